What follows belongs to an exercise in optimizing a design on an open flow for small area and a short achievable clock period; a production flow would make more cautious choices. Where RTL was checked, it was by simulation tests only, not by an equivalence proof against the original. Order is by start time. A run may have started before the one above it ended, and the first run may already hold edits. The series may have gaps, and a smaller design here may also do less where the tests do not look. For runs 11, 16, 18, 26 and 50, only the layout was checked, not whether the RTL still works. The clock port is modelled as an ideal driver; clocking choices that lean on that would not hold on a real chip. Power and IR drop assume default switching activity.

### design/flow/design.v
module ALU_DESIGN #(parameter DW = 8, CW = 4)(INP_VALID,OPA,OPB,CIN,CLK,RST,CMD,CE,MODE,COUT,OFLOW,RES,G,E,L,ERR);
  input [DW-1:0] OPA,OPB;
  input CLK,RST,CE,MODE,CIN;
  input [CW-1:0] CMD;
  input [1:0] INP_VALID;
  output reg [DW+1:0] RES;
  output reg COUT;
  output reg OFLOW;
  output reg G;
  output reg E;
  output reg L;
  output reg ERR;
  reg [DW-1:0] OPA_1, OPB_1;
  reg [DW-1:0] oprd1, oprd2;
  reg [3:0] CMD_tmp;
  reg [DW-1:0] AU_out_tmp1,AU_out_tmp2 ;
  reg [4:0] wait_counter;
  reg oprd1_valid, oprd2_valid;
  wire timeout_err = !RST && (((INP_VALID==2'b01) && oprd2_valid && (wait_counter >= 16)) ||
                              ((INP_VALID==2'b10) && (wait_counter >= 16)));
  wire [DW:0] add_s  = oprd1 + oprd2;
  wire [DW:0] addc_s = oprd1 + oprd2 + CIN;
  always @ (posedge CLK) begin
      if(RST) begin
        oprd1<=0;
        oprd2<=0;
        CMD_tmp<=0;
        wait_counter<=0;
        oprd1_valid<=0;
        oprd2_valid<=0;
      end
      else if (INP_VALID==2'b01)  begin
        oprd1<=OPA;
        CMD_tmp<=CMD;
        oprd1_valid<=1;
        wait_counter<=0;
      end
      else if (INP_VALID==2'b10)  begin
        oprd2<=OPB;
        CMD_tmp<=CMD;
        oprd2_valid<=1;
        wait_counter<=0;
      end
      else if (INP_VALID==2'b11)  begin
        oprd1<=OPA;
        oprd2<=OPB;
        CMD_tmp<=CMD;
        oprd1_valid<=1;
        oprd2_valid<=1;
        wait_counter<=0;
      end
      else begin
        if((oprd1_valid && !oprd2_valid) || (!oprd1_valid && oprd2_valid)) begin
          if(wait_counter < 16) begin
            wait_counter <= wait_counter + 1;
          end else begin
            wait_counter <= 16;
          end
        end
      end
    end
  always @(*) begin
    if (CMD_tmp[0] == 1'b0) begin
      if(oprd2[0])
        OPA_1 = {oprd1[6:0], oprd1[7]};
      else
        OPA_1 = oprd1;
      if(oprd2[1])
        OPB_1 =  {OPA_1[5:0], OPA_1[7:6]};
      else
        OPB_1= OPA_1;
    end else begin
      if(oprd2[0])
        OPA_1 = {oprd1[0], oprd1[7:1]};
      else
        OPA_1 = oprd1;
      if(oprd2[1])
        OPB_1 =  {OPA_1[1:0], OPA_1[7:2]};
      else
        OPB_1= OPA_1;
    end
  end
    always@(posedge CLK)
      begin
       if(CE)
        begin
         if(RST)
          begin
            RES<=0;
            COUT<=0;
            OFLOW<=0;
            G<=0;
            E<=0;
            L<=0;
            ERR<=0;
            AU_out_tmp1<=0;
            AU_out_tmp2<=0;
          end
         else if(MODE && oprd1_valid && oprd2_valid)
         begin
           RES<=0;
           COUT<=0;
           OFLOW<=0;
           G<=0;
           E<=0;
           L<=0;
           ERR<=0;
          case(CMD_tmp)
    4'b0000:                   begin
              RES<=add_s;
              COUT<=add_s[DW];
            end
      4'b0001 :                begin
             OFLOW<=(oprd1<oprd2)?1:0;
             RES<=oprd1-oprd2;
            end
           4'h2:
            begin
             RES<=addc_s;
             COUT<=addc_s[DW];
            end
           4'b0011:
           begin
            OFLOW<=(oprd1<oprd2)?1:0;
            RES<=oprd1-oprd2-CIN;
           end
           4'b0100:RES<=oprd1;
           4'b0101:RES<=oprd1-1;
           4'b0110:RES<=oprd2-1;
           4'b0111:RES<=oprd2+1;
           4'b1000:
           begin
            RES<=0;
            if(oprd1==oprd2)
               E<=1'b1;
            else if(oprd1>oprd2)
               G<=1'b1;
            else
               L<=1'b1;
           end
     4'b1001: begin
                    AU_out_tmp1 <= oprd1 + 1;
                    AU_out_tmp2 <= oprd2 + 1;
                    RES <=AU_out_tmp1 * AU_out_tmp2;
                  end
           4'b1010: begin
                    AU_out_tmp1 <= oprd1 << 1;
                    AU_out_tmp2 <= oprd2;
                    RES <=AU_out_tmp1 - AU_out_tmp2;
                  end
           default:
            begin
            end
          endcase
         end
        else if(!MODE && oprd1_valid && oprd2_valid)
        begin
           RES<=0;
           COUT<=0;
           OFLOW<=0;
           G<=0;
           E<=0;
           L<=0;
           ERR<=0;
           case(CMD_tmp)
             4'b0000:RES<={1'b0,oprd1&oprd2};
             4'b0001:RES<={1'b0,~(oprd1&oprd2)};
             4'b0010:RES<={1'b0,oprd1&&oprd2};
             4'b0011:RES<={1'b0,~(oprd1|oprd2)};
             4'b0100:RES<={1'b0,oprd1^oprd2};
             4'b0101:RES<={1'b0,~(oprd1^oprd2)};
             4'b0110:RES<={1'b0,~oprd1};
             4'b0111:RES<={1'b0,~oprd2};
             4'b1000:RES<={1'b0,oprd1};
             4'b1001:RES<={1'b0,oprd1<<1};
             4'b1010:RES<={1'b0,oprd2<<1};
             4'b1011:RES<={1'b0,oprd2<<1};
             4'b1100:
             begin
               if(oprd2[2])
                 RES <=  {OPB_1[3:0], OPB_1[7:4]} ;
               else
                 RES <= OPB_1;
               if(oprd2[4] | oprd2[5] | oprd2[6] | oprd2[7])
                 ERR<=1'b1;
             end
             4'b1101:
             begin
               if(oprd2[2])
                 RES <=  {OPB_1[3:0], OPB_1[7:4]} ;
               else
                 RES <= OPB_1;
             end
             default:
               begin
               end
          endcase
     end
        if (timeout_err)
          ERR <= 1'b1;
    end
    else if (timeout_err)
      ERR <= 1'b1;
   end
endmodule
### design/flow/run.sh
#!/bin/bash
# synth_recipe.tcl (not shown) runs the flow's synth.tcl, then flattens the netlist and writes it again
# the make line also repeats each setting of config.mk as NAME=value (left out here)
make -C /OpenROAD-flow-scripts/flow DESIGN_CONFIG=/design/flow/config.mk WORK_HOME=/design/flow/orfs CLKGATE_MAP_FILE= SYNTH_SCRIPT=/design/flow/synth_recipe.tcl finish
### design/flow/config.mk
export PLATFORM = sky130hd
export DESIGN_NAME = ALU_DESIGN
export DESIGN_NICKNAME = ALU_DESIGN
export VERILOG_FILES = /design/flow/design.v
export SDC_FILE = /design/flow/constraint.sdc
export NUM_CORES = 4
export LEC_CHECK = 0
export CAP_MARGIN = 20
export CORE_MARGIN = 2
export CORE_UTILIZATION = 40
export SLEW_MARGIN = 20
### design/flow/constraint.sdc
create_clock -name core_clock -period 5.0 [get_ports {CLK}]
set_input_delay 1.0000 -clock core_clock [delete_from_list [all_inputs] [get_ports {CLK}]]
set_output_delay 1.0000 -clock core_clock [all_outputs]
set_load 0.01 [all_outputs]
==> run_results.csv, run 1 <==
group,metric,value,unit
synth,ys.flop_type,"edfxtp_1",
die,die-area,20700,sq um
die,coreArea,19300,sq um
finish,nFillCells,1970,
clocking,post_cts_buffers,0,
synth,syn_area,7820,sq um
power,p_leak,3.43,nW
finish,syn2layout_area_growth,11.7,%
power,peakVddDrop,0.153,mV
placed_design,port_buffers,42,
finish,diodes,0,
finish,drive_above_1_share,7.25,%
clocking,clockRootBuffer,"clkbuf_16",
sta,tightest_slew,0.901,ns
synth,synth.net_count,1081,
detailed_routing,finalWirelength,25100,um
sta,holdWs,0.493,ns
die,io_pins,43,
power,power_density,228,nW/um^2
placed_design,dp_hpwl,19000,um
sta,period_needed,4.39,ns
placed_design,globalplace.congestion,1.01,
detailed_routing,wl_per_cell,20.2,um
synth,async_reset_ff_share,0,%
setup_path,cp_slowest_cell,"fa_1",
clocking,cts_sinks,59,
sta,max_slew_margin,39.8,%
synth,yosysWarnings,1,
synth,synth_edf_count,32,
detailed_routing,firstDrtPassIters,8,
die,initial_utilization,40.5,%
sta,period_share,87.8,%
sta,fmax,228,MHz
detailed_routing,ant_nets,0,
finish,multi_input_area,5740,sq um
setup_path,crit_top_cell,"fa_1",
finish,regArea,1500,sq um
global_routing,gr-total-overflow,0,
synth,yosysUniqueCellTypes,86,
synth,syn_avg_cell_area,8.15,sq um
placed_design,pre_cts_ws,0.589,ns
sta,tns,0,ns
setup_path,cpLargestDelayFamily,"adder cells",
setup_path,path_buf_inv,3,
sta,setup_viol,0,
synth,yosys.area.top_type,"edfxtp_1",
setup_path,worstPathCellList,"inv_1 -> nor2_1 -> fa_1 -> fa_1 -> inv_1 -> fa_1 -> fa_1 -> inv_1 -> ha_1 -> a21oi_1 -> o21bai_1 -> a21oi_1 -> xor2_1 -> a221oi_1 -> nor2_1",
synth,synth_top_area_share,12.3,%
setup_path,cp_max_fo,6,
sta,skew,0.0160,ns
clocking,hold_buffers,0,
clocking,htree_levels,3,
detailed_routing,drtIter0Drc,808,
clocking,cts_buffer_depth,2,
clocking,cts_tree,"built",
synth,ys_top_cells_by_area,"edfxtp_1, ha_1, dfxtp_1",
detailed_routing,drc,0,
synth,synth-seq-cells,59,
setup_path,required,5.07,ns
setup_path,crit_path_end_kind,"flip-flop",
setup_path,cpPeakStageDelay,0.55,ns
clocking,worst_skew_pair.late_latency,0.36,ns
worst_hold_path,min_path_type,"reg2reg",
global_routing,antenna_found_initial,0,
sta,rsz0062_at_grt,"false",
detailed_routing,via_per_inst,5.99,
die,row_count,51,
global_routing,grt_pass1_wl,39500,um
global_routing,grt_pass1_vias,6931,
setup_path,worstSetupStartpointType,"flip-flop",
clocking,cts-resized-gates,0,
die,die_x,144,um
sta,setup_ws,0.612,ns
die,die_y,144,um
sta,final_max_slew_viol_count,0,
clocking,cts_made_buffers,9,
clocking,path_clk_slew,0.05,ns
synth,ys_seq_area_share,19.2,%
setup_path,critPathKind,"reg2reg",
job,cap_violations,0,
detailed_routing,vias,7452,
global_routing,globalRouteTotalUtil,25.0,%
finish,finalNetCount,1095,
sta,final-hold-violation-count,0,
global_routing,grt_max_degree,49,
synth,synth_cells,960,
setup_path,critPathArrivalTime,4.46,ns
run_status,status,"finished clean",
==> power by group <==
| part | switching, mW | total, mW | internal, mW |
|---|---|---|---|
| clock | 0.236 | 0.620 | 0.384 |
| combinational | 0.477 | 0.803 | 0.326 |
| sequential | 0.0306 | 0.568 | 0.537 |
| total | 0.744 | 1.99 | 1.25 |
==> metal layers <==
layer	wire length [um]	global-route usage [%]	vias to the layer above
li1	-	-	3489
met1	11100	35.4	3556
met2	10900	37.3	353
met3	2370	6.13	54
met4	693	8.36	0
met5	0	0	-
==> synthesized netlist by cell type (all sizes together), types with 27 or more instances <==
cell,count
o21ai,37
dfxtp,27
inv,74
mux2i,28
xnor2,34
ha,68
edfxtp,32
clkbuf,32
nand2,79
nor2,115
buf,30
nand3,29
a21oi,40
==> flip-flops by register name (all words and copies together), names as in the netlist <==
| signal | count |
|---|---|
| RES | 10 |
| AU_out_tmp1 | 8 |
| AU_out_tmp2 | 8 |
| oprd1 | 8 |
| oprd2 | 8 |
| wait_counter | 5 |
| CMD_tmp | 4 |
| COUT | 1 |
| E | 1 |
| ERR | 1 |
| G | 1 |
| L | 1 |
| OFLOW | 1 |
| oprd1_valid | 1 |
| oprd2_valid | 1 |
==> metrics by stage <==
stage               total power, mW  utilization [%]  instance area, sq um  std cells
floorplan                      1.15                -                  7820        960
global placement               1.36             43.7                  8450       1228
detailed placement             1.36             43.7                  8450       1228
CTS                            1.99             45.2                  8740       1244
global route                   2.10             45.2                  8740       1244
finish                         1.99             45.2                  8740       1244
==> cell type report <==
cell class | count | area share (%)
multi-input combinational | 764 | 65.7
sequential | 59 | 17.2
timing repair buffer | 65 | 6.79
tap | 265 | 3.79
inverter | 75 | 3.22
clock buffer | 11 | 2.66
clock inverter | 5 | 0.616
==> path summary, 6_finish.rpt <==
kind	startpoint	slack [ns]	endpoint	cells after the start
hold / removal	wait_counter[1]	0.49	wait_counter[1]	2
hold reg to reg	wait_counter[1]	0.49	wait_counter[1]	2
setup reg to reg	AU_out_tmp1[1]	0.61	RES[9]	15
setup / recovery	AU_out_tmp1[1]	0.61	RES[9]	15
==> worst reg2reg max path: stages, from the launching register on <==
cell      delay [ns]
edfxtp_1        0.48
inv_1           0.22
nor2_1          0.10
fa_1            0.46
fa_1            0.55
inv_1           0.05
fa_1            0.46
fa_1            0.54
inv_1           0.05
ha_1            0.33
a21oi_1         0.22
o21bai_1        0.08
a21oi_1         0.17
xor2_1          0.10
a221oi_1        0.24
nor2_1          0.06
==> logic make-up after synthesis <==
logic type / after synthesis / synth area share, %
simple gates: 352 / 21.9
mux: 37 / 6.03
compound gates: 225 / 21.5
flops: 59 / 19.2
fa+ha+maj: 94 / 17.5
buf+inv: 137 / 7.42
xor+xnor: 56 / 6.44
==> cell usage in the layout (no fill, tap or decap), types with 5 or more instances in the layout <==
cell,Yosys,final
a311oi_1,6,6
mux4_2,8,8
inv_1,72,72
xnor2_1,34,34
a31oi_1,13,13
xor2_1,21,21
nor2_1,114,114
dfxtp_1,27,26
o21ai_0,33,33
o211ai_1,6,6
o221ai_1,9,9
nand2_1,79,79
a22oi_1,11,11
nand2b_1,16,16
or3_1,9,9
a21oi_1,40,40
nor2b_1,10,10
clkbuf_16,0,9
edfxtp_1,32,32
nor4_1,9,9
and3_1,10,10
nand3_1,29,29
buf_4,7,23
fa_1,26,26
o22ai_1,8,8
mux2i_1,28,28
nor3_1,21,21
and2_1,22,22
nand4_1,8,8
clkdlybuf4s50_1,0,42
a221oi_1,8,8
a211oi_1,19,19
a21o_1,7,7
a221o_1,5,5
ha_1,68,68
==> run 2, diff against run 1 <==
==> design/flow/design.v (replaced) <==
module ALU_DESIGN #(parameter DW = 8, CW = 4)(INP_VALID,OPA,OPB,CIN,CLK,RST,CMD,CE,MODE,COUT,OFLOW,RES,G,E,L,ERR);
  input [DW-1:0] OPA,OPB;
  input CLK,RST,CE,MODE,CIN;
  input [CW-1:0] CMD;
  input [1:0] INP_VALID;
  output reg [DW+1:0] RES;
  output reg COUT;
  output reg OFLOW;
  output reg G;
  output reg E;
  output reg L;
  output reg ERR;
  reg [7:0] A, B;
  reg [3:0] C;
  reg [4:0] W;
  reg VA, VB;
  reg [7:0] P, Q;
  always @(posedge CLK) begin
    if (INP_VALID[0]) A <= OPA;
    if (INP_VALID[1]) B <= OPB;
    if (|INP_VALID) C <= CMD;
  end
  always @(posedge CLK) begin
    if (RST) begin
      VA <= 1'b0;
      VB <= 1'b0;
    end else begin
      if (INP_VALID[0]) VA <= 1'b1;
      if (INP_VALID[1]) VB <= 1'b1;
    end
  end
  always @(posedge CLK) begin
    if (|INP_VALID)
      W[3:0] <= 4'd0;
    else if ((VA ^ VB) && !W[4])
      W[3:0] <= W[3:0] + 4'd1;
  end
  always @(posedge CLK) begin
    if (RST || (|INP_VALID))
      W[4] <= 1'b0;
    else if ((VA ^ VB) && (&W[3:0]))
      W[4] <= 1'b1;
  end
  wire timeout_err = !RST && W[4] && (INP_VALID == 2'b10 || (INP_VALID == 2'b01 && VB));
  wire c0  = (C == 4'd0);
  wire c1  = (C == 4'd1);
  wire c2  = (C == 4'd2);
  wire c3  = (C == 4'd3);
  wire c4  = (C == 4'd4);
  wire c5  = (C == 4'd5);
  wire c6  = (C == 4'd6);
  wire c7  = (C == 4'd7);
  wire c8  = (C == 4'd8);
  wire c9  = (C == 4'd9);
  wire c10 = (C == 4'd10);
  wire c11 = (C == 4'd11);
  wire c12 = (C == 4'd12);
  wire c13 = (C == 4'd13);
  wire xa   = c0 | c1 | c2 | c3 | c4 | c5 | c8 | c9;
  wire xp   = c10;
  wire x1   = c6;
  wire yb   = c0 | c2 | c6 | c7;
  wire ybn  = c1 | c3 | c8;
  wire y1   = c5;
  wire yqn  = c10;
  wire ci   = c1 | c7 | c9 | c10 | (c2 & CIN) | (c3 & ~CIN);
  wire [7:0] xl = ({8{xa}} & A) | ({8{xp}} & P) | {8{x1}};
  wire [7:0] yl = ({8{yb}} & B) | ({8{ybn}} & ~B) | {8{y1}} | ({8{yqn}} & ~Q);
  wire xh = x1;
  wire yh = ybn | y1 | yqn;
  wire [10:0] sum_c = {xh, xh, xl, 1'b1} + {yh, yh, yl, ci};
  wire [9:0] sum = sum_c[10:1];
  wire allones = &sum[7:0];
  wire lt = sum[9] & ~(~ci & allones);
  wire [63:0] pp;
  genvar gi, gj;
  generate for (gi = 0; gi < 8; gi = gi + 1) begin : g_pp
    for (gj = 0; gj < 8; gj = gj + 1) begin : g_ppj
      assign pp[gi*8+gj] = P[gi] & Q[gj];
    end
  end endgenerate
  wire t1 = pp[6] ^ pp[13];
  wire t2 = pp[6] & pp[13];
  wire t3 = pp[7] ^ pp[14] ^ pp[21];
  wire t4 = (pp[7] & pp[14]) | (pp[7] & pp[21]) | (pp[14] & pp[21]);
  wire t5 = pp[28] ^ pp[35];
  wire t6 = pp[28] & pp[35];
  wire t7 = pp[15] ^ pp[22] ^ pp[29];
  wire t8 = (pp[15] & pp[22]) | (pp[15] & pp[29]) | (pp[22] & pp[29]);
  wire t9 = pp[36] ^ pp[43];
  wire t10 = pp[36] & pp[43];
  wire t11 = pp[23] ^ pp[30] ^ pp[37];
  wire t13 = pp[4] ^ pp[11];
  wire t14 = pp[4] & pp[11];
  wire t15 = pp[5] ^ pp[12] ^ pp[19];
  wire t16 = (pp[5] & pp[12]) | (pp[5] & pp[19]) | (pp[12] & pp[19]);
  wire t17 = pp[26] ^ pp[33];
  wire t18 = pp[26] & pp[33];
  wire t19 = pp[20] ^ pp[27] ^ pp[34];
  wire t20 = (pp[20] & pp[27]) | (pp[20] & pp[34]) | (pp[27] & pp[34]);
  wire t21 = pp[41] ^ pp[48] ^ t1;
  wire t22 = (pp[41] & pp[48]) | (pp[41] & t1) | (pp[48] & t1);
  wire t23 = pp[42] ^ pp[49] ^ pp[56];
  wire t24 = (pp[42] & pp[49]) | (pp[42] & pp[56]) | (pp[49] & pp[56]);
  wire t25 = t3 ^ t5 ^ t2;
  wire t26 = (t3 & t5) | (t3 & t2) | (t5 & t2);
  wire t27 = pp[50] ^ pp[57] ^ t7;
  wire t28 = (pp[50] & pp[57]) | (pp[50] & t7) | (pp[57] & t7);
  wire t29 = t9 ^ t4 ^ t6;
  wire t30 = (t9 & t4) | (t9 & t6) | (t4 & t6);
  wire t31 = pp[44] ^ pp[51] ^ pp[58];
  wire t33 = t11 ^ t8 ^ t10;
  wire t35 = pp[3] ^ pp[10];
  wire t36 = pp[3] & pp[10];
  wire t37 = pp[18] ^ pp[25] ^ pp[32];
  wire t38 = (pp[18] & pp[25]) | (pp[18] & pp[32]) | (pp[25] & pp[32]);
  wire t39 = pp[40] ^ t15 ^ t17;
  wire t40 = (pp[40] & t15) | (pp[40] & t17) | (t15 & t17);
  wire t41 = t19 ^ t21 ^ t16;
  wire t42 = (t19 & t21) | (t19 & t16) | (t21 & t16);
  wire t43 = t23 ^ t25 ^ t20;
  wire t44 = (t23 & t25) | (t23 & t20) | (t25 & t20);
  wire t45 = t27 ^ t29 ^ t24;
  wire t46 = (t27 & t29) | (t27 & t24) | (t29 & t24);
  wire t47 = t31 ^ t33 ^ t28;
  wire t49 = pp[2] ^ pp[9];
  wire t50 = pp[2] & pp[9];
  wire t51 = pp[17] ^ pp[24] ^ t35;
  wire t52 = (pp[17] & pp[24]) | (pp[17] & t35) | (pp[24] & t35);
  wire t53 = t13 ^ t37 ^ t36;
  wire t54 = (t13 & t37) | (t13 & t36) | (t37 & t36);
  wire t55 = t14 ^ t39 ^ t38;
  wire t56 = (t14 & t39) | (t14 & t38) | (t39 & t38);
  wire t57 = t18 ^ t41 ^ t40;
  wire t58 = (t18 & t41) | (t18 & t40) | (t41 & t40);
  wire t59 = t22 ^ t43 ^ t42;
  wire t60 = (t22 & t43) | (t22 & t42) | (t43 & t42);
  wire t61 = t26 ^ t45 ^ t44;
  wire t62 = (t26 & t45) | (t26 & t44) | (t45 & t44);
  wire t63 = t30 ^ t47 ^ t46;
  wire [9:0] mr1 = {t63, t61, t59, t57, t55, t53, t51, pp[16], pp[1], pp[0]};
  wire [9:0] mr2 = {t62, t60, t58, t56, t54, t52, t50, t49, pp[8], 1'b0};
  wire [9:0] prod = mr1 + mr2;
  wire [7:0] qinc = B + 8'd1;
  wire [7:0] lres =
      ({8{c0}}  & (A & B)) |
      ({8{c1}}  & ~(A & B)) |
      ({8{c3}}  & ~(A | B)) |
      ({8{c4}}  & (A ^ B)) |
      ({8{c5}}  & ~(A ^ B)) |
      ({8{c6}}  & ~A) |
      ({8{c7}}  & ~B) |
      ({8{c8}}  & A) |
      ({8{c9}}  & {A[6:0], 1'b0}) |
      ({8{c10 | c11}} & {B[6:0], 1'b0}) |
      {7'd0, c2 & (|A) & (|B)};
  wire s0 = B[0];
  wire s1 = B[1] ^ (C[0] & B[0]);
  wire s2 = B[2] ^ (C[0] & (B[1] | B[0]));
  wire [7:0] r1 = s0 ? {A[6:0], A[7]} : A;
  wire [7:0] r2 = s1 ? {r1[5:0], r1[7:6]} : r1;
  wire [7:0] r3 = s2 ? {r2[3:0], r2[7:4]} : r2;
  wire [7:0] lrot = (c12 | c13) ? r3 : 8'd0;
  wire [9:0] ares =
      ({10{c0 | c1 | c2 | c3 | c4 | c5 | c6 | c7 | c10}} & sum) |
      ({10{c9}} & prod);
  wire [9:0] res_n = MODE ? ares : {2'b00, lres | lrot};
  wire cout_n  = MODE & (c0 | c2) & sum[8];
  wire oflow_n = MODE & (c1 | c3) & lt;
  wire e_n     = MODE & c8 & allones;
  wire g_n     = MODE & c8 & ~sum[9];
  wire l_n     = MODE & c8 & sum[9] & ~allones;
  wire err_n   = ~MODE & c12 & (|B[7:4]);
  wire upd = CE & (RST | (VA & VB));
  always @(posedge CLK) begin
    if (upd) begin
      RES   <= RST ? 10'd0 : res_n;
      COUT  <= !RST & cout_n;
      OFLOW <= !RST & oflow_n;
      G     <= !RST & g_n;
      E     <= !RST & e_n;
      L     <= !RST & l_n;
    end
  end
  always @(posedge CLK) begin
    if (timeout_err)
      ERR <= 1'b1;
    else if (upd)
      ERR <= !RST & err_n;
  end
  wire pq_upd = CE & (RST | (VA & VB & MODE & (c9 | c10)));
  always @(posedge CLK) begin
    if (pq_upd) begin
      P <= RST ? 8'd0 : (c9 ? sum[7:0] : {A[6:0], 1'b0});
      Q <= RST ? 8'd0 : (c9 ? qinc : B);
    end
  end
endmodule
==> run_results.csv, run 2 <==
group,metric,value,unit
clocking,cts_tree,"built",
die,die_x,129,um
detailed_routing,vias,5689,
setup_path,worstSetupStartpointType,"flip-flop",
placed_design,globalplace.congestion,0.972,
sta,final_max_slew_viol_count,0,
finish,multi_input_area,4150,sq um
detailed_routing,routedLengthMet1,8540,um
clocking,htree_levels,3,
synth,syn_area,6270,sq um
setup_path,cp-startpoint,"P[0]",
clocking,cts-resized-gates,0,
sta,skew,0.00629,ns
die,io_pins,43,
clocking,hold_buffers,0,
global_routing,use_met1,32.3,%
global_routing,antenna_found_initial,0,
synth,yosysWarnings,1,
finish,drive_above_1_share,8.61,%
synth,synth.net_count,799,
finish,largest_register_ffs,10,
finish,largest-register,"RES",
power,seqPwrFrac,29.9,%
power,p_leak,2.79,nW
sta,tns,0,ns
synth,async_reset_ff_share,0,%
power,switching_share,39.0,%
setup_path,r2r_slack,0.73,ns
setup_path,required,5.07,ns
setup_path,cpLargestDelayFamily,"adder cells",
worst_hold_path,min_path_type,"reg2reg",
finish,final_common_cell,"a21oi_1",
worst_hold_path,hold_start,"VA",
worst_hold_path,hold_depth,2,
die,die-area,16700,sq um
finish,diodes,0,
setup_path,r2r.worst_path.cells,14,
setup_path,critPathKind,"reg2reg",
detailed_routing,drc,0,
finish,syn2layout_area_growth,13.9,%
job,cap_violations,0,
synth,synthTopCellsByCount,"a21oi_1, nand2_1, edfxtp_1",
setup_path,crit_path_end_kind,"flip-flop",
setup_path,critPathArrivalTime,4.34,ns
clocking,clockRootBuffer,"clkbuf_16",
synth,synth-seq-cells,59,
synth,synth_cells,706,
detailed_routing,wl_met3,1310,um
run_status,status,"finished clean",
finish,regArea,1690,sq um
die,initial_utilization,41.1,%
synth,ys_top_cells_by_area,"edfxtp_1, ha_1, fa_1",
power,power_density,298,nW/um^2
power,peakVddDrop,0.217,mV
placed_design,dp.cells,927,
global_routing,grt_pass1_vias,5616,
sta,max_slew_margin,25.0,%
global_routing,top_usage_layer,"met2",
global_routing,grt_pass1_wl,31100,um
setup_path,cp_max_fo,9,
detailed_routing,wl_met2,9150,um
power,switchingPower,829,uW
worst_hold_path,hold_end,"VA",
die,row_count,45,
setup_path,cp_slowest_cell,"fa_1",
synth,ys_seq_area_share,27.0,%
clocking,cts_made_buffers,9,
detailed_routing,top_layer_used,"met4",
sta,period_needed,4.27,ns
synth,syn_avg_cell_area,8.88,sq um
detailed_routing,via_per_inst,6.03,
-- run 2: cell types whose count changed after synthesis, moves of 13 or more --
cell      change
and2_1       +16
nand2_1      -22
mux2i_1      -13
a21oi_1      +18
inv_1        -23
ha_1         -24
dfxtp_1      -19
o22ai_1      +14
edfxtp_1     +19
nor2_1       -71
-- run 2: power by group through the flow --
stage	Clock, mW	Sequential, mW	Combinational [mW]
floorplan	0	0.606	0.667
global placement	0	0.645	0.878
detailed placement	0	0.645	0.887
CTS	0.597	0.635	0.893
global route	0.616	0.641	0.986
finish	0.586	0.637	0.904
-- run 2: logic make-up after synthesis --
family	synth area share, %
mux	6.89
flops	27.0
buf+inv	6.73
fa+ha+maj	15.8
simple gates	18.9
xor+xnor	5.27
compound gates	19.4
-- run 2: per-stage QoR --
step / worst slack, ns / utilization (%) / hold slack (ns) / area, sq um
6_report: 0.733 / 46.8 / 0.483 / 7140
5_1_grt: 0.589 / 46.8 / 0.520 / 7140
4_1_cts: 0.746 / 46.8 / 0.487 / 7140
3_5_place_dp: 0.712 / 45.0 / 0.474 / 6860
3_3_place_gp: 0.753 / 45.0 / 0.450 / 6860
2_1_floorplan: 1.11 / - / 0.444 / 6270
-- run 2: cell type report --
class	count	share of cell area (%)
multi-input combinational	546	58.2
tap	211	3.70
clock buffer	9	3.15
inverter	50	2.63
timing repair buffer	61	7.89
sequential	59	23.7
clock inverter	7	0.754
==> run 3, diff against run 2 <==
==> design/flow/flow/run.sh (new file) <==
#!/bin/bash
# Layout flow: the standard ORFS flow (standard.sh), with two changes:
#  - synthesis is the standard script (synth_recipe.tcl, ORFS synth.tcl) except
#    that full/half-adder extraction is off (ADDER_MAP_FILE empty) and the
#    final ABC mapping runs flow/syn.abc instead of ORFS's speed script;
#    the registers are unchanged (same passes up to dfflibmap);
#  - the port buffers are sky130_fd_sc_hd__buf_2 cells instead of the
#    default delay cells.
set -uo pipefail
W=$(pwd)
{
  head -n 1 synth_recipe.tcl
  cat <<EOT
proc abc {args} {
  set i [lsearch \$args -script]
  lset args [expr {\$i + 1}] $W/flow/syn.abc
  puts "flow/run.sh: abc \$args"
  yosys abc {*}\$args
}
EOT
  tail -n +2 synth_recipe.tcl
} > my_synth.tcl
bash standard.sh SYNTH_SCRIPT=$W/my_synth.tcl ADDER_MAP_FILE= \
  "BUFFER_PORTS_ARGS=-buffer_cell sky130_fd_sc_hd__buf_2" finish > flow_standard.log 2>&1
rc=$?
cp -r orfs/logs flow_orfs_logs 2>/dev/null
exit $rc
==> design/flow/flow/syn.abc (new file) <==
strash
dch
map
topo
buffer -c
upsize -c
dnsize -c
stime -c
==> design/flow/standard.sh (new file) <==
#!/bin/bash
# synth_recipe.tcl (not shown) runs the flow's synth.tcl, then flattens the netlist and writes it again
# the make line also repeats each setting of config.mk as NAME=value (left out here)
make -C /OpenROAD-flow-scripts/flow DESIGN_CONFIG=/design/flow/config.mk WORK_HOME=/design/flow/orfs CLKGATE_MAP_FILE= SYNTH_SCRIPT=/design/flow/synth_recipe.tcl "${@:-finish}"
removed: design/flow/run.sh
==> run_results.csv, run 3 <==
group,metric,value,unit
global_routing,grt_pass1_wl,31700,um
run_status,status,"finished clean",
synth,synthMostInstantiatedCell,"nand2_1",
finish,syn2layout_area_growth,10.0,%
placed_design,dp.cells,1171,
finish,final_common_cell,"nand2_1",
synth,ys_top_cells_by_area,"edfxtp_1, nand2_1, nand3_1",
setup_path,path_buf_inv,3,
power,clkPwrFrac,32.1,%
finish,regArea,1690,sq um
global_routing,gr-total-overflow,0,
placed_design,globalplace.congestion,0.973,
clocking,cts_made_buffers,9,
synth,ys.flop_type,"edfxtp_1",
synth,synth.net_count,995,
power,peakVddDrop,0.219,mV
clocking,cts_sinks,59,
die,die-area,16600,sq um
detailed_routing,finalWirelength,19700,um
clocking,path_clk_slew,0.06,ns
power,power_density,297,nW/um^2
sta,max_slew_margin,40.0,%
synth,synth_top_area_share,24.6,%
power,p_leak,3.13,nW
detailed_routing,drtIter0Drc,549,
clocking,htree_levels,3,
synth,ys_seq_area_share,27.2,%
setup_path,cp_slowest_cell,"edfxtp_1",
global_routing,globalRouteTotalUtil,24.4,%
sta,final_max_slew_viol_count,0,
finish,largest_register_ffs,10,
synth,yosysWarnings,1,
power,combPwrFrac,37.0,%
die,row_count,45,
synth,synth-seq-cells,59,
synth,yosysUniqueCellTypes,64,
setup_path,cpPeakStageDelay,0.54,ns
finish,diodes,0,
power,p_int,1.21,mW
finish,finalNetCount,1021,
setup_path,cp_max_fo,20,
clocking,worst_skew_pair.late_latency,0.35,ns
finish,final_util,45.0,%
global_routing,antenna_found_initial,0,
finish,fin_cells,1187,
power,power.total,2.03,mW
sta,holdWs,0.485,ns
finish,drive_above_1_share,10.1,%
detailed_routing,ant_nets,0,
die,initial_utilization,40.9,%
setup_path,critPathArrivalTime,3.37,ns
sta,setup_ws,1.73,ns
setup_path,cpLargestDelayFamily,"simple AND/OR/NAND/NOR gates",
synth,synth_cells,968,
die,coreArea,15200,sq um
placed_design,dp_hpwl,15300,um
detailed_routing,vias,6816,
synth,syn_avg_cell_area,6.42,sq um
synth,synth_edf_count,51,
worst_hold_path,min_path_type,"reg2reg",
synth,syn_area,6220,sq um
clocking,hold_buffers,0,
finish,multi_input_area,3910,sq um
die,die_y,129,um
synth,yosys.area.top_type,"edfxtp_1",
sta,fmax,305,MHz
detailed_routing,wl_per_cell,16.6,um
detailed_routing,drc,0,
clocking,post_cts_buffers,0,
setup_path,cp-startpoint,"C[1]",
setup_path,critPathKind,"reg2reg",
-- run 3: cell count changes after synthesis, sizes merged, moves of 19 or more --
cell	change
nand2	+194
ha	-44
xnor2	-21
inv	+67
nand4	+32
fa	-22
and2	-33
nor2	+58
a21oi	-19
nand3	+96
o21ai	+40
o22ai	-19
-- run 3: area by class of cell --
type / count / share of cell area, %
Multi-Input combinational cell: 758 / 57.1
Clock buffer: 9 / 3.29
Clock inverter: 7 / 1.23
Tap cell: 188 / 3.44
Inverter: 120 / 6.66
Sequential cell: 59 / 24.7
Timing Repair Buffer: 46 / 3.51
-- run 3: worst paths after layout --
kind                            slack, ns  cells after the start    to
worst max register to register       1.73                     13  Q[7]
worst min-delay path                 0.48                      2    VA
worst max-delay path                 1.73                     13  Q[7]
worst min register to register       0.48                      2    VA
-- run 3: logic make-up after synthesis --
family	share of synthesized area, %
compound gates	20.7
xor+xnor	1.49
buf+inv	9.94
flops	27.2
mux	0.644
simple gates	40.1
-- run 3: power by group through the flow --
stage	clock network, mW	registers [mW]	logic, mW
2_1_floorplan	0	0.603	0.573
3_3_place_gp	0	0.638	0.739
3_5_place_dp	0	0.638	0.736
4_1_cts	0.658	0.627	0.739
5_1_grt	0.676	0.634	0.843
6_report	0.651	0.628	0.751
-- run 3: layer usage --
metal,global-route usage (%),routed length (um)
met3,6.03,1650
met4,11.1,681
met2,38.5,8760
met1,31.6,8630
met5,0,0
==> run 4, diff against run 3 <==
--- a/design/flow/config.mk
+++ b/design/flow/config.mk
@@ -8,4 +8,5 @@
 export CAP_MARGIN = 20
 export CORE_MARGIN = 2
 export CORE_UTILIZATION = 40
+export SETUP_SLACK_MARGIN = 2.4
 export SLEW_MARGIN = 20
==> run_results.csv, run 4 <==
group,metric,value,unit
setup_path,cp_max_fo,7,
power,combPwrFrac,48.7,%
global_routing,use_met2,43.3,%
clocking,cts_buffer_depth,2,
setup_path,cpLargestDelayFamily,"buffers and inverters",
synth,ys_seq_area_share,27.2,%
finish,multi_input_area,4940,sq um
sta,max_slew_margin,51.4,%
sta,tns,0,ns
synth,synth.net_count,995,
die,row_count,45,
power,clkPwrFrac,26.5,%
clocking,clockRootBuffer,"clkbuf_16",
detailed_routing,wl_met2,10800,um
clocking,hold_buffers,0,
finish,final_common_cell,"nand2_1",
detailed_routing,routedLengthMet1,9380,um
finish,diodes,0,
setup_path,r2r_slack,2.16,ns
synth,ys.flop_type,"edfxtp_1",
global_routing,top_usage_layer,"met2",
detailed_routing,drc,0,
sta,setup_viol,0,
setup_path,critPathKind,"reg2reg",
detailed_routing,via_per_inst,5.87,
detailed_routing,finalWirelength,23300,um
synth,synth_cells,968,
synth,async_reset_ff_share,0,%
power,p_int,1.43,mW
synth,ys_top_cells_by_area,"edfxtp_1, nand2_1, nand3_1",
finish,nFillCells,1402,
synth,synth-seq-cells,59,
synth,syn_avg_cell_area,6.42,sq um
placed_design,port_buffers,42,
synth,synth_edf_count,51,
power,switchingPower,1.05,mW
synth,yosysUniqueCellTypes,64,
finish,syn2layout_area_growth,42.9,%
finish,final_area,8880,sq um
synth,synthMostInstantiatedCell,"nand2_1",
worst_hold_path,hold_start,"VA",
setup_path,crit_top_cell,"buf_6",
clocking,htree_levels,3,
clocking,worst_skew_pair.late_latency,0.35,ns
finish,finalNetCount,1138,
die,initial_utilization,40.9,%
synth,synth_compound_area_share,20.7,%
synth,yosys.area.top_type,"edfxtp_1",
finish,layout_common_cells,"nand2_1, inv_1, buf_4",
sta,final-hold-violation-count,0,
setup_path,r2r_start,"C[2]",
setup_path,path_buf_inv,7,
setup_path,cp_slowest_cell,"edfxtp_1",
sta,tightest_slew,0.727,ns
worst_hold_path,hold_depth,2,
global_routing,grt_max_degree,24,
detailed_routing,top_layer_used,"met4",
setup_path,critPathArrivalTime,2.93,ns
clocking,cts_tree,"built",
power,power_density,279,nW/um^2
sta,skew,0.00607,ns
placed_design,dp_hpwl,15300,um
job,cap_violations,0,
setup_path,worstPathCellList,"buf_6 -> inv_8 -> nand4_1 -> buf_6 -> buf_6 -> buf_4 -> o211ai_1 -> buf_4 -> nand4_1 -> buf_6 -> nor3_4 -> nor2_1 -> nand2_1 -> nand2_2 -> nor3_2 -> a41oi_2",
finish,largest-register,"RES",
detailed_routing,wl_met3,1900,um
run_status,status,"finished clean",
finish,drive_above_1_share,35.8,%
power,seqPwrFrac,24.8,%
die,die-area,16600,sq um
worst_hold_path,hold_end,"VA",
[run 4: cell counts after synthesis]
Identical to the previous run, type by type.
[run 4: how the worst max path moves through the flow]
stage               from  endpoint  depth (start not counted)
floorplan           MODE      P[0]                          3
global placement    C[1]      Q[7]                         13
detailed placement  C[1]      Q[7]                         13
CTS                 C[0]     OFLOW                         16
global route        P[1]    RES[8]                         15
finish              C[2]     OFLOW                         16
[run 4: power groups by stage]
stage / registers (mW) / clock network, mW / logic (mW)
after floorplan: 0.603 / 0 / 0.573
after global placement: 0.638 / 0 / 0.739
after detailed placement: 0.638 / 0 / 0.736
after CTS: 0.612 / 0.658 / 0.911
after global routing: 0.619 / 0.676 / 1.29
final: 0.615 / 0.656 / 1.21
[run 4: layout make-up]
cell class                 count  share of cell area (%)
tap                          188                    2.65
multi-input combinational    758                    55.6
clock inverter                 7                   0.944
clock buffer                   9                    2.53
sequential                    59                    19.0
inverter                     120                    5.55
timing repair buffer         163                    13.6
[run 4: per-stage QoR]
step                      cells  hold WS [ns]  power, mW  utilization, %  setup WS [ns]
after floorplan             968         0.451       1.18               -           2.44
after global placement     1171         0.468       1.38            42.9           1.87
after detailed placement   1171         0.481       1.37            42.9           1.81
after CTS                  1256         0.489       2.18            51.5           2.32
after global routing       1304         0.509       2.59            58.4           2.02
final                      1304         0.485       2.48            58.4           2.16
==> run 5, diff against run 4 <==
==> design/flow/flow/syn.abc (replaced) <==
strash
&get -n
&st
&dch
&nf -a
&put
topo
stime -c
--- a/design/flow/config.mk
+++ b/design/flow/config.mk
@@ -8,5 +8,5 @@
 export CAP_MARGIN = 20
 export CORE_MARGIN = 2
 export CORE_UTILIZATION = 40
-export SETUP_SLACK_MARGIN = 2.4
+export SETUP_SLACK_MARGIN = 0
 export SLEW_MARGIN = 20
==> run_results.csv, run 5 <==
group,metric,value,unit
run_status,status,"finished clean",
setup_path,path_buf_inv,0,
finish,largest_register_ffs,10,
detailed_routing,ant_nets,0,
sta,period_share,81.5,%
power,p_leak,2.02,nW
synth,synth_top_family_by_area,"simple AND/OR/NAND/NOR gates",
setup_path,r2r_end,"L",
sta,tightest_slew,0.979,ns
die,die_x,116,um
synth,yosysWarnings,1,
setup_path,r2r.worst_path.cells,11,
finish,final_area,5730,sq um
sta,period_needed,4.07,ns
placed_design,dp.cells,792,
setup_path,cpPeakStageDelay,0.67,ns
global_routing,gr-total-overflow,0,
sta,holdWs,0.475,ns
detailed_routing,drc,0,
clocking,worst_skew_pair.late_latency,0.34,ns
sta,tns,0,ns
finish,final_util,47.3,%
power,power_density,335,nW/um^2
detailed_routing,wl_per_cell,18.7,um
detailed_routing,via_per_inst,5.97,
synth,syn_avg_cell_area,8.61,sq um
setup_path,r2r_slack,0.93,ns
global_routing,globalRouteTotalUtil,23.5,%
sta,rsz0062_at_grt,"false",
detailed_routing,vias,4824,
setup_path,critPathArrivalTime,4.16,ns
clocking,post_cts_buffers,0,
sta,max_slew_margin,34.5,%
synth,synth_fa_ha_area_share,2.61,%
synth,synthMuxAreaShare,1.48,%
clocking,cts_sinks,59,
clocking,cts-resized-gates,0,
setup_path,worstPathCellList,"or4b_1 -> a21oi_1 -> a2111oi_0 -> xor2_1 -> nor4_1 -> a221oi_1 -> nor3_1 -> nor2_1 -> xor2_1 -> nand4_1 -> and3_1",
worst_hold_path,hold_end,"ERR",
placed_design,globalplace.congestion,0.980,
finish,drive_above_1_share,9.69,%
synth,synth_compound_area_share,21.3,%
power,power.total,1.92,mW
synth,synth_cells,579,
die,coreArea,12100,sq um
detailed_routing,drtIter0Drc,513,
sta,final_max_slew_viol_count,0,
finish,finalNetCount,662,
global_routing,grt_pass1_vias,4539,
detailed_routing,finalWirelength,15100,um
die,row_count,40,
setup_path,r2r_start,"C[2]",
die,die_y,116,um
finish,diodes,0,
sta,final-hold-violation-count,0,
setup_path,required,5.08,ns
placed_design,post_dp_cell_area,5430,sq um
global_routing,grt_max_degree,33,
synth,yosysUniqueCellTypes,54,
clocking,cts_tree,"built",
die,die-area,13400,sq um
setup_path,worstSetupStartpointType,"flip-flop",
synth,synthXorXnorAreaFrac,15.9,%
job,cap_violations,0,
finish,multi_input_area,3270,sq um
clocking,htree_levels,3,
synth,ys.flop_type,"edfxtp_1",
setup_path,cpLargestDelayFamily,"simple AND/OR/NAND/NOR gates",
power,peakVddDrop,0.211,mV
finish,layout_common_cells,"nand2_1, nor2_1, edfxtp_1",
sta,setup_ws,0.927,ns
## run 5: changes by cell type in the layout (fill, tap and decap cells not counted), sizes merged, moves of 13 or more
cell   delta
nand3   -100
buf     -118
nand4    -32
nor2     -32
o21ai    -38
xor2     +17
nand2   -163
inv     -120
maj3     +13
xnor2    +48
## run 5: routing by layer
layer / track usage, % / up-vias / routed length [um]
li1: - / 2300 / -
met1: 31.7 / 2286 / 6650
met2: 38.1 / 215 / 7090
met3: 4.55 / 23 / 1130
met4: 7.38 / 0 / 269
met5: 0 / - / 0
## run 5: how the worst max path moves through the flow
stage | endpoint | cells past startpoint
2_1_floorplan | L | 12
3_3_place_gp | L | 11
3_5_place_dp | L | 11
4_1_cts | L | 11
5_1_grt | L | 10
6_report | L | 11
## run 5: worst min-delay path, cell delays in order, from the launching register on
cell and delay (ns):
dfxtp_1 0.31, clkinv_1 0.04, o22ai_1 0.07
## run 5: area by class of cell
class,instances,area share [%]
Tap cell,168,3.67
Sequential cell,59,29.5
Clock buffer,9,3.93
Inverter,8,0.524
Clock inverter,7,1.33
Multi-Input combinational cell,512,57.0
Timing Repair Buffer,45,4.06
## run 5: power by group
part / leakage [nW] / internal [mW] / switching [mW]
registers: 0.565 / 0.574 / 0.0733
logic: 1.31 / 0.273 / 0.381
clock network: 0.142 / 0.388 / 0.232
total: 2.02 / 1.24 / 0.686
==> run 6, diff against run 5 <==
--- a/design/flow/config.mk
+++ b/design/flow/config.mk
@@ -8,5 +8,5 @@
 export CAP_MARGIN = 20
 export CORE_MARGIN = 2
 export CORE_UTILIZATION = 40
-export SETUP_SLACK_MARGIN = 0
+export SETUP_SLACK_MARGIN = 1.8
 export SLEW_MARGIN = 20
==> run_results.csv, run 6 <==
group,metric,value,unit
power,maxPowerGroup,"combinational cells",
synth,yosys.area.top_type,"edfxtp_1",
finish,diodes,0,
sta,tns,0,ns
sta,final_max_slew_viol_count,0,
clocking,clockRootBuffer,"clkbuf_16",
global_routing,grt_use_met3,5.28,%
power,power.total,2.17,mW
placed_design,post_dp_cell_area,5460,sq um
setup_path,r2r_start,"C[2]",
die,row_count,40,
die,io_pins,43,
clocking,worst_skew_pair.late_latency,0.33,ns
sta,final-hold-violation-count,0,
clocking,cts_made_buffers,9,
synth,async_reset_ff_share,0,%
finish,layout_common_cells,"buf_4, nand2_1, nor2_1",
sta,max_slew_margin,38.2,%
power,seqPwrFrac,28.8,%
run_status,status,"finished clean",
worst_hold_path,min_path_type,"reg2reg",
placed_design,dp_hpwl,11400,um
placed_design,dp.cells,791,
global_routing,globalRouteTotalUtil,26.1,%
clocking,cts_sinks,59,
finish,final_util,57.0,%
sta,period_share,68.1,%
detailed_routing,firstDrtPassIters,5,
detailed_routing,via_per_inst,5.83,
clocking,cts_tree,"built",
job,cap_violations,0,
finish,final_area,6910,sq um
finish,largest_register_ffs,10,
setup_path,critPathArrivalTime,3.49,ns
power,seq-power,627,uW
synth,synth_compound_area_share,21.3,%
synth,synthMostInstantiatedCell,"nand2_1",
detailed_routing,wl_per_cell,19.0,um
finish,final_common_cell,"buf_4",
synth,synth_top_family_by_area,"simple AND/OR/NAND/NOR gates",
synth,synthSimpleGateAreaFrac,24.2,%
detailed_routing,wl_met2,8220,um
finish,nFillCells,1095,
finish,multi_input_area,3670,sq um
global_routing,antenna_found_initial,0,
synth,synth_cells,579,
die,initial_utilization,41.2,%
synth,syn_avg_cell_area,8.61,sq um
detailed_routing,vias,5290,
synth,synth_fa_ha_area_share,2.61,%
synth,synth_top_area_share,30.7,%
finish,largest-register,"RES",
setup_path,critPathKind,"reg2reg",
synth,ys_seq_area_share,33.9,%
synth,synthXorXnorAreaFrac,15.9,%
synth,yosysUniqueCellTypes,54,
placed_design,port_buffers,42,
detailed_routing,wl_met3,1350,um
power,power_combinational,923,uW
sta,tightest_slew,0.925,ns
setup_path,worstPathCellList,"buf_6 -> maj3_2 -> clkinvlp_4 -> a221o_1 -> xor2_2 -> nor4_2 -> a221oi_2 -> buf_4 -> nor3_2 -> nor2_1 -> xor2_1 -> nand4_1 -> o21a_1",
detailed_routing,finalWirelength,17300,um
power,p_leak,2.64,nW
sta,holdWs,0.475,ns
setup_path,required,5.08,ns
global_routing,grt_pass1_vias,4975,
global_routing,gr-total-overflow,0,
global_routing,grt_pass1_wl,26500,um
synth,synthTopCellsByCount,"nand2_1, nor2_1, edfxtp_1",
placed_design,globalplace.congestion,0.981,
die,die_y,116,um
## run 6: cell type report
| type | count | area share, % |
|---|---|---|
| Tap cell | 168 | 3.04 |
| Multi-Input combinational cell | 512 | 53.1 |
| Clock inverter | 7 | 1.10 |
| Timing Repair Buffer | 145 | 14.5 |
| Clock buffer | 9 | 3.26 |
| Sequential cell | 59 | 24.5 |
| Inverter | 8 | 0.507 |
## run 6: kinds of logic (layout without fill, tap and decap cells)
kind of cell | count (synthesis) | after routing
buffers and inverters | 8 | 169
and+or+nand+nor | 259 | 259
xor gates and xnor gates | 79 | 79
DFF | 59 | 59
muxes | 7 | 7
adders and majority gates | 13 | 13
AOI/OAI and AO/OA | 154 | 154
## run 6: critical path, delay by kind of cell, from the launching register on
kind / cells / cell delay [ns]
and+or+nand+nor: 4 / 0.76
adders and majority gates: 1 / 0.21
DFF: 1 / 0.52
xor gates and xnor gates: 2 / 0.44
buffers and inverters: 3 / 0.50
AOI/OAI and AO/OA: 3 / 0.74
## run 6: timing repair
item                                   in CTS  in global routing
gates resized for setup                    54                 28
hold buffers                                0                  0
setup endpoints to repair                  19                 17
pin swaps                                  25                 34
cloned                                      0                  0
endpoints found under the hold margin       0                  0
buffers inserted                           69                 32
## run 6: path summary, 6_finish.rpt
path	end	slack, ns	cells past startpoint
hold / removal	ERR	0.47	2
setup / recovery	OFLOW	1.59	13
setup reg to reg	OFLOW	1.59	13
hold reg to reg	ERR	0.47	2
==> run 7, diff against run 6 <==
==> design/flow/flow/syn.abc (replaced) <==
strash
dch
map
topo
buffer -c
upsize -c
dnsize -c
stime -c
--- a/design/flow/config.mk
+++ b/design/flow/config.mk
@@ -7,6 +7,7 @@
 export LEC_CHECK = 0
 export CAP_MARGIN = 20
 export CORE_MARGIN = 2
-export CORE_UTILIZATION = 40
-export SETUP_SLACK_MARGIN = 1.8
+export CORE_UTILIZATION = 60
+export CTS_BUF_LIST = sky130_fd_sc_hd__clkbuf_4
+export SETUP_SLACK_MARGIN = 1.9
 export SLEW_MARGIN = 20
==> run_results.csv, run 7 <==
group,metric,value,unit
run_status,status,"finished clean",
detailed_routing,drtIter0Drc,1242,
placed_design,pre_cts_ws,1.78,ns
sta,final_max_slew_viol_count,0,
sta,tns,0,ns
global_routing,grt_pass1_vias,6836,
synth,synth_top_area_share,24.6,%
setup_path,crit_path_end_kind,"flip-flop",
detailed_routing,drc,0,
global_routing,antenna_found_initial,0,
job,cap_violations,0,
die,row_count,37,
die,die_y,106,um
synth,ys_seq_area_share,27.2,%
clocking,path_clk_slew,0.12,ns
synth,synthTopCellsByCount,"nand2_1, inv_1, nand3_1",
detailed_routing,finalWirelength,22400,um
synth,synth_cells,968,
finish,drive_above_1_share,17.4,%
finish,diodes,0,
sta,skew,0.0165,ns
power,peakVddDrop,0.243,mV
finish,final_util,70.8,%
sta,rsz0062_at_grt,"true",
power,power.total,1.89,mW
detailed_routing,via_per_inst,6.63,
die,io_pins,43,
sta,setup_viol,0,
global_routing,grt_use_met3,9.03,%
setup_path,cpPeakStageDelay,0.56,ns
finish,layout_common_cells,"nand2_1, inv_1, nand3_1",
placed_design,post_dp_cell_area,6460,sq um
synth,synth.net_count,995,
sta,max_slew_margin,28.2,%
clocking,cts_sinks,59,
sta,tightest_slew,1.07,ns
setup_path,cp_slowest_cell,"edfxtp_1",
global_routing,use_met2,60.1,%
setup_path,critPathArrivalTime,3.37,ns
setup_path,worstPathCellList,"buf_4 -> nand2_1 -> o21ai_0 -> nand2_1 -> nand3_2 -> nand2_1 -> nand2_1 -> nand3_2 -> o2bb2ai_1 -> nand3_2 -> nand3_1 -> nand3_1 -> and2_1 -> nand4_1 -> nand4_1 -> nand3_1 -> nand2_1",
power,p_leak,3.37,nW
finish,regArea,1690,sq um
worst_hold_path,min_path_type,"reg2reg",
detailed_routing,wl_met2,10100,um
global_routing,globalRouteTotalUtil,37.5,%
clocking,cts_tree,"built",
die,die-area,11200,sq um
finish,largest_register_ffs,10,
finish,final_area,7210,sq um
clocking,cts_buffer_depth,2,
placed_design,globalplace.congestion,1.01,
detailed_routing,top_layer_used,"met4",
power,seqPwrFrac,32.9,%
setup_path,critPathKind,"reg2reg",
finish,final_common_cell,"nand2_1",
synth,syn_avg_cell_area,6.42,sq um
clocking,clockRootBuffer,"clkbuf_4",
global_routing,use_met1,46.6,%
finish,multi_input_area,4080,sq um
finish,finalNetCount,1077,
placed_design,port_buffers,42,
sta,fmax,314,MHz
global_routing,grt_pass1_wl,33300,um
sta,final-hold-violation-count,0,
synth,async_reset_ff_share,0,%
synth,synthMostInstantiatedCell,"nand2_1",
detailed_routing,wl_per_cell,18.8,um
synth,ys.flop_type,"edfxtp_1",
setup_path,cp_max_fo,8,
synth,syn_area,6220,sq um
synth,yosysUniqueCellTypes,64,
==> run 7: logic make-up (layout without fill, tap and decap cells) <==
logic type                count (synthesis)  count (layout)  synth area share [%]
AOI/OAI and AO/OA                       196             196                  20.7
xor gates and xnor gates                  8               8                  1.49
DFF                                      59              59                  27.2
muxes                                     4               4                 0.644
buffers and inverters                   151             238                  9.94
and+or+nand+nor                         550             550                  40.1
==> run 7: path summary, 6_finish.rpt <==
| path | from | to | slack (ns) | cells after the start |
|---|---|---|---|---|
| worst max-delay path | P[3] | RES[9] | 1.82 | 17 |
| worst min-delay path | VA | VA | 0.50 | 2 |
| worst max register to register | P[3] | RES[9] | 1.82 | 17 |
| worst min register to register | VA | VA | 0.50 | 2 |
==> run 7: area by class of cell <==
cell class,instances,share of cell area [%]
Multi-Input combinational cell,758,56.5
Sequential cell,59,23.5
Timing Repair Buffer,102,9.10
Inverter,120,6.46
Tap cell,136,2.36
Clock inverter,7,1.15
Clock buffer,9,0.937
==> run 7: power groups by stage <==
stage / registers [mW] / clock network [mW] / logic [mW]
after global placement: 0.641 / 0 / 0.725
after floorplan: 0.603 / 0 / 0.573
final: 0.621 / 0.370 / 0.896
after CTS: 0.628 / 0.371 / 0.751
after detailed placement: 0.641 / 0 / 0.738
after global routing: 0.623 / 0.393 / 0.970
==> run 7: timing repair <==
item	CTS	global route
endpoints found under the hold margin	0	0
setup buffers	7	50
resized for setup	3	36
endpoints found under the setup margin	8	18
pin swaps	1	16
hold buffers	0	0
==> run 8, diff against run 7 <==
==> design/flow/flow/syn.abc (replaced) <==
strash
dch
map -D 2000
topo
buffer -c
upsize -c -D 2000
dnsize -c -D 2000
stime -c
==> run_results.csv, run 8 <==
group,metric,value,unit
run_status,status,"finished clean",
finish,layout_common_cells,"nand2_1, nor2_1, inv_1",
detailed_routing,drtIter0Drc,822,
synth,yosysUniqueCellTypes,56,
setup_path,critPathKind,"reg2reg",
clocking,cts_tree,"built",
clocking,clockRootBuffer,"clkbuf_4",
synth,synthMostInstantiatedCell,"nand2_1",
setup_path,critPathArrivalTime,3.50,ns
setup_path,r2r_end,"RES[5]",
finish,fin_cells,1013,
synth,syn_avg_cell_area,6.76,sq um
sta,fmax,307,MHz
setup_path,crit_top_cell,"buf_4",
placed_design,port_buffers,42,
finish,syn2layout_area_growth,25.3,%
finish,finalNetCount,927,
die,coreArea,8760,sq um
finish,final_util,77.7,%
synth,synth_top_area_share,28.2,%
sta,holdWs,0.505,ns
die,initial_utilization,62.0,%
clocking,cts_sinks,59,
sta,final_max_slew_viol_count,0,
clocking,hold_buffers,0,
die,die_x,99.1,um
worst_hold_path,hold_end,"W[3]",
global_routing,grt_max_degree,24,
placed_design,dp_hpwl,13800,um
synth,ys_seq_area_share,31.1,%
placed_design,dp.cells,937,
global_routing,grt_pass1_vias,5826,
die,io_pins,43,
sta,setup_viol,0,
global_routing,gr-total-overflow,0,
setup_path,cp_max_fo,8,
detailed_routing,via_per_inst,6.54,
die,die-area,9830,sq um
sta,final-hold-violation-count,0,
sta,rsz0062_at_grt,"true",
global_routing,antenna_found_initial,0,
setup_path,cpPeakStageDelay,0.43,ns
clocking,cts_made_buffers,9,
setup_path,cpLargestDelayFamily,"simple AND/OR/NAND/NOR gates",
power,power_density,291,nW/um^2
worst_hold_path,hold_start,"W[3]",
sta,tightest_slew,0.718,ns
power,p_leak,3.10,nW
clocking,cts_buffer_depth,2,
clocking,htree_levels,3,
finish,largest-register,"RES",
finish,final_common_cell,"nand2_1",
synth,synth-seq-cells,59,
worst_hold_path,min_path_type,"reg2reg",
setup_path,worstPathCellList,"buf_4 -> nand2_2 -> inv_1 -> nand2_2 -> buf_4 -> o2111ai_2 -> and2_4 -> nor2_2 -> inv_2 -> nor2_1 -> nor2_1 -> o21ai_1 -> a21oi_2 -> buf_4 -> xnor2_2 -> nand2_1 -> a221oi_1",
setup_path,required,5.25,ns
setup_path,cp-startpoint,"C[2]",
finish,final_area,6810,sq um
setup_path,cp_slowest_cell,"edfxtp_1",
setup_path,crit_path_end_kind,"flip-flop",
detailed_routing,ant_nets,0,
die,row_count,34,
sta,period_needed,3.25,ns
synth,yosys.area.top_type,"edfxtp_1",
sta,skew,0.0258,ns
setup_path,r2r_slack,1.75,ns
die,die_y,99.1,um
setup_path,worstSetupStartpointType,"flip-flop",
placed_design,globalplace.congestion,1.05,
setup_path,path_buf_inv,5,
synth,async_reset_ff_share,0,%
## run 8: per-layer routing
metal	GRT usage [%]	vias up	wire length (um)	part of all wire, %
met2	66.0	548	9630	46
met3	8.01	201	2320	11
li1	-	2929	-	-
met1	44.6	2951	7140	34
met5	0	-	0	0
met4	20.4	0	1800	8.6
## run 8: worst max path at each step
| stage | to | slack [ns] | depth (start not counted) |
|---|---|---|---|
| after CTS | OFLOW | 1.87 | 14 |
| after global placement | OFLOW | 1.64 | 16 |
| final | RES[5] | 1.75 | 17 |
| after floorplan | OFLOW | 2.17 | 13 |
| after global routing | RES[5] | 1.57 | 17 |
| after detailed placement | OFLOW | 1.52 | 16 |
## run 8: layout make-up
cell class | count | area, sq um
clock inverters | 5 | 77.6
inverters | 102 | 399
clock buffers | 11 | 82.6
fillers | 622 | 1960
well taps | 108 | 135
flip-flops and latches | 59 | 1690
multi-input cells | 621 | 3670
repair buffers | 107 | 748
## run 8: logic make-up after synthesis
logic type / Yosys count / share of synthesized area (%)
buffers and inverters: 123 / 8.80
muxes: 4 / 0.737
DFF: 59 / 31.1
xor gates and xnor gates: 39 / 6.54
and+or+nand+nor: 407 / 31.7
AOI/OAI and AO/OA: 171 / 21.1
## run 8: where the power goes
part,switching (mW),internal (mW),total [mW]
clock network,0.202,0.212,0.414
registers,0.0433,0.573,0.616
logic,0.598,0.354,0.952
total,0.843,1.14,1.98
==> run 9, diff against run 8 <==
==> design/flow/flow/syn.abc (replaced) <==
strash
dch
map
topo
buffer -c
upsize -c
dnsize -c
stime -c
--- a/design/flow/config.mk
+++ b/design/flow/config.mk
@@ -7,7 +7,6 @@
 export LEC_CHECK = 0
 export CAP_MARGIN = 20
 export CORE_MARGIN = 2
-export CORE_UTILIZATION = 60
-export CTS_BUF_LIST = sky130_fd_sc_hd__clkbuf_4
+export CORE_UTILIZATION = 40
 export SETUP_SLACK_MARGIN = 1.9
 export SLEW_MARGIN = 20
==> run_results.csv, run 9 <==
group,metric,value,unit
synth,ys_top_cells_by_area,"edfxtp_1, nand2_1, nand3_1",
power,peakVddDrop,0.224,mV
finish,layout_common_cells,"nand2_1, inv_1, nand3_1",
global_routing,use_met1,31.5,%
finish,largest-register,"RES",
power,switchingPower,854,uW
finish,comb.multi_input.count,758,
setup_path,worstSetupStartpointType,"flip-flop",
clocking,cts_sinks,59,
placed_design,dp.cells,1171,
power,p_int,1.25,mW
synth,synth_cells,968,
clocking,clockRootBuffer,"clkbuf_16",
power,clkPwrFrac,31.1,%
synth,synth-seq-cells,59,
synth,synth.net_count,995,
clocking,cts_made_buffers,9,
sta,skew,0.00700,ns
sta,tightest_slew,0.890,ns
synth,yosysWarnings,1,
clocking,worst_skew_pair.late_latency,0.35,ns
synth,ys_seq_area_share,27.2,%
synth,syn_avg_cell_area,6.42,sq um
synth,synth_edf_count,51,
finish,buffer_area_share,8.72,%
synth,ys.flop_type,"edfxtp_1",
setup_path,r2r_end,"OFLOW",
detailed_routing,finalWirelength,20400,um
global_routing,grt_pass1_vias,6322,
setup_path,cp-startpoint,"C[0]",
finish,largest_cell_class,"multi-input combinational cells",
detailed_routing,firstDrtPassIters,5,
die,row_count,45,
setup_path,cp.depth,16,
clocking,htree_levels,3,
sta,max_slew_margin,40.1,%
finish,largest_register_ffs,10,
global_routing,antenna_found_initial,0,
synth,yosysUniqueCellTypes,64,
sta,fmax,339,MHz
detailed_routing,drtIter0Drc,487,
setup_path,critPathKind,"reg2reg",
detailed_routing,drc,0,
detailed_routing,routedLengthMet1,8710,um
synth,syn_area,6220,sq um
global_routing,top_usage_layer,"met2",
finish,n_all_inverters,120,
setup_path,crit_path_end_kind,"flip-flop",
finish,final_common_cell,"nand2_1",
die,die_y,129,um
setup_path,path_buf_inv,2,
sta,period_share,59.0,%
clocking,path_clk_slew,0.06,ns
synth,async_reset_ff_share,0,%
detailed_routing,via_per_inst,5.74,
detailed_routing,wl_met3,1710,um
finish,fin_cells,1240,
finish,drive_above_1_share,16.6,%
sta,period_needed,2.95,ns
power,p_leak,3.41,nW
power,seqPwrFrac,29.3,%
synth,synthTopCellsByCount,"nand2_1, inv_1, nand3_1",
setup_path,r2r.worst_path.cells,16,
detailed_routing,ant_nets,0,
job,cap_violations,0,
die,coreArea,15200,sq um
die,die_x,129,um
placed_design,post_dp_cell_area,6530,sq um
detailed_routing,vias,7115,
run_status,status,"finished clean",
sta,final_max_slew_viol_count,0,
-- run 9: changes by cell type in the layout (fill, tap and decap cells not counted), moves of 12 or more --
cell     delta
nor2_2     -12
xor2_1     -18
nand2_1    +59
nand4_1    +24
inv_1      +29
nand3_1    +72
-- run 9: what timing repair did --
action                     in CTS  in global routing
setup buffers                   3                 50
setup endpoints to repair       4                 20
pin swaps                       0                  9
resized for setup               2                 32
-- run 9: logic make-up (layout without fill, tap and decap cells) --
group                     Yosys count  after routing  synth area share [%]
and+or+nand+nor                   550            550                  40.1
muxes                               4              4                 0.644
AOI/OAI and AO/OA                 196            196                  20.7
DFF                                59             59                  27.2
xor gates and xnor gates            8              8                  1.49
buffers and inverters             151            235                  9.94
-- run 9: stage by stage --
step                hold WS, ns  total power [mW]  utilization (%)
CTS                       0.489              2.03             45.2
global placement          0.468              1.38             42.9
finish                    0.484              2.10             48.7
global route              0.509              2.22             48.7
floorplan                 0.451              1.18                -
detailed placement        0.481              1.37             42.9
-- run 9: power groups by stage --
stage | Combinational (mW) | Clock [mW] | Sequential [mW]
after global placement | 0.739 | 0 | 0.638
after global routing | 0.928 | 0.676 | 0.619
after CTS | 0.742 | 0.658 | 0.626
final | 0.833 | 0.653 | 0.615
after detailed placement | 0.736 | 0 | 0.638
after floorplan | 0.573 | 0 | 0.603
==> run 10, diff against run 9 <==
--- a/design/flow/design.v
+++ b/design/flow/design.v
@@ -56,22 +56,21 @@
   wire c11 = (C == 4'd11);
   wire c12 = (C == 4'd12);
   wire c13 = (C == 4'd13);
-  wire xa   = c0 | c1 | c2 | c3 | c4 | c5 | c8 | c9;
-  wire xp   = c10;
-  wire x1   = c6;
-  wire yb   = c0 | c2 | c6 | c7;
-  wire ybn  = c1 | c3 | c8;
-  wire y1   = c5;
-  wire yqn  = c10;
-  wire ci   = c1 | c7 | c9 | c10 | (c2 & CIN) | (c3 & ~CIN);
+  wire xa    = C[3] ? C[0] : ~(C[2] & C[1]);
+  wire x1    = ~C[3] & C[2] & C[1] & ~C[0];
+  wire xp    = C[3] & C[1] & ~C[0];
+  wire ybsel = ~C[3] & ~(C[2] & ~C[1]);
+  wire yinv  = ~C[2] & C[0];
+  wire y1    = ~C[3] & C[2] & ~C[1] & C[0];
+  wire ci    = c1 | c7 | c9 | c10 | (c2 & CIN) | (c3 & ~CIN);
   wire [7:0] xl = ({8{xa}} & A) | ({8{xp}} & P) | {8{x1}};
-  wire [7:0] yl = ({8{yb}} & B) | ({8{ybn}} & ~B) | {8{y1}} | ({8{yqn}} & ~Q);
+  wire [7:0] yl = ({8{ybsel}} & (B ^ {8{yinv}})) | {8{y1}} | ({8{xp}} & ~Q);
   wire xh = x1;
-  wire yh = ybn | y1 | yqn;
+  wire yh = (ybsel & yinv) | y1 | xp;
   wire [10:0] sum_c = {xh, xh, xl, 1'b1} + {yh, yh, yl, ci};
   wire [9:0] sum = sum_c[10:1];
-  wire allones = &sum[7:0];
-  wire lt = sum[9] & ~(~ci & allones);
+  wire a_lt_b = A < B;
+  wire a_eq_b = A == B;
   wire [63:0] pp;
   genvar gi, gj;
   generate for (gi = 0; gi < 8; gi = gi + 1) begin : g_pp
@@ -141,16 +140,21 @@
   wire [9:0] mr1 = {t63, t61, t59, t57, t55, t53, t51, pp[16], pp[1], pp[0]};
   wire [9:0] mr2 = {t62, t60, t58, t56, t54, t52, t50, t49, pp[8], 1'b0};
   wire [9:0] prod = mr1 + mr2;
-  wire [7:0] qinc = B + 8'd1;
-  wire [7:0] lres =
-      ({8{c0}}  & (A & B)) |
-      ({8{c1}}  & ~(A & B)) |
-      ({8{c3}}  & ~(A | B)) |
-      ({8{c4}}  & (A ^ B)) |
-      ({8{c5}}  & ~(A ^ B)) |
-      ({8{c6}}  & ~A) |
-      ({8{c7}}  & ~B) |
-      ({8{c8}}  & A) |
+  wire [7:0] qinc;
+  genvar gq;
+  generate for (gq = 0; gq < 8; gq = gq + 1) begin : g_qinc
+    if (gq == 0) begin : g0
+      assign qinc[0] = ~B[0];
+    end else begin : gn
+      assign qinc[gq] = B[gq] ^ (&B[gq-1:0]);
+    end
+  end endgenerate
+  wire lt0 = c1 | c3 | c5 | c6 | c7;
+  wire lt1 = c1 | c4 | c6;
+  wire lt2 = c1 | c4 | c7 | c8;
+  wire lt3 = c0 | c5 | c8;
+  wire [7:0] lfun = (A & B & {8{lt3}}) | (A & ~B & {8{lt2}}) | (~A & B & {8{lt1}}) | (~A & ~B & {8{lt0}});
+  wire [7:0] lres = lfun |
       ({8{c9}}  & {A[6:0], 1'b0}) |
       ({8{c10 | c11}} & {B[6:0], 1'b0}) |
       {7'd0, c2 & (|A) & (|B)};
@@ -162,14 +166,14 @@
   wire [7:0] r3 = s2 ? {r2[3:0], r2[7:4]} : r2;
   wire [7:0] lrot = (c12 | c13) ? r3 : 8'd0;
   wire [9:0] ares =
-      ({10{c0 | c1 | c2 | c3 | c4 | c5 | c6 | c7 | c10}} & sum) |
+      ({10{~C[3] | c10}} & sum) |
       ({10{c9}} & prod);
   wire [9:0] res_n = MODE ? ares : {2'b00, lres | lrot};
   wire cout_n  = MODE & (c0 | c2) & sum[8];
-  wire oflow_n = MODE & (c1 | c3) & lt;
-  wire e_n     = MODE & c8 & allones;
-  wire g_n     = MODE & c8 & ~sum[9];
-  wire l_n     = MODE & c8 & sum[9] & ~allones;
+  wire oflow_n = MODE & (c1 | c3) & a_lt_b;
+  wire e_n     = MODE & c8 & a_eq_b;
+  wire g_n     = MODE & c8 & ~a_lt_b & ~a_eq_b;
+  wire l_n     = MODE & c8 & a_lt_b;
   wire err_n   = ~MODE & c12 & (|B[7:4]);
   wire upd = CE & (RST | (VA & VB));
   always @(posedge CLK) begin
==> run_results.csv, run 10 <==
group,metric,value,unit
synth,yosysUniqueCellTypes,63,
setup_path,crit_path_end_kind,"flip-flop",
sta,period_share,58.9,%
detailed_routing,ant_nets,0,
synth,syn_area,6200,sq um
synth,synthMostInstantiatedCell,"nand2_1",
clocking,htree_levels,3,
die,die_y,128,um
finish,final_area,7210,sq um
clocking,path_clk_slew,0.06,ns
sta,setup_viol,0,
synth,async_reset_ff_share,0,%
die,die_x,128,um
clocking,cts_tree,"built",
sta,final-hold-violation-count,0,
clocking,cts_buffer_depth,2,
synth,ys.flop_type,"edfxtp_1",
setup_path,cp_slowest_cell,"edfxtp_1",
setup_path,worstSetupStartpointType,"flip-flop",
synth,ys_seq_area_share,27.3,%
finish,syn2layout_area_growth,16.4,%
finish,final_util,47.6,%
finish,finalNetCount,1033,
synth,syn_avg_cell_area,6.62,sq um
sta,tns,0,ns
detailed_routing,wl_per_cell,17.5,um
setup_path,cpLargestDelayFamily,"simple AND/OR/NAND/NOR gates",
global_routing,grt_max_degree,23,
sta,tightest_slew,0.720,ns
run_status,status,"finished clean",
die,die-area,16500,sq um
synth,synth_edf_count,51,
power,p_leak,3.28,nW
setup_path,cp_max_fo,9,
sta,period_needed,2.94,ns
global_routing,globalRouteTotalUtil,25.4,%
sta,skew,0.00676,ns
global_routing,grt_pass1_wl,32600,um
placed_design,port_buffers,42,
setup_path,required,5.09,ns
placed_design,post_dp_cell_area,6480,sq um
sta,setup_ws,2.06,ns
worst_hold_path,min_path_type,"reg2reg",
detailed_routing,drtIter0Drc,777,
global_routing,gr-total-overflow,0,
setup_path,critPathArrivalTime,3.03,ns
sta,holdWs,0.480,ns
finish,fin_cells,1199,
detailed_routing,finalWirelength,21000,um
die,row_count,45,
detailed_routing,via_per_inst,5.92,
clocking,cts_made_buffers,9,
clocking,cts_sinks,59,
die,coreArea,15100,sq um
setup_path,worstPathCellList,"buf_4 -> nand2_1 -> nand3_1 -> a32oi_1 -> o22ai_1 -> nand3_2 -> o2bb2ai_2 -> nand3_1 -> nand3_1 -> nand3_1 -> nand2_1 -> nand4_1 -> o2bb2ai_1 -> nand3_1 -> a21oi_1",
finish,drive_above_1_share,16.5,%
die,io_pins,43,
placed_design,globalplace.congestion,1.00,
sta,fmax,340,MHz
die,initial_utilization,40.9,%
synth,synth-seq-cells,59,
synth,synthTopCellsByCount,"nand2_1, nand3_1, inv_1",
job,cap_violations,0,
setup_path,path_buf_inv,1,
detailed_routing,vias,7094,
synth,synth_cells,936,
power,power.total,2.00,mW
finish,largest_register_ffs,10,
synth,synth_top_area_share,24.7,%
synth,synth.net_count,963,
placed_design,dp.cells,1139,
[run 10: final cells by class]
class | instances | area share [%]
timing repair buffer | 89 | 8.33
tap | 188 | 3.26
multi-input combinational | 746 | 55.7
clock buffer | 11 | 3.66
sequential | 59 | 23.5
clock inverter | 5 | 0.347
inverter | 101 | 5.26
[run 10: path summary, 6_finish.rpt]
| path | from | end | slack (ns) | depth (start not counted) |
|---|---|---|---|---|
| worst max register to register | Q[3] | RES[9] | 2.06 | 15 |
| worst max-delay path | Q[3] | RES[9] | 2.06 | 15 |
| worst min-delay path | ERR | ERR | 0.48 | 2 |
| worst min register to register | ERR | ERR | 0.48 | 2 |
[run 10: power breakdown]
group | internal (mW) | switching [mW]
Clock | 0.374 | 0.218
Sequential | 0.574 | 0.0453
Combinational | 0.262 | 0.522
[run 10: what timing repair did]
action / CTS / global route
setup buffers: 7 / 36
resized for setup: 0 / 14
setup endpoints to repair: 1 / 12
gates cloned: 0 / 1
hold endpoints to repair: 0 / 0
hold buffers: 0 / 0
[run 10: metal layers]
metal  share of wire [%]  GRT usage [%]
met2                  46           41.7
met1                  42           33.0
met3                 7.1           3.58
met4                 4.6           12.0
met5                   0              0
[run 10: logic make-up after synthesis]
group,count (synthesis),share of synthesized area [%]
XOR/XNOR,12,1.70
buffers and inverters,132,9.13
flip-flops,59,27.3
AND/OR/NAND/NOR,542,41.4
multiplexers,8,1.29
AO/OA/AOI/OAI,183,19.2
==> run 11, diff against run 10 <==
--- a/design/flow/design.v
+++ b/design/flow/design.v
@@ -56,13 +56,22 @@
   wire c11 = (C == 4'd11);
   wire c12 = (C == 4'd12);
   wire c13 = (C == 4'd13);
-  wire xa    = C[3] ? C[0] : ~(C[2] & C[1]);
-  wire x1    = ~C[3] & C[2] & C[1] & ~C[0];
-  wire xp    = C[3] & C[1] & ~C[0];
-  wire ybsel = ~C[3] & ~(C[2] & ~C[1]);
-  wire yinv  = ~C[2] & C[0];
-  wire y1    = ~C[3] & C[2] & ~C[1] & C[0];
-  wire ci    = c1 | c7 | c9 | c10 | (c2 & CIN) | (c3 & ~CIN);
+  function [8:0] adder_sel(input [3:0] k);
+    adder_sel = {k[3] ? k[0] : ~(k[2] & k[1]),         
+                 ~k[3] & k[2] & k[1] & ~k[0],          
+                 k[3] & k[1] & ~k[0],                  
+                 ~k[3] & ~(k[2] & ~k[1]),              
+                 ~k[2] & k[0],                         
+                 ~k[3] & k[2] & ~k[1] & k[0],          
+                 (k == 4'd1) | (k == 4'd7) | (k == 4'd9) | (k == 4'd10),  
+                 k == 4'd2,                            
+                 k == 4'd3};                           
+  endfunction
+  reg [8:0] S;
+  always @(posedge CLK)
+    if (|INP_VALID) S <= adder_sel(CMD);
+  wire xa = S[8], x1 = S[7], xp = S[6], ybsel = S[5], yinv = S[4], y1 = S[3];
+  wire ci = S[2] | (S[1] & CIN) | (S[0] & ~CIN);
   wire [7:0] xl = ({8{xa}} & A) | ({8{xp}} & P) | {8{x1}};
   wire [7:0] yl = ({8{ybsel}} & (B ^ {8{yinv}})) | {8{y1}} | ({8{xp}} & ~Q);
   wire xh = x1;
==> run_results.csv, run 11 <==
group,metric,value,unit
run_status,status,"finished clean",
setup_path,path_buf_inv,2,
power,seq-power,710,uW
setup_path,critPathKind,"reg2reg",
worst_hold_path,hold_start,"VB",
finish,final_area,7360,sq um
clocking,worst_skew_pair.late_latency,0.34,ns
power,power.total,1.99,mW
synth,synth_cells,952,
setup_path,cp_max_fo,8,
finish,largest_register_ffs,10,
detailed_routing,vias,7037,
synth,synth.net_count,979,
detailed_routing,drc,0,
power,p_leak,3.23,nW
placed_design,globalplace.congestion,0.993,
clocking,cts_tree,"built",
finish,final_util,46.5,%
die,io_pins,43,
clocking,cts_buffer_depth,2,
finish,reg.largest.list,"RES: 10 flops, S: 9 flops",
detailed_routing,ant_nets,0,
finish,regArea,1960,sq um
sta,final_max_slew_viol_count,0,
die,row_count,46,
setup_path,cp.depth,18,
global_routing,antenna_found_initial,0,
setup_path,worstPathCellList,"buf_4 -> buf_4 -> nand2_2 -> nand2_2 -> nand2_1 -> nand2_1 -> nand3_1 -> nand3_1 -> nand3_1 -> nand3_1 -> a2bb2oi_2 -> a21oi_2 -> o21bai_2 -> nand3_2 -> nand2_1 -> nand3_1 -> nand3_1 -> a21oi_2",
finish,multi_input_area,3910,sq um
placed_design,port_buffers,42,
detailed_routing,wl_met2,9270,um
sta,period_needed,2.95,ns
synth,ys_seq_area_share,30.4,%
finish,final_common_cell,"nand2_1",
synth,synth_top_area_share,27.9,%
sta,setup_ws,2.05,ns
synth,synthTopCellsByCount,"nand2_1, nor2_1, inv_1",
setup_path,r2r_end,"RES[9]",
power,p_int,1.23,mW
power,seqPwrFrac,35.7,%
finish,largest-register,"RES",
sta,setup_viol,0,
clocking,cts_sinks,68,
sta,tns,0,ns
power,combPwrFrac,35.4,%
die,die_x,131,um
synth,synth_top_family_by_area,"simple AND/OR/NAND/NOR gates",
clocking,htree_levels,3,
clocking,path_clk_slew,0.06,ns
setup_path,r2r.worst_path.cells,18,
placed_design,post_dp_cell_area,6810,sq um
setup_path,r2r_slack,2.05,ns
global_routing,gr-total-overflow,0,
power,switching_share,38.0,%
synth,synth_fa_ha_area_share,0,%
setup_path,worstSetupStartpointType,"flip-flop",
detailed_routing,firstDrtPassIters,7,
detailed_routing,via_per_inst,5.71,
setup_path,cpLargestDelayFamily,"simple AND/OR/NAND/NOR gates",
sta,final-hold-violation-count,0,
power,switchingPower,755,uW
detailed_routing,top_layer_used,"met4",
synth,ys_top_cells_by_area,"edfxtp_1, nand2_1, nand3_1",
setup_path,cpPeakStageDelay,0.52,ns
placed_design,pre_cts_ws,1.93,ns
synth,yosysWarnings,1,
synth,syn_avg_cell_area,6.78,sq um
synth,synthMuxAreaShare,1.24,%
setup_path,critPathArrivalTime,3.04,ns
sta,tightest_slew,0.816,ns
worst_hold_path,min_path_type,"reg2reg",
run 11: stage by stage:
stage | std cells | hold slack (ns)
after floorplan | 952 | 0.460
after global placement | 1185 | 0.481
after detailed placement | 1185 | 0.494
after CTS | 1201 | 0.508
after global routing | 1233 | 0.534
final | 1233 | 0.501
run 11: worst max path at each step:
stage / start / to / slack [ns]
floorplan: RST / P[0] / 2.03
global placement: P[1] / RES[9] / 1.93
detailed placement: P[1] / RES[9] / 1.93
CTS: P[1] / RES[9] / 1.91
global route: Q[5] / RES[9] / 1.82
finish: P[0] / RES[9] / 2.05
run 11: final cells by class:
type                    instances  share of cell area, %
multi-input cells             738                   53.2
flip-flops and latches         68                   26.7
repair buffers                 77                   6.94
inverters                     118                   6.02
well taps                     216                   3.67
clock buffers                  11                   3.16
clock inverters                 5                  0.391
run 11: tightest hold or removal path: cells and delay by family (launching register included):
family | cells | cell delay [ns]
AOI/OAI and AO/OA | 1 | 0.06
DFF | 1 | 0.32
buffers and inverters | 1 | 0.07
run 11: repair_timing:
item                                    4_1_cts  5_1_grt
hold endpoints to repair                      0        0
buffers inserted                              0       32
resized for setup                             0        4
endpoints found under the setup margin        0       11
run 11: cells by family after synthesis:
kind of cell              count (synthesis)
AOI/OAI and AO/OA                       193
xor gates and xnor gates                 11
buffers and inverters                   146
DFF                                      68
muxes                                     8
and+or+nand+nor                         526
==> run 12, diff against run 11 <==
--- a/design/flow/design.v
+++ b/design/flow/design.v
@@ -56,22 +56,13 @@
   wire c11 = (C == 4'd11);
   wire c12 = (C == 4'd12);
   wire c13 = (C == 4'd13);
-  function [8:0] adder_sel(input [3:0] k);
-    adder_sel = {k[3] ? k[0] : ~(k[2] & k[1]),         
-                 ~k[3] & k[2] & k[1] & ~k[0],          
-                 k[3] & k[1] & ~k[0],                  
-                 ~k[3] & ~(k[2] & ~k[1]),              
-                 ~k[2] & k[0],                         
-                 ~k[3] & k[2] & ~k[1] & k[0],          
-                 (k == 4'd1) | (k == 4'd7) | (k == 4'd9) | (k == 4'd10),  
-                 k == 4'd2,                            
-                 k == 4'd3};                           
-  endfunction
-  reg [8:0] S;
-  always @(posedge CLK)
-    if (|INP_VALID) S <= adder_sel(CMD);
-  wire xa = S[8], x1 = S[7], xp = S[6], ybsel = S[5], yinv = S[4], y1 = S[3];
-  wire ci = S[2] | (S[1] & CIN) | (S[0] & ~CIN);
+  wire xa    = C[3] ? C[0] : ~(C[2] & C[1]);
+  wire x1    = ~C[3] & C[2] & C[1] & ~C[0];
+  wire xp    = C[3] & C[1] & ~C[0];
+  wire ybsel = ~C[3] & ~(C[2] & ~C[1]);
+  wire yinv  = ~C[2] & C[0];
+  wire y1    = ~C[3] & C[2] & ~C[1] & C[0];
+  wire ci    = c1 | c7 | c9 | c10 | (c2 & CIN) | (c3 & ~CIN);
   wire [7:0] xl = ({8{xa}} & A) | ({8{xp}} & P) | {8{x1}};
   wire [7:0] yl = ({8{ybsel}} & (B ^ {8{yinv}})) | {8{y1}} | ({8{xp}} & ~Q);
   wire xh = x1;
--- a/design/flow/config.mk
+++ b/design/flow/config.mk
@@ -8,5 +8,5 @@
 export CAP_MARGIN = 20
 export CORE_MARGIN = 2
 export CORE_UTILIZATION = 40
-export SETUP_SLACK_MARGIN = 1.9
+export SETUP_SLACK_MARGIN = 1.5
 export SLEW_MARGIN = 20
==> run_results.csv, run 12 <==
group,metric,value,unit
run_status,status,"finished clean",
worst_hold_path,hold_depth,2,
global_routing,grt_pass1_vias,6199,
global_routing,gr-total-overflow,0,
sta,setup_ws,1.79,ns
setup_path,cp_max_fo,22,
finish,layout_common_cells,"nand2_1, nand3_1, inv_1",
sta,final-hold-violation-count,0,
finish,seq_area_share,25.0,%
detailed_routing,top_layer_used,"met4",
synth,ys.flop_type,"edfxtp_1",
finish,regArea,1690,sq um
sta,period_needed,3.21,ns
finish,syn2layout_area_growth,9.33,%
synth,synthTopCellsByCount,"nand2_1, nand3_1, inv_1",
detailed_routing,drtIter0Drc,668,
worst_hold_path,hold_start,"ERR",
synth,synth.net_count,963,
synth,synth_edf_count,51,
clocking,cts_tree,"built",
placed_design,globalplace.congestion,1.00,
synth,yosys.area.top_type,"edfxtp_1",
finish,buffer_area_share,3.55,%
setup_path,required,5.06,ns
detailed_routing,wl_met3,1260,um
die,die_y,128,um
finish,seq_cells,59,
finish,diodes,0,
finish,finalNetCount,989,
finish,clkCellAreaFrac,4.27,%
finish,final_common_cell,"nand2_1",
worst_hold_path,hold_end,"ERR",
global_routing,grt_pass1_wl,32400,um
detailed_routing,finalWirelength,20400,um
die,row_count,45,
detailed_routing,ant_nets,0,
die,die-area,16500,sq um
sta,rsz0062_at_grt,"false",
synth,syn_area,6200,sq um
clocking,path_clk_slew,0.05,ns
placed_design,dp_hpwl,15800,um
placed_design,post_dp_cell_area,6480,sq um
sta,max_slew_margin,53.0,%
die,initial_utilization,40.9,%
detailed_routing,via_per_inst,5.99,
worst_hold_path,min_path_type,"reg2reg",
global_routing,grt_use_met3,3.70,%
global_routing,top_usage_layer,"met2",
clocking,cts_buffer_depth,2,
setup_path,endpoint,"RES[7]",
global_routing,use_met1,32.9,%
sta,period_share,64.3,%
sta,tns,0,ns
setup_path,r2r.worst_path.cells,9,
synth,async_reset_ff_share,0,%
global_routing,use_met2,41.1,%
synth,synth-seq-cells,59,
finish,final_area,6770,sq um
synth,ys_seq_area_share,27.3,%
job,cap_violations,0,
detailed_routing,vias,6920,
detailed_routing,wl_per_cell,17.6,um
setup_path,r2r_slack,1.79,ns
clocking,post_cts_buffers,0,
setup_path,r2r_start,"B[0]",
setup_path,cp-startpoint,"B[0]",
placed_design,pre_cts_ws,1.89,ns
finish,largest_register_ffs,10,
detailed_routing,wl_met2,9250,um
setup_path,crit_path_end_kind,"flip-flop",
clocking,cts_sinks,59,
==> run 12: changes by cell type in the layout (fill, tap and decap cells not counted), sizes merged, moves of 11 or more <==
cell,previous run,this run
buf,77,46
inv,116,100
nand2,184,224
o21ai,59,48
nor2,124,97
==> run 12: critical path, stage by stage, from the launching register on <==
cell,delay (ns)
edfxtp_1,0.68
o21ai_0,0.39
a21oi_1,0.09
a21oi_2,0.47
mux2i_1,0.31
nand2_1,0.07
nand3_1,0.14
o2111ai_1,0.19
o21ai_0,0.52
a31oi_1,0.07
==> run 12: logic make-up (layout without fill, tap and decap cells) <==
kind of cell    after synthesis  after routing  synth area share (%)
flops                        59             59                  27.3
buf+inv                     132            163                  9.13
compound gates              183            183                  19.2
simple gates                542            542                  41.4
mux                           8              8                  1.29
xor+xnor                     12             12                  1.70
==> run 12: through the flow <==
stage | instances | power [mW]
2_1_floorplan | 936 | 1.16
3_3_place_gp | 1139 | 1.35
3_5_place_dp | 1139 | 1.34
4_1_cts | 1155 | 1.94
5_1_grt | 1155 | 2.06
6_report | 1155 | 1.95
==> run 12: where the power goes <==
| part | internal, mW | leakage (nW) | switching (mW) | total, mW |
|---|---|---|---|---|
| Clock | 0.374 | 0.150 | 0.219 | 0.593 |
| Combinational | 0.231 | 2.33 | 0.487 | 0.718 |
| Sequential | 0.574 | 0.562 | 0.0630 | 0.637 |
| Total | 1.18 | 3.05 | 0.769 | 1.95 |
==> run 13, diff against run 12 <==
--- a/design/flow/config.mk
+++ b/design/flow/config.mk
@@ -8,5 +8,5 @@
 export CAP_MARGIN = 20
 export CORE_MARGIN = 2
 export CORE_UTILIZATION = 40
-export SETUP_SLACK_MARGIN = 1.5
+export SETUP_SLACK_MARGIN = 2.2
 export SLEW_MARGIN = 20
==> run_results.csv, run 13 <==
group,metric,value,unit
power,p_leak,3.57,nW
clocking,cts_tree,"built",
power,maxPowerGroup,"combinational cells",
synth,synth-seq-cells,59,
synth,yosysUniqueCellTypes,63,
placed_design,port_buffers,42,
worst_hold_path,hold_depth,2,
synth,syn_avg_cell_area,6.62,sq um
detailed_routing,wl_per_cell,18.0,um
job,cap_violations,0,
die,die-area,16500,sq um
sta,skew,0.00553,ns
finish,layout_common_cells,"nand2_1, inv_1, nand3_1",
clocking,post_cts_buffers,34,
sta,setup_ws,2.23,ns
synth,synth_top_area_share,24.7,%
finish,final_common_cell,"nand2_1",
setup_path,critPathArrivalTime,2.94,ns
synth,yosysWarnings,1,
detailed_routing,ant_nets,0,
die,io_pins,43,
global_routing,antenna_found_initial,0,
power,power_combinational,907,uW
synth,ys_top_cells_by_area,"edfxtp_1, nand2_1, nand3_1",
finish,nFillCells,1489,
power,peakVddDrop,0.209,mV
global_routing,grt_pass1_wl,33700,um
finish,diodes,0,
setup_path,r2r_end,"RES[8]",
power,seqPwrFrac,29.0,%
synth,yosys.area.top_type,"edfxtp_1",
sta,final-hold-violation-count,0,
run_status,status,"finished clean",
sta,tightest_slew,0.764,ns
synth,synth_edf_count,51,
die,die_x,128,um
synth,synthMostInstantiatedCell,"nand2_1",
finish,regArea,1690,sq um
sta,fmax,360,MHz
sta,setup_viol,0,
die,die_y,128,um
clocking,worst_skew_pair.late_latency,0.33,ns
finish,final_util,52.9,%
power,p_int,1.27,mW
finish,finalNetCount,1065,
worst_hold_path,hold_start,"ERR",
detailed_routing,finalWirelength,22200,um
sta,final_max_slew_viol_count,0,
setup_path,endpoint,"RES[8]",
synth,synth.net_count,963,
detailed_routing,firstDrtPassIters,5,
power,p_clk,589,uW
placed_design,post_dp_cell_area,6480,sq um
detailed_routing,drc,0,
power,switching_share,39.8,%
power,combPwrFrac,43.0,%
finish,final_area,8020,sq um
synth,ys_seq_area_share,27.3,%
finish,drive_above_1_share,26.0,%
die,initial_utilization,40.9,%
clocking,hold_buffers,0,
finish,largest-register,"RES",
clocking,cts_made_buffers,9,
synth,synthTopCellsByCount,"nand2_1, nand3_1, inv_1",
finish,fin_cells,1231,
clocking,path_clk_slew,0.05,ns
setup_path,cp_max_fo,5,
sta,max_slew_margin,48.6,%
sta,period_needed,2.77,ns
detailed_routing,via_per_inst,5.95,
die,row_count,45,
run 13: cell counts after synthesis:
No cell type changed its count.
run 13: worst max-delay path: stages, from the launching register on:
cell and delay [ns]:
edfxtp_1 0.51, buf_4 0.19, a22o_1 0.22, nand2_2 0.08, nand3_4 0.12, o2bb2ai_4 0.19
nand3_4 0.11, buf_6 0.10, a21boi_4 0.20, nand3_2 0.13, nand3_2 0.09, nand2_2 0.09
nand4_1 0.14, buf_4 0.13, nand4_1 0.11, o22ai_1 0.20
run 13: cell type report:
class / count / share of cell area, %
flip-flops and latches: 59 / 21.1
well taps: 188 / 2.93
multi-input cells: 746 / 55.9
clock buffers: 11 / 3.29
repair buffers: 121 / 11.7
inverters: 101 / 4.82
clock inverters: 5 / 0.312
run 13: kinds of logic (layout without fill, tap and decap cells):
group	Yosys count	in the layout	synth area share (%)
AND/OR/NAND/NOR	542	543	41.4
AO/OA/AOI/OAI	183	183	19.2
flip-flops	59	59	27.3
XOR/XNOR	12	12	1.70
buffers and inverters	132	238	9.13
multiplexers	8	8	1.29
run 13: layer usage:
| layer | vias to the layer above | share of wire [%] | global-route usage [%] |
|---|---|---|---|
| met5 | - | 0 | 0 |
| met4 | 0 | 5.4 | 13.7 |
| met3 | 90 | 6.7 | 3.28 |
| met2 | 324 | 47 | 43.0 |
| met1 | 3389 | 40 | 33.9 |
| li1 | 3523 | - | - |
==> run 14, diff against run 13 <==
==> design/flow/flow/syn.abc (replaced) <==
strash
dch
map -D 1700
topo
buffer -c
upsize -c -D 1700
dnsize -c -D 1700
stime -c
--- a/design/flow/config.mk
+++ b/design/flow/config.mk
@@ -8,5 +8,5 @@
 export CAP_MARGIN = 20
 export CORE_MARGIN = 2
 export CORE_UTILIZATION = 40
-export SETUP_SLACK_MARGIN = 2.2
+export SETUP_SLACK_MARGIN = 1.9
 export SLEW_MARGIN = 20
==> run_results.csv, run 14 <==
group,metric,value,unit
run_status,status,"finished clean",
synth,synth_edf_count,51,
clocking,cts_made_buffers,9,
power,switching_share,39.5,%
global_routing,globalRouteTotalUtil,23.4,%
die,io_pins,43,
power,maxPowerGroup,"combinational cells",
job,cap_violations,0,
finish,largest_register_ffs,10,
sta,setup_ws,2.00,ns
power,power_density,296,nW/um^2
synth,yosysUniqueCellTypes,61,
synth,synth-seq-cells,59,
finish,largest-register,"RES",
finish,final_common_cell,"nand2_1",
finish,final_util,48.8,%
clocking,cts_sinks,59,
power,clkPwrFrac,32.0,%
finish,syn2layout_area_growth,17.9,%
sta,period_needed,3.00,ns
setup_path,cp_slowest_cell,"edfxtp_1",
global_routing,gr-total-overflow,0,
setup_path,crit_path_end_kind,"flip-flop",
setup_path,cp_max_fo,8,
setup_path,critPathArrivalTime,3.07,ns
power,p_int,1.22,mW
power,seq-power,617,uW
synth,async_reset_ff_share,0,%
sta,holdWs,0.468,ns
setup_path,path_buf_inv,2,
clocking,cts_tree,"built",
die,coreArea,14000,sq um
sta,fmax,333,MHz
setup_path,critPathKind,"reg2reg",
die,die-area,15500,sq um
sta,final_max_slew_viol_count,0,
setup_path,worstPathCellList,"inv_4 -> nor3_2 -> inv_1 -> nand2_2 -> nor2_1 -> a21oi_1 -> a22oi_2 -> nor4_2 -> nand2_1 -> or4_1 -> nand4_1 -> o22ai_1",
synth,yosys.area.top_type,"edfxtp_1",
synth,syn_area,5790,sq um
finish,layout_common_cells,"nand2_1, inv_1, nor2_1",
detailed_routing,finalWirelength,18600,um
finish,diodes,0,
detailed_routing,firstDrtPassIters,8,
setup_path,required,5.07,ns
die,row_count,43,
synth,synthMostInstantiatedCell,"nand2_1",
die,die_x,124,um
finish,drive_above_1_share,16.9,%
power,switchingPower,798,uW
finish,finalNetCount,980,
power,power_combinational,759,uW
setup_path,worstSetupStartpointType,"flip-flop",
clocking,path_clk_slew,0.06,ns
power,combPwrFrac,37.5,%
power,peakVddDrop,0.165,mV
clocking,hold_buffers,0,
sta,rsz0062_at_grt,"true",
sta,skew,0.00748,ns
setup_path,cpPeakStageDelay,0.57,ns
synth,yosysWarnings,1,
detailed_routing,wl_per_cell,16.3,um
detailed_routing,vias,6438,
die,initial_utilization,41.4,%
clocking,clockRootBuffer,"clkbuf_16",
sta,max_slew_margin,49.0,%
synth,ys.flop_type,"edfxtp_1",
detailed_routing,drtIter0Drc,565,
clocking,worst_skew_pair.late_latency,0.34,ns
worst_hold_path,min_path_type,"reg2reg",
synth,synth.net_count,916,
global_routing,grt_max_degree,23,
[run 14: path summary, 6_finish.rpt]
| check | startpoint | to | slack, ns | cells past startpoint |
|---|---|---|---|---|
| max | C[1] | RES[8] | 2.00 | 12 |
| min | VA | VA | 0.47 | 2 |
| max reg2reg | C[1] | RES[8] | 2.00 | 12 |
| min reg2reg | VA | VA | 0.47 | 2 |
[run 14: layout make-up]
| cell class | count | area, sq um |
|---|---|---|
| Clock buffer | 9 | 225 |
| Clock inverter | 7 | 83.8 |
| Fill cell | 1468 | 7160 |
| Inverter | 118 | 455 |
| Multi-Input combinational cell | 693 | 3710 |
| Sequential cell | 59 | 1690 |
| Tap cell | 180 | 225 |
| Timing Repair Buffer | 72 | 437 |
[run 14: metal layers]
metal / track usage, % / vias to the layer above / share of wire, %
li1: - / 3195 / -
met1: 32.1 / 2895 / 44
met2: 37.5 / 304 / 45
met3: 3.95 / 44 / 8.2
met4: 7.53 / 0 / 3.0
met5: 0 / - / 0
[run 14: repair_timing]
action / in CTS / in global routing
setup buffers: 0 / 27
endpoints found under the setup margin: 7 / 14
hold endpoints to repair: 0 / 0
pin swaps: 0 / 5
resized for setup: 2 / 39
[run 14: logic make-up after synthesis]
logic type | Yosys count | synth area share, %
and+or+nand+nor | 479 | 37.4
muxes | 8 | 1.38
buffers and inverters | 137 | 9.33
xor gates and xnor gates | 15 | 2.27
AOI/OAI and AO/OA | 191 | 20.5
DFF | 59 | 29.2
==> run 15, diff against run 14 <==
==> design/flow/flow/syn.abc (replaced) <==
strash
dch
map -D 2300
topo
buffer -c
upsize -c -D 2300
dnsize -c -D 2300
stime -c
==> run_results.csv, run 15 <==
group,metric,value,unit
run_status,status,"finished clean",
synth,syn_area,5280,sq um
detailed_routing,wl_per_cell,17.4,um
detailed_routing,finalWirelength,18100,um
synth,yosysWarnings,1,
clocking,cts-resized-gates,38,
setup_path,r2r_slack,1.73,ns
finish,fin_cells,1037,
detailed_routing,wl_met3,1170,um
die,coreArea,12800,sq um
power,power_combinational,823,uW
power,maxPowerGroup,"combinational cells",
die,die_x,119,um
global_routing,gr-total-overflow,0,
setup_path,critPathKind,"reg2reg",
global_routing,use_met2,42.3,%
power,p_int,1.30,mW
detailed_routing,firstDrtPassIters,7,
finish,nFillCells,1239,
detailed_routing,drtIter0Drc,591,
clocking,htree_levels,3,
power,combPwrFrac,40.0,%
detailed_routing,ant_nets,0,
setup_path,required,5.06,ns
sta,max_slew_margin,46.7,%
setup_path,cp_max_fo,6,
placed_design,dp_hpwl,13100,um
synth,async_reset_ff_share,0,%
sta,tns,0,ns
detailed_routing,vias,5828,
global_routing,use_met1,31.8,%
die,io_pins,43,
power,power.total,2.06,mW
power,power_density,310,nW/um^2
die,row_count,41,
setup_path,r2r_start,"C[2]",
power,seqPwrFrac,29.9,%
placed_design,post_dp_cell_area,5640,sq um
finish,final_area,6650,sq um
global_routing,grt_pass1_vias,5418,
global_routing,grt_max_degree,20,
synth,yosys.area.top_type,"edfxtp_1",
clocking,cts_buffer_depth,2,
finish,diodes,0,
synth,yosysUniqueCellTypes,58,
detailed_routing,top_layer_used,"met4",
die,initial_utilization,41.3,%
global_routing,antenna_found_initial,0,
global_routing,grt_pass1_wl,28100,um
sta,period_needed,3.27,ns
die,die-area,14100,sq um
sta,final_max_slew_viol_count,0,
finish,final_common_cell,"nand2_1",
worst_hold_path,min_path_type,"reg2reg",
finish,drive_above_1_share,22.9,%
worst_hold_path,hold_depth,2,
power,peakVddDrop,0.214,mV
global_routing,grt_use_met3,4.21,%
synth,ys.flop_type,"edfxtp_1",
detailed_routing,via_per_inst,5.62,
synth,ys_top_cells_by_area,"edfxtp_1, nand2_1, nor2_1",
clocking,post_cts_buffers,36,
synth,synth_edf_count,51,
setup_path,cp-startpoint,"C[2]",
synth,synth.net_count,791,
finish,syn2layout_area_growth,25.8,%
global_routing,globalRouteTotalUtil,25.5,%
synth,synth_top_area_share,29.0,%
worst_hold_path,hold_end,"ERR",
detailed_routing,drc,0,
power,seq-power,615,uW
[run 15: cell count changes after synthesis, moves of 4 or more]
cell     change
nand2_1     -28
nand4_1      -5
or2_2        +5
xor2_1      +24
nand3_2      -5
nand3_1     -55
xnor2_1      +6
o21ai_0      -4
a21oi_1     -14
inv_1       -28
[run 15: logic make-up (layout without fill, tap and decap cells)]
| logic type | Yosys count | after routing | share of synthesized area [%] |
|---|---|---|---|
| flops | 59 | 59 | 32.0 |
| mux | 8 | 8 | 1.52 |
| buf+inv | 111 | 212 | 8.46 |
| simple gates | 381 | 381 | 31.4 |
| compound gates | 159 | 159 | 18.8 |
| xor+xnor | 46 | 46 | 7.77 |
[run 15: critical path, stage by stage, from the launching register on]
cell and delay (ns):
edfxtp_1 0.51, buf_6 0.18, nor2_4 0.17, nand2_1 0.07
a31oi_1 0.14, o21ai_1 0.11, or2_1 0.26, a21boi_2 0.18
nor2_1 0.08, a21oi_2 0.18, o21a_4 0.17, nor2_4 0.04
nor3_2 0.12, nor2_2 0.05, nand2_1 0.06, nand2_2 0.08
a21oi_2 0.15, xor2_1 0.19, o21bai_1 0.14, a31oi_1 0.09
[run 15: area by class of cell]
class / count / area [sq um] / area share, %
repair buffers: 107 / 707 / 10.6
clock inverters: 2 / 35.0 / 0.527
multi-input cells: 594 / 3380 / 50.8
well taps: 172 / 215 / 3.24
clock buffers: 14 / 264 / 3.97
flip-flops and latches: 59 / 1690 / 25.5
inverters: 89 / 357 / 5.37
==> run 16, diff against run 15 <==
--- a/design/flow/design.v
+++ b/design/flow/design.v
@@ -165,38 +165,47 @@
   wire [7:0] r2 = s1 ? {r1[5:0], r1[7:6]} : r1;
   wire [7:0] r3 = s2 ? {r2[3:0], r2[7:4]} : r2;
   wire [7:0] lrot = (c12 | c13) ? r3 : 8'd0;
+  reg Z;
+  wire ma = MODE & ~RST;
+  wire ml = ~MODE & ~RST;
   wire [9:0] ares =
-      ({10{~C[3] | c10}} & sum) |
-      ({10{c9}} & prod);
-  wire [9:0] res_n = MODE ? ares : {2'b00, lres | lrot};
-  wire cout_n  = MODE & (c0 | c2) & sum[8];
-  wire oflow_n = MODE & (c1 | c3) & a_lt_b;
-  wire e_n     = MODE & c8 & a_eq_b;
-  wire g_n     = MODE & c8 & ~a_lt_b & ~a_eq_b;
-  wire l_n     = MODE & c8 & a_lt_b;
-  wire err_n   = ~MODE & c12 & (|B[7:4]);
+      ({10{~C[3] | (c10 & ~Z)}} & sum) |
+      ({10{c9 & ~Z}} & prod);
+  wire [9:0] res_n = ({10{ma}} & ares) | {2'b00, {8{ml}} & (lres | lrot)};
+  wire cout_n  = ma & (c0 | c2) & sum[8];
+  wire oflow_n = ma & (c1 | c3) & a_lt_b;
+  wire e_n     = ma & c8 & a_eq_b;
+  wire g_n     = ma & c8 & ~a_lt_b & ~a_eq_b;
+  wire l_n     = ma & c8 & a_lt_b;
+  wire err_n   = ml & c12 & (|B[7:4]);
   wire upd = CE & (RST | (VA & VB));
   always @(posedge CLK) begin
     if (upd) begin
-      RES   <= RST ? 10'd0 : res_n;
-      COUT  <= !RST & cout_n;
-      OFLOW <= !RST & oflow_n;
-      G     <= !RST & g_n;
-      E     <= !RST & e_n;
-      L     <= !RST & l_n;
+      RES   <= res_n;
+      COUT  <= cout_n;
+      OFLOW <= oflow_n;
+      G     <= g_n;
+      E     <= e_n;
+      L     <= l_n;
     end
   end
   always @(posedge CLK) begin
     if (timeout_err)
       ERR <= 1'b1;
     else if (upd)
-      ERR <= !RST & err_n;
-  end
-  wire pq_upd = CE & (RST | (VA & VB & MODE & (c9 | c10)));
+      ERR <= err_n;
+  end
+  wire pq_upd = CE & ~RST & VA & VB & MODE & (c9 | c10);
+  always @(posedge CLK) begin
+    if (CE & RST)
+      Z <= 1'b1;
+    else if (pq_upd)
+      Z <= 1'b0;
+  end
   always @(posedge CLK) begin
     if (pq_upd) begin
-      P <= RST ? 8'd0 : (c9 ? sum[7:0] : {A[6:0], 1'b0});
-      Q <= RST ? 8'd0 : (c9 ? qinc : B);
+      P <= c9 ? sum[7:0] : {A[6:0], 1'b0};
+      Q <= c9 ? qinc : B;
     end
   end
 endmodule
==> design/flow/flow/syn.abc (replaced) <==
strash
dch
map -D 2000
topo
buffer -c
upsize -c -D 2000
dnsize -c -D 2000
stime -c
==> run_results.csv, run 16 <==
group,metric,value,unit
setup_path,critPathArrivalTime,3.28,ns
detailed_routing,vias,6133,
detailed_routing,drtIter0Drc,516,
global_routing,top_usage_layer,"met2",
setup_path,path_buf_inv,1,
detailed_routing,finalWirelength,19200,um
synth,synth_top_area_share,27.9,%
job,cap_violations,0,
detailed_routing,wl_met3,1270,um
setup_path,endpoint,"RES[9]",
power,switchingPower,605,uW
setup_path,cpPeakStageDelay,0.53,ns
finish,syn2layout_area_growth,28.9,%
die,coreArea,13300,sq um
synth,synthTopCellsByCount,"nand2_1, nor2_1, inv_1",
global_routing,grt_use_met3,5.78,%
synth,synth_cells,783,
finish,largest-register,"RES",
global_routing,antenna_found_initial,0,
setup_path,cp_slowest_cell,"edfxtp_1",
global_routing,use_met1,30.9,%
global_routing,globalRouteTotalUtil,24.7,%
finish,layout_common_cells,"nand2_1, nor2_1, inv_1",
finish,diodes,0,
finish,finalNetCount,918,
sta,final-hold-violation-count,0,
detailed_routing,ant_nets,0,
global_routing,use_met2,40.2,%
synth,ys.flop_type,"edfxtp_1",
run_status,status,"finished clean",
synth,synth.net_count,810,
sta,tns,0,ns
power,power_density,242,nW/um^2
setup_path,r2r_end,"RES[9]",
power,combPwrFrac,31.5,%
finish,drive_above_1_share,28.0,%
sta,rsz0062_at_grt,"true",
power,p_int,1.11,mW
setup_path,cp_max_fo,7,
sta,period_share,62.0,%
setup_path,r2r_start,"P[0]",
global_routing,gr-total-overflow,0,
setup_path,cpLargestDelayFamily,"simple AND/OR/NAND/NOR gates",
placed_design,globalplace.congestion,0.962,
power,clkPwrFrac,33.2,%
die,initial_utilization,41.2,%
setup_path,r2r_slack,1.90,ns
worst_hold_path,hold_depth,1,
power,peakVddDrop,0.225,mV
synth,yosys.area.top_type,"edfxtp_1",
detailed_routing,drc,0,
clocking,cts_made_buffers,9,
setup_path,worstSetupStartpointType,"flip-flop",
detailed_routing,wl_per_cell,17.9,um
clocking,hold_buffers,0,
setup_path,crit_path_end_kind,"flip-flop",
placed_design,dp_hpwl,13900,um
synth,synth_edf_count,51,
die,die-area,14700,sq um
sta,setup_ws,1.90,ns
clocking,cts_buffer_depth,2,
detailed_routing,firstDrtPassIters,5,
global_routing,grt_pass1_wl,27700,um
die,io_pins,43,
sta,fmax,323,MHz
synth,ys_top_cells_by_area,"edfxtp_1, nand2_1, nor2_1",
clocking,worst_skew_pair.late_latency,0.34,ns
placed_design,pre_cts_ws,1.69,ns
sta,tightest_slew,0.867,ns
finish,final_common_cell,"nand2_1",
setup_path,critPathKind,"reg2reg",
[run 16: changes by cell type in the layout (fill, tap and decap cells not counted), moves of 6 or more]
cell / delta
a31oi_1: -10
a32oi_1: +9
mux2i_1: -6
nor2_1: -8
nand2_2: +13
nand3_2: +7
nor3_1: -9
[run 16: timing repair]
item / in CTS / in global routing
setup endpoints to repair: 8 / 12
pin swaps: 0 / 38
buffers inserted: 5 / 61
resized for setup: 1 / 96
gates cloned: 0 / 2
[run 16: final cells by class]
cell class / count / area, sq um / area share (%)
timing repair buffer: 112 / 742 / 10.5
sequential: 60 / 1710 / 24.2
clock buffer: 11 / 243 / 3.43
inverter: 99 / 393 / 5.55
multi-input combinational: 609 / 3740 / 52.9
clock inverter: 5 / 27.5 / 0.389
tap: 176 / 220 / 3.11
[run 16: logic make-up after synthesis]
family,share of synthesized area (%)
muxes,0.364
xor gates and xnor gates,7.95
and+or+nand+nor,30.7
DFF,31.2
buffers and inverters,8.29
AOI/OAI and AO/OA,21.5
[run 16: power by group through the flow]
stage,registers [mW],clock network (mW),logic [mW]
final,0.606,0.569,0.540
after global routing,0.609,0.604,0.577
after CTS,0.606,0.575,0.455
after detailed placement,0.620,0,0.443
after global placement,0.620,0,0.442
after floorplan,0.605,0,0.318
[run 16: metrics by stage]
stage               cell area (sq um)  std cells  hold WS, ns
global route                     7080       1072        0.523
CTS                              6180       1009        0.504
detailed placement               5870        988        0.489
global placement                 5870        988        0.482
finish                           7080       1072        0.502
floorplan                        5500        783        0.462
==> run 17, diff against run 16 <==
--- a/design/flow/design.v
+++ b/design/flow/design.v
@@ -165,47 +165,38 @@
   wire [7:0] r2 = s1 ? {r1[5:0], r1[7:6]} : r1;
   wire [7:0] r3 = s2 ? {r2[3:0], r2[7:4]} : r2;
   wire [7:0] lrot = (c12 | c13) ? r3 : 8'd0;
-  reg Z;
-  wire ma = MODE & ~RST;
-  wire ml = ~MODE & ~RST;
   wire [9:0] ares =
-      ({10{~C[3] | (c10 & ~Z)}} & sum) |
-      ({10{c9 & ~Z}} & prod);
-  wire [9:0] res_n = ({10{ma}} & ares) | {2'b00, {8{ml}} & (lres | lrot)};
-  wire cout_n  = ma & (c0 | c2) & sum[8];
-  wire oflow_n = ma & (c1 | c3) & a_lt_b;
-  wire e_n     = ma & c8 & a_eq_b;
-  wire g_n     = ma & c8 & ~a_lt_b & ~a_eq_b;
-  wire l_n     = ma & c8 & a_lt_b;
-  wire err_n   = ml & c12 & (|B[7:4]);
+      ({10{~C[3] | c10}} & sum) |
+      ({10{c9}} & prod);
+  wire [9:0] res_n = MODE ? ares : {2'b00, lres | lrot};
+  wire cout_n  = MODE & (c0 | c2) & sum[8];
+  wire oflow_n = MODE & (c1 | c3) & a_lt_b;
+  wire e_n     = MODE & c8 & a_eq_b;
+  wire g_n     = MODE & c8 & ~a_lt_b & ~a_eq_b;
+  wire l_n     = MODE & c8 & a_lt_b;
+  wire err_n   = ~MODE & c12 & (|B[7:4]);
   wire upd = CE & (RST | (VA & VB));
   always @(posedge CLK) begin
     if (upd) begin
-      RES   <= res_n;
-      COUT  <= cout_n;
-      OFLOW <= oflow_n;
-      G     <= g_n;
-      E     <= e_n;
-      L     <= l_n;
+      RES   <= RST ? 10'd0 : res_n;
+      COUT  <= !RST & cout_n;
+      OFLOW <= !RST & oflow_n;
+      G     <= !RST & g_n;
+      E     <= !RST & e_n;
+      L     <= !RST & l_n;
     end
   end
   always @(posedge CLK) begin
     if (timeout_err)
       ERR <= 1'b1;
     else if (upd)
-      ERR <= err_n;
-  end
-  wire pq_upd = CE & ~RST & VA & VB & MODE & (c9 | c10);
-  always @(posedge CLK) begin
-    if (CE & RST)
-      Z <= 1'b1;
-    else if (pq_upd)
-      Z <= 1'b0;
-  end
+      ERR <= !RST & err_n;
+  end
+  wire pq_upd = CE & (RST | (VA & VB & MODE & (c9 | c10)));
   always @(posedge CLK) begin
     if (pq_upd) begin
-      P <= c9 ? sum[7:0] : {A[6:0], 1'b0};
-      Q <= c9 ? qinc : B;
+      P <= RST ? 8'd0 : (c9 ? sum[7:0] : {A[6:0], 1'b0});
+      Q <= RST ? 8'd0 : (c9 ? qinc : B);
     end
   end
 endmodule
--- a/design/flow/config.mk
+++ b/design/flow/config.mk
@@ -8,5 +8,6 @@
 export CAP_MARGIN = 20
 export CORE_MARGIN = 2
 export CORE_UTILIZATION = 40
+export CTS_CLUSTER_SIZE = 30
 export SETUP_SLACK_MARGIN = 1.9
 export SLEW_MARGIN = 20
==> run_results.csv, run 17 <==
group,metric,value,unit
run_status,status,"finished clean",
power,p_clk,649,uW
clocking,clockRootBuffer,"clkbuf_16",
power,seqPwrFrac,29.9,%
die,row_count,43,
global_routing,antenna_found_initial,0,
power,p_int,1.30,mW
synth,yosysWarnings,1,
clocking,worst_skew_pair.late_latency,0.34,ns
global_routing,grt_pass1_vias,5438,
sta,setup_viol,0,
finish,layout_common_cells,"nand2_1, nor2_1, inv_1",
synth,yosysUniqueCellTypes,61,
finish,final_util,49.4,%
global_routing,globalRouteTotalUtil,24.7,%
synth,ys.flop_type,"edfxtp_1",
power,clkPwrFrac,31.2,%
sta,final-hold-violation-count,0,
clocking,htree_levels,3,
setup_path,r2r_slack,1.98,ns
finish,final_common_cell,"nand2_1",
worst_hold_path,min_path_type,"reg2reg",
power,power_combinational,807,uW
clocking,cts_buffer_depth,2,
setup_path,endpoint,"RES[5]",
setup_path,crit_path_end_kind,"flip-flop",
die,coreArea,13800,sq um
sta,setup_ws,1.98,ns
detailed_routing,finalWirelength,18600,um
detailed_routing,via_per_inst,5.51,
sta,skew,0.00566,ns
placed_design,port_buffers,42,
power,switchingPower,779,uW
die,die-area,15000,sq um
power,combPwrFrac,38.9,%
finish,finalNetCount,945,
detailed_routing,wl_per_cell,16.9,um
finish,drive_above_1_share,20.6,%
clocking,cts-resized-gates,5,
clocking,cts_sinks,59,
synth,synth.net_count,866,
setup_path,required,5.07,ns
power,peakVddDrop,0.246,mV
detailed_routing,drc,0,
synth,ys_seq_area_share,30.1,%
setup_path,r2r_start,"C[1]",
synth,syn_area,5620,sq um
setup_path,worstSetupStartpointType,"flip-flop",
power,power.total,2.08,mW
sta,period_share,60.3,%
detailed_routing,vias,6075,
synth,synthMostInstantiatedCell,"nand2_1",
finish,fin_cells,1103,
power,p_leak,3.05,nW
synth,synth_top_area_share,27.3,%
clocking,cts_tree,"built",
placed_design,dp_hpwl,14000,um
placed_design,globalplace.congestion,1.01,
finish,syn2layout_area_growth,21.2,%
power,maxPowerGroup,"combinational cells",
die,die_x,123,um
sta,tns,0,ns
worst_hold_path,hold_end,"VA",
clocking,path_clk_slew,0.05,ns
die,die_y,123,um
finish,largest_register_ffs,10,
synth,synth-seq-cells,59,
die,initial_utilization,40.8,%
setup_path,critPathArrivalTime,3.08,ns
setup_path,r2r.worst_path.cells,10,
sta,max_slew_margin,56.3,%
==> run 17: cell types whose count changed in the layout (fill, tap and decap cells not counted), sizes merged, moves of 7 or more <==
cell | previous run | this run
a21oi | 39 | 47
a31oi | 6 | 18
a32oi | 10 | 1
buf | 111 | 87
inv | 96 | 105
nand2 | 185 | 203
nor3 | 15 | 22
==> run 17: critical path: stages (launching register included) <==
cell and delay [ns]:
edfxtp_1 0.52, buf_4 0.19, nor3_1 0.05, buf_4 0.16, buf_4 0.14, nor2_1 0.46
nor3_1 0.08, a2111oi_0 0.48, o2111ai_1 0.21, o21ai_1 0.36, a31oi_1 0.09
==> run 17: layer usage <==
| layer | vias to the layer above | wire length (um) | GRT usage [%] |
|---|---|---|---|
| met5 | - | 0 | 0 |
| met4 | 0 | 727 | 12.4 |
| met3 | 45 | 1430 | 5.07 |
| met2 | 249 | 8500 | 38.8 |
| met1 | 2759 | 7930 | 32.3 |
| li1 | 3022 | - | - |
==> run 17: logic make-up (layout without fill, tap and decap cells) <==
family                 after synthesis  in the layout  synth area share, %
AO/OA/AOI/OAI                      173            173                 19.5
XOR/XNOR                            40             40                 6.24
buffers and inverters              128            211                 9.11
flip-flops                          59             59                 30.1
multiplexers                         8              8                 1.43
AND/OR/NAND/NOR                    431            432                 33.6
==> run 17: layout make-up <==
cell class,instances,area [sq um]
clock buffers,10,229
clock inverters,6,80.1
fillers,1410,6960
inverters,107,432
multi-input cells,653,3580
flip-flops and latches,59,1690
well taps,180,225
repair buffers,88,572
==> run 18, diff against run 17 <==
==> design/flow/design.v (replaced) <==
module ALU_DESIGN #(parameter DW = 8, CW = 4)(INP_VALID,OPA,OPB,CIN,CLK,RST,CMD,CE,MODE,COUT,OFLOW,RES,G,E,L,ERR);
  input [DW-1:0] OPA,OPB;
  input CLK,RST,CE,MODE,CIN;
  input [CW-1:0] CMD;
  input [1:0] INP_VALID;
  output reg [DW+1:0] RES;
  output reg COUT;
  output reg OFLOW;
  output reg G;
  output reg E;
  output reg L;
  output reg ERR;
  reg [7:0] A, B;
  reg [3:0] C;
  reg [4:0] W;
  reg VA, VB;
  reg [7:0] P, Q;
  always @(posedge CLK) begin
    if (INP_VALID[0]) A <= OPA;
    if (INP_VALID[1]) B <= OPB;
    if (|INP_VALID) C <= CMD;
  end
  always @(posedge CLK) begin
    if (RST) begin
      VA <= 1'b0;
      VB <= 1'b0;
    end else begin
      if (INP_VALID[0]) VA <= 1'b1;
      if (INP_VALID[1]) VB <= 1'b1;
    end
  end
  always @(posedge CLK) begin
    if (|INP_VALID)
      W[3:0] <= 4'd0;
    else if ((VA ^ VB) && !W[4])
      W[3:0] <= W[3:0] + 4'd1;
  end
  always @(posedge CLK) begin
    if (RST || (|INP_VALID))
      W[4] <= 1'b0;
    else if ((VA ^ VB) && (&W[3:0]))
      W[4] <= 1'b1;
  end
  wire timeout_err = !RST && W[4] && (INP_VALID == 2'b10 || (INP_VALID == 2'b01 && VB));
  wire c0  = (C == 4'd0);
  wire c1  = (C == 4'd1);
  wire c2  = (C == 4'd2);
  wire c3  = (C == 4'd3);
  wire c4  = (C == 4'd4);
  wire c5  = (C == 4'd5);
  wire c6  = (C == 4'd6);
  wire c7  = (C == 4'd7);
  wire c8  = (C == 4'd8);
  wire c9  = (C == 4'd9);
  wire c10 = (C == 4'd10);
  wire c11 = (C == 4'd11);
  wire c12 = (C == 4'd12);
  wire c13 = (C == 4'd13);
  wire xa    = C[3] ? C[0] : ~(C[2] & C[1]);
  wire x1    = ~C[3] & C[2] & C[1] & ~C[0];
  wire xp    = C[3] & C[1] & ~C[0];
  wire ybsel = ~C[3] & ~(C[2] & ~C[1]);
  wire yinv  = ~C[2] & C[0];
  wire y1    = ~C[3] & C[2] & ~C[1] & C[0];
  wire ci    = c1 | c7 | c9 | c10 | (c2 & CIN) | (c3 & ~CIN);
  wire [7:0] xl = ({8{xa}} & A) | ({8{xp}} & P) | {8{x1}};
  wire [7:0] yl = ({8{ybsel}} & (B ^ {8{yinv}})) | {8{y1}} | ({8{xp}} & ~Q);
  wire xh = x1;
  wire yh = (ybsel & yinv) | y1 | xp;
  wire [10:0] sum_c = {xh, xh, xl, 1'b1} + {yh, yh, yl, ci};
  wire [9:0] sum = sum_c[10:1];
  wire a_lt_b = A < B;
  wire a_eq_b = A == B;
  wire [9:0] prod = P * Q;
  wire [7:0] qinc;
  genvar gq;
  generate for (gq = 0; gq < 8; gq = gq + 1) begin : g_qinc
    if (gq == 0) begin : g0
      assign qinc[0] = ~B[0];
    end else begin : gn
      assign qinc[gq] = B[gq] ^ (&B[gq-1:0]);
    end
  end endgenerate
  wire lt0 = c1 | c3 | c5 | c6 | c7;
  wire lt1 = c1 | c4 | c6;
  wire lt2 = c1 | c4 | c7 | c8;
  wire lt3 = c0 | c5 | c8;
  wire [7:0] lfun = (A & B & {8{lt3}}) | (A & ~B & {8{lt2}}) | (~A & B & {8{lt1}}) | (~A & ~B & {8{lt0}});
  wire [7:0] lres = lfun |
      ({8{c9}}  & {A[6:0], 1'b0}) |
      ({8{c10 | c11}} & {B[6:0], 1'b0}) |
      {7'd0, c2 & (|A) & (|B)};
  wire s0 = B[0];
  wire s1 = B[1] ^ (C[0] & B[0]);
  wire s2 = B[2] ^ (C[0] & (B[1] | B[0]));
  wire [7:0] r1 = s0 ? {A[6:0], A[7]} : A;
  wire [7:0] r2 = s1 ? {r1[5:0], r1[7:6]} : r1;
  wire [7:0] r3 = s2 ? {r2[3:0], r2[7:4]} : r2;
  wire [7:0] lrot = (c12 | c13) ? r3 : 8'd0;
  reg Z;
  wire ma = MODE & ~RST;
  wire ml = ~MODE & ~RST;
  wire [9:0] ares =
      ({10{~C[3] | (c10 & ~Z)}} & sum) |
      ({10{c9 & ~Z}} & prod);
  wire [9:0] res_n = ({10{ma}} & ares) | {2'b00, {8{ml}} & (lres | lrot)};
  wire cout_n  = ma & (c0 | c2) & sum[8];
  wire oflow_n = ma & (c1 | c3) & a_lt_b;
  wire e_n     = ma & c8 & a_eq_b;
  wire g_n     = ma & c8 & ~a_lt_b & ~a_eq_b;
  wire l_n     = ma & c8 & a_lt_b;
  wire err_n   = ml & c12 & (|B[7:4]);
  wire upd = CE & (RST | (VA & VB));
  always @(posedge CLK) begin
    if (upd) begin
      RES   <= res_n;
      COUT  <= cout_n;
      OFLOW <= oflow_n;
      G     <= g_n;
      E     <= e_n;
      L     <= l_n;
    end
  end
  always @(posedge CLK) begin
    if (timeout_err)
      ERR <= 1'b1;
    else if (upd)
      ERR <= err_n;
  end
  wire pq_upd = CE & ~RST & VA & VB & MODE & (c9 | c10);
  always @(posedge CLK) begin
    if (CE & RST)
      Z <= 1'b1;
    else if (pq_upd)
      Z <= 1'b0;
  end
  always @(posedge CLK) begin
    if (pq_upd) begin
      P <= c9 ? sum[7:0] : {A[6:0], 1'b0};
      Q <= c9 ? qinc : B;
    end
  end
endmodule
--- a/design/flow/config.mk
+++ b/design/flow/config.mk
@@ -8,6 +8,5 @@
 export CAP_MARGIN = 20
 export CORE_MARGIN = 2
 export CORE_UTILIZATION = 40
-export CTS_CLUSTER_SIZE = 30
 export SETUP_SLACK_MARGIN = 1.9
 export SLEW_MARGIN = 20
==> run_results.csv, run 18 <==
group,metric,value,unit
detailed_routing,via_per_inst,5.75,
finish,n_all_inverters,104,
power,seqPwrFrac,33.5,%
setup_path,endpoint,"RES[7]",
power,p_int,1.21,mW
finish,largest-register,"RES",
finish,multi_input_area,3680,sq um
synth,synthMuxAreaShare,1.10,%
detailed_routing,wl_per_cell,17.0,um
power,power_density,261,nW/um^2
clocking,cts_made_buffers,9,
power,power_combinational,520,uW
power,maxPowerGroup,"the clock network",
sta,fmax,327,MHz
setup_path,crit_path_end_kind,"flip-flop",
clocking,htree_levels,3,
global_routing,antenna_found_initial,0,
setup_path,r2r.worst_path.cells,17,
detailed_routing,drtIter0Drc,548,
clocking,hold_buffers,0,
synth,synth_top_area_share,27.5,%
setup_path,r2r_end,"RES[7]",
finish,fin_cells,1078,
finish,final_util,50.3,%
power,switching_share,32.8,%
job,cap_violations,0,
power,combPwrFrac,28.9,%
global_routing,grt_pass1_vias,5588,
power,p_leak,3.09,nW
global_routing,top_usage_layer,"met2",
sta,setup_ws,1.94,ns
synth,synth.net_count,837,
setup_path,cp_max_fo,5,
synth,synth_fa_ha_area_share,0,%
synth,ys_seq_area_share,30.7,%
finish,buffer_area_share,7.79,%
detailed_routing,routedLengthMet1,7310,um
finish,regArea,1710,sq um
synth,syn_area,5570,sq um
clocking,cts_buffer_depth,2,
setup_path,r2r_slack,1.94,ns
synth,async_reset_ff_share,0,%
finish,nFillCells,1403,
sta,max_slew_margin,46.0,%
sta,holdWs,0.486,ns
power,seq-power,604,uW
sta,period_share,61.2,%
placed_design,pre_cts_ws,1.62,ns
finish,seq_area_share,24.8,%
synth,synth_top_family_by_area,"simple AND/OR/NAND/NOR gates",
finish,final_area,6890,sq um
die,row_count,43,
power,p_clk,677,uW
detailed_routing,wl_met2,9160,um
placed_design,post_dp_cell_area,5960,sq um
run_status,status,"finished clean",
detailed_routing,ant_nets,0,
finish,clkCellAreaFrac,4.83,%
placed_design,dp.cells,1020,
die,die-area,14900,sq um
die,io_pins,43,
global_routing,use_met2,42.1,%
finish,layout_common_cells,"nand2_1, nor2_1, inv_1",
synth,synth_cells,810,
setup_path,cp-startpoint,"P[1]",
sta,final_max_slew_viol_count,0,
sta,tightest_slew,0.807,ns
synth,synth-seq-cells,60,
synth,yosysWarnings,1,
sta,skew,0.00448,ns
placed_design,port_buffers,42,
==> run 18: cell types whose count changed after synthesis, sizes merged, moves of 6 or more <==
cell   previous run  this run
xor2             27        17
inv             107       100
xnor2            13         6
a21oi            47        41
a32oi             1         7
buf              11         5
nand2           203       197
o21ai            61        55
==> run 18: worst min-delay path by stage <==
| stage | from | end | slack [ns] | depth (start not counted) |
|---|---|---|---|---|
| after floorplan | W[3] | W[3] | 0.46 | 1 |
| after global placement | W[2] | W[2] | 0.48 | 2 |
| after detailed placement | W[2] | W[2] | 0.48 | 2 |
| after CTS | W[2] | W[2] | 0.49 | 2 |
| after global routing | W[3] | W[3] | 0.51 | 1 |
| final | W[2] | W[2] | 0.49 | 2 |
==> run 18: what timing repair did <==
item                                    4_1_cts  5_1_grt
gates resized for setup                       8       63
cloned                                        0        1
pin swaps                                     1       25
setup buffers                                 9       32
endpoints found under the setup margin       14       17
==> run 18: worst max-delay path: stages, from the launching register on <==
cell and delay (ns):
edfxtp_1 0.46, buf_6 0.16, nand2_4 0.07, nand2_1 0.09, nand4_1 0.14, nand4_1 0.27, or2_4 0.36, nand2_2 0.06
o21ai_2 0.06, nand2_2 0.10, nor2_4 0.05, nand3b_1 0.21, nand2_1 0.13, nand2_2 0.09, a21boi_4 0.20, a21oi_2 0.08
a32oi_1 0.16, o22ai_1 0.09
==> run 19, diff against run 18 <==
==> design/flow/design.v: back to that of run 10 <==
--- a/design/flow/flow/run.sh
+++ b/design/flow/flow/run.sh
@@ -4,7 +4,7 @@
 #    that full/half-adder extraction is off (ADDER_MAP_FILE empty) and the
 #    final ABC mapping runs flow/syn.abc instead of ORFS's speed script;
 #    the registers are unchanged (same passes up to dfflibmap);
-#  - the port buffers are sky130_fd_sc_hd__buf_2 cells instead of the
+#  - the port buffers are sky130_fd_sc_hd__buf_1 cells instead of the
 #    default delay cells.
 set -uo pipefail
 W=$(pwd)
@@ -21,7 +21,7 @@
   tail -n +2 synth_recipe.tcl
 } > my_synth.tcl
 bash standard.sh SYNTH_SCRIPT=$W/my_synth.tcl ADDER_MAP_FILE= \
-  "BUFFER_PORTS_ARGS=-buffer_cell sky130_fd_sc_hd__buf_2" finish > flow_standard.log 2>&1
+  "BUFFER_PORTS_ARGS=-buffer_cell sky130_fd_sc_hd__buf_1" finish > flow_standard.log 2>&1
 rc=$?
 cp -r orfs/logs flow_orfs_logs 2>/dev/null
 exit $rc
==> run_results.csv, run 19 <==
group,metric,value,unit
power,clkPwrFrac,31.7,%
sta,final_max_slew_viol_count,0,
die,coreArea,13800,sq um
sta,period_share,64.5,%
finish,layout_common_cells,"nand2_1, nor2_1, inv_1",
clocking,cts_sinks,59,
die,row_count,43,
die,die_x,123,um
setup_path,crit_path_end_kind,"flip-flop",
finish,largest-register,"RES",
power,switching_share,38.0,%
synth,syn_area,5620,sq um
synth,synth_top_area_share,27.3,%
detailed_routing,finalWirelength,18200,um
sta,max_slew_margin,41.2,%
global_routing,use_met1,32.7,%
sta,final-hold-violation-count,0,
power,power.total,2.08,mW
sta,fmax,310,MHz
finish,syn2layout_area_growth,20.0,%
synth,synthSimpleGateAreaFrac,33.6,%
finish,drive_above_1_share,15.7,%
clocking,worst_skew_pair.late_latency,0.34,ns
finish,final_common_cell,"nand2_1",
synth,synth_edf_count,51,
placed_design,pre_cts_ws,1.73,ns
detailed_routing,firstDrtPassIters,5,
placed_design,dp_hpwl,13600,um
job,cap_violations,0,
global_routing,use_met2,38.4,%
synth,yosys.area.top_type,"edfxtp_1",
power,p_int,1.29,mW
die,initial_utilization,40.8,%
synth,yosysWarnings,1,
detailed_routing,routedLengthMet1,7990,um
detailed_routing,via_per_inst,5.53,
power,peakVddDrop,0.227,mV
setup_path,path_buf_inv,3,
detailed_routing,wl_per_cell,16.6,um
detailed_routing,wl_met3,1530,um
global_routing,grt_pass1_wl,28000,um
synth,ys.flop_type,"edfxtp_1",
power,combPwrFrac,38.5,%
power,p_clk,660,uW
clocking,hold_buffers,0,
power,power_combinational,800,uW
setup_path,cp_slowest_cell,"a2111oi_0",
run_status,status,"finished clean",
die,die_y,123,um
power,seq-power,620,uW
synth,synthTopCellsByCount,"nand2_1, nor2_1, inv_1",
finish,fin_cells,1097,
power,maxPowerGroup,"combinational cells",
sta,tightest_slew,0.882,ns
placed_design,post_dp_cell_area,5930,sq um
finish,diodes,0,
synth,synth.net_count,866,
global_routing,grt_use_met3,6.32,%
clocking,cts_tree,"built",
detailed_routing,vias,6064,
clocking,path_clk_slew,0.05,ns
sta,tns,0,ns
synth,synthXorXnorAreaFrac,6.24,%
setup_path,crit_top_cell,"buf_4",
power,p_leak,2.90,nW
detailed_routing,drc,0,
synth,async_reset_ff_share,0,%
detailed_routing,wl_met2,8200,um
placed_design,dp.cells,1045,
clocking,htree_levels,3,
synth,synth_fa_ha_area_share,0,%
[run 19: cell types whose count changed in the layout (fill, tap and decap cells not counted), sizes merged, moves of 6 or more]
cell | previous run | this run
a21oi | 41 | 47
o21ai | 55 | 61
a32oi | 7 | 1
xor2 | 17 | 27
inv | 99 | 106
nand2 | 197 | 203
xnor2 | 6 | 13
[run 19: cell type report]
| cell class | instances | area, sq um |
|---|---|---|
| Clock buffer | 11 | 233 |
| Clock inverter | 5 | 77.6 |
| Fill cell | 1392 | 7030 |
| Inverter | 107 | 417 |
| Multi-Input combinational cell | 653 | 3630 |
| Sequential cell | 59 | 1690 |
| Tap cell | 180 | 225 |
| Timing Repair Buffer | 82 | 465 |
[run 19: worst paths after layout]
check                           start     end  slack, ns  cells after the start
worst max-delay path             C[1]  RES[5]       1.77                     10
worst min-delay path              ERR     ERR       0.47                      2
worst max register to register   C[1]  RES[5]       1.77                     10
worst min register to register    ERR     ERR       0.47                      2
[run 19: logic make-up after synthesis]
logic type,count (synthesis)
compound gates,173
simple gates,431
flops,59
mux,8
buf+inv,128
xor+xnor,40
[run 19: worst min-delay path, delay by kind of cell, from the launching register on]
family | cells | cell delay, ns
buf+inv | 1 | 0.05
flops | 1 | 0.30
compound gates | 1 | 0.07
[run 19: repair_timing]
| action | in CTS | in global routing |
|---|---|---|
| pin swaps | 0 | 20 |
| gates cloned | 0 | 1 |
| setup endpoints to repair | 7 | 13 |
| setup buffers | 4 | 31 |
| resized for setup | 1 | 56 |
==> run 20, diff against run 19 <==
--- a/design/flow/flow/run.sh
+++ b/design/flow/flow/run.sh
@@ -4,7 +4,7 @@
 #    that full/half-adder extraction is off (ADDER_MAP_FILE empty) and the
 #    final ABC mapping runs flow/syn.abc instead of ORFS's speed script;
 #    the registers are unchanged (same passes up to dfflibmap);
-#  - the port buffers are sky130_fd_sc_hd__buf_1 cells instead of the
+#  - the port buffers are sky130_fd_sc_hd__buf_2 cells instead of the
 #    default delay cells.
 set -uo pipefail
 W=$(pwd)
@@ -21,7 +21,7 @@
   tail -n +2 synth_recipe.tcl
 } > my_synth.tcl
 bash standard.sh SYNTH_SCRIPT=$W/my_synth.tcl ADDER_MAP_FILE= \
-  "BUFFER_PORTS_ARGS=-buffer_cell sky130_fd_sc_hd__buf_1" finish > flow_standard.log 2>&1
+  "BUFFER_PORTS_ARGS=-buffer_cell sky130_fd_sc_hd__buf_2" finish > flow_standard.log 2>&1
 rc=$?
 cp -r orfs/logs flow_orfs_logs 2>/dev/null
 exit $rc
==> run_results.csv, run 20 <==
group,metric,value,unit
die,die_x,123,um
power,power_density,305,nW/um^2
finish,multi_input_area,3580,sq um
setup_path,cpPeakStageDelay,0.52,ns
global_routing,antenna_found_initial,0,
global_routing,grt_max_degree,22,
run_status,status,"finished clean",
clocking,cts_buffer_depth,2,
detailed_routing,vias,6075,
global_routing,grt_pass1_vias,5438,
die,initial_utilization,40.8,%
synth,synth_top_area_share,27.3,%
setup_path,cp.depth,10,
setup_path,path_buf_inv,3,
global_routing,gr-total-overflow,0,
setup_path,crit_path_end_kind,"flip-flop",
finish,largest_register_ffs,10,
synth,synth.net_count,866,
die,io_pins,43,
sta,final-hold-violation-count,0,
sta,rsz0062_at_grt,"true",
setup_path,critPathArrivalTime,3.08,ns
placed_design,globalplace.congestion,1.01,
synth,yosysUniqueCellTypes,61,
placed_design,port_buffers,42,
job,cap_violations,0,
power,p_clk,649,uW
sta,fmax,332,MHz
synth,ys.flop_type,"edfxtp_1",
detailed_routing,via_per_inst,5.51,
die,row_count,43,
global_routing,globalRouteTotalUtil,24.7,%
synth,syn_area,5620,sq um
power,seq-power,620,uW
sta,tightest_slew,0.653,ns
synth,yosysWarnings,1,
power,switchingPower,779,uW
finish,nFillCells,1410,
sta,tns,0,ns
synth,synthTopCellsByCount,"nand2_1, nor2_1, inv_1",
finish,drive_above_1_share,20.6,%
power,power_combinational,807,uW
setup_path,cpLargestDelayFamily,"compound AO/OA/AOI/OAI gates",
die,die_y,123,um
synth,yosys.area.top_type,"edfxtp_1",
placed_design,dp_hpwl,14000,um
placed_design,post_dp_cell_area,5980,sq um
setup_path,critPathKind,"reg2reg",
clocking,cts_made_buffers,9,
die,die-area,15000,sq um
placed_design,pre_cts_ws,1.75,ns
sta,holdWs,0.473,ns
synth,synth_cells,839,
finish,finalNetCount,945,
power,peakVddDrop,0.246,mV
finish,final_area,6810,sq um
worst_hold_path,hold_depth,2,
setup_path,cp_max_fo,7,
synth,ys_top_cells_by_area,"edfxtp_1, nand2_1, nor2_1",
clocking,clockRootBuffer,"clkbuf_16",
power,clkPwrFrac,31.2,%
setup_path,crit_top_cell,"buf_4",
setup_path,worstSetupStartpointType,"flip-flop",
power,seqPwrFrac,29.9,%
detailed_routing,ant_nets,0,
setup_path,cp_slowest_cell,"edfxtp_1",
clocking,path_clk_slew,0.05,ns
setup_path,required,5.07,ns
detailed_routing,finalWirelength,18600,um
sta,max_slew_margin,56.3,%
synth,synth-seq-cells,59,
[run 20: timing repair]
action | in CTS | in global routing
pin swaps | 0 | 15
buffers inserted | 1 | 41
gates cloned | 0 | 1
gates resized for setup | 5 | 54
endpoints found under the setup margin | 8 | 15
[run 20: worst paths after layout]
path | start | endpoint | slack, ns
max reg2reg | C[1] | RES[5] | 1.98
max | C[1] | RES[5] | 1.98
min | VA | VA | 0.47
min reg2reg | VA | VA | 0.47
[run 20: cell type report]
class	instances	share of cell area (%)
clock buffers	10	3.36
clock inverters	6	1.18
inverters	107	6.34
multi-input cells	653	52.6
flip-flops and latches	59	24.8
well taps	180	3.31
repair buffers	88	8.40
[run 20: cell families (layout without fill, tap and decap cells)]
| group | after synthesis | after routing | synth area share [%] |
|---|---|---|---|
| simple gates | 431 | 432 | 33.6 |
| mux | 8 | 8 | 1.43 |
| flops | 59 | 59 | 30.1 |
| buf+inv | 128 | 211 | 9.11 |
| xor+xnor | 40 | 40 | 6.24 |
| compound gates | 173 | 173 | 19.5 |
[run 20: layer usage]
layer / global-route usage (%) / routed length (um) / vias to the layer above
li1: - / - / 3022
met1: 32.3 / 7930 / 2759
met2: 38.8 / 8500 / 249
met3: 5.07 / 1430 / 45
met4: 12.4 / 727 / 0
met5: 0 / 0 / -
==> run 21, diff against run 20 <==
==> design/flow/flow/syn.abc (replaced) <==
strash
dch
amap
topo
buffer -c
upsize -c -D 2000
dnsize -c -D 2000
stime -c
==> run_results.csv, run 21 <==
group,metric,value,unit
setup_path,cpLargestDelayFamily,"compound AO/OA/AOI/OAI gates",
sta,skew,0.00496,ns
placed_design,globalplace.congestion,0.953,
sta,setup_viol,0,
finish,final_area,6740,sq um
placed_design,pre_cts_ws,0.915,ns
setup_path,cp_slowest_cell,"edfxtp_1",
sta,period_needed,3.65,ns
detailed_routing,ant_nets,0,
detailed_routing,wl_per_cell,18.0,um
worst_hold_path,hold_end,"W[0]",
finish,finalNetCount,851,
synth,synth-seq-cells,59,
setup_path,path_buf_inv,5,
setup_path,worstSetupStartpointType,"flip-flop",
sta,max_slew_margin,43.4,%
sta,setup_ws,1.35,ns
setup_path,r2r_end,"RES[9]",
global_routing,use_met2,44.2,%
sta,fmax,274,MHz
power,power_combinational,783,uW
finish,final_util,55.7,%
finish,drive_above_1_share,32.7,%
power,power_density,307,nW/um^2
job,cap_violations,0,
global_routing,grt_use_met3,6.64,%
power,p_int,1.32,mW
sta,tns,0,ns
detailed_routing,drc,0,
power,seq-power,607,uW
die,row_count,40,
clocking,cts_made_buffers,9,
worst_hold_path,min_path_type,"reg2reg",
power,switchingPower,744,uW
synth,syn_avg_cell_area,7.15,sq um
setup_path,required,5.09,ns
detailed_routing,via_per_inst,5.80,
finish,final_common_cell,"nor2_1",
setup_path,r2r_slack,1.35,ns
global_routing,globalRouteTotalUtil,26.4,%
clocking,path_clk_slew,0.05,ns
die,die-area,13400,sq um
synth,synthTopCellsByCount,"nor2_1, nand2_1, o21ai_0",
setup_path,r2r.worst_path.cells,26,
clocking,clockRootBuffer,"clkbuf_16",
power,switching_share,36.0,%
global_routing,top_usage_layer,"met2",
finish,layout_common_cells,"nor2_1, buf_4, nand2_1",
detailed_routing,finalWirelength,17900,um
power,maxPowerGroup,"combinational cells",
detailed_routing,drtIter0Drc,512,
power,peakVddDrop,0.265,mV
detailed_routing,firstDrtPassIters,6,
run_status,status,"finished clean",
setup_path,r2r_start,"P[1]",
synth,yosysWarnings,1,
global_routing,use_met1,31.2,%
setup_path,cp_max_fo,5,
setup_path,critPathKind,"reg2reg",
sta,tightest_slew,0.849,ns
setup_path,cpPeakStageDelay,0.43,ns
global_routing,grt_pass1_vias,5361,
synth,yosysUniqueCellTypes,53,
sta,rsz0062_at_grt,"true",
placed_design,dp_hpwl,12800,um
clocking,worst_skew_pair.late_latency,0.34,ns
power,combPwrFrac,37.9,%
clocking,htree_levels,3,
synth,synth_top_area_share,30.6,%
placed_design,post_dp_cell_area,5440,sq um
die,coreArea,12100,sq um
==> run 21: cell families (layout without fill, tap and decap cells) <==
group           after synthesis  after routing  synth area share (%)
buf+inv                      76            204                  5.74
simple gates                321            321                  28.4
compound gates              243            243                  31.7
flops                        59             59                  33.8
xor+xnor                      2              2                 0.350
==> run 21: layout make-up <==
class | count | area, sq um
Timing Repair Buffer | 128 | 887
Inverter | 60 | 251
Clock inverter | 7 | 100
Sequential cell | 59 | 1690
Tap cell | 168 | 210
Fill cell | 1141 | 5370
Clock buffer | 9 | 225
Multi-Input combinational cell | 566 | 3370
==> run 21: timing repair <==
action                     CTS  global route
setup endpoints to repair   17            13
cloned                       0             0
pin swaps                   14            37
gates resized for setup     48            63
setup buffers               40            41
==> run 21: how the worst max path moves through the flow <==
stage / startpoint / end / cells after the start
finish: P[1] / RES[9] / 26
global route: Q[6] / RES[9] / 26
CTS: P[0] / RES[9] / 27
detailed placement: C[1] / RES[7] / 19
global placement: C[1] / RES[7] / 19
floorplan: P[1] / RES[9] / 28
==> run 21: per-layer routing <==
layer	up-vias	wire, um	share of wire, %
met2	231	8600	48
met5	-	0	0
met1	2655	7100	40
li1	2821	-	-
met3	80	1240	6.9
met4	0	994	5.5
==> run 22, diff against run 21 <==
==> design/flow/flow/syn.abc (replaced) <==
strash
&get -n
&st
&dch
&nf -D 2000
&put
topo
buffer -c
upsize -c -D 2000
dnsize -c -D 2000
stime -c
==> run_results.csv, run 22 <==
group,metric,value,unit
setup_path,cp_max_fo,6,
power,combPwrFrac,43.6,%
power,power.total,2.22,mW
detailed_routing,drtIter0Drc,615,
detailed_routing,firstDrtPassIters,6,
synth,synth-seq-cells,59,
detailed_routing,finalWirelength,16500,um
setup_path,critPathArrivalTime,3.73,ns
global_routing,use_met2,35.9,%
detailed_routing,via_per_inst,5.91,
finish,syn2layout_area_growth,23.3,%
synth,ys_top_cells_by_area,"edfxtp_1, xnor2_1, nand2_1",
sta,period_share,72.9,%
clocking,cts_tree,"built",
synth,synth_edf_count,51,
sta,setup_viol,0,
sta,holdWs,0.475,ns
synth,syn_avg_cell_area,8.59,sq um
die,io_pins,43,
clocking,hold_buffers,0,
sta,max_slew_margin,34.5,%
global_routing,grt_pass1_vias,4950,
synth,syn_area,5390,sq um
power,maxPowerGroup,"combinational cells",
sta,fmax,274,MHz
sta,tightest_slew,0.978,ns
global_routing,top_usage_layer,"met2",
clocking,cts_made_buffers,9,
power,p_leak,2.55,nW
clocking,htree_levels,3,
finish,multi_input_area,3700,sq um
sta,final-hold-violation-count,0,
global_routing,globalRouteTotalUtil,22.9,%
finish,drive_above_1_share,27.1,%
synth,synthMuxAreaShare,3.48,%
global_routing,grt_max_degree,33,
power,switching_share,36.3,%
power,p_clk,616,uW
global_routing,grt_pass1_wl,25700,um
finish,final_common_cell,"nand2_1",
run_status,status,"finished clean",
detailed_routing,vias,5210,
finish,nFillCells,1251,
setup_path,critPathKind,"reg2reg",
sta,final_max_slew_viol_count,0,
global_routing,antenna_found_initial,0,
finish,final_util,50.4,%
power,clkPwrFrac,27.8,%
global_routing,grt_use_met3,5.28,%
job,cap_violations,0,
synth,synthXorXnorAreaFrac,17.4,%
synth,ys.flop_type,"edfxtp_1",
synth,synth_fa_ha_area_share,3.16,%
die,initial_utilization,40.9,%
detailed_routing,drc,0,
setup_path,worstPathCellList,"buf_4 -> nand2_1 -> xor2_2 -> xor2_2 -> xnor3_1 -> xnor2_2 -> maj3_1 -> xor2_2 -> or4bb_1 -> a31o_1 -> a32oi_1 -> nor2_1",
global_routing,use_met1,30.9,%
synth,synth_top_area_share,28.4,%
power,switchingPower,804,uW
power,power_density,334,nW/um^2
detailed_routing,wl_per_cell,18.7,um
sta,tns,0,ns
synth,synth_top_family_by_area,"simple AND/OR/NAND/NOR gates",
clocking,clockRootBuffer,"clkbuf_16",
placed_design,port_buffers,42,
synth,yosys.area.top_type,"edfxtp_1",
detailed_routing,ant_nets,0,
clocking,cts_buffer_depth,2,
setup_path,worstSetupStartpointType,"flip-flop",
placed_design,globalplace.congestion,0.901,
global_routing,gr-total-overflow,0,
-- run 22: layout make-up --
cell class / instances / share of cell area (%)
multi-input combinational: 515 / 55.6
tap: 176 / 3.31
sequential: 59 / 25.5
clock inverter: 6 / 0.979
inverter: 10 / 0.565
clock buffer: 10 / 3.45
timing repair buffer: 106 / 10.6
-- run 22: worst paths after layout --
check        start  cells after the start  endpoint  slack (ns)
max reg2reg   Q[3]                     12    RES[9]        1.35
max           Q[3]                     12    RES[9]        1.35
min reg2reg    ERR                      2       ERR        0.48
min            ERR                      2       ERR        0.48
-- run 22: what timing repair did --
action	CTS	global route
pin swaps	10	19
setup endpoints to repair	14	11
resized for setup	27	24
setup buffers	48	13
-- run 22: metrics by stage --
stage,worst slack [ns],std cells
3_5_place_dp,0.987,805
4_1_cts,1.38,869
3_3_place_gp,1.07,805
5_1_grt,1.18,882
6_report,1.35,882
2_1_floorplan,1.66,627
-- run 22: per-layer routing --
layer | part of all wire [%] | wire (um)
met1 | 44 | 7210
met2 | 45 | 7360
met3 | 8.8 | 1450
met4 | 2.9 | 478
met5 | 0 | 0
-- run 22: cells by family (layout without fill, tap and decap cells) --
family                     after synthesis  count (layout)
muxes                                   12              12
xor gates and xnor gates                89              89
DFF                                     59              59
buffers and inverters                   53             132
adders and majority gates               17              17
AOI/OAI and AO/OA                      136             136
and+or+nand+nor                        261             261
==> run 23, diff against run 22 <==
==> design/flow/flow/syn.abc (replaced) <==
strash
dch
map -D 1800
strash
dch
map -D 1800
topo
buffer -c
upsize -c -D 1800
dnsize -c -D 1800
stime -c
==> run_results.csv, run 23 <==
group,metric,value,unit
setup_path,path_buf_inv,2,
setup_path,cpLargestDelayFamily,"simple AND/OR/NAND/NOR gates",
finish,final_common_cell,"nand2_1",
synth,async_reset_ff_share,0,%
sta,skew,0.00903,ns
sta,final-hold-violation-count,0,
die,die_x,121,um
sta,fmax,325,MHz
global_routing,globalRouteTotalUtil,26.7,%
setup_path,required,5.05,ns
power,p_clk,584,uW
power,peakVddDrop,0.279,mV
synth,ys_seq_area_share,30.9,%
detailed_routing,drtIter0Drc,642,
placed_design,globalplace.congestion,0.975,
setup_path,r2r_slack,1.92,ns
detailed_routing,wl_met2,9500,um
detailed_routing,drc,0,
synth,synth.net_count,838,
clocking,htree_levels,3,
die,io_pins,43,
synth,yosysUniqueCellTypes,60,
die,row_count,42,
die,die-area,14600,sq um
setup_path,cp_slowest_cell,"edfxtp_1",
detailed_routing,ant_nets,0,
worst_hold_path,min_path_type,"reg2reg",
placed_design,dp_hpwl,14800,um
placed_design,port_buffers,42,
placed_design,dp.cells,1010,
detailed_routing,wl_per_cell,18.5,um
power,p_int,1.24,mW
finish,final_util,50.2,%
clocking,cts_sinks,59,
finish,largest_register_ffs,10,
run_status,status,"finished clean",
detailed_routing,wl_met3,1570,um
setup_path,critPathArrivalTime,3.13,ns
setup_path,worstPathCellList,"inv_2 -> nand2_1 -> nor2_4 -> clkinv_4 -> o211ai_1 -> nand2_1 -> a21boi_2 -> or2_4 -> nor2_4 -> nor2_2 -> xnor2_2 -> nor2_1 -> a211oi_2 -> a311oi_1",
global_routing,grt_use_met3,5.59,%
synth,syn_avg_cell_area,6.75,sq um
setup_path,cpPeakStageDelay,0.50,ns
die,coreArea,13300,sq um
synth,synth_edf_count,51,
clocking,cts_buffer_depth,2,
global_routing,antenna_found_initial,0,
clocking,hold_buffers,0,
finish,syn2layout_area_growth,21.9,%
sta,tns,0,ns
clocking,path_clk_slew,0.05,ns
sta,rsz0062_at_grt,"true",
detailed_routing,routedLengthMet1,7880,um
synth,synth_top_area_share,28.0,%
setup_path,critPathKind,"reg2reg",
synth,synth-seq-cells,59,
power,power_combinational,822,uW
synth,yosys.area.top_type,"edfxtp_1",
sta,setup_viol,0,
detailed_routing,vias,6280,
global_routing,use_met2,43.9,%
global_routing,grt_max_degree,20,
die,die_y,121,um
global_routing,use_met1,32.4,%
clocking,cts_tree,"built",
die,initial_utilization,41.2,%
sta,tightest_slew,0.809,ns
clocking,worst_skew_pair.late_latency,0.34,ns
finish,layout_common_cells,"nand2_1, nor2_1, inv_1",
finish,fin_cells,1074,
setup_path,crit_path_end_kind,"flip-flop",
setup_path,cp_max_fo,8,
run 23: kinds of logic after synthesis:
logic type,after synthesis,synth area share [%]
muxes,8,1.46
and+or+nand+nor,403,31.7
AOI/OAI and AO/OA,196,22.8
DFF,59,30.9
buffers and inverters,118,8.52
xor gates and xnor gates,27,4.59
run 23: area by class of cell:
| class | instances | area (sq um) |
|---|---|---|
| flip-flops and latches | 59 | 1690 |
| repair buffers | 93 | 593 |
| inverters | 96 | 378 |
| fillers | 1323 | 6620 |
| multi-input cells | 634 | 3510 |
| well taps | 176 | 220 |
| clock buffers | 14 | 274 |
| clock inverters | 2 | 10.0 |
run 23: final timing paths:
kind              start      to  cells after the start
hold / removal     W[2]    W[2]                      1
setup / recovery   C[0]  RES[3]                     14
hold reg to reg    W[2]    W[2]                      1
setup reg to reg   C[0]  RES[3]                     14
run 23: metrics by stage:
stage | hold WS (ns) | worst slack, ns | total power, mW | area, sq um
2_1_floorplan | 0.443 | 2.14 | 1.13 | 5480
3_3_place_gp | 0.465 | 1.78 | 1.32 | 5830
3_5_place_dp | 0.470 | 1.77 | 1.32 | 5830
4_1_cts | 0.480 | 1.90 | 1.92 | 6120
5_1_grt | 0.505 | 1.74 | 2.13 | 6680
6_report | 0.477 | 1.92 | 2.02 | 6680
run 23: what timing repair did:
item | CTS | global route
pin swaps | 0 | 12
endpoints found under the setup margin | 3 | 11
buffers inserted | 1 | 47
gates resized for setup | 4 | 49
==> run 24, diff against run 23 <==
==> design/flow/flow/syn.abc (replaced) <==
strash
dch
map -D 2000
strash
dch
map -D 2000
topo
buffer -c
upsize -c -D 2000
dnsize -c -D 2000
stime -c
--- a/design/flow/config.mk
+++ b/design/flow/config.mk
@@ -8,5 +8,5 @@
 export CAP_MARGIN = 20
 export CORE_MARGIN = 2
 export CORE_UTILIZATION = 40
-export SETUP_SLACK_MARGIN = 1.9
+export SETUP_SLACK_MARGIN = 1.7
 export SLEW_MARGIN = 20
==> run_results.csv, run 24 <==
group,metric,value,unit
die,coreArea,13200,sq um
die,die_y,120,um
power,seq-power,616,uW
synth,ys.flop_type,"edfxtp_1",
detailed_routing,finalWirelength,18000,um
worst_hold_path,hold_end,"ERR",
setup_path,r2r_end,"RES[7]",
placed_design,globalplace.congestion,0.971,
sta,tns,0,ns
setup_path,worstSetupStartpointType,"flip-flop",
global_routing,top_usage_layer,"met2",
global_routing,grt_pass1_vias,5360,
finish,largest_register_ffs,10,
global_routing,gr-total-overflow,0,
global_routing,grt_max_degree,25,
power,clkPwrFrac,34.2,%
finish,final_common_cell,"nand2_1",
power,p_leak,2.81,nW
sta,tightest_slew,0.975,ns
clocking,path_clk_slew,0.06,ns
global_routing,use_met1,31.1,%
finish,drive_above_1_share,15.7,%
sta,fmax,317,MHz
sta,final_max_slew_viol_count,0,
finish,finalNetCount,852,
synth,synth_cells,773,
detailed_routing,firstDrtPassIters,5,
sta,period_share,63.1,%
clocking,clockRootBuffer,"clkbuf_16",
run_status,status,"finished clean",
worst_hold_path,hold_start,"ERR",
power,switchingPower,751,uW
setup_path,crit_path_end_kind,"flip-flop",
die,row_count,42,
synth,synth_top_area_share,28.4,%
setup_path,critPathArrivalTime,3.23,ns
sta,max_slew_margin,35.0,%
synth,syn_area,5390,sq um
global_routing,globalRouteTotalUtil,25.1,%
setup_path,r2r_start,"B[1]",
detailed_routing,top_layer_used,"met4",
sta,setup_viol,0,
power,seqPwrFrac,29.8,%
power,switching_share,36.4,%
global_routing,antenna_found_initial,0,
sta,skew,0.0107,ns
clocking,htree_levels,3,
sta,final-hold-violation-count,0,
die,initial_utilization,40.9,%
synth,syn_avg_cell_area,6.97,sq um
worst_hold_path,min_path_type,"reg2reg",
power,power_combinational,742,uW
finish,diodes,0,
synth,yosysUniqueCellTypes,66,
global_routing,grt_use_met3,5.09,%
power,combPwrFrac,36.0,%
synth,synthMostInstantiatedCell,"nand2_1",
setup_path,cp-startpoint,"B[1]",
placed_design,dp_hpwl,13900,um
placed_design,port_buffers,42,
synth,yosys.area.top_type,"edfxtp_1",
detailed_routing,routedLengthMet1,7430,um
worst_hold_path,hold_depth,2,
power,p_int,1.31,mW
global_routing,use_met2,41.3,%
power,power.total,2.06,mW
clocking,cts_sinks,59,
detailed_routing,wl_met3,1260,um
die,io_pins,43,
finish,syn2layout_area_growth,16.7,%
detailed_routing,wl_met2,8550,um
[run 24: timing repair]
action	in CTS	in global routing
hold buffers	0	0
pin swaps	1	7
setup buffers	4	11
endpoints found under the setup margin	1	5
gates cloned	0	0
resized for setup	0	24
[run 24: worst max-delay path: stages, from the launching register on]
cell and delay, ns:
edfxtp_1 0.57, inv_1 0.26, nor2_1 0.10, o22ai_1 0.75, mux2i_1 0.38, nand2_1 0.09, nand3_1 0.15, nand4_1 0.15
o21ai_0 0.36, a21oi_1 0.09
[run 24: cell type report]
cell class | count | area (sq um)
clock inverter | 7 | 116
fill | 1351 | 6900
timing repair buffer | 59 | 338
sequential | 59 | 1690
multi-input combinational | 600 | 3340
inverter | 96 | 365
tap | 176 | 220
clock buffer | 9 | 225
[run 24: kinds of logic (layout without fill, tap and decap cells)]
family                   after synthesis  after routing  synth area share [%]
buffers and inverters                114            171                  8.47
AO/OA/AOI/OAI                        176            176                  21.0
adder cells (fa/ha/maj)                2              2                 0.464
flip-flops                            59             59                  31.4
XOR/XNOR                              43             43                  7.24
multiplexers                           8              8                  1.49
AND/OR/NAND/NOR                      371            371                  29.9
[run 24: per-stage QoR]
step	std cells	setup slack (ns)	util [%]	hold WS (ns)	instance area, sq um
after floorplan	773	2.16	-	0.443	5390
after global placement	975	1.70	43.5	0.466	5740
after detailed placement	975	1.66	43.5	0.476	5740
after CTS	995	1.73	46.4	0.486	6110
after global routing	1006	1.64	47.7	0.512	6290
final	1006	1.85	47.7	0.479	6290
==> run 25, diff against run 24 <==
==> design/flow/flow/syn.abc (replaced) <==
strash
dch
map -D 2000
strash
dch
map -D 2000
strash
dch
map -D 2000
topo
buffer -c
upsize -c -D 2000
dnsize -c -D 2000
stime -c
--- a/design/flow/config.mk
+++ b/design/flow/config.mk
@@ -8,5 +8,5 @@
 export CAP_MARGIN = 20
 export CORE_MARGIN = 2
 export CORE_UTILIZATION = 40
-export SETUP_SLACK_MARGIN = 1.7
+export SETUP_SLACK_MARGIN = 1.9
 export SLEW_MARGIN = 20
==> run_results.csv, run 25 <==
group,metric,value,unit
run_status,status,"finished clean",
detailed_routing,vias,5931,
setup_path,required,5.09,ns
power,p_clk,589,uW
sta,setup_viol,0,
die,io_pins,43,
power,clkPwrFrac,29.1,%
finish,syn2layout_area_growth,25.7,%
placed_design,globalplace.congestion,0.928,
worst_hold_path,hold_start,"W[3]",
power,switchingPower,790,uW
global_routing,antenna_found_initial,0,
worst_hold_path,hold_depth,1,
global_routing,gr-total-overflow,0,
synth,synth.net_count,793,
setup_path,r2r_end,"RES[9]",
setup_path,r2r.worst_path.cells,17,
synth,synth_edf_count,51,
sta,fmax,333,MHz
global_routing,grt_use_met3,5.32,%
synth,syn_area,5400,sq um
clocking,clockRootBuffer,"clkbuf_16",
synth,ys_seq_area_share,31.3,%
finish,final_util,51.5,%
sta,period_needed,3.01,ns
finish,fin_cells,1031,
detailed_routing,ant_nets,0,
clocking,cts_made_buffers,9,
synth,yosys.area.top_type,"edfxtp_1",
global_routing,globalRouteTotalUtil,25.4,%
synth,synth_top_area_share,28.4,%
die,die_y,120,um
finish,drive_above_1_share,25.3,%
detailed_routing,wl_per_cell,18.5,um
setup_path,worstSetupStartpointType,"flip-flop",
worst_hold_path,hold_end,"W[3]",
detailed_routing,drtIter0Drc,484,
sta,final_max_slew_viol_count,0,
placed_design,dp.cells,962,
placed_design,pre_cts_ws,1.52,ns
synth,yosysUniqueCellTypes,63,
synth,async_reset_ff_share,0,%
detailed_routing,wl_met3,1330,um
setup_path,endpoint,"RES[9]",
finish,largest-register,"RES",
setup_path,crit_path_end_kind,"flip-flop",
power,p_int,1.24,mW
die,initial_utilization,40.9,%
power,switching_share,39.0,%
global_routing,grt_pass1_vias,5294,
finish,nFillCells,1305,
detailed_routing,routedLengthMet1,7640,um
setup_path,cpPeakStageDelay,0.52,ns
synth,synthTopCellsByCount,"nand2_1, inv_1, nor2_1",
die,coreArea,13200,sq um
finish,largest_register_ffs,10,
finish,layout_common_cells,"nand2_1, inv_1, nor2_1",
power,maxPowerGroup,"combinational cells",
power,seqPwrFrac,30.4,%
power,power_density,299,nW/um^2
clocking,cts_buffer_depth,2,
detailed_routing,via_per_inst,5.75,
global_routing,grt_pass1_wl,27800,um
global_routing,use_met2,41.4,%
power,combPwrFrac,40.5,%
worst_hold_path,min_path_type,"reg2reg",
sta,max_slew_margin,28.3,%
synth,yosysWarnings,1,
setup_path,critPathArrivalTime,3.09,ns
synth,ys.flop_type,"edfxtp_1",
setup_path,crit_top_cell,"nand2_4",
-- run 25: cell count changes in the layout (fill, tap and decap cells not counted), moves of 6 or more --
cell / before / now
a21oi_1: 42 / 53
buf_4: 17 / 49
inv_1: 82 / 74
nand2_1: 163 / 145
nand2_2: 7 / 16
nand2_4: 1 / 13
nand3_1: 45 / 38
nor2_1: 99 / 71
nor3_1: 18 / 11
o21ai_0: 50 / 58
o22ai_1: 16 / 10
o22ai_2: 0 / 6
xor2_1: 28 / 19
-- run 25: logic make-up (layout without fill, tap and decap cells) --
| logic type | Yosys count | after routing | share of synthesized area, % |
|---|---|---|---|
| and+or+nand+nor | 356 | 357 | 30.9 |
| AOI/OAI and AO/OA | 197 | 197 | 22.3 |
| DFF | 59 | 59 | 31.3 |
| muxes | 6 | 6 | 1.14 |
| xor gates and xnor gates | 34 | 34 | 5.66 |
| buffers and inverters | 114 | 202 | 8.69 |
-- run 25: area by class of cell --
| cell class | instances | area (sq um) | area share, % |
|---|---|---|---|
| Multi-Input combinational cell | 594 | 3600 | 53.1 |
| Sequential cell | 59 | 1690 | 24.9 |
| Timing Repair Buffer | 96 | 631 | 9.29 |
| Inverter | 90 | 360 | 5.31 |
| Clock buffer | 12 | 258 | 3.80 |
| Tap cell | 176 | 220 | 3.24 |
| Clock inverter | 4 | 23.8 | 0.350 |
==> run 26, diff against run 25 <==
--- a/design/flow/design.v
+++ b/design/flow/design.v
@@ -62,7 +62,7 @@
   wire ybsel = ~C[3] & ~(C[2] & ~C[1]);
   wire yinv  = ~C[2] & C[0];
   wire y1    = ~C[3] & C[2] & ~C[1] & C[0];
-  wire ci    = c1 | c7 | c9 | c10 | (c2 & CIN) | (c3 & ~CIN);
+  wire ci    = c1 | c7 | c10 | (c2 & CIN) | (c3 & ~CIN);
   wire [7:0] xl = ({8{xa}} & A) | ({8{xp}} & P) | {8{x1}};
   wire [7:0] yl = ({8{ybsel}} & (B ^ {8{yinv}})) | {8{y1}} | ({8{xp}} & ~Q);
   wire xh = x1;
@@ -140,12 +140,14 @@
   wire [9:0] mr1 = {t63, t61, t59, t57, t55, t53, t51, pp[16], pp[1], pp[0]};
   wire [9:0] mr2 = {t62, t60, t58, t56, t54, t52, t50, t49, pp[8], 1'b0};
   wire [9:0] prod = mr1 + mr2;
-  wire [7:0] qinc;
+  wire [7:0] pinc, qinc;
   genvar gq;
-  generate for (gq = 0; gq < 8; gq = gq + 1) begin : g_qinc
+  generate for (gq = 0; gq < 8; gq = gq + 1) begin : g_inc
     if (gq == 0) begin : g0
+      assign pinc[0] = ~A[0];
       assign qinc[0] = ~B[0];
     end else begin : gn
+      assign pinc[gq] = A[gq] ^ (&A[gq-1:0]);
       assign qinc[gq] = B[gq] ^ (&B[gq-1:0]);
     end
   end endgenerate
@@ -195,7 +197,7 @@
   wire pq_upd = CE & (RST | (VA & VB & MODE & (c9 | c10)));
   always @(posedge CLK) begin
     if (pq_upd) begin
-      P <= RST ? 8'd0 : (c9 ? sum[7:0] : {A[6:0], 1'b0});
+      P <= RST ? 8'd0 : (c9 ? pinc : {A[6:0], 1'b0});
       Q <= RST ? 8'd0 : (c9 ? qinc : B);
     end
   end
==> design/flow/flow/syn.abc (replaced) <==
strash
dch
map -D 2000
strash
dch
map -D 2000
topo
buffer -c
upsize -c -D 2000
dnsize -c -D 2000
stime -c
==> run_results.csv, run 26 <==
group,metric,value,unit
detailed_routing,firstDrtPassIters,6,
clocking,path_clk_slew,0.05,ns
setup_path,cpLargestDelayFamily,"compound AO/OA/AOI/OAI gates",
placed_design,pre_cts_ws,1.59,ns
sta,skew,0.00821,ns
setup_path,critPathArrivalTime,3.25,ns
die,initial_utilization,41.1,%
global_routing,use_met1,34.4,%
power,p_leak,2.96,nW
finish,finalNetCount,893,
synth,synth.net_count,811,
sta,period_needed,3.08,ns
detailed_routing,via_per_inst,5.76,
synth,synthXorXnorAreaFrac,6.69,%
global_routing,antenna_found_initial,0,
power,power.total,2.06,mW
global_routing,grt_use_met3,4.39,%
detailed_routing,wl_met2,8640,um
synth,ys_seq_area_share,31.0,%
power,p_int,1.29,mW
setup_path,cp_max_fo,12,
power,combPwrFrac,37.5,%
sta,holdWs,0.480,ns
synth,yosys.area.top_type,"edfxtp_1",
synth,yosysWarnings,1,
sta,final-hold-violation-count,0,
clocking,cts_made_buffers,9,
synth,synthSimpleGateAreaFrac,30.5,%
power,seqPwrFrac,30.1,%
die,coreArea,13300,sq um
setup_path,worstPathCellList,"buf_4 -> nand3_4 -> inv_4 -> a221oi_4 -> or2_1 -> and2_4 -> inv_1 -> o21a_1 -> or2_1 -> nand2_1 -> a21oi_1 -> o311ai_2 -> nand2_1 -> a41oi_2",
finish,drive_above_1_share,22.5,%
power,switching_share,37.2,%
setup_path,cpPeakStageDelay,0.49,ns
sta,tns,0,ns
finish,syn2layout_area_growth,23.8,%
synth,synth_compound_area_share,21.3,%
finish,largest_register_ffs,10,
global_routing,grt_max_degree,21,
run_status,status,"finished clean",
finish,fin_cells,1047,
die,die-area,14600,sq um
sta,fmax,325,MHz
sta,tightest_slew,0.684,ns
clocking,cts_buffer_depth,2,
clocking,worst_skew_pair.late_latency,0.34,ns
worst_hold_path,hold_depth,2,
power,clkPwrFrac,32.4,%
global_routing,use_met2,41.3,%
detailed_routing,vias,6035,
placed_design,dp_hpwl,13900,um
synth,ys_top_cells_by_area,"edfxtp_1, nand2_1, nor2_1",
synth,yosysUniqueCellTypes,64,
clocking,cts_tree,"built",
synth,synth_top_area_share,28.1,%
clocking,htree_levels,3,
finish,final_area,6760,sq um
setup_path,crit_path_end_kind,"flip-flop",
detailed_routing,routedLengthMet1,8330,um
synth,synth_fa_ha_area_share,0,%
synth,synthMuxAreaShare,1.47,%
setup_path,worstSetupStartpointType,"flip-flop",
global_routing,gr-total-overflow,0,
detailed_routing,drc,0,
finish,final_common_cell,"nand2_1",
setup_path,required,5.17,ns
sta,max_slew_margin,54.2,%
finish,diodes,0,
sta,final_max_slew_viol_count,0,
clocking,clockRootBuffer,"clkbuf_16",
setup_path,r2r.worst_path.cells,14,
-- run 26: cell count changes after synthesis, moves of 5 or more --
cell / previous run / this run
nor2_1: 76 / 100
nor3_1: 11 / 22
inv_1: 78 / 88
o221ai_1: 12 / 4
a221oi_1: 3 / 10
nand4_1: 15 / 8
nand2_2: 11 / 6
-- run 26: area by class of cell --
cell class / instances / area [sq um]
clock inverter: 5 / 86.3
sequential: 59 / 1690
timing repair inverter: 1 / 5.00
tap: 176 / 220
multi-input combinational: 605 / 3550
inverter: 98 / 380
clock buffer: 11 / 233
timing repair buffer: 92 / 594
fill: 1286 / 6540
-- run 26: path summary, 6_finish.rpt --
kind / startpoint / to / slack [ns]
max: C[3] / RES[3] / 1.92
min: W[3] / W[3] / 0.48
max reg2reg: C[3] / RES[3] / 1.92
min reg2reg: W[3] / W[3] / 0.48
-- run 26: power groups by stage --
stage / Sequential (mW) / Clock (mW) / Combinational [mW]
2_1_floorplan: 0.604 / 0 / 0.503
3_3_place_gp: 0.638 / 0 / 0.630
3_5_place_dp: 0.638 / 0 / 0.641
4_1_cts: 0.619 / 0.678 / 0.672
5_1_grt: 0.623 / 0.701 / 0.846
6_report: 0.619 / 0.667 / 0.770
-- run 26: what timing repair did --
item                                    in CTS  in global routing
cloned                                       0                  1
endpoints found under the setup margin      10                 10
pin swaps                                    2                 15
hold buffers                                 0                  0
setup buffers                               16                 30
hold endpoints to repair                     0                  0
gates resized for setup                      3                 70
==> run 27, diff against run 26 <==
--- a/design/flow/design.v
+++ b/design/flow/design.v
@@ -67,8 +67,21 @@
   wire [7:0] yl = ({8{ybsel}} & (B ^ {8{yinv}})) | {8{y1}} | ({8{xp}} & ~Q);
   wire xh = x1;
   wire yh = (ybsel & yinv) | y1 | xp;
-  wire [10:0] sum_c = {xh, xh, xl, 1'b1} + {yh, yh, yl, ci};
-  wire [9:0] sum = sum_c[10:1];
+  wire [9:0] xx = {xh, xh, xl};
+  wire [9:0] yy = {yh, yh, yl};
+  wire [9:0] sxy = xx + yy;
+  wire [9:0] pr = xx ^ yy;
+  wire [9:0] cxy = sxy ^ pr;
+  wire [9:0] pa;
+  genvar gp;
+  generate for (gp = 0; gp < 10; gp = gp + 1) begin : g_pa
+    if (gp == 0) begin : g0
+      assign pa[0] = 1'b1;
+    end else begin : gn
+      assign pa[gp] = &pr[gp-1:0];
+    end
+  end endgenerate
+  wire [9:0] sum = pr ^ (cxy | (pa & {10{ci}}));
   wire a_lt_b = A < B;
   wire a_eq_b = A == B;
   wire [63:0] pp;
--- a/design/flow/flow/run.sh
+++ b/design/flow/flow/run.sh
@@ -5,7 +5,9 @@
 #    final ABC mapping runs flow/syn.abc instead of ORFS's speed script;
 #    the registers are unchanged (same passes up to dfflibmap);
 #  - the port buffers are sky130_fd_sc_hd__buf_2 cells instead of the
-#    default delay cells.
+#    default delay cells;
+#  - after CTS, flow/skew.tcl delays the clock of the output registers
+#    (useful skew for the register-to-register paths into them).
 set -uo pipefail
 W=$(pwd)
 {
@@ -21,7 +23,8 @@
   tail -n +2 synth_recipe.tcl
 } > my_synth.tcl
 bash standard.sh SYNTH_SCRIPT=$W/my_synth.tcl ADDER_MAP_FILE= \
-  "BUFFER_PORTS_ARGS=-buffer_cell sky130_fd_sc_hd__buf_2" finish > flow_standard.log 2>&1
+  "BUFFER_PORTS_ARGS=-buffer_cell sky130_fd_sc_hd__buf_2" \
+  POST_CTS_TCL=$W/flow/skew.tcl finish > flow_standard.log 2>&1
 rc=$?
 cp -r orfs/logs flow_orfs_logs 2>/dev/null
 exit $rc
==> design/flow/flow/skew.tcl (new file) <==
# Useful skew between registers: the output registers (RES and the flags)
# get their clock later than the registers that feed them (the second
# group, P and Q, has an empty chain here). Each group of
# target registers on one clock-tree leaf net gets a chain of delay cells.
proc skew_esc {s} { return [string map {[ \\[ ] \\]} $s] }
set skew_rx [list {^(RES\[[0-9]+\]|COUT|OFLOW|G|E|L|ERR)\$_} {^(P|Q)\[[0-9]+\]\$_}]
set skew_chain [list {sky130_fd_sc_hd__clkdlybuf4s25_1 sky130_fd_sc_hd__clkbuf_2} {}]
array unset skew_grp
foreach cell [get_cells *] {
  set name [get_full_name $cell]
  for {set gi 0} {$gi < 2} {incr gi} {
    if {[regexp [lindex $skew_rx $gi] $name]} {
      set pin [get_pins -quiet "[skew_esc $name]/CLK"]
      if {$pin eq ""} { continue }
      set net [get_full_name [get_nets -of_objects $pin]]
      lappend skew_grp([list $net $gi]) $pin
    }
  }
}
set nins 0
foreach key [lsort [array names skew_grp]] {
  lassign $key net gi
  set chain [lindex $skew_chain $gi]
  set curnet $net
  foreach bc $chain {
    set pins $skew_grp($key)
    insert_buffer -buffer_cell $bc -net [get_nets [skew_esc $curnet]] -load_pins $pins
    incr nins
    set curnet [get_full_name [get_nets -of_objects [lindex $pins 0]]]
  }
  puts "skew: group $gi on $net: [llength $skew_grp($key)] registers, now on $curnet"
}
puts "skew: inserted $nins cells"
detailed_placement
estimate_parasitics -placement
repair_timing_helper
detailed_placement
check_placement -verbose
--- a/design/flow/config.mk
+++ b/design/flow/config.mk
@@ -8,5 +8,5 @@
 export CAP_MARGIN = 20
 export CORE_MARGIN = 2
 export CORE_UTILIZATION = 40
-export SETUP_SLACK_MARGIN = 1.9
+export SETUP_SLACK_MARGIN = 2.3
 export SLEW_MARGIN = 20
==> run_results.csv, run 27 <==
group,metric,value,unit
global_routing,grt_pass1_vias,5527,
synth,ys_top_cells_by_area,"edfxtp_1, nand2_1, nor2_1",
global_routing,grt_max_degree,23,
synth,async_reset_ff_share,0,%
sta,period_needed,2.50,ns
die,die_y,122,um
synth,ys.flop_type,"edfxtp_1",
global_routing,top_usage_layer,"met2",
power,power.total,2.09,mW
detailed_routing,drtIter0Drc,506,
run_status,status,"finished clean",
synth,synthMostInstantiatedCell,"nand2_1",
sta,fmax,399,MHz
synth,yosys.area.top_type,"edfxtp_1",
job,cap_violations,0,
power,seqPwrFrac,29.2,%
global_routing,gr-total-overflow,0,
detailed_routing,routedLengthMet1,8040,um
detailed_routing,wl_met3,1240,um
worst_hold_path,min_path_type,"reg2reg",
finish,multi_input_area,3590,sq um
synth,synthTopCellsByCount,"nand2_1, nor2_1, inv_1",
synth,synth.net_count,828,
setup_path,worstSetupStartpointType,"flip-flop",
sta,holdWs,0.238,ns
detailed_routing,ant_nets,0,
setup_path,critPathArrivalTime,2.97,ns
global_routing,use_met1,34.0,%
power,clkPwrFrac,34.6,%
synth,synth_compound_area_share,21.0,%
die,initial_utilization,41.3,%
synth,synth_cells,801,
synth,syn_area,5540,sq um
synth,ys_seq_area_share,30.5,%
sta,rsz0062_at_grt,"true",
sta,max_slew_margin,56.1,%
die,die-area,14800,sq um
finish,largest_register_ffs,10,
finish,drive_above_1_share,23.2,%
global_routing,grt_use_met3,4.87,%
placed_design,post_dp_cell_area,5890,sq um
finish,largest-register,"RES",
finish,final_common_cell,"nand2_1",
detailed_routing,wl_per_cell,16.8,um
power,combPwrFrac,36.2,%
clocking,worst_skew_pair.late_latency,0.72,ns
sta,final_max_slew_viol_count,0,
synth,synthXorXnorAreaFrac,5.81,%
global_routing,antenna_found_initial,0,
detailed_routing,firstDrtPassIters,6,
die,row_count,42,
sta,skew,0.398,ns
placed_design,port_buffers,42,
detailed_routing,via_per_inst,5.47,
sta,final-hold-violation-count,0,
finish,diodes,0,
finish,finalNetCount,919,
synth,syn_avg_cell_area,6.91,sq um
worst_hold_path,hold_depth,2,
finish,layout_common_cells,"nand2_1, nor2_1, inv_1",
placed_design,globalplace.congestion,1.06,
power,switching_share,37.4,%
synth,yosysUniqueCellTypes,61,
setup_path,r2r.worst_path.cells,14,
finish,regArea,1690,sq um
synth,synthSimpleGateAreaFrac,32.7,%
power,power_density,306,nW/um^2
setup_path,required,5.47,ns
synth,synth_fa_ha_area_share,0,%
power,p_leak,3.07,nW
die,io_pins,43,
run 27: cell count changes after synthesis, sizes merged, moves of 5 or more:
cell	change
o21ai	-14
xor2	-7
o211ai	+7
nor2	+12
a21oi	-5
nand2	+28
nor3	-8
a221oi	-7
run 27: worst max-delay path, stage by stage, from the launching register on:
cell and delay (ns):
edfxtp_1 0.52, nand2_1 0.16, nor3_2 0.29, nor2_1 0.11
or2_1 0.27, nand2_1 0.08, xnor2_1 0.12, or2_1 0.15
a21boi_4 0.22, nand2_1 0.08, a31o_2 0.26, nand3_1 0.10
nand4_1 0.11, nand3_2 0.11, o22ai_1 0.06
run 27: final cells by class, without the clock buffers:
cell class	count	area share, %
Multi-Input combinational cell	623	52.6
Sequential cell	59	24.8
Timing Repair Buffer	90	8.41
Inverter	101	5.66
Tap cell	176	3.23
Clock inverter	7	1.10
run 27: power groups by stage:
stage	sequential [mW]	combinational, mW	clock, mW
floorplan	0.605	0.508	0
global placement	0.628	0.644	0
detailed placement	0.628	0.643	0
global route	0.615	0.838	0.748
finish	0.611	0.756	0.722
run 27: final timing paths:
kind / to / from / slack [ns]
setup / recovery: RES[8] / Q[4] / 2.50
hold / removal: ERR / W[4] / 0.24
setup reg to reg: RES[8] / Q[4] / 2.50
hold reg to reg: ERR / W[4] / 0.24
run 27: through the flow:
step                      setup slack, ns  std cells  utilization, %
after floorplan                      2.36        801               -
after global placement               1.93       1003            44.0
after detailed placement             1.92       1003            44.0
after global routing                 2.28       1073            50.9
final                                2.50       1073            50.9
==> run 28, diff against run 27 <==
--- a/design/flow/design.v
+++ b/design/flow/design.v
@@ -62,26 +62,13 @@
   wire ybsel = ~C[3] & ~(C[2] & ~C[1]);
   wire yinv  = ~C[2] & C[0];
   wire y1    = ~C[3] & C[2] & ~C[1] & C[0];
-  wire ci    = c1 | c7 | c10 | (c2 & CIN) | (c3 & ~CIN);
+  wire ci    = c1 | c7 | c9 | c10 | (c2 & CIN) | (c3 & ~CIN);
   wire [7:0] xl = ({8{xa}} & A) | ({8{xp}} & P) | {8{x1}};
   wire [7:0] yl = ({8{ybsel}} & (B ^ {8{yinv}})) | {8{y1}} | ({8{xp}} & ~Q);
   wire xh = x1;
   wire yh = (ybsel & yinv) | y1 | xp;
-  wire [9:0] xx = {xh, xh, xl};
-  wire [9:0] yy = {yh, yh, yl};
-  wire [9:0] sxy = xx + yy;
-  wire [9:0] pr = xx ^ yy;
-  wire [9:0] cxy = sxy ^ pr;
-  wire [9:0] pa;
-  genvar gp;
-  generate for (gp = 0; gp < 10; gp = gp + 1) begin : g_pa
-    if (gp == 0) begin : g0
-      assign pa[0] = 1'b1;
-    end else begin : gn
-      assign pa[gp] = &pr[gp-1:0];
-    end
-  end endgenerate
-  wire [9:0] sum = pr ^ (cxy | (pa & {10{ci}}));
+  wire [10:0] sum_c = {xh, xh, xl, 1'b1} + {yh, yh, yl, ci};
+  wire [9:0] sum = sum_c[10:1];
   wire a_lt_b = A < B;
   wire a_eq_b = A == B;
   wire [63:0] pp;
@@ -153,14 +140,12 @@
   wire [9:0] mr1 = {t63, t61, t59, t57, t55, t53, t51, pp[16], pp[1], pp[0]};
   wire [9:0] mr2 = {t62, t60, t58, t56, t54, t52, t50, t49, pp[8], 1'b0};
   wire [9:0] prod = mr1 + mr2;
-  wire [7:0] pinc, qinc;
+  wire [7:0] qinc;
   genvar gq;
-  generate for (gq = 0; gq < 8; gq = gq + 1) begin : g_inc
+  generate for (gq = 0; gq < 8; gq = gq + 1) begin : g_qinc
     if (gq == 0) begin : g0
-      assign pinc[0] = ~A[0];
       assign qinc[0] = ~B[0];
     end else begin : gn
-      assign pinc[gq] = A[gq] ^ (&A[gq-1:0]);
       assign qinc[gq] = B[gq] ^ (&B[gq-1:0]);
     end
   end endgenerate
@@ -210,7 +195,7 @@
   wire pq_upd = CE & (RST | (VA & VB & MODE & (c9 | c10)));
   always @(posedge CLK) begin
     if (pq_upd) begin
-      P <= RST ? 8'd0 : (c9 ? pinc : {A[6:0], 1'b0});
+      P <= RST ? 8'd0 : (c9 ? sum[7:0] : {A[6:0], 1'b0});
       Q <= RST ? 8'd0 : (c9 ? qinc : B);
     end
   end
--- a/design/flow/flow/run.sh
+++ b/design/flow/flow/run.sh
@@ -5,9 +5,7 @@
 #    final ABC mapping runs flow/syn.abc instead of ORFS's speed script;
 #    the registers are unchanged (same passes up to dfflibmap);
 #  - the port buffers are sky130_fd_sc_hd__buf_2 cells instead of the
-#    default delay cells;
-#  - after CTS, flow/skew.tcl delays the clock of the output registers
-#    (useful skew for the register-to-register paths into them).
+#    default delay cells.
 set -uo pipefail
 W=$(pwd)
 {
@@ -23,8 +21,7 @@
   tail -n +2 synth_recipe.tcl
 } > my_synth.tcl
 bash standard.sh SYNTH_SCRIPT=$W/my_synth.tcl ADDER_MAP_FILE= \
-  "BUFFER_PORTS_ARGS=-buffer_cell sky130_fd_sc_hd__buf_2" \
-  POST_CTS_TCL=$W/flow/skew.tcl finish > flow_standard.log 2>&1
+  "BUFFER_PORTS_ARGS=-buffer_cell sky130_fd_sc_hd__buf_2" finish > flow_standard.log 2>&1
 rc=$?
 cp -r orfs/logs flow_orfs_logs 2>/dev/null
 exit $rc
--- a/design/flow/config.mk
+++ b/design/flow/config.mk
@@ -8,5 +8,5 @@
 export CAP_MARGIN = 20
 export CORE_MARGIN = 2
 export CORE_UTILIZATION = 40
-export SETUP_SLACK_MARGIN = 2.3
+export SETUP_SLACK_MARGIN = 1.9
 export SLEW_MARGIN = 20
removed: design/flow/flow/skew.tcl
==> run_results.csv, run 28 <==
group,metric,value,unit
power,peakVddDrop,0.256,mV
sta,final-hold-violation-count,0,
die,die_y,120,um
job,cap_violations,0,
detailed_routing,finalWirelength,18300,um
clocking,htree_levels,3,
synth,ys.flop_type,"edfxtp_1",
detailed_routing,drc,0,
clocking,cts_tree,"built",
detailed_routing,wl_met3,1220,um
detailed_routing,wl_met2,8760,um
global_routing,grt_pass1_wl,27800,um
sta,tightest_slew,0.828,ns
sta,period_needed,3.02,ns
synth,synth_edf_count,51,
sta,period_share,60.5,%
clocking,hold_buffers,0,
power,p_leak,2.91,nW
setup_path,path_buf_inv,3,
finish,drive_above_1_share,20.0,%
sta,final_max_slew_viol_count,0,
setup_path,r2r_slack,1.98,ns
setup_path,cpPeakStageDelay,0.44,ns
placed_design,port_buffers,42,
setup_path,critPathKind,"reg2reg",
synth,synth_top_area_share,28.4,%
power,power.total,2.10,mW
clocking,cts_buffer_depth,2,
clocking,clockRootBuffer,"clkbuf_16",
setup_path,cpLargestDelayFamily,"XOR/XNOR gates",
setup_path,critPathArrivalTime,3.11,ns
die,row_count,42,
synth,syn_area,5390,sq um
finish,seq_area_share,26.0,%
finish,multi_input_area,3420,sq um
finish,multi_input_area_share,52.6,%
worst_hold_path,hold_depth,2,
run_status,status,"finished clean",
global_routing,grt_max_degree,25,
sta,holdWs,0.478,ns
finish,clkCellAreaFrac,5.25,%
setup_path,r2r_end,"RES[9]",
global_routing,use_met2,41.4,%
sta,setup_ws,1.98,ns
global_routing,grt_use_met3,5.09,%
sta,fmax,331,MHz
clocking,cts_sinks,59,
synth,ys_top_cells_by_area,"edfxtp_1, nand2_1, nor2_1",
placed_design,globalplace.congestion,0.971,
worst_hold_path,min_path_type,"reg2reg",
sta,skew,0.00720,ns
detailed_routing,top_layer_used,"met4",
worst_hold_path,hold_start,"ERR",
finish,buffers,74,
synth,ys_seq_area_share,31.4,%
die,die_x,120,um
finish,seq_cells,59,
finish,layout_common_cells,"nand2_1, nor2_1, inv_1",
finish,largest_cell_class,"multi-input combinational cells",
synth,syn_avg_cell_area,6.97,sq um
setup_path,crit_path_end_kind,"flip-flop",
global_routing,top_usage_layer,"met2",
finish,syn2layout_area_growth,20.6,%
setup_path,cp_max_fo,6,
detailed_routing,firstDrtPassIters,6,
sta,rsz0062_at_grt,"true",
placed_design,dp_hpwl,13900,um
worst_hold_path,hold_end,"ERR",
clocking,cts_made_buffers,9,
die,taps,176,
detailed_routing,routedLengthMet1,7480,um
==> run 28: worst max-delay path by stage <==
stage | start | to | slack [ns] | cells after the start
after detailed placement | B[0] | RES[5] | 1.66 | 11
after floorplan | CIN | P[7] | 2.16 | 12
after CTS | P[0] | RES[7] | 1.90 | 18
after global placement | B[0] | RES[5] | 1.70 | 11
final | Q[2] | RES[9] | 1.98 | 12
after global routing | Q[4] | RES[8] | 1.78 | 19
==> run 28: kinds of logic after synthesis <==
family	share of synthesized area, %
xor+xnor	7.24
compound gates	21.0
simple gates	29.9
mux	1.49
fa+ha+maj	0.464
flops	31.4
buf+inv	8.47
==> run 28: per-stage QoR <==
| stage | area, sq um | utilization (%) |
|---|---|---|
| after floorplan | 5390 | - |
| after global placement | 5740 | 43.5 |
| after detailed placement | 5740 | 43.5 |
| after CTS | 6170 | 46.8 |
| after global routing | 6500 | 49.3 |
| final | 6500 | 49.3 |
==> run 28: timing repair <==
| action | in CTS | in global routing |
|---|---|---|
| endpoints found under the hold margin | 0 | 0 |
| setup buffers | 8 | 22 |
| pin swaps | 2 | 16 |
| setup endpoints to repair | 11 | 11 |
| resized for setup | 5 | 48 |
==> run 28: where the power goes <==
group          leakage, nW  switching, mW  internal, mW  total, mW
logic                 2.18          0.505         0.279      0.784
registers            0.563         0.0397         0.574      0.613
clock network        0.165          0.222         0.485      0.707
total                 2.91          0.767          1.34       2.10
==> run 29, diff against run 28 <==
--- a/design/flow/design.v
+++ b/design/flow/design.v
@@ -62,13 +62,26 @@
   wire ybsel = ~C[3] & ~(C[2] & ~C[1]);
   wire yinv  = ~C[2] & C[0];
   wire y1    = ~C[3] & C[2] & ~C[1] & C[0];
-  wire ci    = c1 | c7 | c9 | c10 | (c2 & CIN) | (c3 & ~CIN);
+  wire ci    = c1 | c7 | c10 | (c2 & CIN) | (c3 & ~CIN);
   wire [7:0] xl = ({8{xa}} & A) | ({8{xp}} & P) | {8{x1}};
   wire [7:0] yl = ({8{ybsel}} & (B ^ {8{yinv}})) | {8{y1}} | ({8{xp}} & ~Q);
   wire xh = x1;
   wire yh = (ybsel & yinv) | y1 | xp;
-  wire [10:0] sum_c = {xh, xh, xl, 1'b1} + {yh, yh, yl, ci};
-  wire [9:0] sum = sum_c[10:1];
+  wire [9:0] xx = {xh, xh, xl};
+  wire [9:0] yy = {yh, yh, yl};
+  wire [9:0] sxy = xx + yy;
+  wire [9:0] pr = xx ^ yy;
+  wire [9:0] cxy = sxy ^ pr;
+  wire [9:0] pa;
+  genvar gp;
+  generate for (gp = 0; gp < 10; gp = gp + 1) begin : g_pa
+    if (gp == 0) begin : g0
+      assign pa[0] = 1'b1;
+    end else begin : gn
+      assign pa[gp] = &pr[gp-1:0];
+    end
+  end endgenerate
+  wire [9:0] sum = pr ^ (cxy | (pa & {10{ci}}));
   wire a_lt_b = A < B;
   wire a_eq_b = A == B;
   wire [63:0] pp;
@@ -140,12 +153,14 @@
   wire [9:0] mr1 = {t63, t61, t59, t57, t55, t53, t51, pp[16], pp[1], pp[0]};
   wire [9:0] mr2 = {t62, t60, t58, t56, t54, t52, t50, t49, pp[8], 1'b0};
   wire [9:0] prod = mr1 + mr2;
-  wire [7:0] qinc;
+  wire [7:0] pinc, qinc;
   genvar gq;
-  generate for (gq = 0; gq < 8; gq = gq + 1) begin : g_qinc
+  generate for (gq = 0; gq < 8; gq = gq + 1) begin : g_inc
     if (gq == 0) begin : g0
+      assign pinc[0] = ~A[0];
       assign qinc[0] = ~B[0];
     end else begin : gn
+      assign pinc[gq] = A[gq] ^ (&A[gq-1:0]);
       assign qinc[gq] = B[gq] ^ (&B[gq-1:0]);
     end
   end endgenerate
@@ -195,7 +210,7 @@
   wire pq_upd = CE & (RST | (VA & VB & MODE & (c9 | c10)));
   always @(posedge CLK) begin
     if (pq_upd) begin
-      P <= RST ? 8'd0 : (c9 ? sum[7:0] : {A[6:0], 1'b0});
+      P <= RST ? 8'd0 : (c9 ? pinc : {A[6:0], 1'b0});
       Q <= RST ? 8'd0 : (c9 ? qinc : B);
     end
   end
--- a/design/flow/flow/run.sh
+++ b/design/flow/flow/run.sh
@@ -5,7 +5,9 @@
 #    final ABC mapping runs flow/syn.abc instead of ORFS's speed script;
 #    the registers are unchanged (same passes up to dfflibmap);
 #  - the port buffers are sky130_fd_sc_hd__buf_2 cells instead of the
-#    default delay cells.
+#    default delay cells;
+#  - after CTS, flow/skew.tcl delays the clock of the output registers
+#    (useful skew for the register-to-register paths into them).
 set -uo pipefail
 W=$(pwd)
 {
@@ -21,7 +23,8 @@
   tail -n +2 synth_recipe.tcl
 } > my_synth.tcl
 bash standard.sh SYNTH_SCRIPT=$W/my_synth.tcl ADDER_MAP_FILE= \
-  "BUFFER_PORTS_ARGS=-buffer_cell sky130_fd_sc_hd__buf_2" finish > flow_standard.log 2>&1
+  "BUFFER_PORTS_ARGS=-buffer_cell sky130_fd_sc_hd__buf_2" \
+  POST_CTS_TCL=$W/flow/skew.tcl finish > flow_standard.log 2>&1
 rc=$?
 cp -r orfs/logs flow_orfs_logs 2>/dev/null
 exit $rc
==> design/flow/flow/skew.tcl (new file) <==
# Useful skew between registers: the output registers (RES and the flags)
# get their clock later than the registers that feed them (the second
# group, P and Q, has an empty chain here). Each group of
# target registers on one clock-tree leaf net gets a chain of delay cells.
proc skew_esc {s} { return [string map {[ \\[ ] \\]} $s] }
set skew_rx [list {^(RES\[[0-9]+\]|COUT|OFLOW|G|E|L|ERR)\$_} {^(P|Q)\[[0-9]+\]\$_}]
set skew_chain [list {sky130_fd_sc_hd__clkdlybuf4s25_1 sky130_fd_sc_hd__clkbuf_4} {}]
array unset skew_grp
foreach cell [get_cells *] {
  set name [get_full_name $cell]
  for {set gi 0} {$gi < 2} {incr gi} {
    if {[regexp [lindex $skew_rx $gi] $name]} {
      set pin [get_pins -quiet "[skew_esc $name]/CLK"]
      if {$pin eq ""} { continue }
      set net [get_full_name [get_nets -of_objects $pin]]
      lappend skew_grp([list $net $gi]) $pin
    }
  }
}
set nins 0
foreach key [lsort [array names skew_grp]] {
  lassign $key net gi
  set chain [lindex $skew_chain $gi]
  set curnet $net
  foreach bc $chain {
    set pins $skew_grp($key)
    insert_buffer -buffer_cell $bc -net [get_nets [skew_esc $curnet]] -load_pins $pins
    incr nins
    set curnet [get_full_name [get_nets -of_objects [lindex $pins 0]]]
  }
  puts "skew: group $gi on $net: [llength $skew_grp($key)] registers, now on $curnet"
}
puts "skew: inserted $nins cells"
# The skew must not be what makes the input paths meet timing: from here on
# the repair sees CIN and MODE, whose paths end mostly at the delayed
# registers, arriving later by more than the skew.
set_input_delay 1.5 -clock [get_clocks core_clock] [get_ports {CIN MODE}]
detailed_placement
estimate_parasitics -placement
repair_timing_helper
detailed_placement
check_placement -verbose
--- a/design/flow/config.mk
+++ b/design/flow/config.mk
@@ -8,5 +8,5 @@
 export CAP_MARGIN = 20
 export CORE_MARGIN = 2
 export CORE_UTILIZATION = 40
-export SETUP_SLACK_MARGIN = 1.9
+export SETUP_SLACK_MARGIN = 2.2
 export SLEW_MARGIN = 20
==> run_results.csv, run 29 <==
group,metric,value,unit
run_status,status,"finished clean",
power,power_combinational,726,uW
setup_path,cp.depth,12,
job,cap_violations,0,
power,maxPowerGroup,"the clock network",
synth,synth_compound_area_share,21.0,%
setup_path,cpPeakStageDelay,0.43,ns
clocking,cts_sinks,59,
synth,synthMuxAreaShare,1.45,%
synth,ys_seq_area_share,30.5,%
synth,synth_top_area_share,27.7,%
setup_path,worstSetupStartpointType,"primary input",
sta,setup_viol,0,
detailed_routing,ant_nets,0,
power,combPwrFrac,35.1,%
power,p_int,1.30,mW
power,p_clk,730,uW
detailed_routing,firstDrtPassIters,5,
finish,diodes,0,
synth,ys.flop_type,"edfxtp_1",
sta,tns,0,ns
finish,syn2layout_area_growth,20.7,%
setup_path,r2r_slack,2.46,ns
worst_hold_path,hold_start,"W[4]",
clocking,cts_tree,"built",
setup_path,endpoint,"RES[2]",
synth,synthSimpleGateAreaFrac,32.7,%
sta,tightest_slew,0.816,ns
synth,async_reset_ff_share,0,%
global_routing,grt_pass1_vias,5554,
sta,final_max_slew_viol_count,0,
setup_path,r2r.worst_path.cells,21,
setup_path,worstPathCellList,"buf_2 -> a2111o_1 -> nand2_1 -> inv_1 -> nor2_1 -> nor2_1 -> nor2_1 -> xnor2_1 -> nand2_1 -> o311ai_0 -> nand2_1 -> a31oi_1",
synth,synth.net_count,828,
detailed_routing,vias,5891,
finish,final_common_cell,"nand2_1",
sta,skew,0.429,ns
power,seqPwrFrac,29.6,%
detailed_routing,wl_per_cell,16.8,um
finish,largest-register,"RES",
sta,fmax,369,MHz
power,p_leak,3.00,nW
sta,max_slew_margin,45.6,%
placed_design,port_buffers,42,
sta,period_share,54.2,%
worst_hold_path,min_path_type,"reg2reg",
synth,synth_cells,801,
global_routing,antenna_found_initial,0,
die,io_pins,43,
power,switching_share,37.1,%
sta,period_needed,2.71,ns
die,die-area,14800,sq um
setup_path,crit_path_end_kind,"flip-flop",
synth,yosysUniqueCellTypes,61,
detailed_routing,drc,0,
die,coreArea,13400,sq um
synth,synth_fa_ha_area_share,0,%
setup_path,cp_slowest_cell,"a2111o_1",
synth,synthTopCellsByCount,"nand2_1, nor2_1, inv_1",
setup_path,r2r_start,"C[1]",
synth,synth_top_family_by_area,"simple AND/OR/NAND/NOR gates",
finish,finalNetCount,908,
power,peakVddDrop,0.168,mV
setup_path,path_buf_inv,2,
sta,rsz0062_at_grt,"false",
synth,syn_area,5540,sq um
synth,yosysWarnings,1,
detailed_routing,finalWirelength,17900,um
setup_path,cp-startpoint,"CIN",
sta,holdWs,0.274,ns
setup_path,required,5.54,ns
[run 29: cell count changes in the layout (fill, tap and decap cells not counted), sizes merged, moves of 4 or more]
cell / previous run / this run
o21ai: 58 / 51
a311oi: 7 / 1
o211ai: 2 / 10
nand2: 171 / 195
nor2: 108 / 115
clkdlybuf4s25: 0 / 4
xor2: 29 / 19
or2: 2 / 6
a21oi: 44 / 50
inv: 94 / 101
clkbuf: 9 / 13
buf: 73 / 79
[run 29: logic make-up (layout without fill, tap and decap cells)]
| group | count (synthesis) | after routing |
|---|---|---|
| simple gates | 400 | 400 |
| compound gates | 180 | 180 |
| flops | 59 | 59 |
| xor+xnor | 35 | 35 |
| buf+inv | 119 | 204 |
| mux | 8 | 8 |
[run 29: per-layer routing]
layer | global-route usage [%] | part of all wire, %
met1 | 32.8 | 44
met4 | 8.26 | 2.6
met5 | 0 | 0
met3 | 5.62 | 7.0
met2 | 41.9 | 46
[run 29: per-stage QoR]
stage                     utilization, %  instances  power (mW)  setup slack (ns)
after floorplan                        -        801        1.11              2.24
after global placement              44.0       1004        1.27              1.97
after detailed placement            44.0       1004        1.27              1.90
after global routing                49.9       1062        2.19              2.21
final                               49.9       1062        2.07              2.29
[run 29: area by class of cell]
class | count | area (sq um)
clock inverters | 7 | 76.3
fillers | 1404 | 6720
inverters | 101 | 384
multi-input cells | 623 | 3520
flip-flops and latches | 59 | 1690
well taps | 176 | 220
repair buffers | 79 | 492
==> run 30, diff against run 29 <==
--- a/design/flow/flow/skew.tcl
+++ b/design/flow/flow/skew.tcl
@@ -4,7 +4,7 @@
 # target registers on one clock-tree leaf net gets a chain of delay cells.
 proc skew_esc {s} { return [string map {[ \\[ ] \\]} $s] }
 set skew_rx [list {^(RES\[[0-9]+\]|COUT|OFLOW|G|E|L|ERR)\$_} {^(P|Q)\[[0-9]+\]\$_}]
-set skew_chain [list {sky130_fd_sc_hd__clkdlybuf4s25_1 sky130_fd_sc_hd__clkbuf_4} {}]
+set skew_chain [list {sky130_fd_sc_hd__clkdlybuf4s50_1 sky130_fd_sc_hd__clkbuf_4} {}]
 array unset skew_grp
 foreach cell [get_cells *] {
   set name [get_full_name $cell]
@@ -34,7 +34,7 @@
 # The skew must not be what makes the input paths meet timing: from here on
 # the repair sees CIN and MODE, whose paths end mostly at the delayed
 # registers, arriving later by more than the skew.
-set_input_delay 1.5 -clock [get_clocks core_clock] [get_ports {CIN MODE}]
+set_input_delay 1.65 -clock [get_clocks core_clock] [get_ports {CIN MODE}]
 detailed_placement
 estimate_parasitics -placement
 repair_timing_helper
--- a/design/flow/config.mk
+++ b/design/flow/config.mk
@@ -8,5 +8,5 @@
 export CAP_MARGIN = 20
 export CORE_MARGIN = 2
 export CORE_UTILIZATION = 40
-export SETUP_SLACK_MARGIN = 2.2
+export SETUP_SLACK_MARGIN = 2.5
 export SLEW_MARGIN = 20
==> run_results.csv, run 30 <==
group,metric,value,unit
finish,final_util,52.8,%
die,die-area,14800,sq um
power,p_leak,3.14,nW
setup_path,critPathKind,"reg2out",
clocking,cts_tree,"built",
finish,layout_common_cells,"nand2_1, nor2_1, inv_1",
finish,fin_cells,1085,
global_routing,grt_pass1_wl,29700,um
clocking,cts_sinks,59,
setup_path,path_buf_inv,1,
detailed_routing,drtIter0Drc,675,
clocking,worst_skew_pair.late_latency,0.97,ns
setup_path,cp-startpoint,"RES[7]",
global_routing,grt_pass1_vias,5887,
sta,period_share,50.4,%
worst_hold_path,hold_start,"W[4]",
placed_design,pre_cts_ws,1.95,ns
detailed_routing,firstDrtPassIters,6,
synth,yosysWarnings,1,
setup_path,critPathArrivalTime,1.52,ns
finish,diodes,0,
sta,setup_viol,0,
synth,synthTopCellsByCount,"nand2_1, nor2_1, inv_1",
setup_path,cpPeakStageDelay,0.40,ns
global_routing,grt_max_degree,18,
power,power_density,298,nW/um^2
sta,holdWs,0.00337,ns
sta,final_max_slew_viol_count,0,
clocking,path_clk_slew,0.08,ns
placed_design,dp_hpwl,13500,um
placed_design,dp.cells,1003,
synth,async_reset_ff_share,0,%
sta,rsz0062_at_grt,"true",
detailed_routing,via_per_inst,5.63,
sta,tightest_slew,0.661,ns
setup_path,cp_slowest_cell,"edfxtp_1",
global_routing,globalRouteTotalUtil,26.0,%
power,peakVddDrop,0.244,mV
sta,final-hold-violation-count,0,
finish,final_common_cell,"nand2_1",
global_routing,antenna_found_initial,0,
die,die_x,122,um
finish,drive_above_1_share,26.0,%
synth,synth_cells,801,
detailed_routing,wl_per_cell,17.2,um
setup_path,cpLargestDelayFamily,"flip-flops",
global_routing,gr-total-overflow,0,
synth,synth.net_count,828,
die,io_pins,43,
synth,syn_area,5540,sq um
placed_design,port_buffers,42,
finish,finalNetCount,931,
placed_design,globalplace.congestion,1.00,
synth,ys_top_cells_by_area,"edfxtp_1, nand2_1, nor2_1",
sta,fmax,397,MHz
die,die_y,122,um
setup_path,worstPathCellList,"buf_2",
synth,yosysUniqueCellTypes,61,
sta,skew,0.637,ns
finish,final_area,7080,sq um
power,power.total,2.11,mW
sta,setup_ws,2.48,ns
run_status,status,"finished clean",
synth,ys_seq_area_share,30.5,%
finish,syn2layout_area_growth,27.8,%
setup_path,required,4.00,ns
sta,period_needed,2.52,ns
worst_hold_path,min_path_type,"reg2reg",
sta,tns,0,ns
detailed_routing,finalWirelength,18700,um
synth,ys.flop_type,"edfxtp_1",
==> run 30: cell counts after synthesis <==
Identical to the previous run, type by type.
==> run 30: kinds of logic after synthesis <==
family / count (synthesis) / share of synthesized area (%)
flip-flops: 59 / 30.5
buffers and inverters: 119 / 8.52
multiplexers: 8 / 1.45
XOR/XNOR: 35 / 5.81
AND/OR/NAND/NOR: 400 / 32.7
AO/OA/AOI/OAI: 180 / 21.0
==> run 30: metal layers <==
layer | vias to the layer above | wire length, um | global-route usage, %
li1 | 2955 | - | -
met1 | 2802 | 7830 | 32.4
met2 | 288 | 8830 | 43.7
met3 | 64 | 1340 | 4.78
met4 | 0 | 711 | 12.4
met5 | - | 0 | 0
==> run 30: final cells by class, without the clock buffers <==
class                           count  area (sq um)
Clock inverter                      5          53.8
Fill cell                        1340          6320
Inverter                          101           394
Multi-Input combinational cell    623          3710
Sequential cell                    59          1690
Tap cell                          176           220
Timing Repair Buffer              103           719
Timing Repair inverter              1          7.51
==> run 30: path summary, 6_finish.rpt <==
path,endpoint,cells after the start
worst max register to register,P[5],10
worst max-delay path,RES[7],1
worst min register to register,ERR,2
worst min-delay path,ERR,2
==> run 30: power breakdown <==
part	switching [mW]	leakage (nW)	internal (mW)
registers	0.0361	0.564	0.573
clock network	0.238	0.159	0.448
logic	0.509	2.41	0.302
==> run 31, diff against run 30 <==
--- a/design/flow/flow/skew.tcl
+++ b/design/flow/flow/skew.tcl
@@ -4,7 +4,7 @@
 # target registers on one clock-tree leaf net gets a chain of delay cells.
 proc skew_esc {s} { return [string map {[ \\[ ] \\]} $s] }
 set skew_rx [list {^(RES\[[0-9]+\]|COUT|OFLOW|G|E|L|ERR)\$_} {^(P|Q)\[[0-9]+\]\$_}]
-set skew_chain [list {sky130_fd_sc_hd__clkdlybuf4s50_1 sky130_fd_sc_hd__clkbuf_4} {}]
+set skew_chain [list {sky130_fd_sc_hd__clkdlybuf4s25_1 sky130_fd_sc_hd__clkbuf_4} {}]
 array unset skew_grp
 foreach cell [get_cells *] {
   set name [get_full_name $cell]
--- a/design/flow/config.mk
+++ b/design/flow/config.mk
@@ -8,5 +8,5 @@
 export CAP_MARGIN = 20
 export CORE_MARGIN = 2
 export CORE_UTILIZATION = 40
-export SETUP_SLACK_MARGIN = 2.5
+export SETUP_SLACK_MARGIN = 2.45
 export SLEW_MARGIN = 20
==> run_results.csv, run 31 <==
group,metric,value,unit
sta,setup_ws,2.24,ns
job,cap_violations,0,
setup_path,cp_max_fo,3,
setup_path,required,5.53,ns
finish,final_common_cell,"nand2_1",
synth,yosys.area.top_type,"edfxtp_1",
synth,synth-seq-cells,59,
detailed_routing,ant_nets,0,
detailed_routing,finalWirelength,19100,um
finish,layout_common_cells,"nand2_1, nor2_1, inv_1",
detailed_routing,drc,0,
synth,yosysUniqueCellTypes,61,
finish,largest-register,"RES",
die,coreArea,13400,sq um
detailed_routing,drtIter0Drc,544,
global_routing,grt_use_met3,5.24,%
global_routing,grt_max_degree,23,
global_routing,use_met1,34.2,%
synth,async_reset_ff_share,0,%
placed_design,globalplace.congestion,0.996,
die,die_y,122,um
finish,drive_above_1_share,30.7,%
sta,fmax,363,MHz
setup_path,cpPeakStageDelay,0.40,ns
run_status,status,"finished clean",
setup_path,crit_path_end_kind,"flip-flop",
synth,syn_area,5540,sq um
sta,setup_viol,0,
sta,skew,0.408,ns
detailed_routing,top_layer_used,"met4",
synth,synth.net_count,828,
die,die-area,14800,sq um
global_routing,grt_pass1_wl,30800,um
global_routing,globalRouteTotalUtil,26.9,%
placed_design,pre_cts_ws,1.95,ns
die,initial_utilization,41.3,%
clocking,cts_tree,"built",
detailed_routing,wl_met3,1340,um
placed_design,port_buffers,42,
setup_path,critPathArrivalTime,3.29,ns
synth,synth_top_area_share,27.7,%
synth,synthMostInstantiatedCell,"nand2_1",
worst_hold_path,min_path_type,"reg2reg",
finish,largest_register_ffs,10,
synth,ys_top_cells_by_area,"edfxtp_1, nand2_1, nor2_1",
detailed_routing,vias,6169,
sta,period_needed,2.76,ns
sta,rsz0062_at_grt,"true",
die,die_x,122,um
placed_design,dp_hpwl,13600,um
detailed_routing,firstDrtPassIters,6,
finish,final_util,54.7,%
power,peakVddDrop,0.264,mV
sta,period_share,55.2,%
sta,tns,0,ns
die,row_count,42,
synth,synth_edf_count,51,
synth,synth_cells,801,
synth,yosysWarnings,1,
sta,final-hold-violation-count,0,
finish,syn2layout_area_growth,32.4,%
power,power_density,301,nW/um^2
global_routing,grt_pass1_vias,5894,
global_routing,top_usage_layer,"met2",
sta,max_slew_margin,56.3,%
setup_path,worstSetupStartpointType,"primary input",
sta,tightest_slew,0.649,ns
setup_path,path_buf_inv,2,
synth,ys.flop_type,"edfxtp_1",
die,io_pins,43,
global_routing,antenna_found_initial,0,
## run 31: cell families after synthesis
logic type	count (synthesis)	share of synthesized area [%]
mux	8	1.45
compound gates	180	21.0
buf+inv	119	8.52
simple gates	400	32.7
flops	59	30.5
xor+xnor	35	5.81
## run 31: final cells by class
cell class              count  area [sq um]  area share (%)
well taps                 176           220            3.00
repair buffers            120           837            11.4
repair inverters            1          5.00          0.0683
multi-input cells         624          3810            52.0
inverters                 101           397            5.41
flip-flops and latches     59          1690            23.1
clock inverters             7          76.3            1.04
## run 31: final timing paths
path / endpoint / start / slack (ns) / cells after the start
worst max-delay path: RES[2] / CIN / 2.24 / 12
worst min-delay path: ERR / W[4] / 0.26 / 2
worst max register to register: RES[9] / Q[3] / 2.55 / 13
worst min register to register: ERR / W[4] / 0.26 / 2
## run 31: stage by stage
step           hold WS [ns]  instances  power [mW]  instance area [sq um]
6_report              0.263       1105        2.21                   7330
2_1_floorplan         0.443        801        1.12                   5550
3_3_place_gp          0.469       1003        1.28                   5900
5_1_grt               0.322       1105        2.33                   7330
3_5_place_dp          0.472       1003        1.28                   5900
## run 31: where the power goes
| part | internal (mW) | total, mW | switching (mW) |
|---|---|---|---|
| logic | 0.340 | 0.874 | 0.534 |
| clock network | 0.465 | 0.726 | 0.260 |
| registers | 0.573 | 0.610 | 0.0374 |
| total | 1.38 | 2.21 | 0.832 |
==> run 32, diff against run 31 <==
--- a/design/flow/flow/skew.tcl
+++ b/design/flow/flow/skew.tcl
@@ -34,7 +34,7 @@
 # The skew must not be what makes the input paths meet timing: from here on
 # the repair sees CIN and MODE, whose paths end mostly at the delayed
 # registers, arriving later by more than the skew.
-set_input_delay 1.65 -clock [get_clocks core_clock] [get_ports {CIN MODE}]
+set_input_delay 1.5 -clock [get_clocks core_clock] [get_ports {CIN MODE}]
 detailed_placement
 estimate_parasitics -placement
 repair_timing_helper
--- a/design/flow/config.mk
+++ b/design/flow/config.mk
@@ -8,5 +8,5 @@
 export CAP_MARGIN = 20
 export CORE_MARGIN = 2
 export CORE_UTILIZATION = 40
-export SETUP_SLACK_MARGIN = 2.45
+export SETUP_SLACK_MARGIN = 2.4
 export SLEW_MARGIN = 20
==> run_results.csv, run 32 <==
group,metric,value,unit
die,die_y,122,um
power,power_density,296,nW/um^2
die,initial_utilization,41.3,%
synth,yosysUniqueCellTypes,61,
sta,tightest_slew,0.672,ns
synth,syn_avg_cell_area,6.91,sq um
power,clkPwrFrac,31.7,%
finish,finalNetCount,942,
synth,ys_top_cells_by_area,"edfxtp_1, nand2_1, nor2_1",
setup_path,crit_path_end_kind,"flip-flop",
power,seqPwrFrac,28.4,%
clocking,cts_sinks,59,
global_routing,antenna_found_initial,0,
power,switching_share,38.6,%
global_routing,grt_pass1_vias,5674,
synth,synth_edf_count,51,
sta,rsz0062_at_grt,"true",
finish,n_all_inverters,102,
detailed_routing,drtIter0Drc,576,
sta,max_slew_margin,55.1,%
sta,setup_viol,0,
sta,fmax,386,MHz
sta,holdWs,0.229,ns
power,p_leak,3.19,nW
setup_path,critPathArrivalTime,2.56,ns
clocking,cts_tree,"built",
clocking,worst_skew_pair.late_latency,0.73,ns
finish,syn2layout_area_growth,31.3,%
setup_path,r2r_end,"P[5]",
finish,comb.multi_input.count,623,
setup_path,r2r.worst_path.cells,9,
global_routing,top_usage_layer,"met2",
synth,async_reset_ff_share,0,%
finish,largest_register_ffs,10,
die,coreArea,13400,sq um
run_status,status,"finished clean",
sta,tns,0,ns
placed_design,port_buffers,42,
finish,largest-register,"RES",
detailed_routing,finalWirelength,18700,um
finish,final_common_cell,"nand2_1",
detailed_routing,routedLengthMet1,8080,um
sta,final-hold-violation-count,0,
placed_design,dp.cells,1003,
worst_hold_path,min_path_type,"reg2reg",
finish,nFillCells,1294,
finish,drive_above_1_share,29.6,%
setup_path,worstSetupStartpointType,"primary input",
global_routing,use_met2,41.9,%
die,die-area,14800,sq um
clocking,path_clk_slew,0.05,ns
detailed_routing,via_per_inst,5.51,
synth,synth.net_count,828,
finish,largest_cell_class,"multi-input combinational cells",
detailed_routing,vias,6042,
synth,ys.flop_type,"edfxtp_1",
power,switchingPower,829,uW
die,io_pins,43,
power,combPwrFrac,39.9,%
finish,diodes,0,
die,die_x,122,um
synth,yosys.area.top_type,"edfxtp_1",
die,taps,176,
synth,syn_area,5540,sq um
setup_path,cp-startpoint,"MODE",
synth,synth_top_area_share,27.7,%
detailed_routing,drc,0,
synth,synth_cells,801,
synth,synth-seq-cells,59,
global_routing,use_met1,34.0,%
finish,layout_common_cells,"nand2_1, nor2_1, inv_1",
-- run 32: cell count changes in the layout (fill, tap and decap cells not counted), moves of 3 or more --
cell	before	now
nor2_1	95	100
o21ai_0	39	43
a21oi_2	9	5
buf_4	71	66
o21ai_1	6	3
nor2_2	10	5
-- run 32: power by group through the flow --
stage	registers [mW]	clock network, mW	logic [mW]
2_1_floorplan	0.605	0	0.508
3_5_place_dp	0.627	0	0.647
3_3_place_gp	0.627	0	0.646
6_report	0.611	0.681	0.857
5_1_grt	0.614	0.713	0.937
-- run 32: through the flow --
| stage | cell area, sq um | util (%) | setup WS, ns |
|---|---|---|---|
| 2_1_floorplan | 5540 | - | 2.36 |
| 3_3_place_gp | 5890 | 44.0 | 1.94 |
| 3_5_place_dp | 5890 | 44.0 | 1.92 |
| 5_1_grt | 7270 | 54.2 | 2.31 |
| 6_report | 7270 | 54.2 | 2.41 |
-- run 32: critical path, cell delays in order --
cell and delay (ns):
buf_2 0.30, o211ai_1 0.20, a21oi_4 0.53
-- run 32: kinds of logic after synthesis --
group	Yosys count	share of synthesized area [%]
AO/OA/AOI/OAI	180	21.0
XOR/XNOR	35	5.81
buffers and inverters	119	8.52
flip-flops	59	30.5
multiplexers	8	1.45
AND/OR/NAND/NOR	400	32.7
-- run 32: how the worst min path moves through the flow --
stage / slack, ns / endpoint
after floorplan: 0.44 / W[2]
after detailed placement: 0.47 / W[3]
after global placement: 0.46 / W[2]
after global routing: 0.24 / ERR
final: 0.23 / ERR
==> run 33, diff against run 32 <==
--- a/design/flow/flow/skew.tcl
+++ b/design/flow/flow/skew.tcl
@@ -34,7 +34,7 @@
 # The skew must not be what makes the input paths meet timing: from here on
 # the repair sees CIN and MODE, whose paths end mostly at the delayed
 # registers, arriving later by more than the skew.
-set_input_delay 1.5 -clock [get_clocks core_clock] [get_ports {CIN MODE}]
+set_input_delay 1.65 -clock [get_clocks core_clock] [get_ports {CIN MODE}]
 detailed_placement
 estimate_parasitics -placement
 repair_timing_helper
--- a/design/flow/config.mk
+++ b/design/flow/config.mk
@@ -8,5 +8,7 @@
 export CAP_MARGIN = 20
 export CORE_MARGIN = 2
 export CORE_UTILIZATION = 40
-export SETUP_SLACK_MARGIN = 2.4
+export CTS_CLUSTER_DIAMETER = 500
+export CTS_CLUSTER_SIZE = 60
+export SETUP_SLACK_MARGIN = 2.3
 export SLEW_MARGIN = 20
==> run_results.csv, run 33 <==
group,metric,value,unit
run_status,status,"finished clean",
finish,diodes,0,
placed_design,pre_cts_ws,1.92,ns
power,power.total,2.13,mW
detailed_routing,wl_per_cell,16.8,um
sta,skew,0.405,ns
global_routing,grt_max_degree,23,
synth,async_reset_ff_share,0,%
die,die_y,122,um
sta,period_share,53.9,%
power,p_leak,3.11,nW
sta,setup_viol,0,
finish,final_common_cell,"nand2_1",
placed_design,post_dp_cell_area,5890,sq um
sta,tightest_slew,0.644,ns
sta,holdWs,0.226,ns
detailed_routing,vias,5929,
sta,final_max_slew_viol_count,0,
placed_design,dp.cells,1003,
finish,syn2layout_area_growth,25.0,%
global_routing,gr-total-overflow,0,
finish,drive_above_1_share,24.4,%
finish,final_area,6920,sq um
synth,yosys.area.top_type,"edfxtp_1",
synth,synthMostInstantiatedCell,"nand2_1",
detailed_routing,drc,0,
sta,max_slew_margin,56.9,%
finish,fin_cells,1078,
clocking,cts_tree,"built",
setup_path,worstSetupStartpointType,"primary input",
synth,ys.flop_type,"edfxtp_1",
synth,synthTopCellsByCount,"nand2_1, nor2_1, inv_1",
setup_path,r2r.worst_path.cells,14,
die,coreArea,13400,sq um
worst_hold_path,hold_depth,2,
power,peakVddDrop,0.152,mV
die,die-area,14800,sq um
finish,largest-register,"RES",
detailed_routing,finalWirelength,18100,um
global_routing,globalRouteTotalUtil,25.4,%
synth,synth_top_area_share,27.7,%
setup_path,critPathKind,"in2reg",
detailed_routing,drtIter0Drc,537,
synth,syn_area,5540,sq um
sta,final-hold-violation-count,0,
sta,tns,0,ns
worst_hold_path,min_path_type,"reg2reg",
die,die_x,122,um
setup_path,r2r_end,"RES[8]",
finish,final_util,51.7,%
clocking,cts_sinks,59,
worst_hold_path,hold_end,"ERR",
detailed_routing,firstDrtPassIters,5,
synth,syn_avg_cell_area,6.91,sq um
clocking,path_clk_slew,0.06,ns
power,power_density,307,nW/um^2
placed_design,port_buffers,42,
sta,setup_ws,2.31,ns
detailed_routing,ant_nets,0,
job,cap_violations,0,
setup_path,critPathArrivalTime,3.27,ns
finish,largest_register_ffs,10,
setup_path,r2r_start,"Q[4]",
setup_path,required,5.58,ns
sta,fmax,371,MHz
finish,finalNetCount,924,
detailed_routing,via_per_inst,5.50,
setup_path,cp_max_fo,11,
placed_design,globalplace.congestion,1.06,
synth,synth_cells,801,
die,row_count,42,
[run 33: power by group]
part	total (mW)	switching, mW	internal [mW]	leakage (nW)
combinational	0.777	0.481	0.295	2.36
sequential	0.611	0.0384	0.573	0.564
clock	0.737	0.270	0.467	0.184
[run 33: per-layer routing]
metal  global-route usage (%)  part of all wire, %  vias to the layer above
li1                         -                    -                     2952
met1                     34.0                   45                     2697
met2                     42.1                   47                      243
met3                     4.92                  6.8                       37
met4                     6.75                  1.8                        0
met5                        0                    0                        -
[run 33: area by class of cell]
type	count	area, sq um
Fill cell	1312	6480
Multi-Input combinational cell	623	3620
Sequential cell	59	1690
Timing Repair Buffer	95	634
Inverter	101	388
Tap cell	176	220
Clock inverter	7	75.1
[run 33: cell families after synthesis]
logic type	synth area share (%)
simple gates	32.7
mux	1.45
compound gates	21.0
xor+xnor	5.81
flops	30.5
buf+inv	8.52
[run 33: worst max-delay path by stage]
| stage | from | to | slack, ns | depth (start not counted) |
|---|---|---|---|---|
| 3_3_place_gp | C[3] | RES[8] | 1.93 | 19 |
| 3_5_place_dp | C[0] | RES[8] | 1.92 | 17 |
| 5_1_grt | CIN | RES[8] | 2.25 | 14 |
| 2_1_floorplan | P[1] | RES[9] | 2.36 | 20 |
| 6_report | MODE | RES[8] | 2.31 | 7 |
[run 33: critical path, stage by stage]
cell	delay, ns
buf_2	0.28
clkinv_2	0.26
nor2_1	0.35
inv_1	0.19
nor2_1	0.29
nand3_2	0.13
o22ai_1	0.11
==> run 34, diff against run 33 <==
--- a/design/flow/config.mk
+++ b/design/flow/config.mk
@@ -8,7 +8,5 @@
 export CAP_MARGIN = 20
 export CORE_MARGIN = 2
 export CORE_UTILIZATION = 40
-export CTS_CLUSTER_DIAMETER = 500
-export CTS_CLUSTER_SIZE = 60
 export SETUP_SLACK_MARGIN = 2.3
 export SLEW_MARGIN = 20
==> run_results.csv, run 34 <==
group,metric,value,unit
run_status,status,"finished clean",
synth,synthTopCellsByCount,"nand2_1, nor2_1, inv_1",
global_routing,grt_use_met3,4.92,%
finish,finalNetCount,924,
sta,tightest_slew,0.644,ns
worst_hold_path,hold_start,"W[4]",
synth,synth-seq-cells,59,
worst_hold_path,min_path_type,"reg2reg",
die,io_pins,43,
synth,yosysUniqueCellTypes,61,
setup_path,cp_max_fo,11,
finish,layout_common_cells,"nand2_1, nor2_1, inv_1",
detailed_routing,vias,5929,
setup_path,r2r_slack,2.50,ns
global_routing,grt_pass1_wl,29200,um
sta,skew,0.405,ns
synth,async_reset_ff_share,0,%
detailed_routing,ant_nets,0,
detailed_routing,firstDrtPassIters,5,
global_routing,use_met1,34.0,%
detailed_routing,routedLengthMet1,8080,um
detailed_routing,via_per_inst,5.50,
global_routing,grt_max_degree,23,
sta,max_slew_margin,56.9,%
setup_path,cpLargestDelayFamily,"simple AND/OR/NAND/NOR gates",
setup_path,worstSetupStartpointType,"primary input",
global_routing,top_usage_layer,"met2",
global_routing,use_met2,42.1,%
finish,fin_cells,1078,
sta,period_needed,2.69,ns
power,clkPwrFrac,34.7,%
synth,syn_area,5540,sq um
synth,synth_cells,801,
power,p_leak,3.11,nW
synth,synth_edf_count,51,
synth,synth_fa_ha_area_share,0,%
clocking,worst_skew_pair.late_latency,0.73,ns
detailed_routing,wl_per_cell,16.8,um
synth,synthXorXnorAreaFrac,5.81,%
synth,syn_avg_cell_area,6.91,sq um
setup_path,crit_path_end_kind,"flip-flop",
sta,period_share,53.9,%
detailed_routing,finalWirelength,18100,um
sta,rsz0062_at_grt,"true",
global_routing,antenna_found_initial,0,
detailed_routing,drtIter0Drc,537,
setup_path,r2r_start,"Q[4]",
detailed_routing,drc,0,
detailed_routing,top_layer_used,"met4",
setup_path,critPathArrivalTime,3.27,ns
finish,drive_above_1_share,24.4,%
setup_path,cp_slowest_cell,"nor2_1",
synth,synthMuxAreaShare,1.45,%
power,peakVddDrop,0.152,mV
synth,synth_top_area_share,27.7,%
placed_design,globalplace.congestion,1.06,
synth,ys_seq_area_share,30.5,%
clocking,path_clk_slew,0.06,ns
die,coreArea,13400,sq um
finish,syn2layout_area_growth,25.0,%
setup_path,crit_top_cell,"nor2_1",
synth,synthSimpleGateAreaFrac,32.7,%
synth,yosys.area.top_type,"edfxtp_1",
power,p_int,1.34,mW
synth,synth_top_family_by_area,"simple AND/OR/NAND/NOR gates",
die,initial_utilization,41.3,%
placed_design,dp_hpwl,13400,um
finish,largest-register,"RES",
setup_path,cpPeakStageDelay,0.35,ns
synth,synth_compound_area_share,21.0,%
placed_design,port_buffers,42,
run 34: cell counts after synthesis:
No cell type changed its count.
run 34: cells by family after synthesis:
family / count (synthesis)
simple gates: 400
compound gates: 180
buf+inv: 119
flops: 59
xor+xnor: 35
mux: 8
run 34: final cells by class:
| class | count | area, sq um |
|---|---|---|
| clock inverter | 7 | 75.1 |
| inverter | 101 | 388 |
| multi-input combinational | 623 | 3620 |
| tap | 176 | 220 |
| sequential | 59 | 1690 |
| timing repair buffer | 95 | 634 |
| fill | 1312 | 6480 |
run 34: power groups by stage:
stage	Sequential, mW	Clock [mW]	Combinational, mW
2_1_floorplan	0.605	0	0.508
3_3_place_gp	0.628	0	0.644
3_5_place_dp	0.628	0	0.643
5_1_grt	0.615	0.765	0.858
6_report	0.611	0.737	0.777
run 34: stage by stage:
| stage | cell area [sq um] | setup slack (ns) | utilization, % |
|---|---|---|---|
| 6_report | 6920 | 2.31 | 51.7 |
| 5_1_grt | 6920 | 2.25 | 51.7 |
| 3_5_place_dp | 5890 | 1.92 | 44.0 |
| 3_3_place_gp | 5890 | 1.93 | 44.0 |
| 2_1_floorplan | 5540 | 2.36 | - |
run 34: worst max path at each step:
stage	startpoint	to	slack [ns]	cells past startpoint
final	MODE	RES[8]	2.31	7
after global routing	CIN	RES[8]	2.25	14
after detailed placement	C[0]	RES[8]	1.92	17
after global placement	C[3]	RES[8]	1.93	19
after floorplan	P[1]	RES[9]	2.36	20
==> run 35, diff against run 34 <==
--- a/design/flow/flow/run.sh
+++ b/design/flow/flow/run.sh
@@ -24,6 +24,7 @@
 } > my_synth.tcl
 bash standard.sh SYNTH_SCRIPT=$W/my_synth.tcl ADDER_MAP_FILE= \
   "BUFFER_PORTS_ARGS=-buffer_cell sky130_fd_sc_hd__buf_2" \
+  "CTS_ARGS=-sink_clustering_enable -repair_clock_nets -sink_clustering_size 60 -sink_clustering_max_diameter 300 -dont_use_dummy_load" \
   POST_CTS_TCL=$W/flow/skew.tcl finish > flow_standard.log 2>&1
 rc=$?
 cp -r orfs/logs flow_orfs_logs 2>/dev/null
==> run_results.csv, run 35 <==
group,metric,value,unit
run_status,status,"finished clean",
clocking,cts_sinks,59,
global_routing,antenna_found_initial,0,
setup_path,required,5.46,ns
detailed_routing,via_per_inst,5.49,
placed_design,port_buffers,42,
detailed_routing,vias,5870,
synth,syn_area,5540,sq um
setup_path,cpPeakStageDelay,0.41,ns
worst_hold_path,hold_start,"W[4]",
power,switching_share,37.3,%
global_routing,globalRouteTotalUtil,25.2,%
worst_hold_path,hold_depth,2,
sta,rsz0062_at_grt,"true",
placed_design,dp.cells,1003,
job,cap_violations,0,
placed_design,dp_hpwl,13400,um
sta,period_share,54.8,%
finish,final_common_cell,"nand2_1",
finish,final_util,51.2,%
sta,period_needed,2.74,ns
setup_path,cp_slowest_cell,"a2111o_1",
die,coreArea,13400,sq um
sta,tns,0,ns
die,die_x,122,um
sta,fmax,365,MHz
detailed_routing,finalWirelength,18100,um
setup_path,worstPathCellList,"buf_8 -> a21oi_2 -> a2111o_1 -> nand2_1 -> inv_2 -> nand3_4 -> o21ai_2 -> a21oi_2 -> or2_1 -> nand3_2 -> nand2_2 -> nand2_2 -> nand3_2 -> o22ai_1",
sta,setup_viol,0,
detailed_routing,drtIter0Drc,523,
die,initial_utilization,41.3,%
global_routing,gr-total-overflow,0,
synth,async_reset_ff_share,0,%
synth,syn_avg_cell_area,6.91,sq um
die,row_count,42,
synth,ys_top_cells_by_area,"edfxtp_1, nand2_1, nor2_1",
power,p_int,1.26,mW
worst_hold_path,hold_end,"ERR",
die,die_y,122,um
synth,ys.flop_type,"edfxtp_1",
sta,skew,0.407,ns
setup_path,worstSetupStartpointType,"primary input",
synth,synth-seq-cells,59,
synth,yosys.area.top_type,"edfxtp_1",
setup_path,endpoint,"RES[8]",
setup_path,critPathKind,"in2reg",
synth,synth_cells,801,
clocking,cts_tree,"built",
setup_path,r2r_end,"RES[6]",
setup_path,r2r.worst_path.cells,18,
clocking,path_clk_slew,0.07,ns
sta,max_slew_margin,45.0,%
setup_path,r2r_start,"C[0]",
power,combPwrFrac,38.9,%
finish,fin_cells,1070,
die,io_pins,43,
finish,layout_common_cells,"nand2_1, nor2_1, inv_1",
global_routing,grt_pass1_vias,5544,
detailed_routing,drc,0,
sta,tightest_slew,0.825,ns
finish,diodes,0,
finish,finalNetCount,923,
sta,final-hold-violation-count,0,
power,switchingPower,746,uW
power,power.total,2.00,mW
setup_path,crit_path_end_kind,"flip-flop",
detailed_routing,firstDrtPassIters,6,
setup_path,cp.depth,14,
die,die-area,14800,sq um
placed_design,globalplace.congestion,1.06,
detailed_routing,ant_nets,0,
-- run 35: cell types whose count changed in the layout (fill, tap and decap cells not counted), sizes merged --
cell,previous run,this run
buf,95,94
bufinv,1,0
clkinv,5,1
inv,102,100
-- run 35: power groups by stage --
stage,combinational (mW),sequential (mW),clock [mW]
after detailed placement,0.643,0.628,0
after global routing,0.858,0.614,0.636
after floorplan,0.508,0.605,0
after global placement,0.644,0.628,0
final,0.778,0.610,0.614
-- run 35: cell type report --
| type | count | area, sq um | share of cell area, % |
|---|---|---|---|
| Inverter | 101 | 390 | 5.69 |
| Multi-Input combinational cell | 623 | 3640 | 53.0 |
| Sequential cell | 59 | 1690 | 24.6 |
| Tap cell | 176 | 220 | 3.21 |
| Timing Repair Buffer | 94 | 631 | 9.19 |
-- run 35: kinds of logic after synthesis --
group / after synthesis / synth area share [%]
buf+inv: 119 / 8.52
simple gates: 400 / 32.7
xor+xnor: 35 / 5.81
flops: 59 / 30.5
compound gates: 180 / 21.0
mux: 8 / 1.45
-- run 35: per-layer routing --
| layer | up-vias | global-route usage [%] | wire length (um) |
|---|---|---|---|
| met1 | 2659 | 33.9 | 7980 |
| met4 | 0 | 8.26 | 464 |
| met3 | 48 | 4.54 | 1240 |
| li1 | 2927 | - | - |
| met5 | - | 0 | 0 |
| met2 | 236 | 41.3 | 8440 |
-- run 35: worst min-delay path, delay by kind of cell (launching register included) --
| kind | cells | cell delay, ns |
|---|---|---|
| compound gates | 2 | 0.23 |
| flops | 1 | 0.35 |
==> run 36, diff against run 35 <==
--- a/design/flow/flow/run.sh
+++ b/design/flow/flow/run.sh
@@ -24,7 +24,7 @@
 } > my_synth.tcl
 bash standard.sh SYNTH_SCRIPT=$W/my_synth.tcl ADDER_MAP_FILE= \
   "BUFFER_PORTS_ARGS=-buffer_cell sky130_fd_sc_hd__buf_2" \
-  "CTS_ARGS=-sink_clustering_enable -repair_clock_nets -sink_clustering_size 60 -sink_clustering_max_diameter 300 -dont_use_dummy_load" \
+  "CTS_ARGS=-sink_clustering_enable -repair_clock_nets -dont_use_dummy_load" \
   POST_CTS_TCL=$W/flow/skew.tcl finish > flow_standard.log 2>&1
 rc=$?
 cp -r orfs/logs flow_orfs_logs 2>/dev/null
==> run_results.csv, run 36 <==
group,metric,value,unit
setup_path,cpPeakStageDelay,0.41,ns
placed_design,port_buffers,42,
power,power_density,292,nW/um^2
run_status,status,"finished clean",
sta,final-hold-violation-count,0,
synth,yosysWarnings,1,
global_routing,globalRouteTotalUtil,25.2,%
sta,holdWs,0.224,ns
setup_path,worstPathCellList,"buf_8 -> a21oi_2 -> a2111o_1 -> nand2_1 -> inv_2 -> nand3_4 -> o21ai_2 -> a21oi_2 -> or2_1 -> nand3_2 -> nand2_2 -> nand2_2 -> nand3_2 -> o22ai_1",
die,io_pins,43,
finish,largest-register,"RES",
power,power.total,2.00,mW
die,die_x,122,um
sta,fmax,365,MHz
die,die-area,14800,sq um
sta,setup_ws,2.26,ns
synth,synth_top_area_share,27.7,%
finish,syn2layout_area_growth,24.0,%
die,die_y,122,um
synth,yosys.area.top_type,"edfxtp_1",
clocking,cts_tree,"built",
synth,syn_area,5540,sq um
synth,yosysUniqueCellTypes,61,
synth,ys_seq_area_share,30.5,%
global_routing,antenna_found_initial,0,
worst_hold_path,min_path_type,"reg2reg",
synth,synthTopCellsByCount,"nand2_1, nor2_1, inv_1",
sta,tns,0,ns
setup_path,crit_path_end_kind,"flip-flop",
clocking,worst_skew_pair.late_latency,0.72,ns
detailed_routing,firstDrtPassIters,6,
sta,final_max_slew_viol_count,0,
sta,period_share,54.8,%
setup_path,required,5.46,ns
global_routing,grt_pass1_wl,29000,um
placed_design,dp.cells,1003,
global_routing,grt_max_degree,23,
setup_path,worstSetupStartpointType,"primary input",
setup_path,cp_slowest_cell,"a2111o_1",
detailed_routing,vias,5870,
clocking,path_clk_slew,0.07,ns
setup_path,critPathKind,"in2reg",
setup_path,critPathArrivalTime,3.20,ns
power,p_leak,3.07,nW
synth,async_reset_ff_share,0,%
die,row_count,42,
finish,largest_register_ffs,10,
finish,finalNetCount,923,
synth,ys.flop_type,"edfxtp_1",
finish,final_util,51.2,%
detailed_routing,ant_nets,0,
placed_design,dp_hpwl,13400,um
synth,synthMostInstantiatedCell,"nand2_1",
finish,drive_above_1_share,23.6,%
finish,final_common_cell,"nand2_1",
sta,setup_viol,0,
synth,syn_avg_cell_area,6.91,sq um
sta,rsz0062_at_grt,"true",
die,coreArea,13400,sq um
finish,final_area,6870,sq um
sta,max_slew_margin,45.0,%
synth,synth.net_count,828,
setup_path,path_buf_inv,2,
setup_path,cpLargestDelayFamily,"compound AO/OA/AOI/OAI gates",
detailed_routing,via_per_inst,5.49,
clocking,cts_sinks,59,
finish,diodes,0,
sta,tightest_slew,0.825,ns
detailed_routing,finalWirelength,18100,um
placed_design,pre_cts_ws,1.92,ns
power,peakVddDrop,0.147,mV
==> run 36: cell counts after synthesis <==
No cell type changed its count.
==> run 36: worst paths after layout <==
| path | from | cells after the start | slack [ns] | end |
|---|---|---|---|---|
| worst min register to register | W[4] | 2 | 0.22 | ERR |
| worst min-delay path | W[4] | 2 | 0.22 | ERR |
| worst max register to register | C[0] | 18 | 2.45 | RES[6] |
| worst max-delay path | CIN | 14 | 2.26 | RES[8] |
==> run 36: power breakdown <==
group	switching, mW	internal [mW]
Combinational	0.487	0.292
Sequential	0.0368	0.573
Clock	0.223	0.391
==> run 36: layer usage <==
metal / track usage, % / wire [um] / part of all wire (%)
met1: 33.9 / 7980 / 44
met4: 8.26 / 464 / 2.6
met3: 4.54 / 1240 / 6.8
met5: 0 / 0 / 0
met2: 41.3 / 8440 / 47
==> run 36: area by class of cell <==
type                    count  area, sq um
flip-flops and latches     59         1690
well taps                 176          220
inverters                 101          390
repair buffers             94          631
multi-input cells         623         3640
fillers                  1326         6540
==> run 36: worst register-to-register path, delay by kind of cell, from the launching register on <==
| kind | cells | cell delay [ns] |
|---|---|---|
| compound gates | 5 | 0.58 |
| buf+inv | 4 | 0.38 |
| flops | 1 | 0.49 |
| simple gates | 9 | 1.24 |
==> run 36: logic make-up after synthesis <==
family | share of synthesized area, %
DFF | 30.5
and+or+nand+nor | 32.7
AOI/OAI and AO/OA | 21.0
xor gates and xnor gates | 5.81
buffers and inverters | 8.52
muxes | 1.45
==> run 37, diff against run 36 <==
--- a/design/flow/flow/run.sh
+++ b/design/flow/flow/run.sh
@@ -24,7 +24,6 @@
 } > my_synth.tcl
 bash standard.sh SYNTH_SCRIPT=$W/my_synth.tcl ADDER_MAP_FILE= \
   "BUFFER_PORTS_ARGS=-buffer_cell sky130_fd_sc_hd__buf_2" \
-  "CTS_ARGS=-sink_clustering_enable -repair_clock_nets -dont_use_dummy_load" \
   POST_CTS_TCL=$W/flow/skew.tcl finish > flow_standard.log 2>&1
 rc=$?
 cp -r orfs/logs flow_orfs_logs 2>/dev/null
--- a/design/flow/config.mk
+++ b/design/flow/config.mk
@@ -8,5 +8,6 @@
 export CAP_MARGIN = 20
 export CORE_MARGIN = 2
 export CORE_UTILIZATION = 40
+export PLACE_DENSITY = 0.75
 export SETUP_SLACK_MARGIN = 2.3
 export SLEW_MARGIN = 20
==> run_results.csv, run 37 <==
group,metric,value,unit
global_routing,globalRouteTotalUtil,24.6,%
global_routing,gr-total-overflow,0,
sta,final_max_slew_viol_count,0,
finish,largest_register_ffs,10,
synth,synth_cells,801,
finish,diodes,0,
die,row_count,42,
detailed_routing,vias,6109,
synth,synth.net_count,828,
clocking,path_clk_slew,0.08,ns
finish,layout_common_cells,"nand2_1, nor2_1, inv_1",
synth,syn_area,5540,sq um
sta,final-hold-violation-count,0,
synth,synthMuxAreaShare,1.45,%
finish,final_area,6920,sq um
detailed_routing,top_layer_used,"met4",
finish,fin_cells,1070,
run_status,status,"finished clean",
synth,synthMostInstantiatedCell,"nand2_1",
placed_design,dp_hpwl,13200,um
clocking,cts_sinks,59,
synth,yosysWarnings,1,
synth,yosysUniqueCellTypes,61,
sta,setup_viol,0,
setup_path,cpPeakStageDelay,0.25,ns
global_routing,top_usage_layer,"met2",
clocking,worst_skew_pair.late_latency,0.73,ns
detailed_routing,routedLengthMet1,7320,um
setup_path,cpLargestDelayFamily,"compound AO/OA/AOI/OAI gates",
synth,synth_edf_count,51,
detailed_routing,drtIter0Drc,620,
global_routing,antenna_found_initial,0,
sta,period_share,54.7,%
synth,synth_top_area_share,27.7,%
finish,largest-register,"RES",
power,peakVddDrop,0.247,mV
global_routing,grt_pass1_vias,5600,
global_routing,grt_max_degree,23,
synth,ys_seq_area_share,30.5,%
synth,syn_avg_cell_area,6.91,sq um
setup_path,crit_path_end_kind,"flip-flop",
sta,fmax,366,MHz
placed_design,globalplace.congestion,1.05,
detailed_routing,ant_nets,0,
synth,synthXorXnorAreaFrac,5.81,%
sta,skew,0.398,ns
setup_path,cp_max_fo,4,
synth,synth-seq-cells,59,
power,power_density,313,nW/um^2
detailed_routing,finalWirelength,18300,um
sta,setup_ws,2.27,ns
detailed_routing,wl_met3,1660,um
sta,period_needed,2.73,ns
setup_path,path_buf_inv,2,
worst_hold_path,min_path_type,"reg2reg",
finish,nFillCells,1252,
die,die_x,122,um
global_routing,use_met2,40.7,%
sta,max_slew_margin,43.4,%
placed_design,pre_cts_ws,1.94,ns
setup_path,worstPathCellList,"buf_6 -> a21oi_2 -> a2111o_1 -> nand2_1 -> inv_2 -> nand3_4 -> nor2_1 -> nand2_1 -> a41oi_1 -> xnor2_1 -> a21oi_1 -> a21oi_1",
synth,synth_fa_ha_area_share,0,%
detailed_routing,drc,0,
synth,synthSimpleGateAreaFrac,32.7,%
detailed_routing,wl_per_cell,17.1,um
finish,multi_input_area,3660,sq um
finish,finalNetCount,916,
global_routing,grt_pass1_wl,28400,um
global_routing,use_met1,31.8,%
finish,syn2layout_area_growth,24.9,%
synth,ys_top_cells_by_area,"edfxtp_1, nand2_1, nor2_1",
## run 37: worst reg2reg max path: cells and delay by family, from the launching register on
family	cells	cell delay (ns)
AO/OA/AOI/OAI	6	1.03
buffers and inverters	1	0.12
AND/OR/NAND/NOR	11	0.94
flip-flops	1	0.46
XOR/XNOR	1	0.17
## run 37: layout make-up
class | instances | area share (%)
clock inverters | 7 | 1.45
inverters | 101 | 5.57
multi-input cells | 623 | 52.8
flip-flops and latches | 59 | 24.4
well taps | 176 | 3.18
repair buffers | 87 | 8.25
## run 37: cells by family (layout without fill, tap and decap cells)
logic type                count (synthesis)  count (layout)
buffers and inverters                   119             212
and+or+nand+nor                         400             400
AOI/OAI and AO/OA                       180             180
muxes                                     8               8
DFF                                      59              59
xor gates and xnor gates                 35              35
## run 37: path summary, 6_finish.rpt
path	from	end	slack [ns]	cells past startpoint
setup / recovery	CIN	RES[7]	2.27	12
hold / removal	W[4]	ERR	0.26	2
setup reg to reg	P[0]	RES[9]	2.42	19
hold reg to reg	W[4]	ERR	0.26	2
## run 37: power by group
group          switching, mW  internal (mW)  total [mW]  leakage, nW
clock network          0.262          0.517       0.779        0.182
registers             0.0390          0.573       0.612        0.564
logic                  0.495          0.282       0.777         2.32
total                  0.796           1.37        2.17         3.07
==> run 38, diff against run 37 <==
--- a/design/flow/flow/run.sh
+++ b/design/flow/flow/run.sh
@@ -24,6 +24,7 @@
 } > my_synth.tcl
 bash standard.sh SYNTH_SCRIPT=$W/my_synth.tcl ADDER_MAP_FILE= \
   "BUFFER_PORTS_ARGS=-buffer_cell sky130_fd_sc_hd__buf_2" \
+  "CTS_ARGS=-sink_clustering_enable -repair_clock_nets -dont_use_dummy_load" \
   POST_CTS_TCL=$W/flow/skew.tcl finish > flow_standard.log 2>&1
 rc=$?
 cp -r orfs/logs flow_orfs_logs 2>/dev/null
--- a/design/flow/flow/skew.tcl
+++ b/design/flow/flow/skew.tcl
@@ -34,7 +34,7 @@
 # The skew must not be what makes the input paths meet timing: from here on
 # the repair sees CIN and MODE, whose paths end mostly at the delayed
 # registers, arriving later by more than the skew.
-set_input_delay 1.65 -clock [get_clocks core_clock] [get_ports {CIN MODE}]
+set_input_delay 1.75 -clock [get_clocks core_clock] [get_ports {CIN MODE}]
 detailed_placement
 estimate_parasitics -placement
 repair_timing_helper
--- a/design/flow/config.mk
+++ b/design/flow/config.mk
@@ -8,6 +8,5 @@
 export CAP_MARGIN = 20
 export CORE_MARGIN = 2
 export CORE_UTILIZATION = 40
-export PLACE_DENSITY = 0.75
-export SETUP_SLACK_MARGIN = 2.3
+export SETUP_SLACK_MARGIN = 2.4
 export SLEW_MARGIN = 20
==> run_results.csv, run 38 <==
group,metric,value,unit
sta,fmax,355,MHz
global_routing,antenna_found_initial,0,
placed_design,pre_cts_ws,1.92,ns
worst_hold_path,hold_end,"ERR",
worst_hold_path,hold_depth,2,
global_routing,gr-total-overflow,0,
detailed_routing,vias,5983,
clocking,path_clk_slew,0.08,ns
synth,synth.net_count,828,
finish,n_all_inverters,103,
power,peakVddDrop,0.157,mV
setup_path,cp_max_fo,4,
detailed_routing,finalWirelength,18500,um
setup_path,path_buf_inv,2,
sta,skew,0.396,ns
setup_path,r2r_slack,2.46,ns
finish,multi_input_area_share,53.2,%
finish,largest-register,"RES",
finish,drive_above_1_share,27.1,%
setup_path,r2r_start,"C[1]",
synth,synthMostInstantiatedCell,"nand2_1",
detailed_routing,drtIter0Drc,614,
finish,nFillCells,1308,
sta,setup_viol,0,
synth,synthTopCellsByCount,"nand2_1, nor2_1, inv_1",
synth,synth_top_area_share,27.7,%
clocking,cts_tree,"built",
synth,synth_cells,801,
sta,rsz0062_at_grt,"true",
setup_path,worstPathCellList,"buf_6 -> a2111o_1 -> nand2_1 -> inv_2 -> nand3_4 -> o21ai_4 -> a21oi_2 -> or2_1 -> nand3_2 -> nand2_2 -> nand2_2 -> nand3_2 -> o22ai_1",
finish,seq_cells,59,
setup_path,crit_path_end_kind,"flip-flop",
finish,seq_area_share,23.9,%
setup_path,r2r.worst_path.cells,19,
sta,tightest_slew,0.728,ns
detailed_routing,drc,0,
global_routing,grt_pass1_vias,5646,
placed_design,dp_hpwl,13400,um
finish,largest_cell_class,"multi-input combinational cells",
finish,diodes,0,
finish,regArea,1690,sq um
finish,comb.multi_input.count,623,
finish,multi_input_area,3770,sq um
global_routing,grt_pass1_wl,29100,um
detailed_routing,via_per_inst,5.53,
detailed_routing,ant_nets,0,
detailed_routing,wl_per_cell,17.1,um
synth,ys_seq_area_share,30.5,%
setup_path,cpLargestDelayFamily,"compound AO/OA/AOI/OAI gates",
die,taps,176,
setup_path,critPathArrivalTime,3.27,ns
sta,period_share,56.4,%
sta,final_max_slew_viol_count,0,
synth,ys_top_cells_by_area,"edfxtp_1, nand2_1, nor2_1",
placed_design,globalplace.congestion,1.04,
power,power_density,290,nW/um^2
finish,largest_register_ffs,10,
sta,period_needed,2.82,ns
run_status,status,"finished clean",
setup_path,critPathKind,"in2reg",
worst_hold_path,hold_start,"W[4]",
finish,layout_common_cells,"nand2_1, nor2_1, inv_1",
global_routing,grt_max_degree,18,
die,die_x,122,um
sta,max_slew_margin,51.0,%
job,cap_violations,0,
synth,syn_area,5540,sq um
finish,final_common_cell,"nand2_1",
die,row_count,42,
setup_path,required,5.45,ns
setup_path,cp_slowest_cell,"a2111o_1",
## run 38: cell families after synthesis
| logic type | after synthesis | synth area share, % |
|---|---|---|
| muxes | 8 | 1.45 |
| AOI/OAI and AO/OA | 180 | 21.0 |
| and+or+nand+nor | 400 | 32.7 |
| DFF | 59 | 30.5 |
| xor gates and xnor gates | 35 | 5.81 |
| buffers and inverters | 119 | 8.52 |
## run 38: stage by stage
step	std cells	area [sq um]	utilization (%)
floorplan	801	5540	-
global placement	1003	5890	44.0
detailed placement	1003	5890	44.0
global route	1081	7090	52.9
finish	1081	7090	52.9
## run 38: worst reg2reg max path: stages, from the launching register on
cell and delay (ns):
edfxtp_1 0.47, inv_2 0.14, nand2_2 0.12, nand2_4 0.12, a21oi_1 0.05, o21ai_1 0.10, o211ai_1 0.14, and2_1 0.20
nor2_2 0.20, nand3_1 0.11, nand2_1 0.08, inv_2 0.04, nand2_2 0.05, nand2_2 0.07, nand2_1 0.09, nand3_1 0.09
a41oi_2 0.22, xnor2_1 0.10, a21oi_1 0.20, a21oi_1 0.09
## run 38: report_power, final
group / internal, mW / switching [mW] / total [mW]
clock network: 0.391 / 0.217 / 0.607
registers: 0.574 / 0.0365 / 0.610
logic: 0.319 / 0.519 / 0.838
total: 1.28 / 0.772 / 2.06
## run 38: layer usage
layer	part of all wire (%)	global-route usage, %	vias up
met3	6.9	4.03	50
li1	-	-	2956
met4	3.0	8.84	0
met2	46	42.2	251
met1	44	34.0	2726
met5	0	0	-
==> run 39, diff against run 38 <==
--- a/design/flow/flow/skew.tcl
+++ b/design/flow/flow/skew.tcl
@@ -4,7 +4,7 @@
 # target registers on one clock-tree leaf net gets a chain of delay cells.
 proc skew_esc {s} { return [string map {[ \\[ ] \\]} $s] }
 set skew_rx [list {^(RES\[[0-9]+\]|COUT|OFLOW|G|E|L|ERR)\$_} {^(P|Q)\[[0-9]+\]\$_}]
-set skew_chain [list {sky130_fd_sc_hd__clkdlybuf4s25_1 sky130_fd_sc_hd__clkbuf_4} {}]
+set skew_chain [list {sky130_fd_sc_hd__clkdlybuf4s50_1 sky130_fd_sc_hd__clkbuf_4} {}]
 array unset skew_grp
 foreach cell [get_cells *] {
   set name [get_full_name $cell]
@@ -34,7 +34,7 @@
 # The skew must not be what makes the input paths meet timing: from here on
 # the repair sees CIN and MODE, whose paths end mostly at the delayed
 # registers, arriving later by more than the skew.
-set_input_delay 1.75 -clock [get_clocks core_clock] [get_ports {CIN MODE}]
+set_input_delay 1.85 -clock [get_clocks core_clock] [get_ports {CIN MODE}]
 detailed_placement
 estimate_parasitics -placement
 repair_timing_helper
--- a/design/flow/config.mk
+++ b/design/flow/config.mk
@@ -8,5 +8,5 @@
 export CAP_MARGIN = 20
 export CORE_MARGIN = 2
 export CORE_UTILIZATION = 40
-export SETUP_SLACK_MARGIN = 2.4
+export SETUP_SLACK_MARGIN = 2.35
 export SLEW_MARGIN = 20
==> run_results.csv, run 39 <==
group,metric,value,unit
sta,setup_ws,2.35,ns
die,taps,176,
detailed_routing,drc,0,
synth,ys_seq_area_share,30.5,%
global_routing,grt_pass1_vias,5568,
global_routing,gr-total-overflow,0,
placed_design,dp_hpwl,13400,um
worst_hold_path,hold_start,"VA",
setup_path,path_buf_inv,2,
die,die_y,122,um
detailed_routing,wl_met3,1250,um
run_status,status,"finished clean",
synth,synth.net_count,828,
power,seqPwrFrac,30.1,%
finish,final_area,6910,sq um
setup_path,worstPathCellList,"buf_6 -> a2111o_1 -> nand2_1 -> inv_2 -> nor2_4 -> nor2_1 -> nor2_1 -> xnor2_1 -> nand2_1 -> o311ai_1 -> nand2_1 -> a31oi_1",
setup_path,critPathKind,"in2reg",
setup_path,crit_top_cell,"nand2_1",
finish,seq_area_share,24.5,%
global_routing,use_met1,34.3,%
global_routing,grt_pass1_wl,29200,um
sta,holdWs,0.117,ns
synth,synth_top_area_share,27.7,%
job,cap_violations,0,
setup_path,r2r_end,"Q[7]",
setup_path,cp_max_fo,3,
finish,comb.multi_input.count,623,
synth,synth-seq-cells,59,
detailed_routing,wl_per_cell,16.9,um
die,io_pins,43,
setup_path,cp_slowest_cell,"a2111o_1",
finish,syn2layout_area_growth,24.8,%
synth,synthTopCellsByCount,"nand2_1, nor2_1, inv_1",
power,power.total,2.03,mW
synth,yosysWarnings,1,
setup_path,worstSetupStartpointType,"primary input",
finish,largest-register,"RES",
detailed_routing,vias,5984,
finish,diodes,0,
die,row_count,42,
die,coreArea,13400,sq um
synth,yosys.area.top_type,"edfxtp_1",
detailed_routing,firstDrtPassIters,6,
clocking,cts_sinks,59,
sta,period_needed,2.65,ns
detailed_routing,top_layer_used,"met4",
global_routing,top_usage_layer,"met2",
detailed_routing,wl_met2,8470,um
finish,largest_cell_class,"multi-input combinational cells",
placed_design,post_dp_cell_area,5890,sq um
finish,n_all_inverters,101,
detailed_routing,finalWirelength,18200,um
detailed_routing,ant_nets,0,
sta,tns,0,ns
power,power_density,293,nW/um^2
synth,ys_top_cells_by_area,"edfxtp_1, nand2_1, nor2_1",
synth,async_reset_ff_share,0,%
sta,final-hold-violation-count,0,
finish,drive_above_1_share,24.2,%
setup_path,r2r_start,"C[2]",
detailed_routing,drtIter0Drc,521,
sta,fmax,377,MHz
sta,rsz0062_at_grt,"true",
finish,layout_common_cells,"nand2_1, nor2_1, inv_1",
finish,multi_input_area_share,52.7,%
sta,skew,0.641,ns
setup_path,r2r_slack,2.63,ns
placed_design,dp.cells,1003,
finish,finalNetCount,927,
synth,synthMostInstantiatedCell,"nand2_1",
setup_path,crit_path_end_kind,"flip-flop",
==> run 39: cell counts after synthesis <==
Identical to the previous run, type by type.
==> run 39: worst max-delay path by stage <==
stage | start | endpoint | slack, ns
2_1_floorplan | P[1] | RES[9] | 2.36
6_report | CIN | RES[2] | 2.35
3_5_place_dp | C[0] | RES[8] | 1.92
3_3_place_gp | C[3] | RES[8] | 1.93
5_1_grt | CIN | RES[8] | 2.30
==> run 39: cells by family (layout without fill, tap and decap cells) <==
kind of cell              Yosys count  count (layout)  share of synthesized area, %
xor gates and xnor gates           35              35                          5.81
buffers and inverters             119             216                          8.52
and+or+nand+nor                   400             400                          32.7
AOI/OAI and AO/OA                 180             180                          21.0
muxes                               8               8                          1.45
DFF                                59              59                          30.5
==> run 39: worst reg2reg max path: stages (launching register included) <==
cell and delay, ns:
edfxtp_1 0.47, inv_2 0.14, nand2_2 0.18, nor3_2 0.18, buf_4 0.22, nand2_1 0.09, nor2_1 0.22, nand2_1 0.11
nor2_1 0.17, nand2_1 0.12, nor2_1 0.14, nor2_1 0.05, nor3_1 0.13
==> run 39: power groups by stage <==
| stage | Sequential (mW) | Clock (mW) | Combinational, mW |
|---|---|---|---|
| floorplan | 0.605 | 0 | 0.508 |
| global placement | 0.628 | 0 | 0.644 |
| detailed placement | 0.628 | 0 | 0.643 |
| global route | 0.614 | 0.649 | 0.872 |
| finish | 0.610 | 0.624 | 0.792 |
==> run 40, diff against run 39 <==
--- a/design/flow/config.mk
+++ b/design/flow/config.mk
@@ -8,5 +8,5 @@
 export CAP_MARGIN = 20
 export CORE_MARGIN = 2
 export CORE_UTILIZATION = 40
-export SETUP_SLACK_MARGIN = 2.35
+export SETUP_SLACK_MARGIN = 2.45
 export SLEW_MARGIN = 20
==> run_results.csv, run 40 <==
group,metric,value,unit
job,cap_violations,0,
detailed_routing,routedLengthMet1,8060,um
worst_hold_path,min_path_type,"reg2reg",
finish,nFillCells,1325,
global_routing,grt_max_degree,23,
clocking,worst_skew_pair.late_latency,0.94,ns
run_status,status,"finished clean",
setup_path,r2r.worst_path.cells,21,
setup_path,required,5.67,ns
placed_design,post_dp_cell_area,5900,sq um
detailed_routing,wl_met2,8840,um
die,initial_utilization,41.3,%
global_routing,grt_use_met3,5.99,%
global_routing,top_usage_layer,"met2",
detailed_routing,firstDrtPassIters,7,
synth,ys_top_cells_by_area,"edfxtp_1, nand2_1, nor2_1",
power,seqPwrFrac,29.8,%
synth,synthMostInstantiatedCell,"nand2_1",
finish,diodes,0,
finish,largest-register,"RES",
power,seq-power,611,uW
detailed_routing,wl_met3,1430,um
detailed_routing,drtIter0Drc,559,
setup_path,worstPathCellList,"buf_6 -> a2111o_1 -> nand2_1 -> inv_2 -> nand3_4 -> o21ai_4 -> a21oi_2 -> or2_1 -> nand3_2 -> nand2_2 -> nand2_2 -> nand3_4 -> o22ai_1",
power,switching_share,37.4,%
synth,yosysWarnings,1,
sta,max_slew_margin,58.0,%
placed_design,pre_cts_ws,1.95,ns
setup_path,critPathArrivalTime,3.37,ns
power,combPwrFrac,40.3,%
global_routing,globalRouteTotalUtil,26.3,%
power,power.total,2.05,mW
die,io_pins,43,
detailed_routing,via_per_inst,5.53,
sta,rsz0062_at_grt,"true",
sta,period_share,53.9,%
sta,period_needed,2.70,ns
sta,holdWs,0.0390,ns
synth,synth_top_area_share,27.7,%
global_routing,use_met1,34.1,%
sta,final-hold-violation-count,0,
synth,async_reset_ff_share,0,%
setup_path,crit_path_end_kind,"flip-flop",
worst_hold_path,hold_depth,2,
sta,setup_viol,0,
global_routing,grt_pass1_vias,5738,
synth,yosys.area.top_type,"edfxtp_1",
worst_hold_path,hold_end,"ERR",
finish,finalNetCount,931,
power,clkPwrFrac,29.9,%
synth,synthTopCellsByCount,"nand2_1, nor2_1, inv_1",
sta,setup_ws,2.30,ns
synth,synth_cells,801,
detailed_routing,drc,0,
synth,syn_area,5540,sq um
die,coreArea,13400,sq um
global_routing,antenna_found_initial,0,
die,die_x,122,um
global_routing,grt_pass1_wl,30000,um
setup_path,r2r_slack,2.63,ns
placed_design,globalplace.congestion,0.996,
detailed_routing,wl_per_cell,17.5,um
sta,final_max_slew_viol_count,0,
placed_design,dp_hpwl,13600,um
finish,fin_cells,1078,
synth,synth-seq-cells,59,
setup_path,cp_max_fo,3,
detailed_routing,ant_nets,0,
power,power_density,291,nW/um^2
die,die-area,14800,sq um
detailed_routing,finalWirelength,18800,um
## run 40: logic make-up after synthesis
| logic type | share of synthesized area, % |
|---|---|
| AND/OR/NAND/NOR | 32.7 |
| AO/OA/AOI/OAI | 21.0 |
| flip-flops | 30.5 |
| XOR/XNOR | 5.81 |
| buffers and inverters | 8.52 |
| multiplexers | 1.45 |
## run 40: cell type report
class | count | area share [%]
Inverter | 101 | 5.56
Tap cell | 176 | 3.13
Sequential cell | 59 | 24.0
Timing Repair Buffer | 102 | 9.79
Multi-Input combinational cell | 623 | 53.3
## run 40: worst register-to-register path, cell delays in order (launching register included)
cell and delay (ns):
edfxtp_1 0.45, inv_2 0.14, nand2_2 0.14, nand2_4 0.14, a21oi_1 0.05, o21ai_0 0.11, o211ai_1 0.17, nand2_1 0.11
inv_1 0.08, nor2_4 0.18, nand3_1 0.09, nand2_1 0.08, inv_2 0.05, nand2_1 0.05, nand2_1 0.09, o21ai_4 0.08
a21oi_2 0.08, or2_1 0.27, nand3_2 0.09, nand3_1 0.12, nand3_4 0.09, o22ai_1 0.07
## run 40: worst max path at each step
stage	slack, ns	endpoint	cells past startpoint	start
final	2.30	RES[8]	13	CIN
after detailed placement	1.95	RES[9]	16	Q[3]
after floorplan	2.36	RES[9]	20	P[1]
after global placement	1.98	RES[9]	16	Q[3]
after global routing	2.24	RES[8]	13	CIN
==> run 41, diff against run 40 <==
--- a/design/flow/flow/skew.tcl
+++ b/design/flow/flow/skew.tcl
@@ -34,7 +34,7 @@
 # The skew must not be what makes the input paths meet timing: from here on
 # the repair sees CIN and MODE, whose paths end mostly at the delayed
 # registers, arriving later by more than the skew.
-set_input_delay 1.85 -clock [get_clocks core_clock] [get_ports {CIN MODE}]
+set_input_delay 2.0 -clock [get_clocks core_clock] [get_ports {CIN MODE}]
 detailed_placement
 estimate_parasitics -placement
 repair_timing_helper
--- a/design/flow/config.mk
+++ b/design/flow/config.mk
@@ -8,5 +8,5 @@
 export CAP_MARGIN = 20
 export CORE_MARGIN = 2
 export CORE_UTILIZATION = 40
-export SETUP_SLACK_MARGIN = 2.45
+export SETUP_SLACK_MARGIN = 2.35
 export SLEW_MARGIN = 20
==> run_results.csv, run 41 <==
group,metric,value,unit
setup_path,worstSetupStartpointType,"primary input",
detailed_routing,firstDrtPassIters,5,
setup_path,cpLargestDelayFamily,"compound AO/OA/AOI/OAI gates",
worst_hold_path,hold_start,"VA",
finish,diodes,0,
die,initial_utilization,41.3,%
sta,setup_viol,0,
synth,synth_top_area_share,27.7,%
setup_path,path_buf_inv,2,
setup_path,r2r_start,"C[0]",
setup_path,worstPathCellList,"buf_8 -> a21oi_2 -> a2111o_1 -> nand2_1 -> inv_2 -> nand3_4 -> o21ai_2 -> a21oi_2 -> or2_1 -> nand3_2 -> nand2_2 -> nand2_2 -> nand3_2 -> o22ai_1",
sta,skew,0.633,ns
sta,final_max_slew_viol_count,0,
die,die-area,14800,sq um
global_routing,grt_pass1_wl,29500,um
run_status,status,"finished clean",
sta,tns,0,ns
synth,synthTopCellsByCount,"nand2_1, nor2_1, inv_1",
global_routing,globalRouteTotalUtil,25.6,%
finish,final_common_cell,"nand2_1",
detailed_routing,vias,6031,
power,p_leak,3.14,nW
synth,synth-seq-cells,59,
placed_design,globalplace.congestion,1.06,
synth,synth.net_count,828,
worst_hold_path,min_path_type,"reg2reg",
setup_path,cp-startpoint,"CIN",
power,peakVddDrop,0.147,mV
sta,tightest_slew,0.842,ns
placed_design,post_dp_cell_area,5890,sq um
finish,largest-register,"RES",
worst_hold_path,hold_depth,5,
synth,syn_avg_cell_area,6.91,sq um
setup_path,critPathKind,"in2reg",
detailed_routing,drc,0,
clocking,path_clk_slew,0.07,ns
finish,final_util,52.3,%
placed_design,pre_cts_ws,1.92,ns
detailed_routing,via_per_inst,5.57,
sta,max_slew_margin,43.8,%
synth,async_reset_ff_share,0,%
sta,period_share,57.7,%
synth,yosysUniqueCellTypes,61,
synth,synthMostInstantiatedCell,"nand2_1",
die,row_count,42,
die,die_y,122,um
clocking,cts_sinks,59,
power,power_density,292,nW/um^2
placed_design,dp_hpwl,13400,um
synth,ys.flop_type,"edfxtp_1",
setup_path,cp.depth,14,
finish,finalNetCount,935,
sta,setup_ws,2.11,ns
detailed_routing,finalWirelength,18400,um
synth,ys_top_cells_by_area,"edfxtp_1, nand2_1, nor2_1",
sta,period_needed,2.89,ns
worst_hold_path,hold_end,"ERR",
finish,syn2layout_area_growth,26.5,%
setup_path,cpPeakStageDelay,0.41,ns
synth,yosys.area.top_type,"edfxtp_1",
finish,largest_register_ffs,10,
detailed_routing,ant_nets,0,
setup_path,r2r.worst_path.cells,19,
sta,fmax,347,MHz
finish,final_area,7010,sq um
setup_path,cp_max_fo,4,
setup_path,r2r_slack,2.58,ns
global_routing,antenna_found_initial,0,
setup_path,crit_path_end_kind,"flip-flop",
placed_design,port_buffers,42,
setup_path,required,5.69,ns
-- run 41: cell types whose count changed in the layout (fill, tap and decap cells not counted), sizes merged --
cell,change
clkbuf,+1
dlygate4sd3,+1
inv,+1
clkinvlp,-1
buf,+2
-- run 41: logic make-up after synthesis --
logic type      after synthesis  synth area share, %
simple gates                400                 32.7
compound gates              180                 21.0
buf+inv                     119                 8.52
flops                        59                 30.5
xor+xnor                     35                 5.81
mux                           8                 1.45
-- run 41: final cells by class --
type / count / area (sq um)
fill: 1310 / 6390
inverter: 101 / 390
multi-input combinational: 623 / 3650
sequential: 59 / 1690
tap: 176 / 220
timing repair buffer: 106 / 759
-- run 41: layer usage --
metal	routed length (um)	global-route usage [%]	vias to the layer above
met4	544	8.76	0
met1	8090	34.4	2754
met3	1280	4.21	46
met2	8480	42.0	281
li1	-	-	2950
met5	0	0	-
-- run 41: where the power goes --
group,switching (mW),internal (mW)
combinational,0.497,0.314
clock,0.225,0.402
sequential,0.0369,0.573
total,0.760,1.29
-- run 41: worst max-delay path by stage --
stage / to / slack (ns)
after floorplan: RES[9] / 2.36
after global placement: RES[8] / 1.93
after detailed placement: RES[8] / 1.92
after global routing: RES[8] / 2.06
final: RES[8] / 2.11
-- run 41: through the flow --
stage	hold slack (ns)	power, mW	cells
finish	0.117	2.05	1082
global route	0.183	2.15	1082
detailed placement	0.471	1.27	1003
global placement	0.466	1.27	1003
floorplan	0.443	1.11	801
==> run 42, diff against run 41 <==
--- a/design/flow/config.mk
+++ b/design/flow/config.mk
@@ -8,5 +8,5 @@
 export CAP_MARGIN = 20
 export CORE_MARGIN = 2
 export CORE_UTILIZATION = 40
-export SETUP_SLACK_MARGIN = 2.35
+export SETUP_SLACK_MARGIN = 2.42
 export SLEW_MARGIN = 20
==> run_results.csv, run 42 <==
group,metric,value,unit
finish,nFillCells,1307,
global_routing,grt_pass1_vias,5796,
global_routing,grt_pass1_wl,30300,um
power,p_leak,3.18,nW
synth,synthMostInstantiatedCell,"nand2_1",
finish,finalNetCount,938,
synth,syn_avg_cell_area,6.91,sq um
sta,period_needed,2.89,ns
sta,skew,0.612,ns
synth,ys_top_cells_by_area,"edfxtp_1, nand2_1, nor2_1",
synth,ys.flop_type,"edfxtp_1",
power,p_int,1.29,mW
global_routing,grt_max_degree,23,
die,die_x,122,um
synth,synth_cells,801,
setup_path,crit_top_cell,"nand2_1",
sta,final-hold-violation-count,0,
finish,largest-register,"RES",
power,maxPowerGroup,"combinational cells",
placed_design,dp_hpwl,13600,um
sta,setup_ws,2.11,ns
power,power_density,289,nW/um^2
detailed_routing,vias,6045,
detailed_routing,via_per_inst,5.57,
power,seq-power,610,uW
power,switching_share,37.4,%
setup_path,required,5.76,ns
die,initial_utilization,41.3,%
placed_design,globalplace.congestion,0.996,
placed_design,port_buffers,42,
power,power_combinational,845,uW
sta,tns,0,ns
finish,syn2layout_area_growth,29.2,%
sta,holdWs,0.0425,ns
synth,yosysUniqueCellTypes,61,
synth,synth-seq-cells,59,
sta,setup_viol,0,
synth,yosysWarnings,1,
sta,tightest_slew,0.678,ns
job,cap_violations,0,
sta,fmax,347,MHz
die,io_pins,43,
synth,syn_area,5540,sq um
power,switchingPower,775,uW
setup_path,critPathArrivalTime,3.64,ns
sta,final_max_slew_viol_count,0,
detailed_routing,wl_per_cell,17.4,um
setup_path,worstSetupStartpointType,"primary input",
detailed_routing,firstDrtPassIters,6,
run_status,status,"finished clean",
worst_hold_path,min_path_type,"reg2reg",
setup_path,cpPeakStageDelay,0.56,ns
die,coreArea,13400,sq um
sta,period_share,57.7,%
finish,final_common_cell,"nand2_1",
synth,synth_top_area_share,27.7,%
global_routing,antenna_found_initial,0,
finish,largest_register_ffs,10,
finish,layout_common_cells,"nand2_1, nor2_1, inv_1",
detailed_routing,drc,0,
power,peakVddDrop,0.236,mV
die,die-area,14800,sq um
global_routing,gr-total-overflow,0,
power,seqPwrFrac,29.5,%
sta,rsz0062_at_grt,"true",
clocking,cts_sinks,59,
global_routing,globalRouteTotalUtil,26.6,%
synth,yosys.area.top_type,"edfxtp_1",
clocking,worst_skew_pair.late_latency,0.94,ns
sta,max_slew_margin,54.4,%
synth,synth_edf_count,51,
-- run 42: cell counts after synthesis --
No cell type changed its count.
-- run 42: logic make-up after synthesis --
kind of cell | share of synthesized area [%]
and+or+nand+nor | 32.7
AOI/OAI and AO/OA | 21.0
buffers and inverters | 8.52
DFF | 30.5
xor gates and xnor gates | 5.81
muxes | 1.45
-- run 42: routing by layer --
layer | vias up | global-route usage, % | share of wire, %
li1 | 2972 | - | -
met1 | 2772 | 34.5 | 42
met5 | - | 0 | 0
met3 | 53 | 6.13 | 7.8
met2 | 248 | 44.3 | 47
met4 | 0 | 8.05 | 2.9
-- run 42: worst max-delay path: cells and delay by family --
kind	cells	cell delay [ns]
compound gates	3	1.14
simple gates	2	0.21
buf+inv	3	0.30
-- run 42: final cells by class --
class,count,area [sq um],area share [%]
multi-input combinational,623,3770,52.7
timing repair buffer,109,786,11.0
inverter,101,392,5.47
tap,176,220,3.08
sequential,59,1690,23.6
-- run 42: final timing paths --
check	to	slack, ns	depth (start not counted)	start
setup reg to reg	P[1]	2.63	8	C[2]
hold reg to reg	ERR	0.04	2	W[4]
setup / recovery	RES[0]	2.11	8	CIN
hold / removal	ERR	0.04	2	W[4]
-- run 42: through the flow --
step                      power, mW  cell area, sq um  utilization [%]  instances
after floorplan                1.12              5550                -        801
after global placement         1.28              5900             44.1       1003
after detailed placement       1.28              5900             44.1       1003
after global routing           2.18              7150             53.4       1085
final                          2.07              7150             53.4       1085
==> run 43, diff against run 42 <==
--- a/design/flow/flow/run.sh
+++ b/design/flow/flow/run.sh
@@ -24,7 +24,7 @@
 } > my_synth.tcl
 bash standard.sh SYNTH_SCRIPT=$W/my_synth.tcl ADDER_MAP_FILE= \
   "BUFFER_PORTS_ARGS=-buffer_cell sky130_fd_sc_hd__buf_2" \
-  "CTS_ARGS=-sink_clustering_enable -repair_clock_nets -dont_use_dummy_load" \
+  "CTS_ARGS=-sink_clustering_enable -repair_clock_nets -dont_use_dummy_load -root_buf sky130_fd_sc_hd__clkbuf_16 -buf_list sky130_fd_sc_hd__clkbuf_8" \
   POST_CTS_TCL=$W/flow/skew.tcl finish > flow_standard.log 2>&1
 rc=$?
 cp -r orfs/logs flow_orfs_logs 2>/dev/null
--- a/design/flow/flow/skew.tcl
+++ b/design/flow/flow/skew.tcl
@@ -34,7 +34,7 @@
 # The skew must not be what makes the input paths meet timing: from here on
 # the repair sees CIN and MODE, whose paths end mostly at the delayed
 # registers, arriving later by more than the skew.
-set_input_delay 2.0 -clock [get_clocks core_clock] [get_ports {CIN MODE}]
+set_input_delay 1.85 -clock [get_clocks core_clock] [get_ports {CIN MODE}]
 detailed_placement
 estimate_parasitics -placement
 repair_timing_helper
--- a/design/flow/config.mk
+++ b/design/flow/config.mk
@@ -8,5 +8,5 @@
 export CAP_MARGIN = 20
 export CORE_MARGIN = 2
 export CORE_UTILIZATION = 40
-export SETUP_SLACK_MARGIN = 2.42
+export SETUP_SLACK_MARGIN = 2.35
 export SLEW_MARGIN = 20
==> run_results.csv, run 43 <==
group,metric,value,unit
run_status,status,"finished clean",
sta,final_max_slew_viol_count,0,
clocking,worst_skew_pair.late_latency,0.95,ns
sta,tns,0,ns
finish,finalNetCount,927,
synth,ys_top_cells_by_area,"edfxtp_1, nand2_1, nor2_1",
detailed_routing,ant_nets,0,
sta,tightest_slew,0.822,ns
synth,async_reset_ff_share,0,%
synth,synth_top_family_by_area,"simple AND/OR/NAND/NOR gates",
clocking,cts_tree,"built",
synth,synthMuxAreaShare,1.45,%
finish,drive_above_1_share,24.2,%
finish,largest_register_ffs,10,
synth,yosysUniqueCellTypes,61,
clocking,cts_sinks,59,
synth,synth_fa_ha_area_share,0,%
sta,period_needed,2.65,ns
finish,comb.multi_input.count,623,
synth,synthTopCellsByCount,"nand2_1, nor2_1, inv_1",
finish,layout_common_cells,"nand2_1, nor2_1, inv_1",
detailed_routing,vias,5984,
synth,ys.flop_type,"edfxtp_1",
setup_path,critPathArrivalTime,3.42,ns
synth,synthSimpleGateAreaFrac,32.7,%
worst_hold_path,min_path_type,"reg2reg",
setup_path,required,5.77,ns
setup_path,crit_path_end_kind,"flip-flop",
global_routing,antenna_found_initial,0,
synth,synthMostInstantiatedCell,"nand2_1",
die,initial_utilization,41.3,%
finish,syn2layout_area_growth,24.8,%
finish,seq_area_share,24.5,%
global_routing,grt_pass1_vias,5568,
job,cap_violations,0,
detailed_routing,drtIter0Drc,521,
sta,final-hold-violation-count,0,
placed_design,dp_hpwl,13400,um
sta,setup_viol,0,
sta,fmax,377,MHz
sta,period_share,53.1,%
synth,synth_top_area_share,27.7,%
synth,synth_cells,801,
detailed_routing,drc,0,
synth,ys_seq_area_share,30.5,%
finish,nFillCells,1312,
die,row_count,42,
global_routing,grt_pass1_wl,29200,um
finish,final_common_cell,"nand2_1",
finish,diodes,0,
setup_path,worstSetupStartpointType,"primary input",
die,taps,176,
power,power_density,293,nW/um^2
synth,syn_area,5540,sq um
finish,multi_input_area,3640,sq um
global_routing,globalRouteTotalUtil,25.4,%
synth,yosysWarnings,1,
detailed_routing,wl_per_cell,16.9,um
die,die-area,14800,sq um
finish,largest-register,"RES",
synth,syn_avg_cell_area,6.91,sq um
finish,seq_cells,59,
sta,max_slew_margin,45.1,%
synth,synth_compound_area_share,21.0,%
finish,regArea,1690,sq um
synth,synthXorXnorAreaFrac,5.81,%
power,power.total,2.03,mW
sta,setup_ws,2.35,ns
synth,synth_edf_count,51,
placed_design,pre_cts_ws,1.92,ns
setup_path,cp_max_fo,3,
[run 43: path summary, 6_finish.rpt]
| check | slack, ns | depth (start not counted) | from | endpoint |
|---|---|---|---|---|
| worst max register to register | 2.63 | 12 | C[2] | Q[7] |
| worst min register to register | 0.12 | 5 | VA | ERR |
| worst max-delay path | 2.35 | 12 | CIN | RES[2] |
| worst min-delay path | 0.12 | 5 | VA | ERR |
[run 43: through the flow]
stage | cells | util [%] | hold slack [ns] | area [sq um]
2_1_floorplan | 801 | - | 0.443 | 5540
3_3_place_gp | 1003 | 44.0 | 0.466 | 5890
3_5_place_dp | 1003 | 44.0 | 0.471 | 5890
5_1_grt | 1074 | 51.6 | 0.183 | 6910
6_report | 1074 | 51.6 | 0.117 | 6910
[run 43: power by group]
part           leakage (nW)  switching, mW  internal, mW
sequential            0.564         0.0369         0.573
combinational          2.38          0.491         0.301
clock                 0.145          0.222         0.402
[run 43: critical path: stages]
cell and delay [ns]:
buf_6 0.10, a2111o_1 0.39, nand2_1 0.09, inv_2 0.06, nor2_4 0.09, nor2_1 0.04, nor2_1 0.11, xnor2_1 0.12
nand2_1 0.08, o311ai_1 0.10, nand2_1 0.15, a31oi_1 0.23
[run 43: per-layer routing]
metal / GRT usage (%) / vias up / wire length, um
li1: - / 2940 / -
met1: 34.3 / 2737 / 8010
met2: 41.4 / 259 / 8470
met3: 4.17 / 48 / 1250
met4: 8.62 / 0 / 460
met5: 0 / - / 0
==> run 44, diff against run 43 <==
--- a/design/flow/design.v
+++ b/design/flow/design.v
@@ -180,38 +180,47 @@
   wire [7:0] r2 = s1 ? {r1[5:0], r1[7:6]} : r1;
   wire [7:0] r3 = s2 ? {r2[3:0], r2[7:4]} : r2;
   wire [7:0] lrot = (c12 | c13) ? r3 : 8'd0;
+  reg Z;
+  wire ma = MODE & ~RST;
+  wire ml = ~MODE & ~RST;
   wire [9:0] ares =
-      ({10{~C[3] | c10}} & sum) |
-      ({10{c9}} & prod);
-  wire [9:0] res_n = MODE ? ares : {2'b00, lres | lrot};
-  wire cout_n  = MODE & (c0 | c2) & sum[8];
-  wire oflow_n = MODE & (c1 | c3) & a_lt_b;
-  wire e_n     = MODE & c8 & a_eq_b;
-  wire g_n     = MODE & c8 & ~a_lt_b & ~a_eq_b;
-  wire l_n     = MODE & c8 & a_lt_b;
-  wire err_n   = ~MODE & c12 & (|B[7:4]);
+      ({10{~C[3] | (c10 & ~Z)}} & sum) |
+      ({10{c9 & ~Z}} & prod);
+  wire [9:0] res_n = ({10{ma}} & ares) | {2'b00, {8{ml}} & (lres | lrot)};
+  wire cout_n  = ma & (c0 | c2) & sum[8];
+  wire oflow_n = ma & (c1 | c3) & a_lt_b;
+  wire e_n     = ma & c8 & a_eq_b;
+  wire g_n     = ma & c8 & ~a_lt_b & ~a_eq_b;
+  wire l_n     = ma & c8 & a_lt_b;
+  wire err_n   = ml & c12 & (|B[7:4]);
   wire upd = CE & (RST | (VA & VB));
   always @(posedge CLK) begin
     if (upd) begin
-      RES   <= RST ? 10'd0 : res_n;
-      COUT  <= !RST & cout_n;
-      OFLOW <= !RST & oflow_n;
-      G     <= !RST & g_n;
-      E     <= !RST & e_n;
-      L     <= !RST & l_n;
+      RES   <= res_n;
+      COUT  <= cout_n;
+      OFLOW <= oflow_n;
+      G     <= g_n;
+      E     <= e_n;
+      L     <= l_n;
     end
   end
   always @(posedge CLK) begin
     if (timeout_err)
       ERR <= 1'b1;
     else if (upd)
-      ERR <= !RST & err_n;
-  end
-  wire pq_upd = CE & (RST | (VA & VB & MODE & (c9 | c10)));
+      ERR <= err_n;
+  end
+  wire pq_upd = CE & ~RST & VA & VB & MODE & (c9 | c10);
+  always @(posedge CLK) begin
+    if (CE & RST)
+      Z <= 1'b1;
+    else if (pq_upd)
+      Z <= 1'b0;
+  end
   always @(posedge CLK) begin
     if (pq_upd) begin
-      P <= RST ? 8'd0 : (c9 ? pinc : {A[6:0], 1'b0});
-      Q <= RST ? 8'd0 : (c9 ? qinc : B);
+      P <= c9 ? pinc : {A[6:0], 1'b0};
+      Q <= c9 ? qinc : B;
     end
   end
 endmodule
--- a/design/flow/flow/run.sh
+++ b/design/flow/flow/run.sh
@@ -24,7 +24,7 @@
 } > my_synth.tcl
 bash standard.sh SYNTH_SCRIPT=$W/my_synth.tcl ADDER_MAP_FILE= \
   "BUFFER_PORTS_ARGS=-buffer_cell sky130_fd_sc_hd__buf_2" \
-  "CTS_ARGS=-sink_clustering_enable -repair_clock_nets -dont_use_dummy_load -root_buf sky130_fd_sc_hd__clkbuf_16 -buf_list sky130_fd_sc_hd__clkbuf_8" \
+  "CTS_ARGS=-sink_clustering_enable -repair_clock_nets -dont_use_dummy_load" \
   POST_CTS_TCL=$W/flow/skew.tcl finish > flow_standard.log 2>&1
 rc=$?
 cp -r orfs/logs flow_orfs_logs 2>/dev/null
==> run_results.csv, run 44 <==
group,metric,value,unit
power,seq-power,600,uW
job,cap_violations,0,
die,coreArea,13300,sq um
synth,synth-seq-cells,60,
power,p_leak,3.07,nW
finish,final_area,6740,sq um
sta,tightest_slew,0.772,ns
detailed_routing,wl_per_cell,16.3,um
synth,synth_edf_count,51,
sta,period_needed,2.89,ns
worst_hold_path,min_path_type,"reg2reg",
setup_path,required,5.69,ns
synth,synthXorXnorAreaFrac,6.86,%
synth,synth.net_count,827,
die,io_pins,43,
run_status,status,"finished clean",
clocking,cts_tree,"built",
detailed_routing,vias,5890,
synth,synthMuxAreaShare,0,%
synth,synth_compound_area_share,20.5,%
power,switching_share,32.3,%
synth,synthMostInstantiatedCell,"nand2_1",
sta,final-hold-violation-count,0,
sta,max_slew_margin,48.1,%
global_routing,grt_max_degree,20,
power,p_clk,582,uW
setup_path,crit_path_end_kind,"flip-flop",
sta,setup_viol,0,
clocking,cts_sinks,60,
synth,synthSimpleGateAreaFrac,32.3,%
detailed_routing,firstDrtPassIters,5,
finish,diodes,0,
detailed_routing,drc,0,
setup_path,worstPathCellList,"buf_6 -> a21oi_2 -> a2111o_1 -> inv_2 -> or2_4 -> nor2_4 -> nand3_2 -> nor2_2 -> nand2_1 -> nand2_2 -> nand2_2 -> a31o_1 -> o21ai_2 -> a21oi_1 -> a21oi_2 -> o22ai_2",
synth,syn_avg_cell_area,6.87,sq um
synth,synth_top_area_share,27.9,%
finish,final_common_cell,"nand2_1",
setup_path,cp_slowest_cell,"or2_4",
clocking,worst_skew_pair.late_latency,0.95,ns
synth,ys.flop_type,"edfxtp_1",
sta,period_share,57.8,%
synth,yosysUniqueCellTypes,65,
sta,tns,0,ns
setup_path,cpLargestDelayFamily,"compound AO/OA/AOI/OAI gates",
power,p_int,1.12,mW
global_routing,antenna_found_initial,0,
synth,synth_cells,800,
detailed_routing,ant_nets,0,
power,peakVddDrop,0.241,mV
finish,largest_register_ffs,10,
synth,synthTopCellsByCount,"nand2_1, nor2_1, inv_1",
setup_path,cp_max_fo,2,
finish,finalNetCount,920,
detailed_routing,via_per_inst,5.52,
global_routing,grt_pass1_vias,5765,
finish,nFillCells,1390,
finish,layout_common_cells,"nand2_1, nor2_1, inv_1",
sta,fmax,346,MHz
finish,largest-register,"RES",
global_routing,globalRouteTotalUtil,24.7,%
power,seqPwrFrac,36.2,%
placed_design,dp_hpwl,12900,um
sta,holdWs,0.0784,ns
synth,async_reset_ff_share,0,%
finish,syn2layout_area_growth,22.7,%
synth,synth_fa_ha_area_share,0,%
placed_design,post_dp_cell_area,5840,sq um
global_routing,grt_pass1_wl,28300,um
placed_design,globalplace.congestion,0.951,
clocking,path_clk_slew,0.08,ns
synth,syn_area,5490,sq um
==> run 44: cell types whose count changed after synthesis, moves of 7 or more <==
cell	previous run	this run
nand4_1	6	21
inv_1	88	98
nand2_2	16	6
xor2_1	17	27
inv_2	12	4
mux2i_1	8	0
o211ai_1	8	1
==> run 44: cell type report <==
cell class,instances,area [sq um],share of cell area (%)
tap,176,220,3.27
sequential,60,1710,25.4
multi-input combinational,614,3470,51.6
inverter,107,407,6.04
timing repair buffer,95,647,9.60
==> run 44: cells by family (layout without fill, tap and decap cells) <==
family	after synthesis	count (layout)
compound gates	172	172
xor+xnor	43	43
buf+inv	126	217
flops	60	60
simple gates	399	399
==> run 44: metal layers <==
layer	vias up	GRT usage [%]	share of wire, %
li1	2923	-	-
met1	2693	30.0	43
met2	216	42.0	47
met4	0	11.4	4.5
met3	58	4.79	5.9
met5	-	0	0
==> run 44: path summary, 6_finish.rpt <==
check             start  cells past startpoint  endpoint  slack [ns]
hold / removal       VB                      4       ERR        0.08
setup / recovery    CIN                     16    RES[7]        2.11
setup reg to reg   C[2]                      9      Q[7]        2.56
hold reg to reg      VB                      4       ERR        0.08
==> run 44: through the flow <==
stage                     worst slack (ns)  utilization [%]  std cells
after floorplan                       2.30                -        800
after global placement                1.77             43.7       1000
after detailed placement              1.77             43.7       1000
after global routing                  2.01             50.5       1067
final                                 2.11             50.5       1067
==> run 45, diff against run 44 <==
--- a/design/flow/flow/skew.tcl
+++ b/design/flow/flow/skew.tcl
@@ -34,7 +34,7 @@
 # The skew must not be what makes the input paths meet timing: from here on
 # the repair sees CIN and MODE, whose paths end mostly at the delayed
 # registers, arriving later by more than the skew.
-set_input_delay 1.85 -clock [get_clocks core_clock] [get_ports {CIN MODE}]
+set_input_delay 1.75 -clock [get_clocks core_clock] [get_ports {CIN MODE}]
 detailed_placement
 estimate_parasitics -placement
 repair_timing_helper
==> run_results.csv, run 45 <==
group,metric,value,unit
synth,synth_edf_count,51,
sta,skew,0.631,ns
global_routing,use_met2,42.0,%
setup_path,crit_path_end_kind,"flip-flop",
die,initial_utilization,41.2,%
detailed_routing,drtIter0Drc,448,
job,cap_violations,0,
detailed_routing,routedLengthMet1,7460,um
setup_path,cp_slowest_cell,"or2_4",
finish,largest_register_ffs,10,
power,seqPwrFrac,36.1,%
finish,final_util,50.4,%
synth,synth_cells,800,
global_routing,grt_pass1_vias,5765,
global_routing,globalRouteTotalUtil,24.7,%
placed_design,port_buffers,42,
power,combPwrFrac,28.8,%
global_routing,top_usage_layer,"met2",
clocking,path_clk_slew,0.09,ns
clocking,cts_tree,"built",
setup_path,critPathKind,"in2reg",
global_routing,grt_max_degree,20,
finish,final_common_cell,"nand2_1",
finish,largest-register,"RES",
detailed_routing,wl_per_cell,16.3,um
power,maxPowerGroup,"registers",
global_routing,use_met1,30.0,%
setup_path,path_buf_inv,2,
finish,layout_common_cells,"nand2_1, nor2_1, inv_1",
sta,tightest_slew,0.774,ns
setup_path,cpLargestDelayFamily,"compound AO/OA/AOI/OAI gates",
power,p_int,1.12,mW
sta,setup_viol,0,
synth,synth_top_area_share,27.9,%
run_status,status,"finished clean",
die,coreArea,13300,sq um
setup_path,worstSetupStartpointType,"primary input",
setup_path,worstPathCellList,"buf_6 -> a21oi_2 -> a2111o_1 -> inv_2 -> or2_4 -> nor2_4 -> nand3_2 -> nor2_2 -> nand2_1 -> nand2_2 -> nand2_2 -> a31o_1 -> o21ai_2 -> a21oi_1 -> a21oi_2 -> o22ai_2",
placed_design,dp_hpwl,12900,um
die,die_x,121,um
sta,tns,0,ns
sta,period_needed,2.79,ns
synth,async_reset_ff_share,0,%
die,io_pins,43,
sta,max_slew_margin,47.9,%
sta,final_max_slew_viol_count,0,
power,clkPwrFrac,35.1,%
synth,ys_top_cells_by_area,"edfxtp_1, nand2_1, nor2_1",
detailed_routing,finalWirelength,17400,um
placed_design,dp.cells,1000,
power,peakVddDrop,0.241,mV
global_routing,gr-total-overflow,0,
finish,syn2layout_area_growth,22.6,%
synth,synth.net_count,827,
setup_path,critPathArrivalTime,3.47,ns
clocking,worst_skew_pair.late_latency,0.95,ns
detailed_routing,ant_nets,0,
synth,synthMostInstantiatedCell,"nand2_1",
finish,drive_above_1_share,21.1,%
setup_path,required,5.69,ns
placed_design,globalplace.congestion,0.951,
synth,ys.flop_type,"edfxtp_1",
global_routing,grt_use_met3,4.79,%
power,p_leak,3.07,nW
worst_hold_path,min_path_type,"reg2reg",
global_routing,grt_pass1_wl,28300,um
detailed_routing,top_layer_used,"met4",
detailed_routing,drc,0,
power,power_density,247,nW/um^2
finish,diodes,0,
global_routing,antenna_found_initial,0,
-- run 45: cell type report --
class                   count  area, sq um
repair buffers             95          643
fillers                  1390         6620
inverters                 107          407
flip-flops and latches     60         1710
multi-input cells         614         3470
well taps                 176          220
-- run 45: kinds of logic (layout without fill, tap and decap cells) --
| kind of cell | Yosys count | count (layout) | share of synthesized area [%] |
|---|---|---|---|
| and+or+nand+nor | 399 | 399 | 32.3 |
| AOI/OAI and AO/OA | 172 | 172 | 20.5 |
| buffers and inverters | 126 | 217 | 9.18 |
| DFF | 60 | 60 | 31.2 |
| xor gates and xnor gates | 43 | 43 | 6.86 |
-- run 45: metrics by stage --
step | worst slack [ns] | hold slack (ns) | area (sq um)
6_report | 2.21 | 0.0789 | 6730
5_1_grt | 2.11 | 0.164 | 6730
3_5_place_dp | 1.77 | 0.463 | 5840
3_3_place_gp | 1.77 | 0.459 | 5840
2_1_floorplan | 2.30 | 0.440 | 5500
-- run 45: worst register-to-register path: stages (launching register included) --
cell	delay (ns)
edfxtp_1	0.42
buf_4	0.18
nor2_1	0.16
nand2_2	0.28
nor2_1	0.38
nand2_1	0.13
nor3_2	0.26
nand2_1	0.10
nor2_1	0.17
xor2_1	0.08
-- run 45: final timing paths --
check / start / end / slack (ns) / cells past startpoint
worst max-delay path: CIN / RES[7] / 2.21 / 16
worst min register to register: VB / ERR / 0.08 / 4
worst max register to register: C[2] / Q[7] / 2.57 / 9
worst min-delay path: VB / ERR / 0.08 / 4
==> run 46, diff against run 45 <==
--- a/design/flow/flow/skew.tcl
+++ b/design/flow/flow/skew.tcl
@@ -4,7 +4,7 @@
 # target registers on one clock-tree leaf net gets a chain of delay cells.
 proc skew_esc {s} { return [string map {[ \\[ ] \\]} $s] }
 set skew_rx [list {^(RES\[[0-9]+\]|COUT|OFLOW|G|E|L|ERR)\$_} {^(P|Q)\[[0-9]+\]\$_}]
-set skew_chain [list {sky130_fd_sc_hd__clkdlybuf4s50_1 sky130_fd_sc_hd__clkbuf_4} {}]
+set skew_chain [list {sky130_fd_sc_hd__clkdlybuf4s25_1 sky130_fd_sc_hd__clkbuf_4} {}]
 array unset skew_grp
 foreach cell [get_cells *] {
   set name [get_full_name $cell]
@@ -34,7 +34,7 @@
 # The skew must not be what makes the input paths meet timing: from here on
 # the repair sees CIN and MODE, whose paths end mostly at the delayed
 # registers, arriving later by more than the skew.
-set_input_delay 1.75 -clock [get_clocks core_clock] [get_ports {CIN MODE}]
+set_input_delay 1.65 -clock [get_clocks core_clock] [get_ports {CIN MODE}]
 detailed_placement
 estimate_parasitics -placement
 repair_timing_helper
--- a/design/flow/config.mk
+++ b/design/flow/config.mk
@@ -8,5 +8,5 @@
 export CAP_MARGIN = 20
 export CORE_MARGIN = 2
 export CORE_UTILIZATION = 40
-export SETUP_SLACK_MARGIN = 2.35
+export SETUP_SLACK_MARGIN = 2.3
 export SLEW_MARGIN = 20
==> run_results.csv, run 46 <==
group,metric,value,unit
setup_path,cpPeakStageDelay,0.26,ns
synth,ys.flop_type,"edfxtp_1",
setup_path,required,5.46,ns
setup_path,cp_slowest_cell,"or2_4",
die,die_x,121,um
global_routing,gr-total-overflow,0,
setup_path,critPathArrivalTime,3.38,ns
power,seqPwrFrac,36.4,%
sta,tightest_slew,0.854,ns
finish,largest-register,"RES",
setup_path,r2r_start,"C[1]",
setup_path,endpoint,"RES[7]",
sta,final-hold-violation-count,0,
global_routing,antenna_found_initial,0,
setup_path,cp_max_fo,3,
die,coreArea,13300,sq um
clocking,cts_tree,"built",
power,power_density,248,nW/um^2
finish,final_area,6720,sq um
finish,layout_common_cells,"nand2_1, nor2_1, inv_1",
sta,period_needed,2.92,ns
power,switching_share,32.5,%
sta,rsz0062_at_grt,"true",
synth,synth.net_count,827,
power,switchingPower,540,uW
detailed_routing,finalWirelength,17400,um
setup_path,path_buf_inv,2,
synth,yosysWarnings,1,
detailed_routing,via_per_inst,5.48,
synth,synthMostInstantiatedCell,"nand2_1",
die,die-area,14700,sq um
synth,synth-seq-cells,60,
synth,yosys.area.top_type,"edfxtp_1",
setup_path,r2r.worst_path.cells,16,
synth,synth_cells,800,
setup_path,r2r_end,"RES[5]",
setup_path,worstPathCellList,"buf_6 -> a21oi_2 -> a2111o_1 -> inv_1 -> or2_4 -> nor2_4 -> nand3_2 -> nor2_2 -> nand2_1 -> nand2_2 -> nand2_2 -> a31o_1 -> o21ai_2 -> a21oi_1 -> a21oi_2 -> o22ai_2",
setup_path,r2r_slack,2.37,ns
setup_path,cp.depth,16,
sta,setup_ws,2.08,ns
power,maxPowerGroup,"registers",
die,die_y,121,um
worst_hold_path,hold_end,"ERR",
setup_path,worstSetupStartpointType,"primary input",
die,io_pins,43,
synth,synth_top_area_share,27.9,%
detailed_routing,drc,0,
setup_path,crit_path_end_kind,"flip-flop",
worst_hold_path,hold_start,"W[4]",
synth,yosysUniqueCellTypes,65,
finish,syn2layout_area_growth,22.4,%
power,peakVddDrop,0.180,mV
clocking,worst_skew_pair.late_latency,0.72,ns
setup_path,cp-startpoint,"CIN",
sta,fmax,343,MHz
run_status,status,"finished clean",
global_routing,grt_pass1_vias,5791,
job,cap_violations,0,
worst_hold_path,hold_depth,2,
synth,synthTopCellsByCount,"nand2_1, nor2_1, inv_1",
power,p_clk,573,uW
synth,syn_area,5490,sq um
clocking,cts_sinks,60,
finish,largest_register_ffs,10,
power,combPwrFrac,29.2,%
die,row_count,42,
finish,diodes,0,
sta,setup_viol,0,
power,seq-power,605,uW
placed_design,dp_hpwl,12800,um
placed_design,pre_cts_ws,1.75,ns
==> run 46: cell counts after synthesis <==
Identical to the previous run, type by type.
==> run 46: stage by stage <==
stage / util, % / cells / hold WS, ns / power (mW)
5_1_grt: 50.4 / 1064 / 0.177 / 1.75
3_3_place_gp: 43.7 / 1000 / 0.466 / 1.03
2_1_floorplan: - / 800 / 0.440 / 0.908
6_report: 50.4 / 1064 / 0.150 / 1.66
3_5_place_dp: 43.7 / 1000 / 0.468 / 1.03
==> run 46: cells by family (layout without fill, tap and decap cells) <==
logic type | Yosys count | after routing | synth area share (%)
xor gates and xnor gates | 43 | 43 | 6.86
AOI/OAI and AO/OA | 172 | 172 | 20.5
DFF | 60 | 60 | 31.2
buffers and inverters | 126 | 214 | 9.18
and+or+nand+nor | 399 | 399 | 32.3
==> run 46: per-layer routing <==
| metal | up-vias | GRT usage [%] | wire length [um] |
|---|---|---|---|
| met5 | - | 0 | 0 |
| met4 | 0 | 14.4 | 922 |
| met3 | 68 | 3.57 | 852 |
| met2 | 214 | 41.3 | 8120 |
| met1 | 2646 | 29.6 | 7500 |
| li1 | 2907 | - | - |
==> run 46: layout make-up <==
cell class,count,area [sq um],share of cell area [%]
multi-input cells,614,3480,51.7
flip-flops and latches,60,1710,25.5
repair buffers,92,628,9.34
inverters,107,407,6.05
well taps,176,220,3.28
==> run 47, diff against run 46 <==
--- a/design/flow/flow/skew.tcl
+++ b/design/flow/flow/skew.tcl
@@ -4,7 +4,7 @@
 # target registers on one clock-tree leaf net gets a chain of delay cells.
 proc skew_esc {s} { return [string map {[ \\[ ] \\]} $s] }
 set skew_rx [list {^(RES\[[0-9]+\]|COUT|OFLOW|G|E|L|ERR)\$_} {^(P|Q)\[[0-9]+\]\$_}]
-set skew_chain [list {sky130_fd_sc_hd__clkdlybuf4s25_1 sky130_fd_sc_hd__clkbuf_4} {}]
+set skew_chain [list {sky130_fd_sc_hd__clkdlybuf4s50_1 sky130_fd_sc_hd__clkbuf_4} {}]
 array unset skew_grp
 foreach cell [get_cells *] {
   set name [get_full_name $cell]
@@ -34,7 +34,7 @@
 # The skew must not be what makes the input paths meet timing: from here on
 # the repair sees CIN and MODE, whose paths end mostly at the delayed
 # registers, arriving later by more than the skew.
-set_input_delay 1.65 -clock [get_clocks core_clock] [get_ports {CIN MODE}]
+set_input_delay 1.95 -clock [get_clocks core_clock] [get_ports {CIN MODE}]
 detailed_placement
 estimate_parasitics -placement
 repair_timing_helper
==> run_results.csv, run 47 <==
group,metric,value,unit
run_status,status,"finished clean",
setup_path,r2r.worst_path.cells,8,
die,io_pins,43,
clocking,path_clk_slew,0.09,ns
detailed_routing,ant_nets,0,
detailed_routing,drc,0,
placed_design,port_buffers,42,
finish,drive_above_1_share,21.7,%
synth,ys_seq_area_share,31.2,%
synth,async_reset_ff_share,0,%
die,die_x,121,um
power,switching_share,32.3,%
sta,final-hold-violation-count,0,
finish,diodes,0,
clocking,cts_tree,"built",
die,die_y,121,um
power,p_leak,3.07,nW
power,peakVddDrop,0.180,mV
sta,skew,0.629,ns
setup_path,cp-startpoint,"CIN",
detailed_routing,vias,5900,
sta,max_slew_margin,44.5,%
die,coreArea,13300,sq um
global_routing,grt_pass1_vias,5781,
worst_hold_path,min_path_type,"reg2reg",
power,combPwrFrac,29.1,%
setup_path,critPathArrivalTime,3.69,ns
sta,period_needed,3.00,ns
setup_path,path_buf_inv,2,
global_routing,gr-total-overflow,0,
finish,layout_common_cells,"nand2_1, nor2_1, inv_1",
synth,synth.net_count,827,
placed_design,dp.cells,1000,
sta,setup_viol,0,
detailed_routing,wl_per_cell,16.5,um
finish,largest-register,"RES",
setup_path,required,5.69,ns
synth,synthMostInstantiatedCell,"nand2_1",
placed_design,globalplace.congestion,0.948,
setup_path,endpoint,"RES[7]",
setup_path,cp.depth,16,
global_routing,grt_pass1_wl,28200,um
power,power_density,247,nW/um^2
global_routing,antenna_found_initial,0,
finish,fin_cells,1066,
global_routing,grt_max_degree,20,
synth,synthTopCellsByCount,"nand2_1, nor2_1, inv_1",
setup_path,worstPathCellList,"buf_6 -> a21oi_2 -> a2111o_1 -> inv_1 -> or2_4 -> nor2_4 -> nand3_2 -> nor2_2 -> nand2_1 -> nand2_2 -> nand2_2 -> a31o_1 -> o21ai_2 -> a21oi_1 -> a21oi_2 -> o22ai_2",
clocking,cts_sinks,60,
setup_path,r2r_end,"Q[7]",
power,seqPwrFrac,36.2,%
job,cap_violations,0,
worst_hold_path,hold_depth,4,
sta,tns,0,ns
setup_path,critPathKind,"in2reg",
power,switchingPower,541,uW
setup_path,r2r_slack,2.54,ns
sta,period_share,60.0,%
synth,synth_top_area_share,27.9,%
sta,tightest_slew,0.825,ns
power,clkPwrFrac,34.7,%
finish,final_util,50.7,%
die,row_count,42,
synth,ys.flop_type,"edfxtp_1",
detailed_routing,finalWirelength,17600,um
setup_path,crit_path_end_kind,"flip-flop",
synth,synth-seq-cells,60,
sta,rsz0062_at_grt,"true",
sta,fmax,334,MHz
detailed_routing,drtIter0Drc,498,
synth,yosys.area.top_type,"edfxtp_1",
## run 47: worst min-delay path by stage
stage,slack (ns),endpoint,startpoint
after global placement,0.47,VA,VA
after detailed placement,0.47,VA,VA
after floorplan,0.44,VA,VA
final,0.08,ERR,VB
after global routing,0.14,ERR,VB
## run 47: per-stage QoR
step           cell area [sq um]  worst slack [ns]  power (mW)  hold WS [ns]
6_report                    6770              2.00        1.67        0.0812
5_1_grt                     6770              1.90        1.76         0.143
3_5_place_dp                5830              1.75        1.03         0.468
3_3_place_gp                5830              1.72        1.03         0.466
2_1_floorplan               5500              2.28       0.908         0.440
## run 47: area by class of cell
type | instances | area [sq um]
fill | 1341 | 6570
multi-input combinational | 614 | 3500
sequential | 60 | 1710
timing repair buffer | 94 | 657
inverter | 107 | 407
tap | 176 | 220
## run 47: power groups by stage
stage          Combinational (mW)  Clock [mW]  Sequential (mW)
2_1_floorplan               0.302           0            0.606
3_3_place_gp                0.416           0            0.618
3_5_place_dp                0.412           0            0.618
5_1_grt                     0.532       0.616            0.608
6_report                    0.487       0.581            0.605
## run 47: kinds of logic after synthesis
family	synth area share, %
buf+inv	9.18
xor+xnor	6.86
simple gates	32.3
compound gates	20.5
flops	31.2
## run 47: routing by layer
metal  share of wire, %  vias to the layer above  GRT usage [%]
met2                 47                      264           41.3
met5                  0                        -              0
met4                5.2                        0           14.4
li1                   -                     2917              -
met1                 42                     2650           29.6
met3                5.8                       69           3.57
==> run 48, diff against run 47 <==
--- a/design/flow/design.v
+++ b/design/flow/design.v
@@ -180,47 +180,38 @@
   wire [7:0] r2 = s1 ? {r1[5:0], r1[7:6]} : r1;
   wire [7:0] r3 = s2 ? {r2[3:0], r2[7:4]} : r2;
   wire [7:0] lrot = (c12 | c13) ? r3 : 8'd0;
-  reg Z;
-  wire ma = MODE & ~RST;
-  wire ml = ~MODE & ~RST;
   wire [9:0] ares =
-      ({10{~C[3] | (c10 & ~Z)}} & sum) |
-      ({10{c9 & ~Z}} & prod);
-  wire [9:0] res_n = ({10{ma}} & ares) | {2'b00, {8{ml}} & (lres | lrot)};
-  wire cout_n  = ma & (c0 | c2) & sum[8];
-  wire oflow_n = ma & (c1 | c3) & a_lt_b;
-  wire e_n     = ma & c8 & a_eq_b;
-  wire g_n     = ma & c8 & ~a_lt_b & ~a_eq_b;
-  wire l_n     = ma & c8 & a_lt_b;
-  wire err_n   = ml & c12 & (|B[7:4]);
+      ({10{~C[3] | c10}} & sum) |
+      ({10{c9}} & prod);
+  wire [9:0] res_n = MODE ? ares : {2'b00, lres | lrot};
+  wire cout_n  = MODE & (c0 | c2) & sum[8];
+  wire oflow_n = MODE & (c1 | c3) & a_lt_b;
+  wire e_n     = MODE & c8 & a_eq_b;
+  wire g_n     = MODE & c8 & ~a_lt_b & ~a_eq_b;
+  wire l_n     = MODE & c8 & a_lt_b;
+  wire err_n   = ~MODE & c12 & (|B[7:4]);
   wire upd = CE & (RST | (VA & VB));
   always @(posedge CLK) begin
     if (upd) begin
-      RES   <= res_n;
-      COUT  <= cout_n;
-      OFLOW <= oflow_n;
-      G     <= g_n;
-      E     <= e_n;
-      L     <= l_n;
+      RES   <= RST ? 10'd0 : res_n;
+      COUT  <= !RST & cout_n;
+      OFLOW <= !RST & oflow_n;
+      G     <= !RST & g_n;
+      E     <= !RST & e_n;
+      L     <= !RST & l_n;
     end
   end
   always @(posedge CLK) begin
     if (timeout_err)
       ERR <= 1'b1;
     else if (upd)
-      ERR <= err_n;
-  end
-  wire pq_upd = CE & ~RST & VA & VB & MODE & (c9 | c10);
-  always @(posedge CLK) begin
-    if (CE & RST)
-      Z <= 1'b1;
-    else if (pq_upd)
-      Z <= 1'b0;
-  end
+      ERR <= !RST & err_n;
+  end
+  wire pq_upd = CE & (RST | (VA & VB & MODE & (c9 | c10)));
   always @(posedge CLK) begin
     if (pq_upd) begin
-      P <= c9 ? pinc : {A[6:0], 1'b0};
-      Q <= c9 ? qinc : B;
+      P <= RST ? 8'd0 : (c9 ? pinc : {A[6:0], 1'b0});
+      Q <= RST ? 8'd0 : (c9 ? qinc : B);
     end
   end
 endmodule
--- a/design/flow/flow/skew.tcl
+++ b/design/flow/flow/skew.tcl
@@ -4,7 +4,7 @@
 # target registers on one clock-tree leaf net gets a chain of delay cells.
 proc skew_esc {s} { return [string map {[ \\[ ] \\]} $s] }
 set skew_rx [list {^(RES\[[0-9]+\]|COUT|OFLOW|G|E|L|ERR)\$_} {^(P|Q)\[[0-9]+\]\$_}]
-set skew_chain [list {sky130_fd_sc_hd__clkdlybuf4s50_1 sky130_fd_sc_hd__clkbuf_4} {}]
+set skew_chain [list {sky130_fd_sc_hd__clkdlybuf4s25_1 sky130_fd_sc_hd__clkbuf_4} {}]
 array unset skew_grp
 foreach cell [get_cells *] {
   set name [get_full_name $cell]
@@ -34,7 +34,7 @@
 # The skew must not be what makes the input paths meet timing: from here on
 # the repair sees CIN and MODE, whose paths end mostly at the delayed
 # registers, arriving later by more than the skew.
-set_input_delay 1.95 -clock [get_clocks core_clock] [get_ports {CIN MODE}]
+set_input_delay 1.75 -clock [get_clocks core_clock] [get_ports {CIN MODE}]
 detailed_placement
 estimate_parasitics -placement
 repair_timing_helper
--- a/design/flow/config.mk
+++ b/design/flow/config.mk
@@ -8,5 +8,5 @@
 export CAP_MARGIN = 20
 export CORE_MARGIN = 2
 export CORE_UTILIZATION = 40
-export SETUP_SLACK_MARGIN = 2.3
+export SETUP_SLACK_MARGIN = 2.35
 export SLEW_MARGIN = 20
==> run_results.csv, run 48 <==
group,metric,value,unit
run_status,status,"finished clean",
sta,holdWs,0.223,ns
die,initial_utilization,41.3,%
die,die-area,14800,sq um
power,switchingPower,758,uW
finish,syn2layout_area_growth,25.4,%
setup_path,cpPeakStageDelay,0.41,ns
clocking,path_clk_slew,0.07,ns
sta,max_slew_margin,44.2,%
setup_path,critPathArrivalTime,3.31,ns
sta,final-hold-violation-count,0,
finish,final_util,51.8,%
synth,syn_area,5540,sq um
synth,synth_cells,801,
detailed_routing,firstDrtPassIters,5,
power,power_density,293,nW/um^2
setup_path,worstPathCellList,"buf_8 -> a21oi_2 -> a2111o_1 -> nand2_1 -> inv_2 -> nand3_4 -> o21ai_2 -> a21oi_2 -> or2_1 -> nand3_2 -> nand2_2 -> nand2_2 -> nand3_2 -> o22ai_1",
clocking,cts_tree,"built",
power,combPwrFrac,39.6,%
worst_hold_path,hold_depth,2,
synth,synthSimpleGateAreaFrac,32.7,%
synth,syn_avg_cell_area,6.91,sq um
global_routing,gr-total-overflow,0,
finish,nFillCells,1314,
synth,synth_edf_count,51,
sta,tns,0,ns
clocking,cts_sinks,59,
global_routing,globalRouteTotalUtil,25.6,%
global_routing,grt_max_degree,23,
synth,synthMostInstantiatedCell,"nand2_1",
setup_path,cp_slowest_cell,"a2111o_1",
power,power.total,2.03,mW
detailed_routing,wl_per_cell,16.9,um
setup_path,r2r.worst_path.cells,19,
finish,layout_common_cells,"nand2_1, nor2_1, inv_1",
synth,synthMuxAreaShare,1.45,%
setup_path,critPathKind,"in2reg",
detailed_routing,vias,5982,
global_routing,antenna_found_initial,0,
finish,fin_cells,1078,
die,die_x,122,um
finish,final_area,6950,sq um
synth,ys_seq_area_share,30.5,%
power,peakVddDrop,0.147,mV
worst_hold_path,hold_start,"W[4]",
worst_hold_path,hold_end,"ERR",
synth,yosysUniqueCellTypes,61,
power,p_int,1.27,mW
sta,setup_viol,0,
synth,synth_fa_ha_area_share,0,%
global_routing,grt_pass1_vias,5615,
setup_path,worstSetupStartpointType,"primary input",
power,switching_share,37.3,%
detailed_routing,via_per_inst,5.55,
synth,async_reset_ff_share,0,%
synth,synth-seq-cells,59,
sta,fmax,352,MHz
sta,tightest_slew,0.837,ns
power,p_leak,3.11,nW
setup_path,crit_path_end_kind,"flip-flop",
finish,largest-register,"RES",
placed_design,post_dp_cell_area,5890,sq um
die,io_pins,43,
detailed_routing,drtIter0Drc,472,
synth,synth_compound_area_share,21.0,%
power,seqPwrFrac,30.0,%
clocking,worst_skew_pair.late_latency,0.73,ns
worst_hold_path,min_path_type,"reg2reg",
synth,ys_top_cells_by_area,"edfxtp_1, nand2_1, nor2_1",
power,clkPwrFrac,30.3,%
sta,period_share,56.8,%
-- run 48: cell types whose count changed after synthesis, sizes merged, moves of 8 or more --
cell    delta
xor2       -8
nand4     -12
mux2i      +8
nand3     +12
o211ai     +9
nand2     +12
-- run 48: worst max path at each step --
stage,startpoint,end,slack [ns],cells after the start
after detailed placement,C[0],RES[8],1.92,17
final,CIN,RES[8],2.16,14
after global routing,CIN,RES[8],2.08,14
after floorplan,P[1],RES[9],2.36,20
after global placement,C[3],RES[8],1.93,19
-- run 48: critical path, delay by kind of cell --
kind,cells,cell delay [ns]
buffers and inverters,2,0.13
AOI/OAI and AO/OA,5,0.77
and+or+nand+nor,7,0.64
-- run 48: power groups by stage --
stage / clock network [mW] / registers, mW / logic [mW]
detailed placement: 0 / 0.628 / 0.643
global placement: 0 / 0.628 / 0.644
global route: 0.636 / 0.614 / 0.886
finish: 0.616 / 0.610 / 0.806
floorplan: 0 / 0.605 / 0.508
-- run 48: area by class of cell --
| type | count | area share [%] |
|---|---|---|
| multi-input cells | 623 | 52.6 |
| flip-flops and latches | 59 | 24.4 |
| repair buffers | 102 | 10.0 |
| inverters | 101 | 5.62 |
| well taps | 176 | 3.17 |
-- run 48: metal layers --
| layer | track usage (%) | vias up | wire, um |
|---|---|---|---|
| li1 | - | 2947 | - |
| met1 | 34.4 | 2727 | 8030 |
| met2 | 41.8 | 257 | 8460 |
| met3 | 4.21 | 51 | 1230 |
| met4 | 8.76 | 0 | 523 |
| met5 | 0 | - | 0 |
==> run 49, diff against run 48 <==
--- a/design/flow/flow/skew.tcl
+++ b/design/flow/flow/skew.tcl
@@ -4,7 +4,7 @@
 # target registers on one clock-tree leaf net gets a chain of delay cells.
 proc skew_esc {s} { return [string map {[ \\[ ] \\]} $s] }
 set skew_rx [list {^(RES\[[0-9]+\]|COUT|OFLOW|G|E|L|ERR)\$_} {^(P|Q)\[[0-9]+\]\$_}]
-set skew_chain [list {sky130_fd_sc_hd__clkdlybuf4s25_1 sky130_fd_sc_hd__clkbuf_4} {}]
+set skew_chain [list {sky130_fd_sc_hd__clkdlybuf4s50_1 sky130_fd_sc_hd__clkbuf_4} {}]
 array unset skew_grp
 foreach cell [get_cells *] {
   set name [get_full_name $cell]
@@ -34,7 +34,7 @@
 # The skew must not be what makes the input paths meet timing: from here on
 # the repair sees CIN and MODE, whose paths end mostly at the delayed
 # registers, arriving later by more than the skew.
-set_input_delay 1.75 -clock [get_clocks core_clock] [get_ports {CIN MODE}]
+set_input_delay 1.8 -clock [get_clocks core_clock] [get_ports {CIN MODE}]
 detailed_placement
 estimate_parasitics -placement
 repair_timing_helper
--- a/design/flow/config.mk
+++ b/design/flow/config.mk
@@ -8,5 +8,5 @@
 export CAP_MARGIN = 20
 export CORE_MARGIN = 2
 export CORE_UTILIZATION = 40
-export SETUP_SLACK_MARGIN = 2.35
+export SETUP_SLACK_MARGIN = 2.4
 export SLEW_MARGIN = 20
==> run_results.csv, run 49 <==
group,metric,value,unit
run_status,status,"finished clean",
die,initial_utilization,41.3,%
sta,max_slew_margin,50.1,%
sta,tightest_slew,0.742,ns
synth,ys.flop_type,"edfxtp_1",
global_routing,antenna_found_initial,0,
synth,ys_top_cells_by_area,"edfxtp_1, nand2_1, nor2_1",
finish,fin_cells,1082,
synth,async_reset_ff_share,0,%
sta,setup_ws,2.34,ns
sta,period_needed,2.66,ns
finish,diodes,0,
global_routing,grt_pass1_vias,5648,
setup_path,cp_max_fo,3,
global_routing,grt_pass1_wl,29100,um
power,p_leak,3.13,nW
detailed_routing,vias,6005,
placed_design,post_dp_cell_area,5890,sq um
finish,finalNetCount,935,
die,coreArea,13400,sq um
global_routing,grt_max_degree,18,
synth,yosysWarnings,1,
sta,period_share,53.1,%
detailed_routing,drc,0,
finish,final_area,7080,sq um
die,io_pins,43,
power,power_density,291,nW/um^2
synth,yosys.area.top_type,"edfxtp_1",
worst_hold_path,hold_depth,5,
synth,syn_avg_cell_area,6.91,sq um
finish,final_util,52.8,%
clocking,cts_sinks,59,
global_routing,gr-total-overflow,0,
finish,drive_above_1_share,26.7,%
synth,synth_edf_count,51,
power,peakVddDrop,0.157,mV
clocking,worst_skew_pair.late_latency,0.94,ns
finish,final_common_cell,"nand2_1",
setup_path,r2r_slack,2.55,ns
finish,syn2layout_area_growth,27.8,%
synth,ys_seq_area_share,30.5,%
setup_path,required,5.76,ns
setup_path,critPathArrivalTime,3.42,ns
sta,setup_viol,0,
global_routing,globalRouteTotalUtil,25.5,%
placed_design,dp.cells,1003,
finish,largest_register_ffs,10,
detailed_routing,via_per_inst,5.55,
setup_path,worstSetupStartpointType,"primary input",
synth,synth_cells,801,
setup_path,crit_path_end_kind,"flip-flop",
die,row_count,42,
setup_path,critPathKind,"in2reg",
worst_hold_path,min_path_type,"reg2reg",
sta,fmax,377,MHz
synth,syn_area,5540,sq um
synth,synth_top_area_share,27.7,%
clocking,cts_tree,"built",
die,die-area,14800,sq um
sta,skew,0.622,ns
detailed_routing,drtIter0Drc,541,
die,die_x,122,um
sta,holdWs,0.127,ns
synth,synth-seq-cells,59,
sta,rsz0062_at_grt,"true",
sta,final-hold-violation-count,0,
synth,synthTopCellsByCount,"nand2_1, nor2_1, inv_1",
detailed_routing,ant_nets,0,
placed_design,dp_hpwl,13400,um
detailed_routing,firstDrtPassIters,5,
synth,synthMostInstantiatedCell,"nand2_1",
run 49: cell counts after synthesis:
Identical to the previous run, type by type.
run 49: worst paths after layout:
check	from	endpoint
hold / removal	VA	ERR
setup reg to reg	C[1]	P[7]
setup / recovery	CIN	RES[2]
hold reg to reg	VA	ERR
run 49: where the power goes:
part | total (mW) | internal (mW) | switching [mW]
clock network | 0.617 | 0.401 | 0.216
logic | 0.835 | 0.317 | 0.518
registers | 0.610 | 0.574 | 0.0367
total | 2.06 | 1.29 | 0.771
run 49: worst max-delay path: stages:
cell      delay, ns
buf_6          0.10
a2111o_1       0.39
nand2_1        0.09
inv_2          0.06
nor2_2         0.10
nor2_1         0.05
nor2_1         0.12
xnor2_1        0.14
nand2_1        0.11
o311ai_2       0.09
nand2_1        0.14
a31oi_2        0.22
run 49: layout make-up:
class,instances,area [sq um]
multi-input cells,623,3750
inverters,101,394
fillers,1312,6320
repair buffers,104,712
well taps,176,220
repair inverters,2,12.5
flip-flops and latches,59,1690
run 49: cells by family (layout without fill, tap and decap cells):
family | after synthesis | after routing | share of synthesized area, %
flip-flops | 59 | 59 | 30.5
buffers and inverters | 119 | 224 | 8.52
AO/OA/AOI/OAI | 180 | 180 | 21.0
multiplexers | 8 | 8 | 1.45
XOR/XNOR | 35 | 35 | 5.81
AND/OR/NAND/NOR | 400 | 400 | 32.7
run 49: metal layers:
metal,track usage [%],wire [um]
met1,34.0,8150
met2,42.2,8600
met3,4.03,1290
met4,8.84,531
met5,0,0
==> run 50, diff against run 49 <==
--- a/design/flow/design.v
+++ b/design/flow/design.v
@@ -180,9 +180,10 @@
   wire [7:0] r2 = s1 ? {r1[5:0], r1[7:6]} : r1;
   wire [7:0] r3 = s2 ? {r2[3:0], r2[7:4]} : r2;
   wire [7:0] lrot = (c12 | c13) ? r3 : 8'd0;
+  reg Z;
   wire [9:0] ares =
-      ({10{~C[3] | c10}} & sum) |
-      ({10{c9}} & prod);
+      ({10{~C[3] | (c10 & ~Z)}} & sum) |
+      ({10{c9 & ~Z}} & prod);
   wire [9:0] res_n = MODE ? ares : {2'b00, lres | lrot};
   wire cout_n  = MODE & (c0 | c2) & sum[8];
   wire oflow_n = MODE & (c1 | c3) & a_lt_b;
@@ -207,11 +208,17 @@
     else if (upd)
       ERR <= !RST & err_n;
   end
-  wire pq_upd = CE & (RST | (VA & VB & MODE & (c9 | c10)));
+  wire pq_upd = CE & ~RST & VA & VB & MODE & (c9 | c10);
+  always @(posedge CLK) begin
+    if (CE & RST)
+      Z <= 1'b1;
+    else if (pq_upd)
+      Z <= 1'b0;
+  end
   always @(posedge CLK) begin
     if (pq_upd) begin
-      P <= RST ? 8'd0 : (c9 ? pinc : {A[6:0], 1'b0});
-      Q <= RST ? 8'd0 : (c9 ? qinc : B);
+      P <= c9 ? pinc : {A[6:0], 1'b0};
+      Q <= c9 ? qinc : B;
     end
   end
 endmodule
--- a/design/flow/flow/skew.tcl
+++ b/design/flow/flow/skew.tcl
@@ -34,7 +34,7 @@
 # The skew must not be what makes the input paths meet timing: from here on
 # the repair sees CIN and MODE, whose paths end mostly at the delayed
 # registers, arriving later by more than the skew.
-set_input_delay 1.8 -clock [get_clocks core_clock] [get_ports {CIN MODE}]
+set_input_delay 1.85 -clock [get_clocks core_clock] [get_ports {CIN MODE}]
 detailed_placement
 estimate_parasitics -placement
 repair_timing_helper
--- a/design/flow/config.mk
+++ b/design/flow/config.mk
@@ -8,5 +8,5 @@
 export CAP_MARGIN = 20
 export CORE_MARGIN = 2
 export CORE_UTILIZATION = 40
-export SETUP_SLACK_MARGIN = 2.4
+export SETUP_SLACK_MARGIN = 2.35
 export SLEW_MARGIN = 20
==> run_results.csv, run 50 <==
group,metric,value,unit
placed_design,globalplace.congestion,1.04,
global_routing,grt_pass1_wl,31300,um
power,peakVddDrop,0.207,mV
detailed_routing,wl_per_cell,18.4,um
power,power.total,1.76,mW
finish,final_util,53.6,%
die,io_pins,43,
finish,syn2layout_area_growth,30.8,%
sta,rsz0062_at_grt,"true",
finish,drive_above_1_share,25.6,%
worst_hold_path,min_path_type,"reg2reg",
finish,finalNetCount,936,
power,p_int,1.18,mW
detailed_routing,via_per_inst,5.65,
power,p_leak,3.19,nW
power,switching_share,32.7,%
setup_path,required,5.68,ns
finish,largest-register,"RES",
placed_design,post_dp_cell_area,5850,sq um
setup_path,r2r_slack,2.43,ns
die,die_y,121,um
sta,setup_viol,0,
detailed_routing,finalWirelength,20000,um
setup_path,r2r_end,"P[2]",
power,maxPowerGroup,"the clock network",
setup_path,cp-startpoint,"CIN",
clocking,path_clk_slew,0.07,ns
run_status,status,"finished clean",
die,die_x,121,um
die,row_count,42,
power,power_density,247,nW/um^2
finish,fin_cells,1083,
synth,synth_cells,780,
die,die-area,14600,sq um
synth,syn_avg_cell_area,6.98,sq um
synth,async_reset_ff_share,0,%
power,power_combinational,546,uW
synth,syn_area,5450,sq um
sta,final-hold-violation-count,0,
detailed_routing,vias,6116,
sta,period_needed,2.82,ns
synth,synth-seq-cells,60,
setup_path,crit_path_end_kind,"flip-flop",
synth,yosysWarnings,1,
synth,synth.net_count,807,
finish,regArea,1710,sq um
job,cap_violations,0,
detailed_routing,ant_nets,0,
setup_path,cp_max_fo,4,
die,initial_utilization,41.0,%
setup_path,critPathKind,"in2reg",
sta,final_max_slew_viol_count,0,
global_routing,gr-total-overflow,0,
power,p_clk,608,uW
synth,ys_seq_area_share,31.4,%
sta,max_slew_margin,45.1,%
power,clkPwrFrac,34.6,%
finish,multi_input_area,3490,sq um
clocking,cts_sinks,60,
sta,tns,0,ns
power,seq-power,605,uW
synth,synth_top_area_share,28.1,%
sta,period_share,56.4,%
synth,synthMostInstantiatedCell,"nand2_1",
setup_path,worstSetupStartpointType,"primary input",
setup_path,worstPathCellList,"buf_6 -> inv_2 -> o21ai_2 -> nand3_2 -> nand2_4 -> nor4_4 -> nor3b_2 -> o21a_4 -> o21ai_4 -> buf_12 -> nand3_2 -> o21ai_2 -> and2_4 -> o21ai_4 -> nor2_1",
power,combPwrFrac,31.1,%
synth,ys.flop_type,"edfxtp_1",
setup_path,r2r_start,"C[0]",
sta,skew,0.618,ns
global_routing,globalRouteTotalUtil,28.0,%
## run 50: worst max-delay path: cells and delay by family
kind / cells / cell delay (ns)
simple gates: 7 / 0.81
compound gates: 5 / 0.58
buf+inv: 3 / 0.23
## run 50: how the worst min path moves through the flow
stage          start    to  slack (ns)  cells after the start
6_report          VB   ERR        0.21                      4
5_1_grt           VB   ERR        0.26                      4
3_5_place_dp    W[2]  W[2]        0.47                      1
3_3_place_gp    W[3]  W[3]        0.46                      2
2_1_floorplan   W[2]  W[2]        0.44                      1
## run 50: layout make-up
cell class / count / share of cell area (%)
multi-input combinational: 601 / 49.1
sequential: 60 / 24.0
inverter: 102 / 5.81
tap: 176 / 3.09
timing repair buffer: 127 / 13.9
## run 50: metrics by stage
| step | hold slack [ns] | setup WS (ns) |
|---|---|---|
| detailed placement | 0.470 | 1.59 |
| floorplan | 0.443 | 2.27 |
| finish | 0.207 | 2.18 |
| global route | 0.263 | 2.11 |
| global placement | 0.464 | 1.59 |
## run 50: cell families after synthesis
kind of cell    synth area share, %
compound gates                 21.4
xor+xnor                       7.69
buf+inv                        9.28
flops                          31.4
mux                           0.919
simple gates                   29.3
## run 50: routing by layer
metal / global-route usage, % / up-vias / share of wire (%)
met3: 4.58 / 59 / 7.1
met5: 0 / - / 0.065
met2: 46.9 / 277 / 48
li1: - / 2928 / -
met1: 35.1 / 2850 / 41
met4: 13.1 / 2 / 3.6
==> run 51, diff against run 50 <==
--- a/design/flow/design.v
+++ b/design/flow/design.v
@@ -180,10 +180,9 @@
   wire [7:0] r2 = s1 ? {r1[5:0], r1[7:6]} : r1;
   wire [7:0] r3 = s2 ? {r2[3:0], r2[7:4]} : r2;
   wire [7:0] lrot = (c12 | c13) ? r3 : 8'd0;
-  reg Z;
   wire [9:0] ares =
-      ({10{~C[3] | (c10 & ~Z)}} & sum) |
-      ({10{c9 & ~Z}} & prod);
+      ({10{~C[3] | c10}} & sum) |
+      ({10{c9}} & prod);
   wire [9:0] res_n = MODE ? ares : {2'b00, lres | lrot};
   wire cout_n  = MODE & (c0 | c2) & sum[8];
   wire oflow_n = MODE & (c1 | c3) & a_lt_b;
@@ -208,17 +207,11 @@
     else if (upd)
       ERR <= !RST & err_n;
   end
-  wire pq_upd = CE & ~RST & VA & VB & MODE & (c9 | c10);
-  always @(posedge CLK) begin
-    if (CE & RST)
-      Z <= 1'b1;
-    else if (pq_upd)
-      Z <= 1'b0;
-  end
+  wire pq_upd = CE & (RST | (VA & VB & MODE & (c9 | c10)));
   always @(posedge CLK) begin
     if (pq_upd) begin
-      P <= c9 ? pinc : {A[6:0], 1'b0};
-      Q <= c9 ? qinc : B;
+      P <= RST ? 8'd0 : (c9 ? pinc : {A[6:0], 1'b0});
+      Q <= RST ? 8'd0 : (c9 ? qinc : B);
     end
   end
 endmodule
--- a/design/flow/config.mk
+++ b/design/flow/config.mk
@@ -8,5 +8,5 @@
 export CAP_MARGIN = 20
 export CORE_MARGIN = 2
 export CORE_UTILIZATION = 40
-export SETUP_SLACK_MARGIN = 2.35
+export SETUP_SLACK_MARGIN = 2.3
 export SLEW_MARGIN = 20
==> run_results.csv, run 51 <==
group,metric,value,unit
die,row_count,42,
detailed_routing,drc,0,
run_status,status,"finished clean",
synth,ys.flop_type,"edfxtp_1",
global_routing,top_usage_layer,"met2",
clocking,cts_sinks,59,
detailed_routing,routedLengthMet1,7970,um
setup_path,crit_path_end_kind,"flip-flop",
sta,max_slew_margin,44.2,%
die,coreArea,13400,sq um
global_routing,use_met2,41.2,%
synth,synth-seq-cells,59,
clocking,worst_skew_pair.late_latency,0.95,ns
finish,largest_register_ffs,10,
sta,setup_ws,2.33,ns
setup_path,required,5.68,ns
power,power.total,2.01,mW
die,die_x,122,um
finish,nFillCells,1326,
finish,finalNetCount,922,
global_routing,grt_pass1_vias,5540,
synth,async_reset_ff_share,0,%
clocking,cts_tree,"built",
setup_path,cp_max_fo,4,
die,die_y,122,um
placed_design,globalplace.congestion,1.06,
global_routing,use_met1,34.2,%
setup_path,cp_slowest_cell,"a2111o_1",
synth,synthTopCellsByCount,"nand2_1, nor2_1, inv_1",
synth,yosys.area.top_type,"edfxtp_1",
detailed_routing,finalWirelength,18100,um
sta,period_share,53.4,%
detailed_routing,vias,5902,
setup_path,cpPeakStageDelay,0.38,ns
synth,synthMuxAreaShare,1.45,%
synth,synth_edf_count,51,
power,p_leak,3.06,nW
synth,synth_cells,801,
global_routing,antenna_found_initial,0,
sta,tns,0,ns
setup_path,worstSetupStartpointType,"primary input",
synth,synth_fa_ha_area_share,0,%
synth,ys_seq_area_share,30.5,%
synth,synth_compound_area_share,21.0,%
finish,drive_above_1_share,23.4,%
setup_path,worstPathCellList,"buf_6 -> a2111o_1 -> nand2_1 -> inv_2 -> nand3_4 -> o21ai_2 -> a21oi_2 -> or2_1 -> nand3_2 -> nand2_2 -> nand2_2 -> nand3_2 -> o22ai_1",
sta,setup_viol,0,
setup_path,critPathArrivalTime,3.35,ns
synth,synthXorXnorAreaFrac,5.81,%
synth,syn_avg_cell_area,6.91,sq um
detailed_routing,wl_per_cell,17.0,um
synth,syn_area,5540,sq um
setup_path,path_buf_inv,2,
finish,layout_common_cells,"nand2_1, nor2_1, inv_1",
setup_path,r2r_start,"C[2]",
synth,synthSimpleGateAreaFrac,32.7,%
finish,final_common_cell,"nand2_1",
synth,yosysWarnings,1,
clocking,path_clk_slew,0.07,ns
finish,final_area,6850,sq um
die,initial_utilization,41.3,%
global_routing,grt_max_degree,23,
worst_hold_path,hold_start,"VA",
sta,tightest_slew,0.836,ns
detailed_routing,wl_met2,8380,um
placed_design,dp_hpwl,13400,um
synth,yosysUniqueCellTypes,61,
placed_design,pre_cts_ws,1.92,ns
finish,largest-register,"RES",
sta,skew,0.633,ns
die,io_pins,43,
## run 51: cell count changes in the layout (fill, tap and decap cells not counted), sizes merged, moves of 6 or more
cell,delta
o21ai,-19
buf,-35
nand2,+35
nor2,+9
xor2,-16
nand4,-6
## run 51: through the flow
step / hold WS [ns] / util, %
floorplan: 0.443 / -
global route: 0.183 / 51.1
finish: 0.119 / 51.1
detailed placement: 0.471 / 44.0
global placement: 0.466 / 44.0
## run 51: path summary, 6_finish.rpt
| kind | end | slack, ns | cells after the start |
|---|---|---|---|
| max | RES[8] | 2.33 | 13 |
| min | ERR | 0.12 | 5 |
| max reg2reg | Q[7] | 2.57 | 12 |
| min reg2reg | ERR | 0.12 | 5 |
## run 51: final cells by class
cell class                 instances  area (sq um)  share of cell area [%]
tap                              176           220                    3.22
inverter                         101           390                    5.70
sequential                        59          1690                    24.7
multi-input combinational        623          3620                    52.9
timing repair buffer              93           624                    9.12
## run 51: power breakdown
group / switching [mW] / leakage [nW] / internal [mW]
clock: 0.223 / 0.145 / 0.402
sequential: 0.0366 / 0.564 / 0.573
combinational: 0.484 / 2.35 / 0.286
## run 51: worst register-to-register path, delay by kind of cell (launching register included)
kind	cells	cell delay, ns
AND/OR/NAND/NOR	10	1.42
buffers and inverters	2	0.38
flip-flops	1	0.47
## run 51: logic make-up after synthesis
family,after synthesis
buffers and inverters,119
DFF,59
and+or+nand+nor,400
xor gates and xnor gates,35
AOI/OAI and AO/OA,180
muxes,8
==> run 52, diff against run 51 <==
--- a/design/flow/flow/skew.tcl
+++ b/design/flow/flow/skew.tcl
@@ -2,6 +2,11 @@
 # get their clock later than the registers that feed them (the second
 # group, P and Q, has an empty chain here). Each group of
 # target registers on one clock-tree leaf net gets a chain of delay cells.
+# The clock-tree leaf buffers drive a dozen registers at most: a smaller
+# buffer is enough.
+foreach cell [get_cells clkbuf_*_f_CLK] {
+  replace_cell $cell sky130_fd_sc_hd__clkbuf_8
+}
 proc skew_esc {s} { return [string map {[ \\[ ] \\]} $s] }
 set skew_rx [list {^(RES\[[0-9]+\]|COUT|OFLOW|G|E|L|ERR)\$_} {^(P|Q)\[[0-9]+\]\$_}]
 set skew_chain [list {sky130_fd_sc_hd__clkdlybuf4s50_1 sky130_fd_sc_hd__clkbuf_4} {}]
==> run_results.csv, run 52 <==
group,metric,value,unit
power,p_leak,3.03,nW
synth,synth_edf_count,51,
die,io_pins,43,
finish,diodes,0,
placed_design,dp_hpwl,13400,um
setup_path,cpPeakStageDelay,0.41,ns
die,die-area,14800,sq um
synth,async_reset_ff_share,0,%
sta,final-hold-violation-count,0,
sta,max_slew_margin,42.3,%
worst_hold_path,hold_depth,5,
synth,yosysUniqueCellTypes,61,
detailed_routing,ant_nets,0,
detailed_routing,drtIter0Drc,508,
sta,holdWs,0.120,ns
finish,finalNetCount,924,
global_routing,grt_max_degree,23,
synth,synthMuxAreaShare,1.45,%
synth,synth_compound_area_share,21.0,%
power,power_density,274,nW/um^2
die,coreArea,13400,sq um
setup_path,critPathArrivalTime,3.40,ns
synth,synthMostInstantiatedCell,"nand2_1",
worst_hold_path,hold_end,"ERR",
global_routing,grt_pass1_vias,5528,
sta,tightest_slew,0.865,ns
power,peakVddDrop,0.134,mV
setup_path,cp_slowest_cell,"a2111o_1",
sta,tns,0,ns
finish,layout_common_cells,"nand2_1, nor2_1, inv_1",
setup_path,r2r_slack,2.58,ns
detailed_routing,via_per_inst,5.53,
clocking,cts_tree,"built",
synth,ys_seq_area_share,30.5,%
die,die_x,122,um
die,row_count,42,
synth,synth_fa_ha_area_share,0,%
finish,nFillCells,1339,
finish,drive_above_1_share,23.8,%
finish,largest_register_ffs,10,
die,die_y,122,um
setup_path,r2r_start,"C[2]",
sta,fmax,365,MHz
synth,synthTopCellsByCount,"nand2_1, nor2_1, inv_1",
setup_path,r2r.worst_path.cells,12,
synth,synth_top_area_share,27.7,%
setup_path,r2r_end,"Q[7]",
setup_path,crit_path_end_kind,"flip-flop",
synth,yosys.area.top_type,"edfxtp_1",
sta,period_needed,2.74,ns
global_routing,globalRouteTotalUtil,25.3,%
run_status,status,"finished clean",
detailed_routing,wl_per_cell,16.9,um
finish,largest-register,"RES",
setup_path,required,5.66,ns
synth,synth_cells,801,
clocking,path_clk_slew,0.07,ns
global_routing,grt_pass1_wl,29100,um
sta,final_max_slew_viol_count,0,
placed_design,port_buffers,42,
synth,syn_avg_cell_area,6.91,sq um
detailed_routing,firstDrtPassIters,5,
clocking,worst_skew_pair.late_latency,0.92,ns
sta,skew,0.642,ns
synth,yosysWarnings,1,
finish,fin_cells,1071,
finish,final_common_cell,"nand2_1",
setup_path,worstPathCellList,"buf_8 -> a21oi_2 -> a2111o_1 -> nand2_1 -> inv_2 -> nand3_4 -> o21ai_2 -> a21oi_2 -> or2_1 -> nand3_2 -> nand2_2 -> nand2_2 -> nand3_2 -> o22ai_1",
global_routing,antenna_found_initial,0,
placed_design,globalplace.congestion,1.06,
sta,period_share,54.8,%
-- run 52: per-layer routing --
metal / GRT usage (%) / share of wire, %
met5: 0 / 0
met4: 8.48 / 2.5
met3: 4.17 / 6.7
met2: 41.2 / 46
met1: 34.3 / 44
-- run 52: worst max-delay path by stage --
stage               slack [ns]  cells after the start     end  start
finish                    2.26                     14  RES[8]    CIN
global route              2.21                     14  RES[8]    CIN
detailed placement        1.92                     17  RES[8]   C[0]
global placement          1.93                     19  RES[8]   C[3]
floorplan                 2.36                     20  RES[9]   P[1]
-- run 52: report_power, final --
part	switching, mW	internal, mW
registers	0.0369	0.573
logic	0.487	0.291
clock network	0.204	0.267
total	0.728	1.13
-- run 52: worst max-delay path: cells and delay by family --
kind	cells	cell delay (ns)
compound gates	5	0.76
buf+inv	2	0.14
simple gates	7	0.64
-- run 52: final cells by class --
| cell class | count | area (sq um) | share of cell area, % |
|---|---|---|---|
| flip-flops and latches | 59 | 1690 | 24.9 |
| multi-input cells | 623 | 3630 | 53.6 |
| inverters | 101 | 390 | 5.76 |
| well taps | 176 | 220 | 3.25 |
| repair buffers | 95 | 643 | 9.48 |
-- run 52: through the flow --
stage | setup WS (ns) | cell area, sq um | util [%]
after global placement | 1.93 | 5890 | 44.0
final | 2.26 | 6780 | 50.6
after detailed placement | 1.92 | 5890 | 44.0
after global routing | 2.21 | 6780 | 50.6
after floorplan | 2.36 | 5540 | -
==> run 53, diff against run 52 <==
--- a/design/flow/flow/skew.tcl
+++ b/design/flow/flow/skew.tcl
@@ -5,7 +5,7 @@
 # The clock-tree leaf buffers drive a dozen registers at most: a smaller
 # buffer is enough.
 foreach cell [get_cells clkbuf_*_f_CLK] {
-  replace_cell $cell sky130_fd_sc_hd__clkbuf_8
+  replace_cell $cell sky130_fd_sc_hd__clkbuf_4
 }
 proc skew_esc {s} { return [string map {[ \\[ ] \\]} $s] }
 set skew_rx [list {^(RES\[[0-9]+\]|COUT|OFLOW|G|E|L|ERR)\$_} {^(P|Q)\[[0-9]+\]\$_}]
==> run_results.csv, run 53 <==
group,metric,value,unit
run_status,status,"finished clean",
die,initial_utilization,41.3,%
global_routing,top_usage_layer,"met2",
power,p_clk,394,uW
power,clkPwrFrac,22.2,%
die,die_x,122,um
finish,regArea,1690,sq um
synth,ys_top_cells_by_area,"edfxtp_1, nand2_1, nor2_1",
power,p_int,1.06,mW
synth,yosysWarnings,1,
power,p_leak,3.00,nW
sta,tightest_slew,0.843,ns
detailed_routing,drtIter0Drc,470,
setup_path,cp_max_fo,4,
die,coreArea,13400,sq um
global_routing,grt_max_degree,23,
finish,largest_register_ffs,10,
synth,syn_avg_cell_area,6.91,sq um
synth,syn_area,5540,sq um
sta,period_needed,2.70,ns
sta,setup_ws,2.30,ns
setup_path,required,5.66,ns
synth,synthMostInstantiatedCell,"nand2_1",
die,die_y,122,um
synth,synth_top_area_share,27.7,%
clocking,cts_sinks,59,
finish,multi_input_area,3630,sq um
power,combPwrFrac,43.5,%
placed_design,dp_hpwl,13400,um
sta,period_share,54.0,%
detailed_routing,drc,0,
placed_design,post_dp_cell_area,5890,sq um
global_routing,globalRouteTotalUtil,25.3,%
global_routing,gr-total-overflow,0,
setup_path,critPathKind,"in2reg",
power,seq-power,609,uW
detailed_routing,wl_per_cell,17.0,um
placed_design,port_buffers,42,
finish,final_common_cell,"nand2_1",
synth,synth_cells,801,
worst_hold_path,min_path_type,"reg2reg",
power,switchingPower,716,uW
global_routing,grt_pass1_vias,5527,
die,die-area,14800,sq um
sta,setup_viol,0,
sta,tns,0,ns
job,cap_violations,0,
finish,final_util,50.1,%
power,power_density,265,nW/um^2
sta,skew,0.660,ns
finish,nFillCells,1342,
detailed_routing,via_per_inst,5.54,
power,power.total,1.77,mW
synth,synth_edf_count,51,
setup_path,worstSetupStartpointType,"primary input",
global_routing,use_met2,41.2,%
detailed_routing,finalWirelength,18200,um
synth,yosys.area.top_type,"edfxtp_1",
clocking,worst_skew_pair.late_latency,0.94,ns
global_routing,grt_pass1_wl,29100,um
synth,ys.flop_type,"edfxtp_1",
global_routing,grt_use_met3,4.12,%
die,row_count,42,
finish,drive_above_1_share,23.5,%
clocking,cts_tree,"built",
placed_design,globalplace.congestion,1.06,
sta,rsz0062_at_grt,"true",
clocking,path_clk_slew,0.09,ns
die,io_pins,43,
setup_path,crit_path_end_kind,"flip-flop",
power,seqPwrFrac,34.3,%
[run 53: per-layer routing]
layer	vias up	share of wire [%]
met1	2695	44
met3	50	7.0
met4	0	2.8
met2	244	46
li1	2936	-
met5	-	0
[run 53: path summary, 6_finish.rpt]
path	startpoint	to	slack, ns	cells after the start
worst min-delay path	VA	ERR	0.12	5
worst min register to register	VA	ERR	0.12	5
worst max register to register	C[2]	Q[7]	2.59	12
worst max-delay path	CIN	RES[8]	2.30	13
[run 53: cells by family (layout without fill, tap and decap cells)]
kind of cell | count (synthesis) | after routing | synth area share, %
AO/OA/AOI/OAI | 180 | 180 | 21.0
XOR/XNOR | 35 | 35 | 5.81
buffers and inverters | 119 | 211 | 8.52
flip-flops | 59 | 59 | 30.5
multiplexers | 8 | 8 | 1.45
AND/OR/NAND/NOR | 400 | 400 | 32.7
[run 53: critical path: stages]
cell and delay, ns:
buf_6 0.10, a2111o_1 0.38, nand2_1 0.08, inv_2 0.06, nand3_4 0.07, o21ai_2 0.08
a21oi_2 0.15, or2_1 0.16, nand3_2 0.08, nand2_2 0.09, nand2_2 0.05, nand3_2 0.11
o22ai_1 0.07
[run 53: cell type report]
class | instances | area share (%)
Tap cell | 176 | 3.28
Sequential cell | 59 | 25.2
Timing Repair Buffer | 93 | 9.30
Multi-Input combinational cell | 623 | 54.1
Inverter | 101 | 5.82
==> run 54, diff against run 53 <==
==> design/flow/flow/run.sh (replaced) <==
#!/bin/bash
# Layout flow: the standard ORFS flow (standard.sh), with these changes:
#  - synthesis is the standard script (synth_recipe.tcl, ORFS synth.tcl) except
#    that full/half-adder extraction is off (ADDER_MAP_FILE empty), Yosys's
#    quick ABC run inside synth is skipped (-noabc), and the final ABC
#    mapping runs in two parts: the logic downstream of the CIN port (which
#    arrives late) with flow/late.abc, the rest with flow/syn.abc, so that
#    ABC cannot fold CIN into the start of the adder's carry chain; the
#    registers are unchanged (same passes up to dfflibmap);
#  - the port buffers are sky130_fd_sc_hd__buf_2 cells instead of the
#    default delay cells;
#  - after CTS, flow/skew.tcl delays the clock of the output registers
#    (useful skew for the register-to-register paths into them).
set -uo pipefail
W=$(pwd)
{
  head -n 1 synth_recipe.tcl
  cat <<EOT
proc synth {args} { yosys synth -nofsm -noshare -noabc {*}\$args }
proc abc {args} {
  set i [lsearch \$args -script]
  set g {\$_AND_,\$_OR_,\$_XOR_,\$_XNOR_,\$_MUX_,\$_NOT_,\$_NAND_,\$_NOR_,\$_ANDNOT_,\$_ORNOT_}
  yosys select -set late w:CIN %co*:+\$g
  lset args [expr {\$i + 1}] $W/flow/syn.abc
  puts "flow/run.sh: abc \$args * @late %d"
  yosys abc {*}\$args * @late %d
  lset args [expr {\$i + 1}] $W/flow/late.abc
  puts "flow/run.sh: abc \$args @late"
  yosys abc {*}\$args @late
}
EOT
  tail -n +2 synth_recipe.tcl
} > my_synth.tcl
bash standard.sh SYNTH_SCRIPT=$W/my_synth.tcl ADDER_MAP_FILE= \
  "BUFFER_PORTS_ARGS=-buffer_cell sky130_fd_sc_hd__buf_2" \
  "CTS_ARGS=-sink_clustering_enable -repair_clock_nets -dont_use_dummy_load" \
  POST_CTS_TCL=$W/flow/skew.tcl finish > flow_standard.log 2>&1
rc=$?
cp -r orfs/logs flow_orfs_logs 2>/dev/null
exit $rc
==> design/flow/flow/late.abc (new file) <==
strash
dch
map
topo
buffer -c
upsize -c
dnsize -c
stime -c
--- a/design/flow/flow/skew.tcl
+++ b/design/flow/flow/skew.tcl
@@ -2,11 +2,6 @@
 # get their clock later than the registers that feed them (the second
 # group, P and Q, has an empty chain here). Each group of
 # target registers on one clock-tree leaf net gets a chain of delay cells.
-# The clock-tree leaf buffers drive a dozen registers at most: a smaller
-# buffer is enough.
-foreach cell [get_cells clkbuf_*_f_CLK] {
-  replace_cell $cell sky130_fd_sc_hd__clkbuf_4
-}
 proc skew_esc {s} { return [string map {[ \\[ ] \\]} $s] }
 set skew_rx [list {^(RES\[[0-9]+\]|COUT|OFLOW|G|E|L|ERR)\$_} {^(P|Q)\[[0-9]+\]\$_}]
 set skew_chain [list {sky130_fd_sc_hd__clkdlybuf4s50_1 sky130_fd_sc_hd__clkbuf_4} {}]
@@ -39,7 +34,7 @@
 # The skew must not be what makes the input paths meet timing: from here on
 # the repair sees CIN and MODE, whose paths end mostly at the delayed
 # registers, arriving later by more than the skew.
-set_input_delay 1.85 -clock [get_clocks core_clock] [get_ports {CIN MODE}]
+set_input_delay 1.6 -clock [get_clocks core_clock] [get_ports {CIN MODE}]
 detailed_placement
 estimate_parasitics -placement
 repair_timing_helper
--- a/design/flow/config.mk
+++ b/design/flow/config.mk
@@ -8,5 +8,5 @@
 export CAP_MARGIN = 20
 export CORE_MARGIN = 2
 export CORE_UTILIZATION = 40
-export SETUP_SLACK_MARGIN = 2.3
+export SETUP_SLACK_MARGIN = 2.45
 export SLEW_MARGIN = 20
==> run_results.csv, run 54 <==
group,metric,value,unit
worst_hold_path,hold_end,"ERR",
global_routing,gr-total-overflow,0,
synth,synth_top_family_by_area,"simple AND/OR/NAND/NOR gates",
setup_path,cpPeakStageDelay,0.36,ns
synth,ys_top_cells_by_area,"edfxtp_1, nand2_1, nor2_1",
synth,synth_cells,865,
finish,nFillCells,1426,
placed_design,post_dp_cell_area,6220,sq um
setup_path,critPathKind,"reg2out",
synth,async_reset_ff_share,0,%
sta,period_share,49.4,%
synth,synthXorXnorAreaFrac,6.07,%
power,power_density,288,nW/um^2
die,initial_utilization,41.4,%
placed_design,dp_hpwl,13900,um
setup_path,cp_slowest_cell,"edfxtp_1",
synth,ys_seq_area_share,29.2,%
finish,fin_cells,1155,
power,p_leak,3.28,nW
detailed_routing,ant_nets,0,
synth,synth_compound_area_share,20.9,%
power,peakVddDrop,0.199,mV
job,cap_violations,0,
sta,final_max_slew_viol_count,0,
finish,final_util,52.5,%
placed_design,pre_cts_ws,1.84,ns
die,die-area,15500,sq um
setup_path,required,4.00,ns
die,die_y,124,um
synth,synthSimpleGateAreaFrac,31.9,%
synth,synth.net_count,892,
setup_path,worstSetupStartpointType,"flip-flop",
finish,largest-register,"RES",
clocking,cts_tree,"built",
run_status,status,"finished clean",
clocking,cts_sinks,59,
detailed_routing,firstDrtPassIters,5,
synth,synth_edf_count,51,
sta,tightest_slew,0.938,ns
global_routing,globalRouteTotalUtil,24.6,%
placed_design,dp.cells,1077,
global_routing,grt_pass1_vias,6169,
synth,ys.flop_type,"edfxtp_1",
detailed_routing,finalWirelength,18900,um
die,coreArea,14000,sq um
synth,synthTopCellsByCount,"nand2_1, nor2_1, inv_1",
synth,syn_avg_cell_area,6.70,sq um
synth,synthMuxAreaShare,1.38,%
setup_path,critPathArrivalTime,1.47,ns
sta,setup_ws,2.53,ns
sta,skew,0.637,ns
detailed_routing,via_per_inst,5.44,
setup_path,cp-startpoint,"G",
sta,final-hold-violation-count,0,
setup_path,cp_max_fo,1,
die,io_pins,43,
setup_path,r2r_slack,2.62,ns
synth,yosysUniqueCellTypes,61,
die,row_count,43,
worst_hold_path,hold_start,"W[4]",
power,power.total,2.11,mW
worst_hold_path,min_path_type,"reg2reg",
placed_design,port_buffers,42,
finish,final_common_cell,"nand2_1",
synth,yosysWarnings,1,
global_routing,grt_max_degree,19,
setup_path,r2r_end,"RES[9]",
synth,syn_area,5790,sq um
setup_path,cp.depth,1,
setup_path,path_buf_inv,1,
synth,synth-seq-cells,59,
## run 54: cell types whose count changed after synthesis, moves of 5 or more
cell and change:
nor3_1 +7, nand2_2 -6, a21oi_1 +9, o21bai_1 +9, nand3_1 +19, nor2_1 +25, inv_1 +38, o221ai_1 +6
nand2_1 -16, a21oi_2 +5, nand3_2 -7
## run 54: final cells by class, without the clock buffers
cell class | count | area (sq um) | share of cell area [%]
flip-flops and latches | 59 | 1690 | 23.0
repair buffers | 105 | 709 | 9.66
well taps | 180 | 225 | 3.07
multi-input cells | 656 | 3880 | 52.8
inverters | 138 | 544 | 7.41
## run 54: where the power goes
group / leakage (nW) / switching, mW / internal, mW
clock network: 0.145 / 0.215 / 0.400
logic: 2.57 / 0.551 / 0.340
registers: 0.564 / 0.0357 / 0.573
## run 54: cells by family (layout without fill, tap and decap cells)
| logic type | Yosys count | after routing |
|---|---|---|
| buffers and inverters | 150 | 260 |
| AOI/OAI and AO/OA | 188 | 188 |
| xor gates and xnor gates | 36 | 36 |
| and+or+nand+nor | 422 | 422 |
| muxes | 8 | 8 |
| DFF | 59 | 59 |
| adders and majority gates | 2 | 2 |
## run 54: routing by layer
layer	GRT usage (%)	up-vias	wire length [um]
li1	-	3134	-
met1	31.2	2876	8280
met2	40.6	220	8890
met3	5.28	51	1160
met4	9.98	0	601
met5	0	-	0
==> run 55, diff against run 54 <==
--- a/design/flow/config.mk
+++ b/design/flow/config.mk
@@ -8,5 +8,5 @@
 export CAP_MARGIN = 20
 export CORE_MARGIN = 2
 export CORE_UTILIZATION = 40
-export SETUP_SLACK_MARGIN = 2.45
+export SETUP_SLACK_MARGIN = 2.55
 export SLEW_MARGIN = 20
==> run_results.csv, run 55 <==
group,metric,value,unit
power,power_density,282,nW/um^2
sta,fmax,398,MHz
setup_path,cp-startpoint,"G",
setup_path,r2r.worst_path.cells,16,
placed_design,pre_cts_ws,1.81,ns
synth,yosysWarnings,1,
sta,tns,0,ns
detailed_routing,vias,6489,
synth,syn_area,5790,sq um
power,peakVddDrop,0.208,mV
setup_path,r2r_slack,2.58,ns
run_status,status,"finished clean",
detailed_routing,firstDrtPassIters,5,
placed_design,port_buffers,42,
global_routing,grt_max_degree,19,
detailed_routing,wl_met2,9120,um
sta,setup_viol,0,
finish,drive_above_1_share,29.0,%
sta,rsz0062_at_grt,"true",
synth,yosys.area.top_type,"edfxtp_1",
finish,largest_register_ffs,10,
die,die_x,124,um
detailed_routing,routedLengthMet1,8450,um
placed_design,post_dp_cell_area,6240,sq um
finish,diodes,0,
synth,synth_edf_count,51,
sta,holdWs,0.0254,ns
sta,period_needed,2.51,ns
synth,synth_top_area_share,26.4,%
detailed_routing,drtIter0Drc,620,
finish,fin_cells,1175,
finish,layout_common_cells,"nand2_1, inv_1, nor2_1",
finish,final_area,7660,sq um
setup_path,crit_path_end_kind,"primary output",
finish,final_util,54.8,%
setup_path,worstPathCellList,"buf_2",
synth,ys_top_cells_by_area,"edfxtp_1, nand2_1, nor2_1",
detailed_routing,finalWirelength,19600,um
finish,final_common_cell,"nand2_1",
global_routing,gr-total-overflow,0,
sta,period_share,50.2,%
finish,syn2layout_area_growth,32.3,%
setup_path,endpoint,"G",
detailed_routing,wl_met3,1380,um
setup_path,critPathKind,"reg2out",
finish,finalNetCount,1024,
sta,max_slew_margin,40.0,%
setup_path,required,4.00,ns
finish,largest-register,"RES",
die,io_pins,43,
power,power.total,2.16,mW
setup_path,cpLargestDelayFamily,"flip-flops",
detailed_routing,top_layer_used,"met4",
synth,synth.net_count,892,
die,die_y,124,um
setup_path,cp_slowest_cell,"edfxtp_1",
synth,synthXorXnorAreaFrac,6.07,%
die,initial_utilization,41.4,%
sta,skew,0.643,ns
synth,synthSimpleGateAreaFrac,31.9,%
clocking,cts_tree,"built",
synth,synthMostInstantiatedCell,"nand2_1",
setup_path,cp.depth,1,
detailed_routing,wl_per_cell,16.6,um
setup_path,r2r_end,"RES[9]",
synth,synth-seq-cells,59,
global_routing,antenna_found_initial,0,
detailed_routing,ant_nets,0,
setup_path,cpPeakStageDelay,0.39,ns
sta,setup_ws,2.49,ns
sta,final_max_slew_viol_count,0,
## run 55: cell counts after synthesis
No cell type changed its count.
## run 55: worst min path at each step
| stage | from | to | slack, ns | depth (start not counted) |
|---|---|---|---|---|
| after floorplan | VA | VA | 0.46 | 2 |
| after global placement | ERR | ERR | 0.48 | 2 |
| after global routing | W[4] | ERR | 0.04 | 2 |
| final | W[4] | ERR | 0.03 | 2 |
| after detailed placement | ERR | ERR | 0.48 | 2 |
## run 55: report_power, final
| part | switching, mW | leakage (nW) | internal (mW) | total (mW) |
|---|---|---|---|---|
| logic | 0.577 | 2.71 | 0.361 | 0.938 |
| clock network | 0.214 | 0.145 | 0.400 | 0.614 |
| registers | 0.0376 | 0.564 | 0.573 | 0.611 |
| total | 0.829 | 3.42 | 1.33 | 2.16 |
## run 55: area by class of cell, without the clock buffers
class                           count  area, sq um
Fill cell                        1345         6320
Inverter                          138          533
Multi-Input combinational cell    658         4080
Sequential cell                    59         1690
Tap cell                          180          225
Timing Repair Buffer              123          838
## run 55: worst min-delay path, cell delays in order, from the launching register on
cell and delay (ns):
dfxtp_1 0.35, a32oi_1 0.09, o21ai_0 0.13
## run 55: routing by layer
| layer | vias to the layer above | global-route usage [%] |
|---|---|---|
| li1 | 3182 | - |
| met1 | 2949 | 32.0 |
| met2 | 299 | 40.3 |
| met3 | 59 | 4.64 |
| met4 | 0 | 8.00 |
| met5 | - | 0 |
==> run 56, diff against run 55 <==
==> design/flow/flow/run.sh (replaced) <==
#!/bin/bash
# Layout flow: the standard ORFS flow (standard.sh), with two changes:
#  - synthesis is the standard script (synth_recipe.tcl, ORFS synth.tcl) except
#    that full/half-adder extraction is off (ADDER_MAP_FILE empty) and the
#    final ABC mapping runs flow/syn.abc instead of ORFS's speed script;
#    the registers are unchanged (same passes up to dfflibmap);
#  - the port buffers are sky130_fd_sc_hd__buf_2 cells instead of the
#    default delay cells;
#  - after CTS, flow/skew.tcl delays the clock of the output registers
#    (useful skew for the register-to-register paths into them).
set -uo pipefail
W=$(pwd)
{
  head -n 1 synth_recipe.tcl
  cat <<EOT
proc abc {args} {
  set i [lsearch \$args -script]
  lset args [expr {\$i + 1}] $W/flow/syn.abc
  puts "flow/run.sh: abc \$args"
  yosys abc {*}\$args
}
EOT
  tail -n +2 synth_recipe.tcl
} > my_synth.tcl
bash standard.sh SYNTH_SCRIPT=$W/my_synth.tcl ADDER_MAP_FILE= \
  "BUFFER_PORTS_ARGS=-buffer_cell sky130_fd_sc_hd__buf_2" \
  "CTS_ARGS=-sink_clustering_enable -repair_clock_nets -dont_use_dummy_load" \
  POST_CTS_TCL=$W/flow/skew.tcl finish > flow_standard.log 2>&1
rc=$?
cp -r orfs/logs flow_orfs_logs 2>/dev/null
exit $rc
--- a/design/flow/flow/skew.tcl
+++ b/design/flow/flow/skew.tcl
@@ -34,7 +34,7 @@
 # The skew must not be what makes the input paths meet timing: from here on
 # the repair sees CIN and MODE, whose paths end mostly at the delayed
 # registers, arriving later by more than the skew.
-set_input_delay 1.6 -clock [get_clocks core_clock] [get_ports {CIN MODE}]
+set_input_delay 1.85 -clock [get_clocks core_clock] [get_ports {CIN MODE}]
 detailed_placement
 estimate_parasitics -placement
 repair_timing_helper
--- a/design/flow/config.mk
+++ b/design/flow/config.mk
@@ -8,5 +8,5 @@
 export CAP_MARGIN = 20
 export CORE_MARGIN = 2
 export CORE_UTILIZATION = 40
-export SETUP_SLACK_MARGIN = 2.55
+export SETUP_SLACK_MARGIN = 2.25
 export SLEW_MARGIN = 20
removed: design/flow/flow/late.abc
==> run_results.csv, run 56 <==
group,metric,value,unit
synth,synth_top_area_share,27.7,%
setup_path,worstSetupStartpointType,"primary input",
clocking,cts_tree,"built",
setup_path,required,5.77,ns
sta,skew,0.645,ns
synth,ys_seq_area_share,30.5,%
setup_path,cpPeakStageDelay,0.39,ns
worst_hold_path,hold_end,"ERR",
synth,async_reset_ff_share,0,%
detailed_routing,wl_met2,8400,um
synth,ys.flop_type,"edfxtp_1",
clocking,cts_sinks,59,
global_routing,grt_pass1_vias,5534,
synth,synthTopCellsByCount,"nand2_1, nor2_1, inv_1",
finish,syn2layout_area_growth,23.1,%
global_routing,grt_pass1_wl,29000,um
placed_design,globalplace.congestion,1.06,
placed_design,pre_cts_ws,1.92,ns
detailed_routing,routedLengthMet1,7970,um
sta,rsz0062_at_grt,"false",
detailed_routing,via_per_inst,5.54,
finish,diodes,0,
global_routing,globalRouteTotalUtil,25.2,%
power,peakVddDrop,0.140,mV
setup_path,r2r_start,"C[2]",
synth,synth_cells,801,
global_routing,top_usage_layer,"met2",
detailed_routing,finalWirelength,18100,um
power,p_leak,3.05,nW
run_status,status,"finished clean",
setup_path,r2r_slack,2.55,ns
synth,yosys.area.top_type,"edfxtp_1",
setup_path,path_buf_inv,2,
synth,syn_area,5540,sq um
synth,ys_top_cells_by_area,"edfxtp_1, nand2_1, nor2_1",
power,power_density,293,nW/um^2
detailed_routing,firstDrtPassIters,6,
finish,largest-register,"RES",
setup_path,cp_slowest_cell,"a2111o_1",
detailed_routing,ant_nets,0,
die,io_pins,43,
worst_hold_path,hold_start,"VA",
finish,largest_register_ffs,10,
synth,synth-seq-cells,59,
setup_path,critPathKind,"in2reg",
detailed_routing,drtIter0Drc,559,
global_routing,use_met2,41.2,%
sta,holdWs,0.113,ns
clocking,path_clk_slew,0.05,ns
synth,synthMostInstantiatedCell,"nand2_1",
sta,setup_ws,2.28,ns
setup_path,cpLargestDelayFamily,"compound AO/OA/AOI/OAI gates",
global_routing,gr-total-overflow,0,
setup_path,crit_top_cell,"nand2_1",
finish,layout_common_cells,"nand2_1, nor2_1, inv_1",
global_routing,grt_use_met3,4.31,%
die,die-area,14800,sq um
detailed_routing,wl_met3,1240,um
die,coreArea,13400,sq um
detailed_routing,top_layer_used,"met4",
synth,yosysUniqueCellTypes,61,
sta,final_max_slew_viol_count,0,
finish,finalNetCount,922,
placed_design,post_dp_cell_area,5890,sq um
setup_path,cp_max_fo,3,
global_routing,grt_max_degree,23,
sta,final-hold-violation-count,0,
sta,setup_viol,0,
finish,nFillCells,1326,
sta,period_share,54.4,%
worst_hold_path,min_path_type,"reg2reg",
## run 56: worst max path at each step
stage	start	endpoint	slack (ns)	cells past startpoint
after global placement	C[3]	RES[8]	1.93	19
after global routing	CIN	RES[8]	2.22	14
final	CIN	RES[2]	2.28	12
after detailed placement	C[0]	RES[8]	1.92	17
after floorplan	P[1]	RES[9]	2.36	20
## run 56: logic make-up (layout without fill, tap and decap cells)
| logic type | after synthesis | in the layout | share of synthesized area (%) |
|---|---|---|---|
| muxes | 8 | 8 | 1.45 |
| DFF | 59 | 59 | 30.5 |
| buffers and inverters | 119 | 211 | 8.52 |
| xor gates and xnor gates | 35 | 35 | 5.81 |
| AOI/OAI and AO/OA | 180 | 180 | 21.0 |
| and+or+nand+nor | 400 | 400 | 32.7 |
## run 56: cell type report
| cell class | count | area, sq um | share of cell area, % |
|---|---|---|---|
| inverter | 101 | 393 | 5.76 |
| multi-input combinational | 623 | 3600 | 52.8 |
| sequential | 59 | 1690 | 24.8 |
| tap | 176 | 220 | 3.23 |
| timing repair buffer | 93 | 616 | 9.03 |
## run 56: report_power, final
part / switching [mW] / internal (mW) / total, mW
clock network: 0.225 / 0.402 / 0.627
registers: 0.0379 / 0.573 / 0.611
logic: 0.478 / 0.284 / 0.762
## run 56: through the flow
stage	util, %	power [mW]
after floorplan	-	1.11
after global placement	44.0	1.27
after detailed placement	44.0	1.27
after global routing	50.9	2.10
final	50.9	2.00
==> run 57, diff against run 56 <==
==> design/flow/flow/syn.abc (replaced) <==
strash
dch
map -D 2100
strash
dch
map -D 2100
topo
buffer -c
upsize -c -D 2100
dnsize -c -D 2100
stime -c
--- a/design/flow/config.mk
+++ b/design/flow/config.mk
@@ -8,5 +8,5 @@
 export CAP_MARGIN = 20
 export CORE_MARGIN = 2
 export CORE_UTILIZATION = 40
-export SETUP_SLACK_MARGIN = 2.25
+export SETUP_SLACK_MARGIN = 2.3
 export SLEW_MARGIN = 20
==> run_results.csv, run 57 <==
group,metric,value,unit
synth,syn_area,5350,sq um
power,maxPowerGroup,"combinational cells",
global_routing,gr-total-overflow,0,
global_routing,globalRouteTotalUtil,27.2,%
run_status,status,"finished clean",
die,coreArea,13100,sq um
global_routing,grt_pass1_vias,5781,
power,clkPwrFrac,30.6,%
power,p_int,1.33,mW
detailed_routing,ant_nets,0,
synth,synth_edf_count,51,
placed_design,dp.cells,975,
finish,final_common_cell,"nand2_1",
detailed_routing,wl_per_cell,18.1,um
finish,syn2layout_area_growth,29.2,%
detailed_routing,vias,6136,
die,die-area,14300,sq um
power,seqPwrFrac,29.3,%
synth,synthMostInstantiatedCell,"nand2_1",
worst_hold_path,min_path_type,"reg2reg",
power,power_density,303,nW/um^2
setup_path,critPathArrivalTime,3.53,ns
sta,setup_viol,0,
synth,ys_seq_area_share,31.6,%
sta,tightest_slew,0.791,ns
synth,yosysWarnings,1,
die,io_pins,43,
detailed_routing,drtIter0Drc,594,
sta,fmax,348,MHz
synth,synth-seq-cells,59,
global_routing,grt_pass1_wl,29900,um
power,p_clk,642,uW
synth,synth_cells,773,
sta,tns,0,ns
sta,final-hold-violation-count,0,
die,die_x,120,um
setup_path,crit_path_end_kind,"flip-flop",
finish,final_util,52.6,%
power,switching_share,36.7,%
sta,skew,0.630,ns
sta,final_max_slew_viol_count,0,
synth,async_reset_ff_share,0,%
power,peakVddDrop,0.188,mV
job,cap_violations,0,
die,initial_utilization,40.7,%
sta,holdWs,0.0294,ns
synth,yosys.area.top_type,"edfxtp_1",
worst_hold_path,hold_start,"W[4]",
setup_path,r2r.worst_path.cells,19,
finish,drive_above_1_share,24.7,%
power,switchingPower,769,uW
clocking,path_clk_slew,0.05,ns
setup_path,cp-startpoint,"CIN",
finish,diodes,0,
global_routing,antenna_found_initial,0,
placed_design,post_dp_cell_area,5700,sq um
detailed_routing,via_per_inst,5.72,
clocking,cts_tree,"built",
setup_path,required,5.65,ns
sta,setup_ws,2.13,ns
worst_hold_path,hold_depth,2,
power,power.total,2.10,mW
placed_design,port_buffers,42,
sta,period_needed,2.87,ns
finish,largest-register,"RES",
synth,syn_avg_cell_area,6.92,sq um
sta,max_slew_margin,46.8,%
die,row_count,42,
synth,ys.flop_type,"edfxtp_1",
finish,fin_cells,1073,
setup_path,r2r_start,"C[3]",
run 57: area by class of cell:
cell class | instances | area, sq um | share of cell area (%)
Timing Repair Buffer | 124 | 872 | 12.6
Tap cell | 176 | 220 | 3.18
Multi-Input combinational cell | 608 | 3470 | 50.2
Inverter | 87 | 344 | 4.98
Sequential cell | 59 | 1690 | 24.5
run 57: routing by layer:
layer  part of all wire [%]  global-route usage, %  wire length [um]
met3                    7.2                   6.18              1400
met4                    5.0                   15.1               969
met5                      0                      0                 0
met1                     42                   34.4              8160
met2                     46                   43.0              8840
run 57: critical path, cell delays in order:
cell and delay (ns):
buf_6 0.10, a2111o_1 0.41, nand2_2 0.13, nor3_4 0.06, o21ai_2 0.15, nand2_2 0.08, buf_4 0.14, buf_6 0.10
buf_4 0.12, xnor2_1 0.11, a21oi_1 0.20, a21oi_1 0.09
run 57: logic make-up (layout without fill, tap and decap cells):
logic type | after synthesis | after routing | share of synthesized area [%]
DFF | 59 | 59 | 31.6
buffers and inverters | 106 | 230 | 8.13
muxes | 8 | 8 | 1.50
and+or+nand+nor | 377 | 377 | 30.8
AOI/OAI and AO/OA | 181 | 181 | 21.0
xor gates and xnor gates | 42 | 42 | 7.01
run 57: worst paths after layout:
kind,endpoint
max,RES[5]
min,ERR
max reg2reg,RES[5]
min reg2reg,ERR
==> run 58, diff against run 57 <==
==> design/flow/flow/syn.abc (replaced) <==
strash
dch
map -D 1900
strash
dch
map -D 1900
topo
buffer -c
upsize -c -D 1900
dnsize -c -D 1900
stime -c
==> run_results.csv, run 58 <==
group,metric,value,unit
synth,synth.net_count,841,
sta,tns,0,ns
sta,period_share,53.9,%
sta,final_max_slew_viol_count,0,
worst_hold_path,hold_depth,4,
placed_design,globalplace.congestion,1.02,
placed_design,port_buffers,42,
setup_path,cp_max_fo,3,
setup_path,worstSetupStartpointType,"primary input",
detailed_routing,drc,0,
finish,regArea,1690,sq um
synth,syn_area,5540,sq um
global_routing,grt_max_degree,21,
placed_design,dp.cells,1022,
die,coreArea,13700,sq um
detailed_routing,via_per_inst,5.69,
placed_design,dp_hpwl,13500,um
finish,diodes,0,
finish,largest_register_ffs,10,
setup_path,critPathArrivalTime,3.36,ns
clocking,cts_sinks,59,
clocking,path_clk_slew,0.05,ns
setup_path,crit_path_end_kind,"flip-flop",
setup_path,cpPeakStageDelay,0.16,ns
sta,fmax,371,MHz
global_routing,antenna_found_initial,0,
die,row_count,43,
detailed_routing,wl_per_cell,16.8,um
synth,async_reset_ff_share,0,%
sta,tightest_slew,0.780,ns
synth,syn_avg_cell_area,6.81,sq um
setup_path,required,5.66,ns
setup_path,path_buf_inv,1,
sta,max_slew_margin,47.8,%
detailed_routing,vias,6210,
finish,finalNetCount,940,
setup_path,r2r_start,"C[2]",
finish,fin_cells,1091,
die,die_y,122,um
detailed_routing,firstDrtPassIters,7,
power,power_density,300,nW/um^2
worst_hold_path,hold_start,"VB",
job,cap_violations,0,
sta,rsz0062_at_grt,"true",
synth,ys.flop_type,"edfxtp_1",
setup_path,cp-startpoint,"CIN",
setup_path,r2r.worst_path.cells,12,
die,io_pins,43,
die,initial_utilization,40.4,%
synth,synth_edf_count,51,
synth,yosysUniqueCellTypes,56,
worst_hold_path,min_path_type,"reg2reg",
sta,skew,0.636,ns
die,die_x,122,um
sta,holdWs,0.122,ns
synth,synthTopCellsByCount,"nand2_1, nor2_1, inv_1",
run_status,status,"finished clean",
detailed_routing,ant_nets,0,
finish,multi_input_area,3540,sq um
finish,final_common_cell,"nand2_1",
finish,layout_common_cells,"nand2_1, nor2_1, inv_1",
power,peakVddDrop,0.168,mV
clocking,cts_tree,"built",
setup_path,critPathKind,"in2reg",
sta,setup_ws,2.30,ns
finish,drive_above_1_share,20.7,%
synth,ys_top_cells_by_area,"edfxtp_1, nand2_1, nor2_1",
global_routing,gr-total-overflow,0,
finish,largest-register,"RES",
detailed_routing,finalWirelength,18300,um
finish,final_util,49.6,%
-- run 58: final timing paths --
path                               end  slack [ns]
worst max-delay path            RES[7]        2.30
worst max register to register    Q[7]        2.48
worst min-delay path               ERR        0.12
worst min register to register     ERR        0.12
-- run 58: logic make-up after synthesis --
logic type	after synthesis	synth area share (%)
buf+inv	125	8.96
xor+xnor	33	5.60
compound gates	194	22.4
mux	8	1.44
simple gates	395	31.1
flops	59	30.5
-- run 58: metrics by stage --
stage | total power [mW] | area, sq um
floorplan | 1.11 | 5540
global placement | 1.27 | 5910
detailed placement | 1.27 | 5910
global route | 2.15 | 6800
finish | 2.04 | 6800
-- run 58: tightest hold or removal path, stage by stage (launching register included) --
cell and delay [ns]:
dfxtp_1 0.35, a21oi_1 0.07, nor2_1 0.08, a32oi_1 0.06, o21ai_0 0.13
-- run 58: power by group --
| part | total (mW) | internal, mW | switching [mW] |
|---|---|---|---|
| combinational | 0.781 | 0.298 | 0.483 |
| clock | 0.641 | 0.423 | 0.219 |
| sequential | 0.617 | 0.574 | 0.0432 |
| total | 2.04 | 1.29 | 0.745 |
-- run 58: final cells by class --
type | count | share of cell area (%)
tap | 180 | 3.31
timing repair buffer | 94 | 9.16
inverter | 108 | 6.07
multi-input combinational | 631 | 52.0
sequential | 59 | 24.9
-- run 58: routing by layer --
layer  GRT usage (%)  share of wire (%)
met4            9.77                3.2
met1            33.1                 43
met5               0                  0
met2            40.0                 45
met3            5.20                8.2
==> run 59, diff against run 58 <==
==> design/flow/flow/syn.abc (replaced) <==
strash
dch
map -D 2000
strash
dch
map -D 2000
topo
buffer -c
upsize -c -D 2000
dnsize -c -D 2000
stime -c
--- a/design/flow/config.mk
+++ b/design/flow/config.mk
@@ -7,6 +7,6 @@
 export LEC_CHECK = 0
 export CAP_MARGIN = 20
 export CORE_MARGIN = 2
-export CORE_UTILIZATION = 40
+export CORE_UTILIZATION = 45
 export SETUP_SLACK_MARGIN = 2.3
 export SLEW_MARGIN = 20
==> run_results.csv, run 59 <==
group,metric,value,unit
finish,largest_register_ffs,10,
setup_path,crit_top_cell,"nand2_1",
detailed_routing,routedLengthMet1,7840,um
detailed_routing,drtIter0Drc,545,
global_routing,globalRouteTotalUtil,30.2,%
synth,yosysUniqueCellTypes,61,
placed_design,port_buffers,42,
finish,largest-register,"RES",
synth,synth-seq-cells,59,
worst_hold_path,hold_depth,2,
detailed_routing,top_layer_used,"met4",
power,seqPwrFrac,30.5,%
sta,tightest_slew,0.833,ns
run_status,status,"finished clean",
power,switching_share,37.2,%
detailed_routing,vias,6049,
finish,final_common_cell,"nand2_1",
global_routing,antenna_found_initial,0,
setup_path,cp-startpoint,"CIN",
job,cap_violations,0,
detailed_routing,wl_met3,1090,um
synth,ys_top_cells_by_area,"edfxtp_1, nand2_1, nor2_1",
global_routing,grt_pass1_wl,30700,um
placed_design,globalplace.congestion,0.991,
sta,setup_ws,2.30,ns
worst_hold_path,min_path_type,"reg2reg",
global_routing,use_met1,36.0,%
detailed_routing,wl_per_cell,18.4,um
synth,yosys.area.top_type,"edfxtp_1",
setup_path,endpoint,"RES[2]",
setup_path,critPathArrivalTime,3.48,ns
placed_design,post_dp_cell_area,5850,sq um
synth,syn_avg_cell_area,6.91,sq um
setup_path,cp.depth,12,
clocking,cts_tree,"built",
die,coreArea,12000,sq um
detailed_routing,ant_nets,0,
power,power_density,292,nW/um^2
detailed_routing,firstDrtPassIters,6,
global_routing,grt_max_degree,23,
synth,synthMostInstantiatedCell,"nand2_1",
die,io_pins,43,
setup_path,cp_slowest_cell,"a2111o_1",
sta,holdWs,0.0450,ns
synth,syn_area,5540,sq um
power,peakVddDrop,0.189,mV
setup_path,r2r_end,"P[1]",
synth,ys_seq_area_share,30.5,%
sta,final_max_slew_viol_count,0,
detailed_routing,wl_met2,9420,um
power,p_leak,3.08,nW
setup_path,cpPeakStageDelay,0.39,ns
placed_design,dp_hpwl,14300,um
finish,syn2layout_area_growth,23.6,%
die,initial_utilization,46.1,%
sta,fmax,371,MHz
setup_path,required,5.78,ns
sta,period_needed,2.70,ns
synth,synthTopCellsByCount,"nand2_1, nor2_1, inv_1",
die,row_count,40,
synth,synth_top_area_share,27.7,%
clocking,path_clk_slew,0.05,ns
sta,skew,0.640,ns
setup_path,crit_path_end_kind,"flip-flop",
detailed_routing,drc,0,
global_routing,top_usage_layer,"met2",
sta,tns,0,ns
clocking,cts_sinks,59,
setup_path,worstPathCellList,"buf_2 -> a2111o_1 -> nand2_1 -> inv_2 -> nor2_2 -> nor2_1 -> nor2_1 -> xnor2_1 -> nand2_1 -> o311ai_1 -> nand2_1 -> a31oi_2",
finish,final_util,57.0,%
synth,async_reset_ff_share,0,%
==> run 59: changes by cell type in the layout (fill, tap and decap cells not counted), moves of 4 or more <==
cell,delta
a21oi_2,-4
a221oi_1,-4
inv_1,-9
nand2_2,+12
nand3_1,-10
nand3_2,+9
nand4_1,-10
nor2_1,-7
o211ai_1,+4
o21ai_0,-11
o21ai_1,-4
or2_1,+4
==> run 59: logic make-up (layout without fill, tap and decap cells) <==
kind of cell | Yosys count | count (layout) | synth area share [%]
XOR/XNOR | 35 | 35 | 5.81
buffers and inverters | 119 | 213 | 8.52
AND/OR/NAND/NOR | 400 | 400 | 32.7
flip-flops | 59 | 59 | 30.5
AO/OA/AOI/OAI | 180 | 180 | 21.0
multiplexers | 8 | 8 | 1.45
==> run 59: power by group through the flow <==
stage                     logic, mW  clock network [mW]  registers [mW]
after floorplan               0.508                   0           0.605
after global placement        0.646                   0           0.627
after detailed placement      0.655                   0           0.627
after global routing          0.856               0.649           0.614
final                         0.784               0.607           0.610
==> run 59: worst min-delay path, delay by kind of cell (launching register included) <==
kind	cells	cell delay [ns]
flip-flops	1	0.32
AO/OA/AOI/OAI	2	0.26
==> run 59: area by class of cell <==
type | count | area, sq um
fill | 1132 | 5170
multi-input combinational | 623 | 3650
timing repair buffer | 95 | 627
inverter | 101 | 392
sequential | 59 | 1690
tap | 147 | 184
==> run 60, diff against run 59 <==
--- a/design/flow/flow/skew.tcl
+++ b/design/flow/flow/skew.tcl
@@ -34,7 +34,7 @@
 # The skew must not be what makes the input paths meet timing: from here on
 # the repair sees CIN and MODE, whose paths end mostly at the delayed
 # registers, arriving later by more than the skew.
-set_input_delay 1.85 -clock [get_clocks core_clock] [get_ports {CIN MODE}]
+set_input_delay 1.8 -clock [get_clocks core_clock] [get_ports {CIN MODE}]
 detailed_placement
 estimate_parasitics -placement
 repair_timing_helper
--- a/design/flow/config.mk
+++ b/design/flow/config.mk
@@ -7,6 +7,6 @@
 export LEC_CHECK = 0
 export CAP_MARGIN = 20
 export CORE_MARGIN = 2
-export CORE_UTILIZATION = 45
+export CORE_UTILIZATION = 40
 export SETUP_SLACK_MARGIN = 2.3
 export SLEW_MARGIN = 20
==> run_results.csv, run 60 <==
group,metric,value,unit
global_routing,use_met2,41.2,%
run_status,status,"finished clean",
sta,final-hold-violation-count,0,
setup_path,worstPathCellList,"buf_2 -> o211ai_1 -> a21oi_4 -> buf_12",
die,coreArea,13400,sq um
synth,syn_avg_cell_area,6.91,sq um
synth,yosysWarnings,1,
die,row_count,42,
global_routing,grt_pass1_wl,29100,um
global_routing,use_met1,34.2,%
die,die-area,14800,sq um
finish,finalNetCount,923,
clocking,path_clk_slew,0.05,ns
finish,regArea,1690,sq um
synth,ys.flop_type,"edfxtp_1",
synth,yosysUniqueCellTypes,61,
detailed_routing,wl_met3,1160,um
setup_path,cpPeakStageDelay,0.30,ns
placed_design,pre_cts_ws,1.92,ns
global_routing,grt_max_degree,23,
sta,tns,0,ns
power,switching_share,37.1,%
die,io_pins,43,
sta,rsz0062_at_grt,"false",
detailed_routing,top_layer_used,"met4",
synth,ys_top_cells_by_area,"edfxtp_1, nand2_1, nor2_1",
power,peakVddDrop,0.146,mV
setup_path,required,5.02,ns
synth,ys_seq_area_share,30.5,%
setup_path,critPathKind,"in2reg",
power,p_int,1.26,mW
setup_path,cp_max_fo,16,
synth,synth-seq-cells,59,
placed_design,dp_hpwl,13400,um
clocking,cts_sinks,59,
synth,yosys.area.top_type,"edfxtp_1",
synth,synth.net_count,828,
finish,final_area,6830,sq um
detailed_routing,wl_per_cell,16.9,um
die,die_x,122,um
global_routing,top_usage_layer,"met2",
power,power_density,293,nW/um^2
job,cap_violations,0,
detailed_routing,vias,5905,
detailed_routing,via_per_inst,5.52,
synth,synth_top_area_share,27.7,%
setup_path,critPathArrivalTime,2.68,ns
worst_hold_path,min_path_type,"reg2reg",
detailed_routing,finalWirelength,18100,um
sta,setup_ws,2.34,ns
power,combPwrFrac,38.3,%
sta,fmax,376,MHz
power,clkPwrFrac,31.2,%
global_routing,gr-total-overflow,0,
global_routing,globalRouteTotalUtil,25.3,%
synth,syn_area,5540,sq um
clocking,worst_skew_pair.late_latency,0.95,ns
global_routing,grt_pass1_vias,5540,
setup_path,cp_slowest_cell,"buf_2",
synth,synth_cells,801,
finish,largest-register,"RES",
placed_design,post_dp_cell_area,5890,sq um
sta,setup_viol,0,
finish,largest_register_ffs,10,
die,initial_utilization,41.3,%
setup_path,crit_path_end_kind,"flip-flop",
finish,drive_above_1_share,23.2,%
power,power.total,2.00,mW
global_routing,antenna_found_initial,0,
sta,final_max_slew_viol_count,0,
finish,layout_common_cells,"nand2_1, nor2_1, inv_1",
==> run 60: cell counts after synthesis <==
Identical to the previous run, type by type.
==> run 60: power groups by stage <==
stage               sequential (mW)  combinational, mW  clock [mW]
floorplan                     0.605              0.508           0
global placement              0.628              0.644           0
detailed placement            0.628              0.643           0
global route                  0.614              0.847       0.647
finish                        0.610              0.768       0.626
==> run 60: kinds of logic (layout without fill, tap and decap cells) <==
logic type	after synthesis	count (layout)	share of synthesized area [%]
AO/OA/AOI/OAI	180	180	21.0
XOR/XNOR	35	35	5.81
buffers and inverters	119	212	8.52
flip-flops	59	59	30.5
AND/OR/NAND/NOR	400	400	32.7
multiplexers	8	8	1.45
==> run 60: layout make-up <==
type                            count  area share (%)
Inverter                          101            5.75
Multi-Input combinational cell    623            52.8
Sequential cell                    59            24.8
Tap cell                          176            3.22
Timing Repair Buffer               94            9.12
==> run 60: path summary, 6_finish.rpt <==
kind         cells past startpoint  slack, ns  start  endpoint
max                              4       2.34   MODE      P[1]
min                              5       0.12     VA       ERR
max reg2reg                     12       2.58   C[2]      Q[7]
min reg2reg                      5       0.12     VA       ERR
==> run 60: metrics by stage <==
step,utilization [%],cells
floorplan,-,801
global placement,44.0,1003
detailed placement,44.0,1003
global route,51.0,1070
finish,51.0,1070
==> run 60: worst max-delay path: cells and delay by family <==
kind / cells / cell delay, ns
buf+inv: 2 / 0.46
compound gates: 2 / 0.41
==> run 61, diff against run 60 <==
--- a/design/flow/flow/skew.tcl
+++ b/design/flow/flow/skew.tcl
@@ -34,7 +34,7 @@
 # The skew must not be what makes the input paths meet timing: from here on
 # the repair sees CIN and MODE, whose paths end mostly at the delayed
 # registers, arriving later by more than the skew.
-set_input_delay 1.8 -clock [get_clocks core_clock] [get_ports {CIN MODE}]
+set_input_delay 1.9 -clock [get_clocks core_clock] [get_ports {CIN MODE}]
 detailed_placement
 estimate_parasitics -placement
 repair_timing_helper
==> run_results.csv, run 61 <==
group,metric,value,unit
run_status,status,"finished clean",
setup_path,crit_path_end_kind,"flip-flop",
placed_design,dp.cells,1003,
finish,finalNetCount,925,
sta,final-hold-violation-count,0,
power,seq-power,610,uW
job,cap_violations,0,
synth,synthMuxAreaShare,1.45,%
finish,final_area,6880,sq um
sta,rsz0062_at_grt,"true",
synth,syn_avg_cell_area,6.91,sq um
clocking,path_clk_slew,0.07,ns
detailed_routing,finalWirelength,18100,um
sta,tns,0,ns
finish,drive_above_1_share,23.9,%
synth,synth.net_count,828,
power,clkPwrFrac,30.9,%
placed_design,post_dp_cell_area,5890,sq um
placed_design,globalplace.congestion,1.06,
synth,synthMostInstantiatedCell,"nand2_1",
setup_path,cp_max_fo,4,
detailed_routing,wl_per_cell,16.9,um
power,seqPwrFrac,30.3,%
finish,diodes,0,
global_routing,grt_max_degree,23,
synth,syn_area,5540,sq um
die,initial_utilization,41.3,%
synth,synth_top_area_share,27.7,%
sta,max_slew_margin,44.5,%
detailed_routing,via_per_inst,5.56,
sta,tightest_slew,0.832,ns
finish,largest-register,"RES",
finish,fin_cells,1072,
sta,fmax,361,MHz
die,die_x,122,um
synth,ys_seq_area_share,30.5,%
clocking,cts_tree,"built",
finish,largest_register_ffs,10,
finish,final_common_cell,"nand2_1",
clocking,cts_sinks,59,
synth,ys_top_cells_by_area,"edfxtp_1, nand2_1, nor2_1",
power,power_density,293,nW/um^2
synth,synthSimpleGateAreaFrac,32.7,%
power,power.total,2.01,mW
sta,final_max_slew_viol_count,0,
power,p_clk,623,uW
detailed_routing,vias,5960,
die,coreArea,13400,sq um
worst_hold_path,min_path_type,"reg2reg",
setup_path,required,5.68,ns
setup_path,cp-startpoint,"CIN",
power,peakVddDrop,0.147,mV
power,switching_share,37.0,%
detailed_routing,firstDrtPassIters,5,
global_routing,globalRouteTotalUtil,25.3,%
power,maxPowerGroup,"combinational cells",
finish,syn2layout_area_growth,24.3,%
synth,yosysWarnings,1,
global_routing,antenna_found_initial,0,
clocking,worst_skew_pair.late_latency,0.94,ns
finish,layout_common_cells,"nand2_1, nor2_1, inv_1",
die,io_pins,43,
synth,synth_top_family_by_area,"simple AND/OR/NAND/NOR gates",
sta,setup_viol,0,
power,p_int,1.27,mW
synth,synth_edf_count,51,
synth,synthTopCellsByCount,"nand2_1, nor2_1, inv_1",
synth,synthXorXnorAreaFrac,5.81,%
synth,synth_cells,801,
power,switchingPower,746,uW
detailed_routing,ant_nets,0,
run 61: cell families after synthesis:
group	Yosys count
muxes	8
xor gates and xnor gates	35
DFF	59
and+or+nand+nor	400
AOI/OAI and AO/OA	180
buffers and inverters	119
run 61: worst max-delay path: stages:
cell	delay (ns)
buf_8	0.07
a21oi_2	0.04
a2111o_1	0.41
nand2_1	0.08
inv_2	0.06
nand3_4	0.07
o21ai_2	0.07
a21oi_2	0.15
or2_1	0.16
nand3_2	0.08
nand2_2	0.09
nand2_2	0.05
nand3_2	0.11
o22ai_1	0.07
run 61: cell type report:
cell class              count  area (sq um)
inverters                 101           390
multi-input cells         623          3640
well taps                 176           220
flip-flops and latches     59          1690
fillers                  1323          6520
repair buffers             96           651
run 61: worst paths after layout:
kind | end | slack (ns) | depth (start not counted)
setup reg to reg | Q[7] | 2.57 | 12
hold reg to reg | ERR | 0.12 | 5
setup / recovery | RES[8] | 2.23 | 14
hold / removal | ERR | 0.12 | 5
run 61: per-stage QoR:
step | util (%) | worst slack [ns]
after floorplan | - | 2.36
after global placement | 44.0 | 1.93
after detailed placement | 44.0 | 1.92
after global routing | 51.4 | 2.17
final | 51.4 | 2.23
run 61: per-layer routing:
metal	vias up	GRT usage, %	wire, um
li1	2937	-	-
met4	0	8.62	512
met1	2728	34.2	8050
met5	-	0	0
met2	246	41.2	8380
met3	49	4.17	1180
==> run 62, diff against run 61 <==
--- a/design/flow/flow/skew.tcl
+++ b/design/flow/flow/skew.tcl
@@ -34,7 +34,7 @@
 # The skew must not be what makes the input paths meet timing: from here on
 # the repair sees CIN and MODE, whose paths end mostly at the delayed
 # registers, arriving later by more than the skew.
-set_input_delay 1.9 -clock [get_clocks core_clock] [get_ports {CIN MODE}]
+set_input_delay 1.85 -clock [get_clocks core_clock] [get_ports {CIN MODE}]
 detailed_placement
 estimate_parasitics -placement
 repair_timing_helper
--- a/design/flow/config.mk
+++ b/design/flow/config.mk
@@ -8,5 +8,5 @@
 export CAP_MARGIN = 20
 export CORE_MARGIN = 2
 export CORE_UTILIZATION = 40
-export SETUP_SLACK_MARGIN = 2.3
+export SETUP_SLACK_MARGIN = 2.33
 export SLEW_MARGIN = 20
==> run_results.csv, run 62 <==
group,metric,value,unit
worst_hold_path,hold_start,"VA",
sta,final-hold-violation-count,0,
detailed_routing,wl_met3,1220,um
worst_hold_path,min_path_type,"reg2reg",
power,peakVddDrop,0.148,mV
sta,holdWs,0.118,ns
detailed_routing,drc,0,
synth,synth.net_count,828,
synth,async_reset_ff_share,0,%
sta,setup_viol,0,
die,die_y,122,um
clocking,worst_skew_pair.late_latency,0.95,ns
setup_path,critPathArrivalTime,3.42,ns
detailed_routing,via_per_inst,5.56,
detailed_routing,firstDrtPassIters,5,
synth,yosysUniqueCellTypes,61,
finish,final_area,6890,sq um
setup_path,critPathKind,"in2reg",
global_routing,use_met1,34.3,%
finish,fin_cells,1073,
clocking,cts_sinks,59,
synth,synthSimpleGateAreaFrac,32.7,%
global_routing,top_usage_layer,"met2",
synth,synthMuxAreaShare,1.45,%
finish,regArea,1690,sq um
synth,synth-seq-cells,59,
finish,syn2layout_area_growth,24.4,%
placed_design,dp.cells,1003,
die,die_x,122,um
detailed_routing,routedLengthMet1,8030,um
finish,layout_common_cells,"nand2_1, nor2_1, inv_1",
synth,synthMostInstantiatedCell,"nand2_1",
synth,yosysWarnings,1,
synth,syn_area,5540,sq um
finish,largest-register,"RES",
die,row_count,42,
detailed_routing,wl_per_cell,16.9,um
sta,period_needed,2.65,ns
detailed_routing,ant_nets,0,
placed_design,dp_hpwl,13400,um
setup_path,cp-startpoint,"CIN",
die,initial_utilization,41.3,%
placed_design,post_dp_cell_area,5890,sq um
synth,ys_top_cells_by_area,"edfxtp_1, nand2_1, nor2_1",
setup_path,cp_max_fo,3,
die,coreArea,13400,sq um
die,die-area,14800,sq um
sta,tightest_slew,0.822,ns
setup_path,r2r_start,"C[2]",
sta,rsz0062_at_grt,"true",
detailed_routing,drtIter0Drc,534,
detailed_routing,wl_met2,8360,um
synth,synthXorXnorAreaFrac,5.81,%
die,io_pins,43,
synth,yosys.area.top_type,"edfxtp_1",
setup_path,crit_path_end_kind,"flip-flop",
global_routing,grt_use_met3,4.17,%
finish,drive_above_1_share,24.1,%
global_routing,globalRouteTotalUtil,25.4,%
placed_design,globalplace.congestion,1.06,
sta,setup_ws,2.35,ns
power,p_leak,3.08,nW
run_status,status,"finished clean",
power,power_density,294,nW/um^2
finish,finalNetCount,926,
sta,skew,0.637,ns
detailed_routing,top_layer_used,"met4",
sta,period_share,53.1,%
power,power.total,2.02,mW
synth,syn_avg_cell_area,6.91,sq um
synth,synthTopCellsByCount,"nand2_1, nor2_1, inv_1",
==> run 62: changes by cell type in the layout (fill, tap and decap cells not counted) <==
cell      delta
o311ai_2     -1
a21oi_2      +1
buf_4        +1
buf_6        +1
o21ai_0      -1
buf_8        -1
nor3_2       +1
a21oi_1      -1
nor3_1       -1
o21ai_1      +1
o311ai_1     +1
==> run 62: path summary, 6_finish.rpt <==
path	to	slack (ns)	cells past startpoint
min	ERR	0.12	5
max	RES[2]	2.35	12
max reg2reg	Q[7]	2.63	12
min reg2reg	ERR	0.12	5
==> run 62: worst max-delay path, stage by stage <==
cell and delay (ns):
buf_6 0.10, a2111o_1 0.38, nand2_1 0.08, inv_2 0.06
nor2_4 0.09, nor2_1 0.04, nor2_1 0.11, xnor2_1 0.12
nand2_1 0.08, o311ai_1 0.11, nand2_1 0.15, a31oi_1 0.23
==> run 62: where the power goes <==
part / total (mW) / switching (mW) / internal [mW] / leakage (nW)
registers: 0.610 / 0.0368 / 0.573 / 0.564
logic: 0.786 / 0.490 / 0.296 / 2.37
clock network: 0.628 / 0.226 / 0.402 / 0.145
total: 2.02 / 0.752 / 1.27 / 3.08
==> run 62: area by class of cell <==
cell class | instances | share of cell area [%]
Inverter | 101 | 5.67
Multi-Input combinational cell | 623 | 52.8
Sequential cell | 59 | 24.6
Tap cell | 176 | 3.20
Timing Repair Buffer | 97 | 9.50
==> run 63, diff against run 62 <==
==> design/flow/flow/run.sh (replaced) <==
#!/bin/bash
# Layout flow: the standard ORFS flow (standard.sh), with these changes:
#  - synthesis is the standard script (synth_recipe.tcl, ORFS synth.tcl) except
#    that full/half-adder extraction is off (ADDER_MAP_FILE empty), Yosys's
#    quick ABC run inside synth is skipped (-noabc), and the final ABC
#    mapping runs in two parts: the logic downstream of the CIN port (which
#    arrives late) with flow/late.abc, the rest with flow/syn.abc, so that
#    ABC cannot fold CIN into the start of the adder's carry chain; the
#    registers are unchanged (same passes up to dfflibmap);
#  - the port buffers are sky130_fd_sc_hd__buf_2 cells instead of the
#    default delay cells;
#  - after CTS, flow/skew.tcl delays the clock of the output registers
#    (useful skew for the register-to-register paths into them).
set -uo pipefail
W=$(pwd)
{
  head -n 1 synth_recipe.tcl
  cat <<EOT
proc synth {args} { yosys synth -nofsm -noshare -noabc {*}\$args }
proc abc {args} {
  set i [lsearch \$args -script]
  set g {\$_AND_,\$_OR_,\$_XOR_,\$_XNOR_,\$_MUX_,\$_NOT_,\$_NAND_,\$_NOR_,\$_ANDNOT_,\$_ORNOT_}
  yosys select -set late w:CIN %co*:+\$g
  lset args [expr {\$i + 1}] $W/flow/syn.abc
  puts "flow/run.sh: abc \$args * @late %d"
  yosys abc {*}\$args * @late %d
  lset args [expr {\$i + 1}] $W/flow/late.abc
  puts "flow/run.sh: abc \$args @late"
  yosys abc {*}\$args @late
}
EOT
  tail -n +2 synth_recipe.tcl
} > my_synth.tcl
bash standard.sh SYNTH_SCRIPT=$W/my_synth.tcl ADDER_MAP_FILE= \
  "BUFFER_PORTS_ARGS=-buffer_cell sky130_fd_sc_hd__buf_2" \
  "CTS_ARGS=-sink_clustering_enable -repair_clock_nets -dont_use_dummy_load" \
  POST_CTS_TCL=$W/flow/skew.tcl finish > flow_standard.log 2>&1
rc=$?
cp -r orfs/logs flow_orfs_logs 2>/dev/null
exit $rc
==> design/flow/flow/late.abc (new file) <==
strash
dch
map -D 2000
strash
dch
map -D 2000
topo
buffer -c
upsize -c -D 2000
dnsize -c -D 2000
stime -c
--- a/design/flow/flow/skew.tcl
+++ b/design/flow/flow/skew.tcl
@@ -34,7 +34,7 @@
 # The skew must not be what makes the input paths meet timing: from here on
 # the repair sees CIN and MODE, whose paths end mostly at the delayed
 # registers, arriving later by more than the skew.
-set_input_delay 1.85 -clock [get_clocks core_clock] [get_ports {CIN MODE}]
+set_input_delay 1.6 -clock [get_clocks core_clock] [get_ports {CIN MODE}]
 detailed_placement
 estimate_parasitics -placement
 repair_timing_helper
--- a/design/flow/config.mk
+++ b/design/flow/config.mk
@@ -8,5 +8,5 @@
 export CAP_MARGIN = 20
 export CORE_MARGIN = 2
 export CORE_UTILIZATION = 40
-export SETUP_SLACK_MARGIN = 2.33
+export SETUP_SLACK_MARGIN = 2.3
 export SLEW_MARGIN = 20
==> run_results.csv, run 63 <==
group,metric,value,unit
clocking,worst_skew_pair.late_latency,0.93,ns
clocking,cts_tree,"built",
power,clkPwrFrac,30.0,%
power,p_int,1.28,mW
clocking,path_clk_slew,0.07,ns
synth,async_reset_ff_share,0,%
die,die-area,14900,sq um
finish,fin_cells,1091,
placed_design,dp_hpwl,13700,um
setup_path,crit_path_end_kind,"flip-flop",
sta,tightest_slew,0.899,ns
run_status,status,"finished clean",
placed_design,pre_cts_ws,1.80,ns
detailed_routing,via_per_inst,5.54,
synth,ys_top_cells_by_area,"edfxtp_1, nand2_1, nor2_1",
synth,yosys.area.top_type,"edfxtp_1",
setup_path,required,5.69,ns
synth,synth_cells,811,
sta,max_slew_margin,39.3,%
synth,yosysUniqueCellTypes,60,
finish,layout_common_cells,"nand2_1, nor2_1, inv_1",
power,combPwrFrac,40.2,%
global_routing,grt_max_degree,19,
synth,synthSimpleGateAreaFrac,30.6,%
finish,final_common_cell,"nand2_1",
finish,drive_above_1_share,21.8,%
die,initial_utilization,40.5,%
detailed_routing,wl_per_cell,16.6,um
global_routing,gr-total-overflow,0,
sta,tns,0,ns
power,p_clk,612,uW
detailed_routing,drtIter0Drc,581,
setup_path,worstSetupStartpointType,"flip-flop",
sta,final-hold-violation-count,0,
power,peakVddDrop,0.207,mV
placed_design,port_buffers,42,
setup_path,crit_top_cell,"buf_4",
detailed_routing,drc,0,
finish,largest-register,"RES",
worst_hold_path,min_path_type,"reg2reg",
setup_path,path_buf_inv,10,
detailed_routing,firstDrtPassIters,8,
detailed_routing,vias,6047,
synth,yosysWarnings,1,
synth,synth.net_count,838,
synth,synthMuxAreaShare,1.44,%
placed_design,globalplace.congestion,0.951,
sta,setup_viol,0,
synth,synthTopCellsByCount,"nand2_1, nor2_1, inv_1",
global_routing,globalRouteTotalUtil,25.1,%
setup_path,worstPathCellList,"buf_6 -> nand2_1 -> nor2_4 -> buf_4 -> a221oi_2 -> a21oi_2 -> buf_4 -> buf_4 -> buf_4 -> buf_4 -> buf_4 -> buf_4 -> buf_4 -> buf_4 -> a21oi_1 -> xnor2_1 -> a211oi_1 -> nor2_1",
power,power_density,298,nW/um^2
synth,synthXorXnorAreaFrac,7.56,%
synth,synth_compound_area_share,21.0,%
placed_design,dp.cells,1024,
synth,ys_seq_area_share,30.3,%
synth,syn_area,5580,sq um
global_routing,grt_pass1_wl,28700,um
detailed_routing,ant_nets,0,
power,maxPowerGroup,"combinational cells",
power,switching_share,37.1,%
setup_path,cpLargestDelayFamily,"buffers and inverters",
sta,period_share,51.0,%
die,die_x,122,um
die,die_y,122,um
global_routing,grt_pass1_vias,5711,
synth,synth_top_family_by_area,"simple AND/OR/NAND/NOR gates",
power,p_leak,3.04,nW
setup_path,r2r_slack,2.45,ns
sta,skew,0.607,ns
sta,setup_ws,2.45,ns
## run 63: path summary, 6_finish.rpt
path | start | endpoint | cells after the start
worst max-delay path | C[3] | RES[1] | 18
worst min-delay path | W[4] | ERR | 2
worst max register to register | C[3] | RES[1] | 18
worst min register to register | W[4] | ERR | 2
## run 63: per-layer routing
| metal | wire length, um | part of all wire (%) | vias up | GRT usage [%] |
|---|---|---|---|---|
| met5 | 0 | 0 | - | 0 |
| met4 | 556 | 3.1 | 0 | 9.20 |
| met3 | 1250 | 6.9 | 46 | 5.43 |
| met2 | 8480 | 47 | 269 | 41.6 |
| met1 | 7860 | 43 | 2767 | 32.1 |
| li1 | - | - | 2965 | - |
## run 63: area by class of cell, without the clock buffers
class / instances / area (sq um) / share of cell area (%)
Multi-Input combinational cell: 628 / 3610 / 52.6
Tap cell: 180 / 225 / 3.28
Sequential cell: 59 / 1690 / 24.7
Antenna cell: 1 / 2.50 / 0.0365
Timing Repair Buffer: 93 / 601 / 8.75
Inverter: 113 / 439 / 6.40
## run 63: logic make-up (layout without fill, tap and decap cells)
family,Yosys count,in the layout
xor gates and xnor gates,44,44
muxes,8,8
and+or+nand+nor,392,392
other,0,1
buffers and inverters,124,223
DFF,59,59
AOI/OAI and AO/OA,182,182
adders and majority gates,2,2
## run 63: metrics by stage
step	utilization, %	hold WS (ns)	total power [mW]
after floorplan	-	0.460	1.15
after global placement	43.7	0.481	1.32
after detailed placement	43.7	0.492	1.33
after global routing	49.8	0.0692	2.16
final	49.8	0.0486	2.04
==> run 64, diff against run 63 <==
--- a/design/flow/config.mk
+++ b/design/flow/config.mk
@@ -8,5 +8,5 @@
 export CAP_MARGIN = 20
 export CORE_MARGIN = 2
 export CORE_UTILIZATION = 40
-export SETUP_SLACK_MARGIN = 2.3
+export SETUP_SLACK_MARGIN = 2.4
 export SLEW_MARGIN = 20
==> run_results.csv, run 64 <==
group,metric,value,unit
setup_path,cpPeakStageDelay,0.46,ns
sta,tns,0,ns
setup_path,cp.depth,20,
synth,synth.net_count,838,
finish,drive_above_1_share,21.2,%
sta,holdWs,0.0356,ns
detailed_routing,ant_nets,0,
clocking,path_clk_slew,0.08,ns
setup_path,worstPathCellList,"buf_4 -> nor2_2 -> nand2_4 -> inv_2 -> a21oi_1 -> a21oi_2 -> nand2_1 -> nand2_2 -> inv_2 -> a21oi_2 -> nor2_2 -> o31ai_4 -> nor2_2 -> o31ai_4 -> nor2_2 -> nor2_1 -> a21oi_1 -> xor2_1 -> a21oi_1 -> nor2_1",
synth,yosys.area.top_type,"edfxtp_1",
die,die-area,14900,sq um
finish,diodes,0,
power,p_leak,3.00,nW
global_routing,antenna_found_initial,0,
global_routing,grt_max_degree,19,
synth,ys_top_cells_by_area,"edfxtp_1, nand2_1, nor2_1",
setup_path,crit_top_cell,"nor2_2",
clocking,worst_skew_pair.late_latency,0.94,ns
finish,nFillCells,1419,
synth,synthMostInstantiatedCell,"nand2_1",
run_status,status,"finished clean",
placed_design,dp_hpwl,13500,um
power,switchingPower,745,uW
clocking,cts_tree,"built",
detailed_routing,finalWirelength,17800,um
finish,final_common_cell,"nand2_1",
global_routing,grt_pass1_vias,5467,
finish,final_util,49.2,%
setup_path,critPathKind,"reg2reg",
finish,largest-register,"RES",
finish,layout_common_cells,"nand2_1, nor2_1, inv_1",
global_routing,gr-total-overflow,0,
synth,synth_edf_count,51,
setup_path,required,5.70,ns
synth,syn_area,5580,sq um
detailed_routing,vias,5955,
sta,final_max_slew_viol_count,0,
sta,rsz0062_at_grt,"false",
finish,finalNetCount,933,
power,power_density,297,nW/um^2
setup_path,cp_slowest_cell,"edfxtp_1",
finish,syn2layout_area_growth,21.6,%
placed_design,port_buffers,42,
power,clkPwrFrac,30.3,%
sta,final-hold-violation-count,0,
die,io_pins,43,
finish,fin_cells,1084,
placed_design,pre_cts_ws,1.78,ns
die,initial_utilization,40.5,%
setup_path,r2r_slack,2.53,ns
synth,yosysWarnings,1,
die,row_count,43,
sta,skew,0.618,ns
power,peakVddDrop,0.177,mV
placed_design,post_dp_cell_area,6050,sq um
setup_path,crit_path_end_kind,"flip-flop",
power,p_int,1.27,mW
sta,period_needed,2.47,ns
detailed_routing,drtIter0Drc,580,
synth,syn_avg_cell_area,6.87,sq um
power,combPwrFrac,39.4,%
placed_design,dp.cells,1025,
synth,ys_seq_area_share,30.3,%
finish,regArea,1690,sq um
setup_path,cp_max_fo,8,
power,seqPwrFrac,30.3,%
setup_path,cpLargestDelayFamily,"compound AO/OA/AOI/OAI gates",
die,die_y,122,um
job,cap_violations,0,
sta,setup_viol,0,
setup_path,r2r_start,"C[1]",
-- run 64: cell type report, without the clock buffers --
type                    count  area share, %
multi-input cells         628           52.9
flip-flops and latches     59           24.9
inverters                 113           6.37
repair buffers             87           8.08
well taps                 180           3.32
-- run 64: layer usage --
metal	vias up	track usage, %	wire, um
li1	2953	-	-
met3	45	5.15	1170
met1	2704	32.3	7870
met5	-	0	0
met2	253	39.8	8170
met4	0	9.05	563
-- run 64: cell families after synthesis --
group	synth area share, %
adder cells (fa/ha/maj)	0.426
AND/OR/NAND/NOR	30.6
XOR/XNOR	7.56
AO/OA/AOI/OAI	21.0
buffers and inverters	8.60
flip-flops	30.3
multiplexers	1.44
-- run 64: worst min path at each step --
stage	start	end	slack [ns]	cells past startpoint
floorplan	VA	VA	0.46	2
global placement	ERR	ERR	0.47	2
detailed placement	ERR	ERR	0.47	2
global route	W[4]	ERR	0.09	2
finish	W[4]	ERR	0.04	2
-- run 64: tightest hold or removal path: cells and delay by family, from the launching register on --
family | cells | cell delay [ns]
flip-flops | 1 | 0.36
AO/OA/AOI/OAI | 2 | 0.23
-- run 64: power groups by stage --
stage | logic, mW | registers (mW) | clock network [mW]
2_1_floorplan | 0.549 | 0.608 | 0
3_3_place_gp | 0.707 | 0.626 | 0
3_5_place_dp | 0.705 | 0.626 | 0
5_1_grt | 0.868 | 0.613 | 0.651
6_report | 0.793 | 0.610 | 0.609
==> run 65, diff against run 64 <==
--- a/design/flow/config.mk
+++ b/design/flow/config.mk
@@ -8,5 +8,5 @@
 export CAP_MARGIN = 20
 export CORE_MARGIN = 2
 export CORE_UTILIZATION = 40
-export SETUP_SLACK_MARGIN = 2.4
+export SETUP_SLACK_MARGIN = 2.2
 export SLEW_MARGIN = 20
==> run_results.csv, run 65 <==
group,metric,value,unit
sta,final_max_slew_viol_count,0,
setup_path,crit_path_end_kind,"flip-flop",
job,cap_violations,0,
setup_path,r2r_end,"Q[7]",
clocking,path_clk_slew,0.05,ns
synth,synth_top_area_share,27.5,%
synth,synthTopCellsByCount,"nand2_1, nor2_1, inv_1",
sta,rsz0062_at_grt,"false",
detailed_routing,ant_nets,0,
placed_design,globalplace.congestion,0.978,
finish,finalNetCount,930,
finish,fin_cells,1081,
setup_path,cp_max_fo,18,
synth,ys_seq_area_share,30.3,%
setup_path,cpLargestDelayFamily,"simple AND/OR/NAND/NOR gates",
sta,period_needed,2.55,ns
sta,final-hold-violation-count,0,
setup_path,r2r_start,"C[2]",
detailed_routing,vias,5924,
setup_path,cp-startpoint,"C[2]",
sta,setup_ws,2.45,ns
die,io_pins,43,
finish,syn2layout_area_growth,21.7,%
setup_path,worstPathCellList,"buf_4 -> nor2_2 -> nand2_4 -> nor2_1 -> nand2_1 -> nor2_1 -> nand2_1 -> nor2_1 -> inv_1 -> nor2_1 -> nor2_1 -> nor3_1",
detailed_routing,via_per_inst,5.48,
synth,syn_area,5580,sq um
synth,synth_cells,811,
synth,yosysWarnings,1,
global_routing,gr-total-overflow,0,
setup_path,critPathKind,"reg2reg",
setup_path,worstSetupStartpointType,"flip-flop",
setup_path,r2r.worst_path.cells,12,
placed_design,dp.cells,1024,
die,coreArea,13800,sq um
synth,synthMostInstantiatedCell,"nand2_1",
power,power_density,302,nW/um^2
die,die_x,122,um
global_routing,antenna_found_initial,0,
setup_path,cpPeakStageDelay,0.52,ns
die,die-area,14900,sq um
sta,period_share,51.0,%
power,switchingPower,755,uW
sta,tightest_slew,0.900,ns
power,seqPwrFrac,29.7,%
detailed_routing,wl_per_cell,16.1,um
detailed_routing,drtIter0Drc,545,
synth,async_reset_ff_share,0,%
synth,synth-seq-cells,59,
die,die_y,122,um
global_routing,grt_pass1_wl,28100,um
setup_path,path_buf_inv,2,
setup_path,r2r_slack,2.45,ns
power,power_combinational,795,uW
setup_path,required,5.17,ns
global_routing,grt_max_degree,19,
finish,final_util,49.3,%
finish,largest_register_ffs,10,
run_status,status,"finished clean",
sta,holdWs,0.0267,ns
power,p_clk,643,uW
power,clkPwrFrac,31.4,%
die,row_count,43,
synth,ys.flop_type,"edfxtp_1",
finish,largest-register,"RES",
sta,tns,0,ns
global_routing,grt_pass1_vias,5607,
clocking,worst_skew_pair.late_latency,0.94,ns
finish,final_common_cell,"nand2_1",
synth,yosys.area.top_type,"edfxtp_1",
placed_design,port_buffers,42,
sta,max_slew_margin,39.2,%
-- run 65: per-layer routing --
layer  global-route usage, %  vias up  share of wire [%]  wire length (um)
met2                    39.6      239                 47              8070
met4                    7.54        0                2.3               396
met5                       0        -                  0                 0
met3                    5.01       43                6.9              1200
met1                    32.1     2693                 44              7690
li1                        -     2949                  -                 -
-- run 65: worst reg2reg max path: cells and delay by family (launching register included) --
family / cells / cell delay [ns]
buf+inv: 2 / 0.29
flops: 1 / 0.52
simple gates: 10 / 1.58
-- run 65: worst min path at each step --
stage	start	end	slack (ns)	cells past startpoint
after global placement	ERR	ERR	0.47	2
after detailed placement	ERR	ERR	0.47	2
after floorplan	VA	VA	0.46	2
after global routing	W[4]	ERR	0.07	2
final	W[4]	ERR	0.03	2
-- run 65: cells by family after synthesis --
kind of cell               after synthesis  synth area share (%)
and+or+nand+nor                        392                  30.6
AOI/OAI and AO/OA                      182                  21.0
buffers and inverters                  124                  8.60
DFF                                     59                  30.3
xor gates and xnor gates                44                  7.56
muxes                                    8                  1.44
adders and majority gates                2                 0.426
-- run 65: layout make-up, without the clock buffers --
cell class	instances	area, sq um
multi-input combinational	628	3610
sequential	59	1690
timing repair buffer	82	510
fill	1428	6990
inverter	113	432
tap	180	225
-- run 65: stage by stage --
stage | power (mW) | instance area, sq um
finish | 2.05 | 6790
global route | 2.17 | 6790
detailed placement | 1.31 | 5990
global placement | 1.31 | 5990
floorplan | 1.15 | 5590
==> run 66, diff against run 65 <==
--- a/design/flow/config.mk
+++ b/design/flow/config.mk
@@ -8,5 +8,5 @@
 export CAP_MARGIN = 20
 export CORE_MARGIN = 2
 export CORE_UTILIZATION = 40
-export SETUP_SLACK_MARGIN = 2.2
+export SETUP_SLACK_MARGIN = 2.35
 export SLEW_MARGIN = 20
==> run_results.csv, run 66 <==
group,metric,value,unit
sta,holdWs,0.0335,ns
power,power.total,2.06,mW
die,die-area,14900,sq um
power,peakVddDrop,0.222,mV
sta,final-hold-violation-count,0,
synth,synthTopCellsByCount,"nand2_1, nor2_1, inv_1",
detailed_routing,firstDrtPassIters,7,
synth,yosysWarnings,1,
placed_design,dp.cells,1024,
die,initial_utilization,40.5,%
detailed_routing,drtIter0Drc,456,
setup_path,worstSetupStartpointType,"flip-flop",
placed_design,post_dp_cell_area,6040,sq um
finish,fin_cells,1092,
finish,final_common_cell,"nand2_1",
detailed_routing,top_layer_used,"met4",
sta,period_share,49.2,%
finish,layout_common_cells,"nand2_1, nor2_1, inv_1",
detailed_routing,via_per_inst,5.49,
run_status,status,"finished clean",
placed_design,dp_hpwl,13700,um
sta,fmax,406,MHz
synth,synth_top_area_share,27.5,%
detailed_routing,wl_per_cell,16.8,um
clocking,worst_skew_pair.late_latency,0.94,ns
die,die_x,122,um
synth,synth.net_count,838,
placed_design,pre_cts_ws,1.82,ns
placed_design,port_buffers,42,
finish,final_util,50.2,%
setup_path,r2r_end,"Q[7]",
finish,syn2layout_area_growth,23.9,%
synth,yosys.area.top_type,"edfxtp_1",
detailed_routing,wl_met2,8540,um
synth,syn_area,5580,sq um
clocking,cts_sinks,59,
setup_path,required,5.17,ns
finish,finalNetCount,941,
sta,setup_ws,2.54,ns
finish,largest_register_ffs,10,
die,die_y,122,um
placed_design,globalplace.congestion,0.954,
finish,diodes,0,
finish,largest-register,"RES",
die,coreArea,13800,sq um
power,power_density,298,nW/um^2
setup_path,r2r.worst_path.cells,13,
worst_hold_path,min_path_type,"reg2reg",
sta,rsz0062_at_grt,"false",
detailed_routing,vias,5991,
detailed_routing,ant_nets,0,
global_routing,grt_pass1_vias,5525,
detailed_routing,drc,0,
die,io_pins,43,
synth,synth_edf_count,51,
global_routing,top_usage_layer,"met2",
job,cap_violations,0,
setup_path,critPathArrivalTime,2.63,ns
finish,final_area,6910,sq um
sta,skew,0.611,ns
sta,tns,0,ns
global_routing,grt_max_degree,19,
setup_path,crit_path_end_kind,"flip-flop",
synth,syn_avg_cell_area,6.87,sq um
synth,synth-seq-cells,59,
detailed_routing,routedLengthMet1,8030,um
clocking,path_clk_slew,0.05,ns
sta,final_max_slew_viol_count,0,
synth,ys_seq_area_share,30.3,%
global_routing,globalRouteTotalUtil,24.9,%
detailed_routing,wl_met3,1070,um
## run 66: cell counts after synthesis
No cell type changed its count.
## run 66: how the worst max path moves through the flow
stage,slack [ns],to,depth (start not counted),from
detailed placement,1.82,RES[9],20,C[0]
finish,2.54,Q[7],13,C[3]
floorplan,2.29,RES[8],21,C[0]
global route,2.34,RES[9],20,C[0]
global placement,1.90,RES[8],20,C[0]
## run 66: kinds of logic (layout without fill, tap and decap cells)
group | Yosys count | count (layout) | share of synthesized area, %
AO/OA/AOI/OAI | 182 | 182 | 21.0
XOR/XNOR | 44 | 44 | 7.56
adder cells (fa/ha/maj) | 2 | 2 | 0.426
buffers and inverters | 124 | 225 | 8.60
flip-flops | 59 | 59 | 30.3
multiplexers | 8 | 8 | 1.44
AND/OR/NAND/NOR | 392 | 392 | 30.6
## run 66: power breakdown
group,switching [mW],internal (mW),total [mW]
clock network,0.218,0.401,0.619
logic,0.511,0.316,0.828
registers,0.0369,0.573,0.610
## run 66: cell type report, without the clock buffers
cell class	instances	area [sq um]
Sequential cell	59	1690
Timing Repair Buffer	95	631
Inverter	113	437
Multi-Input combinational cell	628	3630
Tap cell	180	225
Fill cell	1401	6860
## run 66: worst max-delay path, cell delays in order, from the launching register on
cell and delay (ns):
edfxtp_1 0.49, inv_2 0.09, buf_4 0.16, nor2_2 0.20, nand2_4 0.19, nor2_1 0.22, nand2_1 0.09, nor2_1 0.18
nand2_1 0.11, nor2_2 0.15, inv_1 0.07, nor2_1 0.13, nor2_1 0.06, nor3_1 0.13
==> run 67, diff against run 66 <==
--- a/design/flow/config.mk
+++ b/design/flow/config.mk
@@ -8,5 +8,5 @@
 export CAP_MARGIN = 20
 export CORE_MARGIN = 2
 export CORE_UTILIZATION = 40
-export SETUP_SLACK_MARGIN = 2.35
+export SETUP_SLACK_MARGIN = 2.45
 export SLEW_MARGIN = 20
==> run_results.csv, run 67 <==
group,metric,value,unit
synth,synth.net_count,838,
global_routing,use_met2,40.2,%
finish,layout_common_cells,"nand2_1, nor2_1, inv_1",
detailed_routing,drtIter0Drc,610,
global_routing,grt_max_degree,19,
finish,diodes,0,
global_routing,grt_pass1_wl,28100,um
power,peakVddDrop,0.207,mV
placed_design,dp_hpwl,13600,um
global_routing,antenna_found_initial,0,
setup_path,crit_path_end_kind,"flip-flop",
sta,period_share,49.5,%
die,coreArea,13800,sq um
power,p_leak,3.09,nW
detailed_routing,top_layer_used,"met4",
clocking,cts_tree,"built",
detailed_routing,via_per_inst,5.59,
clocking,cts_sinks,59,
detailed_routing,wl_per_cell,16.7,um
die,die_x,122,um
detailed_routing,wl_met3,1280,um
detailed_routing,ant_nets,0,
sta,final_max_slew_viol_count,0,
synth,yosysUniqueCellTypes,60,
sta,holdWs,0.0306,ns
synth,synth_cells,811,
finish,nFillCells,1375,
synth,ys_seq_area_share,30.3,%
detailed_routing,routedLengthMet1,7930,um
sta,rsz0062_at_grt,"true",
power,power_density,297,nW/um^2
global_routing,gr-total-overflow,0,
setup_path,cpPeakStageDelay,0.54,ns
setup_path,worstSetupStartpointType,"flip-flop",
finish,largest_register_ffs,10,
job,cap_violations,0,
synth,yosys.area.top_type,"edfxtp_1",
finish,largest-register,"RES",
setup_path,cp_slowest_cell,"edfxtp_1",
synth,ys.flop_type,"edfxtp_1",
sta,setup_ws,2.53,ns
sta,period_needed,2.47,ns
synth,async_reset_ff_share,0,%
placed_design,pre_cts_ws,1.75,ns
synth,synth-seq-cells,59,
die,die-area,14900,sq um
finish,final_area,6980,sq um
sta,skew,0.614,ns
synth,syn_area,5580,sq um
run_status,status,"finished clean",
synth,ys_top_cells_by_area,"edfxtp_1, nand2_1, nor2_1",
finish,finalNetCount,951,
sta,final-hold-violation-count,0,
sta,tightest_slew,0.961,ns
global_routing,grt_pass1_vias,5519,
global_routing,grt_use_met3,4.92,%
setup_path,cp_max_fo,5,
sta,setup_viol,0,
synth,yosysWarnings,1,
placed_design,post_dp_cell_area,6040,sq um
placed_design,port_buffers,42,
finish,syn2layout_area_growth,25.1,%
finish,final_common_cell,"nand2_1",
detailed_routing,vias,6156,
die,initial_utilization,40.5,%
power,power.total,2.07,mW
global_routing,top_usage_layer,"met2",
synth,synth_edf_count,51,
detailed_routing,wl_met2,8480,um
setup_path,critPathArrivalTime,3.17,ns
synth,synthMostInstantiatedCell,"nand2_1",
run 67: worst paths after layout:
| kind | slack, ns | endpoint | cells past startpoint | start |
|---|---|---|---|---|
| worst min-delay path | 0.03 | ERR | 2 | W[4] |
| worst max-delay path | 2.53 | RES[8] | 20 | C[2] |
| worst max register to register | 2.53 | RES[8] | 20 | C[2] |
| worst min register to register | 0.03 | ERR | 2 | W[4] |
run 67: worst max-delay path, delay by kind of cell (launching register included):
family,cells,cell delay [ns]
simple gates,9,0.79
buf+inv,2,0.18
compound gates,8,1.14
xor+xnor,1,0.17
flops,1,0.54
run 67: cells by family (layout without fill, tap and decap cells):
family | count (synthesis) | count (layout) | synth area share [%]
AO/OA/AOI/OAI | 182 | 182 | 21.0
XOR/XNOR | 44 | 44 | 7.56
adder cells (fa/ha/maj) | 2 | 2 | 0.426
buffers and inverters | 124 | 235 | 8.60
flip-flops | 59 | 59 | 30.3
multiplexers | 8 | 8 | 1.44
AND/OR/NAND/NOR | 392 | 392 | 30.6
run 67: power by group:
| group | total (mW) | internal, mW | switching, mW |
|---|---|---|---|
| combinational | 0.821 | 0.309 | 0.512 |
| sequential | 0.611 | 0.573 | 0.0378 |
| clock | 0.643 | 0.423 | 0.220 |
run 67: cell type report, without the clock buffers:
type                       count  area [sq um]  area share (%)
sequential                    59          1690            24.3
tap                          180           225            3.23
timing repair buffer         103           682            9.78
inverter                     113           437            6.26
multi-input combinational    628          3630            52.0
==> run 68, diff against run 67 <==
==> design/flow/flow/run.sh (replaced) <==
#!/bin/bash
# Layout flow: the standard ORFS flow (standard.sh) with these changes:
#  - Synthesis: the standard script (synth_recipe.tcl, which sources ORFS's
#    synth.tcl), whose passes up to and including dfflibmap are unchanged, so
#    the registers are the standard synthesis's. Then:
#      * no full/half-adder extraction (ADDER_MAP_FILE empty);
#      * no quick ABC run inside Yosys's synth (-noabc);
#      * the final ABC mapping runs in two parts: first everything but the
#        logic downstream of the CIN port, then that logic on its own
#        (flow/syn.abc, then flow/late.abc), so that ABC cannot fold CIN,
#        which arrives late, into the start of the adder's carry chain.
#  - Port buffers: sky130_fd_sc_hd__buf_2 instead of the default delay cells.
#  - CTS without dummy loads.
#  - After CTS, flow/skew.tcl delays the clock of the output registers:
#    useful skew for the register-to-register paths into them. The repair
#    after it sees CIN and MODE arriving later than they do, so that no
#    input path relies on that skew.
# Each tool's full output goes to flow_standard.log and orfs/logs (copied to
# flow_orfs_logs).
set -uo pipefail
W=$(pwd)
{
  head -n 1 synth_recipe.tcl
  cat <<EOT
proc synth {args} { yosys synth -nofsm -noshare -noabc {*}\$args }
proc abc {args} {
  set i [lsearch \$args -script]
  set g {\$_AND_,\$_OR_,\$_XOR_,\$_XNOR_,\$_MUX_,\$_NOT_,\$_NAND_,\$_NOR_,\$_ANDNOT_,\$_ORNOT_}
  yosys select -set late w:CIN %co*:+\$g
  lset args [expr {\$i + 1}] $W/flow/syn.abc
  puts "flow/run.sh: abc \$args * @late %d"
  yosys abc {*}\$args * @late %d
  lset args [expr {\$i + 1}] $W/flow/late.abc
  puts "flow/run.sh: abc \$args @late"
  yosys abc {*}\$args @late
}
EOT
  tail -n +2 synth_recipe.tcl
} > my_synth.tcl
bash standard.sh SYNTH_SCRIPT=$W/my_synth.tcl ADDER_MAP_FILE= \
  "BUFFER_PORTS_ARGS=-buffer_cell sky130_fd_sc_hd__buf_2" \
  "CTS_ARGS=-sink_clustering_enable -repair_clock_nets -dont_use_dummy_load" \
  POST_CTS_TCL=$W/flow/skew.tcl finish > flow_standard.log 2>&1
rc=$?
cp -r orfs/logs flow_orfs_logs 2>/dev/null
exit $rc
--- a/design/flow/flow/skew.tcl
+++ b/design/flow/flow/skew.tcl
@@ -1,7 +1,8 @@
-# Useful skew between registers: the output registers (RES and the flags)
-# get their clock later than the registers that feed them (the second
-# group, P and Q, has an empty chain here). Each group of
-# target registers on one clock-tree leaf net gets a chain of delay cells.
+# Useful skew between registers (run by ORFS after CTS, as POST_CTS_TCL):
+# the output registers (RES and the flags) get their clock later than the
+# registers that feed them. Each group of target registers on one clock-tree
+# leaf net gets its own chain of delay cells. (The second group, P and Q,
+# has an empty chain: their clock is not changed.)
 proc skew_esc {s} { return [string map {[ \\[ ] \\]} $s] }
 set skew_rx [list {^(RES\[[0-9]+\]|COUT|OFLOW|G|E|L|ERR)\$_} {^(P|Q)\[[0-9]+\]\$_}]
 set skew_chain [list {sky130_fd_sc_hd__clkdlybuf4s50_1 sky130_fd_sc_hd__clkbuf_4} {}]
--- a/design/flow/config.mk
+++ b/design/flow/config.mk
@@ -8,5 +8,5 @@
 export CAP_MARGIN = 20
 export CORE_MARGIN = 2
 export CORE_UTILIZATION = 40
-export SETUP_SLACK_MARGIN = 2.45
+export SETUP_SLACK_MARGIN = 2.4
 export SLEW_MARGIN = 20
==> run_results.csv, run 68 <==
group,metric,value,unit
setup_path,r2r_end,"RES[8]",
power,power_density,297,nW/um^2
sta,fmax,405,MHz
setup_path,cpPeakStageDelay,0.46,ns
finish,multi_input_area,3590,sq um
synth,synthMuxAreaShare,1.44,%
global_routing,grt_use_met3,5.15,%
finish,final_util,49.2,%
synth,synth-seq-cells,59,
synth,synthMostInstantiatedCell,"nand2_1",
synth,yosysWarnings,1,
synth,synth_compound_area_share,21.0,%
synth,ys_top_cells_by_area,"edfxtp_1, nand2_1, nor2_1",
detailed_routing,wl_per_cell,16.4,um
synth,synthTopCellsByCount,"nand2_1, nor2_1, inv_1",
synth,ys_seq_area_share,30.3,%
global_routing,grt_pass1_vias,5467,
setup_path,worstSetupStartpointType,"flip-flop",
setup_path,crit_top_cell,"nor2_2",
worst_hold_path,min_path_type,"reg2reg",
synth,async_reset_ff_share,0,%
worst_hold_path,hold_start,"W[4]",
placed_design,globalplace.congestion,0.954,
clocking,worst_skew_pair.late_latency,0.94,ns
finish,syn2layout_area_growth,21.6,%
power,peakVddDrop,0.177,mV
sta,tightest_slew,0.958,ns
die,die-area,14900,sq um
synth,syn_area,5580,sq um
setup_path,cp_slowest_cell,"edfxtp_1",
finish,nFillCells,1419,
die,die_y,122,um
worst_hold_path,hold_depth,2,
synth,synth_cells,811,
die,io_pins,43,
setup_path,path_buf_inv,3,
global_routing,use_met2,39.8,%
sta,period_needed,2.47,ns
detailed_routing,finalWirelength,17800,um
finish,finalNetCount,933,
synth,synthXorXnorAreaFrac,7.56,%
synth,yosys.area.top_type,"edfxtp_1",
finish,diodes,0,
setup_path,cpLargestDelayFamily,"compound AO/OA/AOI/OAI gates",
global_routing,grt_pass1_wl,28200,um
detailed_routing,via_per_inst,5.49,
placed_design,pre_cts_ws,1.78,ns
job,cap_violations,0,
global_routing,globalRouteTotalUtil,24.6,%
run_status,status,"finished clean",
sta,setup_ws,2.53,ns
die,coreArea,13800,sq um
worst_hold_path,hold_end,"ERR",
finish,largest_register_ffs,10,
setup_path,required,5.70,ns
clocking,path_clk_slew,0.08,ns
die,die_x,122,um
placed_design,post_dp_cell_area,6050,sq um
detailed_routing,drtIter0Drc,580,
finish,fin_cells,1084,
setup_path,crit_path_end_kind,"flip-flop",
synth,synthSimpleGateAreaFrac,30.6,%
finish,final_common_cell,"nand2_1",
synth,synth_edf_count,51,
synth,synth_top_family_by_area,"simple AND/OR/NAND/NOR gates",
synth,syn_avg_cell_area,6.87,sq um
detailed_routing,ant_nets,0,
placed_design,dp_hpwl,13500,um
sta,period_share,49.4,%
synth,synth_top_area_share,27.5,%
setup_path,cp_max_fo,8,
-- run 68: cell counts after synthesis --
Identical to the previous run, type by type.
-- run 68: power by group --
part / internal (mW) / leakage [nW] / switching [mW] / total [mW]
Sequential: 0.574 / 0.564 / 0.0363 / 0.610
Combinational: 0.293 / 2.30 / 0.499 / 0.793
Clock: 0.400 / 0.145 / 0.209 / 0.609
-- run 68: layer usage --
metal  wire length, um  share of wire (%)
met1              7870                 44
met2              8170                 46
met3              1170                6.6
met4               563                3.2
met5                 0                  0
-- run 68: logic make-up after synthesis --
| family | Yosys count |
|---|---|
| simple gates | 392 |
| compound gates | 182 |
| buf+inv | 124 |
| flops | 59 |
| xor+xnor | 44 |
| mux | 8 |
| fa+ha+maj | 2 |
-- run 68: worst max-delay path by stage --
stage / startpoint / to / slack (ns) / cells past startpoint
floorplan: C[0] / RES[8] / 2.29 / 21
global placement: C[0] / RES[8] / 1.84 / 20
detailed placement: C[0] / RES[8] / 1.78 / 20
global route: C[2] / RES[8] / 2.39 / 20
finish: C[1] / RES[8] / 2.53 / 20
-- run 68: final cells by class, without the clock buffers --
class	count	share of cell area, %
timing repair buffer	87	8.08
inverter	113	6.37
multi-input combinational	628	52.9
tap	180	3.32
sequential	59	24.9
-- run 68: metrics by stage --
step	power (mW)	hold slack (ns)
final	2.01	0.0356
after global routing	2.13	0.0856
after detailed placement	1.33	0.472
after global placement	1.33	0.468
after floorplan	1.16	0.460
==> run 69, diff against run 68 <==
==> design/flow/flow/late.abc (replaced) <==
strash
dch
map -D 1900
strash
dch
map -D 1900
topo
buffer -c
upsize -c -D 1900
dnsize -c -D 1900
stime -c
==> design/flow/flow/syn.abc (replaced) <==
strash
dch
map -D 1900
strash
dch
map -D 1900
topo
buffer -c
upsize -c -D 1900
dnsize -c -D 1900
stime -c
==> run_results.csv, run 69 <==
group,metric,value,unit
setup_path,cpPeakStageDelay,0.37,ns
detailed_routing,vias,6107,
power,switchingPower,772,uW
synth,synthTopCellsByCount,"nand2_1, nor2_1, inv_1",
die,io_pins,43,
sta,tightest_slew,0.695,ns
setup_path,cp.depth,1,
synth,syn_avg_cell_area,6.90,sq um
setup_path,r2r_start,"C[0]",
setup_path,path_buf_inv,1,
finish,diodes,0,
finish,finalNetCount,976,
clocking,cts_sinks,59,
sta,period_share,49.1,%
synth,synthMostInstantiatedCell,"nand2_1",
synth,synth_fa_ha_area_share,0.175,%
power,switching_share,37.1,%
global_routing,grt_use_met3,5.82,%
sta,setup_viol,0,
sta,max_slew_margin,53.2,%
synth,synth_top_family_by_area,"simple AND/OR/NAND/NOR gates",
sta,tns,0,ns
setup_path,r2r_slack,2.61,ns
setup_path,r2r_end,"RES[8]",
worst_hold_path,hold_start,"W[4]",
clocking,path_clk_slew,0.08,ns
setup_path,cp_slowest_cell,"edfxtp_1",
detailed_routing,firstDrtPassIters,6,
die,die_x,124,um
detailed_routing,finalWirelength,18200,um
synth,synth.net_count,857,
sta,period_needed,2.46,ns
finish,final_area,7240,sq um
power,peakVddDrop,0.208,mV
finish,final_common_cell,"nand2_1",
run_status,status,"finished clean",
finish,final_util,52.0,%
setup_path,worstPathCellList,"buf_2",
die,die_y,124,um
synth,yosysUniqueCellTypes,63,
placed_design,globalplace.congestion,0.998,
worst_hold_path,min_path_type,"reg2reg",
finish,syn2layout_area_growth,26.4,%
clocking,cts_tree,"built",
power,clkPwrFrac,29.2,%
synth,synth-seq-cells,59,
global_routing,use_met1,30.9,%
die,coreArea,13900,sq um
finish,layout_common_cells,"nand2_1, nor2_1, inv_1",
sta,skew,0.617,ns
global_routing,grt_pass1_wl,28800,um
sta,fmax,407,MHz
finish,largest-register,"RES",
detailed_routing,drc,0,
synth,yosys.area.top_type,"edfxtp_1",
job,cap_violations,0,
synth,synthXorXnorAreaFrac,8.71,%
setup_path,cp-startpoint,"RES[1]",
detailed_routing,via_per_inst,5.42,
synth,ys_top_cells_by_area,"edfxtp_1, nand2_1, nor2_1",
finish,drive_above_1_share,26.5,%
power,power_density,287,nW/um^2
global_routing,grt_max_degree,18,
die,initial_utilization,41.1,%
power,p_leak,3.24,nW
placed_design,dp_hpwl,13500,um
synth,synth_edf_count,51,
synth,async_reset_ff_share,0,%
placed_design,post_dp_cell_area,6200,sq um
global_routing,gr-total-overflow,0,
synth,yosysWarnings,1,
[run 69: changes by cell type after synthesis, sizes merged, moves of 4 or more]
cell and delta:
nand3 +8, a21oi -6, inv -7, nand2 +26, buf +4, xor2 +12, xnor2 -4, nand4 +5
o221ai -6, nor2 -15, o21ai +5
[run 69: stage by stage]
| step | total power, mW | instances | setup WS, ns |
|---|---|---|---|
| final | 2.08 | 1127 | 2.54 |
| after global routing | 2.21 | 1127 | 2.39 |
| after detailed placement | 1.34 | 1041 | 1.72 |
| after global placement | 1.34 | 1041 | 1.75 |
| after floorplan | 1.17 | 830 | 2.34 |
[run 69: cell type report, without the clock buffers]
type | count | area, sq um
repair buffers | 113 | 754
flip-flops and latches | 59 | 1690
well taps | 180 | 225
multi-input cells | 652 | 3860
fillers | 1402 | 6690
inverters | 106 | 419
[run 69: power by group through the flow]
stage	clock (mW)	combinational (mW)	sequential [mW]
final	0.607	0.864	0.610
after global routing	0.642	0.951	0.614
after detailed placement	0	0.710	0.632
after global placement	0	0.708	0.632
after floorplan	0	0.567	0.607
[run 69: routing by layer]
metal	up-vias	part of all wire (%)
li1	3048	-
met1	2785	43
met2	230	47
met3	44	6.6
met4	0	3.2
met5	-	0
==> run 70, diff against run 69 <==
==> design/flow/flow/late.abc (replaced) <==
strash
dch
map -D 2200
strash
dch
map -D 2200
topo
buffer -c
upsize -c -D 2200
dnsize -c -D 2200
stime -c
==> design/flow/flow/syn.abc (replaced) <==
strash
dch
map -D 2200
strash
dch
map -D 2200
topo
buffer -c
upsize -c -D 2200
dnsize -c -D 2200
stime -c
==> run_results.csv, run 70 <==
group,metric,value,unit
run_status,status,"finished clean",
synth,synthMostInstantiatedCell,"nand2_1",
finish,drive_above_1_share,30.4,%
detailed_routing,wl_met3,1290,um
global_routing,antenna_found_initial,0,
setup_path,worstPathCellList,"inv_2 -> nor2_4 -> inv_2 -> nor2_1 -> o21ai_1 -> nand2_1 -> a21oi_4 -> nor2_2 -> nand2_1 -> nand2_2 -> inv_2 -> a21oi_2 -> nand3_1 -> o211ai_1 -> nor2_1 -> o31ai_2 -> a21oi_1 -> xnor2_1 -> a211oi_2 -> nor2_1",
synth,ys_seq_area_share,30.8,%
detailed_routing,vias,6228,
global_routing,grt_max_degree,17,
die,coreArea,13300,sq um
finish,diodes,0,
detailed_routing,top_layer_used,"met4",
die,die_x,121,um
clocking,cts_sinks,59,
die,taps,176,
power,peakVddDrop,0.183,mV
finish,syn2layout_area_growth,34.3,%
finish,finalNetCount,965,
finish,n_all_inverters,108,
die,die-area,14700,sq um
synth,synth_top_area_share,27.9,%
sta,tns,0,ns
setup_path,critPathArrivalTime,3.24,ns
setup_path,cpLargestDelayFamily,"compound AO/OA/AOI/OAI gates",
detailed_routing,wl_met2,9060,um
finish,layout_common_cells,"nand2_1, nor2_1, buf_4",
detailed_routing,via_per_inst,5.60,
die,initial_utilization,41.2,%
detailed_routing,routedLengthMet1,7910,um
sta,tightest_slew,0.752,ns
power,power_density,291,nW/um^2
global_routing,top_usage_layer,"met2",
power,power.total,2.15,mW
setup_path,critPathKind,"reg2reg",
job,cap_violations,0,
setup_path,worstSetupStartpointType,"flip-flop",
global_routing,globalRouteTotalUtil,26.6,%
setup_path,path_buf_inv,3,
finish,largest_register_ffs,10,
synth,ys_top_cells_by_area,"edfxtp_1, nand2_1, nor2_1",
global_routing,grt_pass1_wl,30300,um
synth,async_reset_ff_share,0,%
synth,synth_edf_count,51,
synth,yosysUniqueCellTypes,52,
global_routing,use_met2,43.9,%
finish,nFillCells,1234,
synth,synth.net_count,821,
finish,seq_area_share,22.9,%
sta,setup_viol,0,
clocking,cts_tree,"built",
sta,fmax,387,MHz
detailed_routing,drtIter0Drc,589,
global_routing,grt_pass1_vias,5969,
placed_design,port_buffers,42,
setup_path,crit_path_end_kind,"flip-flop",
sta,max_slew_margin,49.4,%
sta,final-hold-violation-count,0,
die,row_count,42,
die,die_y,121,um
global_routing,use_met1,33.2,%
die,io_pins,43,
synth,ys.flop_type,"edfxtp_1",
finish,largest_cell_class,"multi-input combinational cells",
sta,period_share,51.7,%
synth,syn_area,5500,sq um
power,p_leak,3.27,nW
detailed_routing,firstDrtPassIters,6,
finish,final_common_cell,"nand2_1",
detailed_routing,wl_per_cell,17.3,um
synth,syn_avg_cell_area,6.92,sq um
sta,rsz0062_at_grt,"true",
[run 70: cell count changes after synthesis, sizes merged, moves of 4 or more]
cell,before,now
nand2,189,156
nand3,47,30
nor2,126,137
o221ai,8,14
buf,6,1
nand4,14,9
xnor2,17,22
a22oi,8,4
a311oi,5,1
nor3,29,33
[run 70: metrics by stage]
stage                     setup slack (ns)  util, %  std cells  instance area [sq um]  hold slack [ns]
after global routing                  2.27     55.3       1112                   7380            0.240
final                                 2.41     55.3       1112                   7380            0.163
after detailed placement              1.56     44.8       1004                   5980            0.454
after global placement                1.62     44.8       1004                   5980            0.455
after floorplan                       2.30        -        794                   5580            0.460
[run 70: cell families (layout without fill, tap and decap cells)]
| family | after synthesis | count (layout) | share of synthesized area [%] |
|---|---|---|---|
| xor+xnor | 55 | 55 | 9.58 |
| fa+ha+maj | 1 | 1 | 0.205 |
| compound gates | 174 | 174 | 19.5 |
| mux | 8 | 8 | 1.46 |
| flops | 59 | 59 | 30.8 |
| simple gates | 377 | 377 | 30.2 |
| buf+inv | 120 | 262 | 8.22 |
[run 70: final timing paths]
kind / start / end / slack (ns) / cells past startpoint
worst min-delay path: VB / ERR / 0.16 / 7
worst min register to register: VB / ERR / 0.16 / 7
worst max-delay path: C[0] / RES[7] / 2.41 / 20
worst max register to register: C[0] / RES[7] / 2.41 / 20
[run 70: power breakdown]
group          internal, mW  switching, mW  total, mW
Combinational         0.384          0.552      0.936
Sequential            0.575         0.0328      0.607
Clock                 0.400          0.208      0.608
==> run 71, diff against run 70 <==
==> design/flow/flow/late.abc (replaced) <==
strash
dch
map -D 2000
strash
dch
map -D 2000
topo
buffer -c
upsize -c -D 2000
dnsize -c -D 2000
stime -c
--- a/design/flow/flow/skew.tcl
+++ b/design/flow/flow/skew.tcl
@@ -5,7 +5,7 @@
 # has an empty chain: their clock is not changed.)
 proc skew_esc {s} { return [string map {[ \\[ ] \\]} $s] }
 set skew_rx [list {^(RES\[[0-9]+\]|COUT|OFLOW|G|E|L|ERR)\$_} {^(P|Q)\[[0-9]+\]\$_}]
-set skew_chain [list {sky130_fd_sc_hd__clkdlybuf4s50_1 sky130_fd_sc_hd__clkbuf_4} {}]
+set skew_chain [list {sky130_fd_sc_hd__clkdlybuf4s25_1 sky130_fd_sc_hd__clkbuf_4} {}]
 array unset skew_grp
 foreach cell [get_cells *] {
   set name [get_full_name $cell]
==> design/flow/flow/syn.abc (replaced) <==
strash
dch
map -D 2000
strash
dch
map -D 2000
topo
buffer -c
upsize -c -D 2000
dnsize -c -D 2000
stime -c
==> run_results.csv, run 71 <==
group,metric,value,unit
run_status,status,"finished clean",
setup_path,crit_path_end_kind,"flip-flop",
setup_path,cpPeakStageDelay,0.49,ns
sta,final-hold-violation-count,0,
die,die_x,122,um
finish,finalNetCount,943,
setup_path,worstSetupStartpointType,"flip-flop",
sta,final_max_slew_viol_count,0,
die,coreArea,13800,sq um
global_routing,grt_pass1_wl,28200,um
placed_design,dp_hpwl,13500,um
synth,synthMostInstantiatedCell,"nand2_1",
power,power.total,2.05,mW
sta,holdWs,0.256,ns
placed_design,port_buffers,42,
placed_design,globalplace.congestion,0.954,
setup_path,cp_max_fo,6,
sta,tns,0,ns
setup_path,cp_slowest_cell,"edfxtp_1",
synth,synth.net_count,838,
detailed_routing,drtIter0Drc,598,
sta,rsz0062_at_grt,"true",
global_routing,top_usage_layer,"met2",
detailed_routing,vias,6002,
detailed_routing,routedLengthMet1,7940,um
global_routing,use_met2,39.8,%
sta,max_slew_margin,35.5,%
global_routing,antenna_found_initial,0,
finish,drive_above_1_share,24.5,%
detailed_routing,wl_met2,8380,um
global_routing,globalRouteTotalUtil,24.6,%
synth,synth_cells,811,
power,p_leak,3.09,nW
detailed_routing,top_layer_used,"met4",
clocking,path_clk_slew,0.08,ns
finish,final_area,7000,sq um
finish,fin_cells,1094,
die,die_y,122,um
clocking,cts_sinks,59,
sta,period_share,53.8,%
detailed_routing,firstDrtPassIters,6,
finish,layout_common_cells,"nand2_1, nor2_1, inv_1",
power,power_density,293,nW/um^2
synth,yosysWarnings,1,
global_routing,gr-total-overflow,0,
detailed_routing,finalWirelength,18100,um
finish,final_common_cell,"nand2_1",
synth,synth_edf_count,51,
global_routing,use_met1,32.2,%
setup_path,path_buf_inv,5,
die,row_count,43,
placed_design,post_dp_cell_area,6050,sq um
sta,period_needed,2.69,ns
setup_path,critPathArrivalTime,3.15,ns
setup_path,critPathKind,"reg2reg",
synth,ys_top_cells_by_area,"edfxtp_1, nand2_1, nor2_1",
setup_path,cpLargestDelayFamily,"compound AO/OA/AOI/OAI gates",
synth,async_reset_ff_share,0,%
global_routing,grt_max_degree,19,
worst_hold_path,min_path_type,"reg2reg",
finish,largest-register,"RES",
die,io_pins,43,
synth,synth-seq-cells,59,
synth,synth_top_area_share,27.5,%
global_routing,grt_pass1_vias,5466,
synth,syn_area,5580,sq um
detailed_routing,ant_nets,0,
synth,synthTopCellsByCount,"nand2_1, nor2_1, inv_1",
detailed_routing,wl_met3,1160,um
detailed_routing,wl_per_cell,16.5,um
finish,largest_register_ffs,10,
run 71: stage by stage:
| stage | util [%] | setup slack, ns |
|---|---|---|
| global route | 50.8 | 2.21 |
| finish | 50.8 | 2.31 |
| floorplan | - | 2.29 |
| global placement | 43.9 | 1.84 |
| detailed placement | 43.9 | 1.78 |
run 71: cell type report, without the clock buffers:
cell class                      instances  area [sq um]  area share [%]
Sequential cell                        59          1690            24.2
Multi-Input combinational cell        628          3730            53.3
Tap cell                              180           225            3.22
Timing Repair Buffer                   97           623            8.90
Inverter                              113           437            6.24
run 71: worst paths after layout:
kind	start	endpoint	slack [ns]	depth (start not counted)
setup / recovery	C[1]	RES[7]	2.31	20
hold / removal	W[4]	ERR	0.26	2
setup reg to reg	C[1]	RES[7]	2.31	20
hold reg to reg	W[4]	ERR	0.26	2
run 71: power breakdown:
group,internal (mW),switching [mW]
Clock,0.390,0.210
Sequential,0.573,0.0349
Combinational,0.320,0.525
run 71: kinds of logic (layout without fill, tap and decap cells):
| logic type | after synthesis | count (layout) | synth area share [%] |
|---|---|---|---|
| and+or+nand+nor | 392 | 392 | 30.6 |
| AOI/OAI and AO/OA | 182 | 182 | 21.0 |
| buffers and inverters | 124 | 227 | 8.60 |
| DFF | 59 | 59 | 30.3 |
| xor gates and xnor gates | 44 | 44 | 7.56 |
| muxes | 8 | 8 | 1.44 |
| adders and majority gates | 2 | 2 | 0.426 |
==> run 72, diff against run 71 <==
--- a/design/flow/design.v
+++ b/design/flow/design.v
@@ -180,38 +180,47 @@
   wire [7:0] r2 = s1 ? {r1[5:0], r1[7:6]} : r1;
   wire [7:0] r3 = s2 ? {r2[3:0], r2[7:4]} : r2;
   wire [7:0] lrot = (c12 | c13) ? r3 : 8'd0;
+  reg Z;
+  wire ma = MODE & ~RST;
+  wire ml = ~MODE & ~RST;
   wire [9:0] ares =
-      ({10{~C[3] | c10}} & sum) |
-      ({10{c9}} & prod);
-  wire [9:0] res_n = MODE ? ares : {2'b00, lres | lrot};
-  wire cout_n  = MODE & (c0 | c2) & sum[8];
-  wire oflow_n = MODE & (c1 | c3) & a_lt_b;
-  wire e_n     = MODE & c8 & a_eq_b;
-  wire g_n     = MODE & c8 & ~a_lt_b & ~a_eq_b;
-  wire l_n     = MODE & c8 & a_lt_b;
-  wire err_n   = ~MODE & c12 & (|B[7:4]);
+      ({10{~C[3] | (c10 & ~Z)}} & sum) |
+      ({10{c9 & ~Z}} & prod);
+  wire [9:0] res_n = ({10{ma}} & ares) | {2'b00, {8{ml}} & (lres | lrot)};
+  wire cout_n  = ma & (c0 | c2) & sum[8];
+  wire oflow_n = ma & (c1 | c3) & a_lt_b;
+  wire e_n     = ma & c8 & a_eq_b;
+  wire g_n     = ma & c8 & ~a_lt_b & ~a_eq_b;
+  wire l_n     = ma & c8 & a_lt_b;
+  wire err_n   = ml & c12 & (|B[7:4]);
   wire upd = CE & (RST | (VA & VB));
   always @(posedge CLK) begin
     if (upd) begin
-      RES   <= RST ? 10'd0 : res_n;
-      COUT  <= !RST & cout_n;
-      OFLOW <= !RST & oflow_n;
-      G     <= !RST & g_n;
-      E     <= !RST & e_n;
-      L     <= !RST & l_n;
+      RES   <= res_n;
+      COUT  <= cout_n;
+      OFLOW <= oflow_n;
+      G     <= g_n;
+      E     <= e_n;
+      L     <= l_n;
     end
   end
   always @(posedge CLK) begin
     if (timeout_err)
       ERR <= 1'b1;
     else if (upd)
-      ERR <= !RST & err_n;
-  end
-  wire pq_upd = CE & (RST | (VA & VB & MODE & (c9 | c10)));
+      ERR <= err_n;
+  end
+  wire pq_upd = CE & ~RST & VA & VB & MODE & (c9 | c10);
+  always @(posedge CLK) begin
+    if (CE & RST)
+      Z <= 1'b1;
+    else if (pq_upd)
+      Z <= 1'b0;
+  end
   always @(posedge CLK) begin
     if (pq_upd) begin
-      P <= RST ? 8'd0 : (c9 ? pinc : {A[6:0], 1'b0});
-      Q <= RST ? 8'd0 : (c9 ? qinc : B);
+      P <= c9 ? pinc : {A[6:0], 1'b0};
+      Q <= c9 ? qinc : B;
     end
   end
 endmodule
--- a/design/flow/flow/skew.tcl
+++ b/design/flow/flow/skew.tcl
@@ -5,7 +5,7 @@
 # has an empty chain: their clock is not changed.)
 proc skew_esc {s} { return [string map {[ \\[ ] \\]} $s] }
 set skew_rx [list {^(RES\[[0-9]+\]|COUT|OFLOW|G|E|L|ERR)\$_} {^(P|Q)\[[0-9]+\]\$_}]
-set skew_chain [list {sky130_fd_sc_hd__clkdlybuf4s25_1 sky130_fd_sc_hd__clkbuf_4} {}]
+set skew_chain [list {sky130_fd_sc_hd__clkdlybuf4s50_1 sky130_fd_sc_hd__clkbuf_4} {}]
 array unset skew_grp
 foreach cell [get_cells *] {
   set name [get_full_name $cell]
--- a/design/flow/config.mk
+++ b/design/flow/config.mk
@@ -8,5 +8,5 @@
 export CAP_MARGIN = 20
 export CORE_MARGIN = 2
 export CORE_UTILIZATION = 40
-export SETUP_SLACK_MARGIN = 2.4
+export SETUP_SLACK_MARGIN = 2.35
 export SLEW_MARGIN = 20
==> run_results.csv, run 72 <==
group,metric,value,unit
run_status,status,"finished clean",
detailed_routing,drtIter0Drc,544,
finish,drive_above_1_share,20.7,%
global_routing,globalRouteTotalUtil,25.1,%
synth,synth_edf_count,51,
power,power_density,259,nW/um^2
die,die-area,14500,sq um
detailed_routing,drc,0,
power,peakVddDrop,0.202,mV
detailed_routing,vias,5814,
placed_design,globalplace.congestion,0.993,
synth,synth-seq-cells,60,
setup_path,r2r_end,"Q[7]",
die,initial_utilization,41.0,%
detailed_routing,finalWirelength,17900,um
setup_path,path_buf_inv,1,
finish,diodes,0,
worst_hold_path,min_path_type,"reg2reg",
detailed_routing,top_layer_used,"met4",
finish,largest_register_ffs,10,
detailed_routing,ant_nets,0,
die,row_count,42,
synth,synthTopCellsByCount,"nand2_1, nor2_1, inv_1",
detailed_routing,via_per_inst,5.59,
clocking,worst_skew_pair.late_latency,0.96,ns
power,seqPwrFrac,35.6,%
synth,synth.net_count,805,
setup_path,required,4.00,ns
sta,rsz0062_at_grt,"true",
synth,ys_seq_area_share,31.5,%
global_routing,antenna_found_initial,0,
synth,synth_top_area_share,28.2,%
placed_design,dp_hpwl,13600,um
global_routing,gr-total-overflow,0,
detailed_routing,firstDrtPassIters,5,
setup_path,r2r_slack,2.50,ns
synth,yosys.area.top_type,"edfxtp_1",
setup_path,cpLargestDelayFamily,"flip-flops",
finish,syn2layout_area_growth,21.2,%
sta,period_share,51.5,%
setup_path,critPathKind,"reg2out",
sta,tns,0,ns
power,clkPwrFrac,36.6,%
setup_path,r2r_start,"C[3]",
power,switchingPower,561,uW
finish,layout_common_cells,"nand2_1, nor2_1, inv_1",
sta,skew,0.640,ns
die,die_x,121,um
sta,max_slew_margin,44.1,%
worst_hold_path,hold_depth,4,
setup_path,cp.depth,1,
setup_path,cp_slowest_cell,"edfxtp_1",
synth,ys_top_cells_by_area,"edfxtp_1, nand2_1, nor2_1",
setup_path,cp_max_fo,1,
setup_path,crit_path_end_kind,"primary output",
sta,tightest_slew,0.833,ns
setup_path,worstPathCellList,"buf_2",
global_routing,grt_pass1_vias,5563,
clocking,cts_sinks,60,
die,coreArea,13200,sq um
setup_path,critPathArrivalTime,1.57,ns
setup_path,cpPeakStageDelay,0.43,ns
finish,fin_cells,1041,
setup_path,worstSetupStartpointType,"flip-flop",
sta,period_needed,2.57,ns
setup_path,cp-startpoint,"RES[4]",
worst_hold_path,hold_start,"VB",
synth,async_reset_ff_share,0,%
detailed_routing,wl_met2,8330,um
power,p_leak,2.88,nW
worst_hold_path,hold_end,"ERR",
## run 72: logic make-up (layout without fill, tap and decap cells)
logic type	count (synthesis)	after routing	synth area share, %
buffers and inverters	113	200	7.90
DFF	60	60	31.5
xor gates and xnor gates	53	53	9.09
muxes	8	8	1.47
and+or+nand+nor	372	372	29.9
AOI/OAI and AO/OA	172	172	20.1
## run 72: power by group through the flow
stage | Combinational, mW | Sequential, mW | Clock, mW
2_1_floorplan | 0.306 | 0.605 | 0
3_3_place_gp | 0.415 | 0.621 | 0
3_5_place_dp | 0.415 | 0.621 | 0
5_1_grt | 0.522 | 0.611 | 0.653
6_report | 0.474 | 0.608 | 0.624
## run 72: per-layer routing
metal  GRT usage, %  up-vias
li1               -     2830
met1           30.9     2668
met2           41.1      257
met3           5.61       59
met4           13.2        0
met5              0        -
## run 72: per-stage QoR
stage	utilization [%]	worst slack [ns]	instance area, sq um	power, mW
6_report	49.8	2.43	6590	1.71
5_1_grt	49.8	2.34	6590	1.79
3_5_place_dp	44.2	1.74	5850	1.04
3_3_place_gp	44.2	1.78	5850	1.04
2_1_floorplan	-	2.35	5460	0.911
## run 72: layout make-up, without the clock buffers
type	instances	area [sq um]
fillers	1345	6650
inverters	101	389
multi-input cells	605	3460
flip-flops and latches	60	1710
well taps	176	220
repair buffers	82	517
==> run 73, diff against run 72 <==
--- a/design/flow/config.mk
+++ b/design/flow/config.mk
@@ -8,5 +8,5 @@
 export CAP_MARGIN = 20
 export CORE_MARGIN = 2
 export CORE_UTILIZATION = 40
-export SETUP_SLACK_MARGIN = 2.35
+export SETUP_SLACK_MARGIN = 2.4
 export SLEW_MARGIN = 20
==> run_results.csv, run 73 <==
group,metric,value,unit
run_status,status,"finished clean",
global_routing,grt_pass1_vias,5496,
job,cap_violations,0,
detailed_routing,drc,0,
finish,multi_input_area,3460,sq um
setup_path,worstPathCellList,"buf_2",
synth,async_reset_ff_share,0,%
synth,yosysUniqueCellTypes,54,
clocking,cts_sinks,60,
setup_path,cpPeakStageDelay,0.44,ns
synth,synth_top_area_share,28.2,%
setup_path,cp_max_fo,1,
finish,diodes,0,
power,power_combinational,466,uW
synth,ys_top_cells_by_area,"edfxtp_1, nand2_1, nor2_1",
placed_design,port_buffers,42,
setup_path,cp-startpoint,"RES[4]",
detailed_routing,routedLengthMet1,7500,um
global_routing,gr-total-overflow,0,
clocking,path_clk_slew,0.05,ns
setup_path,critPathKind,"reg2out",
global_routing,grt_max_degree,17,
finish,drive_above_1_share,20.0,%
global_routing,use_met1,32.0,%
synth,synthTopCellsByCount,"nand2_1, nor2_1, inv_1",
setup_path,r2r_start,"C[3]",
detailed_routing,wl_per_cell,17.1,um
setup_path,critPathArrivalTime,1.55,ns
synth,syn_area,5440,sq um
detailed_routing,firstDrtPassIters,8,
synth,synth_edf_count,51,
power,power.total,1.68,mW
synth,synthMostInstantiatedCell,"nand2_1",
synth,syn_avg_cell_area,6.99,sq um
global_routing,grt_use_met3,4.86,%
setup_path,cpLargestDelayFamily,"flip-flops",
setup_path,required,4.00,ns
setup_path,crit_path_end_kind,"primary output",
synth,ys.flop_type,"edfxtp_1",
placed_design,globalplace.congestion,1.03,
setup_path,r2r.worst_path.cells,9,
synth,yosys.area.top_type,"edfxtp_1",
synth,synth-seq-cells,60,
sta,period_share,51.1,%
finish,finalNetCount,890,
finish,largest_register_ffs,10,
sta,final_max_slew_viol_count,0,
finish,largest-register,"RES",
detailed_routing,wl_met2,8270,um
die,row_count,42,
global_routing,grt_pass1_wl,28300,um
setup_path,cp.depth,1,
setup_path,cp_slowest_cell,"edfxtp_1",
detailed_routing,wl_met3,1270,um
global_routing,use_met2,41.5,%
clocking,cts_tree,"built",
synth,ys_seq_area_share,31.5,%
power,combPwrFrac,27.7,%
setup_path,r2r_slack,2.60,ns
finish,syn2layout_area_growth,21.0,%
finish,nFillCells,1332,
placed_design,dp_hpwl,13500,um
die,die-area,14500,sq um
setup_path,path_buf_inv,1,
clocking,worst_skew_pair.late_latency,0.95,ns
detailed_routing,via_per_inst,5.63,
sta,skew,0.630,ns
power,p_int,1.14,mW
detailed_routing,ant_nets,0,
sta,setup_viol,0,
power,seq-power,608,uW
==> run 73: cell counts after synthesis <==
Identical to the previous run, type by type.
==> run 73: cells by family (layout without fill, tap and decap cells) <==
family	Yosys count	after routing	synth area share, %
xor gates and xnor gates	53	53	9.09
and+or+nand+nor	372	372	29.9
buffers and inverters	113	196	7.90
AOI/OAI and AO/OA	172	172	20.1
DFF	60	60	31.5
muxes	8	8	1.47
==> run 73: metrics by stage <==
step	hold slack (ns)	area (sq um)	std cells	util, %	setup WS (ns)
2_1_floorplan	0.452	5490	778	-	2.37
3_3_place_gp	0.467	5880	986	44.4	1.80
3_5_place_dp	0.463	5880	986	44.4	1.80
5_1_grt	0.126	6580	1037	49.7	2.37
6_report	0.115	6580	1037	49.7	2.45
==> run 73: worst min-delay path, cell delays in order (launching register included) <==
cell and delay, ns:
dfxtp_1 0.32, inv_1 0.05, o21ai_0 0.09, nand4_1 0.08, nand3_1 0.07
==> run 73: worst min path at each step <==
stage                     cells past startpoint   to  slack [ns]  startpoint
after floorplan                               2   VA        0.45          VA
after global placement                        2  ERR        0.47         ERR
after detailed placement                      2  ERR        0.46         ERR
after global routing                          4  ERR        0.13          VB
final                                         4  ERR        0.12          VB
==> run 73: area by class of cell, without the clock buffers <==
cell class / count / share of cell area, %
Inverter: 101 / 5.93
Timing Repair Buffer: 78 / 7.53
Sequential cell: 60 / 26.0
Tap cell: 176 / 3.35
Multi-Input combinational cell: 605 / 52.7
==> run 74, diff against run 73 <==
--- a/design/flow/config.mk
+++ b/design/flow/config.mk
@@ -8,5 +8,5 @@
 export CAP_MARGIN = 20
 export CORE_MARGIN = 2
 export CORE_UTILIZATION = 40
-export SETUP_SLACK_MARGIN = 2.4
+export SETUP_SLACK_MARGIN = 2.45
 export SLEW_MARGIN = 20
==> run_results.csv, run 74 <==
group,metric,value,unit
sta,period_share,49.7,%
placed_design,post_dp_cell_area,5880,sq um
placed_design,dp.cells,986,
synth,synth_top_area_share,28.2,%
sta,final_max_slew_viol_count,0,
synth,yosysWarnings,1,
clocking,cts_sinks,60,
worst_hold_path,hold_end,"ERR",
power,power_density,251,nW/um^2
detailed_routing,ant_nets,0,
clocking,cts_tree,"built",
setup_path,cp-startpoint,"RES[4]",
setup_path,required,4.00,ns
setup_path,critPathKind,"reg2out",
sta,skew,0.611,ns
placed_design,pre_cts_ws,1.78,ns
global_routing,globalRouteTotalUtil,25.3,%
synth,async_reset_ff_share,0,%
synth,synth_cells,778,
worst_hold_path,hold_depth,4,
placed_design,port_buffers,42,
die,die-area,14500,sq um
finish,drive_above_1_share,23.5,%
synth,ys_top_cells_by_area,"edfxtp_1, nand2_1, nor2_1",
sta,rsz0062_at_grt,"false",
finish,largest-register,"RES",
finish,syn2layout_area_growth,24.9,%
job,cap_violations,0,
detailed_routing,vias,5800,
run_status,status,"finished clean",
setup_path,path_buf_inv,1,
die,die_x,121,um
finish,fin_cells,1052,
power,power.total,1.71,mW
global_routing,grt_pass1_vias,5579,
setup_path,r2r_start,"P[3]",
detailed_routing,wl_per_cell,16.9,um
power,peakVddDrop,0.236,mV
clocking,worst_skew_pair.late_latency,0.93,ns
setup_path,cpLargestDelayFamily,"flip-flops",
placed_design,dp_hpwl,13400,um
finish,layout_common_cells,"nand2_1, nor2_1, inv_1",
finish,final_area,6790,sq um
sta,final-hold-violation-count,0,
sta,max_slew_margin,39.8,%
detailed_routing,via_per_inst,5.51,
synth,synthMostInstantiatedCell,"nand2_1",
synth,synth-seq-cells,60,
setup_path,cp_slowest_cell,"edfxtp_1",
synth,ys_seq_area_share,31.5,%
setup_path,crit_path_end_kind,"primary output",
finish,finalNetCount,905,
sta,setup_viol,0,
die,die_y,121,um
sta,period_needed,2.49,ns
finish,final_common_cell,"nand2_1",
setup_path,r2r_slack,2.61,ns
detailed_routing,drc,0,
global_routing,gr-total-overflow,0,
synth,synth_edf_count,51,
finish,diodes,0,
worst_hold_path,hold_start,"VB",
die,initial_utilization,41.0,%
setup_path,worstSetupStartpointType,"flip-flop",
setup_path,r2r.worst_path.cells,18,
global_routing,grt_pass1_wl,28500,um
synth,yosysUniqueCellTypes,54,
finish,largest_register_ffs,10,
synth,ys.flop_type,"edfxtp_1",
setup_path,cp_max_fo,1,
global_routing,antenna_found_initial,0,
==> run 74: power by group <==
part	internal [mW]	total, mW	switching [mW]
logic	0.178	0.489	0.311
registers	0.576	0.609	0.0327
clock network	0.400	0.609	0.209
total	1.15	1.71	0.552
==> run 74: layout make-up, without the clock buffers <==
| class | instances | area, sq um | area share (%) |
|---|---|---|---|
| repair buffers | 91 | 592 | 8.72 |
| repair inverters | 1 | 5.00 | 0.0737 |
| inverters | 101 | 390 | 5.75 |
| flip-flops and latches | 60 | 1710 | 25.2 |
| well taps | 176 | 220 | 3.24 |
| multi-input cells | 606 | 3570 | 52.6 |
==> run 74: worst max-delay path by stage <==
stage               endpoint  slack (ns)  cells after the start
floorplan             RES[8]        2.37                     19
global route          RES[9]        2.46                     20
detailed placement    RES[8]        1.78                     20
global placement      RES[8]        1.84                     20
finish                RES[4]        2.51                      1
==> run 74: kinds of logic (layout without fill, tap and decap cells) <==
logic type      count (synthesis)  count (layout)  share of synthesized area [%]
xor+xnor                       53              53                           9.09
buf+inv                       113             210                           7.90
flops                          60              60                           31.5
mux                             8               8                           1.47
simple gates                  372             373                           29.9
compound gates                172             172                           20.1
==> run 74: routing by layer <==
layer  GRT usage (%)  vias up  share of wire, %
met3            4.34       47               6.0
li1                -     2850                 -
met4            11.0        0               3.9
met2            42.6      224                47
met1            31.7     2679                43
met5               0        -                 0
==> run 75, diff against run 74 <==
--- a/design/flow/config.mk
+++ b/design/flow/config.mk
@@ -8,5 +8,5 @@
 export CAP_MARGIN = 20
 export CORE_MARGIN = 2
 export CORE_UTILIZATION = 40
-export SETUP_SLACK_MARGIN = 2.45
+export SETUP_SLACK_MARGIN = 2.5
 export SLEW_MARGIN = 20
==> run_results.csv, run 75 <==
group,metric,value,unit
run_status,status,"finished clean",
global_routing,grt_max_degree,18,
detailed_routing,drtIter0Drc,431,
setup_path,crit_path_end_kind,"primary output",
synth,yosys.area.top_type,"edfxtp_1",
global_routing,grt_pass1_vias,5517,
power,peakVddDrop,0.195,mV
detailed_routing,routedLengthMet1,7730,um
setup_path,r2r.worst_path.cells,9,
setup_path,cp_max_fo,1,
synth,synth_cells,778,
detailed_routing,wl_per_cell,17.2,um
global_routing,grt_pass1_wl,27800,um
finish,final_common_cell,"nand2_1",
sta,max_slew_margin,53.3,%
finish,finalNetCount,906,
worst_hold_path,hold_depth,4,
die,die-area,14500,sq um
finish,largest-register,"RES",
sta,setup_viol,0,
sta,period_share,50.9,%
worst_hold_path,min_path_type,"reg2reg",
sta,setup_ws,2.45,ns
sta,period_needed,2.55,ns
setup_path,path_buf_inv,1,
setup_path,r2r_slack,2.55,ns
finish,nFillCells,1310,
detailed_routing,top_layer_used,"met4",
job,cap_violations,0,
detailed_routing,wl_met2,8340,um
finish,fin_cells,1053,
global_routing,globalRouteTotalUtil,25.0,%
finish,largest_register_ffs,10,
setup_path,cp_slowest_cell,"edfxtp_1",
synth,syn_avg_cell_area,6.99,sq um
finish,regArea,1710,sq um
synth,yosysUniqueCellTypes,54,
synth,synthMostInstantiatedCell,"nand2_1",
detailed_routing,drc,0,
placed_design,dp.cells,985,
worst_hold_path,hold_start,"VB",
clocking,cts_sinks,60,
synth,ys_seq_area_share,31.5,%
worst_hold_path,hold_end,"ERR",
sta,final_max_slew_viol_count,0,
sta,holdWs,0.0825,ns
synth,synth-seq-cells,60,
placed_design,post_dp_cell_area,5880,sq um
placed_design,globalplace.congestion,0.993,
detailed_routing,firstDrtPassIters,5,
power,p_leak,2.99,nW
synth,synth_edf_count,51,
clocking,worst_skew_pair.late_latency,0.95,ns
setup_path,cpPeakStageDelay,0.43,ns
placed_design,dp_hpwl,13400,um
setup_path,r2r_start,"C[3]",
die,coreArea,13200,sq um
power,power_density,252,nW/um^2
sta,rsz0062_at_grt,"true",
synth,synth_top_area_share,28.2,%
die,die_y,121,um
setup_path,critPathKind,"reg2out",
clocking,cts_tree,"built",
global_routing,grt_use_met3,4.58,%
global_routing,top_usage_layer,"met2",
setup_path,worstPathCellList,"buf_2",
global_routing,use_met2,39.9,%
detailed_routing,finalWirelength,18100,um
clocking,path_clk_slew,0.10,ns
sta,tightest_slew,0.699,ns
detailed_routing,wl_met3,1120,um
==> run 75: cell counts after synthesis <==
No cell type changed its count.
==> run 75: power by group <==
group	total, mW	switching [mW]	leakage (nW)	internal, mW
Combinational	0.518	0.325	2.29	0.193
Sequential	0.610	0.0333	0.560	0.576
Clock	0.615	0.215	0.145	0.400
Total	1.74	0.574	2.99	1.17
==> run 75: worst reg2reg max path, stage by stage, from the launching register on <==
cell	delay, ns
edfxtp_1	0.51
inv_1	0.11
nor2_1	0.33
nand2_4	0.22
clkinv_2	0.21
nand2_1	0.15
nor4_4	0.32
nand2_1	0.09
nor2_1	0.17
xor2_1	0.08
==> run 75: worst max path at each step <==
| stage | end | from | cells past startpoint |
|---|---|---|---|
| finish | RES[4] | RES[4] | 1 |
| global route | Q[7] | C[3] | 9 |
| detailed placement | RES[8] | C[0] | 20 |
| global placement | RES[8] | C[0] | 20 |
| floorplan | RES[8] | C[2] | 19 |
==> run 75: cell families after synthesis <==
kind of cell	Yosys count	share of synthesized area, %
simple gates	372	29.9
compound gates	172	20.1
buf+inv	113	7.90
flops	60	31.5
xor+xnor	53	9.09
mux	8	1.47
==> run 75: cell type report, without the clock buffers <==
| type | instances | share of cell area, % |
|---|---|---|
| timing repair buffer | 93 | 9.26 |
| sequential | 60 | 24.8 |
| inverter | 101 | 5.69 |
| tap | 176 | 3.19 |
| timing repair inverter | 1 | 0.0725 |
| multi-input combinational | 605 | 52.7 |
==> run 76, diff against run 75 <==
--- a/design/flow/flow/skew.tcl
+++ b/design/flow/flow/skew.tcl
@@ -5,7 +5,7 @@
 # has an empty chain: their clock is not changed.)
 proc skew_esc {s} { return [string map {[ \\[ ] \\]} $s] }
 set skew_rx [list {^(RES\[[0-9]+\]|COUT|OFLOW|G|E|L|ERR)\$_} {^(P|Q)\[[0-9]+\]\$_}]
-set skew_chain [list {sky130_fd_sc_hd__clkdlybuf4s50_1 sky130_fd_sc_hd__clkbuf_4} {}]
+set skew_chain [list {sky130_fd_sc_hd__clkdlybuf4s25_1 sky130_fd_sc_hd__clkbuf_4} {}]
 array unset skew_grp
 foreach cell [get_cells *] {
   set name [get_full_name $cell]
--- a/design/flow/config.mk
+++ b/design/flow/config.mk
@@ -8,5 +8,5 @@
 export CAP_MARGIN = 20
 export CORE_MARGIN = 2
 export CORE_UTILIZATION = 40
-export SETUP_SLACK_MARGIN = 2.5
+export SETUP_SLACK_MARGIN = 2.4
 export SLEW_MARGIN = 20
==> run_results.csv, run 76 <==
group,metric,value,unit
synth,ys_seq_area_share,31.5,%
setup_path,r2r_start,"Q[3]",
sta,period_needed,2.59,ns
finish,nFillCells,1315,
finish,largest_register_ffs,10,
worst_hold_path,hold_end,"ERR",
setup_path,crit_path_end_kind,"flip-flop",
synth,yosys.area.top_type,"edfxtp_1",
placed_design,globalplace.congestion,1.03,
placed_design,post_dp_cell_area,5880,sq um
finish,layout_common_cells,"nand2_1, nor2_1, inv_1",
synth,synth-seq-cells,60,
global_routing,grt_max_degree,17,
finish,syn2layout_area_growth,24.9,%
setup_path,cp-startpoint,"Q[3]",
synth,yosysUniqueCellTypes,54,
sta,setup_ws,2.41,ns
synth,synth_edf_count,51,
die,initial_utilization,41.0,%
synth,synth.net_count,805,
global_routing,grt_pass1_wl,28300,um
placed_design,dp.cells,986,
finish,fin_cells,1047,
setup_path,required,5.56,ns
finish,diodes,0,
detailed_routing,drc,0,
detailed_routing,drtIter0Drc,553,
sta,skew,0.405,ns
clocking,path_clk_slew,0.08,ns
synth,async_reset_ff_share,0,%
power,p_leak,2.96,nW
sta,fmax,386,MHz
sta,final-hold-violation-count,0,
detailed_routing,finalWirelength,18000,um
sta,final_max_slew_viol_count,0,
power,peakVddDrop,0.232,mV
setup_path,endpoint,"RES[9]",
sta,rsz0062_at_grt,"true",
setup_path,cpLargestDelayFamily,"compound AO/OA/AOI/OAI gates",
setup_path,r2r_slack,2.41,ns
synth,ys.flop_type,"edfxtp_1",
worst_hold_path,hold_start,"W[4]",
clocking,cts_sinks,60,
die,coreArea,13200,sq um
sta,holdWs,0.203,ns
placed_design,pre_cts_ws,1.80,ns
sta,tns,0,ns
finish,final_area,6790,sq um
finish,drive_above_1_share,24.3,%
worst_hold_path,hold_depth,2,
synth,synthTopCellsByCount,"nand2_1, nor2_1, inv_1",
job,cap_violations,0,
global_routing,gr-total-overflow,0,
detailed_routing,vias,5854,
run_status,status,"finished clean",
die,die-area,14500,sq um
detailed_routing,firstDrtPassIters,7,
synth,synth_cells,778,
finish,final_util,51.2,%
synth,synthMostInstantiatedCell,"nand2_1",
global_routing,antenna_found_initial,0,
sta,setup_viol,0,
setup_path,r2r.worst_path.cells,19,
setup_path,cp_max_fo,4,
synth,synth_top_area_share,28.2,%
power,power_density,249,nW/um^2
placed_design,dp_hpwl,13500,um
finish,largest-register,"RES",
detailed_routing,wl_per_cell,17.2,um
finish,final_common_cell,"nand2_1",
synth,syn_area,5440,sq um
[run 76: cell counts after synthesis]
Identical to the previous run, type by type.
[run 76: area by class of cell, without the clock buffers]
cell class / instances / area [sq um] / area share (%)
Tap cell: 176 / 220 / 3.24
Inverter: 101 / 393 / 5.79
Sequential cell: 60 / 1710 / 25.2
Timing Repair Buffer: 88 / 576 / 8.48
Multi-Input combinational cell: 605 / 3590 / 52.9
[run 76: worst register-to-register path, delay by kind of cell, from the launching register on]
family / cells / cell delay (ns)
DFF: 1 / 0.46
and+or+nand+nor: 8 / 0.81
xor gates and xnor gates: 2 / 0.35
buffers and inverters: 2 / 0.16
AOI/OAI and AO/OA: 7 / 1.03
[run 76: power by group]
part	internal [mW]	leakage [nW]	total [mW]	switching [mW]
combinational	0.173	2.25	0.485	0.313
clock	0.390	0.144	0.598	0.208
sequential	0.576	0.560	0.608	0.0318
[run 76: routing by layer]
metal  vias to the layer above  part of all wire, %  global-route usage, %
li1                       2840                    -                      -
met5                         -                    0                      0
met1                      2685                   43                   31.9
met3                        67                  6.7                   4.86
met2                       262                   47                   41.5
met4                         0                  3.9                   9.96
[run 76: logic make-up (layout without fill, tap and decap cells)]
group / after synthesis / after routing / synth area share (%)
AND/OR/NAND/NOR: 372 / 372 / 29.9
flip-flops: 60 / 60 / 31.5
XOR/XNOR: 53 / 53 / 9.09
AO/OA/AOI/OAI: 172 / 172 / 20.1
buffers and inverters: 113 / 206 / 7.90
multiplexers: 8 / 8 / 1.47
==> run 77, diff against run 76 <==
--- a/design/flow/flow/skew.tcl
+++ b/design/flow/flow/skew.tcl
@@ -5,7 +5,7 @@
 # has an empty chain: their clock is not changed.)
 proc skew_esc {s} { return [string map {[ \\[ ] \\]} $s] }
 set skew_rx [list {^(RES\[[0-9]+\]|COUT|OFLOW|G|E|L|ERR)\$_} {^(P|Q)\[[0-9]+\]\$_}]
-set skew_chain [list {sky130_fd_sc_hd__clkdlybuf4s25_1 sky130_fd_sc_hd__clkbuf_4} {}]
+set skew_chain [list {sky130_fd_sc_hd__clkdlybuf4s50_1 sky130_fd_sc_hd__clkbuf_8} {}]
 array unset skew_grp
 foreach cell [get_cells *] {
   set name [get_full_name $cell]
==> run_results.csv, run 77 <==
group,metric,value,unit
synth,synthMostInstantiatedCell,"nand2_1",
sta,fmax,391,MHz
sta,skew,0.632,ns
detailed_routing,ant_nets,0,
run_status,status,"finished clean",
synth,ys_top_cells_by_area,"edfxtp_1, nand2_1, nor2_1",
detailed_routing,wl_per_cell,17.0,um
detailed_routing,drtIter0Drc,485,
power,p_int,1.18,mW
power,power_combinational,466,uW
setup_path,crit_path_end_kind,"primary output",
finish,final_area,6610,sq um
synth,ys.flop_type,"edfxtp_1",
detailed_routing,vias,5813,
setup_path,worstPathCellList,"buf_2",
die,io_pins,43,
power,seqPwrFrac,35.4,%
finish,layout_common_cells,"nand2_1, nor2_1, inv_1",
power,maxPowerGroup,"the clock network",
clocking,cts_sinks,60,
die,initial_utilization,41.0,%
detailed_routing,firstDrtPassIters,6,
global_routing,grt_pass1_vias,5483,
finish,diodes,0,
finish,largest-register,"RES",
sta,rsz0062_at_grt,"true",
setup_path,path_buf_inv,1,
power,switchingPower,546,uW
power,peakVddDrop,0.231,mV
sta,max_slew_margin,53.7,%
sta,holdWs,0.103,ns
setup_path,cp_max_fo,1,
synth,synth_cells,778,
synth,synth_edf_count,51,
worst_hold_path,min_path_type,"reg2reg",
sta,period_needed,2.56,ns
power,seq-power,609,uW
power,power_density,261,nW/um^2
clocking,path_clk_slew,0.05,ns
setup_path,cpPeakStageDelay,0.44,ns
clocking,worst_skew_pair.late_latency,0.95,ns
placed_design,port_buffers,42,
power,clkPwrFrac,37.6,%
placed_design,globalplace.congestion,1.03,
synth,synth_top_area_share,28.2,%
global_routing,grt_max_degree,17,
setup_path,cpLargestDelayFamily,"flip-flops",
power,switching_share,31.7,%
synth,yosysWarnings,1,
detailed_routing,drc,0,
setup_path,critPathArrivalTime,1.56,ns
job,cap_violations,0,
power,power.total,1.72,mW
finish,final_common_cell,"nand2_1",
placed_design,post_dp_cell_area,5880,sq um
synth,synth.net_count,805,
placed_design,dp.cells,986,
setup_path,required,4.00,ns
sta,final_max_slew_viol_count,0,
die,row_count,42,
synth,synth-seq-cells,60,
synth,syn_avg_cell_area,6.99,sq um
global_routing,grt_pass1_wl,28200,um
power,combPwrFrac,27.0,%
finish,drive_above_1_share,20.1,%
power,p_clk,647,uW
global_routing,globalRouteTotalUtil,25.0,%
synth,synthTopCellsByCount,"nand2_1, nor2_1, inv_1",
detailed_routing,finalWirelength,17600,um
finish,fin_cells,1037,
detailed_routing,via_per_inst,5.61,
run 77: cell counts after synthesis:
Identical to the previous run, type by type.
run 77: path summary, 6_finish.rpt:
path | start | end | slack [ns] | cells after the start
worst max register to register | C[3] | Q[7] | 2.60 | 9
worst min-delay path | VB | ERR | 0.10 | 4
worst min register to register | VB | ERR | 0.10 | 4
worst max-delay path | RES[4] | RES[4] | 2.44 | 1
run 77: metrics by stage:
stage	util, %	setup WS [ns]
2_1_floorplan	-	2.37
3_3_place_gp	44.4	1.80
3_5_place_dp	44.4	1.80
5_1_grt	49.9	2.37
6_report	49.9	2.44
run 77: layer usage:
metal	GRT usage [%]	part of all wire [%]	vias up
met5	0	0	-
met4	9.96	3.8	0
met3	4.86	6.8	55
met2	41.3	47	268
met1	32.0	42	2672
li1	-	-	2818
run 77: final cells by class, without the clock buffers:
type / count / area (sq um)
fill: 1327 / 6640
multi-input combinational: 605 / 3470
sequential: 60 / 1710
timing repair buffer: 78 / 495
inverter: 101 / 390
tap: 176 / 220
run 77: kinds of logic (layout without fill, tap and decap cells):
group | count (synthesis) | in the layout | share of synthesized area (%)
AOI/OAI and AO/OA | 172 | 172 | 20.1
xor gates and xnor gates | 53 | 53 | 9.09
buffers and inverters | 113 | 196 | 7.90
DFF | 60 | 60 | 31.5
muxes | 8 | 8 | 1.47
and+or+nand+nor | 372 | 372 | 29.9

re-timing with driven ports:
Ports are ideal in the flow. The routed layouts listed here were re-timed in OpenROAD. Step 1 assumes that a clkbuf_16 drives the clock port and a buf_2 every other input. Step 2, shift: input delay + t, output delay - t, t = (earliest + latest rising clock arrival at the registers) / 2. This alone moves slack from input paths to output paths. Slacks: ideal ports / drivers / drivers and shift; pairs: ideal ports / drivers.
| run | shift t [ns] | setup WS [ns] | latest minus earliest clock arrival (ns) | slew at the worst register clock pin (ns) | cell pins on the clock port's net |
|---|---|---|---|---|---|
| run 1 | 0.393 | 0.612 / 0.612 / 0.612 | 0.016 / 0.016 | 0.07 / 0.07 | 1 |
| run 2 | 0.383 | 0.733 / 0.733 / 0.641 | 0.006 / 0.006 | 0.06 / 0.06 | 1 |
| run 3 | 0.383 | 1.726 / 1.726 / 1.726 | 0.007 / 0.007 | 0.06 / 0.06 | 1 |
| run 4 | 0.386 | 2.157 / 2.157 / 2.127 | 0.006 / 0.006 | 0.06 / 0.06 | 1 |
| run 5 | 0.369 | 0.927 / 0.927 / 0.927 | 0.007 / 0.007 | 0.06 / 0.06 | 1 |
| run 6 | 0.369 | 1.594 / 1.594 / 1.594 | 0.009 / 0.009 | 0.06 / 0.06 | 1 |
| run 7 | 0.454 | 1.820 / 1.820 / 1.820 | 0.016 / 0.017 | 0.12 / 0.12 | 1 |
| run 8 | 0.474 | 1.746 / 1.746 / 1.746 | 0.026 / 0.026 | 0.12 / 0.12 | 1 |
| run 9 | 0.383 | 2.049 / 2.049 / 2.033 | 0.007 / 0.007 | 0.06 / 0.06 | 1 |
| run 10 | 0.368 | 2.056 / 2.056 / 2.056 | 0.007 / 0.007 | 0.06 / 0.06 | 1 |
| run 11 | 0.372 | 2.048 / 2.048 / 2.048 | 0.007 / 0.007 | 0.06 / 0.06 | 1 |
| run 12 | 0.369 | 1.787 / 1.787 / 1.787 | 0.005 / 0.005 | 0.05 / 0.05 | 1 |
| run 13 | 0.368 | 2.225 / 2.225 / 2.225 | 0.005 / 0.006 | 0.05 / 0.05 | 1 |
| run 14 | 0.379 | 2.000 / 2.000 / 2.000 | 0.008 / 0.007 | 0.06 / 0.06 | 1 |
| run 15 | 0.375 | 1.731 / 1.731 / 1.453 | 0.009 / 0.008 | 0.05 / 0.05 | 1 |
| run 16 | 0.380 | 1.901 / 1.901 / 1.849 | 0.006 / 0.006 | 0.05 / 0.05 | 1 |
| run 17 | 0.379 | 1.985 / 1.985 / 1.909 | 0.006 / 0.006 | 0.05 / 0.05 | 1 |
| run 18 | 0.377 | 1.939 / 1.939 / 1.939 | 0.005 / 0.004 | 0.05 / 0.05 | 1 |
| run 19 | 0.378 | 1.775 / 1.775 / 1.775 | 0.005 / 0.006 | 0.05 / 0.05 | 1 |
| run 20 | 0.379 | 1.985 / 1.985 / 1.909 | 0.006 / 0.006 | 0.05 / 0.05 | 1 |
| run 21 | 0.378 | 1.350 / 1.350 / 1.350 | 0.005 / 0.005 | 0.06 / 0.06 | 1 |
| run 22 | 0.371 | 1.354 / 1.354 / 1.354 | 0.011 / 0.010 | 0.06 / 0.06 | 1 |
| run 23 | 0.374 | 1.923 / 1.923 / 1.923 | 0.010 / 0.009 | 0.05 / 0.05 | 1 |
| run 24 | 0.367 | 1.847 / 1.847 / 1.750 | 0.011 / 0.011 | 0.06 / 0.06 | 1 |
| run 25 | 0.384 | 1.994 / 1.994 / 1.723 | 0.009 / 0.010 | 0.06 / 0.06 | 1 |
| run 26 | 0.380 | 1.919 / 1.919 / 1.841 | 0.008 / 0.008 | 0.05 / 0.05 | 1 |
| run 27 | 0.560 | 2.495 / 2.495 / 2.139 | 0.398 / 0.398 | 0.11 / 0.11 | 1 |
| run 28 | 0.369 | 1.975 / 1.975 / 1.791 | 0.008 / 0.007 | 0.06 / 0.06 | 1 |
| run 30 | 0.692 | 2.479 / 2.438 / 2.263 | 0.637 / 0.637 | 0.08 / 0.08 | 1 |
| run 54 | 0.686 | 2.528 / 2.484 / 2.145 | 0.637 / 0.637 | 0.07 / 0.07 | 1 |
| run 55 | 0.685 | 2.488 / 2.447 / 2.153 | 0.644 / 0.643 | 0.10 / 0.10 | 1 |
| run 63 | 0.672 | 2.450 / 2.450 / 2.027 | 0.607 / 0.607 | 0.08 / 0.08 | 1 |
| run 64 | 0.676 | 2.530 / 2.498 / 2.045 | 0.618 / 0.618 | 0.08 / 0.08 | 1 |
| run 65 | 0.676 | 2.448 / 2.448 / 2.041 | 0.617 / 0.616 | 0.08 / 0.08 | 1 |
| run 66 | 0.675 | 2.539 / 2.498 / 2.042 | 0.612 / 0.611 | 0.08 / 0.08 | 1 |
| run 67 | 0.672 | 2.526 / 2.502 / 2.024 | 0.614 / 0.615 | 0.08 / 0.08 | 1 |
| run 68 | 0.676 | 2.530 / 2.498 / 2.045 | 0.618 / 0.618 | 0.08 / 0.08 | 1 |
| run 69 | 0.668 | 2.543 / 2.503 / 2.020 | 0.618 / 0.619 | 0.08 / 0.08 | 1 |
| run 70 | 0.671 | 2.414 / 2.414 / 2.241 | 0.612 / 0.612 | 0.08 / 0.08 | 1 |
| run 71 | 0.562 | 2.311 / 2.311 / 2.151 | 0.390 / 0.391 | 0.08 / 0.08 | 1 |
| run 72 | 0.685 | 2.426 / 2.385 / 2.362 | 0.640 / 0.640 | 0.10 / 0.10 | 1 |
| run 73 | 0.672 | 2.446 / 2.408 / 2.453 | 0.629 / 0.630 | 0.08 / 0.08 | 1 |
| run 74 | 0.661 | 2.515 / 2.475 / 2.471 | 0.611 / 0.611 | 0.08 / 0.08 | 1 |
| run 75 | 0.677 | 2.453 / 2.412 / 2.551 | 0.629 / 0.628 | 0.10 / 0.10 | 1 |
| run 76 | 0.559 | 2.409 / 2.409 / 2.409 | 0.405 / 0.405 | 0.08 / 0.08 | 1 |
| run 77 | 0.672 | 2.439 / 2.401 / 2.431 | 0.632 / 0.633 | 0.05 / 0.05 | 1 |
Clock arrivals are far apart in 19 of these runs, so t is only a midpoint there and step 2 fits no single register. For run 69, which loses most, drivers alone change the setup slack by -0.040 ns; drivers and shift together by -0.523 ns.
